This is an optimization exercise on Yosys and OpenROAD, whose aim is small area, a short achievable clock period and few clock cycles, not a production implementation.
RTL that was checked went through simulation tests only; none was proved equivalent to the original.
Order is by start time. A run may have started before the one above it ended, and the first run may already hold edits.
The series may have gaps, and a smaller design here may also do less where the tests do not look.
Only the layout flow was run in runs 8 to 13; the RTL was not checked for function there.
No activity file was given, so power comes from the tool's default toggle rates.

File: design.v
module SM_2300_Task6_dijkstra(
	input  clk_50M,
	input  rst,                  
	input  go,                   
	input  [5:0] src,            
	input  [5:0] dst,            
	input  [209:0] weights,      
	output ready,
	output reg out_valid,
	output reg [5:0] out_node,
	output reg out_last,
	output reg [10:0] path_cost
);
parameter INT_MAX = 10'b1111111111;
parameter V = 8'd37;
wire [9:0] inf = INT_MAX;
reg [209:0] wreg;           
function [10:0] cost_of;
	input [6:0] i;
	input [6:0] j;
	input [209:0] wv;
	begin
	if (i == j)
		cost_of = 0;
	else if ((i ==0 && j == 1)|| (i ==1 && j == 0))
		cost_of = wv[4:0];    
	else if ((i ==1 && j == 2)|| (i ==2 && j == 1))
		cost_of = wv[9:5];    
	else if ((i ==1 && j == 3)|| (i ==3 && j == 1))
		cost_of = wv[14:10];    
	else if ((i ==1 && j == 4)|| (i ==4 && j == 1))
		cost_of = wv[19:15];    
	else if ((i ==4 && j == 5)|| (i ==5 && j == 4))
		cost_of = wv[24:20];    
	else if ((i ==4 && j == 6)|| (i ==6 && j == 4))
		cost_of = wv[29:25];    
	else if ((i ==4 && j == 7)|| (i ==7 && j == 4))
		cost_of = wv[34:30];    
	else if ((i ==7 && j == 8)|| (i ==8 && j == 7))
		cost_of = wv[39:35];    
	else if ((i ==7 && j == 9)|| (i ==9 && j == 7))
		cost_of = wv[44:40];    
	else if ((i ==7 && j == 11)|| (i ==11 && j == 7))
		cost_of = wv[49:45];    
	else if ((i ==11 && j == 12)|| (i ==12 && j == 11))
		cost_of = wv[54:50];    
	else if ((i ==11 && j == 10)|| (i ==10 && j == 11))
		cost_of = wv[59:55];    
	else if ((i ==12 && j == 13)|| (i ==13 && j == 12))
		cost_of = wv[64:60];    
	else if ((i ==13 && j == 14)|| (i ==14 && j == 13))
		cost_of = wv[69:65];    
	else if ((i ==13 && j == 28)|| (i ==28 && j == 13))
		cost_of = wv[74:70];    
	else if ((i ==13 && j == 26)|| (i ==26 && j == 13))
		cost_of = wv[79:75];    
	else if ((i ==26 && j == 27)|| (i ==27 && j == 26))
		cost_of = wv[84:80];    
	else if ((i ==26 && j == 25)|| (i ==25 && j == 26))
		cost_of = wv[89:85];    
	else if ((i ==25 && j == 23)|| (i ==23 && j == 25))
		cost_of = wv[94:90];    
	else if ((i ==25 && j == 0)|| (i ==0 && j == 25))
		cost_of = wv[99:95];    
	else if ((i ==23 && j == 24)|| (i ==24 && j == 23))
		cost_of = wv[104:100];    
	else if ((i ==23 && j == 21)|| (i ==21 && j == 23))
		cost_of = wv[109:105];    
	else if ((i ==21 && j == 22)|| (i ==22 && j == 21))
		cost_of = wv[114:110];    
	else if ((i ==21 && j == 16)|| (i ==16 && j == 21))
		cost_of = wv[119:115];    
	else if ((i ==14 && j == 18)|| (i ==18 && j == 14))
		cost_of = wv[124:120];    
	else if ((i ==14 && j == 15)|| (i ==15 && j == 14))
		cost_of = wv[129:125];    
	else if ((i ==15 && j == 20)|| (i ==20 && j == 15))
		cost_of = wv[134:130];    
	else if ((i ==15 && j == 16)|| (i ==16 && j == 15))
		cost_of = wv[139:135];    
	else if ((i ==16 && j == 17)|| (i ==17 && j == 16))
		cost_of = wv[144:140];    
	else if ((i ==18 && j == 19)|| (i ==19 && j == 18))
		cost_of = wv[149:145];    
	else if ((i ==18 && j == 17)|| (i ==17 && j == 18))
		cost_of = wv[154:150];    
	else if ((i ==17 && j == 29)|| (i ==29 && j == 17))
		cost_of = wv[159:155];    
	else if ((i ==29 && j == 30)|| (i ==30 && j == 29))
		cost_of = wv[164:160];    
	else if ((i ==29 && j == 32)|| (i ==32 && j == 29))
		cost_of = wv[169:165];    
	else if ((i ==32 && j == 33)|| (i ==33 && j == 32))
		cost_of = wv[174:170];    
	else if ((i ==32 && j == 36)|| (i ==36 && j == 32))
		cost_of = wv[179:175];    
	else if ((i ==36 && j == 0)|| (i ==0 && j == 36))
		cost_of = wv[184:180];    
	else if ((i ==36 && j == 35)|| (i ==35 && j == 36))
		cost_of = wv[189:185];    
	else if ((i ==35 && j == 12)|| (i ==12 && j == 35))
		cost_of = wv[194:190];    
	else if ((i ==35 && j == 34)|| (i ==34 && j == 35))
		cost_of = wv[199:195];    
	else if ((i ==30 && j == 12)|| (i ==12 && j == 30))
		cost_of = wv[204:200];    
	else if ((i ==30 && j == 31)|| (i ==31 && j == 30))
		cost_of = wv[209:205];    
	else cost_of = INT_MAX;
	end
endfunction
reg [6:0] start;   
reg [6:0] goal;    
reg [1:0] processed[36:0];
reg [6:0] i,j,cnt;
reg [10:0] val [36:0];    
reg [5:0] parent [36:0];       
reg [10:0] minimum;            
reg [10:0] val_v;              
reg [6:0] end_node;
reg [5:0] vertex;     
reg done_dij;
task min_vertex;
begin
	minimum=INT_MAX;
	for(i=0;i< (V);i= i+1)
	begin
		if(processed[i]==0 && val[i]<minimum )
		begin
			vertex = i;
			minimum = val[i];
		end
	end
end
endtask
task relax_edge ;
begin
val_v = val[vertex];
for( j=0;j< V;j =j+1)
		begin
		if(cost_of(vertex,j,wreg)!=0 && processed[j]==0 && cost_of(vertex,j,wreg)!=inf && (val_v+cost_of(vertex,j,wreg) < val[j]))
			begin
				val[j] = val_v+cost_of(vertex,j,wreg);
				parent[j] = vertex;
			end
		end
end
endtask
parameter state_0=4'd0,
			 state_1=4'd1,
			 state_2=4'd2,
			 state_3=4'd3,
			 state_4=4'd4,
			 state_5=4'd5;
reg [3:0] curr_state;
task dijkstra;
begin
case(curr_state)
	state_0:	begin
						cnt = 0;               
					   for (i =0; i< 37; i=i+1) begin
						  val[i] = INT_MAX;
						  parent[i] = 0;
						  processed[i] = 0;
						  end
						val[start] =0;
						parent[start] = start;
						if(val[start]==0 && parent[start] ==start)
						begin
						curr_state<= state_1;
						end
				end
	state_1:	begin
				min_vertex();
				if(i==V) curr_state<= state_2;
				end
	state_2: begin
				processed[vertex]=1;
				relax_edge ();
				if(j==V) curr_state<= state_3;
				end
	state_3: begin
				i=0;
				j=0;
				if(i==0&&j==0)curr_state <= state_4;
				end
	state_4:begin
			  cnt = cnt +1;
			  if(cnt >0) curr_state <= state_1;
			  if (cnt ==V-1 )
				  curr_state <=state_5;
        end
	state_5:begin
				done_dij=1;
			end
	default: ;
endcase
end
endtask
reg [5:0] a;                
reg [5:0] path_temp[36:0];
reg [5:0] k_out;            
parameter ps1 = 3'd0;
parameter ps4 = 3'd3;
parameter ps7 = 3'd6;
reg [2:0] path_state;
task find_path;
	input [5:0] z;
 begin
      path_temp[a]=z;
		a=a+1;
		z=parent[z];
		end_node= z;
		if(end_node==start)  begin
									path_state<=ps4;
									end
		else path_state<=ps1;
end
endtask
reg busy;
assign ready = ~busy;
always @(posedge clk_50M)
begin
	out_valid <= 0;
	out_last  <= 0;
	if (rst) begin
		busy <= 0;
		done_dij = 0;
		curr_state <= state_0;
		path_state <= ps1;
	end
	else if (!busy) begin
		if (go) begin
			start = src;
			goal = dst;
			end_node = dst;
			wreg <= weights;
			a = 0;
			done_dij = 0;
			curr_state <= state_0;
			path_state <= ps1;
			busy <= 1;
		end
	end
	else begin
		dijkstra();
		if (done_dij==1) begin
			case (path_state)
				ps1: find_path(end_node);
				ps4: begin
						k_out = 0;
						path_state <= ps7;
					end
				ps7: begin                 
						out_valid <= 1;
						out_node  <= path_temp[a-(k_out+1)];    
						path_cost      <= val[goal];
						if (k_out == a-1) begin
							out_last <= 1;
							busy <= 0;
						end
						k_out = k_out + 1;
					end
				default: ;
			endcase
		end
	end
end
endmodule
File: run.sh
#!/bin/bash
# synth_recipe.tcl (not shown) runs the flow's synth.tcl, then flattens the netlist and writes it again
# the make line also repeats each setting of config.mk as NAME=value (left out here)
make -C /OpenROAD-flow-scripts/flow DESIGN_CONFIG=/design/flow/config.mk WORK_HOME=/design/flow/orfs CLKGATE_MAP_FILE= SYNTH_SCRIPT=/design/flow/synth_recipe.tcl finish
File: config.mk
export PLATFORM = sky130hd
export DESIGN_NAME = SM_2300_Task6_dijkstra
export DESIGN_NICKNAME = SM_2300_Task6_dijkstra
export VERILOG_FILES = /design/flow/design.v
export SDC_FILE = /design/flow/constraint.sdc
export NUM_CORES = 8
export LEC_CHECK = 0
export CAP_MARGIN = 20
export CORE_MARGIN = 2
export CORE_UTILIZATION = 25
export SLEW_MARGIN = 20
export SYNTH_MEMORY_MAX_BITS = 65536
File: constraint.sdc
create_clock -name core_clock -period 80.0 [get_ports {clk_50M}]
set_input_delay 16.0000 -clock core_clock [delete_from_list [all_inputs] [get_ports {clk_50M}]]
set_output_delay 16.0000 -clock core_clock [all_outputs]
set_load 0.01 [all_outputs]
==> results.txt, run 1 <==
final instance area 119000 sq um; Final Wtd Congestion around 1.1; setup TNS 0 ns; leak pwr 47.2 nW; # nets final 12978; initial core utilization 0.251; die width 637 microns; critical path startpoint category register; Buffers on Ports 244; DP Wirelength 604000 microns; CP max stage delay a little under 0.7 ns; Non-Filler Instances 17110; Gate Count Post-Synth 11046; H-tree depth 4; critical path's slowest cell or4b_2; Synth area leader edfxtp_1; fin crit period 75.57 ns; cts hold-fix bufs 0; FP Rows roughly 230; CTS tree built; pre-CTS setup slack 0.510 ns; share of cells above drive strength 1 0.111; Highest Signal Layer met5; DIE AREA 405000 sq um; peak supply drop 52.5 uV; Post-synth ARST share 0; Iter 0 DRT Violations ~17000; CP Capture Type register; HP Start done_dij$_SDFFE_PP0N_; post-synth cell types 109; WL per Instance ~43 microns; sequential element share of the synthesized area 0.368; Worst-Skew Late Latency 0.98 ns; min-delay worst type register to register; IO Pins 245; Synth area leaders edfxtp_1 (36%), ha_1 (13%), o21ai_0 (5.0%); pin count of the biggest net entering global routing 110; Via density 6.10; WL met2 between 200000 and 300000 microns; Peak Freq ~13 MHz; antenna viol nets, final 0; status no timing/DRC/antenna violations; cell family contributing the most delay on the critical path compound AO/OA/AOI/OAI gates; cell count after placement ~17000; Die Height 637 microns; Root Driver clkbuf_16; drt first pass iters 10; Post-synth EDFFs 1195; R2R Path Start val[0][9]$_DFFE_PP_; CTS max path bufs 4; TritonCTS Buffers 169; grt ovf 0; Max-Cap Viols 0; Syn-to-layout area delta 19.1%; Slew Limit Fails 0; fillers 42313; fin crit share 0.945; Worst slew margin 0.0737; Final Hold Vio Count 0; Mapped Area 100000 sq um; kind of critical path register to register; crit path buf inv count 58; Detailed Route WL ~740000 microns; DP Area 113000 sq um; final worst slack 4.43 ns; clock transition at the registers of the reported paths 0.07 ns; Worst-Margin Slew 1.37 ns; most used flip-flop cell after synthesis edfxtp_1; Ys Warns 5; worst setup path startpoint val[0][9]$_DFFE_PP_; syn avg cell area 9.06 sq um; WP data required between 80 and 90 ns; total number of vias 104314; most used cell along the critical path ha_1; initial antenna violation count 158; met3 routed WL 83200 microns; clk sink count 1242; routed metal-1 wire length 299000 microns; power per cell area 40.7 nW/um^2; Core ar. 399000 sq um; clock skew 0.114 ns; crit path max fanout 21; DRC viols 0; Total GRT Usage 0.350; WP data arrival 76.22 ns; final setup violation count 0; Power, Total 0.00486 W; vias in the first global route 93805; Synth top area share 0.358; register bit count reported by yosys 1242; first-pass GRT wire length 946000 microns
==> kinds of logic after synthesis <==
family          share of synthesized area
other cells                     0.0000375
compound gates                      0.246
mux                                0.0254
flops                               0.368
xor+xnor                           0.0345
fa+ha+maj                           0.143
buf+inv                            0.0581
simple gates                        0.125
==> metrics by stage <==
stage / hold WS, ns / utilization
2_1_floorplan: 0.446 / -
3_3_place_gp: 0.463 / 0.282
3_5_place_dp: 0.472 / 0.282
4_1_cts: 0.485 / 0.296
5_1_grt: 0.507 / 0.299
6_report: 0.483 / 0.299
==> synth_stat cells (43+ instances only) <==
master,instances
edfxtp_1,1195
ha_1,1079
inv_1,1052
o21ai_0,1004
a21oi_1,989
nor2_1,833
nand2_1,615
o22ai_1,577
clkbuf_1,437
a22oi_1,357
xnor2_1,285
nand2b_1,173
nor2b_1,157
a21o_1,139
nand4_1,139
mux2i_1,135
nand3_1,115
xor2_1,109
nor3_1,106
and2_1,105
mux2_2,103
a22o_1,101
a221oi_1,98
and3_1,81
a211oi_1,73
nor4_1,71
o21bai_1,70
or3_1,65
a221o_1,56
dfxtp_1,47
buf_1,43
==> layout by cell type, fill, tap and decap left out, types with 66 or more instances in the layout <==
master,instances
nand4_1,139
o21bai_1,69
a221oi_1,96
xor2_1,108
nor2b_1,155
o21ai_0,967
a22o_1,101
clkbuf_16,173
edfxtp_1,1195
inv_1,1049
and3_1,81
o22ai_1,575
a22oi_1,357
nand2b_1,172
nand2_1,611
xnor2_1,283
mux2_2,103
nand3_1,114
a21oi_1,951
clkdlybuf4s50_1,244
buf_4,653
nor2_1,779
diode_2,76
and2_1,104
ha_1,1079
nor3_1,96
a21o_1,136
a211oi_1,66
mux2i_1,119
==> flip-flops by register name, indices dropped and copies added (netlist names), 7 cells and up, named ones only <==
register	cells
val	407
parent	222
path_temp	222
wreg	210
processed	74
path_cost	11
cnt	7
==> timing repair <==
action                     CTS  global route
pin swaps                    0            15
setup endpoints to repair    6            12
gates resized for setup      1           140
buffers inserted             0            29
gates cloned                 0             1
==> worst reg2reg max path: cells and delay by family, from the launching register on <==
kind	cells	cell delay, ns
AO/OA/AOI/OAI	132	29.18
adder cells (fa/ha/maj)	38	10.52
buffers and inverters	58	8.53
flip-flops	1	0.49
multiplexers	28	8.38
AND/OR/NAND/NOR	98	18.15
==> power breakdown <==
part / switching [W] / leakage, nW / internal (W)
registers: 0.0000196 / 10.5 / 0.000738
logic: 0.00202 / 34.1 / 0.00127
clock network: 0.000357 / 2.66 / 0.000449
total: 0.00240 / 47.2 / 0.00246
==> per-layer routing <==
layer	up-vias	global-route usage
li1	42856	-
met1	52179	0.458
met2	7595	0.497
met3	1640	0.100
met4	44	0.238
met5	-	0
==> layout make-up <==
cell class	instances	area [sq um]	area share
antenna	76	190	0.00159
clock buffer	202	4450	0.0373
clock inverter	102	1050	0.00880
inverter	1056	3980	0.0334
multi-input combinational	8261	58700	0.492
sequential	1242	36800	0.309
tap	5265	6590	0.0552
timing repair buffer	906	7490	0.0628
==> final timing paths <==
path | end | slack (ns) | cells past startpoint
max | vertex[3]$_SDFFCE_PP0P_ | 4.43 | 354
min reg2reg | done_dij$_SDFFE_PP0N_ | 0.48 | 2
max reg2reg | vertex[3]$_SDFFCE_PP0P_ | 4.43 | 354
min | done_dij$_SDFFE_PP0N_ | 0.48 | 2
Testbench counts, summed over its fixed seeds: cycles 29,880.
==> run 2: changes to the inputs <==
==> design.v (replaced) <==
module SM_2300_Task6_dijkstra(
  input clk_50M,
  input rst,
  input go,
  input [5:0] src,
  input [5:0] dst,
  input [209:0] weights,
  output ready,
  output reg out_valid,
  output reg [5:0] out_node,
  output reg out_last,
  output reg [10:0] path_cost
);
reg [209:0] wreg;
reg [5:0] srcr, dstr;
reg busy, seed;
reg [7:0] dreg [0:20];
reg [1:0] par [0:20];
assign ready = ~busy;
wire [7:0] init0 = (dstr == 6'd0) ? 8'd0 : 8'hff;
wire [1:0] ipar0 = 2'd0;
wire [7:0] init1 = (dstr == 6'd1) ? 8'd0 : (dstr == 6'd3) ? {3'b000, wreg[14:10]} : (dstr == 6'd2) ? {3'b000, wreg[9:5]} : 8'hff;
wire [1:0] ipar1 = (dstr == 6'd3) ? 2'd2 : (dstr == 6'd2) ? 2'd1 : 2'd0;
wire [7:0] init2 = (dstr == 6'd4) ? 8'd0 : (dstr == 6'd6) ? {3'b000, wreg[29:25]} : (dstr == 6'd5) ? {3'b000, wreg[24:20]} : 8'hff;
wire [1:0] ipar2 = (dstr == 6'd6) ? 2'd2 : (dstr == 6'd5) ? 2'd1 : 2'd0;
wire [7:0] init3 = (dstr == 6'd7) ? 8'd0 : (dstr == 6'd9) ? {3'b000, wreg[44:40]} : (dstr == 6'd8) ? {3'b000, wreg[39:35]} : 8'hff;
wire [1:0] ipar3 = (dstr == 6'd9) ? 2'd2 : (dstr == 6'd8) ? 2'd1 : 2'd0;
wire [7:0] init4 = (dstr == 6'd11) ? 8'd0 : (dstr == 6'd10) ? {3'b000, wreg[59:55]} : 8'hff;
wire [1:0] ipar4 = (dstr == 6'd10) ? 2'd2 : 2'd0;
wire [7:0] init5 = (dstr == 6'd12) ? 8'd0 : 8'hff;
wire [1:0] ipar5 = 2'd0;
wire [7:0] init6 = (dstr == 6'd13) ? 8'd0 : (dstr == 6'd28) ? {3'b000, wreg[74:70]} : 8'hff;
wire [1:0] ipar6 = (dstr == 6'd28) ? 2'd2 : 2'd0;
wire [7:0] init7 = (dstr == 6'd14) ? 8'd0 : 8'hff;
wire [1:0] ipar7 = 2'd0;
wire [7:0] init8 = (dstr == 6'd15) ? 8'd0 : (dstr == 6'd20) ? {3'b000, wreg[134:130]} : 8'hff;
wire [1:0] ipar8 = (dstr == 6'd20) ? 2'd1 : 2'd0;
wire [7:0] init9 = (dstr == 6'd16) ? 8'd0 : 8'hff;
wire [1:0] ipar9 = 2'd0;
wire [7:0] init10 = (dstr == 6'd17) ? 8'd0 : 8'hff;
wire [1:0] ipar10 = 2'd0;
wire [7:0] init11 = (dstr == 6'd18) ? 8'd0 : (dstr == 6'd19) ? {3'b000, wreg[149:145]} : 8'hff;
wire [1:0] ipar11 = (dstr == 6'd19) ? 2'd1 : 2'd0;
wire [7:0] init12 = (dstr == 6'd21) ? 8'd0 : (dstr == 6'd22) ? {3'b000, wreg[114:110]} : 8'hff;
wire [1:0] ipar12 = (dstr == 6'd22) ? 2'd1 : 2'd0;
wire [7:0] init13 = (dstr == 6'd23) ? 8'd0 : (dstr == 6'd24) ? {3'b000, wreg[104:100]} : 8'hff;
wire [1:0] ipar13 = (dstr == 6'd24) ? 2'd1 : 2'd0;
wire [7:0] init14 = (dstr == 6'd25) ? 8'd0 : 8'hff;
wire [1:0] ipar14 = 2'd0;
wire [7:0] init15 = (dstr == 6'd26) ? 8'd0 : (dstr == 6'd27) ? {3'b000, wreg[84:80]} : 8'hff;
wire [1:0] ipar15 = (dstr == 6'd27) ? 2'd1 : 2'd0;
wire [7:0] init16 = (dstr == 6'd29) ? 8'd0 : 8'hff;
wire [1:0] ipar16 = 2'd0;
wire [7:0] init17 = (dstr == 6'd30) ? 8'd0 : (dstr == 6'd31) ? {3'b000, wreg[209:205]} : 8'hff;
wire [1:0] ipar17 = (dstr == 6'd31) ? 2'd2 : 2'd0;
wire [7:0] init18 = (dstr == 6'd32) ? 8'd0 : (dstr == 6'd33) ? {3'b000, wreg[174:170]} : 8'hff;
wire [1:0] ipar18 = (dstr == 6'd33) ? 2'd1 : 2'd0;
wire [7:0] init19 = (dstr == 6'd35) ? 8'd0 : (dstr == 6'd34) ? {3'b000, wreg[199:195]} : 8'hff;
wire [1:0] ipar19 = (dstr == 6'd34) ? 2'd2 : 2'd0;
wire [7:0] init20 = (dstr == 6'd36) ? 8'd0 : 8'hff;
wire [1:0] ipar20 = 2'd0;
wire [7:0] d0_0 = seed ? init0 : dreg[0];
wire [1:0] p0_0 = seed ? ipar0 : par[0];
wire [7:0] d1_0 = seed ? init1 : dreg[1];
wire [1:0] p1_0 = seed ? ipar1 : par[1];
wire [7:0] d2_0 = seed ? init2 : dreg[2];
wire [1:0] p2_0 = seed ? ipar2 : par[2];
wire [7:0] d3_0 = seed ? init3 : dreg[3];
wire [1:0] p3_0 = seed ? ipar3 : par[3];
wire [7:0] d4_0 = seed ? init4 : dreg[4];
wire [1:0] p4_0 = seed ? ipar4 : par[4];
wire [7:0] d5_0 = seed ? init5 : dreg[5];
wire [1:0] p5_0 = seed ? ipar5 : par[5];
wire [7:0] d6_0 = seed ? init6 : dreg[6];
wire [1:0] p6_0 = seed ? ipar6 : par[6];
wire [7:0] d7_0 = seed ? init7 : dreg[7];
wire [1:0] p7_0 = seed ? ipar7 : par[7];
wire [7:0] d8_0 = seed ? init8 : dreg[8];
wire [1:0] p8_0 = seed ? ipar8 : par[8];
wire [7:0] d9_0 = seed ? init9 : dreg[9];
wire [1:0] p9_0 = seed ? ipar9 : par[9];
wire [7:0] d10_0 = seed ? init10 : dreg[10];
wire [1:0] p10_0 = seed ? ipar10 : par[10];
wire [7:0] d11_0 = seed ? init11 : dreg[11];
wire [1:0] p11_0 = seed ? ipar11 : par[11];
wire [7:0] d12_0 = seed ? init12 : dreg[12];
wire [1:0] p12_0 = seed ? ipar12 : par[12];
wire [7:0] d13_0 = seed ? init13 : dreg[13];
wire [1:0] p13_0 = seed ? ipar13 : par[13];
wire [7:0] d14_0 = seed ? init14 : dreg[14];
wire [1:0] p14_0 = seed ? ipar14 : par[14];
wire [7:0] d15_0 = seed ? init15 : dreg[15];
wire [1:0] p15_0 = seed ? ipar15 : par[15];
wire [7:0] d16_0 = seed ? init16 : dreg[16];
wire [1:0] p16_0 = seed ? ipar16 : par[16];
wire [7:0] d17_0 = seed ? init17 : dreg[17];
wire [1:0] p17_0 = seed ? ipar17 : par[17];
wire [7:0] d18_0 = seed ? init18 : dreg[18];
wire [1:0] p18_0 = seed ? ipar18 : par[18];
wire [7:0] d19_0 = seed ? init19 : dreg[19];
wire [1:0] p19_0 = seed ? ipar19 : par[19];
wire [7:0] d20_0 = seed ? init20 : dreg[20];
wire [1:0] p20_0 = seed ? ipar20 : par[20];
wire [8:0] s6_ab = d2_0 + wreg[34:30];
wire [8:0] s6_ba = d3_0 + wreg[34:30];
wire u6_b = s6_ab < {1'b0, d3_0};
wire u6_a = s6_ba < {1'b0, d2_0};
wire [7:0] d2_1 = u6_a ? s6_ba[7:0] : d2_0;
wire [7:0] d3_1 = u6_b ? s6_ab[7:0] : d3_0;
wire [1:0] p2_1 = u6_a ? 2'd3 : p2_0;
wire [1:0] p3_1 = u6_b ? 2'd0 : p3_0;
wire [8:0] s21_ab = d13_0 + wreg[109:105];
wire [8:0] s21_ba = d12_0 + wreg[109:105];
wire u21_b = s21_ab < {1'b0, d12_0};
wire u21_a = s21_ba < {1'b0, d13_0};
wire [7:0] d13_1 = u21_a ? s21_ba[7:0] : d13_0;
wire [7:0] d12_1 = u21_b ? s21_ab[7:0] : d12_0;
wire [1:0] p13_1 = u21_a ? 2'd2 : p13_0;
wire [1:0] p12_1 = u21_b ? 2'd0 : p12_0;
wire [8:0] s24_ab = d7_0 + wreg[124:120];
wire [8:0] s24_ba = d11_0 + wreg[124:120];
wire u24_b = s24_ab < {1'b0, d11_0};
wire u24_a = s24_ba < {1'b0, d7_0};
wire [7:0] d7_1 = u24_a ? s24_ba[7:0] : d7_0;
wire [7:0] d11_1 = u24_b ? s24_ab[7:0] : d11_0;
wire [1:0] p7_1 = u24_a ? 2'd1 : p7_0;
wire [1:0] p11_1 = u24_b ? 2'd0 : p11_0;
wire [8:0] s28_ab = d9_0 + wreg[144:140];
wire [8:0] s28_ba = d10_0 + wreg[144:140];
wire u28_b = s28_ab < {1'b0, d10_0};
wire u28_a = s28_ba < {1'b0, d9_0};
wire [7:0] d9_1 = u28_a ? s28_ba[7:0] : d9_0;
wire [7:0] d10_1 = u28_b ? s28_ab[7:0] : d10_0;
wire [1:0] p9_1 = u28_a ? 2'd2 : p9_0;
wire [1:0] p10_1 = u28_b ? 2'd0 : p10_0;
wire [8:0] s32_ab = d16_0 + wreg[164:160];
wire [8:0] s32_ba = d17_0 + wreg[164:160];
wire u32_b = s32_ab < {1'b0, d17_0};
wire u32_a = s32_ba < {1'b0, d16_0};
wire [7:0] d16_1 = u32_a ? s32_ba[7:0] : d16_0;
wire [7:0] d17_1 = u32_b ? s32_ab[7:0] : d17_0;
wire [1:0] p16_1 = u32_a ? 2'd1 : p16_0;
wire [1:0] p17_1 = u32_b ? 2'd0 : p17_0;
wire [8:0] s35_ab = d18_0 + wreg[179:175];
wire [8:0] s35_ba = d20_0 + wreg[179:175];
wire u35_b = s35_ab < {1'b0, d20_0};
wire u35_a = s35_ba < {1'b0, d18_0};
wire [7:0] d18_1 = u35_a ? s35_ba[7:0] : d18_0;
wire [7:0] d20_1 = u35_b ? s35_ab[7:0] : d20_0;
wire [1:0] p18_1 = u35_a ? 2'd2 : p18_0;
wire [1:0] p20_1 = u35_b ? 2'd0 : p20_0;
wire [8:0] s38_ab = d19_0 + wreg[194:190];
wire [8:0] s38_ba = d5_0 + wreg[194:190];
wire u38_b = s38_ab < {1'b0, d5_0};
wire u38_a = s38_ba < {1'b0, d19_0};
wire [7:0] d19_1 = u38_a ? s38_ba[7:0] : d19_0;
wire [7:0] d5_1 = u38_b ? s38_ab[7:0] : d5_0;
wire [1:0] p19_1 = u38_a ? 2'd1 : p19_0;
wire [1:0] p5_1 = u38_b ? 2'd2 : p5_0;
wire [8:0] s0_ab = d0_0 + wreg[4:0];
wire [8:0] s0_ba = d1_0 + wreg[4:0];
wire u0_b = s0_ab < {1'b0, d1_0};
wire u0_a = s0_ba < {1'b0, d0_0};
wire [7:0] d0_1 = u0_a ? s0_ba[7:0] : d0_0;
wire [7:0] d1_1 = u0_b ? s0_ab[7:0] : d1_0;
wire [1:0] p0_1 = u0_a ? 2'd0 : p0_0;
wire [1:0] p1_1 = u0_b ? 2'd0 : p1_0;
wire [8:0] s10_ab = d4_0 + wreg[54:50];
wire [8:0] s10_ba = d5_1 + wreg[54:50];
wire u10_b = s10_ab < {1'b0, d5_1};
wire u10_a = s10_ba < {1'b0, d4_0};
wire [7:0] d4_1 = u10_a ? s10_ba[7:0] : d4_0;
wire [7:0] d5_2 = u10_b ? s10_ab[7:0] : d5_1;
wire [1:0] p4_1 = u10_a ? 2'd1 : p4_0;
wire [1:0] p5_2 = u10_b ? 2'd0 : p5_1;
wire [8:0] s15_ab = d6_0 + wreg[79:75];
wire [8:0] s15_ba = d15_0 + wreg[79:75];
wire u15_b = s15_ab < {1'b0, d15_0};
wire u15_a = s15_ba < {1'b0, d6_0};
wire [7:0] d6_1 = u15_a ? s15_ba[7:0] : d6_0;
wire [7:0] d15_1 = u15_b ? s15_ab[7:0] : d15_0;
wire [1:0] p6_1 = u15_a ? 2'd3 : p6_0;
wire [1:0] p15_1 = u15_b ? 2'd0 : p15_0;
wire [8:0] s18_ab = d14_0 + wreg[94:90];
wire [8:0] s18_ba = d13_1 + wreg[94:90];
wire u18_b = s18_ab < {1'b0, d13_1};
wire u18_a = s18_ba < {1'b0, d14_0};
wire [7:0] d14_1 = u18_a ? s18_ba[7:0] : d14_0;
wire [7:0] d13_2 = u18_b ? s18_ab[7:0] : d13_1;
wire [1:0] p14_1 = u18_a ? 2'd1 : p14_0;
wire [1:0] p13_2 = u18_b ? 2'd0 : p13_1;
wire [8:0] s23_ab = d12_1 + wreg[119:115];
wire [8:0] s23_ba = d9_1 + wreg[119:115];
wire u23_b = s23_ab < {1'b0, d9_1};
wire u23_a = s23_ba < {1'b0, d12_1};
wire [7:0] d12_2 = u23_a ? s23_ba[7:0] : d12_1;
wire [7:0] d9_2 = u23_b ? s23_ab[7:0] : d9_1;
wire [1:0] p12_2 = u23_a ? 2'd2 : p12_1;
wire [1:0] p9_2 = u23_b ? 2'd0 : p9_1;
wire [8:0] s25_ab = d7_1 + wreg[129:125];
wire [8:0] s25_ba = d8_0 + wreg[129:125];
wire u25_b = s25_ab < {1'b0, d8_0};
wire u25_a = s25_ba < {1'b0, d7_1};
wire [7:0] d7_2 = u25_a ? s25_ba[7:0] : d7_1;
wire [7:0] d8_1 = u25_b ? s25_ab[7:0] : d8_0;
wire [1:0] p7_2 = u25_a ? 2'd2 : p7_1;
wire [1:0] p8_1 = u25_b ? 2'd0 : p8_0;
wire [8:0] s13_ab = d6_1 + wreg[69:65];
wire [8:0] s13_ba = d7_2 + wreg[69:65];
wire u13_b = s13_ab < {1'b0, d7_2};
wire u13_a = s13_ba < {1'b0, d6_1};
wire [7:0] d6_2 = u13_a ? s13_ba[7:0] : d6_1;
wire [7:0] d7_3 = u13_b ? s13_ab[7:0] : d7_2;
wire [1:0] p6_2 = u13_a ? 2'd1 : p6_1;
wire [1:0] p7_3 = u13_b ? 2'd0 : p7_2;
wire [8:0] s19_ab = d14_1 + wreg[99:95];
wire [8:0] s19_ba = d0_1 + wreg[99:95];
wire u19_b = s19_ab < {1'b0, d0_1};
wire u19_a = s19_ba < {1'b0, d14_1};
wire [7:0] d14_2 = u19_a ? s19_ba[7:0] : d14_1;
wire [7:0] d0_2 = u19_b ? s19_ab[7:0] : d0_1;
wire [1:0] p14_2 = u19_a ? 2'd2 : p14_1;
wire [1:0] p0_2 = u19_b ? 2'd1 : p0_1;
wire [8:0] s27_ab = d8_1 + wreg[139:135];
wire [8:0] s27_ba = d9_2 + wreg[139:135];
wire u27_b = s27_ab < {1'b0, d9_2};
wire u27_a = s27_ba < {1'b0, d8_1};
wire [7:0] d8_2 = u27_a ? s27_ba[7:0] : d8_1;
wire [7:0] d9_3 = u27_b ? s27_ab[7:0] : d9_2;
wire [1:0] p8_2 = u27_a ? 2'd2 : p8_1;
wire [1:0] p9_3 = u27_b ? 2'd1 : p9_2;
wire [8:0] s30_ab = d11_1 + wreg[154:150];
wire [8:0] s30_ba = d10_1 + wreg[154:150];
wire u30_b = s30_ab < {1'b0, d10_1};
wire u30_a = s30_ba < {1'b0, d11_1};
wire [7:0] d11_2 = u30_a ? s30_ba[7:0] : d11_1;
wire [7:0] d10_2 = u30_b ? s30_ab[7:0] : d10_1;
wire [1:0] p11_2 = u30_a ? 2'd2 : p11_1;
wire [1:0] p10_2 = u30_b ? 2'd1 : p10_1;
wire [8:0] s33_ab = d16_1 + wreg[169:165];
wire [8:0] s33_ba = d18_1 + wreg[169:165];
wire u33_b = s33_ab < {1'b0, d18_1};
wire u33_a = s33_ba < {1'b0, d16_1};
wire [7:0] d16_2 = u33_a ? s33_ba[7:0] : d16_1;
wire [7:0] d18_2 = u33_b ? s33_ab[7:0] : d18_1;
wire [1:0] p16_2 = u33_a ? 2'd2 : p16_1;
wire [1:0] p18_2 = u33_b ? 2'd0 : p18_1;
wire [8:0] s37_ab = d20_1 + wreg[189:185];
wire [8:0] s37_ba = d19_1 + wreg[189:185];
wire u37_b = s37_ab < {1'b0, d19_1};
wire u37_a = s37_ba < {1'b0, d20_1};
wire [7:0] d20_2 = u37_a ? s37_ba[7:0] : d20_1;
wire [7:0] d19_2 = u37_b ? s37_ab[7:0] : d19_1;
wire [1:0] p20_2 = u37_a ? 2'd2 : p20_1;
wire [1:0] p19_2 = u37_b ? 2'd0 : p19_1;
wire [8:0] s40_ab = d17_1 + wreg[204:200];
wire [8:0] s40_ba = d5_2 + wreg[204:200];
wire u40_b = s40_ab < {1'b0, d5_2};
wire u40_a = s40_ba < {1'b0, d17_1};
wire [7:0] d17_2 = u40_a ? s40_ba[7:0] : d17_1;
wire [7:0] d5_3 = u40_b ? s40_ab[7:0] : d5_2;
wire [1:0] p17_2 = u40_a ? 2'd1 : p17_1;
wire [1:0] p5_3 = u40_b ? 2'd3 : p5_2;
wire [8:0] s3_ab = d1_1 + wreg[19:15];
wire [8:0] s3_ba = d2_1 + wreg[19:15];
wire u3_b = s3_ab < {1'b0, d2_1};
wire u3_a = s3_ba < {1'b0, d1_1};
wire [7:0] d1_2 = u3_a ? s3_ba[7:0] : d1_1;
wire [7:0] d2_2 = u3_b ? s3_ab[7:0] : d2_1;
wire [1:0] p1_2 = u3_a ? 2'd3 : p1_1;
wire [1:0] p2_2 = u3_b ? 2'd0 : p2_1;
wire [8:0] s9_ab = d3_1 + wreg[49:45];
wire [8:0] s9_ba = d4_1 + wreg[49:45];
wire u9_b = s9_ab < {1'b0, d4_1};
wire u9_a = s9_ba < {1'b0, d3_1};
wire [7:0] d3_2 = u9_a ? s9_ba[7:0] : d3_1;
wire [7:0] d4_2 = u9_b ? s9_ab[7:0] : d4_1;
wire [1:0] p3_2 = u9_a ? 2'd3 : p3_1;
wire [1:0] p4_2 = u9_b ? 2'd0 : p4_1;
wire [8:0] s12_ab = d5_3 + wreg[64:60];
wire [8:0] s12_ba = d6_2 + wreg[64:60];
wire u12_b = s12_ab < {1'b0, d6_2};
wire u12_a = s12_ba < {1'b0, d5_3};
wire [7:0] d5_4 = u12_a ? s12_ba[7:0] : d5_3;
wire [7:0] d6_3 = u12_b ? s12_ab[7:0] : d6_2;
wire [1:0] p5_4 = u12_a ? 2'd1 : p5_3;
wire [1:0] p6_3 = u12_b ? 2'd0 : p6_2;
wire [8:0] s17_ab = d15_1 + wreg[89:85];
wire [8:0] s17_ba = d14_2 + wreg[89:85];
wire u17_b = s17_ab < {1'b0, d14_2};
wire u17_a = s17_ba < {1'b0, d15_1};
wire [7:0] d15_2 = u17_a ? s17_ba[7:0] : d15_1;
wire [7:0] d14_3 = u17_b ? s17_ab[7:0] : d14_2;
wire [1:0] p15_2 = u17_a ? 2'd2 : p15_1;
wire [1:0] p14_3 = u17_b ? 2'd0 : p14_2;
wire [8:0] s31_ab = d10_2 + wreg[159:155];
wire [8:0] s31_ba = d16_2 + wreg[159:155];
wire u31_b = s31_ab < {1'b0, d16_2};
wire u31_a = s31_ba < {1'b0, d10_2};
wire [7:0] d10_3 = u31_a ? s31_ba[7:0] : d10_2;
wire [7:0] d16_3 = u31_b ? s31_ab[7:0] : d16_2;
wire [1:0] p10_3 = u31_a ? 2'd2 : p10_2;
wire [1:0] p16_3 = u31_b ? 2'd0 : p16_2;
wire [8:0] s36_ab = d20_2 + wreg[184:180];
wire [8:0] s36_ba = d0_2 + wreg[184:180];
wire u36_b = s36_ab < {1'b0, d0_2};
wire u36_a = s36_ba < {1'b0, d20_2};
wire [7:0] d20_3 = u36_a ? s36_ba[7:0] : d20_2;
wire [7:0] d0_3 = u36_b ? s36_ab[7:0] : d0_2;
wire [1:0] p20_3 = u36_a ? 2'd1 : p20_2;
wire [1:0] p0_3 = u36_b ? 2'd2 : p0_2;
wire [7:0] dn0 = d0_3;
wire [1:0] pn0 = p0_3;
wire ch0 = u0_a | u19_b | u36_b;
wire [7:0] dn1 = d1_2;
wire [1:0] pn1 = p1_2;
wire ch1 = u0_b | u3_a;
wire [7:0] dn2 = d2_2;
wire [1:0] pn2 = p2_2;
wire ch2 = u6_a | u3_b;
wire [7:0] dn3 = d3_2;
wire [1:0] pn3 = p3_2;
wire ch3 = u6_b | u9_a;
wire [7:0] dn4 = d4_2;
wire [1:0] pn4 = p4_2;
wire ch4 = u10_a | u9_b;
wire [7:0] dn5 = d5_4;
wire [1:0] pn5 = p5_4;
wire ch5 = u38_b | u10_b | u40_b | u12_a;
wire [7:0] dn6 = d6_3;
wire [1:0] pn6 = p6_3;
wire ch6 = u15_a | u13_a | u12_b;
wire [7:0] dn7 = d7_3;
wire [1:0] pn7 = p7_3;
wire ch7 = u24_a | u25_a | u13_b;
wire [7:0] dn8 = d8_2;
wire [1:0] pn8 = p8_2;
wire ch8 = u25_b | u27_a;
wire [7:0] dn9 = d9_3;
wire [1:0] pn9 = p9_3;
wire ch9 = u28_a | u23_b | u27_b;
wire [7:0] dn10 = d10_3;
wire [1:0] pn10 = p10_3;
wire ch10 = u28_b | u30_b | u31_a;
wire [7:0] dn11 = d11_2;
wire [1:0] pn11 = p11_2;
wire ch11 = u24_b | u30_a;
wire [7:0] dn12 = d12_2;
wire [1:0] pn12 = p12_2;
wire ch12 = u21_b | u23_a;
wire [7:0] dn13 = d13_2;
wire [1:0] pn13 = p13_2;
wire ch13 = u21_a | u18_b;
wire [7:0] dn14 = d14_3;
wire [1:0] pn14 = p14_3;
wire ch14 = u18_a | u19_a | u17_b;
wire [7:0] dn15 = d15_2;
wire [1:0] pn15 = p15_2;
wire ch15 = u15_b | u17_a;
wire [7:0] dn16 = d16_3;
wire [1:0] pn16 = p16_3;
wire ch16 = u32_a | u33_a | u31_b;
wire [7:0] dn17 = d17_2;
wire [1:0] pn17 = p17_2;
wire ch17 = u32_b | u40_a;
wire [7:0] dn18 = d18_2;
wire [1:0] pn18 = p18_2;
wire ch18 = u35_a | u33_b;
wire [7:0] dn19 = d19_2;
wire [1:0] pn19 = p19_2;
wire ch19 = u38_a | u37_b;
wire [7:0] dn20 = d20_3;
wire [1:0] pn20 = p20_3;
wire ch20 = u35_b | u37_a | u36_a;
reg [20:0] sp;
reg [4:0] wsrc;    
always @(*) begin
  sp = 0; wsrc = 0;
  case (srcr)
    6'd0: sp[0] = 1'b1;
    6'd1: sp[1] = 1'b1;
    6'd2: begin sp[1] = 1'b1; wsrc = wreg[9:5]; end
    6'd3: begin sp[1] = 1'b1; wsrc = wreg[14:10]; end
    6'd4: sp[2] = 1'b1;
    6'd5: begin sp[2] = 1'b1; wsrc = wreg[24:20]; end
    6'd6: begin sp[2] = 1'b1; wsrc = wreg[29:25]; end
    6'd7: sp[3] = 1'b1;
    6'd8: begin sp[3] = 1'b1; wsrc = wreg[39:35]; end
    6'd9: begin sp[3] = 1'b1; wsrc = wreg[44:40]; end
    6'd10: begin sp[4] = 1'b1; wsrc = wreg[59:55]; end
    6'd11: sp[4] = 1'b1;
    6'd12: sp[5] = 1'b1;
    6'd13: sp[6] = 1'b1;
    6'd14: sp[7] = 1'b1;
    6'd15: sp[8] = 1'b1;
    6'd16: sp[9] = 1'b1;
    6'd17: sp[10] = 1'b1;
    6'd18: sp[11] = 1'b1;
    6'd19: begin sp[11] = 1'b1; wsrc = wreg[149:145]; end
    6'd20: begin sp[8] = 1'b1; wsrc = wreg[134:130]; end
    6'd21: sp[12] = 1'b1;
    6'd22: begin sp[12] = 1'b1; wsrc = wreg[114:110]; end
    6'd23: sp[13] = 1'b1;
    6'd24: begin sp[13] = 1'b1; wsrc = wreg[104:100]; end
    6'd25: sp[14] = 1'b1;
    6'd26: sp[15] = 1'b1;
    6'd27: begin sp[15] = 1'b1; wsrc = wreg[84:80]; end
    6'd28: begin sp[6] = 1'b1; wsrc = wreg[74:70]; end
    6'd29: sp[16] = 1'b1;
    6'd30: sp[17] = 1'b1;
    6'd31: begin sp[17] = 1'b1; wsrc = wreg[209:205]; end
    6'd32: sp[18] = 1'b1;
    6'd33: begin sp[18] = 1'b1; wsrc = wreg[174:170]; end
    6'd34: begin sp[19] = 1'b1; wsrc = wreg[199:195]; end
    6'd35: sp[19] = 1'b1;
    6'd36: sp[20] = 1'b1;
    default: ;
  endcase
end
wire [7:0] ds = ({8{sp[0]}} & dn0) | ({8{sp[1]}} & dn1) | ({8{sp[2]}} & dn2) | ({8{sp[3]}} & dn3) | ({8{sp[4]}} & dn4) | ({8{sp[5]}} & dn5) | ({8{sp[6]}} & dn6) | ({8{sp[7]}} & dn7) | ({8{sp[8]}} & dn8) | ({8{sp[9]}} & dn9) | ({8{sp[10]}} & dn10) | ({8{sp[11]}} & dn11) | ({8{sp[12]}} & dn12) | ({8{sp[13]}} & dn13) | ({8{sp[14]}} & dn14) | ({8{sp[15]}} & dn15) | ({8{sp[16]}} & dn16) | ({8{sp[17]}} & dn17) | ({8{sp[18]}} & dn18) | ({8{sp[19]}} & dn19) | ({8{sp[20]}} & dn20);
wire blocked = (ch0 & (dn0 < ds)) | (ch1 & (dn1 < ds)) | (ch2 & (dn2 < ds)) | (ch3 & (dn3 < ds)) | (ch4 & (dn4 < ds)) | (ch5 & (dn5 < ds)) | (ch6 & (dn6 < ds)) | (ch7 & (dn7 < ds)) | (ch8 & (dn8 < ds)) | (ch9 & (dn9 < ds)) | (ch10 & (dn10 < ds)) | (ch11 & (dn11 < ds)) | (ch12 & (dn12 < ds)) | (ch13 & (dn13 < ds)) | (ch14 & (dn14 < ds)) | (ch15 & (dn15 < ds)) | (ch16 & (dn16 < ds)) | (ch17 & (dn17 < ds)) | (ch18 & (dn18 < ds)) | (ch19 & (dn19 < ds)) | (ch20 & (dn20 < ds));
wire found = busy & ~blocked;
reg wact;            
reg wself;           
reg [5:0] wcur, wdst;
reg [1:0] opar [0:20];
reg wsame;           
reg [1:0] pw;
reg [5:0] nxt;
always @(*) begin
  pw = 2'd0;
  case (wcur)
    6'd0: pw = opar[0];
    6'd1: pw = opar[1];
    6'd4: pw = opar[2];
    6'd7: pw = opar[3];
    6'd11: pw = opar[4];
    6'd12: pw = opar[5];
    6'd13: pw = opar[6];
    6'd14: pw = opar[7];
    6'd15: pw = opar[8];
    6'd16: pw = opar[9];
    6'd17: pw = opar[10];
    6'd18: pw = opar[11];
    6'd21: pw = opar[12];
    6'd23: pw = opar[13];
    6'd25: pw = opar[14];
    6'd26: pw = opar[15];
    6'd29: pw = opar[16];
    6'd30: pw = opar[17];
    6'd32: pw = opar[18];
    6'd35: pw = opar[19];
    6'd36: pw = opar[20];
    default: ;
  endcase
  nxt = wcur;
  if (!wself) begin
    case (wcur)
      6'd0: case (pw) 2'd0: nxt = 6'd1; 2'd1: nxt = 6'd25; 2'd2: nxt = 6'd36; default: ; endcase
      6'd1: case (pw) 2'd0: nxt = 6'd0; 2'd1: nxt = 6'd2; 2'd2: nxt = 6'd3; 2'd3: nxt = 6'd4; endcase
      6'd4: case (pw) 2'd0: nxt = 6'd1; 2'd1: nxt = 6'd5; 2'd2: nxt = 6'd6; 2'd3: nxt = 6'd7; endcase
      6'd7: case (pw) 2'd0: nxt = 6'd4; 2'd1: nxt = 6'd8; 2'd2: nxt = 6'd9; 2'd3: nxt = 6'd11; endcase
      6'd11: case (pw) 2'd0: nxt = 6'd7; 2'd1: nxt = 6'd12; 2'd2: nxt = 6'd10; default: ; endcase
      6'd12: case (pw) 2'd0: nxt = 6'd11; 2'd1: nxt = 6'd13; 2'd2: nxt = 6'd35; 2'd3: nxt = 6'd30; endcase
      6'd13: case (pw) 2'd0: nxt = 6'd12; 2'd1: nxt = 6'd14; 2'd2: nxt = 6'd28; 2'd3: nxt = 6'd26; endcase
      6'd14: case (pw) 2'd0: nxt = 6'd13; 2'd1: nxt = 6'd18; 2'd2: nxt = 6'd15; default: ; endcase
      6'd15: case (pw) 2'd0: nxt = 6'd14; 2'd1: nxt = 6'd20; 2'd2: nxt = 6'd16; default: ; endcase
      6'd16: case (pw) 2'd0: nxt = 6'd21; 2'd1: nxt = 6'd15; 2'd2: nxt = 6'd17; default: ; endcase
      6'd17: case (pw) 2'd0: nxt = 6'd16; 2'd1: nxt = 6'd18; 2'd2: nxt = 6'd29; default: ; endcase
      6'd18: case (pw) 2'd0: nxt = 6'd14; 2'd1: nxt = 6'd19; 2'd2: nxt = 6'd17; default: ; endcase
      6'd21: case (pw) 2'd0: nxt = 6'd23; 2'd1: nxt = 6'd22; 2'd2: nxt = 6'd16; default: ; endcase
      6'd23: case (pw) 2'd0: nxt = 6'd25; 2'd1: nxt = 6'd24; 2'd2: nxt = 6'd21; default: ; endcase
      6'd25: case (pw) 2'd0: nxt = 6'd26; 2'd1: nxt = 6'd23; 2'd2: nxt = 6'd0; default: ; endcase
      6'd26: case (pw) 2'd0: nxt = 6'd13; 2'd1: nxt = 6'd27; 2'd2: nxt = 6'd25; default: ; endcase
      6'd29: case (pw) 2'd0: nxt = 6'd17; 2'd1: nxt = 6'd30; 2'd2: nxt = 6'd32; default: ; endcase
      6'd30: case (pw) 2'd0: nxt = 6'd29; 2'd1: nxt = 6'd12; 2'd2: nxt = 6'd31; default: ; endcase
      6'd32: case (pw) 2'd0: nxt = 6'd29; 2'd1: nxt = 6'd33; 2'd2: nxt = 6'd36; default: ; endcase
      6'd35: case (pw) 2'd0: nxt = 6'd36; 2'd1: nxt = 6'd12; 2'd2: nxt = 6'd34; default: ; endcase
      6'd36: case (pw) 2'd0: nxt = 6'd32; 2'd1: nxt = 6'd0; 2'd2: nxt = 6'd35; default: ; endcase
      default: ;
    endcase
  end
end
wire nlast = (nxt == wdst);
wire wfree = ~wact | nlast;
wire handover = found & wfree;
reg pend;            
reg [5:0] spn;
always @(*) begin
  spn = 0;
  case (srcr)
    6'd0: spn = 6'd0;
    6'd1: spn = 6'd1;
    6'd2: spn = 6'd1;
    6'd3: spn = 6'd1;
    6'd4: spn = 6'd4;
    6'd5: spn = 6'd4;
    6'd6: spn = 6'd4;
    6'd7: spn = 6'd7;
    6'd8: spn = 6'd7;
    6'd9: spn = 6'd7;
    6'd10: spn = 6'd11;
    6'd11: spn = 6'd11;
    6'd12: spn = 6'd12;
    6'd13: spn = 6'd13;
    6'd14: spn = 6'd14;
    6'd15: spn = 6'd15;
    6'd16: spn = 6'd16;
    6'd17: spn = 6'd17;
    6'd18: spn = 6'd18;
    6'd19: spn = 6'd18;
    6'd20: spn = 6'd15;
    6'd21: spn = 6'd21;
    6'd22: spn = 6'd21;
    6'd23: spn = 6'd23;
    6'd24: spn = 6'd23;
    6'd25: spn = 6'd25;
    6'd26: spn = 6'd26;
    6'd27: spn = 6'd26;
    6'd28: spn = 6'd13;
    6'd29: spn = 6'd29;
    6'd30: spn = 6'd30;
    6'd31: spn = 6'd30;
    6'd32: spn = 6'd32;
    6'd33: spn = 6'd32;
    6'd34: spn = 6'd35;
    6'd35: spn = 6'd35;
    6'd36: spn = 6'd36;
    default: ;
  endcase
end
wire [7:0] ds_r = ({8{sp[0]}} & dreg[0]) | ({8{sp[1]}} & dreg[1]) | ({8{sp[2]}} & dreg[2]) | ({8{sp[3]}} & dreg[3]) | ({8{sp[4]}} & dreg[4]) | ({8{sp[5]}} & dreg[5]) | ({8{sp[6]}} & dreg[6]) | ({8{sp[7]}} & dreg[7]) | ({8{sp[8]}} & dreg[8]) | ({8{sp[9]}} & dreg[9]) | ({8{sp[10]}} & dreg[10]) | ({8{sp[11]}} & dreg[11]) | ({8{sp[12]}} & dreg[12]) | ({8{sp[13]}} & dreg[13]) | ({8{sp[14]}} & dreg[14]) | ({8{sp[15]}} & dreg[15]) | ({8{sp[16]}} & dreg[16]) | ({8{sp[17]}} & dreg[17]) | ({8{sp[18]}} & dreg[18]) | ({8{sp[19]}} & dreg[19]) | ({8{sp[20]}} & dreg[20]);
always @(posedge clk_50M) begin
  if (~busy) begin
    wreg <= weights;
    srcr <= src;
    dstr <= dst;
  end
  seed <= 1'b0;
  if (busy) begin
    dreg[0] <= dn0; par[0] <= pn0;
    dreg[1] <= dn1; par[1] <= pn1;
    dreg[2] <= dn2; par[2] <= pn2;
    dreg[3] <= dn3; par[3] <= pn3;
    dreg[4] <= dn4; par[4] <= pn4;
    dreg[5] <= dn5; par[5] <= pn5;
    dreg[6] <= dn6; par[6] <= pn6;
    dreg[7] <= dn7; par[7] <= pn7;
    dreg[8] <= dn8; par[8] <= pn8;
    dreg[9] <= dn9; par[9] <= pn9;
    dreg[10] <= dn10; par[10] <= pn10;
    dreg[11] <= dn11; par[11] <= pn11;
    dreg[12] <= dn12; par[12] <= pn12;
    dreg[13] <= dn13; par[13] <= pn13;
    dreg[14] <= dn14; par[14] <= pn14;
    dreg[15] <= dn15; par[15] <= pn15;
    dreg[16] <= dn16; par[16] <= pn16;
    dreg[17] <= dn17; par[17] <= pn17;
    dreg[18] <= dn18; par[18] <= pn18;
    dreg[19] <= dn19; par[19] <= pn19;
    dreg[20] <= dn20; par[20] <= pn20;
  end
  out_valid <= 1'b0;
  out_last <= 1'b0;
  if (wact) begin
    out_valid <= 1'b1;
    out_node <= nxt;
    out_last <= nlast;
    wcur <= nxt;
    wself <= 1'b0;
    wact <= ~nlast;
  end
  if (pend)
    path_cost <= wsame ? 11'd0 : {3'b000, ds_r} + {6'd0, wsrc};
  pend <= 1'b0;
  if (handover) begin
    opar[0] <= pn0;
    opar[1] <= pn1;
    opar[2] <= pn2;
    opar[3] <= pn3;
    opar[4] <= pn4;
    opar[5] <= pn5;
    opar[6] <= pn6;
    opar[7] <= pn7;
    opar[8] <= pn8;
    opar[9] <= pn9;
    opar[10] <= pn10;
    opar[11] <= pn11;
    opar[12] <= pn12;
    opar[13] <= pn13;
    opar[14] <= pn14;
    opar[15] <= pn15;
    opar[16] <= pn16;
    opar[17] <= pn17;
    opar[18] <= pn18;
    opar[19] <= pn19;
    opar[20] <= pn20;
    wsame <= (srcr == dstr);
    wself <= (srcr == dstr) | (spn != srcr);
    wcur <= (srcr == dstr) ? dstr : spn;
    wdst <= dstr;
    wact <= 1'b1;
    pend <= 1'b1;
    busy <= 1'b0;
  end
  if (~busy & go) begin
    busy <= 1'b1;
    seed <= 1'b1;
  end
  if (rst) begin
    busy <= 1'b0;
    seed <= 1'b0;
    wact <= 1'b0;
    pend <= 1'b0;
    out_valid <= 1'b0;
    out_last <= 1'b0;
  end
end
endmodule
==> results.txt, run 2 <==
clock transition at the registers of the reported paths 0.07 ns (about the same); Iter 0 DRT Violations 7533 (was 16580); cts repair resizes 0 (was 1); WP data required 80.53 ns (was 80.66 ns); DIE AREA 229000 sq um (was 405000 sq um); pre-CTS setup slack 57.32 ns (was 0.510 ns); kind of critical path register to register (unchanged); Gate Count Post-Synth 6408 (was 11046); Total GRT Usage 0.265 (was 0.350); pin count of the biggest net entering global routing 74 (was 110); share of cells above drive strength 1 0.0849 (was 0.111); setup TNS 0 ns (unchanged); IO Pins 245 (unchanged); H-tree depth 3 (was 4); clock skew 0.0659 ns (was 0.114 ns); Post CTS Setup Buffer Count 0 (unchanged); final worst slack 56.60 ns (was 4.43 ns); antenna viol nets, final 0 (unchanged); crit path max fanout 58 (was 21); CTS max path bufs 3 (was 4); total number of vias 56144 (was 104314); Post-synth EDFFs 503 (was 1195); min-delay worst type register to register (unchanged); commonest non-fill, non-tap cell in the layout ha_1 (was edfxtp_1); clk sink count 515 (was 1242); top-count cell post-synth ha_1 (was edfxtp_1); WL per Instance 32.3 microns (was 43.3 microns); # nets final 7709 (was 12978); Mapped Area 56400 sq um (was 100000 sq um); Peak Freq 42.7 MHz (was 13.2 MHz); Max-Cap Viols 0 (unchanged); syn avg cell area 8.80 sq um (was 9.06 sq um); Final Wtd Congestion 1.07 (was 1.12); crit path buf inv count 7 (was 58); DRC viols 0 (unchanged); initial core utilization 0.251 (about the same); TritonCTS Buffers 73 (was 169); Final Hold Vio Count 0 (unchanged); register bit count reported by yosys 515 (was 1242); final setup violation count 0 (unchanged); cts hold-fix bufs 0 (unchanged); Root Driver clkbuf_16 (unchanged); Worst slew margin 0.113 (was 0.0737); Worst-Skew Late Latency 0.77 ns (was 0.98 ns); grt ovf 0 (unchanged); status no timing/DRC/antenna violations (unchanged); DP Wirelength 264000 microns (was 604000 microns); final instance area 65800 sq um (was 119000 sq um); WP data arrival 23.92 ns (was 76.22 ns); Synth top cells by count ha_1 (729), inv_1 (553), a21oi_1 (539), edfxtp_1 (503), nor2_1 (490) (was edfxtp_1 (1195), ha_1 (1079), inv_1 (1052), o21ai_0 (1004), a21oi_1 (989)); worst hold slack 0.622 ns (was 0.483 ns); critical path depth 78 (was 354); most used flip-flop cell after synthesis edfxtp_1 (unchanged); max FFs per register 210 (was 407); Via density 5.75 (was 6.10); vias in the first global route 52976 (was 93805); DP Area 63100 sq um (was 113000 sq um); most used cell along the critical path ha_1 (unchanged); first-pass GRT wire length 428000 microns (was 946000 microns); Synth area leader edfxtp_1 (unchanged); die width 479 microns (was 637 microns); Detailed Route WL 315000 microns (was 741000 microns); initial antenna violation count 42 (was 158); FP Rows 174 (was 232); highest-count cells in the layout ignoring fill and taps ha_1 (729), inv_1 (551), a21oi_1 (537) (was edfxtp_1 (1195), ha_1 (1079), inv_1 (1049)); Worst R2R Path Depth 78 (was 354); drt first pass iters 8 (was 10); fin crit share 0.292 (was 0.945); Synth area leaders edfxtp_1 (27%), ha_1 (16%), a21oi_1 (4.8%) (was edfxtp_1 (36%), ha_1 (13%), o21ai_0 (5.0%)); Synth top area share 0.268 (was 0.358); Die Height 479 microns (was 637 microns); critical path startpoint category register (unchanged); Post-synth ARST share 0 (unchanged); Buffers on Ports 242 (was 244); Ys Warns 4 (was 5); fin crit period 23.40 ns (was 75.57 ns); Core ar. 225000 sq um (was 399000 sq um); Slew Limit Fails 0 (unchanged); Worst-Margin Slew 1.29 ns (was 1.37 ns); CTS tree built (unchanged); CP Capture Type register (unchanged); sequential element share of the synthesized area 0.272 (was 0.368); critical path's slowest cell a2111oi_0 (was or4b_2); Syn-to-layout area delta 16.6% (was 19.1%); cell family contributing the most delay on the critical path compound AO/OA/AOI/OAI gates (unchanged); post-synth cell types 131 (was 109); RSZ-0062 raised after global routing false; depth of the worst hold-timing path 1 (was 2); CP max stage delay 1.03 ns (was 0.68 ns)
-- run 2: changes by cell type after synthesis, sizes merged, moves of 200 or more --
| cell | delta |
|---|---|
| nand2 | -200 |
| clkbuf | -308 |
| inv | -492 |
| a22oi | -259 |
| ha | -350 |
| o21ai | -575 |
| nor2 | -339 |
| edfxtp | -692 |
| o22ai | -532 |
| a21oi | -444 |
-- run 2: worst paths after layout --
path / startpoint / to / slack (ns)
hold reg to reg: par[9][0]$_DFFE_PP_ / par[9][0]$_DFFE_PP_ / 0.62
setup / recovery: seed$_SDFF_PP0_ / wcur[0]$_DFFE_PP_ / 56.60
hold / removal: par[9][0]$_DFFE_PP_ / par[9][0]$_DFFE_PP_ / 0.62
setup reg to reg: seed$_SDFF_PP0_ / wcur[0]$_DFFE_PP_ / 56.60
-- run 2: final cells by class --
class                      count  area (sq um)
fill                       23786        159000
multi-input combinational   5127         38200
sequential                   515         15400
timing repair buffer         423          3780
tap                         2992          3740
inverter                     562          2120
clock buffer                  81          1910
clock inverter                52           676
antenna                       11          27.5
-- run 2: cells by family (layout without fill, tap and decap cells) --
kind of cell               after synthesis  after routing  synth area share
adders and majority gates              797            797             0.183
xor gates and xnor gates               281            281            0.0436
AOI/OAI and AO/OA                     2133           2133             0.254
other                                    1             13         0.0000665
DFF                                    515            515             0.272
and+or+nand+nor                       1674           1674             0.147
buffers and inverters                  767           1118            0.0551
muxes                                  240            240            0.0452
-- run 2: metrics by stage --
step                utilization  instances
floorplan                     -       6409
global placement          0.281       9616
detailed placement        0.281       9617
CTS                       0.292       9750
global route              0.293       9752
finish                    0.293       9763
-- run 2: routing by layer --
layer | wire length (microns) | part of all wire | global-route usage
met2 | 132000 | 0.42 | 0.394
met3 | 29500 | 0.094 | 0.0596
met4 | 19000 | 0.060 | 0.135
met1 | 134000 | 0.43 | 0.357
met5 | 151 | 0.00048 | 0
Testbench counts for the RTL of run 2, summed over its fixed seeds: cycles 1,046.
Power of run 2 is left out: the tool's default activity adds up to more than one toggle a clock period on the data nets, which glitch-free logic cannot reach.
==> run 3: changes to the inputs <==
==> design.v (replaced) <==
module SM_2300_Task6_dijkstra(
  input clk_50M,
  input rst,
  input go,
  input [5:0] src,
  input [5:0] dst,
  input [209:0] weights,
  output ready,
  output reg out_valid,
  output reg [5:0] out_node,
  output reg out_last,
  output reg [10:0] path_cost
);
reg [209:0] wreg;
reg [5:0] srcr, dstr;
reg busy, seed;
reg [7:0] dreg [0:11];
reg [1:0] par [0:11];
assign ready = ~busy;
function [8:0] relax;
  input [7:0] a;
  input [7:0] d;
  input [5:0] w;
  reg [8:0] s;
  reg c, b, wi;
  integer i;
  begin
    c = 1'b0;
    for (i = 0; i < 8; i = i + 1) begin
      wi = (i < 6) ? w[i] : 1'b0;
      s[i] = a[i] ^ wi ^ c;
      c = (a[i] & wi) | (a[i] & c) | (wi & c);
    end
    s[8] = c;
    b = 1'b0;
    for (i = 0; i < 8; i = i + 1)
      b = (~s[i] & d[i]) | (~s[i] & b) | (d[i] & b);
    b = b & ~s[8];
    relax = {b, b ? s[7:0] : d};
  end
endfunction
wire [5:0] sw0 = {1'b0, wreg[4:0]};
wire [5:0] sw1 = {1'b0, wreg[99:95]};
wire [5:0] sw2 = {1'b0, wreg[184:180]};
wire [5:0] sw3 = wreg[54:50] + wreg[49:45];
wire [5:0] sw4 = {1'b0, wreg[64:60]};
wire [5:0] sw5 = wreg[194:190] + wreg[189:185];
wire [5:0] sw6 = wreg[204:200] + wreg[164:160];
wire [5:0] sw7 = {1'b0, wreg[69:65]};
wire [5:0] sw8 = wreg[79:75] + wreg[89:85];
wire [5:0] sw9 = wreg[124:120] + wreg[154:150];
wire [5:0] sw10 = wreg[129:125] + wreg[139:135];
wire [5:0] sw11 = wreg[119:115] + wreg[109:105];
wire [5:0] sw12 = {1'b0, wreg[144:140]};
wire [5:0] sw13 = {1'b0, wreg[159:155]};
wire [5:0] sw14 = {1'b0, wreg[94:90]};
wire [5:0] sw15 = wreg[169:165] + wreg[179:175];
wire [5:0] sw16 = wreg[19:15] + wreg[34:30];
wire xd0 = (dstr == 6'd0);
wire ys0 = (srcr == 6'd0);
wire xd1 = (dstr == 6'd1) | (dstr == 6'd2) | (dstr == 6'd3);
wire ys1 = (srcr == 6'd1) | (srcr == 6'd2) | (srcr == 6'd3);
wire xd4 = (dstr == 6'd4) | (dstr == 6'd5) | (dstr == 6'd6);
wire ys4 = (srcr == 6'd4) | (srcr == 6'd5) | (srcr == 6'd6);
wire xd7 = (dstr == 6'd7) | (dstr == 6'd8) | (dstr == 6'd9);
wire ys7 = (srcr == 6'd7) | (srcr == 6'd8) | (srcr == 6'd9);
wire xd11 = (dstr == 6'd11) | (dstr == 6'd10);
wire ys11 = (srcr == 6'd11) | (srcr == 6'd10);
wire xd12 = (dstr == 6'd12);
wire ys12 = (srcr == 6'd12);
wire xd13 = (dstr == 6'd13) | (dstr == 6'd28);
wire ys13 = (srcr == 6'd13) | (srcr == 6'd28);
wire xd14 = (dstr == 6'd14);
wire ys14 = (srcr == 6'd14);
wire xd15 = (dstr == 6'd15) | (dstr == 6'd20);
wire ys15 = (srcr == 6'd15) | (srcr == 6'd20);
wire xd16 = (dstr == 6'd16);
wire ys16 = (srcr == 6'd16);
wire xd17 = (dstr == 6'd17);
wire ys17 = (srcr == 6'd17);
wire xd18 = (dstr == 6'd18) | (dstr == 6'd19);
wire ys18 = (srcr == 6'd18) | (srcr == 6'd19);
wire xd21 = (dstr == 6'd21) | (dstr == 6'd22);
wire ys21 = (srcr == 6'd21) | (srcr == 6'd22);
wire xd23 = (dstr == 6'd23) | (dstr == 6'd24);
wire ys23 = (srcr == 6'd23) | (srcr == 6'd24);
wire xd25 = (dstr == 6'd25);
wire ys25 = (srcr == 6'd25);
wire xd26 = (dstr == 6'd26) | (dstr == 6'd27);
wire ys26 = (srcr == 6'd26) | (srcr == 6'd27);
wire xd29 = (dstr == 6'd29);
wire ys29 = (srcr == 6'd29);
wire xd30 = (dstr == 6'd30) | (dstr == 6'd31);
wire ys30 = (srcr == 6'd30) | (srcr == 6'd31);
wire xd32 = (dstr == 6'd32) | (dstr == 6'd33);
wire ys32 = (srcr == 6'd32) | (srcr == 6'd33);
wire xd35 = (dstr == 6'd35) | (dstr == 6'd34);
wire ys35 = (srcr == 6'd35) | (srcr == 6'd34);
wire xd36 = (dstr == 6'd36);
wire ys36 = (srcr == 6'd36);
wire same_core = (xd0 & ys0) | (xd1 & ys1) | (xd4 & ys4) | (xd7 & ys7) | (xd11 & ys11) | (xd12 & ys12) | (xd13 & ys13) | (xd14 & ys14) | (xd15 & ys15) | (xd16 & ys16) | (xd17 & ys17) | (xd18 & ys18) | (xd21 & ys21) | (xd23 & ys23) | (xd25 & ys25) | (xd26 & ys26) | (xd29 & ys29) | (xd30 & ys30) | (xd32 & ys32) | (xd35 & ys35) | (xd36 & ys36);
reg [4:0] offd, offs;
always @(*) begin
  offd = 5'd0;
  offs = 5'd0;
  case (dstr)
    6'd2: offd = wreg[9:5];
    6'd3: offd = wreg[14:10];
    6'd5: offd = wreg[24:20];
    6'd6: offd = wreg[29:25];
    6'd8: offd = wreg[39:35];
    6'd9: offd = wreg[44:40];
    6'd10: offd = wreg[59:55];
    6'd19: offd = wreg[149:145];
    6'd20: offd = wreg[134:130];
    6'd22: offd = wreg[114:110];
    6'd24: offd = wreg[104:100];
    6'd27: offd = wreg[84:80];
    6'd28: offd = wreg[74:70];
    6'd31: offd = wreg[209:205];
    6'd33: offd = wreg[174:170];
    6'd34: offd = wreg[199:195];
    default: ;
  endcase
  case (srcr)
    6'd2: offs = wreg[9:5];
    6'd3: offs = wreg[14:10];
    6'd5: offs = wreg[24:20];
    6'd6: offs = wreg[29:25];
    6'd8: offs = wreg[39:35];
    6'd9: offs = wreg[44:40];
    6'd10: offs = wreg[59:55];
    6'd19: offs = wreg[149:145];
    6'd20: offs = wreg[134:130];
    6'd22: offs = wreg[114:110];
    6'd24: offs = wreg[104:100];
    6'd27: offs = wreg[84:80];
    6'd28: offs = wreg[74:70];
    6'd31: offs = wreg[209:205];
    6'd33: offs = wreg[174:170];
    6'd34: offs = wreg[199:195];
    default: ;
  endcase
end
wire [7:0] init0 = xd0 ? 8'd0 : 8'hff;
wire [1:0] ipar0 = 2'd0;
wire [7:0] init1 = xd12 ? 8'd0 : xd30 ? {3'b000, wreg[204:200]} : xd35 ? {3'b000, wreg[194:190]} : xd11 ? {3'b000, wreg[54:50]} : 8'hff;
wire [1:0] ipar1 = xd30 ? 2'd3 : xd35 ? 2'd2 : xd11 ? 2'd0 : 2'd0;
wire [7:0] init2 = xd13 ? 8'd0 : xd26 ? {3'b000, wreg[79:75]} : 8'hff;
wire [1:0] ipar2 = xd26 ? 2'd2 : 2'd0;
wire [7:0] init3 = xd14 ? 8'd0 : xd15 ? {3'b000, wreg[129:125]} : xd18 ? {3'b000, wreg[124:120]} : 8'hff;
wire [1:0] ipar3 = xd15 ? 2'd2 : xd18 ? 2'd1 : 2'd0;
wire [7:0] init4 = xd16 ? 8'd0 : xd21 ? {3'b000, wreg[119:115]} : xd15 ? {3'b000, wreg[139:135]} : 8'hff;
wire [1:0] ipar4 = xd21 ? 2'd1 : xd15 ? 2'd0 : 2'd0;
wire [7:0] init5 = xd17 ? 8'd0 : xd18 ? {3'b000, wreg[154:150]} : 8'hff;
wire [1:0] ipar5 = xd18 ? 2'd0 : 2'd0;
wire [7:0] init6 = xd25 ? 8'd0 : xd26 ? {3'b000, wreg[89:85]} : 8'hff;
wire [1:0] ipar6 = xd26 ? 2'd1 : 2'd0;
wire [7:0] init7 = xd29 ? 8'd0 : xd32 ? {3'b000, wreg[169:165]} : xd30 ? {3'b000, wreg[164:160]} : 8'hff;
wire [1:0] ipar7 = xd32 ? 2'd2 : xd30 ? 2'd0 : 2'd0;
wire [7:0] init8 = xd36 ? 8'd0 : xd32 ? {3'b000, wreg[179:175]} : xd35 ? {3'b000, wreg[189:185]} : 8'hff;
wire [1:0] ipar8 = xd32 ? 2'd2 : xd35 ? 2'd1 : 2'd0;
wire [7:0] init9 = xd1 ? 8'd0 : xd4 ? {3'b000, wreg[19:15]} : 8'hff;
wire [1:0] ipar9 = xd4 ? 2'd1 : 2'd0;
wire [7:0] init10 = xd7 ? 8'd0 : xd4 ? {3'b000, wreg[34:30]} : xd11 ? {3'b000, wreg[49:45]} : 8'hff;
wire [1:0] ipar10 = xd4 ? 2'd1 : xd11 ? 2'd0 : 2'd0;
wire [7:0] init11 = xd23 ? 8'd0 : xd21 ? {3'b000, wreg[109:105]} : 8'hff;
wire [1:0] ipar11 = xd21 ? 2'd0 : 2'd0;
wire [7:0] d0_0 = seed ? init0 : dreg[0];
wire [1:0] p0_0 = seed ? ipar0 : par[0];
wire [7:0] d1_0 = seed ? init1 : dreg[1];
wire [1:0] p1_0 = seed ? ipar1 : par[1];
wire [7:0] d2_0 = seed ? init2 : dreg[2];
wire [1:0] p2_0 = seed ? ipar2 : par[2];
wire [7:0] d3_0 = seed ? init3 : dreg[3];
wire [1:0] p3_0 = seed ? ipar3 : par[3];
wire [7:0] d4_0 = seed ? init4 : dreg[4];
wire [1:0] p4_0 = seed ? ipar4 : par[4];
wire [7:0] d5_0 = seed ? init5 : dreg[5];
wire [1:0] p5_0 = seed ? ipar5 : par[5];
wire [7:0] d6_0 = seed ? init6 : dreg[6];
wire [1:0] p6_0 = seed ? ipar6 : par[6];
wire [7:0] d7_0 = seed ? init7 : dreg[7];
wire [1:0] p7_0 = seed ? ipar7 : par[7];
wire [7:0] d8_0 = seed ? init8 : dreg[8];
wire [1:0] p8_0 = seed ? ipar8 : par[8];
wire [7:0] d9_0 = seed ? init9 : dreg[9];
wire [1:0] p9_0 = seed ? ipar9 : par[9];
wire [7:0] d10_0 = seed ? init10 : dreg[10];
wire [1:0] p10_0 = seed ? ipar10 : par[10];
wire [7:0] d11_0 = seed ? init11 : dreg[11];
wire [1:0] p11_0 = seed ? ipar11 : par[11];
wire [8:0] r1_b = relax(d0_0, d6_0, sw1);
wire [8:0] r1_a = relax(d6_0, d0_0, sw1);
wire u1_b = r1_b[8];
wire u1_a = r1_a[8];
wire [7:0] d0_1 = r1_a[7:0];
wire [7:0] d6_1 = r1_b[7:0];
wire [1:0] p0_1 = u1_a ? 2'd1 : p0_0;
wire [1:0] p6_1 = u1_b ? 2'd0 : p6_0;
wire [8:0] r3_b = relax(d1_0, d10_0, sw3);
wire [8:0] r3_a = relax(d10_0, d1_0, sw3);
wire u3_b = r3_b[8];
wire u3_a = r3_a[8];
wire [7:0] d1_1 = r3_a[7:0];
wire [7:0] d10_1 = r3_b[7:0];
wire [1:0] p1_1 = u3_a ? 2'd0 : p1_0;
wire [1:0] p10_1 = u3_b ? 2'd0 : p10_0;
wire [8:0] r7_b = relax(d2_0, d3_0, sw7);
wire [8:0] r7_a = relax(d3_0, d2_0, sw7);
wire u7_b = r7_b[8];
wire u7_a = r7_a[8];
wire [7:0] d2_1 = r7_a[7:0];
wire [7:0] d3_1 = r7_b[7:0];
wire [1:0] p2_1 = u7_a ? 2'd1 : p2_0;
wire [1:0] p3_1 = u7_b ? 2'd0 : p3_0;
wire [8:0] r12_b = relax(d4_0, d5_0, sw12);
wire [8:0] r12_a = relax(d5_0, d4_0, sw12);
wire u12_b = r12_b[8];
wire u12_a = r12_a[8];
wire [7:0] d4_1 = r12_a[7:0];
wire [7:0] d5_1 = r12_b[7:0];
wire [1:0] p4_1 = u12_a ? 2'd2 : p4_0;
wire [1:0] p5_1 = u12_b ? 2'd1 : p5_0;
wire [8:0] r2_b = relax(d0_1, d8_0, sw2);
wire [8:0] r2_a = relax(d8_0, d0_1, sw2);
wire u2_b = r2_b[8];
wire u2_a = r2_a[8];
wire [7:0] d0_2 = r2_a[7:0];
wire [7:0] d8_1 = r2_b[7:0];
wire [1:0] p0_2 = u2_a ? 2'd2 : p0_1;
wire [1:0] p8_1 = u2_b ? 2'd0 : p8_0;
wire [8:0] r6_b = relax(d1_1, d7_0, sw6);
wire [8:0] r6_a = relax(d7_0, d1_1, sw6);
wire u6_b = r6_b[8];
wire u6_a = r6_a[8];
wire [7:0] d1_2 = r6_a[7:0];
wire [7:0] d7_1 = r6_b[7:0];
wire [1:0] p1_2 = u6_a ? 2'd3 : p1_1;
wire [1:0] p7_1 = u6_b ? 2'd0 : p7_0;
wire [8:0] r8_b = relax(d2_1, d6_1, sw8);
wire [8:0] r8_a = relax(d6_1, d2_1, sw8);
wire u8_b = r8_b[8];
wire u8_a = r8_a[8];
wire [7:0] d2_2 = r8_a[7:0];
wire [7:0] d6_2 = r8_b[7:0];
wire [1:0] p2_2 = u8_a ? 2'd2 : p2_1;
wire [1:0] p6_2 = u8_b ? 2'd1 : p6_1;
wire [8:0] r9_b = relax(d3_1, d5_1, sw9);
wire [8:0] r9_a = relax(d5_1, d3_1, sw9);
wire u9_b = r9_b[8];
wire u9_a = r9_a[8];
wire [7:0] d3_2 = r9_a[7:0];
wire [7:0] d5_2 = r9_b[7:0];
wire [1:0] p3_2 = u9_a ? 2'd1 : p3_1;
wire [1:0] p5_2 = u9_b ? 2'd0 : p5_1;
wire [8:0] r16_b = relax(d9_0, d10_1, sw16);
wire [8:0] r16_a = relax(d10_1, d9_0, sw16);
wire u16_b = r16_b[8];
wire u16_a = r16_a[8];
wire [7:0] d9_1 = r16_a[7:0];
wire [7:0] d10_2 = r16_b[7:0];
wire [1:0] p9_1 = u16_a ? 2'd1 : p9_0;
wire [1:0] p10_2 = u16_b ? 2'd1 : p10_1;
wire [8:0] r0_b = relax(d0_2, d9_1, sw0);
wire [8:0] r0_a = relax(d9_1, d0_2, sw0);
wire u0_b = r0_b[8];
wire u0_a = r0_a[8];
wire [7:0] d0_3 = r0_a[7:0];
wire [7:0] d9_2 = r0_b[7:0];
wire [1:0] p0_3 = u0_a ? 2'd0 : p0_2;
wire [1:0] p9_2 = u0_b ? 2'd0 : p9_1;
wire [8:0] r4_b = relax(d1_2, d2_2, sw4);
wire [8:0] r4_a = relax(d2_2, d1_2, sw4);
wire u4_b = r4_b[8];
wire u4_a = r4_a[8];
wire [7:0] d1_3 = r4_a[7:0];
wire [7:0] d2_3 = r4_b[7:0];
wire [1:0] p1_3 = u4_a ? 2'd1 : p1_2;
wire [1:0] p2_3 = u4_b ? 2'd0 : p2_2;
wire [8:0] r11_b = relax(d4_1, d11_0, sw11);
wire [8:0] r11_a = relax(d11_0, d4_1, sw11);
wire u11_b = r11_b[8];
wire u11_a = r11_a[8];
wire [7:0] d4_2 = r11_a[7:0];
wire [7:0] d11_1 = r11_b[7:0];
wire [1:0] p4_2 = u11_a ? 2'd1 : p4_1;
wire [1:0] p11_1 = u11_b ? 2'd0 : p11_0;
wire [8:0] r15_b = relax(d7_1, d8_1, sw15);
wire [8:0] r15_a = relax(d8_1, d7_1, sw15);
wire u15_b = r15_b[8];
wire u15_a = r15_a[8];
wire [7:0] d7_2 = r15_a[7:0];
wire [7:0] d8_2 = r15_b[7:0];
wire [1:0] p7_2 = u15_a ? 2'd2 : p7_1;
wire [1:0] p8_2 = u15_b ? 2'd2 : p8_1;
wire [8:0] r5_b = relax(d1_3, d8_2, sw5);
wire [8:0] r5_a = relax(d8_2, d1_3, sw5);
wire u5_b = r5_b[8];
wire u5_a = r5_a[8];
wire [7:0] d1_4 = r5_a[7:0];
wire [7:0] d8_3 = r5_b[7:0];
wire [1:0] p1_4 = u5_a ? 2'd2 : p1_3;
wire [1:0] p8_3 = u5_b ? 2'd1 : p8_2;
wire [8:0] r10_b = relax(d3_2, d4_2, sw10);
wire [8:0] r10_a = relax(d4_2, d3_2, sw10);
wire u10_b = r10_b[8];
wire u10_a = r10_a[8];
wire [7:0] d3_3 = r10_a[7:0];
wire [7:0] d4_3 = r10_b[7:0];
wire [1:0] p3_3 = u10_a ? 2'd2 : p3_2;
wire [1:0] p4_3 = u10_b ? 2'd0 : p4_2;
wire [8:0] r13_b = relax(d5_2, d7_2, sw13);
wire [8:0] r13_a = relax(d7_2, d5_2, sw13);
wire u13_b = r13_b[8];
wire u13_a = r13_a[8];
wire [7:0] d5_3 = r13_a[7:0];
wire [7:0] d7_3 = r13_b[7:0];
wire [1:0] p5_3 = u13_a ? 2'd2 : p5_2;
wire [1:0] p7_3 = u13_b ? 2'd1 : p7_2;
wire [8:0] r14_b = relax(d6_2, d11_1, sw14);
wire [8:0] r14_a = relax(d11_1, d6_2, sw14);
wire u14_b = r14_b[8];
wire u14_a = r14_a[8];
wire [7:0] d6_3 = r14_a[7:0];
wire [7:0] d11_2 = r14_b[7:0];
wire [1:0] p6_3 = u14_a ? 2'd2 : p6_2;
wire [1:0] p11_2 = u14_b ? 2'd1 : p11_1;
wire [7:0] dn0 = d0_3;
wire [1:0] pn0 = p0_3;
wire ch0 = u1_a | u2_a | u0_a;
wire [7:0] dn1 = d1_4;
wire [1:0] pn1 = p1_4;
wire ch1 = u3_a | u6_a | u4_a | u5_a;
wire [7:0] dn2 = d2_3;
wire [1:0] pn2 = p2_3;
wire ch2 = u7_a | u8_a | u4_b;
wire [7:0] dn3 = d3_3;
wire [1:0] pn3 = p3_3;
wire ch3 = u7_b | u9_a | u10_a;
wire [7:0] dn4 = d4_3;
wire [1:0] pn4 = p4_3;
wire ch4 = u12_a | u11_a | u10_b;
wire [7:0] dn5 = d5_3;
wire [1:0] pn5 = p5_3;
wire ch5 = u12_b | u9_b | u13_a;
wire [7:0] dn6 = d6_3;
wire [1:0] pn6 = p6_3;
wire ch6 = u1_b | u8_b | u14_a;
wire [7:0] dn7 = d7_3;
wire [1:0] pn7 = p7_3;
wire ch7 = u6_b | u15_a | u13_b;
wire [7:0] dn8 = d8_3;
wire [1:0] pn8 = p8_3;
wire ch8 = u2_b | u15_b | u5_b;
wire [7:0] dn9 = d9_2;
wire [1:0] pn9 = p9_2;
wire ch9 = u16_a | u0_b;
wire [7:0] dn10 = d10_2;
wire [1:0] pn10 = p10_2;
wire ch10 = u3_b | u16_b;
wire [7:0] dn11 = d11_2;
wire [1:0] pn11 = p11_2;
wire ch11 = u11_b | u14_b;
reg [7:0] dl, dr;      
reg [4:0] wl, wr;      
reg yreal;
always @(*) begin
  dl = 8'hff; dr = 8'hff; wl = 5'd0; wr = 5'd0; yreal = 1'b0;
  if (ys0) begin dl = d0_0; yreal = 1'b1; end
  if (ys12) begin dl = d1_0; yreal = 1'b1; end
  if (ys13) begin dl = d2_0; yreal = 1'b1; end
  if (ys14) begin dl = d3_0; yreal = 1'b1; end
  if (ys16) begin dl = d4_0; yreal = 1'b1; end
  if (ys17) begin dl = d5_0; yreal = 1'b1; end
  if (ys25) begin dl = d6_0; yreal = 1'b1; end
  if (ys29) begin dl = d7_0; yreal = 1'b1; end
  if (ys36) begin dl = d8_0; yreal = 1'b1; end
  if (ys1) begin dl = d9_0; yreal = 1'b1; end
  if (ys7) begin dl = d10_0; yreal = 1'b1; end
  if (ys23) begin dl = d11_0; yreal = 1'b1; end
  if (ys11) begin dl = d1_0; dr = d10_0; wl = wreg[54:50]; wr = wreg[49:45]; end
  if (ys35) begin dl = d1_0; dr = d8_0; wl = wreg[194:190]; wr = wreg[189:185]; end
  if (ys30) begin dl = d1_0; dr = d7_0; wl = wreg[204:200]; wr = wreg[164:160]; end
  if (ys26) begin dl = d2_0; dr = d6_0; wl = wreg[79:75]; wr = wreg[89:85]; end
  if (ys18) begin dl = d3_0; dr = d5_0; wl = wreg[124:120]; wr = wreg[154:150]; end
  if (ys15) begin dl = d3_0; dr = d4_0; wl = wreg[129:125]; wr = wreg[139:135]; end
  if (ys21) begin dl = d4_0; dr = d11_0; wl = wreg[119:115]; wr = wreg[109:105]; end
  if (ys32) begin dl = d7_0; dr = d8_0; wl = wreg[169:165]; wr = wreg[179:175]; end
  if (ys4) begin dl = d9_0; dr = d10_0; wl = wreg[19:15]; wr = wreg[34:30]; end
end
wire [8:0] cl = {1'b0, dl} + {4'd0, wl};
wire [8:0] cr = {1'b0, dr} + {4'd0, wr};
wire ydir = ~yreal & (cr < cl);           
wire [8:0] cy = same_core ? 9'd0 : ydir ? cr : cl;
wire blocked = (ch0 & ({1'b0, dn0} < cy)) | (ch1 & ({1'b0, dn1} < cy)) | (ch2 & ({1'b0, dn2} < cy)) | (ch3 & ({1'b0, dn3} < cy)) | (ch4 & ({1'b0, dn4} < cy)) | (ch5 & ({1'b0, dn5} < cy)) | (ch6 & ({1'b0, dn6} < cy)) | (ch7 & ({1'b0, dn7} < cy)) | (ch8 & ({1'b0, dn8} < cy)) | (ch9 & ({1'b0, dn9} < cy)) | (ch10 & ({1'b0, dn10} < cy)) | (ch11 & ({1'b0, dn11} < cy));
wire found = busy & ~blocked;
reg wact;            
reg wself;           
reg wdir;            
reg pend;            
reg [5:0] wcur, wdst, wxd;
reg [1:0] opar [0:11];
wire dir_now = pend ? ydir : wdir;
reg [5:0] nxt;
reg ndir;
always @(*) begin
  nxt = wcur;
  ndir = dir_now;
  if (!wself) begin
    if (wcur == wxd) nxt = wdst;
    else case (wcur)
      6'd0: case (opar[0]) 2'd0: nxt = 6'd1; 2'd1: nxt = 6'd25; 2'd2: nxt = 6'd36; default: ; endcase
      6'd12: case (opar[1]) 2'd0: begin nxt = 6'd11; ndir = 1'b1; end 2'd1: nxt = 6'd13; 2'd2: begin nxt = 6'd35; ndir = 1'b1; end 2'd3: begin nxt = 6'd30; ndir = 1'b1; end endcase
      6'd13: case (opar[2]) 2'd0: nxt = 6'd12; 2'd1: nxt = 6'd14; 2'd2: begin nxt = 6'd26; ndir = 1'b1; end default: ; endcase
      6'd14: case (opar[3]) 2'd0: nxt = 6'd13; 2'd1: begin nxt = 6'd18; ndir = 1'b1; end 2'd2: begin nxt = 6'd15; ndir = 1'b1; end default: ; endcase
      6'd16: case (opar[4]) 2'd0: begin nxt = 6'd15; ndir = 1'b0; end 2'd1: begin nxt = 6'd21; ndir = 1'b1; end 2'd2: nxt = 6'd17; default: ; endcase
      6'd17: case (opar[5]) 2'd0: begin nxt = 6'd18; ndir = 1'b0; end 2'd1: nxt = 6'd16; 2'd2: nxt = 6'd29; default: ; endcase
      6'd25: case (opar[6]) 2'd0: nxt = 6'd0; 2'd1: begin nxt = 6'd26; ndir = 1'b0; end 2'd2: nxt = 6'd23; default: ; endcase
      6'd29: case (opar[7]) 2'd0: begin nxt = 6'd30; ndir = 1'b0; end 2'd1: nxt = 6'd17; 2'd2: begin nxt = 6'd32; ndir = 1'b1; end default: ; endcase
      6'd36: case (opar[8]) 2'd0: nxt = 6'd0; 2'd1: begin nxt = 6'd35; ndir = 1'b0; end 2'd2: begin nxt = 6'd32; ndir = 1'b0; end default: ; endcase
      6'd1: case (opar[9]) 2'd0: nxt = 6'd0; 2'd1: begin nxt = 6'd4; ndir = 1'b1; end default: ; endcase
      6'd7: case (opar[10]) 2'd0: begin nxt = 6'd11; ndir = 1'b0; end 2'd1: begin nxt = 6'd4; ndir = 1'b0; end default: ; endcase
      6'd23: case (opar[11]) 2'd0: begin nxt = 6'd21; ndir = 1'b0; end 2'd1: nxt = 6'd25; default: ; endcase
      6'd11: nxt = dir_now ? 6'd7 : 6'd12;
      6'd35: nxt = dir_now ? 6'd36 : 6'd12;
      6'd30: nxt = dir_now ? 6'd29 : 6'd12;
      6'd26: nxt = dir_now ? 6'd25 : 6'd13;
      6'd18: nxt = dir_now ? 6'd17 : 6'd14;
      6'd15: nxt = dir_now ? 6'd16 : 6'd14;
      6'd21: nxt = dir_now ? 6'd23 : 6'd16;
      6'd32: nxt = dir_now ? 6'd36 : 6'd29;
      6'd4: nxt = dir_now ? 6'd7 : 6'd1;
      default: ;
    endcase
  end
end
wire nlast = (nxt == wdst);
wire wfree = ~wact | nlast;
wire handover = found & wfree;
reg [5:0] ysn;
always @(*) begin
  ysn = 6'd0;
  if (ys0) ysn = 6'd0;
  if (ys1) ysn = 6'd1;
  if (ys4) ysn = 6'd4;
  if (ys7) ysn = 6'd7;
  if (ys11) ysn = 6'd11;
  if (ys12) ysn = 6'd12;
  if (ys13) ysn = 6'd13;
  if (ys14) ysn = 6'd14;
  if (ys15) ysn = 6'd15;
  if (ys16) ysn = 6'd16;
  if (ys17) ysn = 6'd17;
  if (ys18) ysn = 6'd18;
  if (ys21) ysn = 6'd21;
  if (ys23) ysn = 6'd23;
  if (ys25) ysn = 6'd25;
  if (ys26) ysn = 6'd26;
  if (ys29) ysn = 6'd29;
  if (ys30) ysn = 6'd30;
  if (ys32) ysn = 6'd32;
  if (ys35) ysn = 6'd35;
  if (ys36) ysn = 6'd36;
end
reg [5:0] xdn;
always @(*) begin
  xdn = 6'd0;
  if (xd0) xdn = 6'd0;
  if (xd1) xdn = 6'd1;
  if (xd4) xdn = 6'd4;
  if (xd7) xdn = 6'd7;
  if (xd11) xdn = 6'd11;
  if (xd12) xdn = 6'd12;
  if (xd13) xdn = 6'd13;
  if (xd14) xdn = 6'd14;
  if (xd15) xdn = 6'd15;
  if (xd16) xdn = 6'd16;
  if (xd17) xdn = 6'd17;
  if (xd18) xdn = 6'd18;
  if (xd21) xdn = 6'd21;
  if (xd23) xdn = 6'd23;
  if (xd25) xdn = 6'd25;
  if (xd26) xdn = 6'd26;
  if (xd29) xdn = 6'd29;
  if (xd30) xdn = 6'd30;
  if (xd32) xdn = 6'd32;
  if (xd35) xdn = 6'd35;
  if (xd36) xdn = 6'd36;
end
always @(posedge clk_50M) begin
  if (~busy) begin
    wreg <= weights;
    srcr <= src;
    dstr <= dst;
  end
  seed <= 1'b0;
  dreg[0] <= dn0; par[0] <= pn0;
  dreg[1] <= dn1; par[1] <= pn1;
  dreg[2] <= dn2; par[2] <= pn2;
  dreg[3] <= dn3; par[3] <= pn3;
  dreg[4] <= dn4; par[4] <= pn4;
  dreg[5] <= dn5; par[5] <= pn5;
  dreg[6] <= dn6; par[6] <= pn6;
  dreg[7] <= dn7; par[7] <= pn7;
  dreg[8] <= dn8; par[8] <= pn8;
  dreg[9] <= dn9; par[9] <= pn9;
  dreg[10] <= dn10; par[10] <= pn10;
  dreg[11] <= dn11; par[11] <= pn11;
  out_valid <= 1'b0;
  out_last <= 1'b0;
  if (wact) begin
    out_valid <= 1'b1;
    out_node <= nxt;
    out_last <= nlast;
    wcur <= nxt;
    wdir <= ndir;
    wself <= 1'b0;
    wact <= ~nlast;
  end
  if (pend)
    path_cost <= (srcr == dstr) ? 11'd0 : {2'b00, cy} + {6'd0, offs} + {6'd0, offd};
  pend <= 1'b0;
  if (handover) begin
    opar[0] <= pn0;
    opar[1] <= pn1;
    opar[2] <= pn2;
    opar[3] <= pn3;
    opar[4] <= pn4;
    opar[5] <= pn5;
    opar[6] <= pn6;
    opar[7] <= pn7;
    opar[8] <= pn8;
    opar[9] <= pn9;
    opar[10] <= pn10;
    opar[11] <= pn11;
    wself <= (srcr == dstr) | (ysn != srcr);
    wcur <= (srcr == dstr) ? dstr : ysn;
    wdst <= dstr;
    wxd <= xdn;
    wact <= 1'b1;
    pend <= 1'b1;
    busy <= 1'b0;
  end
  if (~busy & go) begin
    busy <= 1'b1;
    seed <= 1'b1;
  end
  if (rst) begin
    busy <= 1'b0;
    seed <= 1'b0;
    wact <= 1'b0;
    pend <= 1'b0;
    out_valid <= 1'b0;
    out_last <= 1'b0;
  end
end
endmodule
--- a/config.mk
+++ b/config.mk
@@ -6,7 +6,8 @@
 export NUM_CORES = 8
 export LEC_CHECK = 0
+export ABC_AREA = 1
 export CAP_MARGIN = 20
 export CORE_MARGIN = 2
-export CORE_UTILIZATION = 25
+export CORE_UTILIZATION = 40
 export SLEW_MARGIN = 20
 export SYNTH_MEMORY_MAX_BITS = 65536
==> results.txt, run 3 <==
Post-synth ARST share 0 (unchanged); register bit count reported by yosys 408 (was 515); worst setup path startpoint seed$_SDFF_PP0_ (unchanged); setup TNS 0 ns (unchanged); Worst-Margin Slew 1.16 ns (was 1.29 ns); Via density 5.63 (was 5.75); highest-count cells in the layout ignoring fill and taps nand2_1 (1124), inv_1 (876), ha_1 (287) (was ha_1 (729), inv_1 (551), a21oi_1 (537)); commonest non-fill, non-tap cell in the layout nand2_1 (was ha_1); Mapped Area 36700 sq um (was 56400 sq um); # nets final 5767 (was 7709); Root Driver clkbuf_16 (unchanged); Final Wtd Congestion 1.04 (was 1.07); CTS tree built (unchanged); initial core utilization 0.402 (was 0.251); grt ovf 0 (unchanged); Synth top cells by count nand2_1 (1125), inv_1 (877), ha_1 (287), o21ai_0 (284), edfxtp_1 (282) (was ha_1 (729), inv_1 (553), a21oi_1 (539), edfxtp_1 (503), nor2_1 (490)); CP Capture Type register (unchanged); syn avg cell area 7.59 sq um (was 8.80 sq um); HP Start par[11][1]$_DFF_P_ (was par[9][0]$_DFFE_PP_); Ys Warns 4 (unchanged); Synth area leader edfxtp_1 (unchanged); vias in the first global route 33805 (was 52976); R2R Path Start seed$_SDFF_PP0_ (unchanged); r2r setup slk 60.82 ns (was 56.60 ns); Synth area leaders edfxtp_1 (23%), nand2_1 (12%), ha_1 (9.8%) (was edfxtp_1 (27%), ha_1 (16%), a21oi_1 (4.8%)); cts repair resizes 0 (unchanged); first-pass GRT wire length 235000 microns (was 428000 microns); WP data arrival 19.44 ns (was 23.92 ns); Post-synth EDFFs 282 (was 503); antenna viol nets, final 0 (unchanged); Post CTS Setup Buffer Count 0 (unchanged); share of cells above drive strength 1 0.0628 (was 0.0849); TritonCTS Buffers 51 (was 73); Slew Limit Fails 0 (unchanged); min-delay worst type register to register (unchanged); IO Pins 245 (unchanged); Final Hold Vio Count 0 (unchanged); DP Wirelength 138000 microns (was 264000 microns); final setup violation count 0 (unchanged); status no timing/DRC/antenna violations (unchanged); CTS max path bufs 3 (unchanged); Peak Freq 52.1 MHz (was 42.7 MHz); CP max stage delay 0.61 ns (was 1.03 ns); Iter 0 DRT Violations 4198 (was 7533); Worst slew margin 0.227 (was 0.113); cts hold-fix bufs 0 (unchanged); Detailed Route WL 165000 microns (was 315000 microns); Core ar. 91200 sq um (was 225000 sq um); clock transition at the registers of the reported paths 0.07 ns (about the same); Max-Cap Viols 0 (unchanged); DRC viols 0 (unchanged); crit path max fanout 38 (was 58); WP data required 80.26 ns (was 80.53 ns); Reg area 11000 sq um (was 15400 sq um); fillers 9276 (was 23786); top-count cell post-synth nand2_1 (was ha_1); pin count of the biggest net entering global routing 70 (was 74); WL per Instance 26.1 microns (was 32.3 microns); total number of vias 35552 (was 56144); critical path's slowest cell inv_2 (was a2111oi_0); critical path startpoint category register (unchanged); most used flip-flop cell after synthesis edfxtp_1 (unchanged); max FFs per register 210 (unchanged); RSZ-0062 raised after global routing false (unchanged); fin crit share 0.240 (was 0.292); drt first pass iters 8 (unchanged); Worst-Skew Late Latency 0.68 ns (was 0.77 ns); Synth top area share 0.231 (was 0.268); Die Height 307 microns (was 479 microns); fin crit period 19.18 ns (was 23.40 ns); DIE AREA 94100 sq um (was 229000 sq um); multi-input logic area 21700 sq um (was 38200 sq um); FP Rows 111 (was 174); Gate Count Post-Synth 4832 (was 6408); initial antenna violation count 5 (was 42); clock skew 0.0636 ns (was 0.0659 ns); sequential element share of the synthesized area 0.300 (was 0.272); clk sink count 408 (was 515); Total GRT Usage 0.345 (was 0.265); kind of critical path register to register (unchanged); Syn-to-layout area delta 15.2% (was 16.6%); die width 307 microns (was 479 microns); H-tree depth 2 (was 3); post-synth cell types 71 (was 131); Buffers on Ports 243 (was 242)
==> run 3: changes by cell type in the layout (fill, tap and decap cells not counted), moves of 171 or more <==
cell and change:
a21oi_1 -327, edfxtp_1 -221, ha_1 -442, inv_1 +325, nand2_1 +709, nor2_1 -214
xnor2_1 -171
==> run 3: cell type report <==
type,instances,area share
multi-input combinational,3390,0.514
sequential,408,0.260
inverter,945,0.0842
timing repair buffer,291,0.0661
tap,1186,0.0351
clock buffer,73,0.0338
clock inverter,23,0.00699
antenna,1,0.0000592
==> run 3: critical path, delay by kind of cell (launching register included) <==
family	cells	cell delay, ns
AND/OR/NAND/NOR	24	3.48
AO/OA/AOI/OAI	10	1.88
buffers and inverters	22	3.47
adder cells (fa/ha/maj)	30	9.50
flip-flops	1	0.32
==> run 3: worst paths after layout <==
| kind | endpoint | cells past startpoint |
|---|---|---|
| setup / recovery | opar[5][0]$_DFFE_PP_ | 86 |
| hold / removal | par[11][1]$_DFF_P_ | 2 |
| setup reg to reg | opar[5][0]$_DFFE_PP_ | 86 |
| hold reg to reg | par[11][1]$_DFF_P_ | 2 |
==> run 3: cells by family (layout without fill, tap and decap cells) <==
| group | count (synthesis) | count (layout) | synth area share |
|---|---|---|---|
| xor gates and xnor gates | 42 | 42 | 0.0100 |
| other | 1 | 3 | 0.000102 |
| and+or+nand+nor | 1880 | 1880 | 0.220 |
| DFF | 408 | 408 | 0.300 |
| AOI/OAI and AO/OA | 1011 | 1011 | 0.171 |
| adders and majority gates | 455 | 455 | 0.190 |
| buffers and inverters | 1035 | 1332 | 0.110 |
==> run 3: stage by stage <==
step / cells / cell area, sq um / hold WS (ns) / utilization / setup slack (ns)
after floorplan: 4833 / 36700 / 0.411 / - / 59.34
after global placement: 6220 / 40500 / 0.433 / 0.444 / 61.51
after detailed placement: 6220 / 40500 / 0.438 / 0.444 / 61.16
after CTS: 6316 / 42300 / 0.446 / 0.463 / 61.06
after global routing: 6316 / 42300 / 0.483 / 0.463 / 59.59
final: 6317 / 42300 / 0.448 / 0.463 / 60.82
==> run 3: metal layers <==
metal | share of wire | wire length [microns] | vias to the layer above | track usage
li1 | - | - | 16638 | -
met2 | 0.43 | 70900 | 1650 | 0.526
met5 | 0.00015 | 24 | - | 0
met4 | 0.055 | 9030 | 4 | 0.167
met1 | 0.43 | 71600 | 16933 | 0.482
met3 | 0.081 | 13400 | 327 | 0.0491
Testbench counts for the RTL of run 3, summed over its fixed seeds: cycles 970.
Power of run 3 is left out for the same reason.
==> run 4: changes to the inputs <==
--- a/design.v
+++ b/design.v
@@ -40,4 +40,44 @@
   end
 endfunction
+function [9:0] relax2;
+  input [7:0] a1;
+  input [5:0] w1;
+  input [7:0] a2;
+  input [5:0] w2;
+  input [7:0] d;
+  reg [8:0] s1, s2;
+  reg c, b1, b2, le, wi, sel1, sel2;
+  integer i;
+  begin
+    c = 1'b0;
+    for (i = 0; i < 8; i = i + 1) begin
+      wi = (i < 6) ? w1[i] : 1'b0;
+      s1[i] = a1[i] ^ wi ^ c;
+      c = (a1[i] & wi) | (a1[i] & c) | (wi & c);
+    end
+    s1[8] = c;
+    c = 1'b0;
+    for (i = 0; i < 8; i = i + 1) begin
+      wi = (i < 6) ? w2[i] : 1'b0;
+      s2[i] = a2[i] ^ wi ^ c;
+      c = (a2[i] & wi) | (a2[i] & c) | (wi & c);
+    end
+    s2[8] = c;
+    b1 = 1'b0;
+    b2 = 1'b0;
+    le = 1'b1;
+    for (i = 0; i < 8; i = i + 1) begin
+      b1 = (~s1[i] & d[i]) | (~s1[i] & b1) | (d[i] & b1);
+      b2 = (~s2[i] & d[i]) | (~s2[i] & b2) | (d[i] & b2);
+      le = (~s1[i] & s2[i]) | (~s1[i] & le) | (s2[i] & le);
+    end
+    b1 = b1 & ~s1[8];
+    b2 = b2 & ~s2[8];
+    le = (~s1[8] & s2[8]) | (~s1[8] & le) | (s2[8] & le);
+    sel1 = b1 & le;
+    sel2 = b2 & ~le;
+    relax2 = {sel1, sel2, sel1 ? s1[7:0] : sel2 ? s2[7:0] : d};
+  end
+endfunction
 wire [5:0] sw0 = {1'b0, wreg[4:0]};
 wire [5:0] sw1 = {1'b0, wreg[99:95]};
@@ -191,176 +231,171 @@
 wire [7:0] d11_0 = seed ? init11 : dreg[11];
 wire [1:0] p11_0 = seed ? ipar11 : par[11];
-wire [8:0] r1_b = relax(d0_0, d6_0, sw1);
-wire [8:0] r1_a = relax(d6_0, d0_0, sw1);
-wire u1_b = r1_b[8];
-wire u1_a = r1_a[8];
-wire [7:0] d0_1 = r1_a[7:0];
-wire [7:0] d6_1 = r1_b[7:0];
-wire [1:0] p0_1 = u1_a ? 2'd1 : p0_0;
-wire [1:0] p6_1 = u1_b ? 2'd0 : p6_0;
-wire [8:0] r3_b = relax(d1_0, d10_0, sw3);
-wire [8:0] r3_a = relax(d10_0, d1_0, sw3);
-wire u3_b = r3_b[8];
-wire u3_a = r3_a[8];
-wire [7:0] d1_1 = r3_a[7:0];
-wire [7:0] d10_1 = r3_b[7:0];
-wire [1:0] p1_1 = u3_a ? 2'd0 : p1_0;
-wire [1:0] p10_1 = u3_b ? 2'd0 : p10_0;
-wire [8:0] r7_b = relax(d2_0, d3_0, sw7);
-wire [8:0] r7_a = relax(d3_0, d2_0, sw7);
-wire u7_b = r7_b[8];
-wire u7_a = r7_a[8];
-wire [7:0] d2_1 = r7_a[7:0];
-wire [7:0] d3_1 = r7_b[7:0];
-wire [1:0] p2_1 = u7_a ? 2'd1 : p2_0;
-wire [1:0] p3_1 = u7_b ? 2'd0 : p3_0;
-wire [8:0] r12_b = relax(d4_0, d5_0, sw12);
-wire [8:0] r12_a = relax(d5_0, d4_0, sw12);
-wire u12_b = r12_b[8];
-wire u12_a = r12_a[8];
-wire [7:0] d4_1 = r12_a[7:0];
-wire [7:0] d5_1 = r12_b[7:0];
-wire [1:0] p4_1 = u12_a ? 2'd2 : p4_0;
-wire [1:0] p5_1 = u12_b ? 2'd1 : p5_0;
-wire [8:0] r2_b = relax(d0_1, d8_0, sw2);
-wire [8:0] r2_a = relax(d8_0, d0_1, sw2);
-wire u2_b = r2_b[8];
-wire u2_a = r2_a[8];
-wire [7:0] d0_2 = r2_a[7:0];
-wire [7:0] d8_1 = r2_b[7:0];
-wire [1:0] p0_2 = u2_a ? 2'd2 : p0_1;
-wire [1:0] p8_1 = u2_b ? 2'd0 : p8_0;
-wire [8:0] r6_b = relax(d1_1, d7_0, sw6);
-wire [8:0] r6_a = relax(d7_0, d1_1, sw6);
-wire u6_b = r6_b[8];
-wire u6_a = r6_a[8];
-wire [7:0] d1_2 = r6_a[7:0];
-wire [7:0] d7_1 = r6_b[7:0];
-wire [1:0] p1_2 = u6_a ? 2'd3 : p1_1;
-wire [1:0] p7_1 = u6_b ? 2'd0 : p7_0;
-wire [8:0] r8_b = relax(d2_1, d6_1, sw8);
-wire [8:0] r8_a = relax(d6_1, d2_1, sw8);
-wire u8_b = r8_b[8];
-wire u8_a = r8_a[8];
-wire [7:0] d2_2 = r8_a[7:0];
-wire [7:0] d6_2 = r8_b[7:0];
-wire [1:0] p2_2 = u8_a ? 2'd2 : p2_1;
-wire [1:0] p6_2 = u8_b ? 2'd1 : p6_1;
-wire [8:0] r9_b = relax(d3_1, d5_1, sw9);
-wire [8:0] r9_a = relax(d5_1, d3_1, sw9);
-wire u9_b = r9_b[8];
-wire u9_a = r9_a[8];
-wire [7:0] d3_2 = r9_a[7:0];
-wire [7:0] d5_2 = r9_b[7:0];
-wire [1:0] p3_2 = u9_a ? 2'd1 : p3_1;
-wire [1:0] p5_2 = u9_b ? 2'd0 : p5_1;
-wire [8:0] r16_b = relax(d9_0, d10_1, sw16);
-wire [8:0] r16_a = relax(d10_1, d9_0, sw16);
-wire u16_b = r16_b[8];
-wire u16_a = r16_a[8];
-wire [7:0] d9_1 = r16_a[7:0];
-wire [7:0] d10_2 = r16_b[7:0];
-wire [1:0] p9_1 = u16_a ? 2'd1 : p9_0;
-wire [1:0] p10_2 = u16_b ? 2'd1 : p10_1;
-wire [8:0] r0_b = relax(d0_2, d9_1, sw0);
-wire [8:0] r0_a = relax(d9_1, d0_2, sw0);
-wire u0_b = r0_b[8];
-wire u0_a = r0_a[8];
-wire [7:0] d0_3 = r0_a[7:0];
-wire [7:0] d9_2 = r0_b[7:0];
-wire [1:0] p0_3 = u0_a ? 2'd0 : p0_2;
-wire [1:0] p9_2 = u0_b ? 2'd0 : p9_1;
-wire [8:0] r4_b = relax(d1_2, d2_2, sw4);
-wire [8:0] r4_a = relax(d2_2, d1_2, sw4);
-wire u4_b = r4_b[8];
-wire u4_a = r4_a[8];
-wire [7:0] d1_3 = r4_a[7:0];
-wire [7:0] d2_3 = r4_b[7:0];
-wire [1:0] p1_3 = u4_a ? 2'd1 : p1_2;
-wire [1:0] p2_3 = u4_b ? 2'd0 : p2_2;
-wire [8:0] r11_b = relax(d4_1, d11_0, sw11);
-wire [8:0] r11_a = relax(d11_0, d4_1, sw11);
-wire u11_b = r11_b[8];
-wire u11_a = r11_a[8];
-wire [7:0] d4_2 = r11_a[7:0];
-wire [7:0] d11_1 = r11_b[7:0];
-wire [1:0] p4_2 = u11_a ? 2'd1 : p4_1;
-wire [1:0] p11_1 = u11_b ? 2'd0 : p11_0;
-wire [8:0] r15_b = relax(d7_1, d8_1, sw15);
-wire [8:0] r15_a = relax(d8_1, d7_1, sw15);
-wire u15_b = r15_b[8];
-wire u15_a = r15_a[8];
-wire [7:0] d7_2 = r15_a[7:0];
-wire [7:0] d8_2 = r15_b[7:0];
-wire [1:0] p7_2 = u15_a ? 2'd2 : p7_1;
-wire [1:0] p8_2 = u15_b ? 2'd2 : p8_1;
-wire [8:0] r5_b = relax(d1_3, d8_2, sw5);
-wire [8:0] r5_a = relax(d8_2, d1_3, sw5);
-wire u5_b = r5_b[8];
-wire u5_a = r5_a[8];
-wire [7:0] d1_4 = r5_a[7:0];
-wire [7:0] d8_3 = r5_b[7:0];
-wire [1:0] p1_4 = u5_a ? 2'd2 : p1_3;
-wire [1:0] p8_3 = u5_b ? 2'd1 : p8_2;
-wire [8:0] r10_b = relax(d3_2, d4_2, sw10);
-wire [8:0] r10_a = relax(d4_2, d3_2, sw10);
-wire u10_b = r10_b[8];
-wire u10_a = r10_a[8];
-wire [7:0] d3_3 = r10_a[7:0];
-wire [7:0] d4_3 = r10_b[7:0];
-wire [1:0] p3_3 = u10_a ? 2'd2 : p3_2;
-wire [1:0] p4_3 = u10_b ? 2'd0 : p4_2;
-wire [8:0] r13_b = relax(d5_2, d7_2, sw13);
-wire [8:0] r13_a = relax(d7_2, d5_2, sw13);
-wire u13_b = r13_b[8];
-wire u13_a = r13_a[8];
-wire [7:0] d5_3 = r13_a[7:0];
-wire [7:0] d7_3 = r13_b[7:0];
-wire [1:0] p5_3 = u13_a ? 2'd2 : p5_2;
-wire [1:0] p7_3 = u13_b ? 2'd1 : p7_2;
-wire [8:0] r14_b = relax(d6_2, d11_1, sw14);
-wire [8:0] r14_a = relax(d11_1, d6_2, sw14);
-wire u14_b = r14_b[8];
-wire u14_a = r14_a[8];
-wire [7:0] d6_3 = r14_a[7:0];
-wire [7:0] d11_2 = r14_b[7:0];
-wire [1:0] p6_3 = u14_a ? 2'd2 : p6_2;
-wire [1:0] p11_2 = u14_b ? 2'd1 : p11_1;
+wire [8:0] r0_0 = relax(d9_0, d0_0, sw0);
+wire u0_0 = r0_0[8];
+wire [7:0] d0_1 = r0_0[7:0];
+wire [1:0] p0_1 = u0_0 ? 2'd0 : p0_0;
+wire [8:0] r0_1 = relax(d0_0, d9_0, sw0);
+wire u0_1 = r0_1[8];
+wire [7:0] d9_1 = r0_1[7:0];
+wire [1:0] p9_1 = u0_1 ? 2'd0 : p9_0;
+wire [8:0] r3_12 = relax(d10_0, d1_0, sw3);
+wire u3_12 = r3_12[8];
+wire [7:0] d1_1 = r3_12[7:0];
+wire [1:0] p1_1 = u3_12 ? 2'd0 : p1_0;
+wire [8:0] r3_7 = relax(d1_0, d10_0, sw3);
+wire u3_7 = r3_7[8];
+wire [7:0] d10_1 = r3_7[7:0];
+wire [1:0] p10_1 = u3_7 ? 2'd0 : p10_0;
+wire [8:0] r8_13 = relax(d6_0, d2_0, sw8);
+wire u8_13 = r8_13[8];
+wire [7:0] d2_1 = r8_13[7:0];
+wire [1:0] p2_1 = u8_13 ? 2'd2 : p2_0;
+wire [8:0] r8_25 = relax(d2_0, d6_0, sw8);
+wire u8_25 = r8_25[8];
+wire [7:0] d6_1 = r8_25[7:0];
+wire [1:0] p6_1 = u8_25 ? 2'd1 : p6_0;
+wire [8:0] r9_14 = relax(d5_0, d3_0, sw9);
+wire u9_14 = r9_14[8];
+wire [7:0] d3_1 = r9_14[7:0];
+wire [1:0] p3_1 = u9_14 ? 2'd1 : p3_0;
+wire [8:0] r9_17 = relax(d3_0, d5_0, sw9);
+wire u9_17 = r9_17[8];
+wire [7:0] d5_1 = r9_17[7:0];
+wire [1:0] p5_1 = u9_17 ? 2'd0 : p5_0;
+wire [8:0] r11_16 = relax(d11_0, d4_0, sw11);
+wire u11_16 = r11_16[8];
+wire [7:0] d4_1 = r11_16[7:0];
+wire [1:0] p4_1 = u11_16 ? 2'd1 : p4_0;
+wire [8:0] r11_23 = relax(d4_0, d11_0, sw11);
+wire u11_23 = r11_23[8];
+wire [7:0] d11_1 = r11_23[7:0];
+wire [1:0] p11_1 = u11_23 ? 2'd0 : p11_0;
+wire [8:0] r15_29 = relax(d8_0, d7_0, sw15);
+wire u15_29 = r15_29[8];
+wire [7:0] d7_1 = r15_29[7:0];
+wire [1:0] p7_1 = u15_29 ? 2'd2 : p7_0;
+wire [8:0] r15_36 = relax(d7_0, d8_0, sw15);
+wire u15_36 = r15_36[8];
+wire [7:0] d8_1 = r15_36[7:0];
+wire [1:0] p8_1 = u15_36 ? 2'd2 : p8_0;
+wire [8:0] r2_0 = relax(d8_1, d0_1, sw2);
+wire u2_0 = r2_0[8];
+wire [7:0] d0_2 = r2_0[7:0];
+wire [1:0] p0_2 = u2_0 ? 2'd2 : p0_1;
+wire [8:0] r2_36 = relax(d0_1, d8_1, sw2);
+wire u2_36 = r2_36[8];
+wire [7:0] d8_2 = r2_36[7:0];
+wire [1:0] p8_2 = u2_36 ? 2'd0 : p8_1;
+wire [8:0] r4_12 = relax(d2_1, d1_1, sw4);
+wire u4_12 = r4_12[8];
+wire [7:0] d1_2 = r4_12[7:0];
+wire [1:0] p1_2 = u4_12 ? 2'd1 : p1_1;
+wire [8:0] r4_13 = relax(d1_1, d2_1, sw4);
+wire u4_13 = r4_13[8];
+wire [7:0] d2_2 = r4_13[7:0];
+wire [1:0] p2_2 = u4_13 ? 2'd0 : p2_1;
+wire [8:0] r10_14 = relax(d4_1, d3_1, sw10);
+wire u10_14 = r10_14[8];
+wire [7:0] d3_2 = r10_14[7:0];
+wire [1:0] p3_2 = u10_14 ? 2'd2 : p3_1;
+wire [8:0] r10_16 = relax(d3_1, d4_1, sw10);
+wire u10_16 = r10_16[8];
+wire [7:0] d4_2 = r10_16[7:0];
+wire [1:0] p4_2 = u10_16 ? 2'd0 : p4_1;
+wire [8:0] r13_17 = relax(d7_1, d5_1, sw13);
+wire u13_17 = r13_17[8];
+wire [7:0] d5_2 = r13_17[7:0];
+wire [1:0] p5_2 = u13_17 ? 2'd2 : p5_1;
+wire [8:0] r13_29 = relax(d5_1, d7_1, sw13);
+wire u13_29 = r13_29[8];
+wire [7:0] d7_2 = r13_29[7:0];
+wire [1:0] p7_2 = u13_29 ? 2'd1 : p7_1;
+wire [8:0] r14_25 = relax(d11_1, d6_1, sw14);
+wire u14_25 = r14_25[8];
+wire [7:0] d6_2 = r14_25[7:0];
+wire [1:0] p6_2 = u14_25 ? 2'd2 : p6_1;
+wire [8:0] r14_23 = relax(d6_1, d11_1, sw14);
+wire u14_23 = r14_23[8];
+wire [7:0] d11_2 = r14_23[7:0];
+wire [1:0] p11_2 = u14_23 ? 2'd1 : p11_1;
+wire [8:0] r1_0 = relax(d6_2, d0_2, sw1);
+wire u1_0 = r1_0[8];
+wire [7:0] d0_3 = r1_0[7:0];
+wire [1:0] p0_3 = u1_0 ? 2'd1 : p0_2;
+wire [8:0] r1_25 = relax(d0_2, d6_2, sw1);
+wire u1_25 = r1_25[8];
+wire [7:0] d6_3 = r1_25[7:0];
+wire [1:0] p6_3 = u1_25 ? 2'd0 : p6_2;
+wire [9:0] q12 = relax2(d8_2, sw5, d7_2, sw6, d1_2);
+wire [7:0] d1_3 = q12[7:0];
+wire [1:0] p1_3 = q12[9] ? 2'd2 : q12[8] ? 2'd3 : p1_2;
+wire [8:0] r5_36 = relax(d1_2, d8_2, sw5);
+wire u5_36 = r5_36[8];
+wire [7:0] d8_3 = r5_36[7:0];
+wire [1:0] p8_3 = u5_36 ? 2'd1 : p8_2;
+wire [8:0] r6_29 = relax(d1_2, d7_2, sw6);
+wire u6_29 = r6_29[8];
+wire [7:0] d7_3 = r6_29[7:0];
+wire [1:0] p7_3 = u6_29 ? 2'd0 : p7_2;
+wire [8:0] r7_13 = relax(d3_2, d2_2, sw7);
+wire u7_13 = r7_13[8];
+wire [7:0] d2_3 = r7_13[7:0];
+wire [1:0] p2_3 = u7_13 ? 2'd1 : p2_2;
+wire [8:0] r7_14 = relax(d2_2, d3_2, sw7);
+wire u7_14 = r7_14[8];
+wire [7:0] d3_3 = r7_14[7:0];
+wire [1:0] p3_3 = u7_14 ? 2'd0 : p3_2;
+wire [8:0] r12_16 = relax(d5_2, d4_2, sw12);
+wire u12_16 = r12_16[8];
+wire [7:0] d4_3 = r12_16[7:0];
+wire [1:0] p4_3 = u12_16 ? 2'd2 : p4_2;
+wire [8:0] r12_17 = relax(d4_2, d5_2, sw12);
+wire u12_17 = r12_17[8];
+wire [7:0] d5_3 = r12_17[7:0];
+wire [1:0] p5_3 = u12_17 ? 2'd1 : p5_2;
+wire [8:0] r16_1 = relax(d10_1, d9_1, sw16);
+wire u16_1 = r16_1[8];
+wire [7:0] d9_2 = r16_1[7:0];
+wire [1:0] p9_2 = u16_1 ? 2'd1 : p9_1;
+wire [8:0] r16_7 = relax(d9_1, d10_1, sw16);
+wire u16_7 = r16_7[8];
+wire [7:0] d10_2 = r16_7[7:0];
+wire [1:0] p10_2 = u16_7 ? 2'd1 : p10_1;
 wire [7:0] dn0 = d0_3;
 wire [1:0] pn0 = p0_3;
-wire ch0 = u1_a | u2_a | u0_a;
-wire [7:0] dn1 = d1_4;
-wire [1:0] pn1 = p1_4;
-wire ch1 = u3_a | u6_a | u4_a | u5_a;
+wire ch0 = u0_0 | u2_0 | u1_0;
+wire [7:0] dn1 = d1_3;
+wire [1:0] pn1 = p1_3;
+wire ch1 = u3_12 | u4_12 | q12[9] | q12[8];
 wire [7:0] dn2 = d2_3;
 wire [1:0] pn2 = p2_3;
-wire ch2 = u7_a | u8_a | u4_b;
+wire ch2 = u8_13 | u4_13 | u7_13;
 wire [7:0] dn3 = d3_3;
 wire [1:0] pn3 = p3_3;
-wire ch3 = u7_b | u9_a | u10_a;
+wire ch3 = u9_14 | u10_14 | u7_14;
 wire [7:0] dn4 = d4_3;
 wire [1:0] pn4 = p4_3;
-wire ch4 = u12_a | u11_a | u10_b;
+wire ch4 = u11_16 | u10_16 | u12_16;
 wire [7:0] dn5 = d5_3;
 wire [1:0] pn5 = p5_3;
-wire ch5 = u12_b | u9_b | u13_a;
+wire ch5 = u9_17 | u13_17 | u12_17;
 wire [7:0] dn6 = d6_3;
 wire [1:0] pn6 = p6_3;
-wire ch6 = u1_b | u8_b | u14_a;
+wire ch6 = u8_25 | u14_25 | u1_25;
 wire [7:0] dn7 = d7_3;
 wire [1:0] pn7 = p7_3;
-wire ch7 = u6_b | u15_a | u13_b;
+wire ch7 = u15_29 | u13_29 | u6_29;
 wire [7:0] dn8 = d8_3;
 wire [1:0] pn8 = p8_3;
-wire ch8 = u2_b | u15_b | u5_b;
+wire ch8 = u15_36 | u2_36 | u5_36;
 wire [7:0] dn9 = d9_2;
 wire [1:0] pn9 = p9_2;
-wire ch9 = u16_a | u0_b;
+wire ch9 = u0_1 | u16_1;
 wire [7:0] dn10 = d10_2;
 wire [1:0] pn10 = p10_2;
-wire ch10 = u3_b | u16_b;
+wire ch10 = u3_7 | u16_7;
 wire [7:0] dn11 = d11_2;
 wire [1:0] pn11 = p11_2;
-wire ch11 = u11_b | u14_b;
+wire ch11 = u11_23 | u14_23;
 reg [7:0] dl, dr;      
 reg [4:0] wl, wr;      
==> results.txt, run 4 <==
# nets final 5937 (was 5767); DP Wirelength 137000 microns (was 138000 microns); cts hold-fix bufs 0 (unchanged); highest-count cells in the layout ignoring fill and taps nand2_1 (1223), inv_1 (930), nand3_1 (289) (was nand2_1 (1124), inv_1 (876), ha_1 (287)); CTS max path bufs 3 (unchanged); H-tree depth 2 (unchanged); TritonCTS Buffers 51 (unchanged); min-delay worst type register to register (unchanged); Post CTS Setup Buffer Count 0 (unchanged); Detailed Route WL 165000 microns (about the same); grt ovf 0 (unchanged); hold endpoint par[11][1]$_DFF_P_ (unchanged); Via density 5.60 (was 5.63); total number of vias 36719 (was 35552); commonest non-fill, non-tap cell in the layout nand2_1 (unchanged); FP Rows 112 (was 111); syn avg cell area 7.45 sq um (was 7.59 sq um); crit path buf inv count 2 (was 22); top-count cell post-synth nand2_1 (unchanged); critical path depth 2 (was 86); first-pass GRT wire length 233000 microns (was 235000 microns); Synth area leader edfxtp_1 (unchanged); fin crit period 18.27 ns (was 19.18 ns); fin crit share 0.228 (was 0.240); WP data arrival 2.27 ns (was 19.44 ns); kind of critical path register to output port (was register to register); clk sink count 408 (unchanged); vias in the first global route 33672 (was 33805); final setup violation count 0 (unchanged); crit path max fanout 95 (was 38); HP Start par[11][1]$_DFF_P_ (unchanged); post-synth cell types 66 (was 71); Core ar. 92900 sq um (was 91200 sq um); most used flip-flop cell after synthesis edfxtp_1 (unchanged); clock transition at the registers of the reported paths 0.06 ns (was 0.07 ns); initial core utilization 0.402 (about the same); DRC viols 0 (unchanged); Post-synth ARST share 0 (unchanged); Slew Limit Fails 0 (unchanged); Final Wtd Congestion 1.06 (was 1.04); initial antenna violation count 4 (was 5); Worst-Skew Late Latency 0.70 ns (was 0.68 ns); Worst R2R End opar[7][1]$_DFFE_PP_ (was opar[5][0]$_DFFE_PP_); cts repair resizes 0 (unchanged); Worst-Margin Slew 1.20 ns (was 1.16 ns); sequential element share of the synthesized area 0.295 (was 0.300); die width 309 microns (was 307 microns); Total GRT Usage 0.339 (was 0.345); Root Driver clkbuf_16 (unchanged); DIE AREA 95800 sq um (was 94100 sq um); IO Pins 245 (unchanged); depth of the worst hold-timing path 2 (unchanged); Worst slew margin 0.191 (was 0.227); max FFs per register 210 (unchanged); r2r setup slk 63.33 ns (was 60.82 ns); Synth area leaders edfxtp_1 (23%), nand2_1 (12%), ha_1 (9.6%) (was edfxtp_1 (23%), nand2_1 (12%), ha_1 (9.8%)); share of cells above drive strength 1 0.0668 (was 0.0628); CTS tree built (unchanged); R2R Path Start dstr[1]$_DFFE_PN_ (was seed$_SDFF_PP0_); Gate Count Post-Synth 5008 (was 4832); cell family contributing the most delay on the critical path buffers and inverters (was adder cells); Post-synth EDFFs 282 (unchanged); RSZ-0062 raised after global routing false (unchanged); Peak Freq 54.7 MHz (was 52.1 MHz); Synth top area share 0.227 (was 0.231); Ys Warns 4 (unchanged); critical path's slowest cell clkdlybuf4s50_1 (was inv_2); CP max stage delay 0.66 ns (was 0.61 ns); register bit count reported by yosys 408 (unchanged); status no timing/DRC/antenna violations (unchanged); Mapped Area 37300 sq um (was 36700 sq um); Final Hold Vio Count 0 (unchanged); Iter 0 DRT Violations 4881 (was 4198); antenna viol nets, final 0 (unchanged); Synth top cells by count nand2_1 (1225), inv_1 (931), nand3_1 (289), ha_1 (286), edfxtp_1 (282) (was nand2_1 (1125), inv_1 (877), ha_1 (287), o21ai_0 (284), edfxtp_1 (282)); CP Capture Type output port (was register); drt first pass iters 8 (unchanged); Die Height 309 microns (was 307 microns); setup TNS 0 ns (unchanged); critical-path cell list inv_8 -> clkdlybuf4s50_1; Worst R2R Path Depth 65 (was 86); pin count of the biggest net entering global routing 131 (was 70); WL per Instance 25.2 microns (was 26.1 microns); critical path startpoint category register (unchanged); clock skew 0.0566 ns (was 0.0636 ns); Buffers on Ports 243 (unchanged); WP data required 64.00 ns (was 80.26 ns); Syn-to-layout area delta 15.1% (was 15.2%); Max-Cap Viols 0 (unchanged)
run 4: changes by cell type in the layout (fill, tap and decap cells not counted), sizes merged, moves of 11 or more:
| cell | before | now |
|---|---|---|
| nand2 | 1167 | 1284 |
| o22ai | 117 | 104 |
| inv | 934 | 983 |
| o21a | 18 | 3 |
| o221ai | 61 | 27 |
| o211ai | 43 | 31 |
| nand3 | 262 | 299 |
| a2111oi | 17 | 6 |
| a21oi | 215 | 253 |
run 4: logic make-up (layout without fill, tap and decap cells):
kind of cell             Yosys count  count (layout)  share of synthesized area
AO/OA/AOI/OAI                    983             983                      0.159
XOR/XNOR                          46              46                     0.0108
adder cells (fa/ha/maj)          455             455                      0.186
buffers and inverters           1072            1364                      0.113
flip-flops                       408             408                      0.295
other                              1               3                   0.000100
AND/OR/NAND/NOR                 2043            2043                      0.237
run 4: cell type report:
class | instances | area, sq um
Sequential cell | 408 | 11000
Timing Repair Buffer | 285 | 2760
Clock inverter | 32 | 393
Fill cell | 9431 | 50000
Clock buffer | 64 | 1350
Multi-Input combinational cell | 3529 | 22200
Inverter | 983 | 3710
Antenna cell | 1 | 2.50
Tap cell | 1254 | 1570
run 4: worst max-delay path by stage:
stage	to	from
2_1_floorplan	ready	busy$_SDFFE_PP0P_
3_3_place_gp	ready	busy$_SDFFE_PP0P_
3_5_place_dp	ready	busy$_SDFFE_PP0P_
4_1_cts	ready	busy$_SDFFE_PP0P_
5_1_grt	ready	busy$_SDFFE_PP0P_
6_report	ready	busy$_SDFFE_PP0P_
run 4: metal layers:
metal / GRT usage / wire length (microns) / up-vias
met5: 0 / 37 / -
met4: 0.164 / 9020 / 6
met3: 0.0624 / 16200 / 346
met2: 0.506 / 69800 / 1947
met1: 0.471 / 70000 / 17364
li1: - / - / 17056
run 4: tightest hold or removal path: cells and delay by family (launching register included):
| family | cells | cell delay, ns |
|---|---|---|
| DFF | 1 | 0.29 |
| and+or+nand+nor | 2 | 0.10 |
run 4: through the flow:
stage          utilization  area (sq um)  cells  hold slack, ns  setup slack, ns
2_1_floorplan            -         37300   5009           0.411            59.34
3_3_place_gp         0.443         41200   6459           0.431            62.42
3_5_place_dp         0.443         41200   6459           0.430            62.40
4_1_cts              0.462         42900   6555           0.443            61.67
5_1_grt              0.462         42900   6555           0.468            61.60
6_report             0.462         42900   6556           0.440            61.73
Testbench counts for the RTL of run 4, summed over its fixed seeds: cycles 970.
Power of run 4 is left out for the same reason.
==> run 5: changes to the inputs <==
--- a/design.v
+++ b/design.v
@@ -15,7 +15,8 @@
 reg [5:0] srcr, dstr;
 reg busy, seed;
+reg rdy;            
 reg [7:0] dreg [0:11];
 reg [1:0] par [0:11];
-assign ready = ~busy;
+assign ready = rdy;
 function [8:0] relax;
   input [7:0] a;
@@ -140,47 +141,31 @@
 wire ys36 = (srcr == 6'd36);
 wire same_core = (xd0 & ys0) | (xd1 & ys1) | (xd4 & ys4) | (xd7 & ys7) | (xd11 & ys11) | (xd12 & ys12) | (xd13 & ys13) | (xd14 & ys14) | (xd15 & ys15) | (xd16 & ys16) | (xd17 & ys17) | (xd18 & ys18) | (xd21 & ys21) | (xd23 & ys23) | (xd25 & ys25) | (xd26 & ys26) | (xd29 & ys29) | (xd30 & ys30) | (xd32 & ys32) | (xd35 & ys35) | (xd36 & ys36);
+function [4:0] leafw;
+  input [5:0] n;
+  input [209:0] w;
+  begin
+    leafw = 5'd0;
+    case (n)
+      6'd2: leafw = w[9:5];
+      6'd3: leafw = w[14:10];
+      6'd5: leafw = w[24:20];
+      6'd6: leafw = w[29:25];
+      6'd8: leafw = w[39:35];
+      6'd9: leafw = w[44:40];
+      6'd10: leafw = w[59:55];
+      6'd19: leafw = w[149:145];
+      6'd20: leafw = w[134:130];
+      6'd22: leafw = w[114:110];
+      6'd24: leafw = w[104:100];
+      6'd27: leafw = w[84:80];
+      6'd28: leafw = w[74:70];
+      6'd31: leafw = w[209:205];
+      6'd33: leafw = w[174:170];
+      6'd34: leafw = w[199:195];
+      default: ;
+    endcase
+  end
+endfunction
 reg [4:0] offd, offs;
-always @(*) begin
-  offd = 5'd0;
-  offs = 5'd0;
-  case (dstr)
-    6'd2: offd = wreg[9:5];
-    6'd3: offd = wreg[14:10];
-    6'd5: offd = wreg[24:20];
-    6'd6: offd = wreg[29:25];
-    6'd8: offd = wreg[39:35];
-    6'd9: offd = wreg[44:40];
-    6'd10: offd = wreg[59:55];
-    6'd19: offd = wreg[149:145];
-    6'd20: offd = wreg[134:130];
-    6'd22: offd = wreg[114:110];
-    6'd24: offd = wreg[104:100];
-    6'd27: offd = wreg[84:80];
-    6'd28: offd = wreg[74:70];
-    6'd31: offd = wreg[209:205];
-    6'd33: offd = wreg[174:170];
-    6'd34: offd = wreg[199:195];
-    default: ;
-  endcase
-  case (srcr)
-    6'd2: offs = wreg[9:5];
-    6'd3: offs = wreg[14:10];
-    6'd5: offs = wreg[24:20];
-    6'd6: offs = wreg[29:25];
-    6'd8: offs = wreg[39:35];
-    6'd9: offs = wreg[44:40];
-    6'd10: offs = wreg[59:55];
-    6'd19: offs = wreg[149:145];
-    6'd20: offs = wreg[134:130];
-    6'd22: offs = wreg[114:110];
-    6'd24: offs = wreg[104:100];
-    6'd27: offs = wreg[84:80];
-    6'd28: offs = wreg[74:70];
-    6'd31: offs = wreg[209:205];
-    6'd33: offs = wreg[174:170];
-    6'd34: offs = wreg[199:195];
-    default: ;
-  endcase
-end
 wire [7:0] init0 = xd0 ? 8'd0 : 8'hff;
 wire [1:0] ipar0 = 2'd0;
@@ -431,16 +416,20 @@
 wire blocked = (ch0 & ({1'b0, dn0} < cy)) | (ch1 & ({1'b0, dn1} < cy)) | (ch2 & ({1'b0, dn2} < cy)) | (ch3 & ({1'b0, dn3} < cy)) | (ch4 & ({1'b0, dn4} < cy)) | (ch5 & ({1'b0, dn5} < cy)) | (ch6 & ({1'b0, dn6} < cy)) | (ch7 & ({1'b0, dn7} < cy)) | (ch8 & ({1'b0, dn8} < cy)) | (ch9 & ({1'b0, dn9} < cy)) | (ch10 & ({1'b0, dn10} < cy)) | (ch11 & ({1'b0, dn11} < cy));
 wire found = busy & ~blocked;
-reg wact;            
-reg wself;           
-reg wdir;            
-reg pend;            
+wire [7:0] cost_now = (srcr == dstr) ? 8'd0 : cy[7:0] + {3'b000, offs} + {3'b000, offd};
+reg wact, wself, wdir, wpend;
 reg [5:0] wcur, wdst, wxd;
+reg [7:0] wcost;
 reg [1:0] opar [0:11];
-wire dir_now = pend ? ydir : wdir;
+reg sact, sself, sdir, spend;
+reg [5:0] scur, sdst, sxd;
+reg [7:0] scost;
+reg [1:0] spar [0:11];
+wire dir_w = wpend ? ydir : wdir;
+wire [7:0] cost_w = wpend ? cost_now : wcost;
 reg [5:0] nxt;
 reg ndir;
 always @(*) begin
   nxt = wcur;
-  ndir = dir_now;
+  ndir = dir_w;
   if (!wself) begin
     if (wcur == wxd) nxt = wdst;
@@ -458,13 +447,13 @@
       6'd7: case (opar[10]) 2'd0: begin nxt = 6'd11; ndir = 1'b0; end 2'd1: begin nxt = 6'd4; ndir = 1'b0; end default: ; endcase
       6'd23: case (opar[11]) 2'd0: begin nxt = 6'd21; ndir = 1'b0; end 2'd1: nxt = 6'd25; default: ; endcase
-      6'd11: nxt = dir_now ? 6'd7 : 6'd12;
-      6'd35: nxt = dir_now ? 6'd36 : 6'd12;
-      6'd30: nxt = dir_now ? 6'd29 : 6'd12;
-      6'd26: nxt = dir_now ? 6'd25 : 6'd13;
-      6'd18: nxt = dir_now ? 6'd17 : 6'd14;
-      6'd15: nxt = dir_now ? 6'd16 : 6'd14;
-      6'd21: nxt = dir_now ? 6'd23 : 6'd16;
-      6'd32: nxt = dir_now ? 6'd36 : 6'd29;
-      6'd4: nxt = dir_now ? 6'd7 : 6'd1;
+      6'd11: nxt = dir_w ? 6'd7 : 6'd12;
+      6'd35: nxt = dir_w ? 6'd36 : 6'd12;
+      6'd30: nxt = dir_w ? 6'd29 : 6'd12;
+      6'd26: nxt = dir_w ? 6'd25 : 6'd13;
+      6'd18: nxt = dir_w ? 6'd17 : 6'd14;
+      6'd15: nxt = dir_w ? 6'd16 : 6'd14;
+      6'd21: nxt = dir_w ? 6'd23 : 6'd16;
+      6'd32: nxt = dir_w ? 6'd36 : 6'd29;
+      6'd4: nxt = dir_w ? 6'd7 : 6'd1;
       default: ;
     endcase
@@ -472,6 +461,9 @@
 end
 wire nlast = (nxt == wdst);
-wire wfree = ~wact | nlast;
-wire handover = found & wfree;
+wire wfree = ~wact | nlast;             
+wire handover = found & (~sact | wfree);
+wire direct = handover & wfree & ~sact;   
+wire to_slot = handover & ~direct;
+wire move = wfree & sact;                
 reg [5:0] ysn;
 always @(*) begin
@@ -524,4 +516,6 @@
   if (xd36) xdn = 6'd36;
 end
+wire hself = (srcr == dstr) | (ysn != srcr);
+wire [5:0] hcur = (srcr == dstr) ? dstr : ysn;
 always @(posedge clk_50M) begin
   if (~busy) begin
@@ -529,4 +523,6 @@
     srcr <= src;
     dstr <= dst;
+    offs <= leafw(src, weights);
+    offd <= leafw(dst, weights);
   end
   seed <= 1'b0;
@@ -549,13 +545,41 @@
     out_node <= nxt;
     out_last <= nlast;
+    if (nlast) path_cost <= {3'b000, cost_w};
     wcur <= nxt;
     wdir <= ndir;
+    wcost <= cost_w;
+    wpend <= 1'b0;
     wself <= 1'b0;
     wact <= ~nlast;
   end
-  if (pend)
-    path_cost <= (srcr == dstr) ? 11'd0 : {2'b00, cy} + {6'd0, offs} + {6'd0, offd};
-  pend <= 1'b0;
-  if (handover) begin
+  if (spend) begin
+    scost <= cost_now;
+    sdir <= ydir;
+    spend <= 1'b0;
+  end
+  if (move) begin
+    opar[0] <= spar[0];
+    opar[1] <= spar[1];
+    opar[2] <= spar[2];
+    opar[3] <= spar[3];
+    opar[4] <= spar[4];
+    opar[5] <= spar[5];
+    opar[6] <= spar[6];
+    opar[7] <= spar[7];
+    opar[8] <= spar[8];
+    opar[9] <= spar[9];
+    opar[10] <= spar[10];
+    opar[11] <= spar[11];
+    wcur <= scur;
+    wself <= sself;
+    wdst <= sdst;
+    wxd <= sxd;
+    wdir <= spend ? ydir : sdir;
+    wcost <= spend ? cost_now : scost;
+    wpend <= 1'b0;
+    wact <= 1'b1;
+    sact <= 1'b0;
+  end
+  if (direct) begin
     opar[0] <= pn0;
     opar[1] <= pn1;
@@ -570,21 +594,48 @@
     opar[10] <= pn10;
     opar[11] <= pn11;
-    wself <= (srcr == dstr) | (ysn != srcr);
-    wcur <= (srcr == dstr) ? dstr : ysn;
+    wcur <= hcur;
+    wself <= hself;
     wdst <= dstr;
     wxd <= xdn;
+    wpend <= 1'b1;
     wact <= 1'b1;
-    pend <= 1'b1;
+  end
+  if (to_slot) begin
+    spar[0] <= pn0;
+    spar[1] <= pn1;
+    spar[2] <= pn2;
+    spar[3] <= pn3;
+    spar[4] <= pn4;
+    spar[5] <= pn5;
+    spar[6] <= pn6;
+    spar[7] <= pn7;
+    spar[8] <= pn8;
+    spar[9] <= pn9;
+    spar[10] <= pn10;
+    spar[11] <= pn11;
+    scur <= hcur;
+    sself <= hself;
+    sdst <= dstr;
+    sxd <= xdn;
+    spend <= 1'b1;
+    sact <= 1'b1;
+  end
+  if (handover) begin
     busy <= 1'b0;
+    rdy <= 1'b1;
   end
   if (~busy & go) begin
     busy <= 1'b1;
+    rdy <= 1'b0;
     seed <= 1'b1;
   end
   if (rst) begin
     busy <= 1'b0;
+    rdy <= 1'b1;
     seed <= 1'b0;
     wact <= 1'b0;
-    pend <= 1'b0;
+    sact <= 1'b0;
+    wpend <= 1'b0;
+    spend <= 1'b0;
     out_valid <= 1'b0;
     out_last <= 1'b0;
==> results.txt, run 5 <==
status no timing/DRC/antenna violations (unchanged); grt ovf 0 (unchanged); Gate Count Post-Synth 5231 (was 5008); initial core utilization 0.401 (was 0.402); CTS max path bufs 3 (unchanged); Iter 0 DRT Violations 4079 (was 4881); crit path max fanout 11 (was 95); top-count cell post-synth nand2_1 (unchanged); fin crit share 0.222 (was 0.228); Post-synth ARST share 0 (unchanged); IO Pins 245 (unchanged); Reg area 10600 sq um (was 11000 sq um); cell family contributing the most delay on the critical path buffers and inverters (unchanged); clock transition at the registers of the reported paths 0.06 ns (about the same); Core ar. 94600 sq um (was 92900 sq um); share of cells above drive strength 1 0.0632 (was 0.0668); antenna viol nets, final 0 (unchanged); most used flip-flop cell after synthesis edfxtp_1 (unchanged); Post-synth EDFFs 261 (was 282); FP Rows 113 (was 112); Synth area leaders edfxtp_1 (21%), nand2_1 (14%), inv_1 (9.4%) (was edfxtp_1 (23%), nand2_1 (12%), ha_1 (9.6%)); Worst-Skew Late Latency 0.67 ns (was 0.70 ns); Synth top area share 0.206 (was 0.227); multi-input logic area 23000 sq um (was 22200 sq um); GR Layer Usage met2 0.553 (was 0.506); WP data arrival 18.17 ns (was 2.27 ns); register bit count reported by yosys 399 (was 408); final instance area 43500 sq um (was 42900 sq um); # nets final 6158 (was 5937); total number of vias 37341 (was 36719); fillers 9615 (was 9431); initial antenna violation count 8 (was 4); final setup violation count 0 (unchanged); Synth area leader edfxtp_1 (unchanged); die width 312 microns (was 309 microns); DRC viols 0 (unchanged); Worst slew margin 0.187 (was 0.191); kind of critical path input port to register (was register to output port); critical path's slowest cell clkdlybuf4s50_1 (unchanged); Non-Filler Instances 6787 (was 6556); min-delay worst type register to register (unchanged); Via density 5.50 (was 5.60); cts hold-fix bufs 0 (unchanged); clk sink count 399 (was 408); DIE AREA 97400 sq um (was 95800 sq um); cell count after placement 6693 (was 6459); DP Wirelength 144000 microns (was 137000 microns); critical path startpoint category input port (was register); DP Area 41800 sq um (was 41200 sq um); Slew Limit Fails 0 (unchanged); GRT busiest layer met2 (unchanged); CTS tree built (unchanged); Worst-Margin Slew 1.21 ns (was 1.20 ns); pin count of the biggest net entering global routing 68 (was 131); Final Wtd Congestion 1.06 (about the same); Ys Warns 5 (was 4); Buffers on Ports 241 (was 243); drt first pass iters 6 (was 8); Post CTS Setup Buffer Count 0 (unchanged); sequential element share of the synthesized area 0.279 (was 0.295); H-tree depth 2 (unchanged); max FFs per register 130 (was 210); M1 GR Usage 0.463 (was 0.471); Detailed Route WL 172000 microns (was 165000 microns); Peak Freq 56.2 MHz (was 54.7 MHz); crit path buf inv count 3 (was 2); cts repair resizes 0 (unchanged); CP max stage delay 0.57 ns (was 0.66 ns); highest-count cells in the layout ignoring fill and taps nand2_1 (1387), inv_1 (954), nand3_1 (317) (was nand2_1 (1223), inv_1 (930), nand3_1 (289)); WP data required 80.38 ns (was 64.00 ns); Synth top cells by count nand2_1 (1389), inv_1 (955), nand3_1 (317), nor2_1 (287), ha_1 (286) (was nand2_1 (1225), inv_1 (931), nand3_1 (289), ha_1 (286), edfxtp_1 (282)); Root Driver clkbuf_16 (unchanged); Total GRT Usage 0.347 (was 0.339); Final Hold Vio Count 0 (unchanged); first-pass GRT wire length 245000 microns (was 233000 microns); Max-Cap Viols 0 (unchanged); most used cell along the critical path nand3_1; vias in the first global route 35407 (was 33672); met3 usage 0.0556 (was 0.0624); WL per Instance 25.3 microns (was 25.2 microns); fin crit period 17.79 ns (was 18.27 ns); Mapped Area 38000 sq um (was 37300 sq um); TritonCTS Buffers 48 (was 51); commonest non-fill, non-tap cell in the layout nand2_1 (unchanged); Syn-to-layout area delta 14.5% (was 15.1%); critical-path cell list clkdlybuf4s50_1 -> inv_1 -> nand2_1 -> inv_1 -> nand3_1 -> o22ai_1 -> a221oi_1 -> nand3_1 -> a311oi_1 -> nand3_1 (was inv_8 -> clkdlybuf4s50_1); syn avg cell area 7.26 sq um (was 7.45 sq um); Die Height 312 microns (was 309 microns); setup TNS 0 ns (unchanged); post-synth cell types 77 (was 66); CP Capture Type register (was output port); clock skew 0.0384 ns (was 0.0566 ns); RSZ-0062 raised after global routing false (unchanged)
## run 5: changes by cell type after synthesis, moves of 21 or more
cell      change
o22ai_1      +32
edfxtp_1     -21
nand3_1      +28
nor2_1       +22
a21oi_1      -46
inv_1        +24
nand2_1     +164
## run 5: layout make-up
| cell class | count | area share |
|---|---|---|
| Clock buffer | 58 | 0.0290 |
| Antenna cell | 4 | 0.000230 |
| Sequential cell | 399 | 0.244 |
| Timing Repair Buffer | 291 | 0.0641 |
| Clock inverter | 32 | 0.00866 |
| Inverter | 1010 | 0.0875 |
| Multi-Input combinational cell | 3728 | 0.530 |
| Tap cell | 1265 | 0.0364 |
## run 5: path summary, 6_finish.rpt
kind | startpoint | to | slack, ns | depth (start not counted)
worst max-delay path | src[3] | offs[0]$_DFFE_PN_ | 62.21 | 10
worst min-delay path | sdir$_DFF_P_ | sdir$_DFF_P_ | 0.47 | 2
worst max register to register | dstr[1]$_DFFE_PN_ | opar[10][0]$_DFFE_PP_ | 62.73 | 67
worst min register to register | sdir$_DFF_P_ | sdir$_DFF_P_ | 0.47 | 2
## run 5: tightest hold or removal path: cells and delay by family (launching register included)
| family | cells | cell delay [ns] |
|---|---|---|
| AOI/OAI and AO/OA | 1 | 0.08 |
| DFF | 1 | 0.31 |
| and+or+nand+nor | 1 | 0.04 |
## run 5: layer usage
metal  vias to the layer above  part of all wire
met5                         -                 0
met4                         0             0.050
met3                       339             0.078
met2                      1615              0.45
met1                     17645              0.42
li1                      17742                 -
## run 5: cell families (layout without fill, tap and decap cells)
group | count (synthesis) | in the layout | share of synthesized area
AO/OA/AOI/OAI | 984 | 984 | 0.160
XOR/XNOR | 43 | 43 | 0.00992
adder cells (fa/ha/maj) | 455 | 455 | 0.183
buffers and inverters | 1106 | 1391 | 0.115
flip-flops | 399 | 399 | 0.279
other | 1 | 7 | 0.0000987
AND/OR/NAND/NOR | 2243 | 2243 | 0.252
## run 5: stage by stage
step	util	setup WS [ns]	hold WS [ns]
global route	0.459	61.63	0.485
global placement	0.442	61.51	0.448
finish	0.460	62.21	0.469
CTS	0.459	62.32	0.473
detailed placement	0.442	61.63	0.449
floorplan	-	62.65	0.421
Testbench counts for the RTL of run 5, summed over its fixed seeds: cycles 874.
Power of run 5 is left out for the same reason.
==> run 6: changes to the inputs <==
==> flow/run.sh (new file) <==
#!/bin/bash
# Layout flow: the standard layout (standard.sh, all steps unchanged) except that the
# port buffers that buffer_ports adds during placement are sky130_fd_sc_hd__buf_1 cells
# instead of the delay-buffer cell it picks by itself. make's full output goes to
# make_finish.log here; the ORFS step logs stay under orfs/logs/.
set -euo pipefail
bash standard.sh "BUFFER_PORTS_ARGS=-buffer_cell sky130_fd_sc_hd__buf_1" finish > make_finish.log 2>&1
==> standard.sh (new file) <==
#!/bin/bash
# synth_recipe.tcl (not shown) runs the flow's synth.tcl, then flattens the netlist and writes it again
# the make line also repeats each setting of config.mk as NAME=value (left out here)
make -C /OpenROAD-flow-scripts/flow DESIGN_CONFIG=/design/flow/config.mk WORK_HOME=/design/flow/orfs CLKGATE_MAP_FILE= SYNTH_SCRIPT=/design/flow/synth_recipe.tcl "${@:-finish}"
removed: run.sh
==> results.txt, run 6 <==
status no timing/DRC/antenna violations (unchanged); crit path max fanout 11 (unchanged); sequential element share of the synthesized area 0.279 (unchanged); initial antenna violation count 15 (was 8); grt ovf 0 (unchanged); Gate Count Post-Synth 5231 (unchanged); top-count cell post-synth nand2_1 (unchanged); Worst-Skew Late Latency 0.67 ns (about the same); clock transition at the registers of the reported paths 0.06 ns (about the same); cts repair resizes 0 (unchanged); WP data required 80.37 ns (was 80.38 ns); Peak Freq 57.8 MHz (was 56.2 MHz); clk sink count 399 (unchanged); WP data arrival 17.67 ns (was 18.17 ns); cts hold-fix bufs 0 (unchanged); vias in the first global route 35575 (was 35407); setup TNS 0 ns (unchanged); Post-synth EDFFs 261 (unchanged); WL per Instance 25.1 microns (was 25.3 microns); Final Wtd Congestion 1.11 (was 1.06); Root Driver clkbuf_16 (unchanged); share of cells above drive strength 1 0.0635 (was 0.0632); DIE AREA 97400 sq um (unchanged); Buffers on Ports 241 (unchanged); first-pass GRT wire length 244000 microns (was 245000 microns); Detailed Route WL 171000 microns (was 172000 microns); Util after Layout 0.445 (was 0.460); Slew Limit Fails 0 (unchanged); H-tree depth 2 (unchanged); Post-synth ARST share 0 (unchanged); RSZ-0062 raised after global routing false (unchanged); antenna viol nets, final 0 (unchanged); TritonCTS Buffers 50 (was 48); Total GRT Usage 0.343 (was 0.347); Final Hold Vio Count 0 (unchanged); max FFs per register 130 (unchanged); FP Rows 113 (unchanged); CTS tree built (unchanged); final worst slack 62.71 ns (was 62.21 ns); syn avg cell area 7.26 sq um (unchanged); Synth top area share 0.206 (unchanged); pre-CTS setup slack 62.08 ns (was 61.63 ns); CTS max path bufs 3 (unchanged); IO Pins 245 (unchanged); Synth top cells by count nand2_1 (1389), inv_1 (955), nand3_1 (317), nor2_1 (287), ha_1 (286) (unchanged); die width 312 microns (unchanged); fillers 9830 (was 9615); commonest non-fill, non-tap cell in the layout nand2_1 (unchanged); drt first pass iters 6 (unchanged); Die Height 312 microns (unchanged); worst hold slack 0.470 ns (was 0.469 ns); fin crit share 0.216 (was 0.222); DP Wirelength 142000 microns (was 144000 microns); highest-count cells in the layout ignoring fill and taps nand2_1 (1387), inv_1 (954), nand3_1 (317) (unchanged); Worst slew margin 0.148 (was 0.187); Mapped Area 38000 sq um (unchanged); fin crit period 17.29 ns (was 17.79 ns); Post CTS Setup Buffer Count 0 (unchanged); clock skew 0.0405 ns (was 0.0384 ns); Worst-Margin Slew 1.27 ns (was 1.21 ns); final setup violation count 0 (unchanged); most used flip-flop cell after synthesis edfxtp_1 (unchanged); # nets final 6162 (was 6158); Core ar. 94600 sq um (unchanged); Iter 0 DRT Violations 4083 (was 4079); Syn-to-layout area delta 10.8% (was 14.5%); pin count of the biggest net entering global routing 69 (was 68); min-delay worst type register to register (unchanged); Via density 5.54 (was 5.50); Synth area leaders edfxtp_1 (21%), nand2_1 (14%), inv_1 (9.4%) (unchanged); CP Capture Type register (unchanged); critical path startpoint category input port (unchanged); register bit count reported by yosys 399 (unchanged); post-synth cell types 77 (unchanged); kind of critical path input port to register (unchanged); Ys Warns 5 (unchanged); Max-Cap Viols 0 (unchanged); total number of vias 37649 (was 37341); initial core utilization 0.401 (unchanged); Synth area leader edfxtp_1 (unchanged); DRC viols 0 (unchanged)
==> run 6: per-layer routing <==
metal	share of wire	wire length, microns	global-route usage	up-vias
li1	-	-	-	17781
met1	0.42	71800	0.458	17706
met2	0.45	76100	0.548	1773
met3	0.081	13900	0.0604	381
met4	0.052	8840	0.149	8
met5	0.00029	49	0	-
==> run 6: path summary, 6_finish.rpt <==
path	start	end	slack, ns	cells past startpoint
max	src[3]	offs[0]$_DFFE_PN_	62.71	10
min	par[10][1]$_DFF_P_	par[10][1]$_DFF_P_	0.47	2
max reg2reg	seed$_SDFF_PP0_	opar[8][0]$_DFFE_PP_	62.94	63
min reg2reg	par[10][1]$_DFF_P_	par[10][1]$_DFF_P_	0.47	2
==> run 6: critical path, stage by stage <==
cell	delay, ns
buf_1	0.20
inv_1	0.08
nand2_1	0.06
inv_1	0.15
nand3_1	0.25
o22ai_1	0.11
a221oi_1	0.21
nand3_1	0.20
a311oi_1	0.28
nand3_1	0.11
==> run 6: area by class of cell <==
type / instances / area (sq um) / share of cell area
diodes: 3 / 7.51 / 0.000178
clock buffers: 67 / 1390 / 0.0330
clock inverters: 27 / 373 / 0.00886
inverters: 1010 / 3800 / 0.0904
multi-input cells: 3728 / 23000 / 0.547
flip-flops and latches: 399 / 10600 / 0.252
well taps: 1265 / 1580 / 0.0376
repair buffers: 293 / 1290 / 0.0308
==> run 6: metrics by stage <==
step	instances	area [sq um]
after detailed placement	6695	40300
after CTS	6789	42100
after floorplan	5233	38000
final	6792	42100
after global placement	6695	40300
after global routing	6791	42100
==> run 6: cells by family after synthesis <==
group	Yosys count	synth area share
XOR/XNOR	43	0.00992
AND/OR/NAND/NOR	2243	0.252
other	1	0.0000987
adder cells (fa/ha/maj)	455	0.183
flip-flops	399	0.279
AO/OA/AOI/OAI	984	0.160
buffers and inverters	1106	0.115
Power of run 6 is left out for the same reason.
==> run 7: changes to the inputs <==
==> flow/run.sh (replaced) <==
#!/bin/bash
set -euo pipefail
bash standard.sh "BUFFER_PORTS_ARGS=-buffer_cell sky130_fd_sc_hd__buf_1" "CTS_ARGS=-sink_clustering_enable -repair_clock_nets -dont_use_dummy_load" finish > make_finish.log 2>&1
==> results.txt, run 7 <==
CTS tree built (unchanged); # nets final 6162 (unchanged); share of cells above drive strength 1 0.0589 (was 0.0635); Post CTS Setup Buffer Count 0 (unchanged); CP Capture Type register (unchanged); Final Hold Vio Count 0 (unchanged); WL per Instance 25.2 microns (was 25.1 microns); initial antenna violation count 15 (unchanged); highest-count cells in the layout ignoring fill and taps nand2_1 (1387), inv_1 (954), nand3_1 (317) (unchanged); kind of critical path input port to register (unchanged); sequential element share of the synthesized area 0.279 (unchanged); drt first pass iters 6 (unchanged); initial core utilization 0.401 (unchanged); Slew Limit Fails 0 (unchanged); die width 312 microns (unchanged); clock transition at the registers of the reported paths 0.05 ns (was 0.06 ns); Syn-to-layout area delta 9.49% (was 10.8%); vias in the first global route 35421 (was 35575); DP Wirelength 142000 microns (unchanged); fin crit share 0.216 (about the same); register bit count reported by yosys 399 (unchanged); clock skew 0.0718 ns (was 0.0405 ns); max FFs per register 130 (unchanged); top-count cell post-synth nand2_1 (unchanged); Iter 0 DRT Violations 4226 (was 4083); xor/xnor share of the synthesized area 0.00992 (unchanged); Synth area leader edfxtp_1 (unchanged); Core ar. 94600 sq um (unchanged); post-synth cell types 77 (unchanged); grt ovf 0 (unchanged); Buffers on Ports 241 (unchanged); Synth top cells by count nand2_1 (1389), inv_1 (955), nand3_1 (317), nor2_1 (287), ha_1 (286) (unchanged); cts repair resizes 0 (unchanged); H-tree depth 2 (unchanged); Root Driver clkbuf_16 (unchanged); IO Pins 245 (unchanged); Via density 5.55 (was 5.54); pin count of the biggest net entering global routing 69 (unchanged); Worst-Margin Slew 1.28 ns (was 1.27 ns); clk sink count 399 (unchanged); Mapped Area 38000 sq um (unchanged); CTS max path bufs 3 (unchanged); Synth Area in Adders 0.183 (unchanged); Detailed Route WL 170000 microns (was 171000 microns); Worst-Skew Late Latency 0.66 ns (was 0.67 ns); cts hold-fix bufs 0 (unchanged); status no timing/DRC/antenna violations (unchanged); DRC viols 0 (unchanged); TritonCTS Buffers 50 (unchanged); antenna viol nets, final 0 (unchanged); Total GRT Usage 0.343 (about the same); syn avg cell area 7.26 sq um (unchanged); first-pass GRT wire length 243000 microns (was 244000 microns); min-delay worst type register to register (unchanged); crit path max fanout 11 (unchanged); commonest non-fill, non-tap cell in the layout nand2_1 (unchanged); FP Rows 113 (unchanged); critical path startpoint category input port (unchanged); final setup violation count 0 (unchanged); DIE AREA 97400 sq um (unchanged); Max-Cap Viols 0 (unchanged); WP data required 80.37 ns (about the same); Gate Count Post-Synth 5231 (unchanged); Ys Warns 5 (unchanged); most used flip-flop cell after synthesis edfxtp_1 (unchanged); Post-synth ARST share 0 (unchanged); total number of vias 37474 (was 37649); WP data arrival 17.68 ns (was 17.67 ns); Worst slew margin 0.141 (was 0.148); Post-synth EDFFs 261 (unchanged); fin crit period 17.31 ns (was 17.29 ns); Final Wtd Congestion 1.11 (unchanged); Synth top area share 0.206 (unchanged); RSZ-0062 raised after global routing false (unchanged); post-synthesis mux area share 0 (unchanged); setup TNS 0 ns (unchanged); Peak Freq 57.8 MHz (about the same); Synth Area in Compound Gates 0.160 (unchanged); Synth area leaders edfxtp_1 (21%), nand2_1 (14%), inv_1 (9.4%) (unchanged); Post-Synth Simple-Gate Area 0.252 (unchanged); Die Height 312 microns (unchanged); largest family of logic cells by synthesized area simple AND/OR/NAND/NOR gates (unchanged)
## run 7: per-stage QoR
step / area (sq um) / hold WS, ns / setup WS, ns / cells / util
after global routing: 41600 / 0.504 / 61.94 / 6747 / 0.440
after global placement: 40300 / 0.450 / 62.00 / 6695 / 0.426
after CTS: 41600 / 0.470 / 62.74 / 6745 / 0.439
after detailed placement: 40300 / 0.461 / 62.08 / 6695 / 0.426
final: 41600 / 0.471 / 62.69 / 6749 / 0.440
after floorplan: 38000 / 0.421 / 62.65 / 5233 / -
## run 7: layout make-up
type | instances | area, sq um
fill | 9862 | 53000
tap | 1265 | 1580
inverter | 1010 | 3800
timing repair buffer | 293 | 1290
sequential | 399 | 10600
antenna | 4 | 10.0
clock buffer | 50 | 1250
multi-input combinational | 3728 | 23000
## run 7: path summary, 6_finish.rpt
kind	from	endpoint	slack, ns	depth (start not counted)
worst max register to register	seed$_SDFF_PP0_	opar[8][0]$_DFFE_PP_	62.88	65
worst min register to register	scost[0]$_DFF_P_	scost[0]$_DFF_P_	0.47	2
worst min-delay path	scost[0]$_DFF_P_	scost[0]$_DFF_P_	0.47	2
worst max-delay path	src[3]	offs[0]$_DFFE_PN_	62.69	10
## run 7: critical path, stage by stage
cell and delay, ns:
buf_1 0.20, inv_1 0.08, nand2_1 0.06, inv_1 0.17, nand3_1 0.24, o22ai_1 0.11, a221oi_1 0.21, nand3_1 0.20
a311oi_1 0.29, nand3_1 0.12
## run 7: kinds of logic after synthesis
kind of cell	count (synthesis)
compound gates	984
xor+xnor	43
fa+ha+maj	455
buf+inv	1106
flops	399
other cells	1
simple gates	2243
## run 7: per-layer routing
metal,track usage,part of all wire
met5,0,0.00023
met3,0.0599,0.081
met1,0.457,0.42
met4,0.148,0.051
met2,0.547,0.45
Power of run 7 is left out for the same reason.
==> run 8: changes to the inputs <==
--- a/design.v
+++ b/design.v
@@ -417,10 +417,35 @@
 wire found = busy & ~blocked;
 wire [7:0] cost_now = (srcr == dstr) ? 8'd0 : cy[7:0] + {3'b000, offs} + {3'b000, offd};
+function [5:0] coreof;    
+  input [5:0] n;
+  begin
+    coreof = n;
+    case (n)
+      6'd2: coreof = 6'd1;
+      6'd3: coreof = 6'd1;
+      6'd5: coreof = 6'd4;
+      6'd6: coreof = 6'd4;
+      6'd8: coreof = 6'd7;
+      6'd9: coreof = 6'd7;
+      6'd10: coreof = 6'd11;
+      6'd19: coreof = 6'd18;
+      6'd20: coreof = 6'd15;
+      6'd22: coreof = 6'd21;
+      6'd24: coreof = 6'd23;
+      6'd27: coreof = 6'd26;
+      6'd28: coreof = 6'd13;
+      6'd31: coreof = 6'd30;
+      6'd33: coreof = 6'd32;
+      6'd34: coreof = 6'd35;
+      default: ;
+    endcase
+  end
+endfunction
 reg wact, wself, wdir, wpend;
-reg [5:0] wcur, wdst, wxd;
+reg [5:0] wcur, wdst;
 reg [7:0] wcost;
 reg [1:0] opar [0:11];
 reg sact, sself, sdir, spend;
-reg [5:0] scur, sdst, sxd;
+reg [5:0] scur, sdst;
 reg [7:0] scost;
 reg [1:0] spar [0:11];
@@ -433,5 +458,5 @@
   ndir = dir_w;
   if (!wself) begin
-    if (wcur == wxd) nxt = wdst;
+    if (wcur == coreof(wdst)) nxt = wdst;    
     else case (wcur)
       6'd0: case (opar[0]) 2'd0: nxt = 6'd1; 2'd1: nxt = 6'd25; 2'd2: nxt = 6'd36; default: ; endcase
@@ -491,29 +516,4 @@
   if (ys36) ysn = 6'd36;
 end
-reg [5:0] xdn;
-always @(*) begin
-  xdn = 6'd0;
-  if (xd0) xdn = 6'd0;
-  if (xd1) xdn = 6'd1;
-  if (xd4) xdn = 6'd4;
-  if (xd7) xdn = 6'd7;
-  if (xd11) xdn = 6'd11;
-  if (xd12) xdn = 6'd12;
-  if (xd13) xdn = 6'd13;
-  if (xd14) xdn = 6'd14;
-  if (xd15) xdn = 6'd15;
-  if (xd16) xdn = 6'd16;
-  if (xd17) xdn = 6'd17;
-  if (xd18) xdn = 6'd18;
-  if (xd21) xdn = 6'd21;
-  if (xd23) xdn = 6'd23;
-  if (xd25) xdn = 6'd25;
-  if (xd26) xdn = 6'd26;
-  if (xd29) xdn = 6'd29;
-  if (xd30) xdn = 6'd30;
-  if (xd32) xdn = 6'd32;
-  if (xd35) xdn = 6'd35;
-  if (xd36) xdn = 6'd36;
-end
 wire hself = (srcr == dstr) | (ysn != srcr);
 wire [5:0] hcur = (srcr == dstr) ? dstr : ysn;
@@ -539,16 +539,14 @@
   dreg[10] <= dn10; par[10] <= pn10;
   dreg[11] <= dn11; par[11] <= pn11;
-  out_valid <= 1'b0;
-  out_last <= 1'b0;
+  out_valid <= wact;
+  out_node <= nxt;
+  out_last <= wact & nlast;
+  path_cost <= {3'b000, cost_w};
+  wcur <= nxt;
+  wdir <= ndir;
+  wcost <= cost_w;
+  wself <= 1'b0;
   if (wact) begin
-    out_valid <= 1'b1;
-    out_node <= nxt;
-    out_last <= nlast;
-    if (nlast) path_cost <= {3'b000, cost_w};
-    wcur <= nxt;
-    wdir <= ndir;
-    wcost <= cost_w;
     wpend <= 1'b0;
-    wself <= 1'b0;
     wact <= ~nlast;
   end
@@ -574,5 +572,4 @@
     wself <= sself;
     wdst <= sdst;
-    wxd <= sxd;
     wdir <= spend ? ydir : sdir;
     wcost <= spend ? cost_now : scost;
@@ -597,5 +594,4 @@
     wself <= hself;
     wdst <= dstr;
-    wxd <= xdn;
     wpend <= 1'b1;
     wact <= 1'b1;
@@ -617,5 +613,4 @@
     sself <= hself;
     sdst <= dstr;
-    sxd <= xdn;
     spend <= 1'b1;
     sact <= 1'b1;
==> results.txt, run 8 <==
r2r setup slk 63.11 ns (was 62.88 ns); highest-count cells in the layout ignoring fill and taps nand2_1 (1419), inv_1 (906), nand3_1 (327) (was nand2_1 (1387), inv_1 (954), nand3_1 (317)); Synth area leaders edfxtp_1 (17%), nand2_1 (14%), ha_1 (9.6%) (was edfxtp_1 (21%), nand2_1 (14%), inv_1 (9.4%)); clock transition at the registers of the reported paths 0.06 ns (was 0.05 ns); crit path max fanout 7 (was 11); Worst-Skew Late Latency 0.65 ns (was 0.66 ns); grt ovf 0 (unchanged); min-delay worst type register to register (unchanged); kind of critical path input port to register (unchanged); setup TNS 0 ns (unchanged); Post-synth EDFFs 219 (was 261); Synth area leader edfxtp_1 (unchanged); WP data required 80.35 ns (was 80.37 ns); Synth top area share 0.175 (was 0.206); IO Pins 245 (unchanged); Ys Warns 5 (unchanged); Final Hold Vio Count 0 (unchanged); final setup violation count 0 (unchanged); Syn-to-layout area delta 9.15% (was 9.49%); fin crit period 17.39 ns (was 17.31 ns); antenna viol nets, final 0 (unchanged); register bit count reported by yosys 387 (was 399); Buffers on Ports 241 (unchanged); most used flip-flop cell after synthesis edfxtp_1 (unchanged); Max-Cap Viols 0 (unchanged); DIE AREA 96400 sq um (was 97400 sq um); CP Capture Type register (unchanged); Mapped Area 37600 sq um (was 38000 sq um); status no timing/DRC/antenna violations (unchanged); CTS max path bufs 3 (unchanged); depth of the worst hold-timing path 2 (unchanged); Gate Count Post-Synth 5269 (was 5231); hold endpoint par[11][1]$_DFF_P_ (was scost[0]$_DFF_P_); share of cells above drive strength 1 0.0624 (was 0.0589); Root Driver clkbuf_16 (unchanged); final instance area 41000 sq um (was 41600 sq um); Slew Limit Fails 0 (unchanged); initial antenna violation count 17 (was 15); Core ar. 93200 sq um (was 94600 sq um); total number of vias 37818 (was 37474); Via density 5.60 (was 5.55); post-synth cell types 73 (was 77); cts hold-fix bufs 0 (unchanged); H-tree depth 2 (unchanged); clock skew 0.0657 ns (was 0.0718 ns); Util after Layout 0.440 (about the same); die width 311 microns (was 312 microns); Die Height 311 microns (was 312 microns); cts repair resizes 0 (unchanged); HP Start par[11][1]$_DFF_P_ (was scost[0]$_DFF_P_); Iter 0 DRT Violations 4535 (was 4226); DP Area 39800 sq um (was 40300 sq um); top-count cell post-synth nand2_1 (unchanged); Worst R2R End spar[0][0]$_DFFE_PP_ (was opar[8][0]$_DFFE_PP_); clk sink count 387 (was 399); Post CTS Setup Buffer Count 0 (unchanged); initial core utilization 0.403 (was 0.401); WL per Instance 24.0 microns (was 25.2 microns); sequential element share of the synthesized area 0.264 (was 0.279); fin crit share 0.217 (was 0.216); Detailed Route WL 162000 microns (was 170000 microns); syn avg cell area 7.13 sq um (was 7.26 sq um); DRC viols 0 (unchanged); Worst R2R Path Depth 68 (was 65); first-pass GRT wire length 234000 microns (was 243000 microns); drt first pass iters 8 (was 6); R2R Path Start dstr[1]$_DFFE_PN_ (was seed$_SDFF_PP0_); commonest non-fill, non-tap cell in the layout nand2_1 (unchanged); Final Wtd Congestion 1.10 (was 1.11); DP Wirelength 134000 microns (was 142000 microns); WP data arrival 17.74 ns (was 17.68 ns); RSZ-0062 raised after global routing false (unchanged); max FFs per register 130 (unchanged); pin count of the biggest net entering global routing 71 (was 69); Total GRT Usage 0.327 (was 0.343); Post-synth ARST share 0 (unchanged); Peak Freq 57.5 MHz (was 57.8 MHz); vias in the first global route 35330 (was 35421); worst hold slack 0.460 ns (was 0.471 ns); Synth top cells by count nand2_1 (1420), inv_1 (907), nand3_1 (327), ha_1 (289), nor2_1 (288) (was nand2_1 (1389), inv_1 (955), nand3_1 (317), nor2_1 (287), ha_1 (286)); # nets final 6177 (was 6162); TritonCTS Buffers 49 (was 50); FP Rows 112 (was 113); CTS tree built (unchanged); critical path startpoint category input port (unchanged); Worst-Margin Slew 1.24 ns (was 1.28 ns); Worst slew margin 0.172 (was 0.141)
==> run 8: cell types whose count changed after synthesis, sizes merged, moves of 14 or more <==
| cell | before | now |
|---|---|---|
| nand2 | 1453 | 1479 |
| nand3 | 322 | 341 |
| edfxtp | 261 | 219 |
| o21ai | 407 | 391 |
| inv | 1000 | 978 |
| a221oi | 37 | 23 |
| clkbuf | 40 | 54 |
| dfxtp | 138 | 168 |
| a21oi | 201 | 217 |
==> run 8: area by class of cell <==
| cell class | instances | area (sq um) |
|---|---|---|
| diodes | 10 | 25.0 |
| clock buffers | 49 | 1230 |
| fillers | 9745 | 52200 |
| inverters | 984 | 3700 |
| multi-input cells | 3794 | 23400 |
| flip-flops and latches | 387 | 9940 |
| well taps | 1254 | 1570 |
| repair buffers | 279 | 1190 |
==> run 8: kinds of logic after synthesis <==
family                   synth area share
XOR/XNOR                           0.0110
buffers and inverters               0.115
AND/OR/NAND/NOR                     0.261
other                           0.0000998
AO/OA/AOI/OAI                       0.163
adder cells (fa/ha/maj)             0.186
flip-flops                          0.264
==> run 8: through the flow <==
stage                     setup WS [ns]  std cells
final                             62.61       6757
after global routing              62.14       6755
after CTS                         62.70       6747
after detailed placement          62.04       6698
after global placement            61.98       6698
after floorplan                   62.79       5271
==> run 8: how the worst max path moves through the flow <==
stage                     cells after the start                    to             from  slack (ns)
after global placement                        6     offd[0]$_DFFE_PN_           dst[2]       61.98
final                                         6     offd[0]$_DFFE_PN_           dst[2]       62.61
after detailed placement                      6     offd[0]$_DFFE_PN_           dst[2]       62.04
after global routing                         71  spar[0][0]$_DFFE_PP_  seed$_SDFF_PP0_       62.14
after floorplan                               9     offd[3]$_DFFE_PN_           dst[5]       62.79
after CTS                                     6     offd[0]$_DFFE_PN_           dst[2]       62.70
==> run 8: per-layer routing <==
layer / wire (microns) / GRT usage / vias up / share of wire
met3: 15000 / 0.0644 / 395 / 0.092
met1: 68700 / 0.443 / 17866 / 0.42
li1: - / - / 17779 / -
met2: 70400 / 0.503 / 1770 / 0.43
met5: 58 / 0 / - / 0.00036
met4: 8130 / 0.148 / 8 / 0.050
==> run 8: critical path, stage by stage <==
cell and delay [ns]:
buf_1 0.26, nor2_1 0.20, nand4_1 0.32, o22ai_1 0.18
nor4_1 0.56, o2111ai_1 0.22
Power of run 8 is left out for the same reason.
==> run 9: changes to the inputs <==
==> flow/run.sh (replaced) <==
#!/bin/bash
set -euo pipefail
bash standard.sh "BUFFER_PORTS_ARGS=-buffer_cell sky130_fd_sc_hd__buf_1" "CTS_ARGS=-sink_clustering_enable -repair_clock_nets -dont_use_dummy_load -buf_list sky130_fd_sc_hd__clkbuf_8 -root_buf sky130_fd_sc_hd__clkbuf_16" finish > make_finish.log 2>&1
==> results.txt, run 9 <==
Synth area leader edfxtp_1 (unchanged); Die Height 311 microns (unchanged); cts hold-fix bufs 0 (unchanged); pin count of the biggest net entering global routing 71 (unchanged); final setup violation count 0 (unchanged); Final Wtd Congestion 1.10 (unchanged); R2R Path Start dstr[1]$_DFFE_PN_ (unchanged); Post-synth ARST share 0 (unchanged); Peak Freq 57.4 MHz (was 57.5 MHz); Iter 0 DRT Violations 4318 (was 4535); IO Pins 245 (unchanged); Detailed Route WL 163000 microns (was 162000 microns); Syn-to-layout area delta 8.99% (was 9.15%); most used flip-flop cell after synthesis edfxtp_1 (unchanged); fin crit share 0.218 (was 0.217); CTS max path bufs 3 (unchanged); Max-Cap Viols 0 (unchanged); Final Hold Vio Count 0 (unchanged); Ys Warns 5 (unchanged); worst setup path startpoint dst[2] (unchanged); crit path max fanout 7 (unchanged); fillers 9769 (was 9745); syn avg cell area 7.13 sq um (unchanged); cts repair resizes 0 (unchanged); fin crit period 17.43 ns (was 17.39 ns); Total GRT Usage 0.329 (was 0.327); WP data required 80.30 ns (was 80.35 ns); Worst R2R End spar[0][1]$_DFFE_PP_ (was spar[0][0]$_DFFE_PP_); drt first pass iters 8 (unchanged); highest-count cells in the layout ignoring fill and taps nand2_1 (1419), inv_1 (906), nand3_1 (327) (unchanged); status no timing/DRC/antenna violations (unchanged); FP Rows 112 (unchanged); min-delay worst type register to register (unchanged); clock transition at the registers of the reported paths 0.05 ns (was 0.06 ns); crit path to offd[0]$_DFFE_PN_ (unchanged); CP max stage delay 0.57 ns (was 0.56 ns); critical path's slowest cell nor4_1 (unchanged); # nets final 6205 (was 6177); Synth top area share 0.175 (unchanged); antenna viol nets, final 0 (unchanged); Synth area leaders edfxtp_1 (17%), nand2_1 (14%), ha_1 (9.6%) (unchanged); kind of critical path input port to register (unchanged); top-count cell post-synth nand2_1 (unchanged); commonest non-fill, non-tap cell in the layout nand2_1 (unchanged); RSZ-0062 raised after global routing false (unchanged); die width 311 microns (unchanged); Worst slew margin 0.114 (was 0.172); register bit count reported by yosys 387 (unchanged); Mapped Area 37600 sq um (unchanged); clk sink count 387 (unchanged); critical path startpoint category input port (unchanged); Post-synth EDFFs 219 (unchanged); critical-path cell list buf_1 -> nor2_1 -> nand4_1 -> o22ai_1 -> nor4_1 -> o2111ai_1 (unchanged); Synth top cells by count nand2_1 (1420), inv_1 (907), nand3_1 (327), ha_1 (289), nor2_1 (288) (unchanged); TritonCTS Buffers 77 (was 49); r2r setup slk 63.18 ns (was 63.11 ns); Root Driver clkbuf_16 (unchanged); Buffers on Ports 241 (unchanged); Worst-Skew Late Latency 0.63 ns (was 0.65 ns); grt ovf 0 (unchanged); CP Capture Type register (unchanged); setup TNS 0 ns (unchanged); Gate Count Post-Synth 5269 (unchanged); Slew Limit Fails 0 (unchanged); clock skew 0.0608 ns (was 0.0657 ns); max FFs per register 130 (unchanged); Worst R2R Path Depth 68 (unchanged); H-tree depth 3 (was 2); sequential element share of the synthesized area 0.264 (unchanged); Worst-Margin Slew 1.33 ns (was 1.24 ns); share of cells above drive strength 1 0.0672 (was 0.0624); vias in the first global route 35463 (was 35330); Via density 5.57 (was 5.60); DRC viols 0 (unchanged); first-pass GRT wire length 234000 microns (about the same); DIE AREA 96400 sq um (unchanged); initial core utilization 0.403 (unchanged); Post CTS Setup Buffer Count 0 (unchanged); post-synth cell types 73 (unchanged); total number of vias 37786 (was 37818); initial antenna violation count 18 (was 17); DP Wirelength 134000 microns (unchanged); WL per Instance 23.9 microns (was 24.0 microns); WP data arrival 17.73 ns (was 17.74 ns); CTS tree built (unchanged); Core ar. 93200 sq um (unchanged)
==> run 9: cell types whose count changed in the layout (fill, tap and decap cells not counted) <==
cell / previous run / this run
clkbuf_16: 49 / 9
clkbuf_8: 0 / 68
diode_2: 10 / 12
==> run 9: kinds of logic after synthesis <==
logic type / count (synthesis) / synth area share
AOI/OAI and AO/OA: 991 / 0.163
xor gates and xnor gates: 47 / 0.0110
adders and majority gates: 457 / 0.186
buffers and inverters: 1090 / 0.115
DFF: 387 / 0.264
other: 1 / 0.0000998
and+or+nand+nor: 2296 / 0.261
==> run 9: worst min path at each step <==
stage | slack [ns] | cells after the start | from | endpoint
6_report | 0.46 | 2 | sself$_DFFE_PP_ | wself$_DFF_P_
5_1_grt | 0.47 | 2 | sself$_DFFE_PP_ | wself$_DFF_P_
4_1_cts | 0.46 | 2 | sself$_DFFE_PP_ | wself$_DFF_P_
3_5_place_dp | 0.45 | 2 | sself$_DFFE_PP_ | wself$_DFF_P_
3_3_place_gp | 0.44 | 2 | sself$_DFFE_PP_ | wself$_DFF_P_
2_1_floorplan | 0.42 | 0 | dstr[3]$_DFFE_PN_ | sdst[3]$_DFFE_PP_
==> run 9: layout make-up <==
class	instances	area (sq um)	area share
Inverter	984	3700	0.0904
Antenna cell	12	30.0	0.000733
Clock buffer	77	1160	0.0283
Sequential cell	387	9940	0.243
Multi-Input combinational cell	3794	23400	0.570
Timing Repair Buffer	279	1190	0.0291
Tap cell	1254	1570	0.0383
==> run 9: through the flow <==
step	hold slack (ns)	cells	util	setup slack (ns)	instance area, sq um
2_1_floorplan	0.421	5271	-	62.79	37600
6_report	0.457	6787	0.440	62.57	41000
3_5_place_dp	0.448	6698	0.427	62.04	39800
3_3_place_gp	0.436	6698	0.427	61.98	39800
4_1_cts	0.457	6775	0.439	62.67	40900
5_1_grt	0.470	6785	0.439	62.16	41000
==> run 9: metal layers <==
metal  vias up  wire length (microns)  global-route usage
met4         6                   8090               0.151
met2      1777                  70600               0.503
met5         -                     39            0.000988
met3       385                  15800              0.0774
li1      17806                      -                   -
met1     17812                  68000               0.439
==> run 9: critical path, delay by kind of cell <==
family | cells | cell delay [ns]
AO/OA/AOI/OAI | 2 | 0.39
buffers and inverters | 1 | 0.25
AND/OR/NAND/NOR | 3 | 1.08
Power of run 9 is left out for the same reason.
==> run 10: changes to the inputs <==
==> flow/run.sh (replaced) <==
#!/bin/bash
set -euo pipefail
bash standard.sh "BUFFER_PORTS_ARGS=-buffer_cell sky130_fd_sc_hd__buf_1" "CTS_ARGS=-sink_clustering_enable -repair_clock_nets -dont_use_dummy_load -buf_list sky130_fd_sc_hd__clkbuf_4 -root_buf sky130_fd_sc_hd__clkbuf_16" finish > make_finish.log 2>&1
==> results.txt, run 10 <==
Synth top cells by count nand2_1 (1420), inv_1 (907), nand3_1 (327), ha_1 (289), nor2_1 (288) (unchanged); Final Wtd Congestion 1.10 (unchanged); Highest Signal Layer met4 (was met5); FP Rows 112 (unchanged); Worst-Margin Slew 1.24 ns (was 1.33 ns); kind of critical path input port to register (unchanged); max FFs per register 130 (unchanged); r2r setup slk 63.11 ns (was 63.18 ns); total number of vias 38060 (was 37786); pin count of the biggest net entering global routing 71 (unchanged); clock transition at the registers of the reported paths 0.06 ns (was 0.05 ns); setup TNS 0 ns (unchanged); worst setup path startpoint dst[2] (unchanged); fin crit period 17.43 ns (about the same); Post-synth ARST share 0 (unchanged); IO Pins 245 (unchanged); clock skew 0.0623 ns (was 0.0608 ns); Die Height 311 microns (unchanged); Ys Warns 5 (unchanged); Iter 0 DRT Violations 4388 (was 4318); CP max stage delay 0.57 ns (about the same); most used flip-flop cell after synthesis edfxtp_1 (unchanged); DP Area 39800 sq um (unchanged); first-pass GRT wire length 234000 microns (about the same); Root Driver clkbuf_16 (unchanged); Post-synth EDFFs 219 (unchanged); Peak Freq 57.4 MHz (about the same); DRC viols 0 (unchanged); critical path's slowest cell nor4_1 (unchanged); Buffers on Ports 241 (unchanged); RSZ-0062 raised after global routing false (unchanged); share of cells above drive strength 1 0.0729 (was 0.0672); clk sink count 387 (unchanged); vias in the first global route 35800 (was 35463); Synth area leader edfxtp_1 (unchanged); crit path buf inv count 1 (unchanged); WP data required 80.32 ns (was 80.30 ns); TritonCTS Buffers 111 (was 77); met3 routed WL 15300 microns (was 15800 microns); die width 311 microns (unchanged); DP Wirelength 134000 microns (unchanged); Max-Cap Viols 0 (unchanged); grt ovf 0 (unchanged); fin crit share 0.218 (about the same); syn avg cell area 7.13 sq um (unchanged); Via density 5.58 (was 5.57); sequential element share of the synthesized area 0.264 (unchanged); WP data arrival 17.75 ns (was 17.73 ns); H-tree depth 3 (unchanged); Gate Count Post-Synth 5269 (unchanged); CTS max path bufs 3 (unchanged); drt first pass iters 7 (was 8); Final Hold Vio Count 0 (unchanged); register bit count reported by yosys 387 (unchanged); critical path startpoint category input port (unchanged); WL per Instance 23.8 microns (was 23.9 microns); Detailed Route WL 162000 microns (was 163000 microns); cts hold-fix bufs 0 (unchanged); critical path depth 6 (unchanged); commonest non-fill, non-tap cell in the layout nand2_1 (unchanged); antenna viol nets, final 0 (unchanged); initial antenna violation count 13 (was 18); final setup violation count 0 (unchanged); cell family contributing the most delay on the critical path simple AND/OR/NAND/NOR gates (unchanged); min-delay worst type register to register (unchanged); Total GRT Usage 0.328 (was 0.329); Mapped Area 37600 sq um (unchanged); worst hold slack 0.459 ns (was 0.457 ns); final instance area 40800 sq um (was 41000 sq um); Core ar. 93200 sq um (unchanged); Slew Limit Fails 0 (unchanged); Worst-Skew Late Latency 0.64 ns (was 0.63 ns); Post CTS Setup Buffer Count 0 (unchanged); highest-count cells in the layout ignoring fill and taps nand2_1 (1419), inv_1 (906), nand3_1 (327) (unchanged); post-synth cell types 73 (unchanged); top-count cell post-synth nand2_1 (unchanged); CP Capture Type register (unchanged); Synth area leaders edfxtp_1 (17%), nand2_1 (14%), ha_1 (9.6%) (unchanged); Worst R2R Path Depth 68 (unchanged); HP Start par[9][1]$_DFF_P_ (was sself$_DFFE_PP_); crit path max fanout 7 (unchanged); Worst slew margin 0.169 (was 0.114); status no timing/DRC/antenna violations (unchanged); cts repair resizes 0 (unchanged); DIE AREA 96400 sq um (unchanged); depth of the worst hold-timing path 2 (unchanged); WL met2 70600 microns (about the same); R2R Path Start dstr[1]$_DFFE_PN_ (unchanged); initial core utilization 0.403 (unchanged); # nets final 6239 (was 6205); critical-path cell list buf_1 -> nor2_1 -> nand4_1 -> o22ai_1 -> nor4_1 -> o2111ai_1 (unchanged); CTS tree built (unchanged); Syn-to-layout area delta 8.53% (was 8.99%); Util after Layout 0.438 (was 0.440); routed metal-1 wire length 68200 microns (was 68000 microns); Synth top area share 0.175 (unchanged)
## run 10: final cells by class
class / count / area (sq um)
timing repair buffer: 279 / 1190
sequential: 387 / 9940
antenna: 11 / 27.5
tap: 1254 / 1570
multi-input combinational: 3794 / 23400
clock buffer: 111 / 991
inverter: 984 / 3700
fill: 9796 / 52400
## run 10: cell families after synthesis
family	count (synthesis)	share of synthesized area
buf+inv	1090	0.115
simple gates	2296	0.261
compound gates	991	0.163
flops	387	0.264
xor+xnor	47	0.0110
fa+ha+maj	457	0.186
other cells	1	0.0000998
## run 10: final timing paths
path	to
setup / recovery	offd[0]$_DFFE_PN_
hold / removal	par[9][1]$_DFF_P_
hold reg to reg	par[9][1]$_DFF_P_
setup reg to reg	spar[8][0]$_DFFE_PP_
## run 10: tightest hold or removal path, cell delays in order (launching register included)
cell and delay [ns]:
dfxtp_1 0.29, nand2_1 0.05, nor2_1 0.06
## run 10: through the flow
step	instances	setup WS [ns]
after floorplan	5271	62.79
after global placement	6698	61.98
after detailed placement	6698	62.04
after CTS	6809	62.68
after global routing	6818	62.13
final	6820	62.57
## run 10: metal layers
metal | vias to the layer above | track usage
met2 | 1825 | 0.501
met1 | 17916 | 0.439
met3 | 409 | 0.0752
met4 | 0 | 0.154
met5 | - | 0
li1 | 17910 | -
Power of run 10 is left out for the same reason.
==> run 11: changes to the inputs <==
--- a/design.v
+++ b/design.v
@@ -414,5 +414,5 @@
 wire ydir = ~yreal & (cr < cl);           
 wire [8:0] cy = same_core ? 9'd0 : ydir ? cr : cl;
-wire blocked = (ch0 & ({1'b0, dn0} < cy)) | (ch1 & ({1'b0, dn1} < cy)) | (ch2 & ({1'b0, dn2} < cy)) | (ch3 & ({1'b0, dn3} < cy)) | (ch4 & ({1'b0, dn4} < cy)) | (ch5 & ({1'b0, dn5} < cy)) | (ch6 & ({1'b0, dn6} < cy)) | (ch7 & ({1'b0, dn7} < cy)) | (ch8 & ({1'b0, dn8} < cy)) | (ch9 & ({1'b0, dn9} < cy)) | (ch10 & ({1'b0, dn10} < cy)) | (ch11 & ({1'b0, dn11} < cy));
+wire blocked = (ch0 & (dn0[7:2] <= cy[8:2])) | (ch1 & (dn1[7:2] <= cy[8:2])) | (ch2 & (dn2[7:2] <= cy[8:2])) | (ch3 & (dn3[7:2] <= cy[8:2])) | (ch4 & (dn4[7:2] <= cy[8:2])) | (ch5 & (dn5[7:2] <= cy[8:2])) | (ch6 & (dn6[7:2] <= cy[8:2])) | (ch7 & (dn7[7:2] <= cy[8:2])) | (ch8 & (dn8[7:2] <= cy[8:2])) | (ch9 & (dn9[7:2] <= cy[8:2])) | (ch10 & (dn10[7:2] <= cy[8:2])) | (ch11 & (dn11[7:2] <= cy[8:2]));
 wire found = busy & ~blocked;
 wire [7:0] cost_now = (srcr == dstr) ? 8'd0 : cy[7:0] + {3'b000, offs} + {3'b000, offd};
==> results.txt, run 11 <==
status no timing/DRC/antenna violations (unchanged); CP max stage delay 0.81 ns (was 0.57 ns); vias in the first global route 35517 (was 35800); worst hold slack 0.458 ns (was 0.459 ns); die width 308 microns (was 311 microns); Synth top area share 0.178 (was 0.175); Final Hold Vio Count 0 (unchanged); hold endpoint scost[3]$_DFF_P_ (was par[9][1]$_DFF_P_); Worst-Skew Late Latency 0.63 ns (was 0.64 ns); cts hold-fix bufs 0 (unchanged); final instance area 40100 sq um (was 40800 sq um); H-tree depth 3 (unchanged); Mapped Area 37000 sq um (was 37600 sq um); met3 routed WL 14800 microns (was 15300 microns); drt first pass iters 6 (was 7); max FFs per register 130 (unchanged); DP Area 39100 sq um (was 39800 sq um); # nets final 6140 (was 6239); DP Wirelength 132000 microns (was 134000 microns); WP data arrival 17.71 ns (was 17.75 ns); most used flip-flop cell after synthesis edfxtp_1 (unchanged); most used cell along the critical path fa_1; Slew Limit Fails 0 (unchanged); Root Driver clkbuf_16 (unchanged); Synth area leaders edfxtp_1 (18%), nand2_1 (14%), inv_1 (9.9%) (was edfxtp_1 (17%), nand2_1 (14%), ha_1 (9.6%)); Final Wtd Congestion 1.08 (was 1.10); clock transition at the registers of the reported paths 0.07 ns (was 0.06 ns); clock skew 0.0718 ns (was 0.0623 ns); Buffers on Ports 241 (unchanged); R2R Path Start dstr[5]$_DFFE_PN_ (was dstr[1]$_DFFE_PN_); Post CTS Setup Buffer Count 0 (unchanged); Core ar. 91700 sq um (was 93200 sq um); FP Rows 111 (was 112); Iter 0 DRT Violations 4079 (was 4388); Highest Signal Layer met5 (was met4); Detailed Route WL 159000 microns (was 162000 microns); fin crit share 0.218 (about the same); Worst slew margin 0.125 (was 0.169); Die Height 308 microns (was 311 microns); depth of the worst hold-timing path 2 (unchanged); routed metal-1 wire length 65900 microns (was 68200 microns); CP Capture Type register (unchanged); WL met2 70700 microns (was 70600 microns); share of cells above drive strength 1 0.0625 (was 0.0729); Post-synth EDFFs 219 (unchanged); setup TNS 0 ns (unchanged); WP data required 80.28 ns (was 80.32 ns); Worst-Margin Slew 1.31 ns (was 1.24 ns); first-pass GRT wire length 230000 microns (was 234000 microns); critical path's slowest cell nand3_2 (was nor4_1); CTS tree built (unchanged); initial antenna violation count 12 (was 13); highest-count cells in the layout ignoring fill and taps nand2_1 (1375), inv_1 (972), o21ai_0 (314) (was nand2_1 (1419), inv_1 (906), nand3_1 (327)); antenna viol nets, final 0 (unchanged); post-synth cell types 71 (was 73); TritonCTS Buffers 109 (was 111); clk sink count 387 (unchanged); top-count cell post-synth nand2_1 (unchanged); Post-synth ARST share 0 (unchanged); grt ovf 0 (unchanged); Gate Count Post-Synth 5179 (was 5269); r2r setup slk 62.57 ns (was 63.11 ns); DRC viols 0 (unchanged); sequential element share of the synthesized area 0.269 (was 0.264); Syn-to-layout area delta 8.48% (was 8.53%); Synth area leader edfxtp_1 (unchanged); Synth top cells by count nand2_1 (1375), inv_1 (973), o21ai_0 (314), nand3_1 (300), ha_1 (276) (was nand2_1 (1420), inv_1 (907), nand3_1 (327), ha_1 (289), nor2_1 (288)); Via density 5.61 (was 5.58); DIE AREA 94900 sq um (was 96400 sq um); Worst R2R End opar[7][1]$_DFFE_PP_ (was spar[8][0]$_DFFE_PP_); pin count of the biggest net entering global routing 86 (was 71); RSZ-0062 raised after global routing false (unchanged); WL per Instance 23.9 microns (was 23.8 microns); Max-Cap Viols 0 (unchanged); min-delay worst type register to register (unchanged); Peak Freq 57.4 MHz (about the same); critical path startpoint category register (was input port); CTS max path bufs 3 (unchanged); kind of critical path register to register (was input port to register); fin crit period 17.43 ns (about the same); register bit count reported by yosys 387 (unchanged); HP Start scost[3]$_DFF_P_ (was par[9][1]$_DFF_P_); Worst R2R Path Depth 68 (unchanged); cts repair resizes 0 (unchanged); syn avg cell area 7.14 sq um (was 7.13 sq um); Ys Warns 5 (unchanged); IO Pins 245 (unchanged); final setup violation count 0 (unchanged); initial core utilization 0.404 (was 0.403); total number of vias 37394 (was 38060); commonest non-fill, non-tap cell in the layout nand2_1 (unchanged); crit path max fanout 39 (was 7); Total GRT Usage 0.331 (was 0.328)
run 11: changes by cell type after synthesis, moves of 29 or more:
cell and change:
inv_1 +66, nand2_1 -45, nand4_1 +42, inv_2 -38, o22ai_1 -30, o21ai_0 +29
run 11: cell families after synthesis:
| kind of cell | after synthesis | synth area share |
|---|---|---|
| AOI/OAI and AO/OA | 973 | 0.162 |
| xor gates and xnor gates | 46 | 0.0109 |
| adders and majority gates | 445 | 0.185 |
| buffers and inverters | 1111 | 0.119 |
| DFF | 387 | 0.269 |
| other | 1 | 0.000101 |
| and+or+nand+nor | 2216 | 0.255 |
run 11: critical path, delay by kind of cell, from the launching register on:
family	cells	cell delay, ns
adders and majority gates	25	8.24
AOI/OAI and AO/OA	6	1.13
and+or+nand+nor	24	4.83
buffers and inverters	13	2.08
DFF	1	0.63
run 11: worst max path at each step:
stage | start | to | slack, ns | cells after the start
global route | dstr[3]$_DFFE_PN_ | opar[4][1]$_DFFE_PP_ | 61.68 | 63
detailed placement | dst[4] | offd[2]$_DFFE_PN_ | 62.02 | 11
floorplan | dst[3] | offd[2]$_DFFE_PN_ | 62.82 | 8
finish | dstr[5]$_DFFE_PN_ | opar[7][1]$_DFFE_PP_ | 62.57 | 68
CTS | dst[4] | offd[2]$_DFFE_PN_ | 62.67 | 11
global placement | dst[4] | offd[2]$_DFFE_PN_ | 62.00 | 11
run 11: cell type report:
class                           count  area (sq um)
Sequential cell                   387          9940
Fill cell                        9712         51500
Multi-Input combinational cell   3683         22700
Inverter                         1008          3790
Tap cell                         1186          1480
Timing Repair Buffer              281          1220
Antenna cell                        7          17.5
Clock buffer                      109           976
run 11: stage by stage:
| step | util | std cells | setup WS (ns) |
|---|---|---|---|
| floorplan | - | 5181 | 62.82 |
| global placement | 0.427 | 6544 | 62.00 |
| detailed placement | 0.427 | 6544 | 62.02 |
| CTS | 0.437 | 6653 | 62.67 |
| global route | 0.438 | 6657 | 61.68 |
| finish | 0.438 | 6661 | 62.57 |
run 11: metal layers:
| layer | vias up | GRT usage |
|---|---|---|
| li1 | 17613 | - |
| met2 | 1802 | 0.524 |
| met4 | 8 | 0.152 |
| met1 | 17563 | 0.434 |
| met3 | 408 | 0.0692 |
| met5 | - | 0 |
Power of run 11 is left out for the same reason.
==> run 12: changes to the inputs <==
--- a/config.mk
+++ b/config.mk
@@ -9,5 +9,5 @@
 export CAP_MARGIN = 20
 export CORE_MARGIN = 2
-export CORE_UTILIZATION = 40
+export CORE_UTILIZATION = 50
 export SLEW_MARGIN = 20
 export SYNTH_MEMORY_MAX_BITS = 65536
==> results.txt, run 12 <==
status no timing/DRC/antenna violations (unchanged); Post-synth EDFFs 219 (unchanged); post-synth cell types 71 (unchanged); Worst slew margin 0.187 (was 0.125); Synth area leaders edfxtp_1 (18%), nand2_1 (14%), inv_1 (9.9%) (unchanged); Post-synth ARST share 0 (unchanged); DP Wirelength 130000 microns (was 132000 microns); RSZ-0062 raised after global routing false (unchanged); most used cell along the critical path fa_1 (unchanged); Max-Cap Viols 0 (unchanged); CTS max path bufs 3 (unchanged); setup TNS 0 ns (unchanged); critical path startpoint category register (unchanged); crit path max fanout 52 (was 39); Final Hold Vio Count 0 (unchanged); first-pass GRT wire length 227000 microns (was 230000 microns); Synth top area share 0.178 (unchanged); Final Wtd Congestion 1.12 (was 1.08); Iter 0 DRT Violations 4414 (was 4079); vias in the first global route 35022 (was 35517); Ys Warns 5 (unchanged); highest-count cells in the layout ignoring fill and taps nand2_1 (1375), inv_1 (972), o21ai_0 (314) (unchanged); Root Driver clkbuf_16 (unchanged); sequential element share of the synthesized area 0.269 (unchanged); WP data required 80.24 ns (was 80.28 ns); critical path's slowest cell nand3_2 (unchanged); WL per Instance 24.5 microns (was 23.9 microns); die width 276 microns (was 308 microns); clock transition at the registers of the reported paths 0.05 ns (was 0.07 ns); TritonCTS Buffers 107 (was 109); fillers 7258 (was 9712); fin crit period 17.55 ns (was 17.43 ns); initial antenna violation count 4 (was 12); clk sink count 387 (unchanged); commonest non-fill, non-tap cell in the layout nand2_1 (unchanged); pin count of the biggest net entering global routing 91 (was 86); initial core utilization 0.506 (was 0.404); final instance area 39800 sq um (was 40100 sq um); Detailed Route WL 158000 microns (was 159000 microns); Mapped Area 37000 sq um (unchanged); Via density 5.91 (was 5.61); Die Height 276 microns (was 308 microns); Synth top cells by count nand2_1 (1375), inv_1 (973), o21ai_0 (314), nand3_1 (300), ha_1 (276) (unchanged); share of cells above drive strength 1 0.0627 (was 0.0625); syn avg cell area 7.14 sq um (unchanged); Core ar. 73100 sq um (was 91700 sq um); Worst-Margin Slew 1.19 ns (was 1.31 ns); final setup violation count 0 (unchanged); antenna viol nets, final 0 (unchanged); cts hold-fix bufs 0 (unchanged); grt ovf 0 (unchanged); CP Capture Type register (unchanged); max FFs per register 130 (unchanged); Total GRT Usage 0.403 (was 0.331); fin crit share 0.219 (was 0.218); cts repair resizes 0 (unchanged); CTS tree built (unchanged); IO Pins 245 (unchanged); DIE AREA 76200 sq um (was 94900 sq um); Buffers on Ports 241 (unchanged); # nets final 6139 (was 6140); top-count cell post-synth nand2_1 (unchanged); Synth area leader edfxtp_1 (unchanged); Gate Count Post-Synth 5179 (unchanged); DRC viols 0 (unchanged); Slew Limit Fails 0 (unchanged); clock skew 0.0676 ns (was 0.0718 ns); DP Area 38800 sq um (was 39100 sq um); FP Rows 99 (was 111); Worst-Skew Late Latency 0.59 ns (was 0.63 ns); min-delay worst type register to register (unchanged); H-tree depth 3 (unchanged); drt first pass iters 21 (was 6); total number of vias 37982 (was 37394); most used flip-flop cell after synthesis edfxtp_1 (unchanged); Syn-to-layout area delta 7.66% (was 8.48%); CP max stage delay 0.75 ns (was 0.81 ns); Peak Freq 57.0 MHz (was 57.4 MHz); kind of critical path register to register (unchanged); Post CTS Setup Buffer Count 0 (unchanged); register bit count reported by yosys 387 (unchanged); WP data arrival 17.79 ns (was 17.71 ns)
run 12: cell count changes in the layout (fill, tap and decap cells not counted):
cell and change:
nor2_4 +1, diode_2 -5, nor3_1 -1, a2111oi_1 +1, nor2_1 -1, buf_4 +2, nor3_2 +1, a2111oi_0 -1
clkbuf_4 -2, buf_12 -1
run 12: layer usage:
layer | global-route usage | share of wire | vias to the layer above
met2 | 0.605 | 0.42 | 2275
met1 | 0.544 | 0.41 | 17650
met4 | 0.189 | 0.056 | 4
met5 | 0 | 0.00017 | -
li1 | - | - | 17606
met3 | 0.103 | 0.11 | 447
run 12: worst paths after layout:
| path | endpoint | startpoint | cells past startpoint | slack (ns) |
|---|---|---|---|---|
| min | wself$_DFF_P_ | sself$_DFFE_PP_ | 2 | 0.45 |
| max | opar[9][1]$_DFFE_PP_ | seed$_SDFF_PP0_ | 62 | 62.45 |
| max reg2reg | opar[9][1]$_DFFE_PP_ | seed$_SDFF_PP0_ | 62 | 62.45 |
| min reg2reg | wself$_DFF_P_ | sself$_DFFE_PP_ | 2 | 0.45 |
run 12: cell families (layout without fill, tap and decap cells):
kind of cell,Yosys count,count (layout),share of synthesized area
buffers and inverters,1111,1397,0.119
AO/OA/AOI/OAI,973,973,0.162
adder cells (fa/ha/maj),445,445,0.185
flip-flops,387,387,0.269
AND/OR/NAND/NOR,2216,2216,0.255
other,1,5,0.000101
XOR/XNOR,46,46,0.0109
run 12: worst max-delay path, delay by kind of cell (launching register included):
kind                     cells  cell delay, ns
AO/OA/AOI/OAI                5            1.09
AND/OR/NAND/NOR             18            4.34
flip-flops                   1            0.31
adder cells (fa/ha/maj)     25            8.38
buffers and inverters       14            2.98
run 12: cell type report:
class	count	area, sq um	area share
antenna	2	5.00	0.000126
clock buffer	107	961	0.0241
inverter	1008	3790	0.0952
multi-input combinational	3683	22700	0.570
sequential	387	9940	0.250
tap	959	1200	0.0301
timing repair buffer	282	1210	0.0304
run 12: through the flow:
| step | util | hold slack, ns | worst slack (ns) | std cells |
|---|---|---|---|---|
| 2_1_floorplan | - | 0.422 | 62.82 | 5181 |
| 3_3_place_gp | 0.532 | 0.433 | 62.02 | 6318 |
| 3_5_place_dp | 0.532 | 0.447 | 62.00 | 6318 |
| 4_1_cts | 0.545 | 0.450 | 62.57 | 6425 |
| 5_1_grt | 0.545 | 0.458 | 61.48 | 6427 |
| 6_report | 0.545 | 0.449 | 62.45 | 6428 |
Power of run 12 is left out for the same reason.
==> run 13: changes to the inputs <==
--- a/design.v
+++ b/design.v
@@ -16,11 +16,11 @@
 reg busy, seed;
 reg rdy;            
-reg [7:0] dreg [0:11];
-reg [1:0] par [0:11];
+reg [7:0] dreg [0:9];
+reg [1:0] par [0:9];
 assign ready = rdy;
 function [8:0] relax;
   input [7:0] a;
   input [7:0] d;
-  input [5:0] w;
+  input [6:0] w;
   reg [8:0] s;
   reg c, b, wi;
@@ -29,5 +29,5 @@
     c = 1'b0;
     for (i = 0; i < 8; i = i + 1) begin
-      wi = (i < 6) ? w[i] : 1'b0;
+      wi = (i < 7) ? w[i] : 1'b0;
       s[i] = a[i] ^ wi ^ c;
       c = (a[i] & wi) | (a[i] & c) | (wi & c);
@@ -43,7 +43,7 @@
 function [9:0] relax2;
   input [7:0] a1;
-  input [5:0] w1;
+  input [6:0] w1;
   input [7:0] a2;
-  input [5:0] w2;
+  input [6:0] w2;
   input [7:0] d;
   reg [8:0] s1, s2;
@@ -53,5 +53,5 @@
     c = 1'b0;
     for (i = 0; i < 8; i = i + 1) begin
-      wi = (i < 6) ? w1[i] : 1'b0;
+      wi = (i < 7) ? w1[i] : 1'b0;
       s1[i] = a1[i] ^ wi ^ c;
       c = (a1[i] & wi) | (a1[i] & c) | (wi & c);
@@ -60,5 +60,5 @@
     c = 1'b0;
     for (i = 0; i < 8; i = i + 1) begin
-      wi = (i < 6) ? w2[i] : 1'b0;
+      wi = (i < 7) ? w2[i] : 1'b0;
       s2[i] = a2[i] ^ wi ^ c;
       c = (a2[i] & wi) | (a2[i] & c) | (wi & c);
@@ -81,21 +81,41 @@
   end
 endfunction
-wire [5:0] sw0 = {1'b0, wreg[4:0]};
-wire [5:0] sw1 = {1'b0, wreg[99:95]};
-wire [5:0] sw2 = {1'b0, wreg[184:180]};
-wire [5:0] sw3 = wreg[54:50] + wreg[49:45];
-wire [5:0] sw4 = {1'b0, wreg[64:60]};
-wire [5:0] sw5 = wreg[194:190] + wreg[189:185];
-wire [5:0] sw6 = wreg[204:200] + wreg[164:160];
-wire [5:0] sw7 = {1'b0, wreg[69:65]};
-wire [5:0] sw8 = wreg[79:75] + wreg[89:85];
-wire [5:0] sw9 = wreg[124:120] + wreg[154:150];
-wire [5:0] sw10 = wreg[129:125] + wreg[139:135];
-wire [5:0] sw11 = wreg[119:115] + wreg[109:105];
-wire [5:0] sw12 = {1'b0, wreg[144:140]};
-wire [5:0] sw13 = {1'b0, wreg[159:155]};
-wire [5:0] sw14 = {1'b0, wreg[94:90]};
-wire [5:0] sw15 = wreg[169:165] + wreg[179:175];
-wire [5:0] sw16 = wreg[19:15] + wreg[34:30];
+wire [6:0] sw0 = wreg[4:0] + wreg[19:15];
+wire [6:0] pre1 = {2'b00, wreg[4:0]};
+wire [6:0] suf1 = {2'b00, wreg[19:15]};
+wire [6:0] sw1 = {2'b00, wreg[99:95]};
+wire [6:0] sw2 = {2'b00, wreg[184:180]};
+wire [6:0] pre11 = {2'b00, wreg[54:50]};
+wire [6:0] pre7 = wreg[54:50] + wreg[49:45];
+wire [6:0] suf11 = wreg[49:45] + wreg[34:30];
+wire [6:0] suf7 = {2'b00, wreg[34:30]};
+wire [6:0] sw3 = pre7 + {2'b00, wreg[34:30]};
+wire [6:0] sw4 = {2'b00, wreg[64:60]};
+wire [6:0] sw5 = wreg[194:190] + wreg[189:185];
+wire [6:0] pre35 = {2'b00, wreg[194:190]};
+wire [6:0] suf35 = {2'b00, wreg[189:185]};
+wire [6:0] sw6 = wreg[204:200] + wreg[164:160];
+wire [6:0] pre30 = {2'b00, wreg[204:200]};
+wire [6:0] suf30 = {2'b00, wreg[164:160]};
+wire [6:0] sw7 = {2'b00, wreg[69:65]};
+wire [6:0] sw8 = wreg[79:75] + wreg[89:85];
+wire [6:0] pre26 = {2'b00, wreg[79:75]};
+wire [6:0] suf26 = {2'b00, wreg[89:85]};
+wire [6:0] sw9 = wreg[124:120] + wreg[154:150];
+wire [6:0] pre18 = {2'b00, wreg[124:120]};
+wire [6:0] suf18 = {2'b00, wreg[154:150]};
+wire [6:0] sw10 = wreg[129:125] + wreg[139:135];
+wire [6:0] pre15 = {2'b00, wreg[129:125]};
+wire [6:0] suf15 = {2'b00, wreg[139:135]};
+wire [6:0] pre21 = {2'b00, wreg[119:115]};
+wire [6:0] pre23 = wreg[119:115] + wreg[109:105];
+wire [6:0] suf21 = wreg[109:105] + wreg[94:90];
+wire [6:0] suf23 = {2'b00, wreg[94:90]};
+wire [6:0] sw11 = pre23 + {2'b00, wreg[94:90]};
+wire [6:0] sw12 = {2'b00, wreg[144:140]};
+wire [6:0] sw13 = {2'b00, wreg[159:155]};
+wire [6:0] sw14 = wreg[169:165] + wreg[179:175];
+wire [6:0] pre32 = {2'b00, wreg[169:165]};
+wire [6:0] suf32 = {2'b00, wreg[179:175]};
 wire xd0 = (dstr == 6'd0);
 wire ys0 = (srcr == 6'd0);
@@ -168,28 +188,24 @@
 endfunction
 reg [4:0] offd, offs;
-wire [7:0] init0 = xd0 ? 8'd0 : 8'hff;
-wire [1:0] ipar0 = 2'd0;
-wire [7:0] init1 = xd12 ? 8'd0 : xd30 ? {3'b000, wreg[204:200]} : xd35 ? {3'b000, wreg[194:190]} : xd11 ? {3'b000, wreg[54:50]} : 8'hff;
-wire [1:0] ipar1 = xd30 ? 2'd3 : xd35 ? 2'd2 : xd11 ? 2'd0 : 2'd0;
-wire [7:0] init2 = xd13 ? 8'd0 : xd26 ? {3'b000, wreg[79:75]} : 8'hff;
+wire [7:0] init0 = xd0 ? 8'd0 : xd1 ? {1'b0, pre1} : 8'hff;
+wire [1:0] ipar0 = xd1 ? 2'd0 : 2'd0;
+wire [7:0] init1 = xd12 ? 8'd0 : xd30 ? {1'b0, pre30} : xd35 ? {1'b0, pre35} : xd7 ? {1'b0, pre7} : xd11 ? {1'b0, pre11} : 8'hff;
+wire [1:0] ipar1 = xd30 ? 2'd3 : xd35 ? 2'd2 : xd7 ? 2'd0 : xd11 ? 2'd0 : 2'd0;
+wire [7:0] init2 = xd13 ? 8'd0 : xd26 ? {1'b0, pre26} : 8'hff;
 wire [1:0] ipar2 = xd26 ? 2'd2 : 2'd0;
-wire [7:0] init3 = xd14 ? 8'd0 : xd15 ? {3'b000, wreg[129:125]} : xd18 ? {3'b000, wreg[124:120]} : 8'hff;
+wire [7:0] init3 = xd14 ? 8'd0 : xd15 ? {1'b0, pre15} : xd18 ? {1'b0, pre18} : 8'hff;
 wire [1:0] ipar3 = xd15 ? 2'd2 : xd18 ? 2'd1 : 2'd0;
-wire [7:0] init4 = xd16 ? 8'd0 : xd21 ? {3'b000, wreg[119:115]} : xd15 ? {3'b000, wreg[139:135]} : 8'hff;
-wire [1:0] ipar4 = xd21 ? 2'd1 : xd15 ? 2'd0 : 2'd0;
-wire [7:0] init5 = xd17 ? 8'd0 : xd18 ? {3'b000, wreg[154:150]} : 8'hff;
+wire [7:0] init4 = xd16 ? 8'd0 : xd23 ? {1'b0, pre23} : xd21 ? {1'b0, pre21} : xd15 ? {1'b0, suf15} : 8'hff;
+wire [1:0] ipar4 = xd23 ? 2'd1 : xd21 ? 2'd1 : xd15 ? 2'd0 : 2'd0;
+wire [7:0] init5 = xd17 ? 8'd0 : xd18 ? {1'b0, suf18} : 8'hff;
 wire [1:0] ipar5 = xd18 ? 2'd0 : 2'd0;
-wire [7:0] init6 = xd25 ? 8'd0 : xd26 ? {3'b000, wreg[89:85]} : 8'hff;
-wire [1:0] ipar6 = xd26 ? 2'd1 : 2'd0;
-wire [7:0] init7 = xd29 ? 8'd0 : xd32 ? {3'b000, wreg[169:165]} : xd30 ? {3'b000, wreg[164:160]} : 8'hff;
+wire [7:0] init6 = xd25 ? 8'd0 : xd23 ? {1'b0, suf23} : xd21 ? {1'b0, suf21} : xd26 ? {1'b0, suf26} : 8'hff;
+wire [1:0] ipar6 = xd23 ? 2'd2 : xd21 ? 2'd2 : xd26 ? 2'd1 : 2'd0;
+wire [7:0] init7 = xd29 ? 8'd0 : xd32 ? {1'b0, pre32} : xd30 ? {1'b0, suf30} : 8'hff;
 wire [1:0] ipar7 = xd32 ? 2'd2 : xd30 ? 2'd0 : 2'd0;
-wire [7:0] init8 = xd36 ? 8'd0 : xd32 ? {3'b000, wreg[179:175]} : xd35 ? {3'b000, wreg[189:185]} : 8'hff;
+wire [7:0] init8 = xd36 ? 8'd0 : xd32 ? {1'b0, suf32} : xd35 ? {1'b0, suf35} : 8'hff;
 wire [1:0] ipar8 = xd32 ? 2'd2 : xd35 ? 2'd1 : 2'd0;
-wire [7:0] init9 = xd1 ? 8'd0 : xd4 ? {3'b000, wreg[19:15]} : 8'hff;
-wire [1:0] ipar9 = xd4 ? 2'd1 : 2'd0;
-wire [7:0] init10 = xd7 ? 8'd0 : xd4 ? {3'b000, wreg[34:30]} : xd11 ? {3'b000, wreg[49:45]} : 8'hff;
-wire [1:0] ipar10 = xd4 ? 2'd1 : xd11 ? 2'd0 : 2'd0;
-wire [7:0] init11 = xd23 ? 8'd0 : xd21 ? {3'b000, wreg[109:105]} : 8'hff;
-wire [1:0] ipar11 = xd21 ? 2'd0 : 2'd0;
+wire [7:0] init9 = xd4 ? 8'd0 : xd7 ? {1'b0, suf7} : xd11 ? {1'b0, suf11} : xd1 ? {1'b0, suf1} : 8'hff;
+wire [1:0] ipar9 = xd7 ? 2'd1 : xd11 ? 2'd1 : xd1 ? 2'd0 : 2'd0;
 wire [7:0] d0_0 = seed ? init0 : dreg[0];
 wire [1:0] p0_0 = seed ? ipar0 : par[0];
@@ -212,24 +228,20 @@
 wire [7:0] d9_0 = seed ? init9 : dreg[9];
 wire [1:0] p9_0 = seed ? ipar9 : par[9];
-wire [7:0] d10_0 = seed ? init10 : dreg[10];
-wire [1:0] p10_0 = seed ? ipar10 : par[10];
-wire [7:0] d11_0 = seed ? init11 : dreg[11];
-wire [1:0] p11_0 = seed ? ipar11 : par[11];
 wire [8:0] r0_0 = relax(d9_0, d0_0, sw0);
 wire u0_0 = r0_0[8];
 wire [7:0] d0_1 = r0_0[7:0];
 wire [1:0] p0_1 = u0_0 ? 2'd0 : p0_0;
-wire [8:0] r0_1 = relax(d0_0, d9_0, sw0);
-wire u0_1 = r0_1[8];
-wire [7:0] d9_1 = r0_1[7:0];
-wire [1:0] p9_1 = u0_1 ? 2'd0 : p9_0;
-wire [8:0] r3_12 = relax(d10_0, d1_0, sw3);
-wire u3_12 = r3_12[8];
-wire [7:0] d1_1 = r3_12[7:0];
-wire [1:0] p1_1 = u3_12 ? 2'd0 : p1_0;
-wire [8:0] r3_7 = relax(d1_0, d10_0, sw3);
-wire u3_7 = r3_7[8];
-wire [7:0] d10_1 = r3_7[7:0];
-wire [1:0] p10_1 = u3_7 ? 2'd0 : p10_0;
+wire [8:0] r0_4 = relax(d0_0, d9_0, sw0);
+wire u0_4 = r0_4[8];
+wire [7:0] d9_1 = r0_4[7:0];
+wire [1:0] p9_1 = u0_4 ? 2'd0 : p9_0;
+wire [8:0] r5_12 = relax(d8_0, d1_0, sw5);
+wire u5_12 = r5_12[8];
+wire [7:0] d1_1 = r5_12[7:0];
+wire [1:0] p1_1 = u5_12 ? 2'd2 : p1_0;
+wire [8:0] r5_36 = relax(d1_0, d8_0, sw5);
+wire u5_36 = r5_36[8];
+wire [7:0] d8_1 = r5_36[7:0];
+wire [1:0] p8_1 = u5_36 ? 2'd1 : p8_0;
 wire [8:0] r8_13 = relax(d6_0, d2_0, sw8);
 wire u8_13 = r8_13[8];
@@ -240,28 +252,20 @@
 wire [7:0] d6_1 = r8_25[7:0];
 wire [1:0] p6_1 = u8_25 ? 2'd1 : p6_0;
-wire [8:0] r9_14 = relax(d5_0, d3_0, sw9);
-wire u9_14 = r9_14[8];
-wire [7:0] d3_1 = r9_14[7:0];
-wire [1:0] p3_1 = u9_14 ? 2'd1 : p3_0;
-wire [8:0] r9_17 = relax(d3_0, d5_0, sw9);
-wire u9_17 = r9_17[8];
-wire [7:0] d5_1 = r9_17[7:0];
-wire [1:0] p5_1 = u9_17 ? 2'd0 : p5_0;
-wire [8:0] r11_16 = relax(d11_0, d4_0, sw11);
-wire u11_16 = r11_16[8];
-wire [7:0] d4_1 = r11_16[7:0];
-wire [1:0] p4_1 = u11_16 ? 2'd1 : p4_0;
-wire [8:0] r11_23 = relax(d4_0, d11_0, sw11);
-wire u11_23 = r11_23[8];
-wire [7:0] d11_1 = r11_23[7:0];
-wire [1:0] p11_1 = u11_23 ? 2'd0 : p11_0;
-wire [8:0] r15_29 = relax(d8_0, d7_0, sw15);
-wire u15_29 = r15_29[8];
-wire [7:0] d7_1 = r15_29[7:0];
-wire [1:0] p7_1 = u15_29 ? 2'd2 : p7_0;
-wire [8:0] r15_36 = relax(d7_0, d8_0, sw15);
-wire u15_36 = r15_36[8];
-wire [7:0] d8_1 = r15_36[7:0];
-wire [1:0] p8_1 = u15_36 ? 2'd2 : p8_0;
+wire [8:0] r10_14 = relax(d4_0, d3_0, sw10);
+wire u10_14 = r10_14[8];
+wire [7:0] d3_1 = r10_14[7:0];
+wire [1:0] p3_1 = u10_14 ? 2'd2 : p3_0;
+wire [8:0] r10_16 = relax(d3_0, d4_0, sw10);
+wire u10_16 = r10_16[8];
+wire [7:0] d4_1 = r10_16[7:0];
+wire [1:0] p4_1 = u10_16 ? 2'd0 : p4_0;
+wire [8:0] r13_17 = relax(d7_0, d5_0, sw13);
+wire u13_17 = r13_17[8];
+wire [7:0] d5_1 = r13_17[7:0];
+wire [1:0] p5_1 = u13_17 ? 2'd2 : p5_0;
+wire [8:0] r13_29 = relax(d5_0, d7_0, sw13);
+wire u13_29 = r13_29[8];
+wire [7:0] d7_1 = r13_29[7:0];
+wire [1:0] p7_1 = u13_29 ? 2'd1 : p7_0;
 wire [8:0] r2_0 = relax(d8_1, d0_1, sw2);
 wire u2_0 = r2_0[8];
@@ -272,36 +276,31 @@
 wire [7:0] d8_2 = r2_36[7:0];
 wire [1:0] p8_2 = u2_36 ? 2'd0 : p8_1;
-wire [8:0] r4_12 = relax(d2_1, d1_1, sw4);
-wire u4_12 = r4_12[8];
-wire [7:0] d1_2 = r4_12[7:0];
-wire [1:0] p1_2 = u4_12 ? 2'd1 : p1_1;
+wire [9:0] q12 = relax2(d2_1, sw4, d7_1, sw6, d1_1);
+wire [7:0] d1_2 = q12[7:0];
+wire [1:0] p1_2 = q12[9] ? 2'd1 : q12[8] ? 2'd3 : p1_1;
 wire [8:0] r4_13 = relax(d1_1, d2_1, sw4);
 wire u4_13 = r4_13[8];
 wire [7:0] d2_2 = r4_13[7:0];
 wire [1:0] p2_2 = u4_13 ? 2'd0 : p2_1;
-wire [8:0] r10_14 = relax(d4_1, d3_1, sw10);
-wire u10_14 = r10_14[8];
-wire [7:0] d3_2 = r10_14[7:0];
-wire [1:0] p3_2 = u10_14 ? 2'd2 : p3_1;
-wire [8:0] r10_16 = relax(d3_1, d4_1, sw10);
-wire u10_16 = r10_16[8];
-wire [7:0] d4_2 = r10_16[7:0];
-wire [1:0] p4_2 = u10_16 ? 2'd0 : p4_1;
-wire [8:0] r13_17 = relax(d7_1, d5_1, sw13);
-wire u13_17 = r13_17[8];
-wire [7:0] d5_2 = r13_17[7:0];
-wire [1:0] p5_2 = u13_17 ? 2'd2 : p5_1;
-wire [8:0] r13_29 = relax(d5_1, d7_1, sw13);
-wire u13_29 = r13_29[8];
-wire [7:0] d7_2 = r13_29[7:0];
-wire [1:0] p7_2 = u13_29 ? 2'd1 : p7_1;
-wire [8:0] r14_25 = relax(d11_1, d6_1, sw14);
-wire u14_25 = r14_25[8];
-wire [7:0] d6_2 = r14_25[7:0];
-wire [1:0] p6_2 = u14_25 ? 2'd2 : p6_1;
-wire [8:0] r14_23 = relax(d6_1, d11_1, sw14);
-wire u14_23 = r14_23[8];
-wire [7:0] d11_2 = r14_23[7:0];
-wire [1:0] p11_2 = u14_23 ? 2'd1 : p11_1;
+wire [8:0] r6_29 = relax(d1_1, d7_1, sw6);
+wire u6_29 = r6_29[8];
+wire [7:0] d7_2 = r6_29[7:0];
+wire [1:0] p7_2 = u6_29 ? 2'd0 : p7_1;
+wire [8:0] r9_14 = relax(d5_1, d3_1, sw9);
+wire u9_14 = r9_14[8];
+wire [7:0] d3_2 = r9_14[7:0];
+wire [1:0] p3_2 = u9_14 ? 2'd1 : p3_1;
+wire [8:0] r9_17 = relax(d3_1, d5_1, sw9);
+wire u9_17 = r9_17[8];
+wire [7:0] d5_2 = r9_17[7:0];
+wire [1:0] p5_2 = u9_17 ? 2'd0 : p5_1;
+wire [8:0] r11_16 = relax(d6_1, d4_1, sw11);
+wire u11_16 = r11_16[8];
+wire [7:0] d4_2 = r11_16[7:0];
+wire [1:0] p4_2 = u11_16 ? 2'd1 : p4_1;
+wire [8:0] r11_25 = relax(d4_1, d6_1, sw11);
+wire u11_25 = r11_25[8];
+wire [7:0] d6_2 = r11_25[7:0];
+wire [1:0] p6_2 = u11_25 ? 2'd2 : p6_1;
 wire [8:0] r1_0 = relax(d6_2, d0_2, sw1);
 wire u1_0 = r1_0[8];
@@ -312,15 +311,12 @@
 wire [7:0] d6_3 = r1_25[7:0];
 wire [1:0] p6_3 = u1_25 ? 2'd0 : p6_2;
-wire [9:0] q12 = relax2(d8_2, sw5, d7_2, sw6, d1_2);
-wire [7:0] d1_3 = q12[7:0];
-wire [1:0] p1_3 = q12[9] ? 2'd2 : q12[8] ? 2'd3 : p1_2;
-wire [8:0] r5_36 = relax(d1_2, d8_2, sw5);
-wire u5_36 = r5_36[8];
-wire [7:0] d8_3 = r5_36[7:0];
-wire [1:0] p8_3 = u5_36 ? 2'd1 : p8_2;
-wire [8:0] r6_29 = relax(d1_2, d7_2, sw6);
-wire u6_29 = r6_29[8];
-wire [7:0] d7_3 = r6_29[7:0];
-wire [1:0] p7_3 = u6_29 ? 2'd0 : p7_2;
+wire [8:0] r3_12 = relax(d9_1, d1_2, sw3);
+wire u3_12 = r3_12[8];
+wire [7:0] d1_3 = r3_12[7:0];
+wire [1:0] p1_3 = u3_12 ? 2'd0 : p1_2;
+wire [8:0] r3_4 = relax(d1_2, d9_1, sw3);
+wire u3_4 = r3_4[8];
+wire [7:0] d9_2 = r3_4[7:0];
+wire [1:0] p9_2 = u3_4 ? 2'd1 : p9_1;
 wire [8:0] r7_13 = relax(d3_2, d2_2, sw7);
 wire u7_13 = r7_13[8];
@@ -339,12 +335,12 @@
 wire [7:0] d5_3 = r12_17[7:0];
 wire [1:0] p5_3 = u12_17 ? 2'd1 : p5_2;
-wire [8:0] r16_1 = relax(d10_1, d9_1, sw16);
-wire u16_1 = r16_1[8];
-wire [7:0] d9_2 = r16_1[7:0];
-wire [1:0] p9_2 = u16_1 ? 2'd1 : p9_1;
-wire [8:0] r16_7 = relax(d9_1, d10_1, sw16);
-wire u16_7 = r16_7[8];
-wire [7:0] d10_2 = r16_7[7:0];
-wire [1:0] p10_2 = u16_7 ? 2'd1 : p10_1;
+wire [8:0] r14_29 = relax(d8_2, d7_2, sw14);
+wire u14_29 = r14_29[8];
+wire [7:0] d7_3 = r14_29[7:0];
+wire [1:0] p7_3 = u14_29 ? 2'd2 : p7_2;
+wire [8:0] r14_36 = relax(d7_2, d8_2, sw14);
+wire u14_36 = r14_36[8];
+wire [7:0] d8_3 = r14_36[7:0];
+wire [1:0] p8_3 = u14_36 ? 2'd2 : p8_2;
 wire [7:0] dn0 = d0_3;
 wire [1:0] pn0 = p0_3;
@@ -352,5 +348,5 @@
 wire [7:0] dn1 = d1_3;
 wire [1:0] pn1 = p1_3;
-wire ch1 = u3_12 | u4_12 | q12[9] | q12[8];
+wire ch1 = u5_12 | q12[9] | q12[8] | u3_12;
 wire [7:0] dn2 = d2_3;
 wire [1:0] pn2 = p2_3;
@@ -358,34 +354,29 @@
 wire [7:0] dn3 = d3_3;
 wire [1:0] pn3 = p3_3;
-wire ch3 = u9_14 | u10_14 | u7_14;
+wire ch3 = u10_14 | u9_14 | u7_14;
 wire [7:0] dn4 = d4_3;
 wire [1:0] pn4 = p4_3;
-wire ch4 = u11_16 | u10_16 | u12_16;
+wire ch4 = u10_16 | u11_16 | u12_16;
 wire [7:0] dn5 = d5_3;
 wire [1:0] pn5 = p5_3;
-wire ch5 = u9_17 | u13_17 | u12_17;
+wire ch5 = u13_17 | u9_17 | u12_17;
 wire [7:0] dn6 = d6_3;
 wire [1:0] pn6 = p6_3;
-wire ch6 = u8_25 | u14_25 | u1_25;
+wire ch6 = u8_25 | u11_25 | u1_25;
 wire [7:0] dn7 = d7_3;
 wire [1:0] pn7 = p7_3;
-wire ch7 = u15_29 | u13_29 | u6_29;
+wire ch7 = u13_29 | u6_29 | u14_29;
 wire [7:0] dn8 = d8_3;
 wire [1:0] pn8 = p8_3;
-wire ch8 = u15_36 | u2_36 | u5_36;
+wire ch8 = u5_36 | u2_36 | u14_36;
 wire [7:0] dn9 = d9_2;
 wire [1:0] pn9 = p9_2;
-wire ch9 = u0_1 | u16_1;
-wire [7:0] dn10 = d10_2;
-wire [1:0] pn10 = p10_2;
-wire ch10 = u3_7 | u16_7;
-wire [7:0] dn11 = d11_2;
-wire [1:0] pn11 = p11_2;
-wire ch11 = u11_23 | u14_23;
+wire ch9 = u0_4 | u3_4;
 reg [7:0] dl, dr;      
-reg [4:0] wl, wr;      
+reg [6:0] wl, wr;      
+reg [4:0] wm;          
 reg yreal;
 always @(*) begin
-  dl = 8'hff; dr = 8'hff; wl = 5'd0; wr = 5'd0; yreal = 1'b0;
+  dl = 8'hff; dr = 8'hff; wl = 7'd0; wr = 7'd0; wm = 5'd0; yreal = 1'b0;
   if (ys0) begin dl = d0_0; yreal = 1'b1; end
   if (ys12) begin dl = d1_0; yreal = 1'b1; end
@@ -397,22 +388,24 @@
   if (ys29) begin dl = d7_0; yreal = 1'b1; end
   if (ys36) begin dl = d8_0; yreal = 1'b1; end
-  if (ys1) begin dl = d9_0; yreal = 1'b1; end
-  if (ys7) begin dl = d10_0; yreal = 1'b1; end
-  if (ys23) begin dl = d11_0; yreal = 1'b1; end
-  if (ys11) begin dl = d1_0; dr = d10_0; wl = wreg[54:50]; wr = wreg[49:45]; end
-  if (ys35) begin dl = d1_0; dr = d8_0; wl = wreg[194:190]; wr = wreg[189:185]; end
-  if (ys30) begin dl = d1_0; dr = d7_0; wl = wreg[204:200]; wr = wreg[164:160]; end
-  if (ys26) begin dl = d2_0; dr = d6_0; wl = wreg[79:75]; wr = wreg[89:85]; end
-  if (ys18) begin dl = d3_0; dr = d5_0; wl = wreg[124:120]; wr = wreg[154:150]; end
-  if (ys15) begin dl = d3_0; dr = d4_0; wl = wreg[129:125]; wr = wreg[139:135]; end
-  if (ys21) begin dl = d4_0; dr = d11_0; wl = wreg[119:115]; wr = wreg[109:105]; end
-  if (ys32) begin dl = d7_0; dr = d8_0; wl = wreg[169:165]; wr = wreg[179:175]; end
-  if (ys4) begin dl = d9_0; dr = d10_0; wl = wreg[19:15]; wr = wreg[34:30]; end
+  if (ys4) begin dl = d9_0; yreal = 1'b1; end
+  if (ys1) begin dl = d0_0; dr = d9_0; wl = pre1; wr = suf1; end
+  if (ys11) begin dl = d1_0; dr = d9_0; wl = pre11; wr = suf11; wm = wreg[49:45]; end
+  if (ys7) begin dl = d1_0; dr = d9_0; wl = pre7; wr = suf7; wm = wreg[49:45]; end
+  if (ys35) begin dl = d1_0; dr = d8_0; wl = pre35; wr = suf35; end
+  if (ys30) begin dl = d1_0; dr = d7_0; wl = pre30; wr = suf30; end
+  if (ys26) begin dl = d2_0; dr = d6_0; wl = pre26; wr = suf26; end
+  if (ys18) begin dl = d3_0; dr = d5_0; wl = pre18; wr = suf18; end
+  if (ys15) begin dl = d3_0; dr = d4_0; wl = pre15; wr = suf15; end
+  if (ys21) begin dl = d4_0; dr = d6_0; wl = pre21; wr = suf21; wm = wreg[109:105]; end
+  if (ys23) begin dl = d4_0; dr = d6_0; wl = pre23; wr = suf23; wm = wreg[109:105]; end
+  if (ys32) begin dl = d7_0; dr = d8_0; wl = pre32; wr = suf32; end
 end
-wire [8:0] cl = {1'b0, dl} + {4'd0, wl};
-wire [8:0] cr = {1'b0, dr} + {4'd0, wr};
+wire mate_a = (ys7 & xd11) | (ys23 & xd21);    
+wire mate_b = (ys11 & xd7) | (ys21 & xd23);    
+wire [8:0] cl = mate_a ? {4'd0, wm} : {1'b0, dl} + {2'd0, wl};
+wire [8:0] cr = mate_b ? {4'd0, wm} : {1'b0, dr} + {2'd0, wr};
 wire ydir = ~yreal & (cr < cl);           
 wire [8:0] cy = same_core ? 9'd0 : ydir ? cr : cl;
-wire blocked = (ch0 & (dn0[7:2] <= cy[8:2])) | (ch1 & (dn1[7:2] <= cy[8:2])) | (ch2 & (dn2[7:2] <= cy[8:2])) | (ch3 & (dn3[7:2] <= cy[8:2])) | (ch4 & (dn4[7:2] <= cy[8:2])) | (ch5 & (dn5[7:2] <= cy[8:2])) | (ch6 & (dn6[7:2] <= cy[8:2])) | (ch7 & (dn7[7:2] <= cy[8:2])) | (ch8 & (dn8[7:2] <= cy[8:2])) | (ch9 & (dn9[7:2] <= cy[8:2])) | (ch10 & (dn10[7:2] <= cy[8:2])) | (ch11 & (dn11[7:2] <= cy[8:2]));
+wire blocked = (ch0 & (dn0[7:2] <= cy[8:2])) | (ch1 & (dn1[7:2] <= cy[8:2])) | (ch2 & (dn2[7:2] <= cy[8:2])) | (ch3 & (dn3[7:2] <= cy[8:2])) | (ch4 & (dn4[7:2] <= cy[8:2])) | (ch5 & (dn5[7:2] <= cy[8:2])) | (ch6 & (dn6[7:2] <= cy[8:2])) | (ch7 & (dn7[7:2] <= cy[8:2])) | (ch8 & (dn8[7:2] <= cy[8:2])) | (ch9 & (dn9[7:2] <= cy[8:2]));
 wire found = busy & ~blocked;
 wire [7:0] cost_now = (srcr == dstr) ? 8'd0 : cy[7:0] + {3'b000, offs} + {3'b000, offd};
@@ -445,9 +438,9 @@
 reg [5:0] wcur, wdst;
 reg [7:0] wcost;
-reg [1:0] opar [0:11];
+reg [1:0] opar [0:9];
 reg sact, sself, sdir, spend;
 reg [5:0] scur, sdst;
 reg [7:0] scost;
-reg [1:0] spar [0:11];
+reg [1:0] spar [0:9];
 wire dir_w = wpend ? ydir : wdir;
 wire [7:0] cost_w = wpend ? cost_now : wcost;
@@ -460,5 +453,5 @@
     if (wcur == coreof(wdst)) nxt = wdst;    
     else case (wcur)
-      6'd0: case (opar[0]) 2'd0: nxt = 6'd1; 2'd1: nxt = 6'd25; 2'd2: nxt = 6'd36; default: ; endcase
+      6'd0: case (opar[0]) 2'd0: begin nxt = 6'd1; ndir = 1'b1; end 2'd1: nxt = 6'd25; 2'd2: nxt = 6'd36; default: ; endcase
       6'd12: case (opar[1]) 2'd0: begin nxt = 6'd11; ndir = 1'b1; end 2'd1: nxt = 6'd13; 2'd2: begin nxt = 6'd35; ndir = 1'b1; end 2'd3: begin nxt = 6'd30; ndir = 1'b1; end endcase
       6'd13: case (opar[2]) 2'd0: nxt = 6'd12; 2'd1: nxt = 6'd14; 2'd2: begin nxt = 6'd26; ndir = 1'b1; end default: ; endcase
@@ -466,11 +459,11 @@
       6'd16: case (opar[4]) 2'd0: begin nxt = 6'd15; ndir = 1'b0; end 2'd1: begin nxt = 6'd21; ndir = 1'b1; end 2'd2: nxt = 6'd17; default: ; endcase
       6'd17: case (opar[5]) 2'd0: begin nxt = 6'd18; ndir = 1'b0; end 2'd1: nxt = 6'd16; 2'd2: nxt = 6'd29; default: ; endcase
-      6'd25: case (opar[6]) 2'd0: nxt = 6'd0; 2'd1: begin nxt = 6'd26; ndir = 1'b0; end 2'd2: nxt = 6'd23; default: ; endcase
+      6'd25: case (opar[6]) 2'd0: nxt = 6'd0; 2'd1: begin nxt = 6'd26; ndir = 1'b0; end 2'd2: begin nxt = 6'd23; ndir = 1'b0; end default: ; endcase
       6'd29: case (opar[7]) 2'd0: begin nxt = 6'd30; ndir = 1'b0; end 2'd1: nxt = 6'd17; 2'd2: begin nxt = 6'd32; ndir = 1'b1; end default: ; endcase
       6'd36: case (opar[8]) 2'd0: nxt = 6'd0; 2'd1: begin nxt = 6'd35; ndir = 1'b0; end 2'd2: begin nxt = 6'd32; ndir = 1'b0; end default: ; endcase
-      6'd1: case (opar[9]) 2'd0: nxt = 6'd0; 2'd1: begin nxt = 6'd4; ndir = 1'b1; end default: ; endcase
-      6'd7: case (opar[10]) 2'd0: begin nxt = 6'd11; ndir = 1'b0; end 2'd1: begin nxt = 6'd4; ndir = 1'b0; end default: ; endcase
-      6'd23: case (opar[11]) 2'd0: begin nxt = 6'd21; ndir = 1'b0; end 2'd1: nxt = 6'd25; default: ; endcase
+      6'd4: case (opar[9]) 2'd0: begin nxt = 6'd1; ndir = 1'b0; end 2'd1: begin nxt = 6'd7; ndir = 1'b0; end default: ; endcase
+      6'd1: nxt = dir_w ? 6'd4 : 6'd0;
       6'd11: nxt = dir_w ? 6'd7 : 6'd12;
+      6'd7: nxt = dir_w ? 6'd4 : 6'd11;
       6'd35: nxt = dir_w ? 6'd36 : 6'd12;
       6'd30: nxt = dir_w ? 6'd29 : 6'd12;
@@ -479,6 +472,6 @@
       6'd15: nxt = dir_w ? 6'd16 : 6'd14;
       6'd21: nxt = dir_w ? 6'd23 : 6'd16;
+      6'd23: nxt = dir_w ? 6'd25 : 6'd21;
       6'd32: nxt = dir_w ? 6'd36 : 6'd29;
-      6'd4: nxt = dir_w ? 6'd7 : 6'd1;
       default: ;
     endcase
@@ -537,6 +530,4 @@
   dreg[8] <= dn8; par[8] <= pn8;
   dreg[9] <= dn9; par[9] <= pn9;
-  dreg[10] <= dn10; par[10] <= pn10;
-  dreg[11] <= dn11; par[11] <= pn11;
   out_valid <= wact;
   out_node <= nxt;
@@ -567,6 +558,4 @@
     opar[8] <= spar[8];
     opar[9] <= spar[9];
-    opar[10] <= spar[10];
-    opar[11] <= spar[11];
     wcur <= scur;
     wself <= sself;
@@ -589,6 +578,4 @@
     opar[8] <= pn8;
     opar[9] <= pn9;
-    opar[10] <= pn10;
-    opar[11] <= pn11;
     wcur <= hcur;
     wself <= hself;
@@ -608,6 +595,4 @@
     spar[8] <= pn8;
     spar[9] <= pn9;
-    spar[10] <= pn10;
-    spar[11] <= pn11;
     scur <= hcur;
     sself <= hself;
--- a/config.mk
+++ b/config.mk
@@ -9,5 +9,5 @@
 export CAP_MARGIN = 20
 export CORE_MARGIN = 2
-export CORE_UTILIZATION = 50
+export CORE_UTILIZATION = 40
 export SLEW_MARGIN = 20
 export SYNTH_MEMORY_MAX_BITS = 65536
==> results.txt, run 13 <==
status no timing/DRC/antenna violations (unchanged); total number of vias 36161 (was 37982); final setup violation count 0 (unchanged); TritonCTS Buffers 99 (was 107); Final Hold Vio Count 0 (unchanged); sequential element share of the synthesized area 0.260 (was 0.269); crit path max fanout 33 (was 52); Worst-Margin Slew 1.21 ns (was 1.19 ns); FP Rows 109 (was 99); CP max stage delay 0.93 ns (was 0.75 ns); pin count of the biggest net entering global routing 66 (was 91); DP Wirelength 127000 microns (was 130000 microns); IO Pins 245 (unchanged); clock transition at the registers of the reported paths 0.06 ns (was 0.05 ns); drt first pass iters 25 (was 21); top-count cell post-synth nand2_1 (unchanged); Root Driver clkbuf_16 (unchanged); highest-count cells in the layout ignoring fill and taps nand2_1 (1234), inv_1 (909), nand3_1 (294) (was nand2_1 (1375), inv_1 (972), o21ai_0 (314)); first-pass GRT wire length 219000 microns (was 227000 microns); fin crit period 17.49 ns (was 17.55 ns); WP data required 80.21 ns (was 80.24 ns); Worst R2R Path Depth 64 (was 62); DRC viols 0 (unchanged); Buffers on Ports 241 (unchanged); max FFs per register 130 (unchanged); Core ar. 88500 sq um (was 73100 sq um); Detailed Route WL 153000 microns (was 158000 microns); Post-synth ARST share 0 (unchanged); register bit count reported by yosys 359 (was 387); vias in the first global route 33540 (was 35022); H-tree depth 3 (unchanged); r2r setup slk 62.51 ns (was 62.45 ns); antenna viol nets, final 0 (unchanged); Synth area leaders edfxtp_1 (18%), nand2_1 (13%), inv_1 (9.6%) (was edfxtp_1 (18%), nand2_1 (14%), inv_1 (9.9%)); Synth top cells by count nand2_1 (1234), inv_1 (910), nand3_1 (294), nor2_1 (292), o21ai_0 (267) (was nand2_1 (1375), inv_1 (973), o21ai_0 (314), nand3_1 (300), ha_1 (276)); clock skew 0.0956 ns (was 0.0676 ns); commonest non-fill, non-tap cell in the layout nand2_1 (unchanged); critical path's slowest cell nor2_1 (was nand3_2); fin crit share 0.219 (about the same); R2R Path Start dstr[1]$_DFFE_PN_ (was seed$_SDFF_PP0_); cts hold-fix bufs 0 (unchanged); syn avg cell area 7.18 sq um (was 7.14 sq um); Worst slew margin 0.184 (was 0.187); Die Height 303 microns (was 276 microns); RSZ-0062 raised after global routing false (unchanged); most used flip-flop cell after synthesis edfxtp_1 (unchanged); initial antenna violation count 10 (was 4); depth of the worst hold-timing path 2 (unchanged); WP data arrival 17.70 ns (was 17.79 ns); most used cell along the critical path fa_1 (unchanged); Worst-Skew Late Latency 0.63 ns (was 0.59 ns); CTS max path bufs 3 (unchanged); DIE AREA 91800 sq um (was 76200 sq um); Final Wtd Congestion 1.09 (was 1.12); hold endpoint scost[6]$_DFF_P_ (was wself$_DFF_P_); Ys Warns 5 (unchanged); post-synth cell types 77 (was 71); Total GRT Usage 0.328 (was 0.403); Post CTS Setup Buffer Count 0 (unchanged); kind of critical path register to register (unchanged); Synth top area share 0.177 (was 0.178); critical path startpoint category register (unchanged); Gate Count Post-Synth 4980 (was 5179); Worst R2R End spar[4][1]$_DFFE_PP_ (was opar[9][1]$_DFFE_PP_); Max-Cap Viols 0 (unchanged); Synth area leader edfxtp_1 (unchanged); CTS tree built (unchanged); Syn-to-layout area delta 8.58% (was 7.66%); setup TNS 0 ns (unchanged); # nets final 5926 (was 6139); fillers 9197 (was 7258); die width 303 microns (was 276 microns); Iter 0 DRT Violations 3890 (was 4414); Mapped Area 35700 sq um (was 37000 sq um); Via density 5.61 (was 5.91); WL per Instance 23.8 microns (was 24.5 microns); HP Start scost[6]$_DFF_P_ (was sself$_DFFE_PP_); min-delay worst type register to register (unchanged); CP Capture Type register (unchanged); Slew Limit Fails 0 (unchanged); initial core utilization 0.404 (was 0.506); Post-synth EDFFs 211 (was 219); cts repair resizes 0 (unchanged); clk sink count 359 (was 387); Peak Freq 57.2 MHz (was 57.0 MHz); grt ovf 0 (unchanged); share of cells above drive strength 1 0.0766 (was 0.0627)
==> run 13: cell types whose count changed after synthesis, moves of 19 or more <==
cell,delta
nand2_1,-141
inv_1,-63
o21ai_2,+27
dfxtp_1,-20
nand4_1,-38
o21ai_0,-47
o22ai_1,+19
nor2_1,+26
inv_2,+27
==> run 13: layer usage <==
layer  wire length (microns)  global-route usage  vias to the layer above
li1                        -                   -                    16994
met1                   63700               0.437                    16894
met4                    8600               0.168                        4
met5                      27                   0                        -
met2                   67000               0.508                     1879
met3                   13900              0.0609                      390
==> run 13: worst max-delay path by stage <==
stage / start / end / slack [ns] / depth (start not counted)
global placement: dst[3] / offd[4]$_DFFE_PN_ / 62.00 / 9
floorplan: src[3] / offs[3]$_DFFE_PN_ / 62.68 / 7
CTS: dst[3] / offd[4]$_DFFE_PN_ / 62.66 / 9
detailed placement: dst[3] / offd[4]$_DFFE_PN_ / 62.01 / 9
finish: dstr[1]$_DFFE_PN_ / spar[4][1]$_DFFE_PP_ / 62.51 / 64
global route: seed$_SDFF_PP0_ / spar[9][1]$_DFFE_PP_ / 61.60 / 77
==> run 13: kinds of logic (layout without fill, tap and decap cells) <==
family                   count (synthesis)  in the layout  share of synthesized area
AO/OA/AOI/OAI                          992            992                      0.174
XOR/XNOR                                51             51                     0.0125
adder cells (fa/ha/maj)                427            427                      0.184
buffers and inverters                 1072           1362                      0.119
flip-flops                             359            359                      0.260
multiplexers                             1              1                   0.000280
other                                    1              9                   0.000105
AND/OR/NAND/NOR                       2077           2077                      0.251
==> run 13: area by class of cell <==
class	count	area [sq um]	area share
inverters	980	3690	0.0951
clock buffers	99	901	0.0232
diodes	6	15.0	0.000387
well taps	1165	1460	0.0376
flip-flops and latches	359	9300	0.240
repair buffers	283	1230	0.0316
multi-input cells	3551	22200	0.572
==> run 13: worst max-delay path, delay by kind of cell (launching register included) <==
family / cells / cell delay, ns
flops: 1 / 0.64
simple gates: 22 / 4.56
buf+inv: 9 / 1.67
fa+ha+maj: 25 / 8.54
compound gates: 8 / 1.63
==> run 13: metrics by stage <==
stage / hold WS (ns) / utilization / cells / area (sq um) / worst slack [ns]
after floorplan: 0.419 / - / 4982 / 35700 / 62.68
after global placement: 0.453 / 0.428 / 6337 / 37900 / 62.00
after detailed placement: 0.460 / 0.428 / 6338 / 37900 / 62.01
after CTS: 0.461 / 0.438 / 6437 / 38800 / 62.66
after global routing: 0.495 / 0.438 / 6440 / 38800 / 61.60
final: 0.467 / 0.438 / 6443 / 38800 / 62.51
Power of run 13 is left out for the same reason.
==> run 14: changes to the inputs <==
--- a/design.v
+++ b/design.v
@@ -538,51 +538,31 @@
   wcost <= cost_w;
   wself <= 1'b0;
-  if (wact) begin
-    wpend <= 1'b0;
-    wact <= ~nlast;
-  end
   if (spend) begin
     scost <= cost_now;
     sdir <= ydir;
-    spend <= 1'b0;
+  end
+  spend <= to_slot;
+  if (wfree) begin
+    opar[0] <= sact ? spar[0] : pn0;
+    opar[1] <= sact ? spar[1] : pn1;
+    opar[2] <= sact ? spar[2] : pn2;
+    opar[3] <= sact ? spar[3] : pn3;
+    opar[4] <= sact ? spar[4] : pn4;
+    opar[5] <= sact ? spar[5] : pn5;
+    opar[6] <= sact ? spar[6] : pn6;
+    opar[7] <= sact ? spar[7] : pn7;
+    opar[8] <= sact ? spar[8] : pn8;
+    opar[9] <= sact ? spar[9] : pn9;
+    wcur <= sact ? scur : hcur;
+    wself <= sact ? sself : hself;
+    wdst <= sact ? sdst : dstr;
   end
   if (move) begin
-    opar[0] <= spar[0];
-    opar[1] <= spar[1];
-    opar[2] <= spar[2];
-    opar[3] <= spar[3];
-    opar[4] <= spar[4];
-    opar[5] <= spar[5];
-    opar[6] <= spar[6];
-    opar[7] <= spar[7];
-    opar[8] <= spar[8];
-    opar[9] <= spar[9];
-    wcur <= scur;
-    wself <= sself;
-    wdst <= sdst;
     wdir <= spend ? ydir : sdir;
     wcost <= spend ? cost_now : scost;
-    wpend <= 1'b0;
-    wact <= 1'b1;
-    sact <= 1'b0;
-  end
-  if (direct) begin
-    opar[0] <= pn0;
-    opar[1] <= pn1;
-    opar[2] <= pn2;
-    opar[3] <= pn3;
-    opar[4] <= pn4;
-    opar[5] <= pn5;
-    opar[6] <= pn6;
-    opar[7] <= pn7;
-    opar[8] <= pn8;
-    opar[9] <= pn9;
-    wcur <= hcur;
-    wself <= hself;
-    wdst <= dstr;
-    wpend <= 1'b1;
-    wact <= 1'b1;
   end
-  if (to_slot) begin
+  wpend <= direct;
+  wact <= (wact & ~nlast) | move | direct;
+  if (~sact | move) begin
     spar[0] <= pn0;
     spar[1] <= pn1;
@@ -598,7 +578,6 @@
     sself <= hself;
     sdst <= dstr;
-    spend <= 1'b1;
-    sact <= 1'b1;
   end
+  sact <= to_slot | (sact & ~move);
   if (handover) begin
     busy <= 1'b0;
==> results.txt, run 14 <==
status no timing/DRC/antenna violations (unchanged); Final Hold Vio Count 0 (unchanged); fin crit period 17.67 ns (was 17.49 ns); Ys Warns 5 (unchanged); critical path's slowest cell nor2_1 (unchanged); drt first pass iters 8 (was 25); Worst slew margin 0.0985 (was 0.184); antenna viol nets, final 0 (unchanged); Synth area leader edfxtp_1 (unchanged); Max-Cap Viols 0 (unchanged); critical path startpoint category input port (was register); DRC viols 0 (unchanged); Synth Area in Compound Gates 0.173 (was 0.174); CP max stage delay 0.69 ns (was 0.93 ns); grt ovf 0 (unchanged); Post-synth ARST share 0 (unchanged); Post-synth EDFFs 211 (unchanged); Die Height 301 microns (was 303 microns); cts hold-fix bufs 0 (unchanged); final instance area 38400 sq um (was 38800 sq um); post-synthesis mux area share 0.000284 (was 0.000280); Post CTS Setup Buffer Count 0 (unchanged); IO Pins 245 (unchanged); critical-path cell list buf_1 -> inv_1 -> nor2_1 -> nand3_1 -> o22ai_1 -> a21oi_1 -> nand4_1 -> a311oi_1 -> nand3_1; total number of vias 35775 (was 36161); initial core utilization 0.405 (was 0.404); FP Rows 108 (was 109); CP Capture Type register (unchanged); WL per Instance 23.1 microns (was 23.8 microns); vias in the first global route 33607 (was 33540); kind of critical path input port to register (was register to register); share of cells above drive strength 1 0.0616 (was 0.0766); depth of the worst hold-timing path 2 (unchanged); HP Start scur[1]$_DFFE_PN_ (was scost[6]$_DFF_P_); post-synth cell types 72 (was 77); xor/xnor share of the synthesized area 0.0129 (was 0.0125); clock transition at the registers of the reported paths 0.06 ns (about the same); Total GRT Usage 0.322 (was 0.328); cts repair resizes 0 (unchanged); Final Wtd Congestion 1.07 (was 1.09); Gate Count Post-Synth 4955 (was 4980); Via density 5.59 (was 5.61); pin count of the biggest net entering global routing 65 (was 66); Detailed Route WL 148000 microns (was 153000 microns); clk sink count 359 (unchanged); WP data required 80.44 ns (was 80.21 ns); first-pass GRT wire length 214000 microns (was 219000 microns); TritonCTS Buffers 101 (was 99); max FFs per register 130 (unchanged); H-tree depth 3 (unchanged); crit path max fanout 12 (was 33); Slew Limit Fails 0 (unchanged); DP Area 37500 sq um (was 37900 sq um); Worst R2R End busy$_SDFFE_PP0P_ (was spar[4][1]$_DFFE_PP_); register bit count reported by yosys 359 (unchanged); Iter 0 DRT Violations 3743 (was 3890); Root Driver clkbuf_16 (unchanged); WP data arrival 18.11 ns (was 17.70 ns); Core ar. 87200 sq um (was 88500 sq um); RSZ-0062 raised after global routing false (unchanged); fin crit share 0.221 (was 0.219); Syn-to-layout area delta 8.74% (was 8.58%); cell family contributing the most delay on the critical path simple AND/OR/NAND/NOR gates (was adder cells); Synth top cells by count nand2_1 (1259), inv_1 (931), o21ai_0 (305), nand3_1 (291), nor2_1 (265) (was nand2_1 (1234), inv_1 (910), nand3_1 (294), nor2_1 (292), o21ai_0 (267)); initial antenna violation count 10 (unchanged); # nets final 5897 (was 5926); Synth area leaders edfxtp_1 (18%), nand2_1 (13%), inv_1 (9.9%) (was edfxtp_1 (18%), nand2_1 (13%), inv_1 (9.6%)); min-delay worst type register to register (unchanged); highest-count cells in the layout ignoring fill and taps nand2_1 (1259), inv_1 (930), o21ai_0 (305) (was nand2_1 (1234), inv_1 (909), nand3_1 (294)); Worst-Skew Late Latency 0.63 ns (about the same); Worst R2R Path Depth 75 (was 64); hold endpoint wcur[1]$_DFF_P_ (was scost[6]$_DFF_P_); die width 301 microns (was 303 microns); Synth Area in Adders 0.186 (was 0.184); top-count cell post-synth nand2_1 (unchanged); most used flip-flop cell after synthesis edfxtp_1 (unchanged); crit path buf inv count 2 (was 9); DP Wirelength 122000 microns (was 127000 microns); Buffers on Ports 241 (unchanged); setup TNS 0 ns (unchanged); Peak Freq 56.6 MHz (was 57.2 MHz); Post-Synth Simple-Gate Area 0.245 (was 0.251); sequential element share of the synthesized area 0.263 (was 0.260); most used cell along the critical path nand3_1 (was fa_1); Synth top area share 0.180 (was 0.177); largest family of logic cells by synthesized area simple AND/OR/NAND/NOR gates (unchanged); DIE AREA 90600 sq um (was 91800 sq um); r2r setup slk 63.88 ns (was 62.51 ns); commonest non-fill, non-tap cell in the layout nand2_1 (unchanged); CTS tree built (unchanged); Mapped Area 35300 sq um (was 35700 sq um); CTS max path bufs 3 (unchanged); syn avg cell area 7.12 sq um (was 7.18 sq um); Worst-Margin Slew 1.35 ns (was 1.21 ns); clock skew 0.0736 ns (was 0.0956 ns); final setup violation count 0 (unchanged); R2R Path Start dstr[0]$_DFFE_PN_ (was dstr[1]$_DFFE_PN_)
[run 14: changes by cell type after synthesis, moves of 9 or more]
cell,before,now
clkbuf_1,44,56
a31oi_1,17,32
nand2_1,1234,1259
o21ai_2,50,24
o21bai_1,16,7
a211oi_1,23,13
nand2_2,66,52
inv_1,910,931
nor2_1,292,265
inv_2,59,37
o21ai_0,267,305
[run 14: kinds of logic (layout without fill, tap and decap cells)]
| kind of cell | after synthesis | count (layout) |
|---|---|---|
| mux | 1 | 1 |
| compound gates | 997 | 997 |
| xor+xnor | 52 | 52 |
| simple gates | 2041 | 2041 |
| flops | 359 | 359 |
| buf+inv | 1077 | 1363 |
| other cells | 1 | 8 |
| fa+ha+maj | 427 | 427 |
[run 14: how the worst max path moves through the flow]
stage           start                 to  slack [ns]  cells after the start
2_1_floorplan  src[4]  offs[4]$_DFFE_PN_       62.57                      7
6_report       src[2]  offs[0]$_DFFE_PN_       62.33                      9
4_1_cts        src[2]  offs[0]$_DFFE_PN_       62.42                      9
3_3_place_gp   src[2]  offs[0]$_DFFE_PN_       61.77                      9
3_5_place_dp   src[2]  offs[0]$_DFFE_PN_       61.81                      9
5_1_grt        src[2]  offs[0]$_DFFE_PN_       62.15                      9
[run 14: cell type report]
cell class,instances,area (sq um)
antenna,5,12.5
timing repair buffer,285,1230
fill,9185,48800
sequential,359,9300
inverter,977,3670
multi-input combinational,3521,21800
clock buffer,101,916
tap,1155,1450
[run 14: per-layer routing]
| metal | wire, microns | GRT usage | share of wire |
|---|---|---|---|
| met1 | 61000 | 0.423 | 0.41 |
| met5 | 0 | 0 | 0 |
| met2 | 63700 | 0.493 | 0.43 |
| met4 | 9230 | 0.176 | 0.062 |
| met3 | 14200 | 0.0702 | 0.096 |
[run 14: worst min-delay path: cells and delay by family (launching register included)]
kind | cells | cell delay [ns]
simple gates | 2 | 0.11
flops | 1 | 0.32
[run 14: metrics by stage]
step | cells | utilization | setup WS [ns] | hold WS [ns]
CTS | 6398 | 0.440 | 62.42 | 0.434
detailed placement | 6297 | 0.430 | 61.81 | 0.444
global route | 6401 | 0.440 | 62.15 | 0.479
finish | 6403 | 0.440 | 62.33 | 0.444
global placement | 6297 | 0.430 | 61.77 | 0.436
floorplan | 4957 | - | 62.57 | 0.421
Testbench counts for the RTL of run 14, summed over its fixed seeds: cycles 867.
Power of run 14 is left out for the same reason.
==> run 15: changes to the inputs <==
==> flow/run.sh (replaced) <==
#!/bin/bash
# Layout flow: the standard layout (standard.sh, every step as the standard flow runs it)
# with two changes to how the layout is built:
#  - the port buffers that buffer_ports adds during placement are sky130_fd_sc_hd__buf_1
#    cells instead of the larger delay-buffer cell it picks by itself (every port still
#    gets its buffer);
#  - clock tree synthesis uses clkbuf_4 cells below a clkbuf_16 root and no dummy loads.
# make's full output goes to make_finish.log in this folder; the ORFS step logs stay under
# orfs/logs/.
set -euo pipefail
bash standard.sh \
  "BUFFER_PORTS_ARGS=-buffer_cell sky130_fd_sc_hd__buf_1" \
  "CTS_ARGS=-sink_clustering_enable -repair_clock_nets -dont_use_dummy_load -buf_list sky130_fd_sc_hd__clkbuf_4 -root_buf sky130_fd_sc_hd__clkbuf_16" \
  finish > make_finish.log 2>&1
==> results.txt, run 15 <==
status no timing/DRC/antenna violations (unchanged); WP data required 80.44 ns (about the same); # nets final 5897 (unchanged); max FFs per register 130 (unchanged); syn avg cell area 7.12 sq um (unchanged); Post-Synth Simple-Gate Area 0.245 (unchanged); final setup violation count 0 (unchanged); Gate Count Post-Synth 4955 (unchanged); final worst slack 62.33 ns (unchanged); cts hold-fix bufs 0 (unchanged); Syn-to-layout area delta 8.74% (unchanged); Worst slew margin 0.0985 (unchanged); Worst-Skew Late Latency 0.63 ns (about the same); Mapped Area 35300 sq um (unchanged); Root Driver clkbuf_16 (unchanged); Synth area leaders edfxtp_1 (18%), nand2_1 (13%), inv_1 (9.9%) (unchanged); Synth top area share 0.180 (unchanged); critical path's slowest cell nor2_1 (unchanged); TritonCTS Buffers 101 (unchanged); critical-path cell list buf_1 -> inv_1 -> nor2_1 -> nand3_1 -> o22ai_1 -> a21oi_1 -> nand4_1 -> a311oi_1 -> nand3_1 (unchanged); xor/xnor share of the synthesized area 0.0129 (unchanged); crit path max fanout 12 (unchanged); DIE AREA 90600 sq um (unchanged); first-pass GRT wire length 214000 microns (unchanged); pin count of the biggest net entering global routing 65 (unchanged); CP Capture Type register (unchanged); CTS tree built (unchanged); Post CTS Setup Buffer Count 0 (unchanged); pre-CTS setup slack 61.81 ns (unchanged); clk sink count 359 (unchanged); cts repair resizes 0 (unchanged); Synth Area in Compound Gates 0.173 (unchanged); Max-Cap Viols 0 (unchanged); DP Wirelength 122000 microns (unchanged); Core ar. 87200 sq um (unchanged); CP max stage delay 0.69 ns (about the same); Slew Limit Fails 0 (unchanged); Ys Warns 5 (unchanged); Synth top cells by count nand2_1 (1259), inv_1 (931), o21ai_0 (305), nand3_1 (291), nor2_1 (265) (unchanged); post-synthesis mux area share 0.000284 (unchanged); post-synth cell types 72 (unchanged); Total GRT Usage 0.322 (unchanged); Worst-Margin Slew 1.35 ns (unchanged); Detailed Route WL 148000 microns (unchanged); CTS max path bufs 3 (unchanged); die width 301 microns (unchanged); IO Pins 245 (unchanged); critical path startpoint category input port (unchanged); Synth area leader edfxtp_1 (unchanged); WL per Instance 23.1 microns (unchanged); initial core utilization 0.405 (unchanged); DP Area 37500 sq um (unchanged); fin crit period 17.67 ns (unchanged); clock skew 0.0736 ns (unchanged); Final Wtd Congestion 1.07 (unchanged); Peak Freq 56.6 MHz (unchanged); Post-synth ARST share 0 (unchanged); Post-synth EDFFs 211 (unchanged); grt ovf 0 (unchanged); largest family of logic cells by synthesized area simple AND/OR/NAND/NOR gates (unchanged); Synth Area in Adders 0.186 (unchanged); drt first pass iters 8 (unchanged); RSZ-0062 raised after global routing false (unchanged); antenna viol nets, final 0 (unchanged); initial antenna violation count 10 (unchanged); WP data arrival 18.11 ns (about the same); clock transition at the registers of the reported paths 0.06 ns (about the same); Iter 0 DRT Violations 3743 (unchanged); top-count cell post-synth nand2_1 (unchanged); highest-count cells in the layout ignoring fill and taps nand2_1 (1259), inv_1 (930), o21ai_0 (305) (unchanged); DRC viols 0 (unchanged); FP Rows 108 (unchanged); Die Height 301 microns (unchanged); setup TNS 0 ns (unchanged); min-delay worst type register to register (unchanged); Buffers on Ports 241 (unchanged); final instance area 38400 sq um (unchanged); vias in the first global route 33607 (unchanged); register bit count reported by yosys 359 (unchanged); kind of critical path input port to register (unchanged); commonest non-fill, non-tap cell in the layout nand2_1 (unchanged); most used flip-flop cell after synthesis edfxtp_1 (unchanged); Final Hold Vio Count 0 (unchanged); H-tree depth 3 (unchanged); share of cells above drive strength 1 0.0616 (unchanged); fin crit share 0.221 (unchanged); total number of vias 35775 (unchanged); sequential element share of the synthesized area 0.263 (unchanged); Via density 5.59 (unchanged); most used cell along the critical path nand3_1 (unchanged)
## run 15: cell counts in the layout (fill, tap and decap cells not counted)
No cell type changed its count.
## run 15: layout make-up
| cell class | instances | area (sq um) |
|---|---|---|
| diodes | 5 | 12.5 |
| well taps | 1155 | 1450 |
| clock buffers | 101 | 916 |
| multi-input cells | 3521 | 21800 |
| inverters | 977 | 3670 |
| fillers | 9185 | 48800 |
| flip-flops and latches | 359 | 9300 |
| repair buffers | 285 | 1230 |
## run 15: final timing paths
| path | depth (start not counted) | from | end | slack (ns) |
|---|---|---|---|---|
| setup / recovery | 9 | src[2] | offs[0]$_DFFE_PN_ | 62.33 |
| hold / removal | 2 | scur[1]$_DFFE_PN_ | wcur[1]$_DFF_P_ | 0.44 |
| setup reg to reg | 75 | dstr[0]$_DFFE_PN_ | busy$_SDFFE_PP0P_ | 63.88 |
| hold reg to reg | 2 | scur[1]$_DFFE_PN_ | wcur[1]$_DFF_P_ | 0.44 |
## run 15: metal layers
| layer | global-route usage | share of wire | vias up |
|---|---|---|---|
| met5 | 0 | 0 | - |
| met2 | 0.493 | 0.43 | 1786 |
| met3 | 0.0702 | 0.096 | 396 |
| met1 | 0.423 | 0.41 | 16690 |
| li1 | - | - | 16903 |
| met4 | 0.176 | 0.062 | 0 |
## run 15: cell families after synthesis
kind of cell / Yosys count
DFF: 359
adders and majority gates: 427
muxes: 1
AOI/OAI and AO/OA: 997
xor gates and xnor gates: 52
buffers and inverters: 1077
other: 1
and+or+nand+nor: 2041
## run 15: through the flow
step	cells	util	hold slack [ns]
2_1_floorplan	4957	-	0.421
3_3_place_gp	6297	0.430	0.436
3_5_place_dp	6297	0.430	0.444
4_1_cts	6398	0.440	0.434
5_1_grt	6401	0.440	0.479
6_report	6403	0.440	0.444
## run 15: worst max-delay path, delay by kind of cell
family	cells	cell delay (ns)
AO/OA/AOI/OAI	3	0.40
buffers and inverters	2	0.30
AND/OR/NAND/NOR	4	1.41
Power of run 15 is left out for the same reason.
==> run 16: changes to the inputs <==
==> flow/run.sh (replaced) <==
#!/bin/bash
set -euo pipefail
bash standard.sh "BUFFER_PORTS_ARGS=-buffer_cell sky130_fd_sc_hd__buf_1" "CTS_ARGS=-sink_clustering_enable -repair_clock_nets -dont_use_dummy_load -buf_list sky130_fd_sc_hd__clkbuf_4 -root_buf sky130_fd_sc_hd__clkbuf_16" "SETUP_SLACK_MARGIN=62.9" finish > make_finish.log 2>&1
==> results.txt, run 16 <==
WP data required 80.30 ns (was 80.44 ns); Worst-Skew Late Latency 0.63 ns (about the same); FP Rows 108 (unchanged); fin crit period 17.10 ns (was 17.67 ns); pin count of the biggest net entering global routing 66 (was 65); R2R Path Start dstr[4]$_DFFE_PN_ (was dstr[0]$_DFFE_PN_); Detailed Route WL 150000 microns (was 148000 microns); IO Pins 245 (unchanged); clk sink count 359 (unchanged); # nets final 5910 (was 5897); GRT busiest layer met2 (unchanged); Core ar. 87200 sq um (unchanged); total number of vias 35732 (was 35775); highest-count cells in the layout ignoring fill and taps nand2_1 (1248), inv_1 (921), o21ai_0 (304) (was nand2_1 (1259), inv_1 (930), o21ai_0 (305)); clock skew 0.0806 ns (was 0.0736 ns); Final Wtd Congestion 1.06 (was 1.07); Iter 0 DRT Violations 3806 (was 3743); top-count cell post-synth nand2_1 (unchanged); CP Capture Type register (unchanged); DIE AREA 90600 sq um (unchanged); Final Hold Vio Count 0 (unchanged); CTS max path bufs 3 (unchanged); share of cells above drive strength 1 0.0786 (was 0.0616); Total GRT Usage 0.325 (was 0.322); DP Wirelength 124000 microns (was 122000 microns); Mapped Area 35300 sq um (unchanged); final instance area 38800 sq um (was 38400 sq um); max FFs per register 130 (unchanged); crit path max fanout 7 (was 12); GR Layer Usage met2 0.496 (was 0.493); drt first pass iters 6 (was 8); cts hold-fix bufs 0 (unchanged); Synth top area share 0.180 (unchanged); WL per Instance 23.4 microns (was 23.1 microns); Buffers on Ports 241 (unchanged); Worst slew margin 0.138 (was 0.0985); critical path startpoint category input port (unchanged); Worst R2R Path Depth 65 (was 75); worst setup path startpoint dst[0] (was src[2]); sequential element share of the synthesized area 0.263 (unchanged); commonest non-fill, non-tap cell in the layout nand2_1 (unchanged); antenna viol nets, final 0 (unchanged); status no timing/DRC/antenna violations (unchanged); WP data arrival 17.40 ns (was 18.11 ns); Slew Limit Fails 0 (unchanged); clock transition at the registers of the reported paths 0.06 ns (about the same); Die Height 301 microns (unchanged); Worst R2R End busy$_SDFFE_PP0P_ (unchanged); setup TNS 0 ns (unchanged); vias in the first global route 33540 (was 33607); hold endpoint par[9][1]$_DFF_P_ (was wcur[1]$_DFF_P_); CTS tree built (unchanged); Ys Warns 5 (unchanged); Synth top cells by count nand2_1 (1259), inv_1 (931), o21ai_0 (305), nand3_1 (291), nor2_1 (265) (unchanged); TritonCTS Buffers 102 (was 101); min-delay worst type register to register (unchanged); met3 usage 0.0592 (was 0.0702); Synth area leader edfxtp_1 (unchanged); first-pass GRT wire length 216000 microns (was 214000 microns); initial core utilization 0.405 (unchanged); Via density 5.57 (was 5.59); Max-Cap Viols 0 (unchanged); die width 301 microns (unchanged); Gate Count Post-Synth 4955 (unchanged); Root Driver clkbuf_16 (unchanged); H-tree depth 3 (unchanged); fin crit share 0.214 (was 0.221); Worst-Margin Slew 1.28 ns (was 1.35 ns); DP Area 37500 sq um (about the same); DRC viols 0 (unchanged); final setup violation count 0 (unchanged); Post-synth ARST share 0 (unchanged); post-synth cell types 72 (unchanged); M1 GR Usage 0.433 (was 0.423); grt ovf 0 (unchanged); Synth area leaders edfxtp_1 (18%), nand2_1 (13%), inv_1 (9.9%) (unchanged); Peak Freq 58.5 MHz (was 56.6 MHz); most used flip-flop cell after synthesis edfxtp_1 (unchanged); kind of critical path input port to register (unchanged); depth of the worst hold-timing path 2 (unchanged); syn avg cell area 7.12 sq um (unchanged); initial antenna violation count 9 (was 10); Syn-to-layout area delta 10.0% (was 8.74%); register bit count reported by yosys 359 (unchanged); r2r setup slk 64.05 ns (was 63.88 ns); HP Start par[9][1]$_DFF_P_ (was scur[1]$_DFFE_PN_); Post-synth EDFFs 211 (unchanged); RSZ-0062 raised after global routing true (was false)
-- run 16: cell count changes in the layout (fill, tap and decap cells not counted), moves of 6 or more --
cell	previous run	this run
buf_1	241	215
buf_2	0	10
buf_4	44	61
buf_6	0	6
inv_1	930	921
nand2_1	1259	1248
nand2_2	52	59
nand3_1	291	285
nor2_1	265	256
nor2_2	8	14
-- run 16: how the worst max path moves through the flow --
stage | cells past startpoint | slack (ns) | endpoint
2_1_floorplan | 7 | 62.74 | offd[3]$_DFFE_PN_
3_3_place_gp | 9 | 61.73 | offs[0]$_DFFE_PN_
3_5_place_dp | 9 | 61.79 | offs[0]$_DFFE_PN_
4_1_cts | 1 | 62.90 | path_cost[3]
5_1_grt | 8 | 62.84 | offd[3]$_DFFE_PN_
6_report | 8 | 62.90 | offd[3]$_DFFE_PN_
-- run 16: logic make-up (layout without fill, tap and decap cells) --
| logic type | after synthesis | in the layout | synth area share |
|---|---|---|---|
| flip-flops | 359 | 359 | 0.263 |
| AND/OR/NAND/NOR | 2041 | 2041 | 0.245 |
| adder cells (fa/ha/maj) | 427 | 427 | 0.186 |
| multiplexers | 1 | 1 | 0.000284 |
| buffers and inverters | 1077 | 1376 | 0.119 |
| XOR/XNOR | 52 | 52 | 0.0129 |
| other | 1 | 9 | 0.000106 |
| AO/OA/AOI/OAI | 997 | 997 | 0.173 |
-- run 16: final cells by class --
type | instances | area [sq um]
inverters | 977 | 3700
diodes | 6 | 15.0
well taps | 1155 | 1450
multi-input cells | 3521 | 22000
flip-flops and latches | 359 | 9310
repair buffers | 297 | 1430
clock buffers | 102 | 923
fillers | 9205 | 48300
-- run 16: layer usage --
| layer | share of wire | routed length, microns |
|---|---|---|
| met1 | 0.42 | 62500 |
| met2 | 0.43 | 64900 |
| met3 | 0.087 | 13000 |
| met4 | 0.062 | 9280 |
| met5 | 0.00036 | 54 |
-- run 16: worst max-delay path: stages --
cell	delay, ns
buf_4	0.15
nand2_1	0.07
inv_1	0.06
nand2_2	0.11
nor2_2	0.08
a221oi_2	0.32
nand2_1	0.17
or4_4	0.43
-- run 16: stage by stage --
step,worst slack [ns],hold slack [ns],utilization,cells
floorplan,62.74,0.421,-,4957
global placement,61.73,0.444,0.430,6293
detailed placement,61.79,0.444,0.430,6293
CTS,62.90,0.452,0.442,6397
global route,62.84,0.491,0.446,6415
finish,62.90,0.457,0.446,6417
-- run 16: timing repair --
item                                    in CTS  in global routing
cloned                                       0                  0
pin swaps                                    1                 10
endpoints found under the setup margin      21                 20
gates resized for setup                     32                 67
setup buffers                                2                 14
Power of run 16 is left out for the same reason.
==> run 17: changes to the inputs <==
==> flow/run.sh (replaced) <==
#!/bin/bash
set -euo pipefail
bash standard.sh "BUFFER_PORTS_ARGS=-buffer_cell sky130_fd_sc_hd__buf_1" "CTS_ARGS=-sink_clustering_enable -repair_clock_nets -dont_use_dummy_load -buf_list sky130_fd_sc_hd__clkbuf_4 -root_buf sky130_fd_sc_hd__clkbuf_16" "SETUP_SLACK_MARGIN=63.3" finish > make_finish.log 2>&1
==> results.txt, run 17 <==
grt ovf 0 (unchanged); drt first pass iters 6 (unchanged); cell family contributing the most delay on the critical path flip-flops (was simple AND/OR/NAND/NOR gates); kind of critical path register to output port (was input port to register); critical path startpoint category register (was input port); hold endpoint scost[3]$_DFF_P_ (was par[9][1]$_DFF_P_); xor/xnor share of the synthesized area 0.0129 (unchanged); commonest non-fill, non-tap cell in the layout nand2_1 (unchanged); Post-synth ARST share 0 (unchanged); Post-Synth Simple-Gate Area 0.245 (unchanged); post-synthesis mux area share 0.000284 (unchanged); highest-count cells in the layout ignoring fill and taps nand2_1 (1244), inv_1 (915), o21ai_0 (302) (was nand2_1 (1248), inv_1 (921), o21ai_0 (304)); vias in the first global route 34016 (was 33540); Peak Freq 58.6 MHz (was 58.5 MHz); Core ar. 87200 sq um (unchanged); Worst R2R Path Depth 76 (was 65); FP Rows 108 (unchanged); critical-path cell list buf_2 (was buf_4 -> nand2_1 -> inv_1 -> nand2_2 -> nor2_2 -> a221oi_2 -> nand2_1 -> or4_4); Gate Count Post-Synth 4955 (unchanged); Final Wtd Congestion 1.05 (was 1.06); HP Start scost[3]$_DFF_P_ (was par[9][1]$_DFF_P_); Synth Area in Adders 0.186 (unchanged); Synth Area in Compound Gates 0.173 (unchanged); DP Wirelength 124000 microns (about the same); # nets final 5938 (was 5910); Worst-Margin Slew 1.21 ns (was 1.28 ns); top-count cell post-synth nand2_1 (unchanged); R2R Path Start dstr[4]$_DFFE_PN_ (unchanged); fin crit period 17.07 ns (was 17.10 ns); Post-synth EDFFs 211 (unchanged); Max-Cap Viols 0 (unchanged); Root Driver clkbuf_16 (unchanged); Synth top area share 0.180 (unchanged); fin crit share 0.213 (was 0.214); setup TNS 0 ns (unchanged); clock transition at the registers of the reported paths 0.06 ns (about the same); Synth top cells by count nand2_1 (1259), inv_1 (931), o21ai_0 (305), nand3_1 (291), nor2_1 (265) (unchanged); Die Height 301 microns (unchanged); cts hold-fix bufs 0 (unchanged); CTS max path bufs 3 (unchanged); Mapped Area 35300 sq um (unchanged); WP data required 64.00 ns (was 80.30 ns); Total GRT Usage 0.328 (was 0.325); CP max stage delay 0.31 ns (was 0.43 ns); Buffers on Ports 241 (unchanged); Synth area leader edfxtp_1 (unchanged); status no timing/DRC/antenna violations (unchanged); final worst slack 62.93 ns (was 62.90 ns); depth of the worst hold-timing path 2 (unchanged); Iter 0 DRT Violations 3551 (was 3806); most used flip-flop cell after synthesis edfxtp_1 (unchanged); clock skew 0.0654 ns (was 0.0806 ns); syn avg cell area 7.12 sq um (unchanged); Worst-Skew Late Latency 0.63 ns (about the same); crit path buf inv count 1 (was 2); pre-CTS setup slack 61.85 ns (was 61.79 ns); Ys Warns 5 (unchanged); largest family of logic cells by synthesized area simple AND/OR/NAND/NOR gates (unchanged); Final Hold Vio Count 0 (unchanged); critical path's slowest cell dfxtp_1 (was or4_4); Detailed Route WL 151000 microns (was 150000 microns); IO Pins 245 (unchanged); sequential element share of the synthesized area 0.263 (unchanged); Worst slew margin 0.184 (was 0.138); DIE AREA 90600 sq um (unchanged); H-tree depth 3 (unchanged); register bit count reported by yosys 359 (unchanged); max FFs per register 130 (unchanged); die width 301 microns (unchanged); initial antenna violation count 9 (unchanged); antenna viol nets, final 0 (unchanged); CP Capture Type output port (was register); first-pass GRT wire length 218000 microns (was 216000 microns); Syn-to-layout area delta 11.7% (was 10.0%); TritonCTS Buffers 102 (unchanged); crit path max fanout 1 (was 7); share of cells above drive strength 1 0.0929 (was 0.0786); clk sink count 359 (unchanged); post-synth cell types 72 (unchanged); total number of vias 35859 (was 35732); initial core utilization 0.405 (unchanged); CTS tree built (unchanged); r2r setup slk 64.04 ns (was 64.05 ns); final setup violation count 0 (unchanged); pin count of the biggest net entering global routing 90 (was 66); min-delay worst type register to register (unchanged); WP data arrival 1.07 ns (was 17.40 ns); WL per Instance 23.4 microns (about the same); RSZ-0062 raised after global routing true (unchanged); Synth area leaders edfxtp_1 (18%), nand2_1 (13%), inv_1 (9.9%) (unchanged); Worst R2R End busy$_SDFFE_PP0P_ (unchanged); Slew Limit Fails 0 (unchanged); DRC viols 0 (unchanged); Via density 5.56 (was 5.57)
## run 17: layout make-up
class | count | area, sq um
antenna | 6 | 15.0
clock buffer | 102 | 923
fill | 9121 | 47700
inverter | 977 | 3710
multi-input combinational | 3521 | 22300
sequential | 359 | 9310
tap | 1155 | 1450
timing repair buffer | 325 | 1740
## run 17: worst max-delay path by stage
stage,cells after the start,slack [ns],endpoint,from
global placement,9,61.86,offs[2]$_DFFE_PN_,src[2]
detailed placement,9,61.85,offs[2]$_DFFE_PN_,src[2]
CTS,1,62.90,path_cost[0],path_cost[0]$_DFF_P_
finish,1,62.93,path_cost[0],path_cost[0]$_DFF_P_
floorplan,7,62.74,offd[3]$_DFFE_PN_,dst[3]
global route,1,62.90,path_cost[0],path_cost[0]$_DFF_P_
## run 17: what timing repair did
| item | 4_1_cts | 5_1_grt |
|---|---|---|
| gates cloned | 0 | 0 |
| gates resized for setup | 122 | 43 |
| endpoints found under the setup margin | 27 | 33 |
| endpoints found under the hold margin | 0 | 0 |
| buffers inserted | 25 | 16 |
| pin swaps | 32 | 24 |
## run 17: stage by stage
step | util | instance area (sq um) | hold WS [ns] | instances
final | 0.452 | 39400 | 0.456 | 6445
after global routing | 0.452 | 39400 | 0.484 | 6443
after CTS | 0.449 | 39100 | 0.458 | 6422
after detailed placement | 0.431 | 37600 | 0.442 | 6295
after global placement | 0.431 | 37600 | 0.440 | 6295
after floorplan | - | 35500 | 0.421 | 4957
## run 17: logic make-up (layout without fill, tap and decap cells)
group                    count (synthesis)  after routing
AO/OA/AOI/OAI                          997            997
XOR/XNOR                                52             52
adder cells (fa/ha/maj)                427            427
buffers and inverters                 1077           1404
flip-flops                             359            359
multiplexers                             1              1
other                                    1              9
AND/OR/NAND/NOR                       2041           2041
## run 17: layer usage
layer | GRT usage | vias up | wire length, microns
met3 | 0.0647 | 386 | 12800
met2 | 0.505 | 1658 | 65400
met4 | 0.179 | 4 | 9380
li1 | - | 17045 | -
met1 | 0.433 | 16766 | 63300
met5 | 0 | - | 25
Power of run 17 is left out for the same reason.
==> run 18: changes to the inputs <==
==> flow/run.sh (replaced) <==
#!/bin/bash
set -euo pipefail
bash standard.sh "BUFFER_PORTS_ARGS=-buffer_cell sky130_fd_sc_hd__buf_1" "CTS_ARGS=-sink_clustering_enable -repair_clock_nets -dont_use_dummy_load -buf_list sky130_fd_sc_hd__clkbuf_4 -root_buf sky130_fd_sc_hd__clkbuf_16" "SETUP_SLACK_MARGIN=62.9" finish > make_finish.log 2>&1
--- a/config.mk
+++ b/config.mk
@@ -9,5 +9,5 @@
 export CAP_MARGIN = 20
 export CORE_MARGIN = 2
-export CORE_UTILIZATION = 40
+export CORE_UTILIZATION = 50
 export SLEW_MARGIN = 20
 export SYNTH_MEMORY_MAX_BITS = 65536
==> results.txt, run 18 <==
status no timing/DRC/antenna violations (unchanged); Total GRT Usage 0.390 (was 0.328); Core ar. 69900 sq um (was 87200 sq um); min-delay worst type register to register (unchanged); FP Rows 97 (was 108); WL per Instance 23.4 microns (about the same); cts hold-fix bufs 0 (unchanged); drt first pass iters 8 (was 6); max FFs per register 130 (unchanged); RSZ-0062 raised after global routing true (unchanged); final setup violation count 0 (unchanged); Worst-Skew Late Latency 0.63 ns (about the same); top-count cell post-synth nand2_1 (unchanged); DRC viols 0 (unchanged); CP Capture Type register (was output port); Buffers on Ports 241 (unchanged); IO Pins 245 (unchanged); setup TNS 0 ns (unchanged); DP Area 37200 sq um (was 37600 sq um); WP data arrival 17.41 ns (was 1.07 ns); critical-path cell list buf_4 -> inv_4 -> nor2_2 -> nand2_2 -> o22ai_2 -> a31oi_1 -> nand4_1 -> or4_4 (was buf_2); grt ovf 0 (unchanged); fillers 7061 (was 9121); Die Height 270 microns (was 301 microns); Synth area leader edfxtp_1 (unchanged); Synth top area share 0.180 (unchanged); critical path startpoint category input port (was register); Root Driver clkbuf_16 (unchanged); Non-Filler Instances 6193 (was 6445); final instance area 38500 sq um (was 39400 sq um); WP data required 80.28 ns (was 64.00 ns); Worst-Margin Slew 1.27 ns (was 1.21 ns); cell family contributing the most delay on the critical path simple AND/OR/NAND/NOR gates (was flip-flops); initial antenna violation count 5 (was 9); share of cells above drive strength 1 0.0760 (was 0.0929); Synth area leaders edfxtp_1 (18%), nand2_1 (13%), inv_1 (9.9%) (unchanged); Reg area 9310 sq um (unchanged); Post-synth EDFFs 211 (unchanged); vias in the first global route 33840 (was 34016); syn avg cell area 7.12 sq um (unchanged); CTS max path bufs 3 (unchanged); Gate Count Post-Synth 4955 (unchanged); clock transition at the registers of the reported paths 0.05 ns (was 0.06 ns); post-synth cell types 72 (unchanged); Peak Freq 58.3 MHz (was 58.6 MHz); pin count of the biggest net entering global routing 88 (was 90); Mapped Area 35300 sq um (unchanged); DIE AREA 72700 sq um (was 90600 sq um); sequential element share of the synthesized area 0.263 (unchanged); first-pass GRT wire length 211000 microns (was 218000 microns); fin crit period 17.14 ns (was 17.07 ns); clock skew 0.0899 ns (was 0.0654 ns); Final Wtd Congestion 1.13 (was 1.05); Ys Warns 5 (unchanged); critical path's slowest cell or4_4 (was dfxtp_1); total number of vias 36156 (was 35859); Detailed Route WL 145000 microns (was 151000 microns); initial core utilization 0.505 (was 0.405); register bit count reported by yosys 359 (unchanged); fin crit share 0.214 (was 0.213); multi-input logic area 22000 sq um (was 22300 sq um); Synth top cells by count nand2_1 (1259), inv_1 (931), o21ai_0 (305), nand3_1 (291), nor2_1 (265) (unchanged); kind of critical path input port to register (was register to output port); most used flip-flop cell after synthesis edfxtp_1 (unchanged); crit path max fanout 5 (was 1); Slew Limit Fails 0 (unchanged); commonest non-fill, non-tap cell in the layout nand2_1 (unchanged); CP max stage delay 0.56 ns (was 0.31 ns); DP Wirelength 118000 microns (was 124000 microns); cell count after placement 6076 (was 6295); TritonCTS Buffers 101 (was 102); Worst slew margin 0.156 (was 0.184); H-tree depth 3 (unchanged); Util after Layout 0.550 (was 0.452); crit path buf inv count 2 (was 1); Iter 0 DRT Violations 4523 (was 3551); clk sink count 359 (unchanged); die width 270 microns (was 301 microns); Max-Cap Viols 0 (unchanged); Via density 5.84 (was 5.56); CTS tree built (unchanged); Syn-to-layout area delta 8.99% (was 11.7%); highest-count cells in the layout ignoring fill and taps nand2_1 (1249), inv_1 (921), o21ai_0 (304) (was nand2_1 (1244), inv_1 (915), o21ai_0 (302)); antenna viol nets, final 0 (unchanged); # nets final 5901 (was 5938); Post-synth ARST share 0 (unchanged); Final Hold Vio Count 0 (unchanged)
[run 18: cell counts after synthesis]
No cell type changed its count.
[run 18: cell type report]
type | count | share of cell area
well taps | 940 | 0.0306
flip-flops and latches | 359 | 0.242
diodes | 6 | 0.000390
multi-input cells | 3521 | 0.572
clock buffers | 101 | 0.0238
repair buffers | 289 | 0.0351
inverters | 977 | 0.0962
[run 18: cell families after synthesis]
group / count (synthesis) / share of synthesized area
flops: 359 / 0.263
simple gates: 2041 / 0.245
xor+xnor: 52 / 0.0129
buf+inv: 1077 / 0.119
other cells: 1 / 0.000106
compound gates: 997 / 0.173
mux: 1 / 0.000284
fa+ha+maj: 427 / 0.186
[run 18: path summary, 6_finish.rpt]
path / from / end / slack (ns) / cells past startpoint
worst max register to register: dstr[1]$_DFFE_PN_ / busy$_SDFFE_PP0P_ / 63.83 / 74
worst max-delay path: src[1] / offs[3]$_DFFE_PN_ / 62.86 / 8
worst min register to register: par[9][1]$_DFF_P_ / par[9][1]$_DFF_P_ / 0.45 / 2
worst min-delay path: par[9][1]$_DFF_P_ / par[9][1]$_DFF_P_ / 0.45 / 2
[run 18: through the flow]
stage	hold slack (ns)	setup slack, ns
after CTS	0.457	62.87
after floorplan	0.421	62.74
after global routing	0.480	62.84
after detailed placement	0.443	61.84
final	0.454	62.86
after global placement	0.437	61.80
[run 18: worst min-delay path: cells and delay by family, from the launching register on]
family           cells  cell delay [ns]
DFF                  1             0.29
and+or+nand+nor      2             0.11
[run 18: layer usage]
layer  track usage  up-vias  share of wire
met2         0.583     2082           0.42
met3         0.100      506           0.10
li1              -    16923              -
met1         0.507    16641           0.40
met4         0.235        4          0.071
met5             0        -        0.00048
[run 18: repair_timing]
action	CTS	global route
endpoints found under the setup margin	10	17
pin swaps	2	12
buffers inserted	1	9
resized for setup	29	55
Power of run 18 is left out for the same reason.
==> run 19: changes to the inputs <==
==> flow/run.sh (replaced) <==
#!/bin/bash
set -euo pipefail
bash standard.sh "BUFFER_PORTS_ARGS=-buffer_cell sky130_fd_sc_hd__buf_1" "CTS_ARGS=-sink_clustering_enable -repair_clock_nets -dont_use_dummy_load -buf_list sky130_fd_sc_hd__clkbuf_4 -root_buf sky130_fd_sc_hd__clkbuf_16" "SETUP_SLACK_MARGIN=62.9" "PRE_FLOORPLAN_TCL=$PWD/flow/restructure.tcl" finish > make_finish.log 2>&1
==> flow/restructure.tcl (new file) <==
# Area-oriented resynthesis of the combinational logic with OpenROAD's restructure (ABC),
# run at the start of the floorplan step through ORFS's PRE_FLOORPLAN_TCL hook. Registers
# are not touched. ABC maps onto a copy of the platform's liberty file without the cells
# the platform marks don't-use.
set src_lib [lindex $::env(LIB_FILES) 0]
set lib_ok $::env(RESULTS_DIR)/restructure_cells.lib
set patterns {}
foreach c $::env(DONT_USE_CELLS) { lappend patterns $c }
set in [open $src_lib r]
set out [open $lib_ok w]
set skip 0
set depth 0
while {[gets $in line] >= 0} {
  if {!$skip && [regexp {^\s*cell\s*\(\s*"?([A-Za-z0-9_]+)"?\s*\)} $line -> name]} {
    foreach p $patterns {
      if {[string match $p $name]} { set skip 1; set depth 0; break }
    }
  }
  if {$skip} {
    incr depth [regexp -all {\{} $line]
    incr depth [expr {-[regexp -all {\}} $line]}]
    if {$depth <= 0 && [regexp {\}} $line]} { set skip 0 }
    continue
  }
  puts $out $line
}
close $in
close $out
set_dont_use $::env(DONT_USE_CELLS)
file mkdir $::env(RESULTS_DIR)/rmp
restructure -target area -liberty_file $lib_ok \
  -tielo_port sky130_fd_sc_hd__conb_1/LO -tiehi_port sky130_fd_sc_hd__conb_1/HI \
  -work_dir $::env(RESULTS_DIR)/rmp -abc_logfile $::env(LOG_DIR)/restructure_abc.log
--- a/config.mk
+++ b/config.mk
@@ -9,5 +9,5 @@
 export CAP_MARGIN = 20
 export CORE_MARGIN = 2
-export CORE_UTILIZATION = 50
+export CORE_UTILIZATION = 40
 export SLEW_MARGIN = 20
 export SYNTH_MEMORY_MAX_BITS = 65536
==> results.txt, run 19 <==
Mapped Area 29500 sq um (was 35300 sq um); initial core utilization 0.404 (was 0.505); FP Rows 99 (was 97); first error [ERROR EST-0104] inconsistent parasitics state; Ys Warns 5 (unchanged); Gate Count Post-Synth 4085 (was 4955); syn avg cell area 7.23 sq um (was 7.12 sq um); die width 276 microns (was 270 microns); Exit stage floorplan (2_1_floorplan); status aborted with a tool error (was no timing/DRC/antenna violations); Die Height 276 microns (was 270 microns)
==> run 20: changes to the inputs <==
==> flow/run.sh (replaced) <==
#!/bin/bash
set -euo pipefail
bash standard.sh "BUFFER_PORTS_ARGS=-buffer_cell sky130_fd_sc_hd__buf_1" "CTS_ARGS=-sink_clustering_enable -repair_clock_nets -dont_use_dummy_load -buf_list sky130_fd_sc_hd__clkbuf_4 -root_buf sky130_fd_sc_hd__clkbuf_16" "SETUP_SLACK_MARGIN=62.9" "POST_FLOORPLAN_TCL=$PWD/flow/restructure.tcl" finish > make_finish.log 2>&1
--- a/flow/restructure.tcl
+++ b/flow/restructure.tcl
@@ -1,4 +1,4 @@
 # Area-oriented resynthesis of the combinational logic with OpenROAD's restructure (ABC),
-# run at the start of the floorplan step through ORFS's PRE_FLOORPLAN_TCL hook. Registers
+# run at the end of the floorplan step through ORFS's POST_FLOORPLAN_TCL hook. Registers
 # are not touched. ABC maps onto a copy of the platform's liberty file without the cells
 # the platform marks don't-use.
--- a/config.mk
+++ b/config.mk
@@ -9,5 +9,5 @@
 export CAP_MARGIN = 20
 export CORE_MARGIN = 2
-export CORE_UTILIZATION = 40
+export CORE_UTILIZATION = 48
 export SLEW_MARGIN = 20
 export SYNTH_MEMORY_MAX_BITS = 65536
==> results.txt, run 20 <==
register bit count reported by yosys 359; Synth area leaders edfxtp_1 (18%), nand2_1 (13%), inv_1 (9.9%); worst setup path startpoint dst[4]; routed metal-1 wire length 63000 microns; HP Start scur[5]$_DFFE_PN_; sequential element share of the synthesized area 0.263; most used flip-flop cell after synthesis edfxtp_1; total number of vias 36119; min-delay worst type register to register; Synth top cells by count nand2_1 (1259), inv_1 (931), o21ai_0 (305), nand3_1 (291), nor2_1 (265); Worst-Margin Slew about 1.3 ns; RSZ-0062 raised after global routing true; Worst slew margin 0.138; commonest non-fill, non-tap cell in the layout clkinv_1; Via density 6.59; Worst R2R Path Depth 66; critical-path cell list buf_8 -> clkinv_4 -> or2_4 -> buf_6 -> or3_4 -> nor2_2 -> a22o_1 -> a221oi_1 -> nand4_1; R2R Path Start dstr[4]$_DFFE_PN_; post-synth cell types between 70 and 80; Mapped Area 35300 sq um (was 29500 sq um); Post-synth ARST share 0; critical path's slowest cell nor2_2; WL per Instance 27.7 microns; antenna viol nets, final 0; final worst slack 62.81 ns; share of cells above drive strength 1 0.0702; first-pass GRT wire length 214000 microns; Max-Cap Viols 0; depth of the worst hold-timing path 2; grt ovf 0; vias in the first global route around 32000; # nets final 4745; Core ar. 72800 sq um; Die Height 275 microns (was 276 microns); WP data arrival 17.62 ns; Total GRT Usage 0.386; pin count of the biggest net entering global routing between 60 and 70; Worst-Skew Late Latency approximately 0.60 ns; status no timing/DRC/antenna violations (was aborted with a tool error); worst hold slack 0.426 ns; fin crit share 0.215; Slew Limit Fails 0; Highest Signal Layer met4; clk sink count 359; critical path startpoint category input port; clock skew 0.0812 ns; Synth area leader edfxtp_1; fin crit period 17.19 ns; H-tree depth 3; Final Hold Vio Count 0; Gate Count Post-Synth 4955 (was 4085); DIE AREA 75700 sq um; final setup violation count 0; DRC viols 0; Peak Freq 58.2 MHz; die width 275 microns (was 276 microns); Synth top area share 0.180; Post-synth EDFFs 211; cell family contributing the most delay on the critical path simple AND/OR/NAND/NOR gates; cts hold-fix bufs 0; Final Wtd Congestion 1.08; crit path max fanout 5; pre-CTS setup slack 61.43 ns; critical path depth 9; WP data required just over 80 ns; Ys Warns 5 (unchanged); CTS max path bufs 3; Root Driver clkbuf_16; max FFs per register 130; drt first pass iters 8; FP Rows 99 (unchanged); Iter 0 DRT Violations roughly 5200; DP Wirelength between 100000 and 150000 microns; WL met2 62500 microns; CP Capture Type register; met3 routed WL 17400 microns; fillers 7549; crit path buf inv count 3; clock transition at the registers of the reported paths 0.07 ns; initial antenna violation count 5; Detailed Route WL 152000 microns; setup TNS 0 ns; CP max stage delay between 0.3 and 0.4 ns; highest-count cells in the layout ignoring fill and taps clkinv_1 (658), nor2_1 (525), o22ai_1 (494); CTS tree built; syn avg cell area 7.12 sq um (was 7.23 sq um); top-count cell post-synth nand2_1; Syn-to-layout area delta -3.80%; Buffers on Ports 241; initial core utilization 0.485 (was 0.404); TritonCTS Buffers 101; Reg area 9300 sq um; IO Pins ~250; kind of critical path input port to register; multi-input logic area 18100 sq um
==> run 20: cells by family after synthesis <==
kind of cell	Yosys count	synth area share
multiplexers	1	0.000284
XOR/XNOR	52	0.0129
AND/OR/NAND/NOR	2041	0.245
adder cells (fa/ha/maj)	427	0.186
AO/OA/AOI/OAI	997	0.173
flip-flops	359	0.263
other	1	0.000106
buffers and inverters	1077	0.119
==> run 20: final timing paths <==
check | endpoint | slack (ns)
worst max-delay path | offd[1]$_DFFE_PN_ | 62.81
worst min-delay path | wcur[5]$_DFF_P_ | 0.43
worst max register to register | sact$_SDFF_PP0_ | 63.83
worst min register to register | wcur[5]$_DFF_P_ | 0.43
==> run 20: what timing repair did <==
item,4_1_cts,5_1_grt
pin swaps,12,14
setup endpoints to repair,12,23
gates resized for setup,81,77
buffers inserted,11,9
cloned,0,0
==> run 20: per-stage QoR <==
step	area (sq um)	utilization	instances
floorplan	35400	-	4957
global placement	32300	0.444	5356
detailed placement	32300	0.444	5356
CTS	33600	0.462	5468
global route	34000	0.466	5478
finish	34000	0.466	5479
==> run 20: area by class of cell <==
cell class / instances / area share
sequential: 359 / 0.274
clock buffer: 101 / 0.0270
multi-input combinational: 3033 / 0.534
tap: 959 / 0.0353
antenna: 2 / 0.000147
timing repair buffer: 350 / 0.0538
inverter: 675 / 0.0761
==> run 20: worst register-to-register path, delay by kind of cell (launching register included) <==
| family | cells | cell delay, ns |
|---|---|---|
| compound gates | 41 | 9.97 |
| buf+inv | 8 | 2.53 |
| flops | 1 | 0.52 |
| simple gates | 17 | 3.10 |
==> run 20: layer usage <==
metal,global-route usage,vias to the layer above
met5,0,-
met4,0.202,0
met3,0.108,427
met2,0.561,2197
met1,0.517,16855
li1,-,16640
Power of run 20 is left out for the same reason.
==> run 21: changes to the inputs <==
==> flow/run.sh (replaced) <==
#!/bin/bash
# Layout flow: the standard layout (standard.sh: the standard synthesis and every ORFS
# step), with these changes to how the layout is built:
#  - at the end of the floorplan step, restructure.tcl re-maps the combinational logic for
#    area with OpenROAD's restructure command (registers untouched);
#  - the timing repairs aim at a 17.1 ns period (setup margin 62.9 ns on the 80 ns clock);
#    the constraints themselves are unchanged;
#  - the port buffers that buffer_ports adds are sky130_fd_sc_hd__buf_1 cells instead of
#    the delay-buffer cell it picks by itself (every port still gets its buffer);
#  - clock tree synthesis uses clkbuf_4 cells below a clkbuf_16 root and no dummy loads.
# make's full output goes to make_finish.log in this folder; the ORFS step logs stay under
# orfs/logs/.
set -euo pipefail
bash standard.sh \
  "BUFFER_PORTS_ARGS=-buffer_cell sky130_fd_sc_hd__buf_1" \
  "CTS_ARGS=-sink_clustering_enable -repair_clock_nets -dont_use_dummy_load -buf_list sky130_fd_sc_hd__clkbuf_4 -root_buf sky130_fd_sc_hd__clkbuf_16" \
  "SETUP_SLACK_MARGIN=62.9" \
  "POST_FLOORPLAN_TCL=$PWD/flow/restructure.tcl" \
  finish > make_finish.log 2>&1
==> results.txt, run 21 <==
DP Wirelength 123000 microns (unchanged); DRC viols 0 (unchanged); status no timing/DRC/antenna violations (unchanged); CP Capture Type register (unchanged); Worst R2R End sact$_SDFF_PP0_ (unchanged); depth of the worst hold-timing path 2 (unchanged); Total GRT Usage 0.386 (unchanged); fin crit period 17.19 ns (unchanged); clock skew 0.0812 ns (unchanged); fin crit share 0.215 (unchanged); Worst-Skew Late Latency 0.60 ns (about the same); CTS tree built (unchanged); Mapped Area 35300 sq um (unchanged); Syn-to-layout area delta -3.80% (unchanged); WP data arrival 17.62 ns (about the same); grt ovf 0 (unchanged); Max-Cap Viols 0 (unchanged); Synth area leader edfxtp_1 (unchanged); commonest non-fill, non-tap cell in the layout clkinv_1 (unchanged); TritonCTS Buffers 101 (unchanged); most used flip-flop cell after synthesis edfxtp_1 (unchanged); Util after Layout 0.466 (unchanged); sequential element share of the synthesized area 0.263 (unchanged); WP data required 80.44 ns (about the same); DIE AREA 75700 sq um (unchanged); Iter 0 DRT Violations 5239 (unchanged); drt first pass iters 8 (unchanged); critical path startpoint category input port (unchanged); Slew Limit Fails 0 (unchanged); multi-input logic area 18100 sq um (unchanged); final instance area 34000 sq um (unchanged); critical-path cell list buf_8 -> clkinv_4 -> or2_4 -> buf_6 -> or3_4 -> nor2_2 -> a22o_1 -> a221oi_1 -> nand4_1 (unchanged); share of cells above drive strength 1 0.0702 (unchanged); cts hold-fix bufs 0 (unchanged); r2r setup slk 63.83 ns (about the same); Final Wtd Congestion 1.08 (unchanged); Gate Count Post-Synth 4955 (unchanged); initial core utilization 0.485 (unchanged); CTS max path bufs 3 (unchanged); Worst R2R Path Depth 66 (unchanged); Root Driver clkbuf_16 (unchanged); Die Height 275 microns (unchanged); Via density 6.59 (unchanged); clock transition at the registers of the reported paths 0.07 ns (about the same); Detailed Route WL 152000 microns (unchanged); fillers 7549 (unchanged); R2R Path Start dstr[4]$_DFFE_PN_ (unchanged); Buffers on Ports 241 (unchanged); # nets final 4745 (unchanged); cell family contributing the most delay on the critical path simple AND/OR/NAND/NOR gates (unchanged); DP Area 32300 sq um (unchanged); initial antenna violation count 5 (unchanged); Post-synth EDFFs 211 (unchanged); RSZ-0062 raised after global routing true (unchanged); CP max stage delay 0.38 ns (about the same); syn avg cell area 7.12 sq um (unchanged); crit path buf inv count 3 (unchanged); clk sink count 359 (unchanged); setup TNS 0 ns (unchanged); crit path max fanout 5 (unchanged); Final Hold Vio Count 0 (unchanged); post-synth cell types 72 (unchanged); Post-synth ARST share 0 (unchanged); register bit count reported by yosys 359 (unchanged); top-count cell post-synth nand2_1 (unchanged); critical path's slowest cell nor2_2 (unchanged); total number of vias 36119 (unchanged); H-tree depth 3 (unchanged); antenna viol nets, final 0 (unchanged); die width 275 microns (unchanged); Synth top cells by count nand2_1 (1259), inv_1 (931), o21ai_0 (305), nand3_1 (291), nor2_1 (265) (unchanged); Worst slew margin 0.138 (unchanged); highest-count cells in the layout ignoring fill and taps clkinv_1 (658), nor2_1 (525), o22ai_1 (494) (unchanged); Reg area 9300 sq um (unchanged); WL per Instance 27.7 microns (unchanged); Synth area leaders edfxtp_1 (18%), nand2_1 (13%), inv_1 (9.9%) (unchanged); Core ar. 72800 sq um (unchanged); Peak Freq 58.2 MHz (unchanged); final setup violation count 0 (unchanged); HP Start scur[5]$_DFFE_PN_ (unchanged); first-pass GRT wire length 214000 microns (unchanged); Ys Warns 5 (unchanged); min-delay worst type register to register (unchanged); IO Pins 245 (unchanged); vias in the first global route 31891 (unchanged); pin count of the biggest net entering global routing 63 (unchanged); hold endpoint wcur[5]$_DFF_P_ (unchanged); Synth top area share 0.180 (unchanged); Worst-Margin Slew 1.28 ns (unchanged); kind of critical path input port to register (unchanged); FP Rows 99 (unchanged); max FFs per register 130 (unchanged)
==> run 21: tightest hold or removal path, cell delays in order, from the launching register on <==
cell and delay, ns:
edfxtp_1 0.31, a222oi_1 0.06, clkinv_1 0.04
==> run 21: logic make-up after synthesis <==
group / synth area share
AO/OA/AOI/OAI: 0.173
other: 0.000106
XOR/XNOR: 0.0129
multiplexers: 0.000284
buffers and inverters: 0.119
adder cells (fa/ha/maj): 0.186
AND/OR/NAND/NOR: 0.245
flip-flops: 0.263
==> run 21: worst max path at each step <==
stage,slack [ns],cells past startpoint,endpoint,startpoint
2_1_floorplan,62.74,7,offd[3]$_DFFE_PN_,dst[3]
6_report,62.81,9,offd[1]$_DFFE_PN_,dst[4]
5_1_grt,62.78,9,offd[3]$_DFFE_PN_,dst[4]
4_1_cts,62.84,8,offd[4]$_DFFE_PN_,dst[4]
3_3_place_gp,61.41,9,offs[4]$_DFFE_PN_,src[4]
3_5_place_dp,61.43,9,offs[4]$_DFFE_PN_,src[4]
==> run 21: routing by layer <==
metal,up-vias,track usage,routed length (microns)
li1,16640,-,-
met1,16855,0.517,63000
met2,2197,0.561,62500
met5,-,0,0
met4,0,0.202,8730
met3,427,0.108,17400
==> run 21: metrics by stage <==
step	hold slack, ns	worst slack, ns	instances
global route	0.450	62.78	5478
detailed placement	0.436	61.43	5356
finish	0.426	62.81	5479
global placement	0.432	61.41	5356
CTS	0.429	62.84	5468
floorplan	0.421	62.74	4957
==> run 21: timing repair <==
action | CTS | global route
setup endpoints to repair | 12 | 23
endpoints found under the hold margin | 0 | 0
pin swaps | 12 | 14
buffers inserted | 11 | 9
cloned | 0 | 0
resized for setup | 81 | 77
==> run 21: final cells by class <==
cell class | count | share of cell area
Inverter | 675 | 0.0761
Multi-Input combinational cell | 3033 | 0.534
Clock buffer | 101 | 0.0270
Sequential cell | 359 | 0.274
Tap cell | 959 | 0.0353
Antenna cell | 2 | 0.000147
Timing Repair Buffer | 350 | 0.0538
Power of run 21 is left out for the same reason.
==> run 22: changes to the inputs <==
--- a/config.mk
+++ b/config.mk
@@ -9,5 +9,5 @@
 export CAP_MARGIN = 20
 export CORE_MARGIN = 2
-export CORE_UTILIZATION = 48
+export CORE_UTILIZATION = 60
 export SLEW_MARGIN = 20
 export SYNTH_MEMORY_MAX_BITS = 65536
==> results.txt, run 22 <==
Worst slew margin 0.101 (was 0.138); register bit count reported by yosys 359 (unchanged); highest-count cells in the layout ignoring fill and taps clkinv_1 (659), nor2_1 (531), o22ai_1 (495) (was clkinv_1 (658), nor2_1 (525), o22ai_1 (494)); r2r setup slk 63.91 ns (was 63.83 ns); critical path startpoint category input port (unchanged); fin crit share 0.215 (about the same); Slew Limit Fails 0 (unchanged); DP Area 32000 sq um (was 32300 sq um); share of cells above drive strength 1 0.0622 (was 0.0702); grt ovf 0 (unchanged); CTS tree built (unchanged); kind of critical path input port to register (unchanged); DP Wirelength 110000 microns (was 123000 microns); DRC viols 0 (unchanged); syn avg cell area 7.12 sq um (unchanged); Max-Cap Viols 0 (unchanged); WL per Instance 26.2 microns (was 27.7 microns); Final Hold Vio Count 0 (unchanged); crit path to offd[3]$_DFFE_PN_ (was offd[1]$_DFFE_PN_); Syn-to-layout area delta -5.01% (was -3.80%); Gate Count Post-Synth 4955 (unchanged); CP Capture Type register (unchanged); R2R Path Start dstr[4]$_DFFE_PN_ (unchanged); final instance area 33500 sq um (was 34000 sq um); Die Height 247 microns (was 275 microns); # nets final 4728 (was 4745); WP data arrival 17.61 ns (was 17.62 ns); setup TNS 0 ns (unchanged); Core ar. 57900 sq um (was 72800 sq um); max FFs per register 130 (unchanged); commonest non-fill, non-tap cell in the layout clkinv_1 (unchanged); TritonCTS Buffers 97 (was 101); post-synth cell types 72 (unchanged); FP Rows 88 (was 99); initial core utilization 0.609 (was 0.485); first-pass GRT wire length 200000 microns (was 214000 microns); depth of the worst hold-timing path 2 (unchanged); IO Pins 245 (unchanged); RSZ-0062 raised after global routing true (unchanged); fillers 5636 (was 7549); clock skew 0.0631 ns (was 0.0812 ns); vias in the first global route 31927 (was 31891); Total GRT Usage 0.439 (was 0.386); drt first pass iters 8 (unchanged); Worst R2R Path Depth 67 (was 66); most used flip-flop cell after synthesis edfxtp_1 (unchanged); CTS max path bufs 3 (unchanged); Synth top cells by count nand2_1 (1259), inv_1 (931), o21ai_0 (305), nand3_1 (291), nor2_1 (265) (unchanged); DIE AREA 60800 sq um (was 75700 sq um); clk sink count 359 (unchanged); fin crit period 17.22 ns (was 17.19 ns); Iter 0 DRT Violations 5861 (was 5239); status no timing/DRC/antenna violations (unchanged); Final Wtd Congestion 1.10 (was 1.08); Via density 6.92 (was 6.59); pin count of the biggest net entering global routing 72 (was 63); Post-synth ARST share 0 (unchanged); Root Driver clkbuf_16 (unchanged); Post-synth EDFFs 211 (unchanged); top-count cell post-synth nand2_1 (unchanged); total number of vias 36472 (was 36119); Buffers on Ports 241 (unchanged); Worst-Margin Slew 1.33 ns (was 1.28 ns); min-delay worst type register to register (unchanged); worst setup path startpoint dst[4] (unchanged); antenna viol nets, final 0 (unchanged); Worst R2R End rdy$_SDFFE_PP1P_ (was sact$_SDFF_PP0_); Synth area leader edfxtp_1 (unchanged); Detailed Route WL 138000 microns (was 152000 microns); H-tree depth 3 (unchanged); initial antenna violation count 5 (unchanged); WP data required 80.38 ns (was 80.44 ns); Ys Warns 5 (unchanged); multi-input logic area 18100 sq um (about the same); cts hold-fix bufs 0 (unchanged); final setup violation count 0 (unchanged); Peak Freq 58.1 MHz (was 58.2 MHz); Mapped Area 35300 sq um (unchanged); sequential element share of the synthesized area 0.263 (unchanged); Synth top area share 0.180 (unchanged); Synth area leaders edfxtp_1 (18%), nand2_1 (13%), inv_1 (9.9%) (unchanged); clock transition at the registers of the reported paths 0.06 ns (was 0.07 ns); crit path max fanout 5 (unchanged); die width 247 microns (was 275 microns); Reg area 9300 sq um (about the same); Worst-Skew Late Latency 0.60 ns (about the same)
-- run 22: changes by cell type in the layout (fill, tap and decap cells not counted), moves of 4 or more --
cell and change:
buf_1 +7, buf_4 -11, buf_6 -4, clkbuf_2 -6
nor2_1 +6, nor2_2 -5
-- run 22: layout make-up --
type | instances | area share
multi-input cells | 3033 | 0.540
flip-flops and latches | 359 | 0.277
inverters | 675 | 0.0769
repair buffers | 337 | 0.0508
well taps | 765 | 0.0285
clock buffers | 97 | 0.0264
diodes | 3 | 0.000224
-- run 22: worst min path at each step --
| stage | start | to | slack, ns |
|---|---|---|---|
| after detailed placement | scur[1]$_DFFE_PN_ | wcur[1]$_DFF_P_ | 0.44 |
| after CTS | scur[0]$_DFFE_PN_ | wcur[0]$_DFF_P_ | 0.45 |
| after global routing | scur[1]$_DFFE_PN_ | wcur[1]$_DFF_P_ | 0.47 |
| after global placement | scur[4]$_DFFE_PN_ | wcur[4]$_DFF_P_ | 0.43 |
| final | wact$_SDFF_PP0_ | out_valid$_SDFF_PP0_ | 0.45 |
| after floorplan | wcost[3]$_DFF_P_ | path_cost[3]$_DFF_P_ | 0.42 |
-- run 22: critical path, stage by stage --
cell      delay [ns]
buf_8           0.10
or2_0           0.28
or3_4           0.38
or3_4           0.40
o22ai_1         0.17
a221oi_1        0.07
nand4b_1        0.20
-- run 22: cell families after synthesis --
group	after synthesis	synth area share
xor gates and xnor gates	52	0.0129
other	1	0.000106
DFF	359	0.263
buffers and inverters	1077	0.119
AOI/OAI and AO/OA	997	0.173
muxes	1	0.000284
adders and majority gates	427	0.186
and+or+nand+nor	2041	0.245
-- run 22: stage by stage --
step	worst slack, ns	hold slack, ns	std cells	util
after floorplan	62.74	0.421	4957	-
after global routing	62.78	0.465	5267	0.579
after CTS	62.82	0.452	5259	0.574
after global placement	61.41	0.432	5148	0.552
after detailed placement	61.45	0.439	5148	0.552
final	62.78	0.453	5269	0.579
-- run 22: routing by layer --
metal  wire, microns  global-route usage
met1           53000               0.577
met2           54300               0.617
met3           20000               0.144
met4           10500               0.276
met5             166              0.0155
-- run 22: repair_timing --
action / CTS / global route
gates cloned: 0 / 0
endpoints found under the setup margin: 10 / 18
pin swaps: 12 / 17
buffers inserted: 14 / 5
gates resized for setup: 70 / 67
Power of run 22 is left out for the same reason.

==> port drivers added, routing unchanged <==
Ports are ideal in the flow. The routed layouts listed here were re-timed in OpenROAD.
Step 1, drivers: a clkbuf_16 drives clk_50M and a buf_2 each remaining input, both assumed.
Step 2 also shifts input and output timing later by t, the mid clock arrival at the registers, as if the neighbouring blocks saw the same clock.
a / b / c = ideal ports / drivers / drivers and shift; a / b = the first two.
run | t (ns) | setup slack, ns | clock arrival spread, ns | slew at the worst register clock pin (ns)
run 1 | 1.026 | 4.433 / 4.433 / 4.433 | 0.115 / 0.115 | 0.08 / 0.08
run 2 | 0.828 | 56.601 / 56.601 / 56.601 | 0.070 / 0.069 | 0.08 / 0.08
run 3 | 0.727 | 60.822 / 60.822 / 60.822 | 0.064 / 0.064 | 0.07 / 0.07
run 4 | 0.750 | 61.730 / 61.651 / 62.401 | 0.057 / 0.057 | 0.07 / 0.07
run 5 | 0.720 | 62.211 / 62.254 / 61.534 | 0.038 / 0.039 | 0.08 / 0.08
run 6 | 0.728 | 62.709 / 62.698 / 61.999 | 0.042 / 0.041 | 0.07 / 0.07
run 7 | 0.703 | 62.693 / 62.703 / 62.006 | 0.076 / 0.076 | 0.07 / 0.07
run 8 | 0.690 | 62.610 / 62.622 / 61.932 | 0.066 / 0.067 | 0.06 / 0.06
run 9 | 0.669 | 62.569 / 62.582 / 61.913 | 0.061 / 0.061 | 0.07 / 0.07
run 10 | 0.681 | 62.569 / 62.578 / 61.896 | 0.067 / 0.067 | 0.07 / 0.07
run 11 | 0.668 | 62.567 / 62.567 / 62.007 | 0.080 / 0.080 | 0.07 / 0.07
run 12 | 0.635 | 62.454 / 62.454 / 61.906 | 0.075 / 0.075 | 0.07 / 0.07
run 13 | 0.658 | 62.512 / 62.512 / 61.983 | 0.097 / 0.098 | 0.07 / 0.07
run 14 | 0.668 | 62.328 / 62.352 / 61.684 | 0.073 / 0.074 | 0.07 / 0.07
run 15 | 0.668 | 62.328 / 62.352 / 61.684 | 0.073 / 0.074 | 0.07 / 0.07
run 16 | 0.664 | 62.903 / 62.865 / 62.271 | 0.081 / 0.081 | 0.07 / 0.07
run 17 | 0.668 | 62.929 / 62.855 / 62.335 | 0.065 / 0.065 | 0.07 / 0.07
run 18 | 0.657 | 62.861 / 62.854 / 62.226 | 0.090 / 0.090 | 0.07 / 0.07
run 20 | 0.629 | 62.814 / 62.819 / 62.190 | 0.086 / 0.086 | 0.07 / 0.07
run 21 | 0.629 | 62.814 / 62.819 / 62.190 | 0.086 / 0.086 | 0.07 / 0.07
run 22 | 0.635 | 62.777 / 62.793 / 62.158 | 0.064 / 0.063 | 0.08 / 0.08
After both steps every run listed still meets setup and hold. For run 6, which loses most, drivers alone change the setup slack by -0.011 ns; drivers and shift together by -0.710 ns.
